Context: an optimization exercise on an open-source flow, tuned for small area. The choices shown serve that exercise and are no tape-out recipe. Where RTL was checked, it was by simulation tests only, not by an equivalence proof against the original. Order is by start time. A run may have started before the one above it ended, and the first run may already hold edits. The series may have gaps, and a smaller design here may also do less where the tests do not look. The RTL of runs 3 to 7 and 10 was laid out without a check of its function. The clock port is modelled as an ideal driver, which makes a skipped or thinned clock tree look cheaper than it is; a real chip needs a root buffer or a tree. Power is estimated from default activity; no workload was simulated.

===== flow/config.mk =====
export PLATFORM = sky130hd
export DESIGN_NAME = CF_cross
export DESIGN_NICKNAME = CF_cross
export VERILOG_FILES = /design/flow/design.v
export SDC_FILE = /design/flow/constraint.sdc
export NUM_CORES = 4
export LEC_CHECK = 0
export CAP_MARGIN = 20
export CORE_MARGIN = 2
export CORE_UTILIZATION = 40
export SLEW_MARGIN = 20

===== flow/constraint.sdc =====
create_clock -name core_clock -period 7.0 [get_ports {s_axis_video_aclk}]
set_input_delay 1.4000 -clock core_clock [delete_from_list [all_inputs] [get_ports {s_axis_video_aclk}]]
set_output_delay 1.4000 -clock core_clock [all_outputs]
set_load 0.01 [all_outputs]

===== flow/design.v =====
`timescale 1ns / 1ps
module CF_cross
  #(
    parameter NPPC = 4,
    parameter DATA_WIDTH = 24,
    parameter POSITION_WIDTH = 12,
    parameter FFT_LENGTH = 64,
    parameter HEIGHT = 2160
    )
   (
    input [NPPC * DATA_WIDTH-1:0]  VIDEO_IN_tdata,
    input 			   VIDEO_IN_tvalid,
    input 			   VIDEO_IN_tuser,
    input 			   VIDEO_IN_tlast,
    output 			   VIDEO_IN_tready,
    input [POSITION_WIDTH - 1 : 0] xStart,
    input [POSITION_WIDTH - 1 : 0] yStart,
    output [NPPC * DATA_WIDTH-1:0] VIDEO_OUT_tdata,
    output 			   VIDEO_OUT_tvalid,
    output 			   VIDEO_OUT_tuser,
    output 			   VIDEO_OUT_tlast,
    input 			   VIDEO_OUT_tready,
    input 			   s_axis_video_aclk,
    input 			   s_axis_video_aresetn
    );
   wire 			   PixelValid = VIDEO_IN_tvalid && VIDEO_IN_tready;
   wire 			   LastPixel = VIDEO_IN_tvalid && VIDEO_IN_tready && VIDEO_IN_tlast;
   wire 			   yLine;
   wire 			   xLine;
   wire 			   yLeftBorder;
   wire 			   yRightBorder;
   wire 			   xBorder;
   wire [DATA_WIDTH - 1 : 0] 	   IN_PX3 = VIDEO_IN_tdata[4 * DATA_WIDTH-1-:DATA_WIDTH];
   wire [DATA_WIDTH - 1 : 0] 	   IN_PX2 = VIDEO_IN_tdata[3 * DATA_WIDTH-1-:DATA_WIDTH];
   wire [DATA_WIDTH - 1 : 0] 	   IN_PX1 = VIDEO_IN_tdata[2 * DATA_WIDTH-1-:DATA_WIDTH];
   wire [DATA_WIDTH - 1 : 0] 	   IN_PX0 = VIDEO_IN_tdata[1 * DATA_WIDTH-1-:DATA_WIDTH];
   wire [DATA_WIDTH - 1 : 0] 	   R = 24'hff0000;
   wire [DATA_WIDTH - 1 : 0] 	   B = 24'h000000;
   reg [POSITION_WIDTH - 1 : 0]    xPos;
   reg [POSITION_WIDTH - 1 : 0]    yPos;
   always @(posedge s_axis_video_aclk)
     begin
	if (PixelValid) xPos <= xPos + 1;
	if (LastPixel)
	  begin
	     xPos <= 12'b0;
	     if (yPos == HEIGHT - 1) yPos <= 12'b0;
	     else yPos <= yPos + 1;
	  end
	if (VIDEO_IN_tuser) yPos <= 12'b0;
	if (!s_axis_video_aresetn)
	  begin
	     xPos <= 12'b0;
	     yPos <= 12'b0;
	  end
     end  
   assign xLine = xPos == (xStart + FFT_LENGTH/2)/NPPC;
   assign yLine = (yPos >= (yStart + FFT_LENGTH/2 - 2)) && (yPos < (yStart + FFT_LENGTH/2 + 2));
   assign xBorder = (xPos >= xStart/NPPC) && (xPos < xStart/NPPC + FFT_LENGTH/NPPC) && ((yPos == yStart) || (yPos == yStart + FFT_LENGTH - 1));
   assign yLeftBorder = (yPos >= yStart) && (yPos < yStart + FFT_LENGTH) && (xPos == xStart/NPPC);
   assign yRightBorder = (yPos >= yStart) && (yPos < yStart + FFT_LENGTH) && (xPos == xStart/NPPC + FFT_LENGTH/NPPC - 1);
   assign VIDEO_OUT_tdata = (xBorder || xLine || yLine) ? {R, R, R, R} :
			    yLeftBorder ? {IN_PX3, IN_PX2, IN_PX1, R}:
			    yRightBorder ? {R, IN_PX2, IN_PX1, IN_PX0} :
			    {IN_PX3, IN_PX2, IN_PX1, IN_PX0};
   assign VIDEO_OUT_tvalid = VIDEO_IN_tvalid;
   assign VIDEO_OUT_tuser = VIDEO_IN_tuser;
   assign VIDEO_OUT_tlast = VIDEO_IN_tlast;
   assign VIDEO_IN_tready = VIDEO_OUT_tready;
endmodule

===== flow/run.sh =====
#!/bin/bash
# synth_recipe.tcl (not shown) runs the flow's synth.tcl, then flattens the netlist and writes it again
# the make line also repeats each setting of config.mk as NAME=value (left out here)
make -C /OpenROAD-flow-scripts/flow DESIGN_CONFIG=/design/flow/config.mk WORK_HOME=/design/flow/orfs CLKGATE_MAP_FILE= SYNTH_SCRIPT=/design/flow/synth_recipe.tcl finish

==> impl_metrics.py, run 1 <==
metrics = {
    "worst_hold_path": {
        "min_path_type": "register to register",
    },
    "timing": {
        "period_minus_slack_ns": 6.856,
        "slew_violations": 0,
        "fin_worst_skew_ns": 0.001796,
        "finalSetupTns_ns": 0,
        "max-slew-margin-rel": 0.4587,
        "fmax_mhz": 145.8,
        "hold_violations": 0,
        "tightest_slew_ns": 0.8050,
        "setup_viol": 0,
        "fin_crit_sh": 0.9795,
        "worst_hold_slack_ns": 0.5794,
    },
    "route": {
        "via_per_inst": 5.753,
        "drtIter0Drc": 408,
        "routedWlPerCell_um": 19.01,
        "routed-via-count": 6604,
        "dr.pass1.iters": 5,
        "ant_nets": 0,
        "drc": 0,
        "finalWirelength_mm": 21.82,
    },
    "synthesis": {
        "synth_cells": 751,
        "synth_edf_count": 0,
        "yosys.cell_count.top_type": "ha_1",
        "seq_area_frac_synth": 0.08392,
        "synth.area.top_cells": "ha_1, xnor2_1, dfxtp_1",
        "synth_top_cell_by_area": "ha_1",
        "synth_ff_type": "dfxtp_1",
        "syn_area_per_cell_um2": 7.624,
        "syn_nets": 951,
        "ys_ff_latch": 24,
        "synth_top_area_frac": 0.1617,
        "async_flop_share": 0,
        "synth_common_cells": "ha_1, xnor2_1, o21ai_0, nor2_1, clkbuf_1",
        "yosysWarningCount": 1,
        "synth_cell_types": 68,
        "syn_area_um2": 5725,
    },
    "setup_path": {
        "arrival_ns": 5.46,
        "cp_cell_sequence": "clkdlybuf4s50_1 -> ha_1 -> and2_1 -> xnor2_1 -> or2_2 -> nor3b_2 -> a21oi_1 -> xnor2_1 -> ha_1 -> o21ai_0 -> o21ai_0 -> o211ai_1 -> a21oi_2 -> a211oi_4 -> buf_12 -> or4_1 -> clkdlybuf4s50_1",
        "cp_top_family": "simple AND/OR/NAND/NOR gates",
        "critPathKind": "input port to primary output",
        "r2r_slack_ns": 5.23,
        "worstPathRequired_ns": 5.60,
        "cpPeakStageDelay_ns": 0.54,
        "cp_slowest_cell": "or4_1",
        "startpoint_type": "input port",
        "end_kind": "primary output",
        "crit_buf_inv": 3,
        "critical_path.max_fanout": 34,
    },
    "run": {
        "drv_cap": 0,
    },
    "clock_network": {
        "clk_latency_ns": 0.25,
        "cts_tree": "built",
        "cts_sinks": 24,
        "htreeDepth": 1,
        "clk_pin_slew_ns": 0.06,
        "cts_buffers": 3,
        "cts-root-buf": "clkbuf_16",
        "ctsLongestPathBuffers": 2,
    },
    "floorplanning": {
        "die_x_um": 123.6,
        "die_h_um": 123.6,
        "coreArea_um2": 13930,
        "rows": 43,
        "initial_core_util": 0.4109,
        "die_area_um2": 15290,
        "io_pins": 226,
    },
    "final_layout": {
        "areaGrowthSynthToFinish_pct": 50.22,
        "fin_nets": 1168,
        "drive_gt1_frac": 0.1200,
    },
    "global_routing": {
        "busiest_layer": "met2",
        "globalRoute.totalOverflow": 0,
        "met1_usage": 0.3256,
        "grtUsageMet3": 0.03755,
        "grt_antenna_before_repair": 2,
        "grt_start_max_net_pins": 50,
        "grt_pass1_wl_mm": 32.40,
        "grt_use_total": 0.2656,
        "grt_pass1_vias": 6255,
        "grt_util_met2": 0.4890,
    },
    "power_and_ir_drop": {
        "ir_drop_v": 0.0001157,
        "leakage_nw": 3.749,
        "p_per_area_nw_per_um2": 70.69,
    },
    "place": {
        "hpwl_mm": 17.43,
        "port_buffers": 223,
        "place.gp.congestion": 0.8860,
    },
    "outcome": {
        "status": "finished clean",
    },
}
through the flow:
stage,instances,utilization,cell area (um2),setup slack (ns),power [mW]
finish,1148,0.6172,8601,0.1435,0.6080
global route,1148,0.6172,8601,-0.04257,0.6449
CTS,1145,0.6060,8444,0.06919,0.6107
detailed placement,1141,0.5994,8353,0.02086,0.4752
global placement,1141,0.5994,8353,0.02122,0.4691
floorplan,751,-,5725,1.077,0.2966
tightest hold or removal path: stages (launching register included):
cell and delay (ns):
dfxtp_1 0.34, xnor2_1 0.16, nor2_1 0.04
final timing paths:
path                                       startpoint               endpoint  depth (start not counted)
worst max-delay path                        yStart[6]    VIDEO_OUT_tdata[65]                         17
worst max register to register  yPos[11]$_SDFFE_PP0P_  yPos[11]$_SDFFE_PP0P_                          3
worst min-delay path             yPos[0]$_SDFFE_PP0P_   yPos[0]$_SDFFE_PP0P_                          2
worst min register to register   yPos[0]$_SDFFE_PP0P_   yPos[0]$_SDFFE_PP0P_                          2
cells in the final DEF, fill, tap and decap left out, types with 32 or more instances in the layout:
master and count:
buf_4 51, clkdlybuf4s50_1 189, dlymetal6s2s_1 33, ha_1 74
inv_1 35, nand2_1 32, nand3_1 32, nor2_1 46
nor4_1 37, o21ai_0 53, or4_1 34, xnor2_1 58
cell families (layout without fill, tap and decap cells):
family          count (synthesis)  count (layout)  synth area share
xor+xnor                       85              85            0.1324
flops                          24              24           0.08392
compound gates                152             152            0.1702
simple gates                  307             307            0.3595
buf+inv                       106             322           0.08676
mux                             3               3          0.005463
fa+ha+maj                      74              74            0.1617
other cells                     0               1                 0
where the power goes:
part	total [mW]	switching (mW)	internal [mW]
Combinational	0.336	0.145	0.191
Sequential	0.139	0.00122	0.137
Clock	0.133	0.0461	0.0872
area by class of cell:
type	instances	area, um2
multi-input combinational	621	4830
clock buffer	4	88.84
antenna	1	2.502
sequential	24	480.5
inverter	36	135.1
fill	1252	5334
timing repair buffer	282	2839
tap	180	225.2
registers in the layout, summed over array words and instances (netlist names):
name	count
xPos	12
yPos	12
metal layers:
layer,routed length (um),share of wire,vias up
li1,-,-,3234
met1,9121,0.42,3155
met2,11010,0.50,189
met3,1257,0.058,24
met4,420,0.019,2
met5,10,0.00046,-
repair_timing:
item,4_1_cts,5_1_grt
buffers inserted,0,2
pin swaps,0,1
hold buffers,0,0
gates resized for setup,2,46
endpoints found under the setup margin,2,75
==> inputs of run 2 (changes only) <==
==> flow/design.v (replaced) <==
`timescale 1ns / 1ps
module CF_cross
  #(
    parameter NPPC = 4,
    parameter DATA_WIDTH = 24,
    parameter POSITION_WIDTH = 12,
    parameter FFT_LENGTH = 64,
    parameter HEIGHT = 2160
    )
   (
    input [NPPC * DATA_WIDTH-1:0]  VIDEO_IN_tdata,
    input 			   VIDEO_IN_tvalid,
    input 			   VIDEO_IN_tuser,
    input 			   VIDEO_IN_tlast,
    output 			   VIDEO_IN_tready,
    input [POSITION_WIDTH - 1 : 0] xStart,
    input [POSITION_WIDTH - 1 : 0] yStart,
    output [NPPC * DATA_WIDTH-1:0] VIDEO_OUT_tdata,
    output 			   VIDEO_OUT_tvalid,
    output 			   VIDEO_OUT_tuser,
    output 			   VIDEO_OUT_tlast,
    input 			   VIDEO_OUT_tready,
    input 			   s_axis_video_aclk,
    input 			   s_axis_video_aresetn
    );
   reg [11:0] xPos;
   reg [11:0] yPos;
   wire       acc  = VIDEO_IN_tvalid & VIDEO_OUT_tready;
   wire       last = acc & VIDEO_IN_tlast;
   wire       yWrap = (yPos == HEIGHT - 1);
   wire       xClr  = ~s_axis_video_aresetn | last;
   wire       yClr  = ~s_axis_video_aresetn | VIDEO_IN_tuser | (last & yWrap);
   always @(posedge s_axis_video_aclk) begin
      xPos <= xClr ? 12'd0 : xPos + {11'd0, acc};
      yPos <= yClr ? 12'd0 : yPos + {11'd0, last};
   end
   wire [9:0] xs = xStart[11:2];
   wire [4:0] dxl = {1'b0, xPos[3:0]} - {1'b0, xs[3:0]};    
   wire       xIn = ({1'b0, xPos[11:4]} == {3'b0, xs[9:4]} + {8'd0, dxl[4]});  
   wire       xEq0  = xIn & (dxl[3:0] == 4'd0);
   wire       xEq8  = xIn & (dxl[3:0] == 4'd8);
   wire       xEq15 = xIn & (dxl[3:0] == 4'd15);
   wire [6:0] dyl = {1'b0, yPos[5:0]} - {1'b0, yStart[5:0]};  
   wire       yIn = ({1'b0, yPos[11:6]} == {1'b0, yStart[11:6]} + {6'd0, dyl[6]});  
   wire       yEq0  = yIn & (dyl[5:0] == 6'd0);
   wire       yEq63 = yIn & (dyl[5:0] == 6'd63);
   wire       yMid  = yIn & ((dyl[5:1] == 5'd15) | (dyl[5:1] == 5'd16));  
   wire       allRed = xEq8 | yMid | (xIn & (yEq0 | yEq63));
   wire       red0 = allRed | (yIn & xEq0);
   wire       red3 = allRed | (yIn & xEq15);
   CF_cross_paint p0 (.px(VIDEO_IN_tdata[23:0]),  .red(red0),   .out(VIDEO_OUT_tdata[23:0]));
   CF_cross_paint p1 (.px(VIDEO_IN_tdata[47:24]), .red(allRed), .out(VIDEO_OUT_tdata[47:24]));
   CF_cross_paint p2 (.px(VIDEO_IN_tdata[71:48]), .red(allRed), .out(VIDEO_OUT_tdata[71:48]));
   CF_cross_paint p3 (.px(VIDEO_IN_tdata[95:72]), .red(red3),   .out(VIDEO_OUT_tdata[95:72]));
   assign VIDEO_OUT_tvalid = VIDEO_IN_tvalid;
   assign VIDEO_OUT_tuser = VIDEO_IN_tuser;
   assign VIDEO_OUT_tlast = VIDEO_IN_tlast;
   assign VIDEO_IN_tready = VIDEO_OUT_tready;
endmodule
module CF_cross_paint
  (
   input [23:0]  px,
   input 	 red,
   output [23:0] out
   );
   assign out = red ? 24'hff0000 : px;
endmodule
==> flow/flow/run.sh (new file) <==
#!/bin/bash
# Standard ORFS layout (standard.sh), with the port buffers that buffer_ports inserts
# made from the smallest buffer cell instead of its default choice.
set -euo pipefail
bash standard.sh "BUFFER_PORTS_ARGS=-buffer_cell sky130_fd_sc_hd__buf_1" finish > standard_flow.log 2>&1
==> flow/standard.sh (new file) <==
#!/bin/bash
# synth_recipe.tcl (not shown) runs the flow's synth.tcl, then flattens the netlist and writes it again
# the make line also repeats each setting of config.mk as NAME=value (left out here)
make -C /OpenROAD-flow-scripts/flow DESIGN_CONFIG=/design/flow/config.mk WORK_HOME=/design/flow/orfs CLKGATE_MAP_FILE= SYNTH_SCRIPT=/design/flow/synth_recipe.tcl "${@:-finish}"
--- a/flow/config.mk
+++ b/flow/config.mk
@@ -10,2 +10,3 @@
 export CORE_UTILIZATION = 40
 export SLEW_MARGIN = 20
+export SYNTH_HIERARCHICAL = 1
removed: flow/run.sh
==> impl_metrics.py, run 2 <==
metrics = {
    "synthesis": {
        "syn_nets": 496,
        "ys_ff_latch": 24,
        "synth_ff_type": "dfxtp_1",
        "yosysWarningCount": 7,
        "synth_cell_types": 55,
        "synth.area.top_cells": "dfxtp_1, nor2b_1, ha_1",
        "seq_area_frac_synth": 0.1772,
        "syn_area_per_cell_um2": 7.747,
        "synth_edf_count": 0,
        "synth_common_cells": "nor2b_1, nor2_1, or2_1, dfxtp_1, inv_1",
        "synth_cells": 350,
        "synth_top_area_frac": 0.1772,
        "async_flop_share": 0,
        "yosys.cell_count.top_type": "nor2b_1",
        "syn_area_um2": 2711,
        "synth_top_cell_by_area": "dfxtp_1",
    },
    "timing": {
        "tightest_slew_ns": 0.8584,
        "period_minus_slack_ns": 6.538,
        "fin_worst_skew_ns": 0.001260,
        "rsz0062_at_grt": "false",
        "hold_violations": 0,
        "fmax_mhz": 153.0,
        "worst_hold_slack_ns": 0.5218,
        "finalSetupTns_ns": 0,
        "max-slew-margin-rel": 0.4268,
        "setup_viol": 0,
        "slew_violations": 0,
        "layout_setup_ws_ns": 0.4623,
        "fin_crit_sh": 0.9340,
    },
    "setup_path": {
        "timing.rr.start": "yPos[9]$_SDFF_PP0_",
        "cpPeakStageDelay_ns": 0.39,
        "r2r_slack_ns": 5.08,
        "arrival_ns": 5.14,
        "r2r-end": "yPos[3]$_SDFF_PP0_",
        "cp_slowest_cell": "fa_1",
        "cp_cell_sequence": "buf_1 -> ha_1 -> inv_1 -> fa_1 -> a211oi_1 -> nor3_1 -> o21a_1 -> nor2_1 -> ha_1 -> ha_1 -> xor2_1 -> a311oi_2 -> o211ai_2 -> a2111oi_4 -> inv_1 -> o211ai_2 -> buf_4 -> or2_1 -> buf_1",
        "r2r_cells": 3,
        "startpoint_type": "input port",
        "worstPathRequired_ns": 5.60,
        "critical_path.max_fanout": 24,
        "end_kind": "primary output",
        "path_common_cell": "ha_1",
        "critPathKind": "input port to primary output",
    },
    "clock_network": {
        "ctsLongestPathBuffers": 2,
        "post_cts_buffers": 0,
        "clk_latency_ns": 0.26,
        "clk_pin_slew_ns": 0.08,
        "ctsResizeCount": 0,
        "cts-root-buf": "clkbuf_8",
        "cts_buffers": 3,
        "cts_sinks": 24,
        "cts_tree": "built",
        "cts-hold-fix-buffers": 0,
        "htreeDepth": 1,
    },
    "floorplanning": {
        "die_h_um": 86.33,
        "rows": 30,
        "coreArea_um2": 6681,
        "io_pins": 226,
        "die_area_um2": 7453,
        "initial_core_util": 0.4058,
        "die_x_um": 86.33,
    },
    "route": {
        "routed-via-count": 3147,
        "drc": 0,
        "drtIter0Drc": 95,
        "finalWirelength_mm": 9.345,
        "routedWlPerCell_um": 14.49,
        "dr.pass1.iters": 5,
        "via_per_inst": 4.879,
        "ant_nets": 0,
    },
    "global_routing": {
        "globalRoute.totalOverflow": 0,
        "grt_antenna_before_repair": 0,
        "grt_use_total": 0.2335,
        "grt_pass1_wl_mm": 13.94,
        "grt_start_max_net_pins": 49,
        "grt_pass1_vias": 2793,
    },
    "final_layout": {
        "areaGrowthSynthToFinish_pct": 33.27,
        "mostFrequentLayoutCell": "buf_1",
        "n_antenna_cell": 0,
        "fin_nets": 713,
        "mostFrequentLayoutCells": "buf_1, nor2b_1, nor2_1",
        "stdcell_area_um2": 3613,
        "drive_gt1_frac": 0.02655,
        "reg.largest.list": "xPos (12), yPos (12)",
    },
    "power_and_ir_drop": {
        "leakage_nw": 1.440,
        "p_per_area_nw_per_um2": 99.26,
        "power.total_uw": 358.7,
        "ir_drop_v": 0.0001024,
    },
    "place": {
        "hpwl_mm": 7.871,
        "dpl_worst_slack_ns": 0.4599,
        "port_buffers": 223,
        "place_area_um2": 3572,
        "place.gp.congestion": 0.8797,
    },
    "worst_hold_path": {
        "hold_end": "xPos[11]$_SDFF_PP0_",
        "holdCritStartpoint": "xPos[11]$_SDFF_PP0_",
        "min_path_type": "register to register",
        "hold_depth": 2,
    },
    "outcome": {
        "status": "finished clean",
    },
    "run": {
        "drv_cap": 0,
    },
}
run 2: cell types whose count changed after synthesis, sizes merged, moves of 24 or more:
cell,change
clkbuf,-39
nor4b,-35
xnor2,-42
nand2,-24
nor2b,+54
or4,-33
o21ai,-50
ha,-56
or2,+28
nor4,-37
run 2: per-module statistics from Yosys (local to each module, per instance):
module,times used,cell area [um2]
CF_cross,1,2041
CF_cross_paint,4,167.7
run 2: where the power goes:
part / internal (mW) / total (mW) / switching (mW)
registers: 0.137 / 0.138 / 0.000619
clock network: 0.0385 / 0.0824 / 0.0439
logic: 0.0607 / 0.139 / 0.0778
run 2: critical path, delay by kind of cell:
family / cells / cell delay [ns]
buf+inv: 5 / 0.72
compound gates: 6 / 1.47
simple gates: 3 / 0.37
xor+xnor: 1 / 0.15
fa+ha+maj: 4 / 1.00
run 2: kinds of logic after synthesis:
kind of cell / Yosys count / share of synthesized area
flip-flops: 24 / 0.1772
buffers and inverters: 38 / 0.07430
AND/OR/NAND/NOR: 195 / 0.4190
XOR/XNOR: 37 / 0.1195
adder cells (fa/ha/maj): 20 / 0.09783
AO/OA/AOI/OAI: 36 / 0.1121
run 2: stage by stage:
step	cells	util
floorplan	350	-
global placement	642	0.5346
detailed placement	642	0.5346
CTS	645	0.5408
global route	645	0.5408
finish	645	0.5408
run 2: area by class of cell:
cell class	instances	area [um2]
inverter	24	90.09
clock buffer	3	41.29
timing repair buffer	226	872.1
fill	707	3068
multi-input combinational	288	2029
tap	80	100.1
sequential	24	480.5
run 2: worst max-delay path by stage:
stage                    from  slack [ns]  cells after the start                   to
detailed placement  yStart[0]        0.46                     19  VIDEO_OUT_tdata[90]
global route        yStart[0]        0.13                     19  VIDEO_OUT_tdata[90]
CTS                 yStart[0]        0.44                     19  VIDEO_OUT_tdata[90]
finish              yStart[0]        0.46                     19  VIDEO_OUT_tdata[90]
floorplan           yStart[0]        0.95                     17  VIDEO_OUT_tdata[28]
global placement    yStart[0]        0.54                     19  VIDEO_OUT_tdata[88]
run 2: layer usage:
metal,wire length (um),share of wire,GRT usage,up-vias
met5,0,0,0,-
met4,115,0.012,0.04972,0
met3,613,0.066,0.02762,8
met2,4094,0.44,0.3643,120
met1,4522,0.48,0.3456,1430
li1,-,-,-,1589
==> inputs of run 3 (changes only) <==
==> flow/design.v (replaced) <==
`timescale 1ns / 1ps
module CF_cross
  #(
    parameter NPPC = 4,
    parameter DATA_WIDTH = 24,
    parameter POSITION_WIDTH = 12,
    parameter FFT_LENGTH = 64,
    parameter HEIGHT = 2160
    )
   (
    input [NPPC * DATA_WIDTH-1:0]  VIDEO_IN_tdata,
    input 			   VIDEO_IN_tvalid,
    input 			   VIDEO_IN_tuser,
    input 			   VIDEO_IN_tlast,
    output 			   VIDEO_IN_tready,
    input [POSITION_WIDTH - 1 : 0] xStart,
    input [POSITION_WIDTH - 1 : 0] yStart,
    output [NPPC * DATA_WIDTH-1:0] VIDEO_OUT_tdata,
    output 			   VIDEO_OUT_tvalid,
    output 			   VIDEO_OUT_tuser,
    output 			   VIDEO_OUT_tlast,
    input 			   VIDEO_OUT_tready,
    input 			   s_axis_video_aclk,
    input 			   s_axis_video_aresetn
    );
   reg [11:0] xPos;
   reg [11:0] yPos;
   wire [11:0] xNext;
   wire [11:0] yNext;
   always @(posedge s_axis_video_aclk) begin
      xPos <= xNext;
      yPos <= yNext;
   end
   wire acc, nlast, xClr, xInA, xInB, xL0, xL15N, xL8, xPos_c11, xPos_c3, xPos_c4, xPos_c7, xPos_c8, xPos_m23, xPos_m67, xPos_nc1, xPos_nc10, xPos_nc2, xPos_nc5, xPos_nc6, xPos_nc9, xPos_t0, xPos_t1, xPos_t10, xPos_t11, xPos_t2, xPos_t3, xPos_t4, xPos_t5, xPos_t6, xPos_t7, xPos_t8, xPos_t9, xh_D0, xh_D1, xh_D2, xh_D3, xh_D4, xh_D5, xh_nc0, xh_nc1, xh_nc2, xh_nc3, xh_nc4, xh_nc5, xh_nc6, xh_nq4, xh_q1, xh_q2, xh_q3, xh_q5, xh_q6, xh_z23, xl_d0, xl_d1, xl_d2, xl_d3, xl_k1, xl_k2, xl_k3, xl_k4, xl_nb1, xl_nb2, xl_nb3, yClr, yClrN, yInA, yInB, yL0, yL63, yLmidN, yPos_c1, yPos_c11, yPos_c4, yPos_c7, yPos_c8, yPos_m67, yPos_nc10, yPos_nc2, yPos_nc3, yPos_nc5, yPos_nc6, yPos_nc9, yPos_t0, yPos_t1, yPos_t10, yPos_t11, yPos_t2, yPos_t3, yPos_t4, yPos_t5, yPos_t6, yPos_t7, yPos_t8, yPos_t9, yh_D0, yh_D1, yh_D2, yh_D3, yh_D4, yh_D5, yh_nc0, yh_nc1, yh_nc2, yh_nc3, yh_nc4, yh_nc5, yh_nq4, yh_q1, yh_q2, yh_q3, yh_q5, yh_q6, yh_z23, yl_d0, yl_d1, yl_d2, yl_d3, yl_d4, yl_d5, yl_k1, yl_k2, yl_k3, yl_k4, yl_k5, yl_k6, yl_nb1, yl_nb2, yl_nb3, yl_nb4, yl_nb5, ym0, ym1N, ymA, yw1, yw2, yw3;
   CF_cross_and2 u1 (.a(VIDEO_IN_tvalid), .b(VIDEO_OUT_tready), .y(acc));
   CF_cross_nand3 u2 (.a(VIDEO_IN_tvalid), .b(VIDEO_OUT_tready), .c(VIDEO_IN_tlast), .y(nlast));
   CF_cross_nand2 u3 (.a(s_axis_video_aresetn), .b(nlast), .y(xClr));
   CF_cross_xnor2 u4 (.a(xPos[0]), .b(acc), .y(xPos_t0));
   CF_cross_nor2 u5 (.a(xClr), .b(xPos_t0), .y(xNext[0]));
   CF_cross_nand2 u6 (.a(acc), .b(xPos[0]), .y(xPos_nc1));
   CF_cross_nand3 u7 (.a(acc), .b(xPos[0]), .c(xPos[1]), .y(xPos_nc2));
   CF_cross_nor2b u8 (.a(xPos_nc2), .bn(xPos[2]), .y(xPos_c3));
   CF_cross_nand2 u9 (.a(xPos[2]), .b(xPos[3]), .y(xPos_m23));
   CF_cross_nor2 u10 (.a(xPos_nc2), .b(xPos_m23), .y(xPos_c4));
   CF_cross_nand2 u11 (.a(xPos_c4), .b(xPos[4]), .y(xPos_nc5));
   CF_cross_nand3 u12 (.a(xPos_c4), .b(xPos[4]), .c(xPos[5]), .y(xPos_nc6));
   CF_cross_nor2b u13 (.a(xPos_nc6), .bn(xPos[6]), .y(xPos_c7));
   CF_cross_nand2 u14 (.a(xPos[6]), .b(xPos[7]), .y(xPos_m67));
   CF_cross_nor2 u15 (.a(xPos_nc6), .b(xPos_m67), .y(xPos_c8));
   CF_cross_nand2 u16 (.a(xPos_c8), .b(xPos[8]), .y(xPos_nc9));
   CF_cross_nand3 u17 (.a(xPos_c8), .b(xPos[8]), .c(xPos[9]), .y(xPos_nc10));
   CF_cross_nor2b u18 (.a(xPos_nc10), .bn(xPos[10]), .y(xPos_c11));
   CF_cross_xor2 u19 (.a(xPos[1]), .b(xPos_nc1), .y(xPos_t1));
   CF_cross_nor2 u20 (.a(xClr), .b(xPos_t1), .y(xNext[1]));
   CF_cross_xor2 u21 (.a(xPos[2]), .b(xPos_nc2), .y(xPos_t2));
   CF_cross_nor2 u22 (.a(xClr), .b(xPos_t2), .y(xNext[2]));
   CF_cross_xnor2 u23 (.a(xPos[3]), .b(xPos_c3), .y(xPos_t3));
   CF_cross_nor2 u24 (.a(xClr), .b(xPos_t3), .y(xNext[3]));
   CF_cross_xnor2 u25 (.a(xPos[4]), .b(xPos_c4), .y(xPos_t4));
   CF_cross_nor2 u26 (.a(xClr), .b(xPos_t4), .y(xNext[4]));
   CF_cross_xor2 u27 (.a(xPos[5]), .b(xPos_nc5), .y(xPos_t5));
   CF_cross_nor2 u28 (.a(xClr), .b(xPos_t5), .y(xNext[5]));
   CF_cross_xor2 u29 (.a(xPos[6]), .b(xPos_nc6), .y(xPos_t6));
   CF_cross_nor2 u30 (.a(xClr), .b(xPos_t6), .y(xNext[6]));
   CF_cross_xnor2 u31 (.a(xPos[7]), .b(xPos_c7), .y(xPos_t7));
   CF_cross_nor2 u32 (.a(xClr), .b(xPos_t7), .y(xNext[7]));
   CF_cross_xnor2 u33 (.a(xPos[8]), .b(xPos_c8), .y(xPos_t8));
   CF_cross_nor2 u34 (.a(xClr), .b(xPos_t8), .y(xNext[8]));
   CF_cross_xor2 u35 (.a(xPos[9]), .b(xPos_nc9), .y(xPos_t9));
   CF_cross_nor2 u36 (.a(xClr), .b(xPos_t9), .y(xNext[9]));
   CF_cross_xor2 u37 (.a(xPos[10]), .b(xPos_nc10), .y(xPos_t10));
   CF_cross_nor2 u38 (.a(xClr), .b(xPos_t10), .y(xNext[10]));
   CF_cross_xnor2 u39 (.a(xPos[11]), .b(xPos_c11), .y(xPos_t11));
   CF_cross_nor2 u40 (.a(xClr), .b(xPos_t11), .y(xNext[11]));
   CF_cross_xor2 u41 (.a(yPos[0]), .b(nlast), .y(yPos_t0));
   CF_cross_nor2 u42 (.a(yClr), .b(yPos_t0), .y(yNext[0]));
   CF_cross_nor2b u43 (.a(nlast), .bn(yPos[0]), .y(yPos_c1));
   CF_cross_nand2 u44 (.a(yPos_c1), .b(yPos[1]), .y(yPos_nc2));
   CF_cross_nand3 u45 (.a(yPos_c1), .b(yPos[1]), .c(yPos[2]), .y(yPos_nc3));
   CF_cross_nor2b u46 (.a(yPos_nc3), .bn(yPos[3]), .y(yPos_c4));
   CF_cross_nand2 u47 (.a(yPos_c4), .b(yPos[4]), .y(yPos_nc5));
   CF_cross_nand3 u48 (.a(yPos_c4), .b(yPos[4]), .c(yPos[5]), .y(yPos_nc6));
   CF_cross_nor2b u49 (.a(yPos_nc6), .bn(yPos[6]), .y(yPos_c7));
   CF_cross_nand2 u50 (.a(yPos[6]), .b(yPos[7]), .y(yPos_m67));
   CF_cross_nor2 u51 (.a(yPos_nc6), .b(yPos_m67), .y(yPos_c8));
   CF_cross_nand2 u52 (.a(yPos_c8), .b(yPos[8]), .y(yPos_nc9));
   CF_cross_nand3 u53 (.a(yPos_c8), .b(yPos[8]), .c(yPos[9]), .y(yPos_nc10));
   CF_cross_nor2b u54 (.a(yPos_nc10), .bn(yPos[10]), .y(yPos_c11));
   CF_cross_xnor2 u55 (.a(yPos[1]), .b(yPos_c1), .y(yPos_t1));
   CF_cross_nor2 u56 (.a(yClr), .b(yPos_t1), .y(yNext[1]));
   CF_cross_xor2 u57 (.a(yPos[2]), .b(yPos_nc2), .y(yPos_t2));
   CF_cross_nor2 u58 (.a(yClr), .b(yPos_t2), .y(yNext[2]));
   CF_cross_xor2 u59 (.a(yPos[3]), .b(yPos_nc3), .y(yPos_t3));
   CF_cross_nor2 u60 (.a(yClr), .b(yPos_t3), .y(yNext[3]));
   CF_cross_xnor2 u61 (.a(yPos[4]), .b(yPos_c4), .y(yPos_t4));
   CF_cross_nor2 u62 (.a(yClr), .b(yPos_t4), .y(yNext[4]));
   CF_cross_xor2 u63 (.a(yPos[5]), .b(yPos_nc5), .y(yPos_t5));
   CF_cross_nor2 u64 (.a(yClr), .b(yPos_t5), .y(yNext[5]));
   CF_cross_xor2 u65 (.a(yPos[6]), .b(yPos_nc6), .y(yPos_t6));
   CF_cross_nor2 u66 (.a(yClr), .b(yPos_t6), .y(yNext[6]));
   CF_cross_xnor2 u67 (.a(yPos[7]), .b(yPos_c7), .y(yPos_t7));
   CF_cross_nor2 u68 (.a(yClr), .b(yPos_t7), .y(yNext[7]));
   CF_cross_xnor2 u69 (.a(yPos[8]), .b(yPos_c8), .y(yPos_t8));
   CF_cross_nor2 u70 (.a(yClr), .b(yPos_t8), .y(yNext[8]));
   CF_cross_xor2 u71 (.a(yPos[9]), .b(yPos_nc9), .y(yPos_t9));
   CF_cross_nor2 u72 (.a(yClr), .b(yPos_t9), .y(yNext[9]));
   CF_cross_xor2 u73 (.a(yPos[10]), .b(yPos_nc10), .y(yPos_t10));
   CF_cross_nor2 u74 (.a(yClr), .b(yPos_t10), .y(yNext[10]));
   CF_cross_xnor2 u75 (.a(yPos[11]), .b(yPos_c11), .y(yPos_t11));
   CF_cross_nor2 u76 (.a(yClr), .b(yPos_t11), .y(yNext[11]));
   CF_cross_nor4 u77 (.a(yPos[4]), .b(yPos[7]), .c(yPos[8]), .d(yPos[9]), .y(yw1));
   CF_cross_nand4 u78 (.a(yPos[5]), .b(yPos[6]), .c(yPos[11]), .d(yw1), .y(yw2));
   CF_cross_nor2 u79 (.a(yPos[10]), .b(yw2), .y(yw3));
   CF_cross_a21oi u80 (.a1(yw3), .a2(yPos_c4), .b1(VIDEO_IN_tuser), .y(yClrN));
   CF_cross_nand2 u81 (.a(s_axis_video_aresetn), .b(yClrN), .y(yClr));
   CF_cross_xor2 u82 (.a(xPos[0]), .b(xStart[2]), .y(xl_d0));
   CF_cross_nand2b u83 (.an(xPos[0]), .b(xStart[2]), .y(xl_k1));
   CF_cross_inv u84 (.a(xStart[3]), .y(xl_nb1));
   CF_cross_fa u85 (.a(xPos[1]), .b(xl_nb1), .ci(xl_k1), .s(xl_d1), .co(xl_k2));
   CF_cross_inv u86 (.a(xStart[4]), .y(xl_nb2));
   CF_cross_fa u87 (.a(xPos[2]), .b(xl_nb2), .ci(xl_k2), .s(xl_d2), .co(xl_k3));
   CF_cross_inv u88 (.a(xStart[5]), .y(xl_nb3));
   CF_cross_fa u89 (.a(xPos[3]), .b(xl_nb3), .ci(xl_k3), .s(xl_d3), .co(xl_k4));
   CF_cross_nor2 u90 (.a(xl_k4), .b(xPos[4]), .y(xh_q1));
   CF_cross_nor3 u91 (.a(xl_k4), .b(xPos[4]), .c(xPos[5]), .y(xh_q2));
   CF_cross_nor4 u92 (.a(xl_k4), .b(xPos[4]), .c(xPos[5]), .d(xPos[6]), .y(xh_q3));
   CF_cross_nor2 u93 (.a(xPos[6]), .b(xPos[7]), .y(xh_z23));
   CF_cross_nand2 u94 (.a(xh_q2), .b(xh_z23), .y(xh_nq4));
   CF_cross_nor2 u95 (.a(xh_nq4), .b(xPos[8]), .y(xh_q5));
   CF_cross_nor3 u96 (.a(xh_nq4), .b(xPos[8]), .c(xPos[9]), .y(xh_q6));
   CF_cross_xor2 u97 (.a(xPos[4]), .b(xStart[6]), .y(xh_D0));
   CF_cross_xnor2 u98 (.a(xh_D0), .b(xl_k4), .y(xh_nc0));
   CF_cross_xor2 u99 (.a(xPos[5]), .b(xStart[7]), .y(xh_D1));
   CF_cross_xor2 u100 (.a(xh_D1), .b(xh_q1), .y(xh_nc1));
   CF_cross_xor2 u101 (.a(xPos[6]), .b(xStart[8]), .y(xh_D2));
   CF_cross_xor2 u102 (.a(xh_D2), .b(xh_q2), .y(xh_nc2));
   CF_cross_xor2 u103 (.a(xPos[7]), .b(xStart[9]), .y(xh_D3));
   CF_cross_xor2 u104 (.a(xh_D3), .b(xh_q3), .y(xh_nc3));
   CF_cross_xor2 u105 (.a(xPos[8]), .b(xStart[10]), .y(xh_D4));
   CF_cross_xnor2 u106 (.a(xh_D4), .b(xh_nq4), .y(xh_nc4));
   CF_cross_xor2 u107 (.a(xPos[9]), .b(xStart[11]), .y(xh_D5));
   CF_cross_xor2 u108 (.a(xh_D5), .b(xh_q5), .y(xh_nc5));
   CF_cross_xor2 u109 (.a(xPos[10]), .b(xh_q6), .y(xh_nc6));
   CF_cross_nor4 u110 (.a(xh_nc0), .b(xh_nc1), .c(xh_nc2), .d(xh_nc3), .y(xInA));
   CF_cross_nor4 u111 (.a(xh_nc4), .b(xh_nc5), .c(xh_nc6), .d(xPos[11]), .y(xInB));
   CF_cross_nor4 u112 (.a(xl_d0), .b(xl_d1), .c(xl_d2), .d(xl_d3), .y(xL0));
   CF_cross_nor4b u113 (.a(xl_d0), .b(xl_d1), .c(xl_d2), .dn(xl_d3), .y(xL8));
   CF_cross_nand4 u114 (.a(xl_d0), .b(xl_d1), .c(xl_d2), .d(xl_d3), .y(xL15N));
   CF_cross_xor2 u115 (.a(yPos[0]), .b(yStart[0]), .y(yl_d0));
   CF_cross_nand2b u116 (.an(yPos[0]), .b(yStart[0]), .y(yl_k1));
   CF_cross_inv u117 (.a(yStart[1]), .y(yl_nb1));
   CF_cross_fa u118 (.a(yPos[1]), .b(yl_nb1), .ci(yl_k1), .s(yl_d1), .co(yl_k2));
   CF_cross_inv u119 (.a(yStart[2]), .y(yl_nb2));
   CF_cross_fa u120 (.a(yPos[2]), .b(yl_nb2), .ci(yl_k2), .s(yl_d2), .co(yl_k3));
   CF_cross_inv u121 (.a(yStart[3]), .y(yl_nb3));
   CF_cross_fa u122 (.a(yPos[3]), .b(yl_nb3), .ci(yl_k3), .s(yl_d3), .co(yl_k4));
   CF_cross_inv u123 (.a(yStart[4]), .y(yl_nb4));
   CF_cross_fa u124 (.a(yPos[4]), .b(yl_nb4), .ci(yl_k4), .s(yl_d4), .co(yl_k5));
   CF_cross_inv u125 (.a(yStart[5]), .y(yl_nb5));
   CF_cross_fa u126 (.a(yPos[5]), .b(yl_nb5), .ci(yl_k5), .s(yl_d5), .co(yl_k6));
   CF_cross_nor2 u127 (.a(yl_k6), .b(yPos[6]), .y(yh_q1));
   CF_cross_nor3 u128 (.a(yl_k6), .b(yPos[6]), .c(yPos[7]), .y(yh_q2));
   CF_cross_nor4 u129 (.a(yl_k6), .b(yPos[6]), .c(yPos[7]), .d(yPos[8]), .y(yh_q3));
   CF_cross_nor2 u130 (.a(yPos[8]), .b(yPos[9]), .y(yh_z23));
   CF_cross_nand2 u131 (.a(yh_q2), .b(yh_z23), .y(yh_nq4));
   CF_cross_nor2 u132 (.a(yh_nq4), .b(yPos[10]), .y(yh_q5));
   CF_cross_nor3 u133 (.a(yh_nq4), .b(yPos[10]), .c(yPos[11]), .y(yh_q6));
   CF_cross_xor2 u134 (.a(yPos[6]), .b(yStart[6]), .y(yh_D0));
   CF_cross_xnor2 u135 (.a(yh_D0), .b(yl_k6), .y(yh_nc0));
   CF_cross_xor2 u136 (.a(yPos[7]), .b(yStart[7]), .y(yh_D1));
   CF_cross_xor2 u137 (.a(yh_D1), .b(yh_q1), .y(yh_nc1));
   CF_cross_xor2 u138 (.a(yPos[8]), .b(yStart[8]), .y(yh_D2));
   CF_cross_xor2 u139 (.a(yh_D2), .b(yh_q2), .y(yh_nc2));
   CF_cross_xor2 u140 (.a(yPos[9]), .b(yStart[9]), .y(yh_D3));
   CF_cross_xor2 u141 (.a(yh_D3), .b(yh_q3), .y(yh_nc3));
   CF_cross_xor2 u142 (.a(yPos[10]), .b(yStart[10]), .y(yh_D4));
   CF_cross_xnor2 u143 (.a(yh_D4), .b(yh_nq4), .y(yh_nc4));
   CF_cross_xor2 u144 (.a(yPos[11]), .b(yStart[11]), .y(yh_D5));
   CF_cross_xor2 u145 (.a(yh_D5), .b(yh_q5), .y(yh_nc5));
   CF_cross_nor4 u146 (.a(yh_nc0), .b(yh_nc1), .c(yh_nc2), .d(yh_nc3), .y(yInA));
   CF_cross_nor3 u147 (.a(yh_nc4), .b(yh_nc5), .c(yh_q6), .y(yInB));
   CF_cross_nor4 u148 (.a(yl_d1), .b(yl_d2), .c(yl_d3), .d(yl_d4), .y(ym0));
   CF_cross_nand4 u149 (.a(yl_d1), .b(yl_d2), .c(yl_d3), .d(yl_d4), .y(ym1N));
   CF_cross_nor3b u150 (.a(yl_d0), .b(yl_d5), .cn(ym0), .y(yL0));
   CF_cross_and3b u151 (.an(ym1N), .b(yl_d0), .c(yl_d5), .y(yL63));
   CF_cross_nor2 u152 (.a(yl_d5), .b(ym1N), .y(ymA));
   CF_cross_a21oi u153 (.a1(yl_d5), .a2(ym0), .b1(ymA), .y(yLmidN));
   wire       xIn = xInA & xInB;
   wire       yIn = yInA & yInB;
   wire       allRed = (xIn & xL8) | (yIn & ~yLmidN) | (xIn & yIn & (yL0 | yL63));
   wire       red0 = allRed | (xIn & yIn & xL0);
   wire       red3 = allRed | (xIn & yIn & ~xL15N);
   CF_cross_paint p0 (.px(VIDEO_IN_tdata[23:0]),  .red(red0),   .out(VIDEO_OUT_tdata[23:0]));
   CF_cross_paint p1 (.px(VIDEO_IN_tdata[47:24]), .red(allRed), .out(VIDEO_OUT_tdata[47:24]));
   CF_cross_paint p2 (.px(VIDEO_IN_tdata[71:48]), .red(allRed), .out(VIDEO_OUT_tdata[71:48]));
   CF_cross_paint p3 (.px(VIDEO_IN_tdata[95:72]), .red(red3),   .out(VIDEO_OUT_tdata[95:72]));
   assign VIDEO_OUT_tvalid = VIDEO_IN_tvalid;
   assign VIDEO_OUT_tuser = VIDEO_IN_tuser;
   assign VIDEO_OUT_tlast = VIDEO_IN_tlast;
   assign VIDEO_IN_tready = VIDEO_OUT_tready;
endmodule
module CF_cross_paint
  (
   input [23:0]  px,
   input 	 red,
   output [23:0] out
   );
   assign out = red ? 24'hff0000 : px;
endmodule
module CF_cross_a21oi (input a1, input a2, input b1, output y);
   assign y = ~((a1 & a2) | b1);
endmodule
module CF_cross_and2 (input a, input b, output y);
   assign y = a & b;
endmodule
module CF_cross_and3b (input an, input b, input c, output y);
   assign y = ~an & b & c;
endmodule
module CF_cross_fa (input a, input b, input ci, output s, output co);
   assign {co, s} = a + b + ci;
endmodule
module CF_cross_inv (input a, output y);
   assign y = ~a;
endmodule
module CF_cross_nand2 (input a, input b, output y);
   assign y = ~(a & b);
endmodule
module CF_cross_nand2b (input an, input b, output y);
   assign y = an | ~b;
endmodule
module CF_cross_nand3 (input a, input b, input c, output y);
   assign y = ~(a & b & c);
endmodule
module CF_cross_nand4 (input a, input b, input c, input d, output y);
   assign y = ~(a & b & c & d);
endmodule
module CF_cross_nor2 (input a, input b, output y);
   assign y = ~(a | b);
endmodule
module CF_cross_nor2b (input a, input bn, output y);
   assign y = ~a & bn;
endmodule
module CF_cross_nor3 (input a, input b, input c, output y);
   assign y = ~(a | b | c);
endmodule
module CF_cross_nor3b (input a, input b, input cn, output y);
   assign y = ~a & ~b & cn;
endmodule
module CF_cross_nor4 (input a, input b, input c, input d, output y);
   assign y = ~(a | b | c | d);
endmodule
module CF_cross_nor4b (input a, input b, input c, input dn, output y);
   assign y = ~a & ~b & ~c & dn;
endmodule
module CF_cross_xnor2 (input a, input b, output y);
   assign y = ~(a ^ b);
endmodule
module CF_cross_xor2 (input a, input b, output y);
   assign y = a ^ b;
endmodule
==> impl_metrics.py, run 3 <==
metrics = {
    "setup_path": {
        "worstPathRequired_ns": 5.60,
        "cpPeakStageDelay_ns": 0.46,
        "crit_cells": 17,
        "critical_path.max_fanout": 24,
        "arrival_ns": 5.44,
        "cp_slowest_cell": "fa_1",
        "critPathKind": "input port to primary output",
        "cp_top_family": "adder cells",
        "crit_buf_inv": 3,
        "end_kind": "primary output",
        "path_common_cell": "fa_1",
        "cp_cell_sequence": "buf_1 -> nand2b_1 -> fa_1 -> fa_1 -> fa_1 -> fa_1 -> fa_1 -> nor3_2 -> nand2_1 -> nor2_1 -> xor2_1 -> nor3_2 -> nand4_2 -> o221ai_1 -> buf_12 -> and2b_1 -> buf_1",
        "startpoint_type": "input port",
        "r2r_cells": 9,
    },
    "clock_network": {
        "cts_sinks": 24,
        "ctsLongestPathBuffers": 2,
        "cts-root-buf": "clkbuf_8",
        "clk_pin_slew_ns": 0.09,
        "ctsResizeCount": 0,
        "post_cts_buffers": 0,
        "clk_latency_ns": 0.26,
        "cts_buffers": 3,
        "htreeDepth": 1,
        "cts-hold-fix-buffers": 0,
        "cts_tree": "built",
    },
    "synthesis": {
        "syn_area_per_cell_um2": 8.282,
        "ys_ff_latch": 24,
        "synth.area.top_cells": "dfxtp_1, nor2b_1, xor2_1",
        "synth_ff_type": "dfxtp_1",
        "synth_top_cell_by_area": "dfxtp_1",
        "yosysWarningCount": 7,
        "yosys.cell_count.top_type": "nor2b_1",
        "synth_cells": 294,
        "syn_area_um2": 2435,
        "syn_nets": 428,
        "synth_cell_types": 28,
        "synth_edf_count": 0,
        "async_flop_share": 0,
        "synth_common_cells": "nor2b_1, nor2_1, xor2_1, or2_1, dfxtp_1",
        "seq_area_frac_synth": 0.1973,
        "synth_top_area_frac": 0.1973,
    },
    "timing": {
        "fmax_mhz": 146.2,
        "slew_violations": 0,
        "rsz0062_at_grt": "true",
        "period_minus_slack_ns": 6.841,
        "fin_crit_sh": 0.9774,
        "setup_viol": 0,
        "hold_violations": 0,
        "fin_worst_skew_ns": 0.002186,
        "finalSetupTns_ns": 0,
        "tightest_slew_ns": 0.4426,
        "max-slew-margin-rel": 0.7042,
    },
    "power_and_ir_drop": {
        "ir_drop_v": 0.00008458,
        "internal_power_uw": 229.9,
        "seq_power_share": 0.403,
        "sw_frac_of_total": 0.3293,
        "clkPwrFrac": 0.238,
        "leakage_nw": 1.181,
        "power_frac_comb": 0.359,
        "switchingPower_uw": 112.8,
        "p_per_area_nw_per_um2": 100.6,
    },
    "route": {
        "drc": 0,
        "ant_nets": 0,
        "via_per_inst": 4.587,
        "routed-via-count": 2697,
        "dr.pass1.iters": 4,
        "finalWirelength_mm": 8.291,
        "routedWlPerCell_um": 14.10,
        "drtIter0Drc": 92,
    },
    "final_layout": {
        "fin_nets": 648,
        "reg.largest.list": "xPos (12), yPos (12)",
        "stdcell_area_um2": 3408,
        "areaGrowthSynthToFinish_pct": 39.98,
        "mostFrequentLayoutCells": "buf_1, nor2b_1, nor2_1, xor2_1, or2_1",
        "mostFrequentLayoutCell": "buf_1",
        "post-route-util": 0.5791,
        "drive_gt1_frac": 0.06445,
    },
    "global_routing": {
        "globalRoute.totalOverflow": 0,
        "grt_pass1_wl_mm": 10.96,
        "grt_use_total": 0.2165,
        "grt_antenna_before_repair": 1,
        "grt_pass1_vias": 2208,
        "grt_start_max_net_pins": 49,
    },
    "place": {
        "place_area_um2": 3336,
        "port_buffers": 223,
        "place.gp.congestion": 0.8564,
        "hpwl_mm": 6.914,
    },
    "floorplanning": {
        "initial_core_util": 0.4137,
        "die_h_um": 82.02,
        "io_pins": 226,
        "die_area_um2": 6727,
        "rows": 28,
        "coreArea_um2": 5886,
        "die_x_um": 82.02,
    },
    "worst_hold_path": {
        "min_path_type": "register to register",
        "hold_depth": 2,
    },
    "outcome": {
        "status": "finished clean",
    },
    "run": {
        "drv_cap": 0,
    },
}
-- run 3: power groups by stage --
stage	registers [mW]	clock network (mW)	logic, mW
final	0.138	0.0815	0.123
after global routing	0.138	0.0904	0.134
after CTS	0.138	0.0845	0.123
after detailed placement	0.141	0	0.121
after global placement	0.141	0	0.121
after floorplan	0.141	0	0.0676
-- run 3: final cells by class --
cell class | instances | area (um2)
clock buffer | 3 | 41.29
fill | 588 | 2477
inverter | 8 | 30.03
sequential | 24 | 480.5
tap | 75 | 93.84
multi-input combinational | 250 | 1847
timing repair buffer | 227 | 913.4
antenna | 1 | 2.502
-- run 3: metrics by stage --
stage | std cells | hold WS [ns] | worst slack (ns) | power [mW]
2_1_floorplan | 294 | 0.5110 | 0.3188 | 0.2088
3_3_place_gp | 583 | 0.5320 | 0.1940 | 0.2620
3_5_place_dp | 583 | 0.5482 | 0.1077 | 0.2627
4_1_cts | 586 | 0.5641 | 0.1044 | 0.3454
5_1_grt | 587 | 0.5934 | -0.001706 | 0.3632
6_report | 588 | 0.5505 | 0.1585 | 0.3427
-- run 3: worst paths after layout --
check | endpoint | slack (ns) | from
max | VIDEO_OUT_tdata[0] | 0.16 | yStart[0]
min | xPos[11]$_DFF_P_ | 0.55 | xPos[11]$_DFF_P_
max reg2reg | yPos[11]$_DFF_P_ | 4.90 | yPos[0]$_DFF_P_
min reg2reg | xPos[11]$_DFF_P_ | 0.55 | xPos[11]$_DFF_P_
-- run 3: metal layers --
layer,GRT usage,vias to the layer above,share of wire
met1,0.3070,1230,0.45
met5,0,-,0
li1,-,1357,-
met3,0.04396,2,0.096
met2,0.3504,108,0.45
met4,0.02167,0,0.0023
-- run 3: cells by family after synthesis --
logic type                 synth area share
buffers and inverters               0.05139
and+or+nand+nor                      0.4841
adders and majority gates           0.06577
DFF                                  0.1973
xor gates and xnor gates             0.1835
AOI/OAI and AO/OA                   0.01799
-- run 3: worst min-delay path, cell delays in order, from the launching register on --
cell     delay [ns]
dfxtp_1        0.34
xnor2_1        0.14
nor2_1         0.04
-- run 3: modules after synthesis, one instance, submodules excluded, excerpt --
module	cells	area [um2]	times used	flops+latches
CF_cross_nor3	1	10.01	5	0
CF_cross_nand4	1	6.256	3	0
CF_cross_nand2	1	3.754	13	0
CF_cross_xor2	1	8.758	36	0
CF_cross_nand3	1	5.005	7	0
CF_cross_paint	26	167.7	4	0
CF_cross_a21oi	1	8.758	2	0
CF_cross_nor4	1	12.51	8	0
CF_cross_and2	1	6.256	1	0
CF_cross	37	574.3	1	24
CF_cross_nor2	1	3.754	35	0
CF_cross_and3b	1	8.758	1	0
CF_cross_nor3b	1	12.51	1	0
CF_cross_nor4b	1	15.01	1	0
==> inputs of run 4 (changes only) <==
--- a/flow/design.v
+++ b/flow/design.v
@@ -32,5 +32,5 @@
       yPos <= yNext;
    end
-   wire acc, nlast, xClr, xInA, xInB, xL0, xL15N, xL8, xPos_c11, xPos_c3, xPos_c4, xPos_c7, xPos_c8, xPos_m23, xPos_m67, xPos_nc1, xPos_nc10, xPos_nc2, xPos_nc5, xPos_nc6, xPos_nc9, xPos_t0, xPos_t1, xPos_t10, xPos_t11, xPos_t2, xPos_t3, xPos_t4, xPos_t5, xPos_t6, xPos_t7, xPos_t8, xPos_t9, xh_D0, xh_D1, xh_D2, xh_D3, xh_D4, xh_D5, xh_nc0, xh_nc1, xh_nc2, xh_nc3, xh_nc4, xh_nc5, xh_nc6, xh_nq4, xh_q1, xh_q2, xh_q3, xh_q5, xh_q6, xh_z23, xl_d0, xl_d1, xl_d2, xl_d3, xl_k1, xl_k2, xl_k3, xl_k4, xl_nb1, xl_nb2, xl_nb3, yClr, yClrN, yInA, yInB, yL0, yL63, yLmidN, yPos_c1, yPos_c11, yPos_c4, yPos_c7, yPos_c8, yPos_m67, yPos_nc10, yPos_nc2, yPos_nc3, yPos_nc5, yPos_nc6, yPos_nc9, yPos_t0, yPos_t1, yPos_t10, yPos_t11, yPos_t2, yPos_t3, yPos_t4, yPos_t5, yPos_t6, yPos_t7, yPos_t8, yPos_t9, yh_D0, yh_D1, yh_D2, yh_D3, yh_D4, yh_D5, yh_nc0, yh_nc1, yh_nc2, yh_nc3, yh_nc4, yh_nc5, yh_nq4, yh_q1, yh_q2, yh_q3, yh_q5, yh_q6, yh_z23, yl_d0, yl_d1, yl_d2, yl_d3, yl_d4, yl_d5, yl_k1, yl_k2, yl_k3, yl_k4, yl_k5, yl_k6, yl_nb1, yl_nb2, yl_nb3, yl_nb4, yl_nb5, ym0, ym1N, ymA, yw1, yw2, yw3;
+   wire acc, e0, e15, nRed0, nRed1, nRed2, nRed3, nlast, rA, rB, xClr, xIn, xL0, xL15n, xL8, xPos_c11, xPos_c3, xPos_c4, xPos_c7, xPos_c8, xPos_m23, xPos_m67, xPos_nc1, xPos_nc10, xPos_nc2, xPos_nc5, xPos_nc6, xPos_nc9, xPos_t0, xPos_t1, xPos_t10, xPos_t11, xPos_t2, xPos_t3, xPos_t4, xPos_t5, xPos_t6, xPos_t7, xPos_t8, xPos_t9, xh_D0, xh_D1, xh_D2, xh_D3, xh_D4, xh_D5, xh_e0a, xh_e0b, xh_e1a, xh_e1b, xh_eq0n, xh_eq1n, xh_m1, xh_m2, xh_m3, xh_m4, xh_m5, xh_m6, xh_n1, xh_n2, xh_n3, xh_n4, xh_n5, xh_n6, xl_d0, xl_d1, xl_d2, xl_d3, xl_k1, xl_k2, xl_k3, xl_k4, xl_nb1, xl_nb2, xl_nb3, yClr, yClrN, yIn, yL0, yL63, yLmidn, yPos_c1, yPos_c11, yPos_c4, yPos_c7, yPos_c8, yPos_m67, yPos_nc10, yPos_nc2, yPos_nc3, yPos_nc5, yPos_nc6, yPos_nc9, yPos_t0, yPos_t1, yPos_t10, yPos_t11, yPos_t2, yPos_t3, yPos_t4, yPos_t5, yPos_t6, yPos_t7, yPos_t8, yPos_t9, yh_D0, yh_D1, yh_D2, yh_D3, yh_D4, yh_D5, yh_e0a, yh_e0b, yh_e1a, yh_e1b, yh_eq0n, yh_eq1n, yh_m1, yh_m2, yh_m3, yh_m4, yh_m5, yh_n1, yh_n2, yh_n3, yh_n4, yh_n5, yh_n6, yl_d0, yl_d1, yl_d2, yl_d3, yl_d4, yl_d5, yl_k1, yl_k2, yl_k3, yl_k4, yl_k5, yl_k6, yl_nb1, yl_nb2, yl_nb3, yl_nb4, yl_nb5, ym0, ym1n, ymA, yw1, yw2, yw3;
    CF_cross_and2 u1 (.a(VIDEO_IN_tvalid), .b(VIDEO_OUT_tready), .y(acc));
    CF_cross_nand3 u2 (.a(VIDEO_IN_tvalid), .b(VIDEO_OUT_tready), .c(VIDEO_IN_tlast), .y(nlast));
@@ -122,77 +122,177 @@
    CF_cross_inv u88 (.a(xStart[5]), .y(xl_nb3));
    CF_cross_fa u89 (.a(xPos[3]), .b(xl_nb3), .ci(xl_k3), .s(xl_d3), .co(xl_k4));
-   CF_cross_nor2 u90 (.a(xl_k4), .b(xPos[4]), .y(xh_q1));
-   CF_cross_nor3 u91 (.a(xl_k4), .b(xPos[4]), .c(xPos[5]), .y(xh_q2));
-   CF_cross_nor4 u92 (.a(xl_k4), .b(xPos[4]), .c(xPos[5]), .d(xPos[6]), .y(xh_q3));
-   CF_cross_nor2 u93 (.a(xPos[6]), .b(xPos[7]), .y(xh_z23));
-   CF_cross_nand2 u94 (.a(xh_q2), .b(xh_z23), .y(xh_nq4));
-   CF_cross_nor2 u95 (.a(xh_nq4), .b(xPos[8]), .y(xh_q5));
-   CF_cross_nor3 u96 (.a(xh_nq4), .b(xPos[8]), .c(xPos[9]), .y(xh_q6));
-   CF_cross_xor2 u97 (.a(xPos[4]), .b(xStart[6]), .y(xh_D0));
-   CF_cross_xnor2 u98 (.a(xh_D0), .b(xl_k4), .y(xh_nc0));
-   CF_cross_xor2 u99 (.a(xPos[5]), .b(xStart[7]), .y(xh_D1));
-   CF_cross_xor2 u100 (.a(xh_D1), .b(xh_q1), .y(xh_nc1));
-   CF_cross_xor2 u101 (.a(xPos[6]), .b(xStart[8]), .y(xh_D2));
-   CF_cross_xor2 u102 (.a(xh_D2), .b(xh_q2), .y(xh_nc2));
-   CF_cross_xor2 u103 (.a(xPos[7]), .b(xStart[9]), .y(xh_D3));
-   CF_cross_xor2 u104 (.a(xh_D3), .b(xh_q3), .y(xh_nc3));
-   CF_cross_xor2 u105 (.a(xPos[8]), .b(xStart[10]), .y(xh_D4));
-   CF_cross_xnor2 u106 (.a(xh_D4), .b(xh_nq4), .y(xh_nc4));
-   CF_cross_xor2 u107 (.a(xPos[9]), .b(xStart[11]), .y(xh_D5));
-   CF_cross_xor2 u108 (.a(xh_D5), .b(xh_q5), .y(xh_nc5));
-   CF_cross_xor2 u109 (.a(xPos[10]), .b(xh_q6), .y(xh_nc6));
-   CF_cross_nor4 u110 (.a(xh_nc0), .b(xh_nc1), .c(xh_nc2), .d(xh_nc3), .y(xInA));
-   CF_cross_nor4 u111 (.a(xh_nc4), .b(xh_nc5), .c(xh_nc6), .d(xPos[11]), .y(xInB));
-   CF_cross_nor4 u112 (.a(xl_d0), .b(xl_d1), .c(xl_d2), .d(xl_d3), .y(xL0));
-   CF_cross_nor4b u113 (.a(xl_d0), .b(xl_d1), .c(xl_d2), .dn(xl_d3), .y(xL8));
-   CF_cross_nand4 u114 (.a(xl_d0), .b(xl_d1), .c(xl_d2), .d(xl_d3), .y(xL15N));
-   CF_cross_xor2 u115 (.a(yPos[0]), .b(yStart[0]), .y(yl_d0));
-   CF_cross_nand2b u116 (.an(yPos[0]), .b(yStart[0]), .y(yl_k1));
-   CF_cross_inv u117 (.a(yStart[1]), .y(yl_nb1));
-   CF_cross_fa u118 (.a(yPos[1]), .b(yl_nb1), .ci(yl_k1), .s(yl_d1), .co(yl_k2));
-   CF_cross_inv u119 (.a(yStart[2]), .y(yl_nb2));
-   CF_cross_fa u120 (.a(yPos[2]), .b(yl_nb2), .ci(yl_k2), .s(yl_d2), .co(yl_k3));
-   CF_cross_inv u121 (.a(yStart[3]), .y(yl_nb3));
-   CF_cross_fa u122 (.a(yPos[3]), .b(yl_nb3), .ci(yl_k3), .s(yl_d3), .co(yl_k4));
-   CF_cross_inv u123 (.a(yStart[4]), .y(yl_nb4));
-   CF_cross_fa u124 (.a(yPos[4]), .b(yl_nb4), .ci(yl_k4), .s(yl_d4), .co(yl_k5));
-   CF_cross_inv u125 (.a(yStart[5]), .y(yl_nb5));
-   CF_cross_fa u126 (.a(yPos[5]), .b(yl_nb5), .ci(yl_k5), .s(yl_d5), .co(yl_k6));
-   CF_cross_nor2 u127 (.a(yl_k6), .b(yPos[6]), .y(yh_q1));
-   CF_cross_nor3 u128 (.a(yl_k6), .b(yPos[6]), .c(yPos[7]), .y(yh_q2));
-   CF_cross_nor4 u129 (.a(yl_k6), .b(yPos[6]), .c(yPos[7]), .d(yPos[8]), .y(yh_q3));
-   CF_cross_nor2 u130 (.a(yPos[8]), .b(yPos[9]), .y(yh_z23));
-   CF_cross_nand2 u131 (.a(yh_q2), .b(yh_z23), .y(yh_nq4));
-   CF_cross_nor2 u132 (.a(yh_nq4), .b(yPos[10]), .y(yh_q5));
-   CF_cross_nor3 u133 (.a(yh_nq4), .b(yPos[10]), .c(yPos[11]), .y(yh_q6));
-   CF_cross_xor2 u134 (.a(yPos[6]), .b(yStart[6]), .y(yh_D0));
-   CF_cross_xnor2 u135 (.a(yh_D0), .b(yl_k6), .y(yh_nc0));
-   CF_cross_xor2 u136 (.a(yPos[7]), .b(yStart[7]), .y(yh_D1));
-   CF_cross_xor2 u137 (.a(yh_D1), .b(yh_q1), .y(yh_nc1));
-   CF_cross_xor2 u138 (.a(yPos[8]), .b(yStart[8]), .y(yh_D2));
-   CF_cross_xor2 u139 (.a(yh_D2), .b(yh_q2), .y(yh_nc2));
-   CF_cross_xor2 u140 (.a(yPos[9]), .b(yStart[9]), .y(yh_D3));
-   CF_cross_xor2 u141 (.a(yh_D3), .b(yh_q3), .y(yh_nc3));
-   CF_cross_xor2 u142 (.a(yPos[10]), .b(yStart[10]), .y(yh_D4));
-   CF_cross_xnor2 u143 (.a(yh_D4), .b(yh_nq4), .y(yh_nc4));
-   CF_cross_xor2 u144 (.a(yPos[11]), .b(yStart[11]), .y(yh_D5));
-   CF_cross_xor2 u145 (.a(yh_D5), .b(yh_q5), .y(yh_nc5));
-   CF_cross_nor4 u146 (.a(yh_nc0), .b(yh_nc1), .c(yh_nc2), .d(yh_nc3), .y(yInA));
-   CF_cross_nor3 u147 (.a(yh_nc4), .b(yh_nc5), .c(yh_q6), .y(yInB));
-   CF_cross_nor4 u148 (.a(yl_d1), .b(yl_d2), .c(yl_d3), .d(yl_d4), .y(ym0));
-   CF_cross_nand4 u149 (.a(yl_d1), .b(yl_d2), .c(yl_d3), .d(yl_d4), .y(ym1N));
-   CF_cross_nor3b u150 (.a(yl_d0), .b(yl_d5), .cn(ym0), .y(yL0));
-   CF_cross_and3b u151 (.an(ym1N), .b(yl_d0), .c(yl_d5), .y(yL63));
-   CF_cross_nor2 u152 (.a(yl_d5), .b(ym1N), .y(ymA));
-   CF_cross_a21oi u153 (.a1(yl_d5), .a2(ym0), .b1(ymA), .y(yLmidN));
-   wire       xIn = xInA & xInB;
-   wire       yIn = yInA & yInB;
-   wire       allRed = (xIn & xL8) | (yIn & ~yLmidN) | (xIn & yIn & (yL0 | yL63));
-   wire       red0 = allRed | (xIn & yIn & xL0);
-   wire       red3 = allRed | (xIn & yIn & ~xL15N);
-   CF_cross_paint p0 (.px(VIDEO_IN_tdata[23:0]),  .red(red0),   .out(VIDEO_OUT_tdata[23:0]));
-   CF_cross_paint p1 (.px(VIDEO_IN_tdata[47:24]), .red(allRed), .out(VIDEO_OUT_tdata[47:24]));
-   CF_cross_paint p2 (.px(VIDEO_IN_tdata[71:48]), .red(allRed), .out(VIDEO_OUT_tdata[71:48]));
-   CF_cross_paint p3 (.px(VIDEO_IN_tdata[95:72]), .red(red3),   .out(VIDEO_OUT_tdata[95:72]));
+   CF_cross_xor2 u90 (.a(xPos[4]), .b(xStart[6]), .y(xh_D0));
+   CF_cross_xor2 u91 (.a(xPos[5]), .b(xStart[7]), .y(xh_D1));
+   CF_cross_xor2 u92 (.a(xPos[6]), .b(xStart[8]), .y(xh_D2));
+   CF_cross_xor2 u93 (.a(xPos[7]), .b(xStart[9]), .y(xh_D3));
+   CF_cross_xor2 u94 (.a(xPos[8]), .b(xStart[10]), .y(xh_D4));
+   CF_cross_xor2 u95 (.a(xPos[9]), .b(xStart[11]), .y(xh_D5));
+   CF_cross_inv u96 (.a(xPos[4]), .y(xh_n1));
+   CF_cross_nor2 u97 (.a(xPos[4]), .b(xPos[5]), .y(xh_n2));
+   CF_cross_nor3 u98 (.a(xPos[4]), .b(xPos[5]), .c(xPos[6]), .y(xh_n3));
+   CF_cross_nor4 u99 (.a(xPos[4]), .b(xPos[5]), .c(xPos[6]), .d(xPos[7]), .y(xh_n4));
+   CF_cross_nor2b u100 (.a(xPos[8]), .bn(xh_n4), .y(xh_n5));
+   CF_cross_nor3b u101 (.a(xPos[8]), .b(xPos[9]), .cn(xh_n4), .y(xh_n6));
+   CF_cross_xor2 u102 (.a(xh_D1), .b(xh_n1), .y(xh_m1));
+   CF_cross_xor2 u103 (.a(xh_D2), .b(xh_n2), .y(xh_m2));
+   CF_cross_xor2 u104 (.a(xh_D3), .b(xh_n3), .y(xh_m3));
+   CF_cross_xor2 u105 (.a(xh_D4), .b(xh_n4), .y(xh_m4));
+   CF_cross_xor2 u106 (.a(xh_D5), .b(xh_n5), .y(xh_m5));
+   CF_cross_xor2 u107 (.a(xPos[10]), .b(xh_n6), .y(xh_m6));
+   CF_cross_nor4 u108 (.a(xh_m1), .b(xh_m2), .c(xh_m3), .d(xh_m4), .y(xh_e1a));
+   CF_cross_nor3 u109 (.a(xh_m5), .b(xh_m6), .c(xPos[11]), .y(xh_e1b));
+   CF_cross_nand3 u110 (.a(xh_D0), .b(xh_e1a), .c(xh_e1b), .y(xh_eq1n));
+   CF_cross_nor4 u111 (.a(xh_D0), .b(xh_D1), .c(xh_D2), .d(xh_D3), .y(xh_e0a));
+   CF_cross_nor4 u112 (.a(xh_D4), .b(xh_D5), .c(xPos[10]), .d(xPos[11]), .y(xh_e0b));
+   CF_cross_nand2 u113 (.a(xh_e0a), .b(xh_e0b), .y(xh_eq0n));
+   CF_cross_mux2i u114 (.a0(xh_eq1n), .a1(xh_eq0n), .s(xl_k4), .y(xIn));
+   CF_cross_nor4 u115 (.a(xl_d0), .b(xl_d1), .c(xl_d2), .d(xl_d3), .y(xL0));
+   CF_cross_nor4b u116 (.a(xl_d0), .b(xl_d1), .c(xl_d2), .dn(xl_d3), .y(xL8));
+   CF_cross_nand4 u117 (.a(xl_d0), .b(xl_d1), .c(xl_d2), .d(xl_d3), .y(xL15n));
+   CF_cross_xor2 u118 (.a(yPos[0]), .b(yStart[0]), .y(yl_d0));
+   CF_cross_nand2b u119 (.an(yPos[0]), .b(yStart[0]), .y(yl_k1));
+   CF_cross_inv u120 (.a(yStart[1]), .y(yl_nb1));
+   CF_cross_fa u121 (.a(yPos[1]), .b(yl_nb1), .ci(yl_k1), .s(yl_d1), .co(yl_k2));
+   CF_cross_inv u122 (.a(yStart[2]), .y(yl_nb2));
+   CF_cross_fa u123 (.a(yPos[2]), .b(yl_nb2), .ci(yl_k2), .s(yl_d2), .co(yl_k3));
+   CF_cross_inv u124 (.a(yStart[3]), .y(yl_nb3));
+   CF_cross_fa u125 (.a(yPos[3]), .b(yl_nb3), .ci(yl_k3), .s(yl_d3), .co(yl_k4));
+   CF_cross_inv u126 (.a(yStart[4]), .y(yl_nb4));
+   CF_cross_fa u127 (.a(yPos[4]), .b(yl_nb4), .ci(yl_k4), .s(yl_d4), .co(yl_k5));
+   CF_cross_inv u128 (.a(yStart[5]), .y(yl_nb5));
+   CF_cross_fa u129 (.a(yPos[5]), .b(yl_nb5), .ci(yl_k5), .s(yl_d5), .co(yl_k6));
+   CF_cross_xor2 u130 (.a(yPos[6]), .b(yStart[6]), .y(yh_D0));
+   CF_cross_xor2 u131 (.a(yPos[7]), .b(yStart[7]), .y(yh_D1));
+   CF_cross_xor2 u132 (.a(yPos[8]), .b(yStart[8]), .y(yh_D2));
+   CF_cross_xor2 u133 (.a(yPos[9]), .b(yStart[9]), .y(yh_D3));
+   CF_cross_xor2 u134 (.a(yPos[10]), .b(yStart[10]), .y(yh_D4));
+   CF_cross_xor2 u135 (.a(yPos[11]), .b(yStart[11]), .y(yh_D5));
+   CF_cross_inv u136 (.a(yPos[6]), .y(yh_n1));
+   CF_cross_nor2 u137 (.a(yPos[6]), .b(yPos[7]), .y(yh_n2));
+   CF_cross_nor3 u138 (.a(yPos[6]), .b(yPos[7]), .c(yPos[8]), .y(yh_n3));
+   CF_cross_nor4 u139 (.a(yPos[6]), .b(yPos[7]), .c(yPos[8]), .d(yPos[9]), .y(yh_n4));
+   CF_cross_nor2b u140 (.a(yPos[10]), .bn(yh_n4), .y(yh_n5));
+   CF_cross_xor2 u141 (.a(yh_D1), .b(yh_n1), .y(yh_m1));
+   CF_cross_xor2 u142 (.a(yh_D2), .b(yh_n2), .y(yh_m2));
+   CF_cross_xor2 u143 (.a(yh_D3), .b(yh_n3), .y(yh_m3));
+   CF_cross_xor2 u144 (.a(yh_D4), .b(yh_n4), .y(yh_m4));
+   CF_cross_xor2 u145 (.a(yh_D5), .b(yh_n5), .y(yh_m5));
+   CF_cross_nor4 u146 (.a(yh_m1), .b(yh_m2), .c(yh_m3), .d(yh_m4), .y(yh_e1a));
+   CF_cross_nor2b u147 (.a(yPos[11]), .bn(yh_n5), .y(yh_n6));
+   CF_cross_nor2 u148 (.a(yh_m5), .b(yh_n6), .y(yh_e1b));
+   CF_cross_nand3 u149 (.a(yh_D0), .b(yh_e1a), .c(yh_e1b), .y(yh_eq1n));
+   CF_cross_nor3 u150 (.a(yh_D0), .b(yh_D1), .c(yh_D2), .y(yh_e0a));
+   CF_cross_nor3 u151 (.a(yh_D3), .b(yh_D4), .c(yh_D5), .y(yh_e0b));
+   CF_cross_nand2 u152 (.a(yh_e0a), .b(yh_e0b), .y(yh_eq0n));
+   CF_cross_mux2i u153 (.a0(yh_eq1n), .a1(yh_eq0n), .s(yl_k6), .y(yIn));
+   CF_cross_nor4 u154 (.a(yl_d1), .b(yl_d2), .c(yl_d3), .d(yl_d4), .y(ym0));
+   CF_cross_nand4 u155 (.a(yl_d1), .b(yl_d2), .c(yl_d3), .d(yl_d4), .y(ym1n));
+   CF_cross_nor3b u156 (.a(yl_d0), .b(yl_d5), .cn(ym0), .y(yL0));
+   CF_cross_and3b u157 (.an(ym1n), .b(yl_d0), .c(yl_d5), .y(yL63));
+   CF_cross_nor2 u158 (.a(yl_d5), .b(ym1n), .y(ymA));
+   CF_cross_a21oi u159 (.a1(yl_d5), .a2(ym0), .b1(ymA), .y(yLmidn));
+   CF_cross_red red (.xIn(xIn), .xEq0hn(xh_eq0n), .xL0(xL0), .xL8(xL8), .xL15n(xL15n),
+                     .yIn(yIn), .yEq0hn(yh_eq0n), .yL0(yL0), .yL63(yL63), .yLmidn(yLmidn),
+                     .rA(rA), .rB(rB), .e0(e0), .e15(e15));
+   CF_cross_nor2 u160 (.a(rA), .b(rB), .y(nRed1));
+   CF_cross_nor2 u161 (.a(rA), .b(rB), .y(nRed2));
+   CF_cross_nor3 u162 (.a(rA), .b(rB), .c(e0), .y(nRed0));
+   CF_cross_nor3 u163 (.a(rA), .b(rB), .c(e15), .y(nRed3));
+   CF_cross_and2 u164 (.a(VIDEO_IN_tdata[0]), .b(nRed0), .y(VIDEO_OUT_tdata[0]));
+   CF_cross_and2 u165 (.a(VIDEO_IN_tdata[1]), .b(nRed0), .y(VIDEO_OUT_tdata[1]));
+   CF_cross_and2 u166 (.a(VIDEO_IN_tdata[2]), .b(nRed0), .y(VIDEO_OUT_tdata[2]));
+   CF_cross_and2 u167 (.a(VIDEO_IN_tdata[3]), .b(nRed0), .y(VIDEO_OUT_tdata[3]));
+   CF_cross_and2 u168 (.a(VIDEO_IN_tdata[4]), .b(nRed0), .y(VIDEO_OUT_tdata[4]));
+   CF_cross_and2 u169 (.a(VIDEO_IN_tdata[5]), .b(nRed0), .y(VIDEO_OUT_tdata[5]));
+   CF_cross_and2 u170 (.a(VIDEO_IN_tdata[6]), .b(nRed0), .y(VIDEO_OUT_tdata[6]));
+   CF_cross_and2 u171 (.a(VIDEO_IN_tdata[7]), .b(nRed0), .y(VIDEO_OUT_tdata[7]));
+   CF_cross_and2 u172 (.a(VIDEO_IN_tdata[8]), .b(nRed0), .y(VIDEO_OUT_tdata[8]));
+   CF_cross_and2 u173 (.a(VIDEO_IN_tdata[9]), .b(nRed0), .y(VIDEO_OUT_tdata[9]));
+   CF_cross_and2 u174 (.a(VIDEO_IN_tdata[10]), .b(nRed0), .y(VIDEO_OUT_tdata[10]));
+   CF_cross_and2 u175 (.a(VIDEO_IN_tdata[11]), .b(nRed0), .y(VIDEO_OUT_tdata[11]));
+   CF_cross_and2 u176 (.a(VIDEO_IN_tdata[12]), .b(nRed0), .y(VIDEO_OUT_tdata[12]));
+   CF_cross_and2 u177 (.a(VIDEO_IN_tdata[13]), .b(nRed0), .y(VIDEO_OUT_tdata[13]));
+   CF_cross_and2 u178 (.a(VIDEO_IN_tdata[14]), .b(nRed0), .y(VIDEO_OUT_tdata[14]));
+   CF_cross_and2 u179 (.a(VIDEO_IN_tdata[15]), .b(nRed0), .y(VIDEO_OUT_tdata[15]));
+   CF_cross_nand2b u180 (.an(VIDEO_IN_tdata[16]), .b(nRed0), .y(VIDEO_OUT_tdata[16]));
+   CF_cross_nand2b u181 (.an(VIDEO_IN_tdata[17]), .b(nRed0), .y(VIDEO_OUT_tdata[17]));
+   CF_cross_nand2b u182 (.an(VIDEO_IN_tdata[18]), .b(nRed0), .y(VIDEO_OUT_tdata[18]));
+   CF_cross_nand2b u183 (.an(VIDEO_IN_tdata[19]), .b(nRed0), .y(VIDEO_OUT_tdata[19]));
+   CF_cross_nand2b u184 (.an(VIDEO_IN_tdata[20]), .b(nRed0), .y(VIDEO_OUT_tdata[20]));
+   CF_cross_nand2b u185 (.an(VIDEO_IN_tdata[21]), .b(nRed0), .y(VIDEO_OUT_tdata[21]));
+   CF_cross_nand2b u186 (.an(VIDEO_IN_tdata[22]), .b(nRed0), .y(VIDEO_OUT_tdata[22]));
+   CF_cross_nand2b u187 (.an(VIDEO_IN_tdata[23]), .b(nRed0), .y(VIDEO_OUT_tdata[23]));
+   CF_cross_and2 u188 (.a(VIDEO_IN_tdata[24]), .b(nRed1), .y(VIDEO_OUT_tdata[24]));
+   CF_cross_and2 u189 (.a(VIDEO_IN_tdata[25]), .b(nRed1), .y(VIDEO_OUT_tdata[25]));
+   CF_cross_and2 u190 (.a(VIDEO_IN_tdata[26]), .b(nRed1), .y(VIDEO_OUT_tdata[26]));
+   CF_cross_and2 u191 (.a(VIDEO_IN_tdata[27]), .b(nRed1), .y(VIDEO_OUT_tdata[27]));
+   CF_cross_and2 u192 (.a(VIDEO_IN_tdata[28]), .b(nRed1), .y(VIDEO_OUT_tdata[28]));
+   CF_cross_and2 u193 (.a(VIDEO_IN_tdata[29]), .b(nRed1), .y(VIDEO_OUT_tdata[29]));
+   CF_cross_and2 u194 (.a(VIDEO_IN_tdata[30]), .b(nRed1), .y(VIDEO_OUT_tdata[30]));
+   CF_cross_and2 u195 (.a(VIDEO_IN_tdata[31]), .b(nRed1), .y(VIDEO_OUT_tdata[31]));
+   CF_cross_and2 u196 (.a(VIDEO_IN_tdata[32]), .b(nRed1), .y(VIDEO_OUT_tdata[32]));
+   CF_cross_and2 u197 (.a(VIDEO_IN_tdata[33]), .b(nRed1), .y(VIDEO_OUT_tdata[33]));
+   CF_cross_and2 u198 (.a(VIDEO_IN_tdata[34]), .b(nRed1), .y(VIDEO_OUT_tdata[34]));
+   CF_cross_and2 u199 (.a(VIDEO_IN_tdata[35]), .b(nRed1), .y(VIDEO_OUT_tdata[35]));
+   CF_cross_and2 u200 (.a(VIDEO_IN_tdata[36]), .b(nRed1), .y(VIDEO_OUT_tdata[36]));
+   CF_cross_and2 u201 (.a(VIDEO_IN_tdata[37]), .b(nRed1), .y(VIDEO_OUT_tdata[37]));
+   CF_cross_and2 u202 (.a(VIDEO_IN_tdata[38]), .b(nRed1), .y(VIDEO_OUT_tdata[38]));
+   CF_cross_and2 u203 (.a(VIDEO_IN_tdata[39]), .b(nRed1), .y(VIDEO_OUT_tdata[39]));
+   CF_cross_nand2b u204 (.an(VIDEO_IN_tdata[40]), .b(nRed1), .y(VIDEO_OUT_tdata[40]));
+   CF_cross_nand2b u205 (.an(VIDEO_IN_tdata[41]), .b(nRed1), .y(VIDEO_OUT_tdata[41]));
+   CF_cross_nand2b u206 (.an(VIDEO_IN_tdata[42]), .b(nRed1), .y(VIDEO_OUT_tdata[42]));
+   CF_cross_nand2b u207 (.an(VIDEO_IN_tdata[43]), .b(nRed1), .y(VIDEO_OUT_tdata[43]));
+   CF_cross_nand2b u208 (.an(VIDEO_IN_tdata[44]), .b(nRed1), .y(VIDEO_OUT_tdata[44]));
+   CF_cross_nand2b u209 (.an(VIDEO_IN_tdata[45]), .b(nRed1), .y(VIDEO_OUT_tdata[45]));
+   CF_cross_nand2b u210 (.an(VIDEO_IN_tdata[46]), .b(nRed1), .y(VIDEO_OUT_tdata[46]));
+   CF_cross_nand2b u211 (.an(VIDEO_IN_tdata[47]), .b(nRed1), .y(VIDEO_OUT_tdata[47]));
+   CF_cross_and2 u212 (.a(VIDEO_IN_tdata[48]), .b(nRed2), .y(VIDEO_OUT_tdata[48]));
+   CF_cross_and2 u213 (.a(VIDEO_IN_tdata[49]), .b(nRed2), .y(VIDEO_OUT_tdata[49]));
+   CF_cross_and2 u214 (.a(VIDEO_IN_tdata[50]), .b(nRed2), .y(VIDEO_OUT_tdata[50]));
+   CF_cross_and2 u215 (.a(VIDEO_IN_tdata[51]), .b(nRed2), .y(VIDEO_OUT_tdata[51]));
+   CF_cross_and2 u216 (.a(VIDEO_IN_tdata[52]), .b(nRed2), .y(VIDEO_OUT_tdata[52]));
+   CF_cross_and2 u217 (.a(VIDEO_IN_tdata[53]), .b(nRed2), .y(VIDEO_OUT_tdata[53]));
+   CF_cross_and2 u218 (.a(VIDEO_IN_tdata[54]), .b(nRed2), .y(VIDEO_OUT_tdata[54]));
+   CF_cross_and2 u219 (.a(VIDEO_IN_tdata[55]), .b(nRed2), .y(VIDEO_OUT_tdata[55]));
+   CF_cross_and2 u220 (.a(VIDEO_IN_tdata[56]), .b(nRed2), .y(VIDEO_OUT_tdata[56]));
+   CF_cross_and2 u221 (.a(VIDEO_IN_tdata[57]), .b(nRed2), .y(VIDEO_OUT_tdata[57]));
+   CF_cross_and2 u222 (.a(VIDEO_IN_tdata[58]), .b(nRed2), .y(VIDEO_OUT_tdata[58]));
+   CF_cross_and2 u223 (.a(VIDEO_IN_tdata[59]), .b(nRed2), .y(VIDEO_OUT_tdata[59]));
+   CF_cross_and2 u224 (.a(VIDEO_IN_tdata[60]), .b(nRed2), .y(VIDEO_OUT_tdata[60]));
+   CF_cross_and2 u225 (.a(VIDEO_IN_tdata[61]), .b(nRed2), .y(VIDEO_OUT_tdata[61]));
+   CF_cross_and2 u226 (.a(VIDEO_IN_tdata[62]), .b(nRed2), .y(VIDEO_OUT_tdata[62]));
+   CF_cross_and2 u227 (.a(VIDEO_IN_tdata[63]), .b(nRed2), .y(VIDEO_OUT_tdata[63]));
+   CF_cross_nand2b u228 (.an(VIDEO_IN_tdata[64]), .b(nRed2), .y(VIDEO_OUT_tdata[64]));
+   CF_cross_nand2b u229 (.an(VIDEO_IN_tdata[65]), .b(nRed2), .y(VIDEO_OUT_tdata[65]));
+   CF_cross_nand2b u230 (.an(VIDEO_IN_tdata[66]), .b(nRed2), .y(VIDEO_OUT_tdata[66]));
+   CF_cross_nand2b u231 (.an(VIDEO_IN_tdata[67]), .b(nRed2), .y(VIDEO_OUT_tdata[67]));
+   CF_cross_nand2b u232 (.an(VIDEO_IN_tdata[68]), .b(nRed2), .y(VIDEO_OUT_tdata[68]));
+   CF_cross_nand2b u233 (.an(VIDEO_IN_tdata[69]), .b(nRed2), .y(VIDEO_OUT_tdata[69]));
+   CF_cross_nand2b u234 (.an(VIDEO_IN_tdata[70]), .b(nRed2), .y(VIDEO_OUT_tdata[70]));
+   CF_cross_nand2b u235 (.an(VIDEO_IN_tdata[71]), .b(nRed2), .y(VIDEO_OUT_tdata[71]));
+   CF_cross_and2 u236 (.a(VIDEO_IN_tdata[72]), .b(nRed3), .y(VIDEO_OUT_tdata[72]));
+   CF_cross_and2 u237 (.a(VIDEO_IN_tdata[73]), .b(nRed3), .y(VIDEO_OUT_tdata[73]));
+   CF_cross_and2 u238 (.a(VIDEO_IN_tdata[74]), .b(nRed3), .y(VIDEO_OUT_tdata[74]));
+   CF_cross_and2 u239 (.a(VIDEO_IN_tdata[75]), .b(nRed3), .y(VIDEO_OUT_tdata[75]));
+   CF_cross_and2 u240 (.a(VIDEO_IN_tdata[76]), .b(nRed3), .y(VIDEO_OUT_tdata[76]));
+   CF_cross_and2 u241 (.a(VIDEO_IN_tdata[77]), .b(nRed3), .y(VIDEO_OUT_tdata[77]));
+   CF_cross_and2 u242 (.a(VIDEO_IN_tdata[78]), .b(nRed3), .y(VIDEO_OUT_tdata[78]));
+   CF_cross_and2 u243 (.a(VIDEO_IN_tdata[79]), .b(nRed3), .y(VIDEO_OUT_tdata[79]));
+   CF_cross_and2 u244 (.a(VIDEO_IN_tdata[80]), .b(nRed3), .y(VIDEO_OUT_tdata[80]));
+   CF_cross_and2 u245 (.a(VIDEO_IN_tdata[81]), .b(nRed3), .y(VIDEO_OUT_tdata[81]));
+   CF_cross_and2 u246 (.a(VIDEO_IN_tdata[82]), .b(nRed3), .y(VIDEO_OUT_tdata[82]));
+   CF_cross_and2 u247 (.a(VIDEO_IN_tdata[83]), .b(nRed3), .y(VIDEO_OUT_tdata[83]));
+   CF_cross_and2 u248 (.a(VIDEO_IN_tdata[84]), .b(nRed3), .y(VIDEO_OUT_tdata[84]));
+   CF_cross_and2 u249 (.a(VIDEO_IN_tdata[85]), .b(nRed3), .y(VIDEO_OUT_tdata[85]));
+   CF_cross_and2 u250 (.a(VIDEO_IN_tdata[86]), .b(nRed3), .y(VIDEO_OUT_tdata[86]));
+   CF_cross_and2 u251 (.a(VIDEO_IN_tdata[87]), .b(nRed3), .y(VIDEO_OUT_tdata[87]));
+   CF_cross_nand2b u252 (.an(VIDEO_IN_tdata[88]), .b(nRed3), .y(VIDEO_OUT_tdata[88]));
+   CF_cross_nand2b u253 (.an(VIDEO_IN_tdata[89]), .b(nRed3), .y(VIDEO_OUT_tdata[89]));
+   CF_cross_nand2b u254 (.an(VIDEO_IN_tdata[90]), .b(nRed3), .y(VIDEO_OUT_tdata[90]));
+   CF_cross_nand2b u255 (.an(VIDEO_IN_tdata[91]), .b(nRed3), .y(VIDEO_OUT_tdata[91]));
+   CF_cross_nand2b u256 (.an(VIDEO_IN_tdata[92]), .b(nRed3), .y(VIDEO_OUT_tdata[92]));
+   CF_cross_nand2b u257 (.an(VIDEO_IN_tdata[93]), .b(nRed3), .y(VIDEO_OUT_tdata[93]));
+   CF_cross_nand2b u258 (.an(VIDEO_IN_tdata[94]), .b(nRed3), .y(VIDEO_OUT_tdata[94]));
+   CF_cross_nand2b u259 (.an(VIDEO_IN_tdata[95]), .b(nRed3), .y(VIDEO_OUT_tdata[95]));
    assign VIDEO_OUT_tvalid = VIDEO_IN_tvalid;
    assign VIDEO_OUT_tuser = VIDEO_IN_tuser;
@@ -200,11 +300,14 @@
    assign VIDEO_IN_tready = VIDEO_OUT_tready;
 endmodule
-module CF_cross_paint
+module CF_cross_red
   (
-   input [23:0]  px,
-   input 	 red,
-   output [23:0] out
+   input  xIn, xEq0hn, xL0, xL8, xL15n,
+   input  yIn, yEq0hn, yL0, yL63, yLmidn,
+   output rA, rB, e0, e15
    );
-   assign out = red ? 24'hff0000 : px;
+   assign rA = (xIn & xL8) | (yIn & ~yLmidn);
+   assign rB = xIn & ((~yEq0hn & yL0) | (yIn & yL63));
+   assign e0  = yIn & ~xEq0hn & xL0;
+   assign e15 = yIn & xIn & ~xL15n;
 endmodule
 module CF_cross_a21oi (input a1, input a2, input b1, output y);
@@ -223,4 +326,7 @@
    assign y = ~a;
 endmodule
+module CF_cross_mux2i (input a0, input a1, input s, output y);
+   assign y = ~(s ? a1 : a0);
+endmodule
 module CF_cross_nand2 (input a, input b, output y);
    assign y = ~(a & b);
==> flow/flow/run.sh (replaced) <==
#!/bin/bash
# Standard ORFS layout (standard.sh) with two changes:
#  - the port buffers that buffer_ports inserts use the smallest buffer cell;
#  - after floorplan, combinational cells are swapped for their smallest drive strength
#    (flow/downsize.tcl); the later repair steps upsize where timing needs it.
set -euo pipefail
here=$(pwd)
bash standard.sh "BUFFER_PORTS_ARGS=-buffer_cell sky130_fd_sc_hd__buf_1" \
  "POST_FLOORPLAN_TCL=$here/flow/downsize.tcl" finish > standard_flow.log 2>&1
==> flow/flow/downsize.tcl (new file) <==
# Swap every combinational cell for the smallest-area cell of the same function and pins
# (drive strength only). Registers keep their cells. Later repair steps upsize where timing,
# slew or capacitance call for it.
set dont_use_pats $::env(DONT_USE_CELLS)
proc ds_dont_use { name pats } {
  foreach p $pats {
    if { [string match $p $name] } { return 1 }
  }
  return 0
}
set n_swapped 0
set saved 0.0
foreach inst [get_cells *] {
  set lc [get_lib_cells -of_objects $inst]
  if { $lc == "" } { continue }
  if { [get_property $lc is_sequential] } { continue }
  set name [get_name $lc]
  if { ![string match "sky130_fd_sc_hd__*" $name] } { continue }
  if { [string match "*tap*" $name] || [string match "*fill*" $name] } { continue }
  set equivs [sta::equiv_cells $lc]
  if { $equivs == "" } { continue }
  set best $lc
  set best_area [get_property $lc area]
  foreach e $equivs {
    set en [get_name $e]
    if { [ds_dont_use $en $dont_use_pats] } { continue }
    if { ![string match "sky130_fd_sc_hd__*" $en] } { continue }
    set a [get_property $e area]
    if { $a < $best_area - 1e-6 } {
      set best $e
      set best_area $a
    }
  }
  if { $best != $lc } {
    set saved [expr { $saved + [get_property $lc area] - $best_area }]
    replace_cell $inst $best
    incr n_swapped
  }
}
puts "downsize: swapped $n_swapped cells, saved [format %.1f $saved] um2"
--- a/flow/config.mk
+++ b/flow/config.mk
@@ -9,4 +9,5 @@
 export CORE_MARGIN = 2
 export CORE_UTILIZATION = 40
+export CTS_BUF_LIST = sky130_fd_sc_hd__clkbuf_2 sky130_fd_sc_hd__clkbuf_4
 export SLEW_MARGIN = 20
 export SYNTH_HIERARCHICAL = 1
==> impl_metrics.py, run 4 <==
metrics = {
    "floorplanning": {
        "rows": 28,
        "die_x_um": 82.24,
        "die_h_um": 82.24,
        "initial_core_util": 0.4136,
    },
    "synthesis": {
        "synth_ff_type": "dfxtp_1",
        "synth.area.top_cells": "dfxtp_1, and2_1, xor2_1",
        "syn_area_um2": 2449,
        "async_flop_share": 0,
        "synth_cell_types": 22,
        "syn_area_per_cell_um2": 8.244,
        "ys_ff_latch": 24,
        "synth_edf_count": 0,
        "seq_area_frac_synth": 0.1962,
        "yosys.cell_count.top_type": "and2_1",
        "syn_nets": 431,
        "synth_top_area_frac": 0.1962,
        "synth_cells": 297,
        "synth_top_cell_by_area": "dfxtp_1",
        "synth_common_cells": "and2_1, xor2_1, nor2_1, nand2b_1, dfxtp_1",
        "yosysWarningCount": 7,
    },
    "outcome": {
        "status": "stopped before the end",
        "failing_step": "floorplan",
        "firstError": "Error: floorplan.tcl, 161 liberty_cell objects do not have a is_sequential property.",
    },
}
==> run 4: cells by family after synthesis <==
family / share of synthesized area
fa+ha+maj: 0.06540
buf+inv: 0.02913
compound gates: 0.01226
simple gates: 0.5135
xor+xnor: 0.1753
flops: 0.1962
mux: 0.008176
==> run 4: Yosys stat by module (local to each module, per instance), a selection <==
module	cells inside	copies in the design	flip-flops and latches
CF_cross_xnor2	1	11	0
CF_cross_and2	1	65	0
CF_cross_nand4	1	3	0
CF_cross_nand2	1	13	0
CF_cross_nand3	1	9	0
CF_cross_mux2i	1	2	0
CF_cross_a21oi	1	2	0
CF_cross_nand2b	1	34	0
CF_cross_fa	1	8	0
CF_cross_and3b	1	1	0
CF_cross_inv	1	10	0
CF_cross_nor3	1	7	0
CF_cross_xor2	1	38	0
CF_cross_nor2	1	34	0
CF_cross_nor2b	1	10	0
==> inputs of run 5 (changes only) <==
==> flow/flow/downsize.tcl (replaced) <==
# Swap every combinational cell for the smallest-area cell of the same family and function
# (drive strength only). Registers keep their cells. Later repair steps upsize where timing,
# slew or capacitance call for it.
set dont_use_pats $::env(DONT_USE_CELLS)
proc ds_dont_use { name pats } {
  foreach p $pats {
    if { [string match $p $name] } { return 1 }
  }
  return 0
}
set n_swapped 0
set saved 0.0
foreach inst [get_cells *] {
  set lc [get_lib_cells -of_objects $inst]
  if { $lc == "" } { continue }
  set name [get_name $lc]
  if { ![regexp {^(sky130_fd_sc_hd__[a-z0-9]+)_[0-9]+$} $name -> base] } { continue }
  # registers, latches, taps and fillers keep their cells
  if { [regexp {__(s?df|s?edf|dl|sdl|tap|fill|decap|conb|diode)} $name] } { continue }
  set best $lc
  set best_area [get_property $lc area]
  foreach e [get_lib_cells */${base}_*] {
    set en [get_name $e]
    if { ![regexp {^sky130_fd_sc_hd__[a-z0-9]+_[0-9]+$} $en] } { continue }
    if { [ds_dont_use $en $dont_use_pats] } { continue }
    set a [get_property $e area]
    if { $a < $best_area - 1e-6 && [sta::equiv_cells $lc $e] } {
      set best $e
      set best_area $a
    }
  }
  if { $best != $lc } {
    set saved [expr { $saved + [get_property $lc area] - $best_area }]
    replace_cell $inst $best
    incr n_swapped
  }
}
puts "downsize: swapped $n_swapped cells, saved [format %.1f $saved] um2"
==> impl_metrics.py, run 5 <==
metrics = {
    "power_and_ir_drop": {
        "ir_drop_v": 0.0001013,
        "switchingPower_uw": 99.63,
        "internal_power_uw": 208.9,
        "leakage_nw": 1.100,
        "clkPwrFrac": 0.188,
        "p_per_area_nw_per_um2": 96.13,
        "seq_power_share": 0.449,
        "sw_frac_of_total": 0.3229,
        "power_frac_comb": 0.363,
    },
    "synthesis": {
        "synth_top_cell_by_area": "dfxtp_1",
        "ys_ff_latch": 24,
        "syn_nets": 431,
        "syn_area_per_cell_um2": 8.244,
        "async_flop_share": 0,
        "synth.area.top_cells": "dfxtp_1, and2_1, xor2_1",
        "synth_common_cells": "and2_1, xor2_1, nor2_1, nand2b_1, dfxtp_1",
        "synth_top_area_frac": 0.1962,
        "seq_area_frac_synth": 0.1962,
        "synth_cell_types": 22,
        "synth_ff_type": "dfxtp_1",
        "synth_edf_count": 0,
        "yosysWarningCount": 7,
        "yosys.cell_count.top_type": "and2_1",
        "syn_area_um2": 2449,
        "synth_cells": 297,
    },
    "final_layout": {
        "fillers": 615,
        "mostFrequentLayoutCells": "buf_1, and2_1, xor2_1",
        "reg.largest.list": "xPos (12), yPos (12)",
        "areaGrowthSynthToFinish_pct": 31.07,
        "seq_area_um2": 480.5,
        "n_antenna_cell": 0,
        "mostFrequentLayoutCell": "buf_1",
        "fin_nets": 655,
        "drive_gt1_frac": 0.01349,
        "multi_input_area_um2": 1734,
    },
    "clock_network": {
        "cts-root-buf": "clkbuf_4",
        "htreeDepth": 1,
        "cts_sinks": 24,
        "clk_latency_ns": 0.30,
        "ctsLongestPathBuffers": 2,
        "cts_buffers": 3,
        "post_cts_buffers": 0,
        "cts_tree": "built",
        "clk_pin_slew_ns": 0.12,
    },
    "timing": {
        "tightest_slew_ns": 0.6916,
        "period_minus_slack_ns": 6.613,
        "hold_violations": 0,
        "rsz0062_at_grt": "false",
        "fin_worst_skew_ns": 0.005624,
        "fmax_mhz": 151.2,
        "fin_crit_sh": 0.9448,
        "max-slew-margin-rel": 0.5374,
        "finalSetupTns_ns": 0,
        "layout_setup_ws_ns": 0.3866,
        "setup_viol": 0,
        "slew_violations": 0,
    },
    "run": {
        "drv_cap": 0,
    },
    "global_routing": {
        "grt_start_max_net_pins": 25,
        "grt_antenna_before_repair": 0,
        "grt_pass1_wl_mm": 10.60,
        "globalRoute.totalOverflow": 0,
        "grt_use_total": 0.2015,
        "grt_pass1_vias": 2238,
    },
    "route": {
        "dr.pass1.iters": 4,
        "finalWirelength_mm": 7.600,
        "drc": 0,
        "ant_nets": 0,
        "routed-via-count": 2635,
        "routedWlPerCell_um": 12.79,
        "via_per_inst": 4.436,
        "drtIter0Drc": 94,
    },
    "place": {
        "dpl_worst_slack_ns": 0.1640,
        "port_buffers": 223,
        "hpwl_mm": 6.468,
        "place.gp.congestion": 0.8034,
    },
    "floorplanning": {
        "initial_core_util": 0.4136,
        "io_pins": 226,
        "die_x_um": 82.24,
        "die_h_um": 82.24,
        "coreArea_um2": 5921,
        "die_area_um2": 6763,
        "rows": 28,
    },
    "setup_path": {
        "startpoint_type": "input port",
        "end_kind": "primary output",
        "worstPathRequired_ns": 5.60,
        "critical_path.max_fanout": 24,
        "critPathKind": "input port to primary output",
        "arrival_ns": 5.21,
    },
    "outcome": {
        "status": "finished clean",
    },
    "worst_hold_path": {
        "min_path_type": "register to register",
    },
}
## run 5: power by group through the flow
stage | clock (mW) | combinational, mW | sequential [mW]
final | 0.0580 | 0.112 | 0.138
after global routing | 0.0664 | 0.125 | 0.139
after CTS | 0.0603 | 0.113 | 0.138
after detailed placement | 0 | 0.112 | 0.141
after global placement | 0 | 0.111 | 0.141
after floorplan | 0 | 0.0652 | 0.141
## run 5: repair_timing
item / in CTS / in global routing
gates resized for setup: 0 / 1
endpoints found under the hold margin: 0 / 0
endpoints found under the setup margin: 0 / 16
hold buffers: 0 / 0
## run 5: worst paths after layout
kind	cells past startpoint	endpoint	startpoint	slack (ns)
min	2	xPos[11]$_DFF_P_	xPos[11]$_DFF_P_	0.56
min reg2reg	2	xPos[11]$_DFF_P_	xPos[11]$_DFF_P_	0.56
max	13	VIDEO_OUT_tdata[72]	yStart[0]	0.39
max reg2reg	9	yPos[11]$_DFF_P_	yPos[0]$_DFF_P_	4.87
## run 5: modules after synthesis, one instance, submodules excluded, excerpt
module,copies in the design,flip-flops and latches
CF_cross_a21oi,2,0
CF_cross_nor4,9,0
CF_cross_nor3b,2,0
CF_cross_red,1,0
CF_cross_nor3,7,0
CF_cross_nand4,3,0
CF_cross_xor2,38,0
CF_cross_and2,65,0
CF_cross_nand2,13,0
CF_cross_nand3,9,0
## run 5: critical path: stages
cell and delay [ns]:
buf_1 0.11, nand2b_1 0.08, fa_1 0.38, fa_1 0.39, fa_1 0.41, fa_1 0.40, fa_1 0.56, nor2_1 0.06
a21oi_1 0.14, o21ai_1 0.21, nor3_4 0.64, and2_1 0.27, buf_1 0.17
## run 5: logic make-up after synthesis
kind of cell / count (synthesis) / synth area share
xor gates and xnor gates: 49 / 0.1753
muxes: 2 / 0.008176
and+or+nand+nor: 195 / 0.5135
buffers and inverters: 15 / 0.02913
DFF: 24 / 0.1962
adders and majority gates: 8 / 0.06540
AOI/OAI and AO/OA: 4 / 0.01226
## run 5: final cells by class
type	count	area share
repair buffers	223	0.2608
well taps	75	0.02924
inverters	11	0.01287
clock buffers	3	0.007018
flip-flops and latches	24	0.1497
multi-input cells	258	0.5403
## run 5: routing by layer
layer	share of wire	global-route usage	wire, um	vias to the layer above
li1	-	-	-	1378
met1	0.47	0.2867	3542	1170
met2	0.46	0.3250	3473	85
met3	0.074	0.03152	560	2
met4	0.0030	0.03500	23	0
met5	0	0	0	-
## run 5: metrics by stage
stage / cells / utilization / total power [mW] / hold slack (ns) / area [um2]
after floorplan: 297 / - / 0.2064 / 0.5328 / 2449
after detailed placement: 591 / 0.5353 / 0.2531 / 0.5395 / 3169
final: 594 / 0.5421 / 0.3085 / 0.5624 / 3209
after global routing: 594 / 0.5421 / 0.3303 / 0.5957 / 3209
after global placement: 591 / 0.5353 / 0.2527 / 0.5319 / 3169
after CTS: 594 / 0.5391 / 0.3115 / 0.5606 / 3192
==> inputs of run 6 (changes only) <==
--- a/flow/config.mk
+++ b/flow/config.mk
@@ -10,4 +10,5 @@
 export CORE_UTILIZATION = 40
 export CTS_BUF_LIST = sky130_fd_sc_hd__clkbuf_2 sky130_fd_sc_hd__clkbuf_4
+export CTS_CLUSTER_SIZE = 8
 export SLEW_MARGIN = 20
 export SYNTH_HIERARCHICAL = 1
==> impl_metrics.py, run 6 <==
metrics = {
    "outcome": {
        "status": "finished clean",
    },
    "synthesis": {
        "synth_top_area_frac": 0.1962,
        "yosys.cell_count.top_type": "and2_1",
        "synth_cell_types": 22,
        "syn_nets": 431,
        "syn_area_um2": 2449,
        "synth_common_cells": "and2_1, xor2_1, nor2_1, nand2b_1, dfxtp_1",
        "async_flop_share": 0,
        "synth_cells": 297,
        "syn_area_per_cell_um2": 8.244,
        "synth_top_cell_by_area": "dfxtp_1",
        "synth_edf_count": 0,
        "seq_area_frac_synth": 0.1962,
        "ys_ff_latch": 24,
        "synth.area.top_cells": "dfxtp_1, and2_1, xor2_1",
        "synth_ff_type": "dfxtp_1",
        "yosysWarningCount": 7,
    },
    "route": {
        "ant_nets": 0,
        "finalWirelength_mm": 7.600,
        "drtIter0Drc": 94,
        "via_per_inst": 4.436,
        "dr.pass1.iters": 4,
        "routedWlPerCell_um": 12.79,
        "drc": 0,
        "routed-via-count": 2635,
    },
    "timing": {
        "hold_violations": 0,
        "max-slew-margin-rel": 0.5374,
        "tightest_slew_ns": 0.6916,
        "period_minus_slack_ns": 6.613,
        "worst_hold_slack_ns": 0.5624,
        "fin_worst_skew_ns": 0.005624,
        "rsz0062_at_grt": "false",
        "fin_crit_sh": 0.9448,
        "fmax_mhz": 151.2,
        "slew_violations": 0,
        "setup_viol": 0,
        "finalSetupTns_ns": 0,
    },
    "floorplanning": {
        "die_h_um": 82.24,
        "rows": 28,
        "initial_core_util": 0.4136,
        "die_area_um2": 6763,
        "coreArea_um2": 5921,
        "die_x_um": 82.24,
        "io_pins": 226,
    },
    "clock_network": {
        "cts_buffers": 3,
        "clk_pin_slew_ns": 0.12,
        "cts-root-buf": "clkbuf_4",
        "clk_latency_ns": 0.30,
        "htreeDepth": 1,
        "cts_sinks": 24,
        "ctsLongestPathBuffers": 2,
        "cts_tree": "built",
    },
    "global_routing": {
        "grt_use_total": 0.2015,
        "grt_start_max_net_pins": 25,
        "grt_pass1_vias": 2238,
        "grt_pass1_wl_mm": 10.60,
        "globalRoute.totalOverflow": 0,
        "grt_antenna_before_repair": 0,
    },
    "final_layout": {
        "multi_input_area_um2": 1734,
        "areaGrowthSynthToFinish_pct": 31.07,
        "fillers": 615,
        "reg.largest.list": "xPos (12), yPos (12)",
        "fin_nets": 655,
        "stdcell_area_um2": 3209,
        "mostFrequentLayoutCells": "buf_1, and2_1, xor2_1",
        "mostFrequentLayoutCell": "buf_1",
        "seq_area_um2": 480.5,
        "post-route-util": 0.5421,
        "drive_gt1_frac": 0.01349,
        "n_antenna_cell": 0,
        "instances_no_fill": 594,
    },
    "place": {
        "place.gp.congestion": 0.8034,
        "port_buffers": 223,
        "hpwl_mm": 6.468,
        "place_area_um2": 3169,
        "placedCellCount": 591,
    },
    "setup_path": {
        "worstPathRequired_ns": 5.60,
        "critical_path.max_fanout": 24,
        "arrival_ns": 5.21,
        "end_kind": "primary output",
        "critPathKind": "input port to primary output",
        "startpoint_type": "input port",
        "r2r_cells": 9,
    },
    "power_and_ir_drop": {
        "p_per_area_nw_per_um2": 96.13,
        "leakage_nw": 1.100,
        "ir_drop_v": 0.0001013,
    },
    "run": {
        "drv_cap": 0,
    },
    "worst_hold_path": {
        "min_path_type": "register to register",
        "hold_depth": 2,
    },
}
-- run 6: layout make-up --
class                           instances  share of cell area
Timing Repair Buffer                  223              0.2608
Tap cell                               75             0.02924
Sequential cell                        24              0.1497
Multi-Input combinational cell        258              0.5403
Inverter                               11             0.01287
Clock buffer                            3            0.007018
-- run 6: power breakdown --
group	switching (mW)	internal (mW)	total (mW)
clock	0.0380	0.0201	0.0580
combinational	0.0605	0.0515	0.112
sequential	0.00115	0.137	0.138
total	0.0996	0.209	0.309
-- run 6: final timing paths --
path	startpoint	end	slack, ns
max	yStart[0]	VIDEO_OUT_tdata[72]	0.39
min	xPos[11]$_DFF_P_	xPos[11]$_DFF_P_	0.56
max reg2reg	yPos[0]$_DFF_P_	yPos[11]$_DFF_P_	4.87
min reg2reg	xPos[11]$_DFF_P_	xPos[11]$_DFF_P_	0.56
-- run 6: per-layer routing --
metal	GRT usage	vias up	wire length, um
met4	0.03500	0	23
met3	0.03152	2	560
met5	0	-	0
met2	0.3250	85	3473
met1	0.2867	1170	3542
li1	-	1378	-
-- run 6: what timing repair did --
action | CTS | global route
endpoints found under the setup margin | 0 | 16
hold buffers | 0 | 0
setup buffers | 0 | 0
resized for setup | 0 | 1
-- run 6: worst max-delay path: stages --
cell and delay, ns:
buf_1 0.11, nand2b_1 0.08, fa_1 0.38, fa_1 0.39, fa_1 0.41, fa_1 0.40
fa_1 0.56, nor2_1 0.06, a21oi_1 0.14, o21ai_1 0.21, nor3_4 0.64, and2_1 0.27
buf_1 0.17
-- run 6: logic make-up after synthesis --
logic type | Yosys count | synth area share
AND/OR/NAND/NOR | 195 | 0.5135
adder cells (fa/ha/maj) | 8 | 0.06540
flip-flops | 24 | 0.1962
multiplexers | 2 | 0.008176
XOR/XNOR | 49 | 0.1753
AO/OA/AOI/OAI | 4 | 0.01226
buffers and inverters | 15 | 0.02913
-- run 6: per-module statistics from Yosys (local to each module, per instance), a selection --
module / copies in the design / cells
CF_cross_nor3: 7 / 1
CF_cross_and3b: 1 / 1
CF_cross_red: 1 / 10
CF_cross: 1 / 28
CF_cross_nor4b: 1 / 1
CF_cross_nand4: 3 / 1
CF_cross_xnor2: 11 / 1
-- run 6: per-stage QoR --
stage / setup WS, ns / total power [mW]
after global routing: 0.1791 / 0.3303
after CTS: 0.1445 / 0.3115
after floorplan: 0.8623 / 0.2064
after detailed placement: 0.1640 / 0.2531
after global placement: 0.2527 / 0.2527
final: 0.3866 / 0.3085
==> inputs of run 7 (changes only) <==
--- a/flow/config.mk
+++ b/flow/config.mk
@@ -9,6 +9,5 @@
 export CORE_MARGIN = 2
 export CORE_UTILIZATION = 40
-export CTS_BUF_LIST = sky130_fd_sc_hd__clkbuf_2 sky130_fd_sc_hd__clkbuf_4
-export CTS_CLUSTER_SIZE = 8
+export CTS_BUF_LIST = sky130_fd_sc_hd__clkbuf_4 sky130_fd_sc_hd__clkbuf_8
 export SLEW_MARGIN = 20
 export SYNTH_HIERARCHICAL = 1
==> impl_metrics.py, run 7 <==
metrics = {
    "synthesis": {
        "yosys.cell_count.top_type": "and2_1",
        "synth_top_area_frac": 0.1962,
        "synth.area.top_cells": "dfxtp_1, and2_1, xor2_1",
        "syn_area_um2": 2449,
        "synth_ff_type": "dfxtp_1",
        "synth_common_cells": "and2_1, xor2_1, nor2_1, nand2b_1, dfxtp_1",
        "yosysWarningCount": 7,
        "ys_ff_latch": 24,
        "synth_edf_count": 0,
        "seq_area_frac_synth": 0.1962,
        "syn_nets": 431,
        "synth_cells": 297,
        "synth_cell_types": 22,
        "synth_top_cell_by_area": "dfxtp_1",
        "syn_area_per_cell_um2": 8.244,
        "async_flop_share": 0,
    },
    "route": {
        "route.met3.wl_um": 543,
        "drtIter0Drc": 88,
        "dr.pass1.iters": 4,
        "routed-via-count": 2635,
        "routedWlPerCell_um": 12.79,
        "wl_met2_mm": 3.497,
        "drt-met1-wl_mm": 3.539,
        "drc": 0,
        "via_per_inst": 4.436,
        "finalWirelength_mm": 7.597,
        "ant_nets": 0,
        "highest_layer": "met4",
    },
    "global_routing": {
        "grt_pass1_wl_mm": 10.61,
        "grt_use_total": 0.2015,
        "grt_antenna_before_repair": 0,
        "grt_start_max_net_pins": 25,
        "globalRoute.totalOverflow": 0,
        "grt_pass1_vias": 2240,
    },
    "timing": {
        "fin_crit_sh": 0.9448,
        "setup_viol": 0,
        "fin_worst_skew_ns": 0.003043,
        "slew_violations": 0,
        "hold_violations": 0,
        "fmax_mhz": 151.2,
        "tightest_slew_ns": 0.6916,
        "max-slew-margin-rel": 0.5374,
        "period_minus_slack_ns": 6.613,
        "rsz0062_at_grt": "false",
        "finalSetupTns_ns": 0,
        "worst_hold_slack_ns": 0.5618,
    },
    "final_layout": {
        "reg.largest.list": "xPos (12), yPos (12)",
        "areaGrowthSynthToFinish_pct": 31.83,
        "drive_gt1_frac": 0.01349,
        "mostFrequentLayoutCell": "buf_1",
        "post-route-util": 0.5452,
        "stdcell_area_um2": 3228,
        "mostFrequentLayoutCells": "buf_1, and2_1, xor2_1",
        "fin_nets": 655,
        "n_antenna_cell": 0,
        "instances_no_fill": 594,
    },
    "worst_hold_path": {
        "hold_depth": 2,
        "min_path_type": "register to register",
    },
    "clock_network": {
        "clk_pin_slew_ns": 0.08,
        "cts_sinks": 24,
        "cts-root-buf": "clkbuf_8",
        "cts_tree": "built",
        "cts_buffers": 3,
        "clk_latency_ns": 0.26,
        "post_cts_buffers": 0,
        "ctsLongestPathBuffers": 2,
        "cts-hold-fix-buffers": 0,
        "htreeDepth": 1,
    },
    "floorplanning": {
        "die_h_um": 82.24,
        "io_pins": 226,
        "coreArea_um2": 5921,
        "die_area_um2": 6763,
        "rows": 28,
        "die_x_um": 82.24,
        "initial_core_util": 0.4136,
    },
    "run": {
        "drv_cap": 0,
    },
    "power_and_ir_drop": {
        "p_per_area_nw_per_um2": 101.6,
        "ir_drop_v": 0.0001074,
        "leakage_nw": 1.108,
    },
    "setup_path": {
        "arrival_ns": 5.21,
        "cp_top_family": "adder cells",
        "crit_buf_inv": 2,
        "cpPeakStageDelay_ns": 0.64,
        "end_kind": "primary output",
        "worstPathRequired_ns": 5.60,
        "cp_slowest_cell": "nor3_4",
        "path_common_cell": "fa_1",
        "crit_cells": 13,
        "critical_path.max_fanout": 24,
        "r2r_cells": 9,
        "startpoint_type": "input port",
        "cp_cell_sequence": "buf_1 -> nand2b_1 -> fa_1 -> fa_1 -> fa_1 -> fa_1 -> fa_1 -> nor2_1 -> a21oi_1 -> o21ai_1 -> nor3_4 -> and2_1 -> buf_1",
        "critPathKind": "input port to primary output",
    },
    "place": {
        "place_area_um2": 3169,
        "placedCellCount": 591,
        "hpwl_mm": 6.468,
        "port_buffers": 223,
        "place.gp.congestion": 0.8034,
    },
    "outcome": {
        "status": "finished clean",
    },
}
[run 7: changes by cell type in the layout (fill, tap and decap cells not counted)]
cell	delta
clkbuf_4	-3
clkbuf_8	+3
[run 7: modules after synthesis (local to each module, per instance), a selection]
module	cell area, um2	copies in the design
CF_cross	510.5	1
CF_cross_nor4	12.51	9
CF_cross_and2	6.256	65
CF_cross_xnor2	8.758	11
CF_cross_nor3b	12.51	2
CF_cross_nand4	6.256	3
CF_cross_and3b	8.758	1
CF_cross_red	45.04	1
CF_cross_xor2	8.758	38
[run 7: final timing paths]
kind	end	start	slack, ns
setup reg to reg	yPos[11]$_DFF_P_	yPos[0]$_DFF_P_	4.88
hold / removal	xPos[11]$_DFF_P_	xPos[11]$_DFF_P_	0.56
setup / recovery	VIDEO_OUT_tdata[72]	yStart[0]	0.39
hold reg to reg	xPos[11]$_DFF_P_	xPos[11]$_DFF_P_	0.56
[run 7: per-layer routing]
layer,track usage,vias up
met2,0.3250,79
li1,-,1378
met3,0.03152,2
met5,0,-
met1,0.2867,1176
met4,0.03500,0
[run 7: final cells by class]
cell class / count / area (um2)
fillers: 611 / 2693
multi-input cells: 258 / 1734
repair buffers: 223 / 837.1
flip-flops and latches: 24 / 480.5
well taps: 75 / 93.84
clock buffers: 3 / 41.29
inverters: 11 / 41.29
[run 7: report_power, final]
part	total (mW)	internal (mW)	leakage, nW	switching, mW
Clock	0.0776	0.0383	0.0216	0.0392
Sequential	0.138	0.137	0.193	0.00115
Combinational	0.112	0.0515	0.893	0.0604
Total	0.328	0.227	1.11	0.101
[run 7: cells by family (layout without fill, tap and decap cells)]
kind of cell | after synthesis | in the layout | share of synthesized area
and+or+nand+nor | 195 | 195 | 0.5135
xor gates and xnor gates | 49 | 49 | 0.1753
DFF | 24 | 24 | 0.1962
buffers and inverters | 15 | 237 | 0.02913
adders and majority gates | 8 | 8 | 0.06540
AOI/OAI and AO/OA | 4 | 4 | 0.01226
muxes | 2 | 2 | 0.008176
[run 7: timing repair]
item / CTS / global route
gates resized for setup: 0 / 1
setup endpoints to repair: 0 / 16
endpoints found under the hold margin: 0 / 0
[run 7: tightest hold or removal path, cell delays in order, from the launching register on]
cell and delay (ns):
dfxtp_1 0.34, xnor2_1 0.14, nor2_1 0.04
[run 7: metrics by stage]
step                      setup WS [ns]  power (mW)
after floorplan                  0.8623      0.2064
after global placement           0.2527      0.2527
after detailed placement         0.1640      0.2531
after CTS                        0.1445      0.3315
after global routing             0.1791      0.3502
final                            0.3866      0.3278
==> inputs of run 8 (changes only) <==
==> flow/design.v (replaced) <==
`timescale 1ns / 1ps
module CF_cross
  #(
    parameter NPPC = 4,
    parameter DATA_WIDTH = 24,
    parameter POSITION_WIDTH = 12,
    parameter FFT_LENGTH = 64,
    parameter HEIGHT = 2160
    )
   (
    input [NPPC * DATA_WIDTH-1:0]  VIDEO_IN_tdata,
    input 			   VIDEO_IN_tvalid,
    input 			   VIDEO_IN_tuser,
    input 			   VIDEO_IN_tlast,
    output 			   VIDEO_IN_tready,
    input [POSITION_WIDTH - 1 : 0] xStart,
    input [POSITION_WIDTH - 1 : 0] yStart,
    output [NPPC * DATA_WIDTH-1:0] VIDEO_OUT_tdata,
    output 			   VIDEO_OUT_tvalid,
    output 			   VIDEO_OUT_tuser,
    output 			   VIDEO_OUT_tlast,
    input 			   VIDEO_OUT_tready,
    input 			   s_axis_video_aclk,
    input 			   s_axis_video_aresetn
    );
   localparam [11:0] XINV = 12'b010101011111;
   localparam [11:0] YINV = 12'b001010111111;
   reg [11:0] xQ;     
   reg [11:0] yQ;     
   wire [11:0] xD;
   wire [11:0] yD;
   always @(posedge s_axis_video_aclk) begin
      xQ <= xD;
      yQ <= yD;
   end
   wire acc, last, xclr, xclr_n, xc1, xc2, xc3, x23,
        xc4, xc5, xc6, xc7, xc8, xc9, xc10, xc11,
        xt_t0, xt_t1, xt_t2, xt_t3, xt_t4, xt_t5, xt_t6, xt_t7,
        xt_t8, xt_t9, xt_t10, xt_t11, yc1, yc2, yc3, y23,
        yc4, yc5, yc6, yc7, yc8, yc9, yc10, yc11,
        yw_a, yw_b, yw_c, yw, yclr, yclr_p, yt_t0, yt_t1,
        yt_t2, yt_t3, yt_t4, yt_t5, yt_t6, yt_t7, yt_t8, yt_t9,
        yt_t10, yt_t11, xf0_s, xf0_c, xf1_s, xf1_c, xf2_s, xf2_c,
        xf3_s, xf3_c, xL0, xL8, xL15, xq1, xq2, xq3,
        xq4, xq5, xq6, xd0, xe0, xd1, xe1, xd2,
        xe2, xd3, xe3, xd4, xe4, xd5, xe5, xe6,
        xInA, xInB, xIn, yf0_s, yf0_c, yf1_s, yf1_c, yf2_s,
        yf2_c, yf3_s, yf3_c, yf4_s, yf4_c, yf5_s, yf5_c, ym0,
        ym1, yL0, yL63, yma, ymb, yLmid, yd0, yd1,
        yd2, yd3, yd4, yd5, yeq0a, yeq0b, yeq0, ynz1,
        ynz2, ynz3, ynz4, ynz5, ynz6, ymm1, ymm2, ymm3,
        ymm4, ymm5, ye1a, ye1b, yeq1, yIn, red0a, red0b,
        red1a, red1b, red2a, red2b, red3a, red3b;
   CF_cross_nand2 g1 (.a(VIDEO_IN_tvalid), .b(VIDEO_OUT_tready), .y(acc));
   CF_cross_nand3 g2 (.a(VIDEO_IN_tvalid), .b(VIDEO_OUT_tready), .c(VIDEO_IN_tlast), .y(last));
   CF_cross_nand2 g3 (.a(s_axis_video_aresetn), .b(last), .y(xclr));
   CF_cross_inv g4 (.a(xclr), .y(xclr_n));
   CF_cross_nor2 g5 (.a(acc), .b(xQ[0]), .y(xc1));
   CF_cross_nor3 g6 (.a(acc), .b(xQ[0]), .c(xQ[1]), .y(xc2));
   CF_cross_nor4 g7 (.a(acc), .b(xQ[0]), .c(xQ[1]), .d(xQ[2]), .y(xc3));
   CF_cross_nor2 g8 (.a(xQ[2]), .b(xQ[3]), .y(x23));
   CF_cross_nand2 g9 (.a(xc2), .b(x23), .y(xc4));
   CF_cross_nor2 g10 (.a(xc4), .b(xQ[4]), .y(xc5));
   CF_cross_nand2 g11 (.a(xc5), .b(xQ[5]), .y(xc6));
   CF_cross_nor2 g12 (.a(xc6), .b(xQ[6]), .y(xc7));
   CF_cross_nand2 g13 (.a(xc7), .b(xQ[7]), .y(xc8));
   CF_cross_nor2 g14 (.a(xc8), .b(xQ[8]), .y(xc9));
   CF_cross_nand2 g15 (.a(xc9), .b(xQ[9]), .y(xc10));
   CF_cross_nor2 g16 (.a(xc10), .b(xQ[10]), .y(xc11));
   CF_cross_xor2 g17 (.a(xQ[0]), .b(acc), .y(xt_t0));
   CF_cross_nand2 g18 (.a(xclr_n), .b(xt_t0), .y(xD[0]));
   CF_cross_xnor2 g19 (.a(xQ[1]), .b(xc1), .y(xt_t1));
   CF_cross_nand2 g20 (.a(xclr_n), .b(xt_t1), .y(xD[1]));
   CF_cross_xnor2 g21 (.a(xQ[2]), .b(xc2), .y(xt_t2));
   CF_cross_nand2 g22 (.a(xclr_n), .b(xt_t2), .y(xD[2]));
   CF_cross_xnor2 g23 (.a(xQ[3]), .b(xc3), .y(xt_t3));
   CF_cross_nand2 g24 (.a(xclr_n), .b(xt_t3), .y(xD[3]));
   CF_cross_xor2 g25 (.a(xQ[4]), .b(xc4), .y(xt_t4));
   CF_cross_nand2 g26 (.a(xclr_n), .b(xt_t4), .y(xD[4]));
   CF_cross_xnor2 g27 (.a(xQ[5]), .b(xc5), .y(xt_t5));
   CF_cross_nor2 g28 (.a(xclr), .b(xt_t5), .y(xD[5]));
   CF_cross_xor2 g29 (.a(xQ[6]), .b(xc6), .y(xt_t6));
   CF_cross_nand2 g30 (.a(xclr_n), .b(xt_t6), .y(xD[6]));
   CF_cross_xnor2 g31 (.a(xQ[7]), .b(xc7), .y(xt_t7));
   CF_cross_nor2 g32 (.a(xclr), .b(xt_t7), .y(xD[7]));
   CF_cross_xor2 g33 (.a(xQ[8]), .b(xc8), .y(xt_t8));
   CF_cross_nand2 g34 (.a(xclr_n), .b(xt_t8), .y(xD[8]));
   CF_cross_xnor2 g35 (.a(xQ[9]), .b(xc9), .y(xt_t9));
   CF_cross_nor2 g36 (.a(xclr), .b(xt_t9), .y(xD[9]));
   CF_cross_xor2 g37 (.a(xQ[10]), .b(xc10), .y(xt_t10));
   CF_cross_nand2 g38 (.a(xclr_n), .b(xt_t10), .y(xD[10]));
   CF_cross_xnor2 g39 (.a(xQ[11]), .b(xc11), .y(xt_t11));
   CF_cross_nor2 g40 (.a(xclr), .b(xt_t11), .y(xD[11]));
   CF_cross_nor2 g41 (.a(last), .b(yQ[0]), .y(yc1));
   CF_cross_nor3 g42 (.a(last), .b(yQ[0]), .c(yQ[1]), .y(yc2));
   CF_cross_nor4 g43 (.a(last), .b(yQ[0]), .c(yQ[1]), .d(yQ[2]), .y(yc3));
   CF_cross_nor2 g44 (.a(yQ[2]), .b(yQ[3]), .y(y23));
   CF_cross_nand2 g45 (.a(yc2), .b(y23), .y(yc4));
   CF_cross_nor2 g46 (.a(yc4), .b(yQ[4]), .y(yc5));
   CF_cross_nor3 g47 (.a(yc4), .b(yQ[4]), .c(yQ[5]), .y(yc6));
   CF_cross_nand2 g48 (.a(yc6), .b(yQ[6]), .y(yc7));
   CF_cross_nor2 g49 (.a(yc7), .b(yQ[7]), .y(yc8));
   CF_cross_nand2 g50 (.a(yc8), .b(yQ[8]), .y(yc9));
   CF_cross_nor2 g51 (.a(yc9), .b(yQ[9]), .y(yc10));
   CF_cross_nand2 g52 (.a(yc10), .b(yQ[10]), .y(yc11));
   CF_cross_nor4 g53 (.a(yc4), .b(yQ[5]), .c(yQ[8]), .d(yQ[10]), .y(yw_a));
   CF_cross_nand4 g54 (.a(yQ[4]), .b(yQ[6]), .c(yQ[7]), .d(yQ[9]), .y(yw_b));
   CF_cross_nand2 g55 (.a(yQ[11]), .b(yw_a), .y(yw_c));
   CF_cross_nor2 g56 (.a(yw_b), .b(yw_c), .y(yw));
   CF_cross_nor3b g57 (.a(VIDEO_IN_tuser), .b(yw), .cn(s_axis_video_aresetn), .y(yclr));
   CF_cross_inv g58 (.a(yclr), .y(yclr_p));
   CF_cross_xor2 g59 (.a(yQ[0]), .b(last), .y(yt_t0));
   CF_cross_nand2 g60 (.a(yclr), .b(yt_t0), .y(yD[0]));
   CF_cross_xnor2 g61 (.a(yQ[1]), .b(yc1), .y(yt_t1));
   CF_cross_nand2 g62 (.a(yclr), .b(yt_t1), .y(yD[1]));
   CF_cross_xnor2 g63 (.a(yQ[2]), .b(yc2), .y(yt_t2));
   CF_cross_nand2 g64 (.a(yclr), .b(yt_t2), .y(yD[2]));
   CF_cross_xnor2 g65 (.a(yQ[3]), .b(yc3), .y(yt_t3));
   CF_cross_nand2 g66 (.a(yclr), .b(yt_t3), .y(yD[3]));
   CF_cross_xor2 g67 (.a(yQ[4]), .b(yc4), .y(yt_t4));
   CF_cross_nand2 g68 (.a(yclr), .b(yt_t4), .y(yD[4]));
   CF_cross_xnor2 g69 (.a(yQ[5]), .b(yc5), .y(yt_t5));
   CF_cross_nand2 g70 (.a(yclr), .b(yt_t5), .y(yD[5]));
   CF_cross_xnor2 g71 (.a(yQ[6]), .b(yc6), .y(yt_t6));
   CF_cross_nor2 g72 (.a(yclr_p), .b(yt_t6), .y(yD[6]));
   CF_cross_xor2 g73 (.a(yQ[7]), .b(yc7), .y(yt_t7));
   CF_cross_nand2 g74 (.a(yclr), .b(yt_t7), .y(yD[7]));
   CF_cross_xnor2 g75 (.a(yQ[8]), .b(yc8), .y(yt_t8));
   CF_cross_nor2 g76 (.a(yclr_p), .b(yt_t8), .y(yD[8]));
   CF_cross_xor2 g77 (.a(yQ[9]), .b(yc9), .y(yt_t9));
   CF_cross_nand2 g78 (.a(yclr), .b(yt_t9), .y(yD[9]));
   CF_cross_xnor2 g79 (.a(yQ[10]), .b(yc10), .y(yt_t10));
   CF_cross_nor2 g80 (.a(yclr_p), .b(yt_t10), .y(yD[10]));
   CF_cross_xor2 g81 (.a(yQ[11]), .b(yc11), .y(yt_t11));
   CF_cross_nor2 g82 (.a(yclr_p), .b(yt_t11), .y(yD[11]));
   CF_cross_ha g83 (.a(xStart[2]), .b(xQ[0]), .s(xf0_s), .co(xf0_c));
   CF_cross_fa g84 (.a(xStart[3]), .b(xQ[1]), .ci(xf0_c), .s(xf1_s), .co(xf1_c));
   CF_cross_fa g85 (.a(xStart[4]), .b(xQ[2]), .ci(xf1_c), .s(xf2_s), .co(xf2_c));
   CF_cross_fa g86 (.a(xStart[5]), .b(xQ[3]), .ci(xf2_c), .s(xf3_s), .co(xf3_c));
   CF_cross_nand4 g87 (.a(xf0_s), .b(xf1_s), .c(xf2_s), .d(xf3_s), .y(xL0));
   CF_cross_nand4b g88 (.an(xf3_s), .b(xf0_s), .c(xf1_s), .d(xf2_s), .y(xL8));
   CF_cross_nor4 g89 (.a(xf0_s), .b(xf1_s), .c(xf2_s), .d(xf3_s), .y(xL15));
   CF_cross_nand2 g90 (.a(xf3_c), .b(xQ[4]), .y(xq1));
   CF_cross_nor2 g91 (.a(xq1), .b(xQ[5]), .y(xq2));
   CF_cross_nand2 g92 (.a(xq2), .b(xQ[6]), .y(xq3));
   CF_cross_nor2 g93 (.a(xq3), .b(xQ[7]), .y(xq4));
   CF_cross_nand2 g94 (.a(xq4), .b(xQ[8]), .y(xq5));
   CF_cross_nor2 g95 (.a(xq5), .b(xQ[9]), .y(xq6));
   CF_cross_xor2 g96 (.a(xQ[4]), .b(xStart[6]), .y(xd0));
   CF_cross_xnor2 g97 (.a(xd0), .b(xf3_c), .y(xe0));
   CF_cross_xor2 g98 (.a(xQ[5]), .b(xStart[7]), .y(xd1));
   CF_cross_xnor2 g99 (.a(xd1), .b(xq1), .y(xe1));
   CF_cross_xor2 g100 (.a(xQ[6]), .b(xStart[8]), .y(xd2));
   CF_cross_xnor2 g101 (.a(xd2), .b(xq2), .y(xe2));
   CF_cross_xor2 g102 (.a(xQ[7]), .b(xStart[9]), .y(xd3));
   CF_cross_xnor2 g103 (.a(xd3), .b(xq3), .y(xe3));
   CF_cross_xor2 g104 (.a(xQ[8]), .b(xStart[10]), .y(xd4));
   CF_cross_xnor2 g105 (.a(xd4), .b(xq4), .y(xe4));
   CF_cross_xor2 g106 (.a(xQ[9]), .b(xStart[11]), .y(xd5));
   CF_cross_xnor2 g107 (.a(xd5), .b(xq5), .y(xe5));
   CF_cross_xnor2 g108 (.a(xQ[10]), .b(xq6), .y(xe6));
   CF_cross_nor4 g109 (.a(xe0), .b(xe1), .c(xe2), .d(xe3), .y(xInA));
   CF_cross_nor4 g110 (.a(xe4), .b(xe5), .c(xe6), .d(xQ[11]), .y(xInB));
   CF_cross_nand2 g111 (.a(xInA), .b(xInB), .y(xIn));
   CF_cross_ha g112 (.a(yStart[0]), .b(yQ[0]), .s(yf0_s), .co(yf0_c));
   CF_cross_fa g113 (.a(yStart[1]), .b(yQ[1]), .ci(yf0_c), .s(yf1_s), .co(yf1_c));
   CF_cross_fa g114 (.a(yStart[2]), .b(yQ[2]), .ci(yf1_c), .s(yf2_s), .co(yf2_c));
   CF_cross_fa g115 (.a(yStart[3]), .b(yQ[3]), .ci(yf2_c), .s(yf3_s), .co(yf3_c));
   CF_cross_fa g116 (.a(yStart[4]), .b(yQ[4]), .ci(yf3_c), .s(yf4_s), .co(yf4_c));
   CF_cross_fa g117 (.a(yStart[5]), .b(yQ[5]), .ci(yf4_c), .s(yf5_s), .co(yf5_c));
   CF_cross_nand4 g118 (.a(yf1_s), .b(yf2_s), .c(yf3_s), .d(yf4_s), .y(ym0));
   CF_cross_nor4 g119 (.a(yf1_s), .b(yf2_s), .c(yf3_s), .d(yf4_s), .y(ym1));
   CF_cross_nand3b g120 (.an(ym0), .b(yf0_s), .c(yf5_s), .y(yL0));
   CF_cross_nor3b g121 (.a(yf0_s), .b(yf5_s), .cn(ym1), .y(yL63));
   CF_cross_nand2 g122 (.a(yf5_s), .b(ym1), .y(yma));
   CF_cross_nor2 g123 (.a(yf5_s), .b(ym0), .y(ymb));
   CF_cross_nor2b g124 (.a(ymb), .bn(yma), .y(yLmid));
   CF_cross_xor2 g125 (.a(yQ[6]), .b(yStart[6]), .y(yd0));
   CF_cross_xnor2 g126 (.a(yQ[7]), .b(yStart[7]), .y(yd1));
   CF_cross_xor2 g127 (.a(yQ[8]), .b(yStart[8]), .y(yd2));
   CF_cross_xnor2 g128 (.a(yQ[9]), .b(yStart[9]), .y(yd3));
   CF_cross_xor2 g129 (.a(yQ[10]), .b(yStart[10]), .y(yd4));
   CF_cross_xor2 g130 (.a(yQ[11]), .b(yStart[11]), .y(yd5));
   CF_cross_nor3 g131 (.a(yd0), .b(yd1), .c(yd2), .y(yeq0a));
   CF_cross_nor3 g132 (.a(yd3), .b(yd4), .c(yd5), .y(yeq0b));
   CF_cross_nand2 g133 (.a(yeq0a), .b(yeq0b), .y(yeq0));
   CF_cross_inv g134 (.a(yQ[6]), .y(ynz1));
   CF_cross_nand2 g135 (.a(ynz1), .b(yQ[7]), .y(ynz2));
   CF_cross_nor2 g136 (.a(ynz2), .b(yQ[8]), .y(ynz3));
   CF_cross_nand2 g137 (.a(ynz3), .b(yQ[9]), .y(ynz4));
   CF_cross_nor2 g138 (.a(ynz4), .b(yQ[10]), .y(ynz5));
   CF_cross_nor2b g139 (.a(yQ[11]), .bn(ynz5), .y(ynz6));
   CF_cross_xor2 g140 (.a(yd1), .b(ynz1), .y(ymm1));
   CF_cross_xnor2 g141 (.a(yd2), .b(ynz2), .y(ymm2));
   CF_cross_xor2 g142 (.a(yd3), .b(ynz3), .y(ymm3));
   CF_cross_xnor2 g143 (.a(yd4), .b(ynz4), .y(ymm4));
   CF_cross_xor2 g144 (.a(yd5), .b(ynz5), .y(ymm5));
   CF_cross_nor4 g145 (.a(ymm1), .b(ymm2), .c(ymm3), .d(ymm4), .y(ye1a));
   CF_cross_nor2 g146 (.a(ymm5), .b(ynz6), .y(ye1b));
   CF_cross_nand3 g147 (.a(yd0), .b(ye1a), .c(ye1b), .y(yeq1));
   CF_cross_mux2i g148 (.a0(yeq0), .a1(yeq1), .s(yf5_c), .y(yIn));
   wire rAn, rBn, e0n, e15n;
   CF_cross_red red (.xIn(~xIn), .xL0(~xL0), .xL8(~xL8), .xL15(xL15),
                     .yIn(yIn), .yL0(~yL0), .yL63(yL63), .yLmid(~yLmid),
                     .rAn(rAn), .rBn(rBn), .e0n(e0n), .e15n(e15n));
   CF_cross_nand3 g149 (.a(rAn), .b(rBn), .c(e0n), .y(red0a));
   CF_cross_nor2b g150 (.a(red0a), .bn(VIDEO_IN_tdata[0]), .y(VIDEO_OUT_tdata[0]));
   CF_cross_nor2b g151 (.a(red0a), .bn(VIDEO_IN_tdata[1]), .y(VIDEO_OUT_tdata[1]));
   CF_cross_nor2b g152 (.a(red0a), .bn(VIDEO_IN_tdata[2]), .y(VIDEO_OUT_tdata[2]));
   CF_cross_nor2b g153 (.a(red0a), .bn(VIDEO_IN_tdata[3]), .y(VIDEO_OUT_tdata[3]));
   CF_cross_nor2b g154 (.a(red0a), .bn(VIDEO_IN_tdata[4]), .y(VIDEO_OUT_tdata[4]));
   CF_cross_nor2b g155 (.a(red0a), .bn(VIDEO_IN_tdata[5]), .y(VIDEO_OUT_tdata[5]));
   CF_cross_nor2b g156 (.a(red0a), .bn(VIDEO_IN_tdata[6]), .y(VIDEO_OUT_tdata[6]));
   CF_cross_nor2b g157 (.a(red0a), .bn(VIDEO_IN_tdata[7]), .y(VIDEO_OUT_tdata[7]));
   CF_cross_nor2b g158 (.a(red0a), .bn(VIDEO_IN_tdata[8]), .y(VIDEO_OUT_tdata[8]));
   CF_cross_nor2b g159 (.a(red0a), .bn(VIDEO_IN_tdata[9]), .y(VIDEO_OUT_tdata[9]));
   CF_cross_nor2b g160 (.a(red0a), .bn(VIDEO_IN_tdata[10]), .y(VIDEO_OUT_tdata[10]));
   CF_cross_nor2b g161 (.a(red0a), .bn(VIDEO_IN_tdata[11]), .y(VIDEO_OUT_tdata[11]));
   CF_cross_nand3 g162 (.a(rAn), .b(rBn), .c(e0n), .y(red0b));
   CF_cross_nor2b g163 (.a(red0b), .bn(VIDEO_IN_tdata[12]), .y(VIDEO_OUT_tdata[12]));
   CF_cross_nor2b g164 (.a(red0b), .bn(VIDEO_IN_tdata[13]), .y(VIDEO_OUT_tdata[13]));
   CF_cross_nor2b g165 (.a(red0b), .bn(VIDEO_IN_tdata[14]), .y(VIDEO_OUT_tdata[14]));
   CF_cross_nor2b g166 (.a(red0b), .bn(VIDEO_IN_tdata[15]), .y(VIDEO_OUT_tdata[15]));
   CF_cross_or2 g167 (.a(VIDEO_IN_tdata[16]), .b(red0b), .y(VIDEO_OUT_tdata[16]));
   CF_cross_or2 g168 (.a(VIDEO_IN_tdata[17]), .b(red0b), .y(VIDEO_OUT_tdata[17]));
   CF_cross_or2 g169 (.a(VIDEO_IN_tdata[18]), .b(red0b), .y(VIDEO_OUT_tdata[18]));
   CF_cross_or2 g170 (.a(VIDEO_IN_tdata[19]), .b(red0b), .y(VIDEO_OUT_tdata[19]));
   CF_cross_or2 g171 (.a(VIDEO_IN_tdata[20]), .b(red0b), .y(VIDEO_OUT_tdata[20]));
   CF_cross_or2 g172 (.a(VIDEO_IN_tdata[21]), .b(red0b), .y(VIDEO_OUT_tdata[21]));
   CF_cross_or2 g173 (.a(VIDEO_IN_tdata[22]), .b(red0b), .y(VIDEO_OUT_tdata[22]));
   CF_cross_or2 g174 (.a(VIDEO_IN_tdata[23]), .b(red0b), .y(VIDEO_OUT_tdata[23]));
   CF_cross_nand2 g175 (.a(rAn), .b(rBn), .y(red1a));
   CF_cross_nor2b g176 (.a(red1a), .bn(VIDEO_IN_tdata[24]), .y(VIDEO_OUT_tdata[24]));
   CF_cross_nor2b g177 (.a(red1a), .bn(VIDEO_IN_tdata[25]), .y(VIDEO_OUT_tdata[25]));
   CF_cross_nor2b g178 (.a(red1a), .bn(VIDEO_IN_tdata[26]), .y(VIDEO_OUT_tdata[26]));
   CF_cross_nor2b g179 (.a(red1a), .bn(VIDEO_IN_tdata[27]), .y(VIDEO_OUT_tdata[27]));
   CF_cross_nor2b g180 (.a(red1a), .bn(VIDEO_IN_tdata[28]), .y(VIDEO_OUT_tdata[28]));
   CF_cross_nor2b g181 (.a(red1a), .bn(VIDEO_IN_tdata[29]), .y(VIDEO_OUT_tdata[29]));
   CF_cross_nor2b g182 (.a(red1a), .bn(VIDEO_IN_tdata[30]), .y(VIDEO_OUT_tdata[30]));
   CF_cross_nor2b g183 (.a(red1a), .bn(VIDEO_IN_tdata[31]), .y(VIDEO_OUT_tdata[31]));
   CF_cross_nor2b g184 (.a(red1a), .bn(VIDEO_IN_tdata[32]), .y(VIDEO_OUT_tdata[32]));
   CF_cross_nor2b g185 (.a(red1a), .bn(VIDEO_IN_tdata[33]), .y(VIDEO_OUT_tdata[33]));
   CF_cross_nor2b g186 (.a(red1a), .bn(VIDEO_IN_tdata[34]), .y(VIDEO_OUT_tdata[34]));
   CF_cross_nor2b g187 (.a(red1a), .bn(VIDEO_IN_tdata[35]), .y(VIDEO_OUT_tdata[35]));
   CF_cross_nand2 g188 (.a(rAn), .b(rBn), .y(red1b));
   CF_cross_nor2b g189 (.a(red1b), .bn(VIDEO_IN_tdata[36]), .y(VIDEO_OUT_tdata[36]));
   CF_cross_nor2b g190 (.a(red1b), .bn(VIDEO_IN_tdata[37]), .y(VIDEO_OUT_tdata[37]));
   CF_cross_nor2b g191 (.a(red1b), .bn(VIDEO_IN_tdata[38]), .y(VIDEO_OUT_tdata[38]));
   CF_cross_nor2b g192 (.a(red1b), .bn(VIDEO_IN_tdata[39]), .y(VIDEO_OUT_tdata[39]));
   CF_cross_or2 g193 (.a(VIDEO_IN_tdata[40]), .b(red1b), .y(VIDEO_OUT_tdata[40]));
   CF_cross_or2 g194 (.a(VIDEO_IN_tdata[41]), .b(red1b), .y(VIDEO_OUT_tdata[41]));
   CF_cross_or2 g195 (.a(VIDEO_IN_tdata[42]), .b(red1b), .y(VIDEO_OUT_tdata[42]));
   CF_cross_or2 g196 (.a(VIDEO_IN_tdata[43]), .b(red1b), .y(VIDEO_OUT_tdata[43]));
   CF_cross_or2 g197 (.a(VIDEO_IN_tdata[44]), .b(red1b), .y(VIDEO_OUT_tdata[44]));
   CF_cross_or2 g198 (.a(VIDEO_IN_tdata[45]), .b(red1b), .y(VIDEO_OUT_tdata[45]));
   CF_cross_or2 g199 (.a(VIDEO_IN_tdata[46]), .b(red1b), .y(VIDEO_OUT_tdata[46]));
   CF_cross_or2 g200 (.a(VIDEO_IN_tdata[47]), .b(red1b), .y(VIDEO_OUT_tdata[47]));
   CF_cross_nand2 g201 (.a(rAn), .b(rBn), .y(red2a));
   CF_cross_nor2b g202 (.a(red2a), .bn(VIDEO_IN_tdata[48]), .y(VIDEO_OUT_tdata[48]));
   CF_cross_nor2b g203 (.a(red2a), .bn(VIDEO_IN_tdata[49]), .y(VIDEO_OUT_tdata[49]));
   CF_cross_nor2b g204 (.a(red2a), .bn(VIDEO_IN_tdata[50]), .y(VIDEO_OUT_tdata[50]));
   CF_cross_nor2b g205 (.a(red2a), .bn(VIDEO_IN_tdata[51]), .y(VIDEO_OUT_tdata[51]));
   CF_cross_nor2b g206 (.a(red2a), .bn(VIDEO_IN_tdata[52]), .y(VIDEO_OUT_tdata[52]));
   CF_cross_nor2b g207 (.a(red2a), .bn(VIDEO_IN_tdata[53]), .y(VIDEO_OUT_tdata[53]));
   CF_cross_nor2b g208 (.a(red2a), .bn(VIDEO_IN_tdata[54]), .y(VIDEO_OUT_tdata[54]));
   CF_cross_nor2b g209 (.a(red2a), .bn(VIDEO_IN_tdata[55]), .y(VIDEO_OUT_tdata[55]));
   CF_cross_nor2b g210 (.a(red2a), .bn(VIDEO_IN_tdata[56]), .y(VIDEO_OUT_tdata[56]));
   CF_cross_nor2b g211 (.a(red2a), .bn(VIDEO_IN_tdata[57]), .y(VIDEO_OUT_tdata[57]));
   CF_cross_nor2b g212 (.a(red2a), .bn(VIDEO_IN_tdata[58]), .y(VIDEO_OUT_tdata[58]));
   CF_cross_nor2b g213 (.a(red2a), .bn(VIDEO_IN_tdata[59]), .y(VIDEO_OUT_tdata[59]));
   CF_cross_nand2 g214 (.a(rAn), .b(rBn), .y(red2b));
   CF_cross_nor2b g215 (.a(red2b), .bn(VIDEO_IN_tdata[60]), .y(VIDEO_OUT_tdata[60]));
   CF_cross_nor2b g216 (.a(red2b), .bn(VIDEO_IN_tdata[61]), .y(VIDEO_OUT_tdata[61]));
   CF_cross_nor2b g217 (.a(red2b), .bn(VIDEO_IN_tdata[62]), .y(VIDEO_OUT_tdata[62]));
   CF_cross_nor2b g218 (.a(red2b), .bn(VIDEO_IN_tdata[63]), .y(VIDEO_OUT_tdata[63]));
   CF_cross_or2 g219 (.a(VIDEO_IN_tdata[64]), .b(red2b), .y(VIDEO_OUT_tdata[64]));
   CF_cross_or2 g220 (.a(VIDEO_IN_tdata[65]), .b(red2b), .y(VIDEO_OUT_tdata[65]));
   CF_cross_or2 g221 (.a(VIDEO_IN_tdata[66]), .b(red2b), .y(VIDEO_OUT_tdata[66]));
   CF_cross_or2 g222 (.a(VIDEO_IN_tdata[67]), .b(red2b), .y(VIDEO_OUT_tdata[67]));
   CF_cross_or2 g223 (.a(VIDEO_IN_tdata[68]), .b(red2b), .y(VIDEO_OUT_tdata[68]));
   CF_cross_or2 g224 (.a(VIDEO_IN_tdata[69]), .b(red2b), .y(VIDEO_OUT_tdata[69]));
   CF_cross_or2 g225 (.a(VIDEO_IN_tdata[70]), .b(red2b), .y(VIDEO_OUT_tdata[70]));
   CF_cross_or2 g226 (.a(VIDEO_IN_tdata[71]), .b(red2b), .y(VIDEO_OUT_tdata[71]));
   CF_cross_nand3 g227 (.a(rAn), .b(rBn), .c(e15n), .y(red3a));
   CF_cross_nor2b g228 (.a(red3a), .bn(VIDEO_IN_tdata[72]), .y(VIDEO_OUT_tdata[72]));
   CF_cross_nor2b g229 (.a(red3a), .bn(VIDEO_IN_tdata[73]), .y(VIDEO_OUT_tdata[73]));
   CF_cross_nor2b g230 (.a(red3a), .bn(VIDEO_IN_tdata[74]), .y(VIDEO_OUT_tdata[74]));
   CF_cross_nor2b g231 (.a(red3a), .bn(VIDEO_IN_tdata[75]), .y(VIDEO_OUT_tdata[75]));
   CF_cross_nor2b g232 (.a(red3a), .bn(VIDEO_IN_tdata[76]), .y(VIDEO_OUT_tdata[76]));
   CF_cross_nor2b g233 (.a(red3a), .bn(VIDEO_IN_tdata[77]), .y(VIDEO_OUT_tdata[77]));
   CF_cross_nor2b g234 (.a(red3a), .bn(VIDEO_IN_tdata[78]), .y(VIDEO_OUT_tdata[78]));
   CF_cross_nor2b g235 (.a(red3a), .bn(VIDEO_IN_tdata[79]), .y(VIDEO_OUT_tdata[79]));
   CF_cross_nor2b g236 (.a(red3a), .bn(VIDEO_IN_tdata[80]), .y(VIDEO_OUT_tdata[80]));
   CF_cross_nor2b g237 (.a(red3a), .bn(VIDEO_IN_tdata[81]), .y(VIDEO_OUT_tdata[81]));
   CF_cross_nor2b g238 (.a(red3a), .bn(VIDEO_IN_tdata[82]), .y(VIDEO_OUT_tdata[82]));
   CF_cross_nor2b g239 (.a(red3a), .bn(VIDEO_IN_tdata[83]), .y(VIDEO_OUT_tdata[83]));
   CF_cross_nand3 g240 (.a(rAn), .b(rBn), .c(e15n), .y(red3b));
   CF_cross_nor2b g241 (.a(red3b), .bn(VIDEO_IN_tdata[84]), .y(VIDEO_OUT_tdata[84]));
   CF_cross_nor2b g242 (.a(red3b), .bn(VIDEO_IN_tdata[85]), .y(VIDEO_OUT_tdata[85]));
   CF_cross_nor2b g243 (.a(red3b), .bn(VIDEO_IN_tdata[86]), .y(VIDEO_OUT_tdata[86]));
   CF_cross_nor2b g244 (.a(red3b), .bn(VIDEO_IN_tdata[87]), .y(VIDEO_OUT_tdata[87]));
   CF_cross_or2 g245 (.a(VIDEO_IN_tdata[88]), .b(red3b), .y(VIDEO_OUT_tdata[88]));
   CF_cross_or2 g246 (.a(VIDEO_IN_tdata[89]), .b(red3b), .y(VIDEO_OUT_tdata[89]));
   CF_cross_or2 g247 (.a(VIDEO_IN_tdata[90]), .b(red3b), .y(VIDEO_OUT_tdata[90]));
   CF_cross_or2 g248 (.a(VIDEO_IN_tdata[91]), .b(red3b), .y(VIDEO_OUT_tdata[91]));
   CF_cross_or2 g249 (.a(VIDEO_IN_tdata[92]), .b(red3b), .y(VIDEO_OUT_tdata[92]));
   CF_cross_or2 g250 (.a(VIDEO_IN_tdata[93]), .b(red3b), .y(VIDEO_OUT_tdata[93]));
   CF_cross_or2 g251 (.a(VIDEO_IN_tdata[94]), .b(red3b), .y(VIDEO_OUT_tdata[94]));
   CF_cross_or2 g252 (.a(VIDEO_IN_tdata[95]), .b(red3b), .y(VIDEO_OUT_tdata[95]));
   assign VIDEO_OUT_tvalid = VIDEO_IN_tvalid;
   assign VIDEO_OUT_tuser = VIDEO_IN_tuser;
   assign VIDEO_OUT_tlast = VIDEO_IN_tlast;
   assign VIDEO_IN_tready = VIDEO_OUT_tready;
endmodule
module CF_cross_red
  (
   input  xIn, xL0, xL8, xL15,
   input  yIn, yL0, yL63, yLmid,
   output rAn, rBn, e0n, e15n
   );
   assign rAn = ~((xIn & xL8) | (yIn & yLmid));
   assign rBn = ~(xIn & yIn & (yL0 | yL63));
   assign e0n  = ~(xIn & yIn & xL0);
   assign e15n = ~(xIn & yIn & xL15);
endmodule
module CF_cross_fa (input a, input b, input ci, output s, output co);
   assign {co, s} = a + b + ci;
endmodule
module CF_cross_ha (input a, input b, output s, output co);
   assign {co, s} = a + b;
endmodule
module CF_cross_inv (input a, output y);
   assign y = ~a;
endmodule
module CF_cross_mux2i (input a0, input a1, input s, output y);
   assign y = ~(s ? a1 : a0);
endmodule
module CF_cross_nand2 (input a, input b, output y);
   assign y = ~(a & b);
endmodule
module CF_cross_nand3 (input a, input b, input c, output y);
   assign y = ~(a & b & c);
endmodule
module CF_cross_nand3b (input an, input b, input c, output y);
   assign y = ~(~an & b & c);
endmodule
module CF_cross_nand4 (input a, input b, input c, input d, output y);
   assign y = ~(a & b & c & d);
endmodule
module CF_cross_nand4b (input an, input b, input c, input d, output y);
   assign y = ~(~an & b & c & d);
endmodule
module CF_cross_nor2 (input a, input b, output y);
   assign y = ~(a | b);
endmodule
module CF_cross_nor2b (input a, input bn, output y);
   assign y = ~a & bn;
endmodule
module CF_cross_nor3 (input a, input b, input c, output y);
   assign y = ~(a | b | c);
endmodule
module CF_cross_nor3b (input a, input b, input cn, output y);
   assign y = ~a & ~b & cn;
endmodule
module CF_cross_nor4 (input a, input b, input c, input d, output y);
   assign y = ~(a | b | c | d);
endmodule
module CF_cross_or2 (input a, input b, output y);
   assign y = a | b;
endmodule
module CF_cross_xnor2 (input a, input b, output y);
   assign y = ~(a ^ b);
endmodule
module CF_cross_xor2 (input a, input b, output y);
   assign y = a ^ b;
endmodule
==> flow/flow/run.sh (replaced) <==
#!/bin/bash
# Standard ORFS layout (standard.sh) with these changes:
#  - the port buffers that buffer_ports inserts use the smallest buffer cell;
#  - after floorplan, combinational cells are swapped for their smallest drive strength
#    (flow/downsize.tcl); the later repair steps upsize where timing needs it;
#  - after clock tree synthesis, the clock buffers that drive registers are made clkbuf_8
#    (flow/cts_leaves.tcl) to keep the register clock slew low.
set -euo pipefail
here=$(pwd)
bash standard.sh "BUFFER_PORTS_ARGS=-buffer_cell sky130_fd_sc_hd__buf_1" \
  "POST_FLOORPLAN_TCL=$here/flow/downsize.tcl" \
  "POST_CTS_TCL=$here/flow/cts_leaves.tcl" finish > standard_flow.log 2>&1
==> flow/flow/cts_leaves.tcl (new file) <==
# After clock tree synthesis: clock buffers that drive register clock pins are made
# sky130_fd_sc_hd__clkbuf_8, so the clock slew at the registers stays well under the limit.
set n 0
foreach inst [get_cells *] {
  set lc [get_lib_cells -of_objects $inst]
  if { $lc == "" } { continue }
  if { ![string match "sky130_fd_sc_hd__clkbuf_*" [get_name $lc]] } { continue }
  set drives_reg 0
  foreach pin [get_pins -of_objects $inst -filter "direction == output"] {
    set net [get_nets -of_objects $pin]
    foreach load [get_pins -of_objects $net -filter "direction == input"] {
      if { [get_property $load is_register_clock] } { set drives_reg 1 }
    }
  }
  if { $drives_reg && [get_name $lc] != "sky130_fd_sc_hd__clkbuf_8" } {
    replace_cell $inst [get_lib_cells */sky130_fd_sc_hd__clkbuf_8]
    incr n
  }
}
puts "cts_leaves: resized $n clock buffers"
if { $n > 0 } {
  detailed_placement
  check_placement -verbose
  estimate_parasitics -placement
}
--- a/flow/config.mk
+++ b/flow/config.mk
@@ -9,5 +9,5 @@
 export CORE_MARGIN = 2
 export CORE_UTILIZATION = 40
-export CTS_BUF_LIST = sky130_fd_sc_hd__clkbuf_4 sky130_fd_sc_hd__clkbuf_8
+export CTS_BUF_LIST = sky130_fd_sc_hd__clkbuf_2 sky130_fd_sc_hd__clkbuf_4
 export SLEW_MARGIN = 20
 export SYNTH_HIERARCHICAL = 1
==> impl_metrics.py, run 8 <==
metrics = {
    "synthesis": {
        "syn_nets": 425,
        "synth_cells": 289,
        "synth_cell_types": 21,
        "synth.area.top_cells": "nor2b_4, dfxtp_1, xnor2_1",
        "seq_area_frac_synth": 0.1727,
        "syn_area_um2": 2783,
        "async_flop_share": 0,
        "ys_ff_latch": 24,
        "synth_edf_count": 0,
        "synth_top_area_frac": 0.3264,
        "yosys.cell_count.top_type": "nor2b_4",
        "syn_area_per_cell_um2": 9.629,
        "synth_ff_type": "dfxtp_1",
        "yosysWarningCount": 7,
        "synth_top_cell_by_area": "nor2b_4",
        "synth_common_cells": "nor2b_4, nand2_1, or2_1, nor2_1, xnor2_1",
    },
    "place": {
        "hpwl_mm": 6.971,
        "port_buffers": 223,
        "place.gp.congestion": 0.8802,
    },
    "floorplanning": {
        "die_x_um": 87.41,
        "initial_core_util": 0.4119,
        "rows": 30,
        "die_h_um": 87.41,
        "io_pins": 226,
    },
    "outcome": {
        "status": "stopped before the end",
        "firstError": "[ERROR STA-2204] get_property NULL is not an object.",
        "failing_step": "clock tree synthesis",
    },
    "clock_network": {
        "cts_sinks": 24,
    },
}
[run 8: worst min-delay path by stage]
stage | cells past startpoint | slack (ns) | endpoint
after floorplan | 2 | 0.49 | xQ[10]$_DFF_P_
after global placement | 2 | 0.51 | xQ[10]$_DFF_P_
after detailed placement | 2 | 0.52 | xQ[10]$_DFF_P_
[run 8: power by group through the flow]
| stage | clock [mW] | sequential [mW] | combinational, mW |
|---|---|---|---|
| after global placement | 0 | 0.142 | 0.114 |
| after floorplan | 0 | 0.142 | 0.0841 |
| after detailed placement | 0 | 0.142 | 0.115 |
[run 8: Yosys stat by module, one instance, submodules excluded, excerpt]
module	cells	flip-flops and latches
CF_cross_or2	1	0
CF_cross_nand3	1	0
CF_cross_nand2	1	0
CF_cross_nor4	1	0
CF_cross_nor2	1	0
CF_cross_nor3	1	0
[run 8: cell families after synthesis]
group | after synthesis | share of synthesized area
AOI/OAI and AO/OA | 2 | 0.007195
muxes | 1 | 0.003597
buffers and inverters | 12 | 0.02158
adders and majority gates | 10 | 0.06654
DFF | 24 | 0.1727
and+or+nand+nor | 192 | 0.5773
xor gates and xnor gates | 48 | 0.1511
[run 8: stage by stage]
stage	cells	util	cell area, um2	hold WS [ns]	setup slack (ns)
floorplan	289	-	2783	0.4917	0.2903
detailed placement	590	0.4617	3119	0.5183	0.2050
global placement	590	0.4617	3119	0.5133	0.2699
==> inputs of run 9 (changes only) <==
==> flow/flow/cts_leaves.tcl (replaced) <==
# After clock tree synthesis: clock buffers that drive register clock pins are made
# sky130_fd_sc_hd__clkbuf_8, so the clock slew at the registers stays well under the limit.
set n 0
set big [get_lib_cells */sky130_fd_sc_hd__clkbuf_8]
foreach inst [[ord::get_db_block] getInsts] {
  set mname [[$inst getMaster] getName]
  if { ![string match "sky130_fd_sc_hd__clkbuf_*" $mname] } { continue }
  if { $mname == "sky130_fd_sc_hd__clkbuf_8" } { continue }
  set drives_reg 0
  foreach it [$inst getITerms] {
    if { ![$it isOutputSignal] } { continue }
    set net [$it getNet]
    if { $net == "NULL" } { continue }
    foreach load [$net getITerms] {
      if { [[$load getMTerm] getName] == "CLK" } { set drives_reg 1 }
    }
  }
  if { $drives_reg } {
    replace_cell [get_cells [$inst getName]] $big
    incr n
  }
}
puts "cts_leaves: resized $n clock buffers"
if { $n > 0 } {
  detailed_placement
  check_placement -verbose
  estimate_parasitics -placement
}
==> impl_metrics.py, run 9 <==
metrics = {
    "power_and_ir_drop": {
        "p_per_area_nw_per_um2": 103.3,
        "leakage_nw": 1.173,
        "power.total_uw": 328.9,
        "ir_drop_v": 0.00009092,
    },
    "setup_path": {
        "end_kind": "primary output",
        "cp_top_family": "adder cells",
        "cp_cell_sequence": "buf_1 -> ha_1 -> fa_1 -> fa_1 -> fa_1 -> fa_1 -> fa_1 -> nor2_1 -> nor2b_1 -> inv_1 -> a22oi_2 -> buf_4 -> nand3_1 -> or2_1 -> buf_1",
        "startpoint_type": "input port",
        "critPathKind": "input port to primary output",
        "worstPathRequired_ns": 5.60,
        "cpPeakStageDelay_ns": 0.58,
        "path_common_cell": "fa_1",
        "critical_path.max_fanout": 12,
        "crit_buf_inv": 4,
        "cp_slowest_cell": "fa_1",
        "arrival_ns": 5.23,
    },
    "timing": {
        "fin_worst_skew_ns": 0.007190,
        "setup_viol": 0,
        "hold_violations": 0,
        "tightest_slew_ns": 0.5687,
        "fmax_mhz": 150.9,
        "rsz0062_at_grt": "false",
        "fin_crit_sh": 0.9465,
        "slew_violations": 0,
        "max-slew-margin-rel": 0.6192,
        "finalSetupTns_ns": 0,
        "period_minus_slack_ns": 6.625,
    },
    "place": {
        "placedCellCount": 590,
        "place_area_um2": 3119,
        "place.gp.congestion": 0.8802,
        "hpwl_mm": 6.971,
        "port_buffers": 223,
    },
    "floorplanning": {
        "die_area_um2": 7640,
        "io_pins": 226,
        "rows": 30,
        "initial_core_util": 0.4119,
        "die_x_um": 87.41,
        "die_h_um": 87.41,
        "coreArea_um2": 6756,
    },
    "final_layout": {
        "stdcell_area_um2": 3183,
        "drive_gt1_frac": 0.01744,
        "fin_nets": 653,
        "mostFrequentLayoutCells": "buf_1, nor2b_1, nand2_1",
        "reg.largest.list": "xQ (12), yQ (12)",
        "areaGrowthSynthToFinish_pct": 14.39,
        "n_antenna_cell": 0,
        "mostFrequentLayoutCell": "buf_1",
        "instances_no_fill": 596,
    },
    "route": {
        "drc": 0,
        "routedWlPerCell_um": 13.67,
        "via_per_inst": 4.542,
        "drtIter0Drc": 100,
        "routed-via-count": 2707,
        "ant_nets": 0,
        "finalWirelength_mm": 8.146,
        "dr.pass1.iters": 5,
    },
    "synthesis": {
        "synth_top_area_frac": 0.3264,
        "synthAdderAreaFrac": 0.06655,
        "synth_ff_type": "dfxtp_1",
        "synth.area.top_cells": "nor2b_4, dfxtp_1, xnor2_1",
        "synth_top_cell_by_area": "nor2b_4",
        "ys_ff_latch": 24,
        "synthXorXnorAreaFrac": 0.1511,
        "synth.area.mux_share": 0.003597,
        "yosysWarningCount": 7,
        "synth_cell_types": 21,
        "synth_compound_area_frac": 0.007194,
        "synth_top_family_by_area": "simple AND/OR/NAND/NOR gates",
        "yosys.cell_count.top_type": "nor2b_4",
        "synth_common_cells": "nor2b_4, nand2_1, or2_1, nor2_1, xnor2_1",
        "syn_nets": 425,
        "async_flop_share": 0,
        "yosys.area_share.simple": 0.5773,
        "synth_cells": 289,
        "syn_area_um2": 2783,
        "synth_edf_count": 0,
        "syn_area_per_cell_um2": 9.629,
        "seq_area_frac_synth": 0.1727,
    },
    "clock_network": {
        "clk_latency_ns": 0.28,
        "cts_sinks": 24,
        "cts_tree": "built",
        "clk_pin_slew_ns": 0.08,
    },
    "global_routing": {
        "grt_start_max_net_pins": 14,
        "grt_pass1_wl_mm": 11.64,
        "grt_use_total": 0.1925,
        "grt_antenna_before_repair": 0,
        "globalRoute.totalOverflow": 0,
        "grt_pass1_vias": 2350,
    },
    "worst_hold_path": {
        "min_path_type": "register to register",
    },
    "run": {
        "drv_cap": 0,
    },
    "outcome": {
        "status": "finished clean",
    },
}
## run 9: report_power, final
part	internal [mW]	switching [mW]	leakage [nW]
Clock	0.0332	0.0414	0.0205
Combinational	0.0525	0.0633	0.958
Sequential	0.137	0.00121	0.194
## run 9: Yosys stat by module, one instance, submodules excluded, a selection
module,flops+latches,cells inside
CF_cross_nand3b,0,1
CF_cross,24,33
CF_cross_nor2b,0,1
CF_cross_fa,0,1
CF_cross_nor3,0,1
CF_cross_mux2i,0,1
CF_cross_xor2,0,1
CF_cross_nand4,0,1
CF_cross_nand3,0,1
CF_cross_nor3b,0,1
## run 9: cells by family after synthesis
logic type	after synthesis
compound gates	2
xor+xnor	48
fa+ha+maj	10
buf+inv	12
flops	24
mux	1
simple gates	192
## run 9: cell type report
class	count	area, um2
Fill cell	735	3573
Timing Repair Buffer	227	867.1
Clock buffer	3	35.03
Sequential cell	24	480.5
Inverter	8	30.03
Tap cell	80	100.1
Multi-Input combinational cell	253	1667
Clock inverter	1	3.754
## run 9: worst register-to-register path, cell delays in order (launching register included)
cell and delay [ns]:
dfxtp_1 0.36, nor3_1 0.32, nand2_1 0.18, nor3_1 0.30, nand2_1 0.13, nor2_1 0.17
nand2_1 0.11, nor2_1 0.19, nand2_1 0.10, xor2_1 0.17, nor2_1 0.09
## run 9: path summary, 6_finish.rpt
check                 start             endpoint  slack (ns)  cells after the start
min          xQ[11]$_DFF_P_       xQ[11]$_DFF_P_        0.54                      2
min reg2reg  xQ[11]$_DFF_P_       xQ[11]$_DFF_P_        0.54                      2
max reg2reg   yQ[0]$_DFF_P_       yQ[11]$_DFF_P_        4.82                     10
max               yStart[0]  VIDEO_OUT_tdata[22]        0.37                     15
## run 9: metrics by stage
stage	setup WS (ns)	util	hold WS [ns]
final	0.3746	0.4711	0.5426
after global routing	0.1477	0.4711	0.5819
after detailed placement	0.2050	0.4617	0.5183
after global placement	0.2699	0.4617	0.5133
after floorplan	0.2903	-	0.4917
## run 9: per-layer routing
layer	global-route usage	part of all wire	wire length (um)	vias to the layer above
met2	0.3161	0.48	3886	90
met3	0.02559	0.069	566	4
li1	-	-	-	1365
met5	0	0	0	-
met4	0.03497	0.0063	51	0
met1	0.2713	0.45	3641	1248
==> inputs of run 10 (changes only) <==
==> flow/design.v (replaced) <==
`timescale 1ns / 1ps
module CF_cross
  #(
    parameter NPPC = 4,
    parameter DATA_WIDTH = 24,
    parameter POSITION_WIDTH = 12,
    parameter FFT_LENGTH = 64,
    parameter HEIGHT = 2160
    )
   (
    input [NPPC * DATA_WIDTH-1:0]  VIDEO_IN_tdata,
    input 			   VIDEO_IN_tvalid,
    input 			   VIDEO_IN_tuser,
    input 			   VIDEO_IN_tlast,
    output 			   VIDEO_IN_tready,
    input [POSITION_WIDTH - 1 : 0] xStart,
    input [POSITION_WIDTH - 1 : 0] yStart,
    output [NPPC * DATA_WIDTH-1:0] VIDEO_OUT_tdata,
    output 			   VIDEO_OUT_tvalid,
    output 			   VIDEO_OUT_tuser,
    output 			   VIDEO_OUT_tlast,
    input 			   VIDEO_OUT_tready,
    input 			   s_axis_video_aclk,
    input 			   s_axis_video_aresetn
    );
   localparam [11:0] XINV = 12'b010101011111;
   localparam [11:0] YINV = 12'b001010111111;
   reg [11:0] xQ;     
   reg [11:0] yQ;     
   wire [11:0] xD;
   wire [11:0] yD;
   always @(posedge s_axis_video_aclk) begin
      xQ <= xD;
      yQ <= yD;
   end
   wire acc, last, xclr, xclr_n, xc1, xc2, xc3, x23,
        xc4, xc5, xc6, xc7, xc8, xc9, xc10, xc11,
        xt_t0, xt_t1, xt_t2, xt_t3, xt_t4, xt_t5, xt_t6, xt_t7,
        xt_t8, xt_t9, xt_t10, xt_t11, yc1, yc2, yc3, y23,
        yc4, yc5, yc6, yc7, yc8, yc9, yc10, yc11,
        yw_a, yw_b, yw_c, yw, yclr, yclr_p, yt_t0, yt_t1,
        yt_t2, yt_t3, yt_t4, yt_t5, yt_t6, yt_t7, yt_t8, yt_t9,
        yt_t10, yt_t11, xf0_s, xf0_c, xf1_s, xf1_c, xf2_s, xf2_c,
        xf3_s, xf3_c, xL0, xL8, xL15, xq1, xq2, xq3,
        xq4, xq5, xq6, xd0, xe0, xd1, xe1, xd2,
        xe2, xd3, xe3, xd4, xe4, xd5, xe5, xe6,
        xInA, xInB, xIn, yf0_s, yf0_c, yf1_s, yf1_c, yf2_s,
        yf2_c, yf3_s, yf3_c, yf4_s, yf4_c, yf5_s, yf5_c, ym0,
        ym1, yL0, yL63, yLmid, yd0, yd1, yd2, yd3,
        yd4, yd5, yeq0a, yeq0b, yeq0, ynz1, ynz2, ynz3,
        ynz4, ynz5, ynz6, ymm1, ymm2, ymm3, ymm4, ymm5,
        ye1a, ye1b, yeq1, yIn, red0a, red0b, red1a, red1b,
        red2a, red2b, red3a, red3b;
   CF_cross_nand2 g1 (.a(VIDEO_IN_tvalid), .b(VIDEO_OUT_tready), .y(acc));
   CF_cross_nand3 g2 (.a(VIDEO_IN_tvalid), .b(VIDEO_OUT_tready), .c(VIDEO_IN_tlast), .y(last));
   CF_cross_nand2 g3 (.a(s_axis_video_aresetn), .b(last), .y(xclr));
   CF_cross_inv g4 (.a(xclr), .y(xclr_n));
   CF_cross_nor2 g5 (.a(acc), .b(xQ[0]), .y(xc1));
   CF_cross_nor3 g6 (.a(acc), .b(xQ[0]), .c(xQ[1]), .y(xc2));
   CF_cross_nor4 g7 (.a(acc), .b(xQ[0]), .c(xQ[1]), .d(xQ[2]), .y(xc3));
   CF_cross_nor2 g8 (.a(xQ[2]), .b(xQ[3]), .y(x23));
   CF_cross_nand2 g9 (.a(xc2), .b(x23), .y(xc4));
   CF_cross_nor2 g10 (.a(xc4), .b(xQ[4]), .y(xc5));
   CF_cross_nand2 g11 (.a(xc5), .b(xQ[5]), .y(xc6));
   CF_cross_nor2 g12 (.a(xc6), .b(xQ[6]), .y(xc7));
   CF_cross_nand2 g13 (.a(xc7), .b(xQ[7]), .y(xc8));
   CF_cross_nor2 g14 (.a(xc8), .b(xQ[8]), .y(xc9));
   CF_cross_nand2 g15 (.a(xc9), .b(xQ[9]), .y(xc10));
   CF_cross_nor2 g16 (.a(xc10), .b(xQ[10]), .y(xc11));
   CF_cross_xor2 g17 (.a(xQ[0]), .b(acc), .y(xt_t0));
   CF_cross_nand2 g18 (.a(xclr_n), .b(xt_t0), .y(xD[0]));
   CF_cross_xnor2 g19 (.a(xQ[1]), .b(xc1), .y(xt_t1));
   CF_cross_nand2 g20 (.a(xclr_n), .b(xt_t1), .y(xD[1]));
   CF_cross_xnor2 g21 (.a(xQ[2]), .b(xc2), .y(xt_t2));
   CF_cross_nand2 g22 (.a(xclr_n), .b(xt_t2), .y(xD[2]));
   CF_cross_xnor2 g23 (.a(xQ[3]), .b(xc3), .y(xt_t3));
   CF_cross_nand2 g24 (.a(xclr_n), .b(xt_t3), .y(xD[3]));
   CF_cross_xor2 g25 (.a(xQ[4]), .b(xc4), .y(xt_t4));
   CF_cross_nand2 g26 (.a(xclr_n), .b(xt_t4), .y(xD[4]));
   CF_cross_xnor2 g27 (.a(xQ[5]), .b(xc5), .y(xt_t5));
   CF_cross_nor2 g28 (.a(xclr), .b(xt_t5), .y(xD[5]));
   CF_cross_xor2 g29 (.a(xQ[6]), .b(xc6), .y(xt_t6));
   CF_cross_nand2 g30 (.a(xclr_n), .b(xt_t6), .y(xD[6]));
   CF_cross_xnor2 g31 (.a(xQ[7]), .b(xc7), .y(xt_t7));
   CF_cross_nor2 g32 (.a(xclr), .b(xt_t7), .y(xD[7]));
   CF_cross_xor2 g33 (.a(xQ[8]), .b(xc8), .y(xt_t8));
   CF_cross_nand2 g34 (.a(xclr_n), .b(xt_t8), .y(xD[8]));
   CF_cross_xnor2 g35 (.a(xQ[9]), .b(xc9), .y(xt_t9));
   CF_cross_nor2 g36 (.a(xclr), .b(xt_t9), .y(xD[9]));
   CF_cross_xor2 g37 (.a(xQ[10]), .b(xc10), .y(xt_t10));
   CF_cross_nand2 g38 (.a(xclr_n), .b(xt_t10), .y(xD[10]));
   CF_cross_xnor2 g39 (.a(xQ[11]), .b(xc11), .y(xt_t11));
   CF_cross_nor2 g40 (.a(xclr), .b(xt_t11), .y(xD[11]));
   CF_cross_nor2 g41 (.a(last), .b(yQ[0]), .y(yc1));
   CF_cross_nor3 g42 (.a(last), .b(yQ[0]), .c(yQ[1]), .y(yc2));
   CF_cross_nor4 g43 (.a(last), .b(yQ[0]), .c(yQ[1]), .d(yQ[2]), .y(yc3));
   CF_cross_nor2 g44 (.a(yQ[2]), .b(yQ[3]), .y(y23));
   CF_cross_nand2 g45 (.a(yc2), .b(y23), .y(yc4));
   CF_cross_nor2 g46 (.a(yc4), .b(yQ[4]), .y(yc5));
   CF_cross_nor3 g47 (.a(yc4), .b(yQ[4]), .c(yQ[5]), .y(yc6));
   CF_cross_nand2 g48 (.a(yc6), .b(yQ[6]), .y(yc7));
   CF_cross_nor2 g49 (.a(yc7), .b(yQ[7]), .y(yc8));
   CF_cross_nand2 g50 (.a(yc8), .b(yQ[8]), .y(yc9));
   CF_cross_nor2 g51 (.a(yc9), .b(yQ[9]), .y(yc10));
   CF_cross_nand2 g52 (.a(yc10), .b(yQ[10]), .y(yc11));
   CF_cross_nor4 g53 (.a(yc4), .b(yQ[5]), .c(yQ[8]), .d(yQ[10]), .y(yw_a));
   CF_cross_nand4 g54 (.a(yQ[4]), .b(yQ[6]), .c(yQ[7]), .d(yQ[9]), .y(yw_b));
   CF_cross_nand2 g55 (.a(yQ[11]), .b(yw_a), .y(yw_c));
   CF_cross_nor2 g56 (.a(yw_b), .b(yw_c), .y(yw));
   CF_cross_nor3b g57 (.a(VIDEO_IN_tuser), .b(yw), .cn(s_axis_video_aresetn), .y(yclr));
   CF_cross_inv g58 (.a(yclr), .y(yclr_p));
   CF_cross_xor2 g59 (.a(yQ[0]), .b(last), .y(yt_t0));
   CF_cross_nand2 g60 (.a(yclr), .b(yt_t0), .y(yD[0]));
   CF_cross_xnor2 g61 (.a(yQ[1]), .b(yc1), .y(yt_t1));
   CF_cross_nand2 g62 (.a(yclr), .b(yt_t1), .y(yD[1]));
   CF_cross_xnor2 g63 (.a(yQ[2]), .b(yc2), .y(yt_t2));
   CF_cross_nand2 g64 (.a(yclr), .b(yt_t2), .y(yD[2]));
   CF_cross_xnor2 g65 (.a(yQ[3]), .b(yc3), .y(yt_t3));
   CF_cross_nand2 g66 (.a(yclr), .b(yt_t3), .y(yD[3]));
   CF_cross_xor2 g67 (.a(yQ[4]), .b(yc4), .y(yt_t4));
   CF_cross_nand2 g68 (.a(yclr), .b(yt_t4), .y(yD[4]));
   CF_cross_xnor2 g69 (.a(yQ[5]), .b(yc5), .y(yt_t5));
   CF_cross_nand2 g70 (.a(yclr), .b(yt_t5), .y(yD[5]));
   CF_cross_xnor2 g71 (.a(yQ[6]), .b(yc6), .y(yt_t6));
   CF_cross_nor2 g72 (.a(yclr_p), .b(yt_t6), .y(yD[6]));
   CF_cross_xor2 g73 (.a(yQ[7]), .b(yc7), .y(yt_t7));
   CF_cross_nand2 g74 (.a(yclr), .b(yt_t7), .y(yD[7]));
   CF_cross_xnor2 g75 (.a(yQ[8]), .b(yc8), .y(yt_t8));
   CF_cross_nor2 g76 (.a(yclr_p), .b(yt_t8), .y(yD[8]));
   CF_cross_xor2 g77 (.a(yQ[9]), .b(yc9), .y(yt_t9));
   CF_cross_nand2 g78 (.a(yclr), .b(yt_t9), .y(yD[9]));
   CF_cross_xnor2 g79 (.a(yQ[10]), .b(yc10), .y(yt_t10));
   CF_cross_nor2 g80 (.a(yclr_p), .b(yt_t10), .y(yD[10]));
   CF_cross_xor2 g81 (.a(yQ[11]), .b(yc11), .y(yt_t11));
   CF_cross_nor2 g82 (.a(yclr_p), .b(yt_t11), .y(yD[11]));
   CF_cross_ha g83 (.a(xStart[2]), .b(xQ[0]), .s(xf0_s), .co(xf0_c));
   CF_cross_fa g84 (.a(xStart[3]), .b(xQ[1]), .ci(xf0_c), .s(xf1_s), .co(xf1_c));
   CF_cross_fa g85 (.a(xStart[4]), .b(xQ[2]), .ci(xf1_c), .s(xf2_s), .co(xf2_c));
   CF_cross_fa g86 (.a(xStart[5]), .b(xQ[3]), .ci(xf2_c), .s(xf3_s), .co(xf3_c));
   CF_cross_nand4 g87 (.a(xf0_s), .b(xf1_s), .c(xf2_s), .d(xf3_s), .y(xL0));
   CF_cross_nand4b g88 (.an(xf3_s), .b(xf0_s), .c(xf1_s), .d(xf2_s), .y(xL8));
   CF_cross_nor4 g89 (.a(xf0_s), .b(xf1_s), .c(xf2_s), .d(xf3_s), .y(xL15));
   CF_cross_nand2 g90 (.a(xf3_c), .b(xQ[4]), .y(xq1));
   CF_cross_nor2 g91 (.a(xq1), .b(xQ[5]), .y(xq2));
   CF_cross_nand2 g92 (.a(xq2), .b(xQ[6]), .y(xq3));
   CF_cross_nor2 g93 (.a(xq3), .b(xQ[7]), .y(xq4));
   CF_cross_nand2 g94 (.a(xq4), .b(xQ[8]), .y(xq5));
   CF_cross_nor2 g95 (.a(xq5), .b(xQ[9]), .y(xq6));
   CF_cross_xor2 g96 (.a(xQ[4]), .b(xStart[6]), .y(xd0));
   CF_cross_xnor2 g97 (.a(xd0), .b(xf3_c), .y(xe0));
   CF_cross_xor2 g98 (.a(xQ[5]), .b(xStart[7]), .y(xd1));
   CF_cross_xnor2 g99 (.a(xd1), .b(xq1), .y(xe1));
   CF_cross_xor2 g100 (.a(xQ[6]), .b(xStart[8]), .y(xd2));
   CF_cross_xnor2 g101 (.a(xd2), .b(xq2), .y(xe2));
   CF_cross_xor2 g102 (.a(xQ[7]), .b(xStart[9]), .y(xd3));
   CF_cross_xnor2 g103 (.a(xd3), .b(xq3), .y(xe3));
   CF_cross_xor2 g104 (.a(xQ[8]), .b(xStart[10]), .y(xd4));
   CF_cross_xnor2 g105 (.a(xd4), .b(xq4), .y(xe4));
   CF_cross_xor2 g106 (.a(xQ[9]), .b(xStart[11]), .y(xd5));
   CF_cross_xnor2 g107 (.a(xd5), .b(xq5), .y(xe5));
   CF_cross_xnor2 g108 (.a(xQ[10]), .b(xq6), .y(xe6));
   CF_cross_nor4 g109 (.a(xe0), .b(xe1), .c(xe2), .d(xe3), .y(xInA));
   CF_cross_nor4 g110 (.a(xe4), .b(xe5), .c(xe6), .d(xQ[11]), .y(xInB));
   CF_cross_nand2 g111 (.a(xInA), .b(xInB), .y(xIn));
   CF_cross_ha g112 (.a(yStart[0]), .b(yQ[0]), .s(yf0_s), .co(yf0_c));
   CF_cross_fa g113 (.a(yStart[1]), .b(yQ[1]), .ci(yf0_c), .s(yf1_s), .co(yf1_c));
   CF_cross_fa g114 (.a(yStart[2]), .b(yQ[2]), .ci(yf1_c), .s(yf2_s), .co(yf2_c));
   CF_cross_fa g115 (.a(yStart[3]), .b(yQ[3]), .ci(yf2_c), .s(yf3_s), .co(yf3_c));
   CF_cross_fa g116 (.a(yStart[4]), .b(yQ[4]), .ci(yf3_c), .s(yf4_s), .co(yf4_c));
   CF_cross_fa g117 (.a(yStart[5]), .b(yQ[5]), .ci(yf4_c), .s(yf5_s), .co(yf5_c));
   CF_cross_nand4 g118 (.a(yf1_s), .b(yf2_s), .c(yf3_s), .d(yf4_s), .y(ym0));
   CF_cross_or4 g119 (.a(yf1_s), .b(yf2_s), .c(yf3_s), .d(yf4_s), .y(ym1));
   CF_cross_nand3b g120 (.an(ym0), .b(yf0_s), .c(yf5_s), .y(yL0));
   CF_cross_nor3 g121 (.a(ym1), .b(yf0_s), .c(yf5_s), .y(yL63));
   CF_cross_mux2i g122 (.a0(ym0), .a1(ym1), .s(yf5_s), .y(yLmid));
   CF_cross_xor2 g123 (.a(yQ[6]), .b(yStart[6]), .y(yd0));
   CF_cross_xnor2 g124 (.a(yQ[7]), .b(yStart[7]), .y(yd1));
   CF_cross_xor2 g125 (.a(yQ[8]), .b(yStart[8]), .y(yd2));
   CF_cross_xnor2 g126 (.a(yQ[9]), .b(yStart[9]), .y(yd3));
   CF_cross_xor2 g127 (.a(yQ[10]), .b(yStart[10]), .y(yd4));
   CF_cross_xor2 g128 (.a(yQ[11]), .b(yStart[11]), .y(yd5));
   CF_cross_nor3 g129 (.a(yd0), .b(yd1), .c(yd2), .y(yeq0a));
   CF_cross_nor3 g130 (.a(yd3), .b(yd4), .c(yd5), .y(yeq0b));
   CF_cross_nand2 g131 (.a(yeq0a), .b(yeq0b), .y(yeq0));
   CF_cross_inv g132 (.a(yQ[6]), .y(ynz1));
   CF_cross_nand2 g133 (.a(ynz1), .b(yQ[7]), .y(ynz2));
   CF_cross_nor2 g134 (.a(ynz2), .b(yQ[8]), .y(ynz3));
   CF_cross_nand2 g135 (.a(ynz3), .b(yQ[9]), .y(ynz4));
   CF_cross_nor2 g136 (.a(ynz4), .b(yQ[10]), .y(ynz5));
   CF_cross_nor2b g137 (.a(yQ[11]), .bn(ynz5), .y(ynz6));
   CF_cross_xor2 g138 (.a(yd1), .b(ynz1), .y(ymm1));
   CF_cross_xnor2 g139 (.a(yd2), .b(ynz2), .y(ymm2));
   CF_cross_xor2 g140 (.a(yd3), .b(ynz3), .y(ymm3));
   CF_cross_xnor2 g141 (.a(yd4), .b(ynz4), .y(ymm4));
   CF_cross_xor2 g142 (.a(yd5), .b(ynz5), .y(ymm5));
   CF_cross_nor4 g143 (.a(ymm1), .b(ymm2), .c(ymm3), .d(ymm4), .y(ye1a));
   CF_cross_nor2 g144 (.a(ymm5), .b(ynz6), .y(ye1b));
   CF_cross_nand3 g145 (.a(yd0), .b(ye1a), .c(ye1b), .y(yeq1));
   CF_cross_mux2i g146 (.a0(yeq0), .a1(yeq1), .s(yf5_c), .y(yIn));
   wire rAn, rBn, e0n, e15n;
   CF_cross_red red (.xIn(~xIn), .xL0(~xL0), .xL8(~xL8), .xL15(xL15),
                     .yIn(yIn), .yL0(~yL0), .yL63(yL63), .yLmid(yLmid),
                     .rAn(rAn), .rBn(rBn), .e0n(e0n), .e15n(e15n));
   CF_cross_nand3 g147 (.a(rAn), .b(rBn), .c(e0n), .y(red0a));
   CF_cross_nor2b g148 (.a(red0a), .bn(VIDEO_IN_tdata[0]), .y(VIDEO_OUT_tdata[0]));
   CF_cross_nor2b g149 (.a(red0a), .bn(VIDEO_IN_tdata[1]), .y(VIDEO_OUT_tdata[1]));
   CF_cross_nor2b g150 (.a(red0a), .bn(VIDEO_IN_tdata[2]), .y(VIDEO_OUT_tdata[2]));
   CF_cross_nor2b g151 (.a(red0a), .bn(VIDEO_IN_tdata[3]), .y(VIDEO_OUT_tdata[3]));
   CF_cross_nor2b g152 (.a(red0a), .bn(VIDEO_IN_tdata[4]), .y(VIDEO_OUT_tdata[4]));
   CF_cross_nor2b g153 (.a(red0a), .bn(VIDEO_IN_tdata[5]), .y(VIDEO_OUT_tdata[5]));
   CF_cross_nor2b g154 (.a(red0a), .bn(VIDEO_IN_tdata[6]), .y(VIDEO_OUT_tdata[6]));
   CF_cross_nor2b g155 (.a(red0a), .bn(VIDEO_IN_tdata[7]), .y(VIDEO_OUT_tdata[7]));
   CF_cross_nor2b g156 (.a(red0a), .bn(VIDEO_IN_tdata[8]), .y(VIDEO_OUT_tdata[8]));
   CF_cross_nor2b g157 (.a(red0a), .bn(VIDEO_IN_tdata[9]), .y(VIDEO_OUT_tdata[9]));
   CF_cross_nor2b g158 (.a(red0a), .bn(VIDEO_IN_tdata[10]), .y(VIDEO_OUT_tdata[10]));
   CF_cross_nor2b g159 (.a(red0a), .bn(VIDEO_IN_tdata[11]), .y(VIDEO_OUT_tdata[11]));
   CF_cross_nand3 g160 (.a(rAn), .b(rBn), .c(e0n), .y(red0b));
   CF_cross_nor2b g161 (.a(red0b), .bn(VIDEO_IN_tdata[12]), .y(VIDEO_OUT_tdata[12]));
   CF_cross_nor2b g162 (.a(red0b), .bn(VIDEO_IN_tdata[13]), .y(VIDEO_OUT_tdata[13]));
   CF_cross_nor2b g163 (.a(red0b), .bn(VIDEO_IN_tdata[14]), .y(VIDEO_OUT_tdata[14]));
   CF_cross_nor2b g164 (.a(red0b), .bn(VIDEO_IN_tdata[15]), .y(VIDEO_OUT_tdata[15]));
   CF_cross_or2 g165 (.a(VIDEO_IN_tdata[16]), .b(red0b), .y(VIDEO_OUT_tdata[16]));
   CF_cross_or2 g166 (.a(VIDEO_IN_tdata[17]), .b(red0b), .y(VIDEO_OUT_tdata[17]));
   CF_cross_or2 g167 (.a(VIDEO_IN_tdata[18]), .b(red0b), .y(VIDEO_OUT_tdata[18]));
   CF_cross_or2 g168 (.a(VIDEO_IN_tdata[19]), .b(red0b), .y(VIDEO_OUT_tdata[19]));
   CF_cross_or2 g169 (.a(VIDEO_IN_tdata[20]), .b(red0b), .y(VIDEO_OUT_tdata[20]));
   CF_cross_or2 g170 (.a(VIDEO_IN_tdata[21]), .b(red0b), .y(VIDEO_OUT_tdata[21]));
   CF_cross_or2 g171 (.a(VIDEO_IN_tdata[22]), .b(red0b), .y(VIDEO_OUT_tdata[22]));
   CF_cross_or2 g172 (.a(VIDEO_IN_tdata[23]), .b(red0b), .y(VIDEO_OUT_tdata[23]));
   CF_cross_nand2 g173 (.a(rAn), .b(rBn), .y(red1a));
   CF_cross_nor2b g174 (.a(red1a), .bn(VIDEO_IN_tdata[24]), .y(VIDEO_OUT_tdata[24]));
   CF_cross_nor2b g175 (.a(red1a), .bn(VIDEO_IN_tdata[25]), .y(VIDEO_OUT_tdata[25]));
   CF_cross_nor2b g176 (.a(red1a), .bn(VIDEO_IN_tdata[26]), .y(VIDEO_OUT_tdata[26]));
   CF_cross_nor2b g177 (.a(red1a), .bn(VIDEO_IN_tdata[27]), .y(VIDEO_OUT_tdata[27]));
   CF_cross_nor2b g178 (.a(red1a), .bn(VIDEO_IN_tdata[28]), .y(VIDEO_OUT_tdata[28]));
   CF_cross_nor2b g179 (.a(red1a), .bn(VIDEO_IN_tdata[29]), .y(VIDEO_OUT_tdata[29]));
   CF_cross_nor2b g180 (.a(red1a), .bn(VIDEO_IN_tdata[30]), .y(VIDEO_OUT_tdata[30]));
   CF_cross_nor2b g181 (.a(red1a), .bn(VIDEO_IN_tdata[31]), .y(VIDEO_OUT_tdata[31]));
   CF_cross_nor2b g182 (.a(red1a), .bn(VIDEO_IN_tdata[32]), .y(VIDEO_OUT_tdata[32]));
   CF_cross_nor2b g183 (.a(red1a), .bn(VIDEO_IN_tdata[33]), .y(VIDEO_OUT_tdata[33]));
   CF_cross_nor2b g184 (.a(red1a), .bn(VIDEO_IN_tdata[34]), .y(VIDEO_OUT_tdata[34]));
   CF_cross_nor2b g185 (.a(red1a), .bn(VIDEO_IN_tdata[35]), .y(VIDEO_OUT_tdata[35]));
   CF_cross_nand2 g186 (.a(rAn), .b(rBn), .y(red1b));
   CF_cross_nor2b g187 (.a(red1b), .bn(VIDEO_IN_tdata[36]), .y(VIDEO_OUT_tdata[36]));
   CF_cross_nor2b g188 (.a(red1b), .bn(VIDEO_IN_tdata[37]), .y(VIDEO_OUT_tdata[37]));
   CF_cross_nor2b g189 (.a(red1b), .bn(VIDEO_IN_tdata[38]), .y(VIDEO_OUT_tdata[38]));
   CF_cross_nor2b g190 (.a(red1b), .bn(VIDEO_IN_tdata[39]), .y(VIDEO_OUT_tdata[39]));
   CF_cross_or2 g191 (.a(VIDEO_IN_tdata[40]), .b(red1b), .y(VIDEO_OUT_tdata[40]));
   CF_cross_or2 g192 (.a(VIDEO_IN_tdata[41]), .b(red1b), .y(VIDEO_OUT_tdata[41]));
   CF_cross_or2 g193 (.a(VIDEO_IN_tdata[42]), .b(red1b), .y(VIDEO_OUT_tdata[42]));
   CF_cross_or2 g194 (.a(VIDEO_IN_tdata[43]), .b(red1b), .y(VIDEO_OUT_tdata[43]));
   CF_cross_or2 g195 (.a(VIDEO_IN_tdata[44]), .b(red1b), .y(VIDEO_OUT_tdata[44]));
   CF_cross_or2 g196 (.a(VIDEO_IN_tdata[45]), .b(red1b), .y(VIDEO_OUT_tdata[45]));
   CF_cross_or2 g197 (.a(VIDEO_IN_tdata[46]), .b(red1b), .y(VIDEO_OUT_tdata[46]));
   CF_cross_or2 g198 (.a(VIDEO_IN_tdata[47]), .b(red1b), .y(VIDEO_OUT_tdata[47]));
   CF_cross_nand2 g199 (.a(rAn), .b(rBn), .y(red2a));
   CF_cross_nor2b g200 (.a(red2a), .bn(VIDEO_IN_tdata[48]), .y(VIDEO_OUT_tdata[48]));
   CF_cross_nor2b g201 (.a(red2a), .bn(VIDEO_IN_tdata[49]), .y(VIDEO_OUT_tdata[49]));
   CF_cross_nor2b g202 (.a(red2a), .bn(VIDEO_IN_tdata[50]), .y(VIDEO_OUT_tdata[50]));
   CF_cross_nor2b g203 (.a(red2a), .bn(VIDEO_IN_tdata[51]), .y(VIDEO_OUT_tdata[51]));
   CF_cross_nor2b g204 (.a(red2a), .bn(VIDEO_IN_tdata[52]), .y(VIDEO_OUT_tdata[52]));
   CF_cross_nor2b g205 (.a(red2a), .bn(VIDEO_IN_tdata[53]), .y(VIDEO_OUT_tdata[53]));
   CF_cross_nor2b g206 (.a(red2a), .bn(VIDEO_IN_tdata[54]), .y(VIDEO_OUT_tdata[54]));
   CF_cross_nor2b g207 (.a(red2a), .bn(VIDEO_IN_tdata[55]), .y(VIDEO_OUT_tdata[55]));
   CF_cross_nor2b g208 (.a(red2a), .bn(VIDEO_IN_tdata[56]), .y(VIDEO_OUT_tdata[56]));
   CF_cross_nor2b g209 (.a(red2a), .bn(VIDEO_IN_tdata[57]), .y(VIDEO_OUT_tdata[57]));
   CF_cross_nor2b g210 (.a(red2a), .bn(VIDEO_IN_tdata[58]), .y(VIDEO_OUT_tdata[58]));
   CF_cross_nor2b g211 (.a(red2a), .bn(VIDEO_IN_tdata[59]), .y(VIDEO_OUT_tdata[59]));
   CF_cross_nand2 g212 (.a(rAn), .b(rBn), .y(red2b));
   CF_cross_nor2b g213 (.a(red2b), .bn(VIDEO_IN_tdata[60]), .y(VIDEO_OUT_tdata[60]));
   CF_cross_nor2b g214 (.a(red2b), .bn(VIDEO_IN_tdata[61]), .y(VIDEO_OUT_tdata[61]));
   CF_cross_nor2b g215 (.a(red2b), .bn(VIDEO_IN_tdata[62]), .y(VIDEO_OUT_tdata[62]));
   CF_cross_nor2b g216 (.a(red2b), .bn(VIDEO_IN_tdata[63]), .y(VIDEO_OUT_tdata[63]));
   CF_cross_or2 g217 (.a(VIDEO_IN_tdata[64]), .b(red2b), .y(VIDEO_OUT_tdata[64]));
   CF_cross_or2 g218 (.a(VIDEO_IN_tdata[65]), .b(red2b), .y(VIDEO_OUT_tdata[65]));
   CF_cross_or2 g219 (.a(VIDEO_IN_tdata[66]), .b(red2b), .y(VIDEO_OUT_tdata[66]));
   CF_cross_or2 g220 (.a(VIDEO_IN_tdata[67]), .b(red2b), .y(VIDEO_OUT_tdata[67]));
   CF_cross_or2 g221 (.a(VIDEO_IN_tdata[68]), .b(red2b), .y(VIDEO_OUT_tdata[68]));
   CF_cross_or2 g222 (.a(VIDEO_IN_tdata[69]), .b(red2b), .y(VIDEO_OUT_tdata[69]));
   CF_cross_or2 g223 (.a(VIDEO_IN_tdata[70]), .b(red2b), .y(VIDEO_OUT_tdata[70]));
   CF_cross_or2 g224 (.a(VIDEO_IN_tdata[71]), .b(red2b), .y(VIDEO_OUT_tdata[71]));
   CF_cross_nand3 g225 (.a(rAn), .b(rBn), .c(e15n), .y(red3a));
   CF_cross_nor2b g226 (.a(red3a), .bn(VIDEO_IN_tdata[72]), .y(VIDEO_OUT_tdata[72]));
   CF_cross_nor2b g227 (.a(red3a), .bn(VIDEO_IN_tdata[73]), .y(VIDEO_OUT_tdata[73]));
   CF_cross_nor2b g228 (.a(red3a), .bn(VIDEO_IN_tdata[74]), .y(VIDEO_OUT_tdata[74]));
   CF_cross_nor2b g229 (.a(red3a), .bn(VIDEO_IN_tdata[75]), .y(VIDEO_OUT_tdata[75]));
   CF_cross_nor2b g230 (.a(red3a), .bn(VIDEO_IN_tdata[76]), .y(VIDEO_OUT_tdata[76]));
   CF_cross_nor2b g231 (.a(red3a), .bn(VIDEO_IN_tdata[77]), .y(VIDEO_OUT_tdata[77]));
   CF_cross_nor2b g232 (.a(red3a), .bn(VIDEO_IN_tdata[78]), .y(VIDEO_OUT_tdata[78]));
   CF_cross_nor2b g233 (.a(red3a), .bn(VIDEO_IN_tdata[79]), .y(VIDEO_OUT_tdata[79]));
   CF_cross_nor2b g234 (.a(red3a), .bn(VIDEO_IN_tdata[80]), .y(VIDEO_OUT_tdata[80]));
   CF_cross_nor2b g235 (.a(red3a), .bn(VIDEO_IN_tdata[81]), .y(VIDEO_OUT_tdata[81]));
   CF_cross_nor2b g236 (.a(red3a), .bn(VIDEO_IN_tdata[82]), .y(VIDEO_OUT_tdata[82]));
   CF_cross_nor2b g237 (.a(red3a), .bn(VIDEO_IN_tdata[83]), .y(VIDEO_OUT_tdata[83]));
   CF_cross_nand3 g238 (.a(rAn), .b(rBn), .c(e15n), .y(red3b));
   CF_cross_nor2b g239 (.a(red3b), .bn(VIDEO_IN_tdata[84]), .y(VIDEO_OUT_tdata[84]));
   CF_cross_nor2b g240 (.a(red3b), .bn(VIDEO_IN_tdata[85]), .y(VIDEO_OUT_tdata[85]));
   CF_cross_nor2b g241 (.a(red3b), .bn(VIDEO_IN_tdata[86]), .y(VIDEO_OUT_tdata[86]));
   CF_cross_nor2b g242 (.a(red3b), .bn(VIDEO_IN_tdata[87]), .y(VIDEO_OUT_tdata[87]));
   CF_cross_or2 g243 (.a(VIDEO_IN_tdata[88]), .b(red3b), .y(VIDEO_OUT_tdata[88]));
   CF_cross_or2 g244 (.a(VIDEO_IN_tdata[89]), .b(red3b), .y(VIDEO_OUT_tdata[89]));
   CF_cross_or2 g245 (.a(VIDEO_IN_tdata[90]), .b(red3b), .y(VIDEO_OUT_tdata[90]));
   CF_cross_or2 g246 (.a(VIDEO_IN_tdata[91]), .b(red3b), .y(VIDEO_OUT_tdata[91]));
   CF_cross_or2 g247 (.a(VIDEO_IN_tdata[92]), .b(red3b), .y(VIDEO_OUT_tdata[92]));
   CF_cross_or2 g248 (.a(VIDEO_IN_tdata[93]), .b(red3b), .y(VIDEO_OUT_tdata[93]));
   CF_cross_or2 g249 (.a(VIDEO_IN_tdata[94]), .b(red3b), .y(VIDEO_OUT_tdata[94]));
   CF_cross_or2 g250 (.a(VIDEO_IN_tdata[95]), .b(red3b), .y(VIDEO_OUT_tdata[95]));
   assign VIDEO_OUT_tvalid = VIDEO_IN_tvalid;
   assign VIDEO_OUT_tuser = VIDEO_IN_tuser;
   assign VIDEO_OUT_tlast = VIDEO_IN_tlast;
   assign VIDEO_IN_tready = VIDEO_OUT_tready;
endmodule
module CF_cross_red
  (
   input  xIn, xL0, xL8, xL15,
   input  yIn, yL0, yL63, yLmid,
   output rAn, rBn, e0n, e15n
   );
   assign rAn = ~((xIn & xL8) | (yIn & yLmid));
   assign rBn = ~(xIn & yIn & (yL0 | yL63));
   assign e0n  = ~(xIn & yIn & xL0);
   assign e15n = ~(xIn & yIn & xL15);
endmodule
module CF_cross_fa (input a, input b, input ci, output s, output co);
   assign {co, s} = a + b + ci;
endmodule
module CF_cross_ha (input a, input b, output s, output co);
   assign {co, s} = a + b;
endmodule
module CF_cross_inv (input a, output y);
   assign y = ~a;
endmodule
module CF_cross_mux2i (input a0, input a1, input s, output y);
   assign y = ~(s ? a1 : a0);
endmodule
module CF_cross_nand2 (input a, input b, output y);
   assign y = ~(a & b);
endmodule
module CF_cross_nand3 (input a, input b, input c, output y);
   assign y = ~(a & b & c);
endmodule
module CF_cross_nand3b (input an, input b, input c, output y);
   assign y = ~(~an & b & c);
endmodule
module CF_cross_nand4 (input a, input b, input c, input d, output y);
   assign y = ~(a & b & c & d);
endmodule
module CF_cross_nand4b (input an, input b, input c, input d, output y);
   assign y = ~(~an & b & c & d);
endmodule
module CF_cross_nor2 (input a, input b, output y);
   assign y = ~(a | b);
endmodule
module CF_cross_nor2b (input a, input bn, output y);
   assign y = ~a & bn;
endmodule
module CF_cross_nor3 (input a, input b, input c, output y);
   assign y = ~(a | b | c);
endmodule
module CF_cross_nor3b (input a, input b, input cn, output y);
   assign y = ~a & ~b & cn;
endmodule
module CF_cross_nor4 (input a, input b, input c, input d, output y);
   assign y = ~(a | b | c | d);
endmodule
module CF_cross_or2 (input a, input b, output y);
   assign y = a | b;
endmodule
module CF_cross_or4 (input a, input b, input c, input d, output y);
   assign y = a | b | c | d;
endmodule
module CF_cross_xnor2 (input a, input b, output y);
   assign y = ~(a ^ b);
endmodule
module CF_cross_xor2 (input a, input b, output y);
   assign y = a ^ b;
endmodule
==> impl_metrics.py, run 10 <==
metrics = {
    "final_layout": {
        "fin_nets": 647,
        "mostFrequentLayoutCells": "buf_1, nor2b_1, nand2_1",
        "mostFrequentLayoutCell": "buf_1",
        "areaGrowthSynthToFinish_pct": 15.05,
        "instances_no_fill": 591,
        "fillers": 743,
        "post-route-util": 0.4726,
        "stdcell_area_um2": 3176,
        "multi_input_area_um2": 1657,
        "reg.largest.list": "xQ (12), yQ (12)",
        "seq_area_um2": 480.5,
        "drive_gt1_frac": 0.01176,
    },
    "worst_hold_path": {
        "min_path_type": "register to register",
    },
    "timing": {
        "rsz0062_at_grt": "true",
        "period_minus_slack_ns": 6.828,
        "fmax_mhz": 146.5,
        "setup_viol": 0,
        "fin_worst_skew_ns": 0.0007175,
        "hold_violations": 0,
        "tightest_slew_ns": 1.036,
        "worst_hold_slack_ns": 0.5388,
        "layout_setup_ws_ns": 0.1724,
        "fin_crit_sh": 0.9754,
        "max-slew-margin-rel": 0.3079,
        "slew_violations": 0,
        "finalSetupTns_ns": 0,
    },
    "floorplanning": {
        "die_x_um": 87.07,
        "coreArea_um2": 6719,
        "io_pins": 226,
        "initial_core_util": 0.4108,
        "die_area_um2": 7581,
        "die_h_um": 87.07,
        "rows": 30,
    },
    "global_routing": {
        "grt_pass1_wl_mm": 11.18,
        "grt_pass1_vias": 2281,
        "globalRoute.totalOverflow": 0,
        "grt_start_max_net_pins": 15,
        "grt_antenna_before_repair": 1,
        "grt_use_total": 0.1849,
    },
    "clock_network": {
        "cts_sinks": 24,
        "clk_latency_ns": 0.29,
        "cts_tree": "built",
        "clk_pin_slew_ns": 0.08,
    },
    "synthesis": {
        "yosys.cell_count.top_type": "nor2b_4",
        "synth_edf_count": 0,
        "syn_area_um2": 2760,
        "synth_cell_types": 22,
        "synth_cells": 286,
        "yosysWarningCount": 7,
        "async_flop_share": 0,
        "synth_top_cell_by_area": "nor2b_4",
        "synth_common_cells": "nor2b_4, nand2_1, or2_1, nor2_1, xnor2_1",
        "synth.area.top_cells": "nor2b_4, dfxtp_1, xnor2_1",
        "synth_ff_type": "dfxtp_1",
        "ys_ff_latch": 24,
        "syn_nets": 422,
        "seq_area_frac_synth": 0.1741,
        "synth_top_area_frac": 0.3241,
        "syn_area_per_cell_um2": 9.651,
    },
    "power_and_ir_drop": {
        "clkPwrFrac": 0.315,
        "p_per_area_nw_per_um2": 115.8,
        "internal_power_uw": 259.9,
        "power_frac_comb": 0.309,
        "power.total_uw": 367.7,
        "sw_frac_of_total": 0.2930,
        "switchingPower_uw": 107.7,
        "leakage_nw": 1.169,
        "ir_drop_v": 0.00009072,
        "seq_power_share": 0.377,
    },
    "route": {
        "drtIter0Drc": 55,
        "dr.pass1.iters": 4,
        "via_per_inst": 4.545,
        "drc": 0,
        "routed-via-count": 2686,
        "ant_nets": 0,
        "routedWlPerCell_um": 13.24,
        "finalWirelength_mm": 7.827,
    },
    "run": {
        "drv_cap": 0,
    },
    "place": {
        "place_area_um2": 3103,
        "placedCellCount": 586,
        "dpl_worst_slack_ns": 0.1736,
        "port_buffers": 223,
        "hpwl_mm": 6.709,
        "place.gp.congestion": 0.8101,
    },
    "setup_path": {
        "critPathKind": "input port to primary output",
        "startpoint_type": "input port",
        "arrival_ns": 5.43,
        "critical_path.max_fanout": 12,
        "worstPathRequired_ns": 5.60,
        "end_kind": "primary output",
    },
    "outcome": {
        "status": "finished clean",
    },
}
## run 10: final timing paths
check	start	endpoint	slack, ns	depth (start not counted)
worst max-delay path	yStart[0]	VIDEO_OUT_tdata[90]	0.17	13
worst min-delay path	xQ[11]$_DFF_P_	xQ[11]$_DFF_P_	0.54	2
worst max register to register	yQ[0]$_DFF_P_	yQ[10]$_DFF_P_	4.84	8
worst min register to register	xQ[11]$_DFF_P_	xQ[11]$_DFF_P_	0.54	2
## run 10: worst max-delay path, stage by stage
cell and delay [ns]:
buf_1 0.09, ha_1 0.20, fa_1 0.38, fa_1 0.39, fa_1 0.39, fa_1 0.39
fa_1 0.51, nand3b_1 0.11, inv_1 0.04, o211ai_1 0.54, nand3_1 0.46, or2_1 0.38
buf_1 0.14
## run 10: cells by family (layout without fill, tap and decap cells)
family                     count (synthesis)  in the layout  synth area share
AOI/OAI and AO/OA                          2              2          0.007253
and+or+nand+nor                          189            189            0.5716
DFF                                       24             24            0.1741
other                                      0              1                 0
muxes                                      2              2          0.007253
buffers and inverters                     11            235           0.02040
xor gates and xnor gates                  48             48            0.1523
adders and majority gates                 10             10           0.06709
## run 10: area by class of cell
class | count | share of cell area
timing repair buffer | 224 | 0.2660
tap | 80 | 0.03152
inverter | 7 | 0.008274
sequential | 24 | 0.1513
antenna | 1 | 0.0007880
multi-input combinational | 251 | 0.5217
clock buffer | 3 | 0.01103
clock inverter | 1 | 0.009456
## run 10: metal layers
metal | vias up | wire length [um] | track usage
li1 | 1347 | - | -
met1 | 1241 | 3436 | 0.2481
met2 | 92 | 3739 | 0.3053
met3 | 6 | 570 | 0.03602
met4 | 0 | 81 | 0.04403
met5 | - | 0 | 0
## run 10: power by group through the flow
stage / clock network (mW) / registers [mW] / logic [mW]
final: 0.116 / 0.138 / 0.113
after global routing: 0.125 / 0.139 / 0.126
after detailed placement: 0 / 0.142 / 0.113
after global placement: 0 / 0.142 / 0.112
after floorplan: 0 / 0.142 / 0.0826
## run 10: Yosys stat by module (local to each module, per instance), a selection
module           cells inside  flops+latches
CF_cross_red                4              0
CF_cross_fa                 1              0
CF_cross_ha                 1              0
CF_cross_nor4               1              0
CF_cross_mux2i              1              0
CF_cross_nand4b             1              0
CF_cross_xor2               1              0
CF_cross_xnor2              1              0
CF_cross_or4                1              0
CF_cross_nand3b             1              0
CF_cross_or2                1              0
CF_cross_nand3              1              0
CF_cross_inv                1              0
==> inputs of run 11 (changes only) <==
--- a/flow/design.v
+++ b/flow/design.v
@@ -36,10 +36,10 @@
    wire acc, last, xclr, xclr_n, xc1, xc2, xc3, x23,
         xc4, xc5, xc6, xc7, xc8, xc9, xc10, xc11,
-        xt_t0, xt_t1, xt_t2, xt_t3, xt_t4, xt_t5, xt_t6, xt_t7,
-        xt_t8, xt_t9, xt_t10, xt_t11, yc1, yc2, yc3, y23,
+        xt_b0, xt_t1, xt_t2, xt_t3, xt_b4, xt_b5, xt_b6, xt_b7,
+        xt_b8, xt_b9, xt_b10, xt_t11, yc1, yc2, yc3, y23,
         yc4, yc5, yc6, yc7, yc8, yc9, yc10, yc11,
-        yw_a, yw_b, yw_c, yw, yclr, yclr_p, yt_t0, yt_t1,
-        yt_t2, yt_t3, yt_t4, yt_t5, yt_t6, yt_t7, yt_t8, yt_t9,
-        yt_t10, yt_t11, xf0_s, xf0_c, xf1_s, xf1_c, xf2_s, xf2_c,
+        yw_a, yw_b, yw_c, yw, yclr, yclr_p, yt_b0, yt_t1,
+        yt_t2, yt_t3, yt_b4, yt_t5, yt_b6, yt_b7, yt_b8, yt_b9,
+        yt_b10, yt_t11, xf0_s, xf0_c, xf1_s, xf1_c, xf2_s, xf2_c,
         xf3_s, xf3_c, xL0, xL8, xL15, xq1, xq2, xq3,
         xq4, xq5, xq6, xd0, xe0, xd1, xe1, xd2,
@@ -68,6 +68,6 @@
    CF_cross_nand2 g15 (.a(xc9), .b(xQ[9]), .y(xc10));
    CF_cross_nor2 g16 (.a(xc10), .b(xQ[10]), .y(xc11));
-   CF_cross_xor2 g17 (.a(xQ[0]), .b(acc), .y(xt_t0));
-   CF_cross_nand2 g18 (.a(xclr_n), .b(xt_t0), .y(xD[0]));
+   CF_cross_a21oi g17 (.a1(acc), .a2(xQ[0]), .b1(xclr), .y(xt_b0));
+   CF_cross_nand2b g18 (.an(xc1), .b(xt_b0), .y(xD[0]));
    CF_cross_xnor2 g19 (.a(xQ[1]), .b(xc1), .y(xt_t1));
    CF_cross_nand2 g20 (.a(xclr_n), .b(xt_t1), .y(xD[1]));
@@ -76,18 +76,18 @@
    CF_cross_xnor2 g23 (.a(xQ[3]), .b(xc3), .y(xt_t3));
    CF_cross_nand2 g24 (.a(xclr_n), .b(xt_t3), .y(xD[3]));
-   CF_cross_xor2 g25 (.a(xQ[4]), .b(xc4), .y(xt_t4));
-   CF_cross_nand2 g26 (.a(xclr_n), .b(xt_t4), .y(xD[4]));
-   CF_cross_xnor2 g27 (.a(xQ[5]), .b(xc5), .y(xt_t5));
-   CF_cross_nor2 g28 (.a(xclr), .b(xt_t5), .y(xD[5]));
-   CF_cross_xor2 g29 (.a(xQ[6]), .b(xc6), .y(xt_t6));
-   CF_cross_nand2 g30 (.a(xclr_n), .b(xt_t6), .y(xD[6]));
-   CF_cross_xnor2 g31 (.a(xQ[7]), .b(xc7), .y(xt_t7));
-   CF_cross_nor2 g32 (.a(xclr), .b(xt_t7), .y(xD[7]));
-   CF_cross_xor2 g33 (.a(xQ[8]), .b(xc8), .y(xt_t8));
-   CF_cross_nand2 g34 (.a(xclr_n), .b(xt_t8), .y(xD[8]));
-   CF_cross_xnor2 g35 (.a(xQ[9]), .b(xc9), .y(xt_t9));
-   CF_cross_nor2 g36 (.a(xclr), .b(xt_t9), .y(xD[9]));
-   CF_cross_xor2 g37 (.a(xQ[10]), .b(xc10), .y(xt_t10));
-   CF_cross_nand2 g38 (.a(xclr_n), .b(xt_t10), .y(xD[10]));
+   CF_cross_a21oi g25 (.a1(xc4), .a2(xQ[4]), .b1(xclr), .y(xt_b4));
+   CF_cross_nand2b g26 (.an(xc5), .b(xt_b4), .y(xD[4]));
+   CF_cross_o21ai g27 (.a1(xc5), .a2(xQ[5]), .b1(xclr_n), .y(xt_b5));
+   CF_cross_nor2b g28 (.a(xt_b5), .bn(xc6), .y(xD[5]));
+   CF_cross_a21oi g29 (.a1(xc6), .a2(xQ[6]), .b1(xclr), .y(xt_b6));
+   CF_cross_nand2b g30 (.an(xc7), .b(xt_b6), .y(xD[6]));
+   CF_cross_o21ai g31 (.a1(xc7), .a2(xQ[7]), .b1(xclr_n), .y(xt_b7));
+   CF_cross_nor2b g32 (.a(xt_b7), .bn(xc8), .y(xD[7]));
+   CF_cross_a21oi g33 (.a1(xc8), .a2(xQ[8]), .b1(xclr), .y(xt_b8));
+   CF_cross_nand2b g34 (.an(xc9), .b(xt_b8), .y(xD[8]));
+   CF_cross_o21ai g35 (.a1(xc9), .a2(xQ[9]), .b1(xclr_n), .y(xt_b9));
+   CF_cross_nor2b g36 (.a(xt_b9), .bn(xc10), .y(xD[9]));
+   CF_cross_a21oi g37 (.a1(xc10), .a2(xQ[10]), .b1(xclr), .y(xt_b10));
+   CF_cross_nand2b g38 (.an(xc11), .b(xt_b10), .y(xD[10]));
    CF_cross_xnor2 g39 (.a(xQ[11]), .b(xc11), .y(xt_t11));
    CF_cross_nor2 g40 (.a(xclr), .b(xt_t11), .y(xD[11]));
@@ -110,6 +110,6 @@
    CF_cross_nor3b g57 (.a(VIDEO_IN_tuser), .b(yw), .cn(s_axis_video_aresetn), .y(yclr));
    CF_cross_inv g58 (.a(yclr), .y(yclr_p));
-   CF_cross_xor2 g59 (.a(yQ[0]), .b(last), .y(yt_t0));
-   CF_cross_nand2 g60 (.a(yclr), .b(yt_t0), .y(yD[0]));
+   CF_cross_a21oi g59 (.a1(last), .a2(yQ[0]), .b1(yclr_p), .y(yt_b0));
+   CF_cross_nand2b g60 (.an(yc1), .b(yt_b0), .y(yD[0]));
    CF_cross_xnor2 g61 (.a(yQ[1]), .b(yc1), .y(yt_t1));
    CF_cross_nand2 g62 (.a(yclr), .b(yt_t1), .y(yD[1]));
@@ -118,18 +118,18 @@
    CF_cross_xnor2 g65 (.a(yQ[3]), .b(yc3), .y(yt_t3));
    CF_cross_nand2 g66 (.a(yclr), .b(yt_t3), .y(yD[3]));
-   CF_cross_xor2 g67 (.a(yQ[4]), .b(yc4), .y(yt_t4));
-   CF_cross_nand2 g68 (.a(yclr), .b(yt_t4), .y(yD[4]));
+   CF_cross_a21oi g67 (.a1(yc4), .a2(yQ[4]), .b1(yclr_p), .y(yt_b4));
+   CF_cross_nand2b g68 (.an(yc5), .b(yt_b4), .y(yD[4]));
    CF_cross_xnor2 g69 (.a(yQ[5]), .b(yc5), .y(yt_t5));
    CF_cross_nand2 g70 (.a(yclr), .b(yt_t5), .y(yD[5]));
-   CF_cross_xnor2 g71 (.a(yQ[6]), .b(yc6), .y(yt_t6));
-   CF_cross_nor2 g72 (.a(yclr_p), .b(yt_t6), .y(yD[6]));
-   CF_cross_xor2 g73 (.a(yQ[7]), .b(yc7), .y(yt_t7));
-   CF_cross_nand2 g74 (.a(yclr), .b(yt_t7), .y(yD[7]));
-   CF_cross_xnor2 g75 (.a(yQ[8]), .b(yc8), .y(yt_t8));
-   CF_cross_nor2 g76 (.a(yclr_p), .b(yt_t8), .y(yD[8]));
-   CF_cross_xor2 g77 (.a(yQ[9]), .b(yc9), .y(yt_t9));
-   CF_cross_nand2 g78 (.a(yclr), .b(yt_t9), .y(yD[9]));
-   CF_cross_xnor2 g79 (.a(yQ[10]), .b(yc10), .y(yt_t10));
-   CF_cross_nor2 g80 (.a(yclr_p), .b(yt_t10), .y(yD[10]));
+   CF_cross_o21ai g71 (.a1(yc6), .a2(yQ[6]), .b1(yclr), .y(yt_b6));
+   CF_cross_nor2b g72 (.a(yt_b6), .bn(yc7), .y(yD[6]));
+   CF_cross_a21oi g73 (.a1(yc7), .a2(yQ[7]), .b1(yclr_p), .y(yt_b7));
+   CF_cross_nand2b g74 (.an(yc8), .b(yt_b7), .y(yD[7]));
+   CF_cross_o21ai g75 (.a1(yc8), .a2(yQ[8]), .b1(yclr), .y(yt_b8));
+   CF_cross_nor2b g76 (.a(yt_b8), .bn(yc9), .y(yD[8]));
+   CF_cross_a21oi g77 (.a1(yc9), .a2(yQ[9]), .b1(yclr_p), .y(yt_b9));
+   CF_cross_nand2b g78 (.an(yc10), .b(yt_b9), .y(yD[9]));
+   CF_cross_o21ai g79 (.a1(yc10), .a2(yQ[10]), .b1(yclr), .y(yt_b10));
+   CF_cross_nor2b g80 (.a(yt_b10), .bn(yc11), .y(yD[10]));
    CF_cross_xor2 g81 (.a(yQ[11]), .b(yc11), .y(yt_t11));
    CF_cross_nor2 g82 (.a(yclr_p), .b(yt_t11), .y(yD[11]));
@@ -322,4 +322,7 @@
    assign e15n = ~(xIn & yIn & xL15);
 endmodule
+module CF_cross_a21oi (input a1, input a2, input b1, output y);
+   assign y = ~((a1 & a2) | b1);
+endmodule
 module CF_cross_fa (input a, input b, input ci, output s, output co);
    assign {co, s} = a + b + ci;
@@ -337,4 +340,7 @@
    assign y = ~(a & b);
 endmodule
+module CF_cross_nand2b (input an, input b, output y);
+   assign y = an | ~b;
+endmodule
 module CF_cross_nand3 (input a, input b, input c, output y);
    assign y = ~(a & b & c);
@@ -364,4 +370,7 @@
    assign y = ~(a | b | c | d);
 endmodule
+module CF_cross_o21ai (input a1, input a2, input b1, output y);
+   assign y = ~((a1 | a2) & b1);
+endmodule
 module CF_cross_or2 (input a, input b, output y);
    assign y = a | b;
--- a/flow/flow/cts_leaves.tcl
+++ b/flow/flow/cts_leaves.tcl
@@ -1,4 +1,5 @@
 # After clock tree synthesis: clock buffers that drive register clock pins are made
-# sky130_fd_sc_hd__clkbuf_8, so the clock slew at the registers stays well under the limit.
+# sky130_fd_sc_hd__clkbuf_8, so the clock slew at the registers stays well under the limit,
+# and the dummy loads CTS adds for balancing are removed.
 set n 0
 set big [get_lib_cells */sky130_fd_sc_hd__clkbuf_8]
@@ -22,4 +23,14 @@
 }
 puts "cts_leaves: resized $n clock buffers"
+# dummy loads that CTS added to balance the clock tree are removed
+set nd 0
+foreach inst [[ord::get_db_block] getInsts] {
+  if { [string match "clkload*" [$inst getName]] } {
+    odb::dbInst_destroy $inst
+    incr nd
+  }
+}
+puts "cts_leaves: removed $nd dummy loads"
+if { $nd > 0 } { incr n }
 if { $n > 0 } {
   detailed_placement
==> impl_metrics.py, run 11 <==
metrics = {
    "outcome": {
        "status": "finished clean",
    },
    "synthesis": {
        "async_flop_share": 0,
        "seq_area_frac_synth": 0.1704,
        "synth_top_cell_by_area": "nor2b_4",
        "ys_ff_latch": 24,
        "syn_nets": 422,
        "syn_area_per_cell_um2": 9.861,
        "synth_cells": 286,
        "yosysWarningCount": 7,
        "syn_area_um2": 2820,
        "synth_top_area_frac": 0.3465,
        "synth_edf_count": 0,
        "synth_common_cells": "nor2b_4, or2_1, nand2_1, dfxtp_1, nor2_1",
        "yosys.cell_count.top_type": "nor2b_4",
        "synth_cell_types": 25,
        "synth.area.top_cells": "nor2b_4, dfxtp_1, or2_1",
        "synth_ff_type": "dfxtp_1",
    },
    "setup_path": {
        "cp_cell_sequence": "buf_1 -> ha_1 -> fa_1 -> fa_1 -> fa_1 -> fa_1 -> fa_1 -> mux2i_1 -> a22oi_1 -> buf_4 -> nand3_1 -> nor2b_1 -> buf_1",
        "startpoint_type": "input port",
        "critPathKind": "input port to primary output",
        "end_kind": "primary output",
        "cpPeakStageDelay_ns": 0.56,
        "path_common_cell": "fa_1",
        "arrival_ns": 5.15,
        "worstPathRequired_ns": 5.60,
        "cp_slowest_cell": "fa_1",
        "critical_path.max_fanout": 12,
    },
    "floorplanning": {
        "rows": 30,
        "io_pins": 226,
        "die_x_um": 87.97,
        "coreArea_um2": 6794,
        "initial_core_util": 0.4151,
        "die_area_um2": 7738,
        "die_h_um": 87.97,
    },
    "power_and_ir_drop": {
        "clkPwrFrac": 0.221,
        "seq_power_share": 0.423,
        "switchingPower_uw": 104.6,
        "internal_power_uw": 221.7,
        "sw_frac_of_total": 0.3207,
        "p_per_area_nw_per_um2": 103.7,
        "power_frac_comb": 0.356,
        "ir_drop_v": 0.00009597,
        "leakage_nw": 1.151,
    },
    "timing": {
        "hold_violations": 0,
        "fmax_mhz": 152.6,
        "finalSetupTns_ns": 0,
        "tightest_slew_ns": 0.9337,
        "max-slew-margin-rel": 0.3762,
        "fin_worst_skew_ns": 0.005604,
        "layout_setup_ws_ns": 0.4479,
        "rsz0062_at_grt": "false",
        "slew_violations": 0,
        "setup_viol": 0,
        "period_minus_slack_ns": 6.552,
        "fin_crit_sh": 0.9360,
    },
    "final_layout": {
        "drive_gt1_frac": 0.009804,
        "reg.largest.list": "xQ (12), yQ (12)",
        "n_antenna_cell": 0,
        "mostFrequentLayoutCell": "buf_1",
        "fin_nets": 648,
        "mostFrequentLayoutCells": "buf_1, nor2b_1, or2_1",
        "fillers": 740,
        "areaGrowthSynthToFinish_pct": 11.58,
    },
    "global_routing": {
        "grt_start_max_net_pins": 14,
        "met1_usage": 0.2850,
        "grt_pass1_vias": 2324,
        "globalRoute.totalOverflow": 0,
        "grt_use_total": 0.1977,
        "grtUsageMet3": 0.02545,
        "busiest_layer": "met2",
        "grt_util_met2": 0.3202,
        "grt_antenna_before_repair": 0,
        "grt_pass1_wl_mm": 11.87,
    },
    "run": {
        "drv_cap": 0,
    },
    "clock_network": {
        "cts_sinks": 24,
        "cts_tree": "built",
        "clk_pin_slew_ns": 0.07,
        "clk_latency_ns": 0.28,
    },
    "worst_hold_path": {
        "min_path_type": "register to register",
    },
    "route": {
        "finalWirelength_mm": 8.475,
        "ant_nets": 0,
        "drc": 0,
        "routedWlPerCell_um": 13.99,
        "drtIter0Drc": 112,
        "dr.pass1.iters": 4,
        "via_per_inst": 4.401,
        "routed-via-count": 2667,
    },
    "place": {
        "port_buffers": 223,
        "hpwl_mm": 7.252,
        "dpl_worst_slack_ns": 0.4713,
        "place.gp.congestion": 0.7705,
    },
}
[run 11: stage by stage]
step,utilization,std cells,power [mW],hold slack [ns],area (um2)
floorplan,-,286,0.2240,0.4894,2820
global placement,0.4580,603,0.2562,0.5093,3112
detailed placement,0.4580,603,0.2564,0.5239,3112
global route,0.4632,606,0.3487,0.5805,3147
finish,0.4632,606,0.3263,0.5410,3147
[run 11: cell type report]
| class | count | area, um2 | area share |
|---|---|---|---|
| multi-input cells | 251 | 1633 | 0.5189 |
| repair buffers | 225 | 852.1 | 0.2708 |
| inverters | 7 | 26.28 | 0.008350 |
| well taps | 96 | 120.1 | 0.03817 |
| flip-flops and latches | 24 | 480.5 | 0.1527 |
| clock buffers | 3 | 35.03 | 0.01113 |
[run 11: kinds of logic after synthesis]
kind of cell	count (synthesis)	share of synthesized area
simple gates	189	0.5887
xor+xnor	33	0.1025
flops	24	0.1704
compound gates	17	0.04570
buf+inv	11	0.01997
fa+ha+maj	10	0.06566
mux	2	0.007099
[run 11: power by group through the flow]
stage | clock network [mW] | logic [mW] | registers [mW]
after floorplan | 0 | 0.0826 | 0.141
after global placement | 0 | 0.115 | 0.141
after detailed placement | 0 | 0.115 | 0.141
after global routing | 0.0828 | 0.128 | 0.138
final | 0.0721 | 0.116 | 0.138
[run 11: critical path: cells and delay by family]
kind	cells	cell delay, ns
AO/OA/AOI/OAI	1	0.16
multiplexers	1	0.09
adder cells (fa/ha/maj)	6	2.31
AND/OR/NAND/NOR	2	0.73
buffers and inverters	3	0.46
[run 11: modules after synthesis, one instance, submodules excluded, excerpt]
module           times used  flip-flops and latches  cells inside  area [um2]
CF_cross_ha               2                       0             1       12.51
CF_cross_inv              3                       0             1       3.754
CF_cross_nand2           29                       0             1       3.754
CF_cross_nand2b           9                       0             1       6.256
CF_cross_nand3            6                       0             1       5.005
CF_cross_nor2b           71                       0             1       13.76
CF_cross_nor3b            1                       0             1       12.51
CF_cross_o21ai            6                       0             1       5.005
CF_cross_or2             32                       0             1       6.256
CF_cross_or4              1                       0             1       7.507
CF_cross_red              1                       0             4       30.03
CF_cross_xnor2           19                       0             1       8.758
CF_cross_xor2            14                       0             1       8.758
[run 11: path summary, 6_finish.rpt]
| kind | from | endpoint | slack [ns] | cells past startpoint |
|---|---|---|---|---|
| setup / recovery | yStart[0] | VIDEO_OUT_tdata[8] | 0.45 | 13 |
| hold / removal | xQ[11]$_DFF_P_ | xQ[11]$_DFF_P_ | 0.54 | 2 |
| setup reg to reg | yQ[1]$_DFF_P_ | yQ[7]$_DFF_P_ | 4.71 | 9 |
| hold reg to reg | xQ[11]$_DFF_P_ | xQ[11]$_DFF_P_ | 0.54 | 2 |
[run 11: metal layers]
metal | share of wire | vias to the layer above | wire length (um)
li1 | - | 1367 | -
met1 | 0.44 | 1198 | 3751
met2 | 0.47 | 100 | 4024
met3 | 0.079 | 2 | 670
met4 | 0.0034 | 0 | 29
met5 | 0 | - | 0
==> inputs of run 12 (changes only) <==
--- a/flow/config.mk
+++ b/flow/config.mk
@@ -10,4 +10,5 @@
 export CORE_UTILIZATION = 40
 export CTS_BUF_LIST = sky130_fd_sc_hd__clkbuf_2 sky130_fd_sc_hd__clkbuf_4
+export GPL_TIMING_DRIVEN = 0
 export SLEW_MARGIN = 20
 export SYNTH_HIERARCHICAL = 1
==> impl_metrics.py, run 12 <==
metrics = {
    "outcome": {
        "status": "finished clean",
    },
    "synthesis": {
        "syn_nets": 422,
        "synth.area.top_cells": "nor2b_4, dfxtp_1, or2_1",
        "synth_ff_type": "dfxtp_1",
        "synth_cells": 286,
        "synth_top_area_frac": 0.3465,
        "synth_top_cell_by_area": "nor2b_4",
        "synth_edf_count": 0,
        "synth_cell_types": 25,
        "async_flop_share": 0,
        "yosys.cell_count.top_type": "nor2b_4",
        "syn_area_um2": 2820,
        "synth_common_cells": "nor2b_4, or2_1, nand2_1, dfxtp_1, nor2_1",
        "syn_area_per_cell_um2": 9.861,
        "ys_ff_latch": 24,
        "yosysWarningCount": 7,
        "seq_area_frac_synth": 0.1704,
    },
    "global_routing": {
        "busiest_layer": "met2",
        "grt_antenna_before_repair": 0,
        "globalRoute.totalOverflow": 0,
        "grt_use_total": 0.1963,
        "grt_pass1_vias": 2355,
        "met1_usage": 0.2775,
        "grt_start_max_net_pins": 13,
        "grt_pass1_wl_mm": 11.82,
        "grtUsageMet3": 0.03299,
        "grt_util_met2": 0.3202,
    },
    "final_layout": {
        "drive_gt1_frac": 0.01359,
        "n_antenna_cell": 0,
        "fillers": 723,
        "instances_no_fill": 611,
        "areaGrowthSynthToFinish_pct": 12.56,
        "fin_nets": 653,
        "reg.largest.list": "xQ (12), yQ (12)",
        "mostFrequentLayoutCells": "buf_1, nor2b_1, or2_1",
        "mostFrequentLayoutCell": "buf_1",
    },
    "setup_path": {
        "cpPeakStageDelay_ns": 0.56,
        "crit_buf_inv": 2,
        "cp_top_family": "adder cells",
        "timing.rr.start": "yQ[1]$_DFF_P_",
        "cp_slowest_cell": "fa_1",
        "arrival_ns": 5.31,
        "end_kind": "primary output",
        "r2r_slack_ns": 4.78,
        "startpoint_type": "input port",
        "path_common_cell": "fa_1",
        "r2r_cells": 9,
        "r2r-end": "yQ[7]$_DFF_P_",
        "critPathKind": "input port to primary output",
        "critical_path.max_fanout": 12,
        "cp_cell_sequence": "buf_1 -> ha_1 -> fa_1 -> fa_1 -> fa_1 -> fa_1 -> fa_1 -> mux2i_1 -> a22oi_2 -> nand3_1 -> nor2b_1 -> buf_1",
        "critPathLaunch": "yStart[0]",
        "worstPathRequired_ns": 5.60,
    },
    "place": {
        "port_buffers": 223,
        "dpl_worst_slack_ns": 0.02452,
        "hpwl_mm": 7.349,
        "place.gp.congestion": 0.7803,
        "placedCellCount": 605,
    },
    "floorplanning": {
        "initial_core_util": 0.4151,
        "die_area_um2": 7738,
        "rows": 30,
        "coreArea_um2": 6794,
        "die_h_um": 87.97,
        "io_pins": 226,
        "die_x_um": 87.97,
    },
    "clock_network": {
        "clk_pin_slew_ns": 0.08,
        "clk_latency_ns": 0.28,
        "cts_sinks": 24,
        "cts_tree": "built",
    },
    "timing": {
        "slew_violations": 0,
        "max-slew-margin-rel": 0.4017,
        "layout_setup_ws_ns": 0.2907,
        "fin_crit_sh": 0.9585,
        "rsz0062_at_grt": "false",
        "fin_worst_skew_ns": 0.005404,
        "period_minus_slack_ns": 6.709,
        "fmax_mhz": 149.0,
        "tightest_slew_ns": 0.8956,
        "hold_violations": 0,
        "finalSetupTns_ns": 0,
        "setup_viol": 0,
    },
    "power_and_ir_drop": {
        "p_per_area_nw_per_um2": 103.0,
        "power.total_uw": 327.0,
        "leakage_nw": 1.160,
        "ir_drop_v": 0.0001035,
    },
    "route": {
        "drc": 0,
        "drtIter0Drc": 123,
        "ant_nets": 0,
        "routedWlPerCell_um": 13.96,
        "routed-via-count": 2706,
        "via_per_inst": 4.429,
        "finalWirelength_mm": 8.531,
        "dr.pass1.iters": 4,
    },
    "worst_hold_path": {
        "hold_depth": 2,
        "min_path_type": "register to register",
        "hold_end": "xQ[11]$_DFF_P_",
        "holdCritStartpoint": "xQ[11]$_DFF_P_",
    },
    "run": {
        "drv_cap": 0,
    },
}
## run 12: cell counts after synthesis
No cell type changed its count.
## run 12: stage by stage
step | util | cell area (um2) | hold WS (ns)
finish | 0.4672 | 3174 | 0.5383
global route | 0.4672 | 3174 | 0.5713
detailed placement | 0.4580 | 3112 | 0.5147
global placement | 0.4580 | 3112 | 0.5113
floorplan | - | 2820 | 0.4894
## run 12: final cells by class
class                      instances  area [um2]  share of cell area
timing repair buffer             226       859.6              0.2708
buffer                             4       15.01            0.004730
sequential                        24       480.5              0.1514
clock buffer                       3       35.03             0.01104
tap                               96       120.1             0.03784
inverter                           7       26.28            0.008278
multi-input combinational        251        1638              0.5160
## run 12: layer usage
metal | wire, um | share of wire | vias to the layer above
met5 | 0 | 0 | -
met4 | 53 | 0.0062 | 0
met3 | 621 | 0.073 | 4
met2 | 4081 | 0.48 | 92
met1 | 3775 | 0.44 | 1233
li1 | - | - | 1377
## run 12: logic make-up (layout without fill, tap and decap cells)
group,count (synthesis),in the layout,synth area share
simple gates,189,189,0.5887
xor+xnor,33,33,0.1025
flops,24,24,0.1704
compound gates,17,17,0.04570
buf+inv,11,240,0.01997
fa+ha+maj,10,10,0.06566
mux,2,2,0.007099
## run 12: worst max-delay path by stage
stage | to | slack, ns | depth (start not counted)
floorplan | VIDEO_OUT_tdata[0] | 0.29 | 11
global placement | VIDEO_OUT_tdata[8] | 0.02 | 12
detailed placement | VIDEO_OUT_tdata[8] | 0.02 | 12
global route | VIDEO_OUT_tdata[8] | 0.04 | 19
finish | VIDEO_OUT_tdata[8] | 0.29 | 12
## run 12: worst min-delay path, cell delays in order, from the launching register on
cell and delay, ns:
dfxtp_1 0.33, xnor2_1 0.13, nor2_1 0.04
## run 12: modules after synthesis (local to each module, per instance), a selection
module | cell area, um2 | cells inside | flip-flops and latches
CF_cross_nand3b | 7.507 | 1 | 0
CF_cross_nand4b | 8.758 | 1 | 0
CF_cross_a21oi | 8.758 | 1 | 0
CF_cross_mux2i | 10.01 | 1 | 0
CF_cross_or4 | 7.507 | 1 | 0
CF_cross_red | 30.03 | 4 | 0
CF_cross_xor2 | 8.758 | 1 | 0
CF_cross_nand2b | 6.256 | 1 | 0
CF_cross_nand2 | 3.754 | 1 | 0
CF_cross_nand4 | 6.256 | 1 | 0
## run 12: where the power goes
part           switching [mW]  internal, mW  total, mW  leakage, nW
clock network          0.0397        0.0325     0.0721       0.0190
logic                  0.0642        0.0526      0.117        0.946
registers            0.000968         0.137      0.138        0.194
total                   0.105         0.222      0.327         1.16
==> inputs of run 13 (changes only) <==
--- a/flow/design.v
+++ b/flow/design.v
@@ -199,6 +199,5 @@
    CF_cross_mux2i g146 (.a0(yeq0), .a1(yeq1), .s(yf5_c), .y(yIn));
    wire rAn, rBn, e0n, e15n;
-   CF_cross_red red (.xIn(~xIn), .xL0(~xL0), .xL8(~xL8), .xL15(xL15),
-                     .yIn(yIn), .yL0(~yL0), .yL63(yL63), .yLmid(yLmid),
+   CF_cross_red red (.xIn_n(xIn), .xL0_n(xL0), .xL8_n(xL8), .xL15(xL15), .yIn(yIn), .yL0_n(yL0), .yL63(yL63), .yLmid(yLmid),
                      .rAn(rAn), .rBn(rBn), .e0n(e0n), .e15n(e15n));
    CF_cross_nand3 g147 (.a(rAn), .b(rBn), .c(e0n), .y(red0a));
@@ -313,8 +312,11 @@
 module CF_cross_red
   (
-   input  xIn, xL0, xL8, xL15,
-   input  yIn, yL0, yL63, yLmid,
+   input  xIn_n, xL0_n, xL8_n, xL15, yIn, yL0_n, yL63, yLmid,
    output rAn, rBn, e0n, e15n
    );
+   wire xIn = ~xIn_n;
+   wire xL0 = ~xL0_n;
+   wire xL8 = ~xL8_n;
+   wire yL0 = ~yL0_n;
    assign rAn = ~((xIn & xL8) | (yIn & yLmid));
    assign rBn = ~(xIn & yIn & (yL0 | yL63));
--- a/flow/config.mk
+++ b/flow/config.mk
@@ -10,5 +10,4 @@
 export CORE_UTILIZATION = 40
 export CTS_BUF_LIST = sky130_fd_sc_hd__clkbuf_2 sky130_fd_sc_hd__clkbuf_4
-export GPL_TIMING_DRIVEN = 0
 export SLEW_MARGIN = 20
 export SYNTH_HIERARCHICAL = 1
==> impl_metrics.py, run 13 <==
metrics = {
    "global_routing": {
        "globalRoute.totalOverflow": 0,
        "grt_pass1_vias": 2497,
        "grt_start_max_net_pins": 15,
        "grt_pass1_wl_mm": 12.34,
        "grt_use_total": 0.2037,
        "grt_antenna_before_repair": 1,
    },
    "route": {
        "finalWirelength_mm": 8.830,
        "routed-via-count": 2726,
        "drtIter0Drc": 56,
        "routedWlPerCell_um": 14.60,
        "drc": 0,
        "dr.pass1.iters": 4,
        "ant_nets": 0,
        "via_per_inst": 4.506,
    },
    "final_layout": {
        "areaGrowthSynthToFinish_pct": 11.33,
        "reg.largest.list": "xQ (12), yQ (12)",
        "fin_nets": 646,
        "stdcell_area_um2": 3136,
        "mostFrequentLayoutCell": "buf_1",
        "mostFrequentLayoutCells": "buf_1, nor2b_1, or2_1",
        "post-route-util": 0.4615,
        "instances_no_fill": 605,
        "drive_gt1_frac": 0.007874,
    },
    "power_and_ir_drop": {
        "ir_drop_v": 0.00007643,
        "power.total_uw": 327.2,
        "p_per_area_nw_per_um2": 104.4,
        "leakage_nw": 1.119,
    },
    "synthesis": {
        "syn_area_per_cell_um2": 9.882,
        "synth_ff_type": "dfxtp_1",
        "syn_area_um2": 2816,
        "synth_top_cell_by_area": "nor2b_4",
        "synth_top_area_frac": 0.3518,
        "synth.area.top_cells": "nor2b_4, dfxtp_1, or2_1",
        "yosys.cell_count.top_type": "nor2b_4",
        "synth_common_cells": "nor2b_4, or2_1, nand2_1, dfxtp_1, nor2_1",
        "seq_area_frac_synth": 0.1706,
        "syn_nets": 421,
        "yosysWarningCount": 7,
        "async_flop_share": 0,
        "synth_cells": 285,
        "synth_cell_types": 24,
        "ys_ff_latch": 24,
        "synth_edf_count": 0,
    },
    "timing": {
        "setup_viol": 0,
        "rsz0062_at_grt": "true",
        "hold_violations": 0,
        "fin_crit_sh": 0.9771,
        "max-slew-margin-rel": 0.3977,
        "finalSetupTns_ns": 0,
        "fin_worst_skew_ns": 0.01284,
        "tightest_slew_ns": 0.9015,
        "slew_violations": 0,
        "period_minus_slack_ns": 6.839,
        "layout_setup_ws_ns": 0.1605,
        "worst_hold_slack_ns": 0.5322,
        "fmax_mhz": 146.2,
    },
    "setup_path": {
        "worstPathRequired_ns": 5.60,
        "cpPeakStageDelay_ns": 0.55,
        "cp_cell_sequence": "buf_1 -> ha_1 -> fa_1 -> fa_1 -> fa_1 -> fa_1 -> fa_1 -> nand3b_1 -> inv_1 -> o21ai_1 -> nand3_1 -> nor2b_1 -> buf_1",
        "arrival_ns": 5.44,
        "critical_path.max_fanout": 12,
        "end_kind": "primary output",
        "critPathKind": "input port to primary output",
        "startpoint_type": "input port",
        "cp_slowest_cell": "nand3_1",
        "r2r_cells": 9,
        "path_common_cell": "fa_1",
    },
    "clock_network": {
        "clk_pin_slew_ns": 0.09,
        "cts_sinks": 24,
        "clk_latency_ns": 0.28,
        "cts_tree": "built",
    },
    "outcome": {
        "status": "finished clean",
    },
    "floorplanning": {
        "die_area_um2": 7728,
        "initial_core_util": 0.4145,
        "rows": 30,
        "die_x_um": 87.91,
        "io_pins": 226,
        "coreArea_um2": 6794,
        "die_h_um": 87.91,
    },
    "run": {
        "drv_cap": 0,
    },
    "place": {
        "hpwl_mm": 7.662,
        "placedCellCount": 601,
        "place_area_um2": 3098,
        "place.gp.congestion": 0.9172,
        "dpl_worst_slack_ns": 0.1461,
        "port_buffers": 223,
    },
    "worst_hold_path": {
        "min_path_type": "register to register",
        "hold_depth": 2,
    },
}
run 13: layer usage:
layer  track usage  vias up  share of wire
li1              -     1366              -
met3       0.04807        6          0.090
met2        0.3189      113           0.44
met5             0        -              0
met1        0.2893     1241           0.45
met4       0.03497        0          0.012
run 13: cell families (layout without fill, tap and decap cells):
logic type,after synthesis,count (layout),synth area share
compound gates,17,17,0.04220
xor+xnor,33,33,0.1026
fa+ha+maj,10,10,0.06575
buf+inv,8,231,0.01599
flops,24,24,0.1706
mux,2,2,0.007108
other cells,0,1,0
simple gates,191,191,0.5957
run 13: modules after synthesis, one instance, submodules excluded, a selection:
module,cells inside,flops+latches
CF_cross_red,7,0
CF_cross_fa,1,0
CF_cross_nor2b,1,0
CF_cross_nor3b,1,0
CF_cross_nor4,1,0
CF_cross_ha,1,0
CF_cross_mux2i,1,0
CF_cross_xor2,1,0
CF_cross_xnor2,1,0
CF_cross_nand3,1,0
CF_cross_nand2,1,0
run 13: cell type report:
class                           instances  area [um2]
Fill cell                             725        3659
Multi-Input combinational cell        253        1638
Sequential cell                        24       480.5
Antenna cell                            1       2.502
Timing Repair Buffer                  224       844.6
Tap cell                               96       120.1
Inverter                                4       15.01
Clock buffer                            3       35.03
run 13: critical path: cells and delay by family:
family	cells	cell delay, ns
adders and majority gates	6	2.25
and+or+nand+nor	3	0.94
AOI/OAI and AO/OA	1	0.53
buffers and inverters	3	0.32
run 13: final timing paths:
kind                            slack (ns)            from            endpoint
worst max register to register        4.72   yQ[1]$_DFF_P_       yQ[4]$_DFF_P_
worst max-delay path                  0.16       yStart[0]  VIDEO_OUT_tdata[2]
worst min register to register        0.53  xQ[10]$_DFF_P_      xQ[10]$_DFF_P_
worst min-delay path                  0.53  xQ[10]$_DFF_P_      xQ[10]$_DFF_P_
run 13: power by group:
group | internal [mW] | total (mW) | switching, mW
clock network | 0.0325 | 0.0739 | 0.0414
registers | 0.137 | 0.138 | 0.000995
logic | 0.0520 | 0.115 | 0.0633
total | 0.222 | 0.327 | 0.106
==> inputs of run 14 (changes only) <==
--- a/flow/flow/cts_leaves.tcl
+++ b/flow/flow/cts_leaves.tcl
@@ -22,4 +22,10 @@
   }
 }
+# the root buffer, driven by the clock port, only drives the leaf buffers
+foreach inst [[ord::get_db_block] getInsts] {
+  if { [$inst getName] == "clkbuf_0_s_axis_video_aclk" && [[$inst getMaster] getName] != "sky130_fd_sc_hd__clkbuf_2" } {
+    replace_cell [get_cells [$inst getName]] [get_lib_cells */sky130_fd_sc_hd__clkbuf_2]
+  }
+}
 puts "cts_leaves: resized $n clock buffers"
 # dummy loads that CTS added to balance the clock tree are removed
--- a/flow/config.mk
+++ b/flow/config.mk
@@ -10,4 +10,5 @@
 export CORE_UTILIZATION = 40
 export CTS_BUF_LIST = sky130_fd_sc_hd__clkbuf_2 sky130_fd_sc_hd__clkbuf_4
+export SETUP_SLACK_MARGIN = 0.15
 export SLEW_MARGIN = 20
 export SYNTH_HIERARCHICAL = 1
==> impl_metrics.py, run 14 <==
metrics = {
    "worst_hold_path": {
        "min_path_type": "register to register",
        "holdCritStartpoint": "xQ[10]$_DFF_P_",
    },
    "global_routing": {
        "grt_antenna_before_repair": 1,
        "grt_start_max_net_pins": 15,
        "grt_pass1_vias": 2497,
        "globalRoute.totalOverflow": 0,
        "grt_pass1_wl_mm": 12.34,
        "grt_use_total": 0.2037,
    },
    "final_layout": {
        "drive_gt1_frac": 0.01378,
        "reg.largest.list": "xQ (12), yQ (12)",
        "fillers": 729,
        "fin_nets": 646,
        "instances_no_fill": 605,
        "stdcell_area_um2": 3147,
        "areaGrowthSynthToFinish_pct": 11.73,
        "mostFrequentLayoutCell": "buf_1",
        "mostFrequentLayoutCells": "buf_1, nor2b_1, or2_1",
    },
    "timing": {
        "setup_viol": 0,
        "rsz0062_at_grt": "false",
        "worst_hold_slack_ns": 0.5322,
        "fin_worst_skew_ns": 0.01280,
        "period_minus_slack_ns": 6.557,
        "fmax_mhz": 152.5,
        "hold_violations": 0,
        "finalSetupTns_ns": 0,
        "max-slew-margin-rel": 0.3977,
        "tightest_slew_ns": 0.9015,
        "slew_violations": 0,
        "fin_crit_sh": 0.9366,
    },
    "synthesis": {
        "synth.area.top_cells": "nor2b_4, dfxtp_1, or2_1",
        "syn_nets": 421,
        "synth_ff_type": "dfxtp_1",
        "seq_area_frac_synth": 0.1706,
        "yosysWarningCount": 7,
        "async_flop_share": 0,
        "synth_cells": 285,
        "yosys.cell_count.top_type": "nor2b_4",
        "synth_edf_count": 0,
        "synth_top_area_frac": 0.3518,
        "syn_area_per_cell_um2": 9.882,
        "synth_common_cells": "nor2b_4, or2_1, nand2_1, dfxtp_1, nor2_1",
        "syn_area_um2": 2816,
        "ys_ff_latch": 24,
        "synth_cell_types": 24,
        "synth_top_cell_by_area": "nor2b_4",
    },
    "run": {
        "drv_cap": 0,
    },
    "setup_path": {
        "arrival_ns": 5.16,
        "end_kind": "primary output",
        "startpoint_type": "input port",
        "critPathLaunch": "yStart[0]",
        "critical_path.max_fanout": 12,
        "worstPathRequired_ns": 5.60,
        "critPathKind": "input port to primary output",
        "timing.rr.start": "yQ[1]$_DFF_P_",
    },
    "route": {
        "routed-via-count": 2726,
        "ant_nets": 0,
        "finalWirelength_mm": 8.838,
        "drtIter0Drc": 53,
        "drc": 0,
        "routedWlPerCell_um": 14.61,
        "via_per_inst": 4.506,
        "dr.pass1.iters": 4,
    },
    "clock_network": {
        "clk_latency_ns": 0.28,
        "clk_pin_slew_ns": 0.09,
        "cts_tree": "built",
        "cts_sinks": 24,
    },
    "floorplanning": {
        "die_x_um": 87.91,
        "rows": 30,
        "initial_core_util": 0.4145,
        "coreArea_um2": 6794,
        "die_h_um": 87.91,
        "io_pins": 226,
        "die_area_um2": 7728,
    },
    "outcome": {
        "status": "finished clean",
    },
    "place": {
        "place_area_um2": 3098,
        "hpwl_mm": 7.662,
        "placedCellCount": 601,
        "port_buffers": 223,
        "place.gp.congestion": 0.9172,
    },
    "power_and_ir_drop": {
        "internal_power_uw": 218.9,
        "leakage_nw": 1.133,
        "switchingPower_uw": 105.7,
        "ir_drop_v": 0.00007632,
        "clkPwrFrac": 0.220,
        "power.total_uw": 324.6,
        "sw_frac_of_total": 0.3257,
        "seq_power_share": 0.425,
        "p_per_area_nw_per_um2": 103.2,
        "power_frac_comb": 0.355,
    },
}
==> run 14: metrics by stage <==
step	worst slack, ns	utilization
floorplan	0.2857	-
global placement	0.2397	0.4560
global route	0.2232	0.4628
detailed placement	0.1461	0.4560
finish	0.4435	0.4632
==> run 14: worst max-delay path: stages <==
cell,delay [ns]
buf_1,0.08
ha_1,0.20
fa_1,0.38
fa_1,0.39
fa_1,0.38
fa_1,0.40
fa_1,0.50
nand3b_1,0.11
inv_1,0.05
o21ai_2,0.38
nand3_1,0.39
or2_1,0.37
buf_1,0.14
==> run 14: cells by family after synthesis <==
kind of cell | Yosys count | synth area share
AND/OR/NAND/NOR | 191 | 0.5957
AO/OA/AOI/OAI | 17 | 0.04220
adder cells (fa/ha/maj) | 10 | 0.06575
flip-flops | 24 | 0.1706
buffers and inverters | 8 | 0.01599
XOR/XNOR | 33 | 0.1026
multiplexers | 2 | 0.007108
==> run 14: layer usage <==
metal / routed length [um] / track usage
met2: 3931 / 0.3189
met5: 0 / 0
met1: 3977 / 0.2893
met3: 820 / 0.04807
met4: 109 / 0.03497
==> run 14: path summary, 6_finish.rpt <==
path / endpoint / slack [ns] / cells after the start
worst max-delay path: VIDEO_OUT_tdata[91] / 0.44 / 13
worst min-delay path: xQ[10]$_DFF_P_ / 0.53 / 2
worst max register to register: yQ[4]$_DFF_P_ / 4.72 / 9
worst min register to register: xQ[10]$_DFF_P_ / 0.53 / 2
==> run 14: power groups by stage <==
stage / Combinational [mW] / Sequential [mW] / Clock (mW)
after floorplan: 0.0823 / 0.141 / 0
after global placement: 0.114 / 0.141 / 0
after detailed placement: 0.114 / 0.141 / 0
after global routing: 0.127 / 0.138 / 0.0820
final: 0.115 / 0.138 / 0.0713
==> run 14: layout make-up <==
| class | count | area, um2 | share of cell area |
|---|---|---|---|
| Sequential cell | 24 | 480.5 | 0.1527 |
| Timing Repair Buffer | 224 | 844.6 | 0.2684 |
| Tap cell | 96 | 120.1 | 0.03817 |
| Clock buffer | 3 | 32.53 | 0.01034 |
| Inverter | 4 | 15.01 | 0.004771 |
| Antenna cell | 1 | 2.502 | 0.0007952 |
| Multi-Input combinational cell | 253 | 1652 | 0.5248 |
==> run 14: per-module statistics from Yosys (local to each module, per instance), excerpt <==
module | flops+latches | cell area (um2) | times used | cells
CF_cross | 24 | 510.5 | 1 | 28
CF_cross_ha | 0 | 12.51 | 2 | 1
CF_cross_inv | 0 | 3.754 | 3 | 1
CF_cross_mux2i | 0 | 10.01 | 2 | 1
CF_cross_nand2 | 0 | 3.754 | 29 | 1
CF_cross_nand4 | 0 | 6.256 | 3 | 1
CF_cross_nand4b | 0 | 8.758 | 1 | 1
CF_cross_nor2 | 0 | 3.754 | 20 | 1
CF_cross_nor2b | 0 | 13.76 | 71 | 1
CF_cross_nor3 | 0 | 10.01 | 6 | 1
CF_cross_nor3b | 0 | 12.51 | 1 | 1
CF_cross_nor4 | 0 | 12.51 | 7 | 1
CF_cross_o21ai | 0 | 5.005 | 6 | 1
CF_cross_red | 0 | 41.29 | 1 | 7
CF_cross_xnor2 | 0 | 8.758 | 19 | 1
==> inputs of run 15 (changes only) <==
==> flow/design.v (replaced) <==
`timescale 1ns / 1ps
module CF_cross
  #(
    parameter NPPC = 4,
    parameter DATA_WIDTH = 24,
    parameter POSITION_WIDTH = 12,
    parameter FFT_LENGTH = 64,
    parameter HEIGHT = 2160
    )
   (
    input [NPPC * DATA_WIDTH-1:0]  VIDEO_IN_tdata,
    input 			   VIDEO_IN_tvalid,
    input 			   VIDEO_IN_tuser,
    input 			   VIDEO_IN_tlast,
    output 			   VIDEO_IN_tready,
    input [POSITION_WIDTH - 1 : 0] xStart,
    input [POSITION_WIDTH - 1 : 0] yStart,
    output [NPPC * DATA_WIDTH-1:0] VIDEO_OUT_tdata,
    output 			   VIDEO_OUT_tvalid,
    output 			   VIDEO_OUT_tuser,
    output 			   VIDEO_OUT_tlast,
    input 			   VIDEO_OUT_tready,
    input 			   s_axis_video_aclk,
    input 			   s_axis_video_aresetn
    );
   localparam [11:0] XINV = 12'b010101011111;
   localparam [11:0] YINV = 12'b001010111111;
   reg [11:0] xQ;     
   reg [11:0] yQ;     
   wire [11:0] xD;
   wire [11:0] yD;
   always @(posedge s_axis_video_aclk) begin
      xQ <= xD;
      yQ <= yD;
   end
   wire acc, last, xclr, xclr_n, xc1, xc2, xc3, x23,
        xc4, xc5, xc6, xc7, xc8, xc9, xc10, xc11,
        xt_b0, xt_t1, xt_t2, xt_t3, xt_b4, xt_b5, xt_b6, xt_b7,
        xt_b8, xt_b9, xt_b10, xt_t11, yc1, yc2, yc3, y23,
        yc4, yc5, yc6, yc7, yc8, yc9, yc10, yc11,
        yw_a, yw_b, yw_c, yw, yclr, yclr_p, yt_b0, yt_t1,
        yt_t2, yt_t3, yt_b4, yt_t5, yt_b6, yt_b7, yt_b8, yt_b9,
        yt_b10, yt_t11, xf0_s, xf0_c, xf1_s, xf1_c, xf2_s, xf2_c,
        xf3_s, xf3_c, xL0, xL8, xL15, xq1, xq2, xq3,
        xq4, xq5, xq6, xd0, xe0, xd1, xe1, xd2,
        xe2, xd3, xe3, xd4, xe4, xd5, xe5, xe6,
        xInA, xInB, xIn, yf0_s, yf0_c, yf1_s, yf1_c, yf2_s,
        yf2_c, yf3_s, yf3_c, yf4_s, yf4_c, yf5_s, yf5_c, ym0,
        ym1, yf05, yL0, yL63, yLmid, yd0, yd1, yd2,
        yd3, yd4, yd5, yeq0a, yeq0b, yeq0, ynz1, ynz2,
        ynz3, ynz4, ynz5, ynz6, ymm1, ymm2, ymm3, ymm4,
        ymm5, ye1a, ye1b, yeq1, yIn, red0a, red0b, red1a,
        red1b, red2a, red2b, red3a, red3b;
   CF_cross_nand2 g1 (.a(VIDEO_IN_tvalid), .b(VIDEO_OUT_tready), .y(acc));
   CF_cross_nand3 g2 (.a(VIDEO_IN_tvalid), .b(VIDEO_OUT_tready), .c(VIDEO_IN_tlast), .y(last));
   CF_cross_nand2 g3 (.a(s_axis_video_aresetn), .b(last), .y(xclr));
   CF_cross_inv g4 (.a(xclr), .y(xclr_n));
   CF_cross_nor2 g5 (.a(acc), .b(xQ[0]), .y(xc1));
   CF_cross_nor3 g6 (.a(acc), .b(xQ[0]), .c(xQ[1]), .y(xc2));
   CF_cross_nor4 g7 (.a(acc), .b(xQ[0]), .c(xQ[1]), .d(xQ[2]), .y(xc3));
   CF_cross_nor2 g8 (.a(xQ[2]), .b(xQ[3]), .y(x23));
   CF_cross_nand2 g9 (.a(xc2), .b(x23), .y(xc4));
   CF_cross_nor2 g10 (.a(xc4), .b(xQ[4]), .y(xc5));
   CF_cross_nand2 g11 (.a(xc5), .b(xQ[5]), .y(xc6));
   CF_cross_nor2 g12 (.a(xc6), .b(xQ[6]), .y(xc7));
   CF_cross_nand2 g13 (.a(xc7), .b(xQ[7]), .y(xc8));
   CF_cross_nor2 g14 (.a(xc8), .b(xQ[8]), .y(xc9));
   CF_cross_nand2 g15 (.a(xc9), .b(xQ[9]), .y(xc10));
   CF_cross_nor2 g16 (.a(xc10), .b(xQ[10]), .y(xc11));
   CF_cross_a21oi g17 (.a1(acc), .a2(xQ[0]), .b1(xclr), .y(xt_b0));
   CF_cross_nand2b g18 (.an(xc1), .b(xt_b0), .y(xD[0]));
   CF_cross_xnor2 g19 (.a(xQ[1]), .b(xc1), .y(xt_t1));
   CF_cross_nand2 g20 (.a(xclr_n), .b(xt_t1), .y(xD[1]));
   CF_cross_xnor2 g21 (.a(xQ[2]), .b(xc2), .y(xt_t2));
   CF_cross_nand2 g22 (.a(xclr_n), .b(xt_t2), .y(xD[2]));
   CF_cross_xnor2 g23 (.a(xQ[3]), .b(xc3), .y(xt_t3));
   CF_cross_nand2 g24 (.a(xclr_n), .b(xt_t3), .y(xD[3]));
   CF_cross_a21oi g25 (.a1(xc4), .a2(xQ[4]), .b1(xclr), .y(xt_b4));
   CF_cross_nand2b g26 (.an(xc5), .b(xt_b4), .y(xD[4]));
   CF_cross_o21ai g27 (.a1(xc5), .a2(xQ[5]), .b1(xclr_n), .y(xt_b5));
   CF_cross_nor2b g28 (.a(xt_b5), .bn(xc6), .y(xD[5]));
   CF_cross_a21oi g29 (.a1(xc6), .a2(xQ[6]), .b1(xclr), .y(xt_b6));
   CF_cross_nand2b g30 (.an(xc7), .b(xt_b6), .y(xD[6]));
   CF_cross_o21ai g31 (.a1(xc7), .a2(xQ[7]), .b1(xclr_n), .y(xt_b7));
   CF_cross_nor2b g32 (.a(xt_b7), .bn(xc8), .y(xD[7]));
   CF_cross_a21oi g33 (.a1(xc8), .a2(xQ[8]), .b1(xclr), .y(xt_b8));
   CF_cross_nand2b g34 (.an(xc9), .b(xt_b8), .y(xD[8]));
   CF_cross_o21ai g35 (.a1(xc9), .a2(xQ[9]), .b1(xclr_n), .y(xt_b9));
   CF_cross_nor2b g36 (.a(xt_b9), .bn(xc10), .y(xD[9]));
   CF_cross_a21oi g37 (.a1(xc10), .a2(xQ[10]), .b1(xclr), .y(xt_b10));
   CF_cross_nand2b g38 (.an(xc11), .b(xt_b10), .y(xD[10]));
   CF_cross_xnor2 g39 (.a(xQ[11]), .b(xc11), .y(xt_t11));
   CF_cross_nor2 g40 (.a(xclr), .b(xt_t11), .y(xD[11]));
   CF_cross_nor2 g41 (.a(last), .b(yQ[0]), .y(yc1));
   CF_cross_nor3 g42 (.a(last), .b(yQ[0]), .c(yQ[1]), .y(yc2));
   CF_cross_nor4 g43 (.a(last), .b(yQ[0]), .c(yQ[1]), .d(yQ[2]), .y(yc3));
   CF_cross_nor2 g44 (.a(yQ[2]), .b(yQ[3]), .y(y23));
   CF_cross_nand2 g45 (.a(yc2), .b(y23), .y(yc4));
   CF_cross_nor2 g46 (.a(yc4), .b(yQ[4]), .y(yc5));
   CF_cross_nor3 g47 (.a(yc4), .b(yQ[4]), .c(yQ[5]), .y(yc6));
   CF_cross_nand2 g48 (.a(yc6), .b(yQ[6]), .y(yc7));
   CF_cross_nor2 g49 (.a(yc7), .b(yQ[7]), .y(yc8));
   CF_cross_nand2 g50 (.a(yc8), .b(yQ[8]), .y(yc9));
   CF_cross_nor2 g51 (.a(yc9), .b(yQ[9]), .y(yc10));
   CF_cross_nand2 g52 (.a(yc10), .b(yQ[10]), .y(yc11));
   CF_cross_nor4 g53 (.a(yc4), .b(yQ[5]), .c(yQ[8]), .d(yQ[10]), .y(yw_a));
   CF_cross_nand4 g54 (.a(yQ[4]), .b(yQ[6]), .c(yQ[7]), .d(yQ[9]), .y(yw_b));
   CF_cross_nand2 g55 (.a(yQ[11]), .b(yw_a), .y(yw_c));
   CF_cross_nor2 g56 (.a(yw_b), .b(yw_c), .y(yw));
   CF_cross_nor3b g57 (.a(VIDEO_IN_tuser), .b(yw), .cn(s_axis_video_aresetn), .y(yclr));
   CF_cross_inv g58 (.a(yclr), .y(yclr_p));
   CF_cross_a21oi g59 (.a1(last), .a2(yQ[0]), .b1(yclr_p), .y(yt_b0));
   CF_cross_nand2b g60 (.an(yc1), .b(yt_b0), .y(yD[0]));
   CF_cross_xnor2 g61 (.a(yQ[1]), .b(yc1), .y(yt_t1));
   CF_cross_nand2 g62 (.a(yclr), .b(yt_t1), .y(yD[1]));
   CF_cross_xnor2 g63 (.a(yQ[2]), .b(yc2), .y(yt_t2));
   CF_cross_nand2 g64 (.a(yclr), .b(yt_t2), .y(yD[2]));
   CF_cross_xnor2 g65 (.a(yQ[3]), .b(yc3), .y(yt_t3));
   CF_cross_nand2 g66 (.a(yclr), .b(yt_t3), .y(yD[3]));
   CF_cross_a21oi g67 (.a1(yc4), .a2(yQ[4]), .b1(yclr_p), .y(yt_b4));
   CF_cross_nand2b g68 (.an(yc5), .b(yt_b4), .y(yD[4]));
   CF_cross_xnor2 g69 (.a(yQ[5]), .b(yc5), .y(yt_t5));
   CF_cross_nand2 g70 (.a(yclr), .b(yt_t5), .y(yD[5]));
   CF_cross_o21ai g71 (.a1(yc6), .a2(yQ[6]), .b1(yclr), .y(yt_b6));
   CF_cross_nor2b g72 (.a(yt_b6), .bn(yc7), .y(yD[6]));
   CF_cross_a21oi g73 (.a1(yc7), .a2(yQ[7]), .b1(yclr_p), .y(yt_b7));
   CF_cross_nand2b g74 (.an(yc8), .b(yt_b7), .y(yD[7]));
   CF_cross_o21ai g75 (.a1(yc8), .a2(yQ[8]), .b1(yclr), .y(yt_b8));
   CF_cross_nor2b g76 (.a(yt_b8), .bn(yc9), .y(yD[8]));
   CF_cross_a21oi g77 (.a1(yc9), .a2(yQ[9]), .b1(yclr_p), .y(yt_b9));
   CF_cross_nand2b g78 (.an(yc10), .b(yt_b9), .y(yD[9]));
   CF_cross_o21ai g79 (.a1(yc10), .a2(yQ[10]), .b1(yclr), .y(yt_b10));
   CF_cross_nor2b g80 (.a(yt_b10), .bn(yc11), .y(yD[10]));
   CF_cross_xor2 g81 (.a(yQ[11]), .b(yc11), .y(yt_t11));
   CF_cross_nor2 g82 (.a(yclr_p), .b(yt_t11), .y(yD[11]));
   CF_cross_ha g83 (.a(xStart[2]), .b(xQ[0]), .s(xf0_s), .co(xf0_c));
   CF_cross_fa g84 (.a(xStart[3]), .b(xQ[1]), .ci(xf0_c), .s(xf1_s), .co(xf1_c));
   CF_cross_fa g85 (.a(xStart[4]), .b(xQ[2]), .ci(xf1_c), .s(xf2_s), .co(xf2_c));
   CF_cross_fa g86 (.a(xStart[5]), .b(xQ[3]), .ci(xf2_c), .s(xf3_s), .co(xf3_c));
   CF_cross_nand4 g87 (.a(xf0_s), .b(xf1_s), .c(xf2_s), .d(xf3_s), .y(xL0));
   CF_cross_nand4b g88 (.an(xf3_s), .b(xf0_s), .c(xf1_s), .d(xf2_s), .y(xL8));
   CF_cross_nor4 g89 (.a(xf0_s), .b(xf1_s), .c(xf2_s), .d(xf3_s), .y(xL15));
   CF_cross_nand2 g90 (.a(xf3_c), .b(xQ[4]), .y(xq1));
   CF_cross_nor2 g91 (.a(xq1), .b(xQ[5]), .y(xq2));
   CF_cross_nand2 g92 (.a(xq2), .b(xQ[6]), .y(xq3));
   CF_cross_nor2 g93 (.a(xq3), .b(xQ[7]), .y(xq4));
   CF_cross_nand2 g94 (.a(xq4), .b(xQ[8]), .y(xq5));
   CF_cross_nor2 g95 (.a(xq5), .b(xQ[9]), .y(xq6));
   CF_cross_xor2 g96 (.a(xQ[4]), .b(xStart[6]), .y(xd0));
   CF_cross_xnor2 g97 (.a(xd0), .b(xf3_c), .y(xe0));
   CF_cross_xor2 g98 (.a(xQ[5]), .b(xStart[7]), .y(xd1));
   CF_cross_xnor2 g99 (.a(xd1), .b(xq1), .y(xe1));
   CF_cross_xor2 g100 (.a(xQ[6]), .b(xStart[8]), .y(xd2));
   CF_cross_xnor2 g101 (.a(xd2), .b(xq2), .y(xe2));
   CF_cross_xor2 g102 (.a(xQ[7]), .b(xStart[9]), .y(xd3));
   CF_cross_xnor2 g103 (.a(xd3), .b(xq3), .y(xe3));
   CF_cross_xor2 g104 (.a(xQ[8]), .b(xStart[10]), .y(xd4));
   CF_cross_xnor2 g105 (.a(xd4), .b(xq4), .y(xe4));
   CF_cross_xor2 g106 (.a(xQ[9]), .b(xStart[11]), .y(xd5));
   CF_cross_xnor2 g107 (.a(xd5), .b(xq5), .y(xe5));
   CF_cross_xnor2 g108 (.a(xQ[10]), .b(xq6), .y(xe6));
   CF_cross_nor4 g109 (.a(xe0), .b(xe1), .c(xe2), .d(xe3), .y(xInA));
   CF_cross_nor4 g110 (.a(xe4), .b(xe5), .c(xe6), .d(xQ[11]), .y(xInB));
   CF_cross_nand2 g111 (.a(xInA), .b(xInB), .y(xIn));
   CF_cross_ha g112 (.a(yStart[0]), .b(yQ[0]), .s(yf0_s), .co(yf0_c));
   CF_cross_fa g113 (.a(yStart[1]), .b(yQ[1]), .ci(yf0_c), .s(yf1_s), .co(yf1_c));
   CF_cross_fa g114 (.a(yStart[2]), .b(yQ[2]), .ci(yf1_c), .s(yf2_s), .co(yf2_c));
   CF_cross_fa g115 (.a(yStart[3]), .b(yQ[3]), .ci(yf2_c), .s(yf3_s), .co(yf3_c));
   CF_cross_fa g116 (.a(yStart[4]), .b(yQ[4]), .ci(yf3_c), .s(yf4_s), .co(yf4_c));
   CF_cross_fa g117 (.a(yStart[5]), .b(yQ[5]), .ci(yf4_c), .s(yf5_s), .co(yf5_c));
   CF_cross_nand4 g118 (.a(yf1_s), .b(yf2_s), .c(yf3_s), .d(yf4_s), .y(ym0));
   CF_cross_or4 g119 (.a(yf1_s), .b(yf2_s), .c(yf3_s), .d(yf4_s), .y(ym1));
   CF_cross_nand2 g120 (.a(yf0_s), .b(yf5_s), .y(yf05));
   CF_cross_nor2 g121 (.a(ym0), .b(yf05), .y(yL0));
   CF_cross_nor3 g122 (.a(ym1), .b(yf0_s), .c(yf5_s), .y(yL63));
   CF_cross_mux2i g123 (.a0(ym0), .a1(ym1), .s(yf5_s), .y(yLmid));
   CF_cross_xor2 g124 (.a(yQ[6]), .b(yStart[6]), .y(yd0));
   CF_cross_xnor2 g125 (.a(yQ[7]), .b(yStart[7]), .y(yd1));
   CF_cross_xor2 g126 (.a(yQ[8]), .b(yStart[8]), .y(yd2));
   CF_cross_xnor2 g127 (.a(yQ[9]), .b(yStart[9]), .y(yd3));
   CF_cross_xor2 g128 (.a(yQ[10]), .b(yStart[10]), .y(yd4));
   CF_cross_xor2 g129 (.a(yQ[11]), .b(yStart[11]), .y(yd5));
   CF_cross_nor3 g130 (.a(yd0), .b(yd1), .c(yd2), .y(yeq0a));
   CF_cross_nor3 g131 (.a(yd3), .b(yd4), .c(yd5), .y(yeq0b));
   CF_cross_nand2 g132 (.a(yeq0a), .b(yeq0b), .y(yeq0));
   CF_cross_inv g133 (.a(yQ[6]), .y(ynz1));
   CF_cross_nand2 g134 (.a(ynz1), .b(yQ[7]), .y(ynz2));
   CF_cross_nor2 g135 (.a(ynz2), .b(yQ[8]), .y(ynz3));
   CF_cross_nand2 g136 (.a(ynz3), .b(yQ[9]), .y(ynz4));
   CF_cross_nor2 g137 (.a(ynz4), .b(yQ[10]), .y(ynz5));
   CF_cross_nor2b g138 (.a(yQ[11]), .bn(ynz5), .y(ynz6));
   CF_cross_xor2 g139 (.a(yd1), .b(ynz1), .y(ymm1));
   CF_cross_xnor2 g140 (.a(yd2), .b(ynz2), .y(ymm2));
   CF_cross_xor2 g141 (.a(yd3), .b(ynz3), .y(ymm3));
   CF_cross_xnor2 g142 (.a(yd4), .b(ynz4), .y(ymm4));
   CF_cross_xor2 g143 (.a(yd5), .b(ynz5), .y(ymm5));
   CF_cross_nor4 g144 (.a(ymm1), .b(ymm2), .c(ymm3), .d(ymm4), .y(ye1a));
   CF_cross_nor2 g145 (.a(ymm5), .b(ynz6), .y(ye1b));
   CF_cross_nand3 g146 (.a(yd0), .b(ye1a), .c(ye1b), .y(yeq1));
   CF_cross_mux2i g147 (.a0(yeq0), .a1(yeq1), .s(yf5_c), .y(yIn));
   wire rAn, rBn, e0n, e15n;
   CF_cross_red red (.xIn_n(xIn), .xL0_n(xL0), .xL8_n(xL8), .xL15(xL15), .yIn(yIn), .yL0(yL0), .yL63(yL63), .yLmid(yLmid),
                     .rAn(rAn), .rBn(rBn), .e0n(e0n), .e15n(e15n));
   CF_cross_nand3 g148 (.a(rAn), .b(rBn), .c(e0n), .y(red0a));
   CF_cross_nor2b g149 (.a(red0a), .bn(VIDEO_IN_tdata[0]), .y(VIDEO_OUT_tdata[0]));
   CF_cross_nor2b g150 (.a(red0a), .bn(VIDEO_IN_tdata[1]), .y(VIDEO_OUT_tdata[1]));
   CF_cross_nor2b g151 (.a(red0a), .bn(VIDEO_IN_tdata[2]), .y(VIDEO_OUT_tdata[2]));
   CF_cross_nor2b g152 (.a(red0a), .bn(VIDEO_IN_tdata[3]), .y(VIDEO_OUT_tdata[3]));
   CF_cross_nor2b g153 (.a(red0a), .bn(VIDEO_IN_tdata[4]), .y(VIDEO_OUT_tdata[4]));
   CF_cross_nor2b g154 (.a(red0a), .bn(VIDEO_IN_tdata[5]), .y(VIDEO_OUT_tdata[5]));
   CF_cross_nor2b g155 (.a(red0a), .bn(VIDEO_IN_tdata[6]), .y(VIDEO_OUT_tdata[6]));
   CF_cross_nor2b g156 (.a(red0a), .bn(VIDEO_IN_tdata[7]), .y(VIDEO_OUT_tdata[7]));
   CF_cross_nor2b g157 (.a(red0a), .bn(VIDEO_IN_tdata[8]), .y(VIDEO_OUT_tdata[8]));
   CF_cross_nor2b g158 (.a(red0a), .bn(VIDEO_IN_tdata[9]), .y(VIDEO_OUT_tdata[9]));
   CF_cross_nor2b g159 (.a(red0a), .bn(VIDEO_IN_tdata[10]), .y(VIDEO_OUT_tdata[10]));
   CF_cross_nor2b g160 (.a(red0a), .bn(VIDEO_IN_tdata[11]), .y(VIDEO_OUT_tdata[11]));
   CF_cross_nand3 g161 (.a(rAn), .b(rBn), .c(e0n), .y(red0b));
   CF_cross_nor2b g162 (.a(red0b), .bn(VIDEO_IN_tdata[12]), .y(VIDEO_OUT_tdata[12]));
   CF_cross_nor2b g163 (.a(red0b), .bn(VIDEO_IN_tdata[13]), .y(VIDEO_OUT_tdata[13]));
   CF_cross_nor2b g164 (.a(red0b), .bn(VIDEO_IN_tdata[14]), .y(VIDEO_OUT_tdata[14]));
   CF_cross_nor2b g165 (.a(red0b), .bn(VIDEO_IN_tdata[15]), .y(VIDEO_OUT_tdata[15]));
   CF_cross_or2 g166 (.a(VIDEO_IN_tdata[16]), .b(red0b), .y(VIDEO_OUT_tdata[16]));
   CF_cross_or2 g167 (.a(VIDEO_IN_tdata[17]), .b(red0b), .y(VIDEO_OUT_tdata[17]));
   CF_cross_or2 g168 (.a(VIDEO_IN_tdata[18]), .b(red0b), .y(VIDEO_OUT_tdata[18]));
   CF_cross_or2 g169 (.a(VIDEO_IN_tdata[19]), .b(red0b), .y(VIDEO_OUT_tdata[19]));
   CF_cross_or2 g170 (.a(VIDEO_IN_tdata[20]), .b(red0b), .y(VIDEO_OUT_tdata[20]));
   CF_cross_or2 g171 (.a(VIDEO_IN_tdata[21]), .b(red0b), .y(VIDEO_OUT_tdata[21]));
   CF_cross_or2 g172 (.a(VIDEO_IN_tdata[22]), .b(red0b), .y(VIDEO_OUT_tdata[22]));
   CF_cross_or2 g173 (.a(VIDEO_IN_tdata[23]), .b(red0b), .y(VIDEO_OUT_tdata[23]));
   CF_cross_nand2 g174 (.a(rAn), .b(rBn), .y(red1a));
   CF_cross_nor2b g175 (.a(red1a), .bn(VIDEO_IN_tdata[24]), .y(VIDEO_OUT_tdata[24]));
   CF_cross_nor2b g176 (.a(red1a), .bn(VIDEO_IN_tdata[25]), .y(VIDEO_OUT_tdata[25]));
   CF_cross_nor2b g177 (.a(red1a), .bn(VIDEO_IN_tdata[26]), .y(VIDEO_OUT_tdata[26]));
   CF_cross_nor2b g178 (.a(red1a), .bn(VIDEO_IN_tdata[27]), .y(VIDEO_OUT_tdata[27]));
   CF_cross_nor2b g179 (.a(red1a), .bn(VIDEO_IN_tdata[28]), .y(VIDEO_OUT_tdata[28]));
   CF_cross_nor2b g180 (.a(red1a), .bn(VIDEO_IN_tdata[29]), .y(VIDEO_OUT_tdata[29]));
   CF_cross_nor2b g181 (.a(red1a), .bn(VIDEO_IN_tdata[30]), .y(VIDEO_OUT_tdata[30]));
   CF_cross_nor2b g182 (.a(red1a), .bn(VIDEO_IN_tdata[31]), .y(VIDEO_OUT_tdata[31]));
   CF_cross_nor2b g183 (.a(red1a), .bn(VIDEO_IN_tdata[32]), .y(VIDEO_OUT_tdata[32]));
   CF_cross_nor2b g184 (.a(red1a), .bn(VIDEO_IN_tdata[33]), .y(VIDEO_OUT_tdata[33]));
   CF_cross_nor2b g185 (.a(red1a), .bn(VIDEO_IN_tdata[34]), .y(VIDEO_OUT_tdata[34]));
   CF_cross_nor2b g186 (.a(red1a), .bn(VIDEO_IN_tdata[35]), .y(VIDEO_OUT_tdata[35]));
   CF_cross_nand2 g187 (.a(rAn), .b(rBn), .y(red1b));
   CF_cross_nor2b g188 (.a(red1b), .bn(VIDEO_IN_tdata[36]), .y(VIDEO_OUT_tdata[36]));
   CF_cross_nor2b g189 (.a(red1b), .bn(VIDEO_IN_tdata[37]), .y(VIDEO_OUT_tdata[37]));
   CF_cross_nor2b g190 (.a(red1b), .bn(VIDEO_IN_tdata[38]), .y(VIDEO_OUT_tdata[38]));
   CF_cross_nor2b g191 (.a(red1b), .bn(VIDEO_IN_tdata[39]), .y(VIDEO_OUT_tdata[39]));
   CF_cross_or2 g192 (.a(VIDEO_IN_tdata[40]), .b(red1b), .y(VIDEO_OUT_tdata[40]));
   CF_cross_or2 g193 (.a(VIDEO_IN_tdata[41]), .b(red1b), .y(VIDEO_OUT_tdata[41]));
   CF_cross_or2 g194 (.a(VIDEO_IN_tdata[42]), .b(red1b), .y(VIDEO_OUT_tdata[42]));
   CF_cross_or2 g195 (.a(VIDEO_IN_tdata[43]), .b(red1b), .y(VIDEO_OUT_tdata[43]));
   CF_cross_or2 g196 (.a(VIDEO_IN_tdata[44]), .b(red1b), .y(VIDEO_OUT_tdata[44]));
   CF_cross_or2 g197 (.a(VIDEO_IN_tdata[45]), .b(red1b), .y(VIDEO_OUT_tdata[45]));
   CF_cross_or2 g198 (.a(VIDEO_IN_tdata[46]), .b(red1b), .y(VIDEO_OUT_tdata[46]));
   CF_cross_or2 g199 (.a(VIDEO_IN_tdata[47]), .b(red1b), .y(VIDEO_OUT_tdata[47]));
   CF_cross_nand2 g200 (.a(rAn), .b(rBn), .y(red2a));
   CF_cross_nor2b g201 (.a(red2a), .bn(VIDEO_IN_tdata[48]), .y(VIDEO_OUT_tdata[48]));
   CF_cross_nor2b g202 (.a(red2a), .bn(VIDEO_IN_tdata[49]), .y(VIDEO_OUT_tdata[49]));
   CF_cross_nor2b g203 (.a(red2a), .bn(VIDEO_IN_tdata[50]), .y(VIDEO_OUT_tdata[50]));
   CF_cross_nor2b g204 (.a(red2a), .bn(VIDEO_IN_tdata[51]), .y(VIDEO_OUT_tdata[51]));
   CF_cross_nor2b g205 (.a(red2a), .bn(VIDEO_IN_tdata[52]), .y(VIDEO_OUT_tdata[52]));
   CF_cross_nor2b g206 (.a(red2a), .bn(VIDEO_IN_tdata[53]), .y(VIDEO_OUT_tdata[53]));
   CF_cross_nor2b g207 (.a(red2a), .bn(VIDEO_IN_tdata[54]), .y(VIDEO_OUT_tdata[54]));
   CF_cross_nor2b g208 (.a(red2a), .bn(VIDEO_IN_tdata[55]), .y(VIDEO_OUT_tdata[55]));
   CF_cross_nor2b g209 (.a(red2a), .bn(VIDEO_IN_tdata[56]), .y(VIDEO_OUT_tdata[56]));
   CF_cross_nor2b g210 (.a(red2a), .bn(VIDEO_IN_tdata[57]), .y(VIDEO_OUT_tdata[57]));
   CF_cross_nor2b g211 (.a(red2a), .bn(VIDEO_IN_tdata[58]), .y(VIDEO_OUT_tdata[58]));
   CF_cross_nor2b g212 (.a(red2a), .bn(VIDEO_IN_tdata[59]), .y(VIDEO_OUT_tdata[59]));
   CF_cross_nand2 g213 (.a(rAn), .b(rBn), .y(red2b));
   CF_cross_nor2b g214 (.a(red2b), .bn(VIDEO_IN_tdata[60]), .y(VIDEO_OUT_tdata[60]));
   CF_cross_nor2b g215 (.a(red2b), .bn(VIDEO_IN_tdata[61]), .y(VIDEO_OUT_tdata[61]));
   CF_cross_nor2b g216 (.a(red2b), .bn(VIDEO_IN_tdata[62]), .y(VIDEO_OUT_tdata[62]));
   CF_cross_nor2b g217 (.a(red2b), .bn(VIDEO_IN_tdata[63]), .y(VIDEO_OUT_tdata[63]));
   CF_cross_or2 g218 (.a(VIDEO_IN_tdata[64]), .b(red2b), .y(VIDEO_OUT_tdata[64]));
   CF_cross_or2 g219 (.a(VIDEO_IN_tdata[65]), .b(red2b), .y(VIDEO_OUT_tdata[65]));
   CF_cross_or2 g220 (.a(VIDEO_IN_tdata[66]), .b(red2b), .y(VIDEO_OUT_tdata[66]));
   CF_cross_or2 g221 (.a(VIDEO_IN_tdata[67]), .b(red2b), .y(VIDEO_OUT_tdata[67]));
   CF_cross_or2 g222 (.a(VIDEO_IN_tdata[68]), .b(red2b), .y(VIDEO_OUT_tdata[68]));
   CF_cross_or2 g223 (.a(VIDEO_IN_tdata[69]), .b(red2b), .y(VIDEO_OUT_tdata[69]));
   CF_cross_or2 g224 (.a(VIDEO_IN_tdata[70]), .b(red2b), .y(VIDEO_OUT_tdata[70]));
   CF_cross_or2 g225 (.a(VIDEO_IN_tdata[71]), .b(red2b), .y(VIDEO_OUT_tdata[71]));
   CF_cross_nand3 g226 (.a(rAn), .b(rBn), .c(e15n), .y(red3a));
   CF_cross_nor2b g227 (.a(red3a), .bn(VIDEO_IN_tdata[72]), .y(VIDEO_OUT_tdata[72]));
   CF_cross_nor2b g228 (.a(red3a), .bn(VIDEO_IN_tdata[73]), .y(VIDEO_OUT_tdata[73]));
   CF_cross_nor2b g229 (.a(red3a), .bn(VIDEO_IN_tdata[74]), .y(VIDEO_OUT_tdata[74]));
   CF_cross_nor2b g230 (.a(red3a), .bn(VIDEO_IN_tdata[75]), .y(VIDEO_OUT_tdata[75]));
   CF_cross_nor2b g231 (.a(red3a), .bn(VIDEO_IN_tdata[76]), .y(VIDEO_OUT_tdata[76]));
   CF_cross_nor2b g232 (.a(red3a), .bn(VIDEO_IN_tdata[77]), .y(VIDEO_OUT_tdata[77]));
   CF_cross_nor2b g233 (.a(red3a), .bn(VIDEO_IN_tdata[78]), .y(VIDEO_OUT_tdata[78]));
   CF_cross_nor2b g234 (.a(red3a), .bn(VIDEO_IN_tdata[79]), .y(VIDEO_OUT_tdata[79]));
   CF_cross_nor2b g235 (.a(red3a), .bn(VIDEO_IN_tdata[80]), .y(VIDEO_OUT_tdata[80]));
   CF_cross_nor2b g236 (.a(red3a), .bn(VIDEO_IN_tdata[81]), .y(VIDEO_OUT_tdata[81]));
   CF_cross_nor2b g237 (.a(red3a), .bn(VIDEO_IN_tdata[82]), .y(VIDEO_OUT_tdata[82]));
   CF_cross_nor2b g238 (.a(red3a), .bn(VIDEO_IN_tdata[83]), .y(VIDEO_OUT_tdata[83]));
   CF_cross_nand3 g239 (.a(rAn), .b(rBn), .c(e15n), .y(red3b));
   CF_cross_nor2b g240 (.a(red3b), .bn(VIDEO_IN_tdata[84]), .y(VIDEO_OUT_tdata[84]));
   CF_cross_nor2b g241 (.a(red3b), .bn(VIDEO_IN_tdata[85]), .y(VIDEO_OUT_tdata[85]));
   CF_cross_nor2b g242 (.a(red3b), .bn(VIDEO_IN_tdata[86]), .y(VIDEO_OUT_tdata[86]));
   CF_cross_nor2b g243 (.a(red3b), .bn(VIDEO_IN_tdata[87]), .y(VIDEO_OUT_tdata[87]));
   CF_cross_or2 g244 (.a(VIDEO_IN_tdata[88]), .b(red3b), .y(VIDEO_OUT_tdata[88]));
   CF_cross_or2 g245 (.a(VIDEO_IN_tdata[89]), .b(red3b), .y(VIDEO_OUT_tdata[89]));
   CF_cross_or2 g246 (.a(VIDEO_IN_tdata[90]), .b(red3b), .y(VIDEO_OUT_tdata[90]));
   CF_cross_or2 g247 (.a(VIDEO_IN_tdata[91]), .b(red3b), .y(VIDEO_OUT_tdata[91]));
   CF_cross_or2 g248 (.a(VIDEO_IN_tdata[92]), .b(red3b), .y(VIDEO_OUT_tdata[92]));
   CF_cross_or2 g249 (.a(VIDEO_IN_tdata[93]), .b(red3b), .y(VIDEO_OUT_tdata[93]));
   CF_cross_or2 g250 (.a(VIDEO_IN_tdata[94]), .b(red3b), .y(VIDEO_OUT_tdata[94]));
   CF_cross_or2 g251 (.a(VIDEO_IN_tdata[95]), .b(red3b), .y(VIDEO_OUT_tdata[95]));
   assign VIDEO_OUT_tvalid = VIDEO_IN_tvalid;
   assign VIDEO_OUT_tuser = VIDEO_IN_tuser;
   assign VIDEO_OUT_tlast = VIDEO_IN_tlast;
   assign VIDEO_IN_tready = VIDEO_OUT_tready;
endmodule
module CF_cross_red
  (
   input  xIn_n, xL0_n, xL8_n, xL15, yIn, yL0, yL63, yLmid,
   output rAn, rBn, e0n, e15n
   );
   wire xIn = ~xIn_n;
   wire xL0 = ~xL0_n;
   wire xL8 = ~xL8_n;
   assign rAn = ~((xIn & xL8) | (yIn & yLmid));
   assign rBn = ~(xIn & yIn & (yL0 | yL63));
   assign e0n  = ~(xIn & yIn & xL0);
   assign e15n = ~(xIn & yIn & xL15);
endmodule
module CF_cross_a21oi (input a1, input a2, input b1, output y);
   assign y = ~((a1 & a2) | b1);
endmodule
module CF_cross_fa (input a, input b, input ci, output s, output co);
   assign {co, s} = a + b + ci;
endmodule
module CF_cross_ha (input a, input b, output s, output co);
   assign {co, s} = a + b;
endmodule
module CF_cross_inv (input a, output y);
   assign y = ~a;
endmodule
module CF_cross_mux2i (input a0, input a1, input s, output y);
   assign y = ~(s ? a1 : a0);
endmodule
module CF_cross_nand2 (input a, input b, output y);
   assign y = ~(a & b);
endmodule
module CF_cross_nand2b (input an, input b, output y);
   assign y = an | ~b;
endmodule
module CF_cross_nand3 (input a, input b, input c, output y);
   assign y = ~(a & b & c);
endmodule
module CF_cross_nand4 (input a, input b, input c, input d, output y);
   assign y = ~(a & b & c & d);
endmodule
module CF_cross_nand4b (input an, input b, input c, input d, output y);
   assign y = ~(~an & b & c & d);
endmodule
module CF_cross_nor2 (input a, input b, output y);
   assign y = ~(a | b);
endmodule
module CF_cross_nor2b (input a, input bn, output y);
   assign y = ~a & bn;
endmodule
module CF_cross_nor3 (input a, input b, input c, output y);
   assign y = ~(a | b | c);
endmodule
module CF_cross_nor3b (input a, input b, input cn, output y);
   assign y = ~a & ~b & cn;
endmodule
module CF_cross_nor4 (input a, input b, input c, input d, output y);
   assign y = ~(a | b | c | d);
endmodule
module CF_cross_o21ai (input a1, input a2, input b1, output y);
   assign y = ~((a1 | a2) & b1);
endmodule
module CF_cross_or2 (input a, input b, output y);
   assign y = a | b;
endmodule
module CF_cross_or4 (input a, input b, input c, input d, output y);
   assign y = a | b | c | d;
endmodule
module CF_cross_xnor2 (input a, input b, output y);
   assign y = ~(a ^ b);
endmodule
module CF_cross_xor2 (input a, input b, output y);
   assign y = a ^ b;
endmodule
--- a/flow/flow/cts_leaves.tcl
+++ b/flow/flow/cts_leaves.tcl
@@ -22,10 +22,4 @@
   }
 }
-# the root buffer, driven by the clock port, only drives the leaf buffers
-foreach inst [[ord::get_db_block] getInsts] {
-  if { [$inst getName] == "clkbuf_0_s_axis_video_aclk" && [[$inst getMaster] getName] != "sky130_fd_sc_hd__clkbuf_2" } {
-    replace_cell [get_cells [$inst getName]] [get_lib_cells */sky130_fd_sc_hd__clkbuf_2]
-  }
-}
 puts "cts_leaves: resized $n clock buffers"
 # dummy loads that CTS added to balance the clock tree are removed
--- a/flow/config.mk
+++ b/flow/config.mk
@@ -10,5 +10,4 @@
 export CORE_UTILIZATION = 40
 export CTS_BUF_LIST = sky130_fd_sc_hd__clkbuf_2 sky130_fd_sc_hd__clkbuf_4
-export SETUP_SLACK_MARGIN = 0.15
 export SLEW_MARGIN = 20
 export SYNTH_HIERARCHICAL = 1
==> impl_metrics.py, run 15 <==
metrics = {
    "outcome": {
        "status": "finished clean",
    },
    "floorplanning": {
        "die_h_um": 87.86,
        "die_area_um2": 7719,
        "coreArea_um2": 6794,
        "io_pins": 226,
        "die_x_um": 87.86,
        "initial_core_util": 0.4140,
        "rows": 30,
    },
    "clock_network": {
        "clk_latency_ns": 0.28,
        "clk_pin_slew_ns": 0.07,
        "cts_tree": "built",
        "cts_sinks": 24,
    },
    "route": {
        "finalWirelength_mm": 8.678,
        "via_per_inst": 4.417,
        "dr.pass1.iters": 4,
        "routed-via-count": 2672,
        "routedWlPerCell_um": 14.34,
        "drtIter0Drc": 102,
        "ant_nets": 0,
        "drc": 0,
    },
    "setup_path": {
        "cpPeakStageDelay_ns": 0.55,
        "path_common_cell": "fa_1",
        "cp_top_family": "adder cells",
        "critPathKind": "input port to primary output",
        "r2r_cells": 9,
        "arrival_ns": 5.14,
        "crit_buf_inv": 2,
        "crit_cells": 12,
        "worstPathRequired_ns": 5.60,
        "startpoint_type": "input port",
        "cp_slowest_cell": "fa_1",
        "critical_path.max_fanout": 12,
        "end_kind": "primary output",
        "cp_cell_sequence": "buf_1 -> ha_1 -> fa_1 -> fa_1 -> fa_1 -> fa_1 -> fa_1 -> nor3_1 -> o21ai_2 -> nand3_1 -> nor2b_1 -> buf_1",
    },
    "worst_hold_path": {
        "hold_depth": 2,
        "min_path_type": "register to register",
    },
    "timing": {
        "fin_crit_sh": 0.9348,
        "max-slew-margin-rel": 0.2920,
        "period_minus_slack_ns": 6.544,
        "hold_violations": 0,
        "tightest_slew_ns": 1.060,
        "rsz0062_at_grt": "false",
        "setup_viol": 0,
        "finalSetupTns_ns": 0,
        "fin_worst_skew_ns": 0.01234,
        "fmax_mhz": 152.8,
        "slew_violations": 0,
    },
    "place": {
        "place.gp.congestion": 0.9249,
        "hpwl_mm": 7.491,
        "port_buffers": 223,
        "placedCellCount": 601,
    },
    "final_layout": {
        "fin_nets": 646,
        "post-route-util": 0.4622,
        "instances_no_fill": 605,
        "mostFrequentLayoutCell": "buf_1",
        "mostFrequentLayoutCells": "buf_1, nor2b_1, or2_1",
        "drive_gt1_frac": 0.01181,
        "areaGrowthSynthToFinish_pct": 11.65,
        "reg.largest.list": "xQ (12), yQ (12)",
    },
    "global_routing": {
        "grt_use_total": 0.2036,
        "grt_pass1_wl_mm": 12.28,
        "grt_antenna_before_repair": 2,
        "grt_pass1_vias": 2457,
        "grt_start_max_net_pins": 15,
        "globalRoute.totalOverflow": 0,
    },
    "synthesis": {
        "syn_nets": 421,
        "synth_common_cells": "nor2b_4, or2_1, nand2_1, dfxtp_1, nor2_1",
        "yosysWarningCount": 7,
        "synth.area.top_cells": "nor2b_4, dfxtp_1, or2_1",
        "yosys.cell_count.top_type": "nor2b_4",
        "synth_top_cell_by_area": "nor2b_4",
        "synth_cell_types": 23,
        "syn_area_per_cell_um2": 9.869,
        "syn_area_um2": 2813,
        "seq_area_frac_synth": 0.1708,
        "async_flop_share": 0,
        "ys_ff_latch": 24,
        "synth_edf_count": 0,
        "synth_top_area_frac": 0.3523,
        "synth_cells": 285,
        "synth_ff_type": "dfxtp_1",
    },
    "power_and_ir_drop": {
        "p_per_area_nw_per_um2": 104.0,
        "leakage_nw": 1.118,
        "power.total_uw": 326.7,
        "ir_drop_v": 0.00006885,
    },
    "run": {
        "drv_cap": 0,
    },
}
[run 15: layout make-up]
class	instances	area, um2
timing repair buffer	224	844.6
multi-input combinational	254	1647
sequential	24	480.5
antenna	1	2.502
inverter	3	11.26
tap	96	120.1
clock buffer	3	35.03
fill	747	3654
[run 15: power by group]
part / internal, mW / leakage (nW) / switching [mW]
Combinational: 0.0519 / 0.905 / 0.0638
Sequential: 0.137 / 0.194 / 0.000988
Clock: 0.0325 / 0.0190 / 0.0404
Total: 0.222 / 1.12 / 0.105
[run 15: final timing paths]
path / startpoint / end / slack (ns)
setup / recovery: yStart[0] / VIDEO_OUT_tdata[5] / 0.46
hold reg to reg: xQ[11]$_DFF_P_ / xQ[11]$_DFF_P_ / 0.54
setup reg to reg: yQ[1]$_DFF_P_ / yQ[7]$_DFF_P_ / 4.58
hold / removal: xQ[11]$_DFF_P_ / xQ[11]$_DFF_P_ / 0.54
[run 15: per-module statistics from Yosys (local to each module, per instance), a selection]
module | copies in the design | flip-flops and latches | cells inside
CF_cross_xor2 | 14 | 0 | 1
CF_cross | 1 | 24 | 28
CF_cross_inv | 3 | 0 | 1
CF_cross_or4 | 1 | 0 | 1
CF_cross_nor4 | 7 | 0 | 1
CF_cross_nor3 | 6 | 0 | 1
CF_cross_fa | 8 | 0 | 1
CF_cross_nand2 | 30 | 0 | 1
CF_cross_a21oi | 9 | 0 | 1
[run 15: per-stage QoR]
stage	cell area, um2	hold slack (ns)	worst slack, ns
after floorplan	2813	0.4894	0.2860
final	3141	0.5363	0.4561
after global placement	3094	0.5106	0.2620
after global routing	3138	0.5732	0.1973
after detailed placement	3094	0.5210	0.1456
[run 15: worst register-to-register path, stage by stage, from the launching register on]
cell      delay, ns
dfxtp_1        0.44
nor3_1         0.10
nand2_1        0.14
nor4_1         0.07
nand2_1        0.06
nor2_1         0.05
nor3b_1        0.86
inv_1          0.31
a21oi_1        0.22
nand2b_1       0.07
[run 15: routing by layer]
metal	GRT usage	wire length, um
met1	0.2793	3878
met2	0.3368	3966
met3	0.04336	800
met4	0.02937	32
met5	0	0
[run 15: logic make-up (layout without fill, tap and decap cells)]
logic type	Yosys count	count (layout)	synth area share
flip-flops	24	24	0.1708
AO/OA/AOI/OAI	17	17	0.04226
other	0	1	0
AND/OR/NAND/NOR	192	192	0.5965
adder cells (fa/ha/maj)	10	10	0.06583
multiplexers	2	2	0.007118
XOR/XNOR	33	33	0.1028
buffers and inverters	7	230	0.01468
==> inputs of run 16 (changes only) <==
==> flow/flow/cts_leaves.tcl (replaced) <==
# After clock tree synthesis: the clock tree is rebuilt as one sky130_fd_sc_hd__clkbuf_16,
# driven by the clock port, that drives every register clock pin (24 of them), in place
# of the root buffer and leaf buffers CTS built; the dummy loads CTS adds for balancing
# are removed.
set block [ord::get_db_block]
set port_net [$block findNet s_axis_video_aclk]
set roots {}
foreach it [$port_net getITerms] { lappend roots [$it getInst] }
if { [llength $roots] != 1 } { error "cts_leaves: expected one cell on the clock port" }
set root [lindex $roots 0]
set root_out ""
foreach it [$root getITerms] {
  if { [$it isOutputSignal] } { set root_out [$it getNet] }
}
# dummy loads
foreach inst [$block getInsts] {
  if { [string match "clkload*" [$inst getName]] } { odb::dbInst_destroy $inst }
}
set moved 0
set removed 0
foreach it [$root_out getITerms] {
  set inst [$it getInst]
  if { $inst == $root } { continue }
  if { ![string match "sky130_fd_sc_hd__clkbuf_*" [[$inst getMaster] getName]] } { continue }
  set leaf_out ""
  foreach lit [$inst getITerms] {
    if { [$lit isOutputSignal] } { set leaf_out [$lit getNet] }
  }
  foreach sink [$leaf_out getITerms] {
    if { [$sink getInst] == $inst } { continue }
    $sink disconnect
    $sink connect $root_out
    incr moved
  }
  odb::dbInst_destroy $inst
  odb::dbNet_destroy $leaf_out
  incr removed
}
replace_cell [get_cells [$root getName]] [get_lib_cells */sky130_fd_sc_hd__clkbuf_16]
# put the buffer at the centre of its sinks; detailed placement legalizes it
set sx 0
set sy 0
set ns 0
foreach sink [$root_out getITerms] {
  set inst [$sink getInst]
  if { $inst == $root } { continue }
  set bb [$inst getBBox]
  set sx [expr { $sx + ([$bb xMin] + [$bb xMax]) / 2 }]
  set sy [expr { $sy + ([$bb yMin] + [$bb yMax]) / 2 }]
  incr ns
}
if { $ns > 0 } {
  $root setLocation [expr { $sx / $ns }] [expr { $sy / $ns }]
}
puts "cts_leaves: moved $moved clock sinks to the root buffer, removed $removed buffers"
detailed_placement
check_placement -verbose
estimate_parasitics -placement
==> impl_metrics.py, run 16 <==
metrics = {
    "route": {
        "finalWirelength_mm": 8.740,
        "ant_nets": 0,
        "routed-via-count": 2696,
        "drc": 0,
        "dr.pass1.iters": 6,
        "drtIter0Drc": 142,
        "routedWlPerCell_um": 14.49,
        "via_per_inst": 4.471,
    },
    "worst_hold_path": {
        "hold_end": "xQ[11]$_DFF_P_",
        "min_path_type": "register to register",
        "hold_depth": 2,
        "holdCritStartpoint": "xQ[11]$_DFF_P_",
    },
    "run": {
        "drv_cap": 0,
    },
    "final_layout": {
        "drive_gt1_frac": 0.007905,
        "stdcell_area_um2": 3131,
        "mostFrequentLayoutCell": "buf_1",
        "instances_no_fill": 603,
        "reg.largest.list": "xQ (12), yQ (12)",
        "mostFrequentLayoutCells": "buf_1, nor2b_1, or2_1",
        "areaGrowthSynthToFinish_pct": 11.30,
        "fin_nets": 644,
    },
    "synthesis": {
        "syn_area_per_cell_um2": 9.869,
        "synth_cells": 285,
        "ys_ff_latch": 24,
        "synth_ff_type": "dfxtp_1",
        "yosysWarningCount": 7,
        "synth_top_area_frac": 0.3523,
        "syn_area_um2": 2813,
        "synth_common_cells": "nor2b_4, or2_1, nand2_1, dfxtp_1, nor2_1",
        "syn_nets": 421,
        "async_flop_share": 0,
        "yosys.cell_count.top_type": "nor2b_4",
        "seq_area_frac_synth": 0.1708,
        "synth_top_cell_by_area": "nor2b_4",
        "synth.area.top_cells": "nor2b_4, dfxtp_1, or2_1",
        "synth_cell_types": 23,
        "synth_edf_count": 0,
    },
    "global_routing": {
        "grt_use_total": 0.2122,
        "grt_pass1_vias": 2432,
        "grt_start_max_net_pins": 25,
        "grt_pass1_wl_mm": 12.25,
        "grt_antenna_before_repair": 2,
        "globalRoute.totalOverflow": 0,
    },
    "place": {
        "place.gp.congestion": 0.9249,
        "placedCellCount": 601,
        "place_area_um2": 3094,
        "hpwl_mm": 7.491,
        "port_buffers": 223,
    },
    "setup_path": {
        "startpoint_type": "input port",
        "cp_slowest_cell": "fa_1",
        "critPathLaunch": "yStart[0]",
        "worstPathRequired_ns": 5.60,
        "arrival_ns": 5.14,
        "critical_path.max_fanout": 12,
        "critPathKind": "input port to primary output",
        "cp_top_family": "adder cells",
        "timing.rr.start": "yQ[1]$_DFF_P_",
        "r2r_slack_ns": 4.64,
        "cpPeakStageDelay_ns": 0.55,
        "path_common_cell": "fa_1",
        "cp_cell_sequence": "buf_1 -> ha_1 -> fa_1 -> fa_1 -> fa_1 -> fa_1 -> fa_1 -> nor3_1 -> o21ai_2 -> nand3_1 -> nor2b_1 -> buf_1",
        "r2r-end": "yQ[9]$_DFF_P_",
        "end_kind": "primary output",
        "crit_buf_inv": 2,
        "r2r_cells": 9,
        "crit_cells": 12,
    },
    "power_and_ir_drop": {
        "leakage_nw": 1.111,
        "ir_drop_v": 0.00007935,
        "p_per_area_nw_per_um2": 100.8,
    },
    "floorplanning": {
        "coreArea_um2": 6794,
        "rows": 30,
        "io_pins": 226,
        "die_h_um": 87.86,
        "die_x_um": 87.86,
        "initial_core_util": 0.4140,
        "die_area_um2": 7719,
    },
    "timing": {
        "max-slew-margin-rel": 0.3253,
        "slew_violations": 0,
        "fmax_mhz": 152.9,
        "fin_worst_skew_ns": 0.002711,
        "tightest_slew_ns": 1.010,
        "hold_violations": 0,
        "setup_viol": 0,
        "finalSetupTns_ns": 0,
        "period_minus_slack_ns": 6.542,
        "rsz0062_at_grt": "false",
        "fin_crit_sh": 0.9346,
        "worst_hold_slack_ns": 0.5486,
    },
    "clock_network": {
        "clk_pin_slew_ns": 0.09,
        "clk_latency_ns": 0.16,
        "cts_sinks": 24,
    },
    "outcome": {
        "status": "finished clean",
    },
}
run 16: cell counts after synthesis:
Identical to the previous run, type by type.
run 16: worst register-to-register path: cells and delay by family (launching register included):
family                 cells  cell delay, ns
DFF                        1            0.44
and+or+nand+nor            7            1.32
buffers and inverters      1            0.29
AOI/OAI and AO/OA          1            0.21
run 16: cell families (layout without fill, tap and decap cells):
logic type | count (synthesis) | after routing | share of synthesized area
other | 0 | 1 | 0
AOI/OAI and AO/OA | 17 | 17 | 0.04226
muxes | 2 | 2 | 0.007118
and+or+nand+nor | 192 | 192 | 0.5965
buffers and inverters | 7 | 228 | 0.01468
adders and majority gates | 10 | 10 | 0.06583
DFF | 24 | 24 | 0.1708
xor gates and xnor gates | 33 | 33 | 0.1028
run 16: per-module statistics from Yosys, one instance, submodules excluded, excerpt:
module	times used	cell area, um2	cells inside	flip-flops and latches
CF_cross	1	510.5	28	24
CF_cross_nand4	3	6.256	1	0
CF_cross_nor3b	1	12.51	1	0
CF_cross_mux2i	2	10.01	1	0
CF_cross_nand2b	9	6.256	1	0
CF_cross_fa	8	20.02	1	0
CF_cross_o21ai	6	5.005	1	0
run 16: final cells by class:
class                           instances  area [um2]
Antenna cell                            1       2.502
Clock buffer                            1       25.02
Fill cell                             746        3664
Inverter                                3       11.26
Multi-Input combinational cell        254        1647
Sequential cell                        24       480.5
Tap cell                               96       120.1
Timing Repair Buffer                  224       844.6
run 16: report_power, final:
group	switching (mW)	total [mW]	leakage, nW	internal, mW
combinational	0.0635	0.115	0.905	0.0519
clock	0.0355	0.0618	0.0123	0.0263
sequential	0.00102	0.138	0.194	0.137
total	0.100	0.315	1.11	0.215
run 16: routing by layer:
| layer | vias up | track usage | share of wire |
|---|---|---|---|
| met1 | 1215 | 0.2970 | 0.44 |
| met5 | - | 0 | 0 |
| met3 | 2 | 0.04336 | 0.095 |
| li1 | 1359 | - | - |
| met2 | 120 | 0.3540 | 0.46 |
| met4 | 0 | 0.01259 | 0.0025 |
run 16: worst max path at each step:
stage / end / slack [ns]
finish: VIDEO_OUT_tdata[10] / 0.46
global route: VIDEO_OUT_tdata[89] / 0.20
detailed placement: VIDEO_OUT_tdata[79] / 0.15
global placement: VIDEO_OUT_tdata[79] / 0.26
floorplan: VIDEO_OUT_tdata[0] / 0.29
run 16: metrics by stage:
stage	total power, mW	util	worst slack (ns)
after floorplan	0.2237	-	0.2860
after global placement	0.2551	0.4554	0.2620
after detailed placement	0.2559	0.4554	0.1456
after global routing	0.3334	0.4604	0.1973
final	0.3154	0.4608	0.4579
==> inputs of run 17 (changes only) <==
--- a/flow/config.mk
+++ b/flow/config.mk
@@ -8,5 +8,5 @@
 export CAP_MARGIN = 20
 export CORE_MARGIN = 2
-export CORE_UTILIZATION = 40
+export CORE_UTILIZATION = 55
 export CTS_BUF_LIST = sky130_fd_sc_hd__clkbuf_2 sky130_fd_sc_hd__clkbuf_4
 export SLEW_MARGIN = 20
==> impl_metrics.py, run 17 <==
metrics = {
    "setup_path": {
        "timing.rr.start": "yQ[1]$_DFF_P_",
        "worstPathRequired_ns": 5.60,
        "startpoint_type": "input port",
        "r2r_slack_ns": 4.64,
        "r2r_cells": 9,
        "end_kind": "primary output",
        "r2r-end": "yQ[7]$_DFF_P_",
        "critical_path.max_fanout": 12,
        "arrival_ns": 5.31,
        "critPathKind": "input port to primary output",
    },
    "synthesis": {
        "yosysWarningCount": 7,
        "async_flop_share": 0,
        "synth_ff_type": "dfxtp_1",
        "synth_cells": 285,
        "syn_area_um2": 2813,
        "synth_edf_count": 0,
        "seq_area_frac_synth": 0.1708,
        "yosys.cell_count.top_type": "nor2b_4",
        "synth_top_cell_by_area": "nor2b_4",
        "syn_nets": 421,
        "synth_top_area_frac": 0.3523,
        "synth_cell_types": 23,
        "syn_area_per_cell_um2": 9.869,
        "ys_ff_latch": 24,
        "synth.area.top_cells": "nor2b_4, dfxtp_1, or2_1",
        "synth_common_cells": "nor2b_4, or2_1, nand2_1, dfxtp_1, nor2_1",
    },
    "global_routing": {
        "grt_antenna_before_repair": 0,
        "grt_use_total": 0.2677,
        "grt_start_max_net_pins": 25,
        "globalRoute.totalOverflow": 0,
        "grt_pass1_wl_mm": 10.65,
        "grt_pass1_vias": 2091,
    },
    "final_layout": {
        "multi_input_area_um2": 1643,
        "fillers": 504,
        "areaGrowthSynthToFinish_pct": 9.920,
        "seq_area_um2": 480.5,
        "mostFrequentLayoutCells": "buf_1, nor2b_1, or2_1",
        "fin_nets": 644,
        "reg.largest.list": "xQ (12), yQ (12)",
        "mostFrequentLayoutCell": "buf_1",
        "drive_gt1_frac": 0.005929,
        "n_antenna_cell": 0,
    },
    "floorplanning": {
        "rows": 26,
        "die_h_um": 75.51,
        "die_area_um2": 5702,
        "die_x_um": 75.51,
        "coreArea_um2": 5010,
        "io_pins": 226,
        "initial_core_util": 0.5614,
    },
    "timing": {
        "fin_crit_sh": 0.9587,
        "fmax_mhz": 149.0,
        "max-slew-margin-rel": 0.3216,
        "layout_setup_ws_ns": 0.2891,
        "rsz0062_at_grt": "false",
        "period_minus_slack_ns": 6.711,
        "fin_worst_skew_ns": 0.002431,
        "finalSetupTns_ns": 0,
        "slew_violations": 0,
        "tightest_slew_ns": 1.015,
        "hold_violations": 0,
        "setup_viol": 0,
    },
    "power_and_ir_drop": {
        "p_per_area_nw_per_um2": 102.2,
        "seq_power_share": 0.437,
        "ir_drop_v": 0.00007990,
        "clkPwrFrac": 0.194,
        "power_frac_comb": 0.369,
        "internal_power_uw": 215.3,
        "leakage_nw": 1.111,
        "sw_frac_of_total": 0.3184,
        "switchingPower_uw": 100.6,
    },
    "route": {
        "drc": 0,
        "ant_nets": 0,
        "drtIter0Drc": 152,
        "finalWirelength_mm": 8.195,
        "dr.pass1.iters": 6,
        "routed-via-count": 2730,
        "routedWlPerCell_um": 14.23,
        "via_per_inst": 4.740,
    },
    "place": {
        "place.gp.congestion": 0.9330,
        "dpl_worst_slack_ns": 0.3097,
        "hpwl_mm": 6.972,
        "port_buffers": 223,
    },
    "worst_hold_path": {
        "holdCritStartpoint": "xQ[11]$_DFF_P_",
        "min_path_type": "register to register",
        "hold_depth": 2,
        "hold_end": "xQ[11]$_DFF_P_",
    },
    "clock_network": {
        "clk_latency_ns": 0.16,
        "cts_sinks": 24,
        "clk_pin_slew_ns": 0.09,
    },
    "outcome": {
        "status": "finished clean",
    },
    "run": {
        "drv_cap": 0,
    },
}
-- run 17: cells by family (layout without fill, tap and decap cells) --
family | after synthesis | after routing | synth area share
and+or+nand+nor | 192 | 192 | 0.5965
DFF | 24 | 24 | 0.1708
xor gates and xnor gates | 33 | 33 | 0.1028
buffers and inverters | 7 | 228 | 0.01468
muxes | 2 | 2 | 0.007118
AOI/OAI and AO/OA | 17 | 17 | 0.04226
adders and majority gates | 10 | 10 | 0.06583
-- run 17: cell type report --
| type | instances | share of cell area |
|---|---|---|
| clock buffers | 1 | 0.008094 |
| inverters | 3 | 0.003642 |
| multi-input cells | 254 | 0.5314 |
| flip-flops and latches | 24 | 0.1554 |
| well taps | 70 | 0.02833 |
| repair buffers | 224 | 0.2732 |
-- run 17: worst max-delay path: stages --
cell,delay (ns)
buf_1,0.08
ha_1,0.20
fa_1,0.39
fa_1,0.39
fa_1,0.39
fa_1,0.39
fa_1,0.57
nor3_1,0.07
o21ai_1,0.41
nand3_1,0.46
nor2b_1,0.35
buf_1,0.20
-- run 17: per-layer routing --
| metal | vias to the layer above | part of all wire | GRT usage |
|---|---|---|---|
| met5 | - | 0 | 0 |
| met4 | 0 | 0.0090 | 0.02534 |
| met3 | 10 | 0.11 | 0.05820 |
| met2 | 146 | 0.42 | 0.3758 |
| met1 | 1220 | 0.46 | 0.4313 |
| li1 | 1354 | - | - |
-- run 17: worst max-delay path by stage --
stage	start	endpoint	cells after the start
finish	yStart[0]	VIDEO_OUT_tdata[72]	12
global route	yStart[0]	VIDEO_OUT_tdata[87]	12
global placement	yStart[0]	VIDEO_OUT_tdata[0]	12
floorplan	yStart[0]	VIDEO_OUT_tdata[0]	10
detailed placement	yStart[0]	VIDEO_OUT_tdata[0]	12
-- run 17: power groups by stage --
| stage | Sequential (mW) | Combinational (mW) | Clock [mW] |
|---|---|---|---|
| floorplan | 0.141 | 0.0823 | 0 |
| global route | 0.138 | 0.128 | 0.0712 |
| finish | 0.138 | 0.117 | 0.0613 |
| detailed placement | 0.141 | 0.115 | 0 |
| global placement | 0.141 | 0.114 | 0 |
-- run 17: per-module statistics from Yosys (local to each module, per instance), a selection --
module,area [um2],flip-flops and latches,cells
CF_cross_nor4,12.51,0,1
CF_cross_nand4b,8.758,0,1
CF_cross_nor3b,12.51,0,1
CF_cross_nor2b,13.76,0,1
CF_cross_xor2,8.758,0,1
CF_cross_red,37.54,0,6
CF_cross,510.5,24,28
CF_cross_a21oi,8.758,0,1
CF_cross_nand2b,6.256,0,1
CF_cross_nand2,3.754,0,1
CF_cross_fa,20.02,0,1
CF_cross_ha,12.51,0,1
CF_cross_nand3,5.005,0,1
CF_cross_or4,7.507,0,1
CF_cross_o21ai,5.005,0,1
CF_cross_or2,6.256,0,1
-- run 17: per-stage QoR --
| stage | std cells | instance area (um2) | hold slack, ns | power, mW | util |
|---|---|---|---|---|---|
| detailed placement | 575 | 3062 | 0.5181 | 0.2559 | 0.6111 |
| floorplan | 285 | 2813 | 0.4894 | 0.2237 | - |
| global route | 576 | 3092 | 0.5874 | 0.3380 | 0.6171 |
| finish | 576 | 3092 | 0.5451 | 0.3159 | 0.6171 |
| global placement | 575 | 3062 | 0.5095 | 0.2556 | 0.6111 |

## re-timing with driven ports
Ports are ideal in the flow. The routed layouts listed here were re-timed in OpenROAD. Step 1: set_driving_cell puts a clkbuf_16 on s_axis_video_aclk and a buf_2 on each other input, an assumption about the parent block. Step 2 moves the port delays by t, midway between the first and last clock arrival at a register: inputs arrive t later, outputs are due t later. That takes back most of the time a late clock gives input paths. Slacks: no drivers / after step 1 / after step 2; pairs: no drivers / after step 1.
| run | shift t [ns] | setup slack, ns | pins driven straight from the clock port |
|---|---|---|---|
| run 1 | 0.283 | 0.144 / 0.115 / 0.115 | 1 |
| run 2 | 0.291 | 0.462 / 0.432 / 0.432 | 1 |
| run 3 | 0.282 | 0.159 / 0.115 / 0.115 | 1 |
| run 5 | 0.323 | 0.387 / 0.340 / 0.340 | 1 |
| run 6 | 0.323 | 0.387 / 0.340 / 0.340 | 1 |
| run 7 | 0.279 | 0.387 / 0.340 / 0.340 | 1 |
| run 9 | 0.300 | 0.375 / 0.336 / 0.336 | 1 |
| run 10 | 0.312 | 0.172 / 0.148 / 0.148 | 1 |
| run 11 | 0.300 | 0.448 / 0.422 / 0.422 | 1 |
| run 12 | 0.296 | 0.291 / 0.256 / 0.256 | 1 |
| run 13 | 0.296 | 0.161 / 0.140 / 0.140 | 1 |
| run 14 | 0.293 | 0.443 / 0.423 / 0.423 | 1 |
| run 15 | 0.295 | 0.456 / 0.437 / 0.437 | 1 |
| run 16 | 0.181 | 0.458 / 0.438 / 0.438 | 1 |
| run 17 | 0.183 | 0.289 / 0.259 / 0.259 | 1 |
After both steps setup and hold are still met in every run listed.
